Background: an optimization exercise with open tools, aiming at small area and a short achievable clock period. Do not read the settings as production practice. RTL that was checked went through simulation tests only; none was proved equivalent to the original. Order is by start time. A run may have started before the one above it ended, and the first run may already hold edits. Some runs may be left out. An edit can pass the tests and still lose a function that they never use. For runs 2 to 6, 18 and 22, only the layout was checked, not whether the RTL still works. No activity file was given, so power comes from the tool's default toggle rates.

$ cat config.mk
export PLATFORM = sky130hd
export DESIGN_NAME = fc_head
export DESIGN_NICKNAME = fc_head
export VERILOG_FILES = /design/flow/design.v
export SDC_FILE = /design/flow/constraint.sdc
export NUM_CORES = 4
export LEC_CHECK = 0
export CAP_MARGIN = 20
export CORE_MARGIN = 2
export CORE_UTILIZATION = 40
export SLEW_MARGIN = 20
$ cat constraint.sdc
create_clock -name core_clock -period 8.0 [get_ports {clk}]
set_input_delay 1.6000 -clock core_clock [delete_from_list [all_inputs] [get_ports {clk}]]
set_output_delay 1.6000 -clock core_clock [all_outputs]
set_load 0.01 [all_outputs]
$ cat design.v
`timescale 1ns / 1ps
module neuron #(
    parameter DATA_WIDTH = 16,
    parameter signed [DATA_WIDTH-1:0] BIAS = 0    
)(
    input clk,
    input rst,
    input [DATA_WIDTH-1:0] data_in,       
    input [DATA_WIDTH-1:0] weight_in,     
    input data_in_valid,
    input data_in_last,                   
    output reg [DATA_WIDTH-1:0] neuron_out,
    output reg neuron_out_valid
);
    localparam SW = 2*DATA_WIDTH;
    function [SW-1:0] sat_add;
        input [SW-1:0] a;
        input [SW-1:0] b;
        reg [SW-1:0] s;
        begin
            s = a + b;
            if (!a[SW-1] && !b[SW-1] && s[SW-1])
                sat_add = {1'b0, {(SW-1){1'b1}}};
            else if (a[SW-1] && b[SW-1] && !s[SW-1])
                sat_add = {1'b1, {(SW-1){1'b0}}};
            else
                sat_add = s;
        end
    endfunction
    reg [SW-1:0] mul;
    reg mul_valid, mul_last;
    reg [SW-1:0] sum;
    reg [SW-1:0] total;
    reg total_valid;
    wire [SW-1:0] sum_next = sat_add(sum, mul);
    wire [SW-1:0] bias_q = {{2{BIAS[DATA_WIDTH-1]}}, BIAS, {(DATA_WIDTH-2){1'b0}}};
    wire [SW-1:0] biased = sat_add(total, bias_q);
    always @(posedge clk) begin
        mul <= $signed(data_in) * $signed(weight_in);
        if (rst) begin
            mul_valid <= 0;
            mul_last <= 0;
            sum <= 0;
            total <= 0;
            total_valid <= 0;
            neuron_out <= 0;
            neuron_out_valid <= 0;
        end else begin
            mul_valid <= data_in_valid;
            mul_last <= data_in_valid && data_in_last;
            total_valid <= 0;
            if (mul_valid) begin
                if (mul_last) begin
                    sum <= 0;
                    total <= sum_next;
                    total_valid <= 1;
                end else begin
                    sum <= sum_next;
                end
            end
            neuron_out_valid <= total_valid;
            if (total_valid) begin
                if (biased[SW-1:SW-3] == 3'b000 || biased[SW-1:SW-3] == 3'b111)
                    neuron_out <= biased[SW-3:DATA_WIDTH-2];
                else if (biased[SW-1])
                    neuron_out <= {1'b1, {(DATA_WIDTH-1){1'b0}}};
                else
                    neuron_out <= {1'b0, {(DATA_WIDTH-1){1'b1}}};
            end
        end
    end
endmodule
`timescale 1ns / 1ps
module Softmax #(
    parameter dataWidth = 16,         
    parameter numInputs = 4          
)(
    input clk,
    input rst,
    input [dataWidth*numInputs-1:0] in,    
    input in_valid,                        
    output reg [dataWidth*numInputs-1:0] out,  
    output reg valid,                      
    output reg [7:0] led_control           
);
localparam STAGE_IDLE = 2'b00,
           STAGE_EXP = 2'b01,
           STAGE_SUM = 2'b10,
           STAGE_NORM = 2'b11;
reg [1:0] state;
reg [dataWidth-1:0] input_array [0:numInputs-1];
reg [dataWidth-1:0] exp_values [0:numInputs-1];  
reg [dataWidth+2-1:0] sum_exp;  
reg [dataWidth-1:0] softmax_output [0:numInputs-1];
reg [1:0] max_class;
reg [4:0] shift_amt;
function [dataWidth-1:0] exp_lut;
    input [3:0] idx;
    begin
        case (idx)
            4'd0:  exp_lut = 16'h0800;  
            4'd1:  exp_lut = 16'h09D0;  
            4'd2:  exp_lut = 16'h0C20;  
            4'd3:  exp_lut = 16'h0F80;  
            4'd4:  exp_lut = 16'h1480;  
            4'd5:  exp_lut = 16'h1C80;  
            4'd6:  exp_lut = 16'h2A00;  
            4'd7:  exp_lut = 16'h4000;  
            4'd8:  exp_lut = 16'h6800;  
            4'd9:  exp_lut = 16'hAC00;  
            4'd10: exp_lut = 16'h1280;  
            4'd11: exp_lut = 16'h1F80;  
            4'd12: exp_lut = 16'h2C00;  
            4'd13: exp_lut = 16'h4C00;  
            4'd14: exp_lut = 16'h8000;  
            default: exp_lut = 16'hD800;  
        endcase
    end
endfunction
function [dataWidth-1:0] exp_function;
    input [dataWidth-1:0] x;
    reg [3:0] lut_idx;
    begin
        lut_idx = x[15:12] + 4'd8;  
        exp_function = exp_lut(lut_idx);
    end
endfunction
function [4:0] get_shift_amount;
    input [dataWidth+2-1:0] sum;
    reg [4:0] shift;
    begin
        shift = 0;
        if (sum[17:14] == 4'b0000) shift = 4;  
        else if (sum[17:15] == 3'b001) shift = 3;  
        else if (sum[17:16] == 2'b01) shift = 2;  
        else if (sum[17] == 1'b1) shift = 1;  
        else shift = 0;  
        get_shift_amount = shift;
    end
endfunction
always @(posedge clk) begin
    if (rst) begin
        state <= STAGE_IDLE;
        out <= 0;
        valid <= 0;
        led_control <= 8'b0;
        sum_exp <= 0;
        for (integer i = 0; i < numInputs; i = i + 1) begin
            input_array[i] <= 0;
            exp_values[i] <= 0;
        end
    end else begin
        valid <= 0;
        case (state)
            STAGE_IDLE: begin
                if (in_valid) begin
                    input_array[0] <= in[15:0];
                    input_array[1] <= in[31:16];
                    input_array[2] <= in[47:32];
                    input_array[3] <= in[63:48];
                    state <= STAGE_EXP;
                end
            end
            STAGE_EXP: begin
                exp_values[0] <= exp_function(input_array[0]);
                exp_values[1] <= exp_function(input_array[1]);
                exp_values[2] <= exp_function(input_array[2]);
                exp_values[3] <= exp_function(input_array[3]);
                state <= STAGE_SUM;
            end
            STAGE_SUM: begin
                sum_exp <= exp_values[0] + exp_values[1] + exp_values[2] + exp_values[3];
                state <= STAGE_NORM;
            end
            STAGE_NORM: begin
                shift_amt = get_shift_amount(sum_exp);
                softmax_output[0] = exp_values[0] >> shift_amt;
                softmax_output[1] = exp_values[1] >> shift_amt;
                softmax_output[2] = exp_values[2] >> shift_amt;
                softmax_output[3] = exp_values[3] >> shift_amt;
                out <= {softmax_output[3], softmax_output[2], softmax_output[1], softmax_output[0]};
                max_class = 0;
                if (softmax_output[1] > softmax_output[max_class]) max_class = 1;
                if (softmax_output[2] > softmax_output[max_class]) max_class = 2;
                if (softmax_output[3] > softmax_output[max_class]) max_class = 3;
                case (max_class)
                    2'b00: led_control <= 8'b00000001;  
                    2'b01: led_control <= 8'b00000010;  
                    2'b10: led_control <= 8'b00000100;  
                    2'b11: led_control <= 8'b00001000;  
                    default: led_control <= 8'b00000000;
                endcase
                valid <= 1;
                state <= STAGE_IDLE;
            end
        endcase
    end
end
endmodule
`timescale 1ns / 1ps
module fc_head #(
    parameter DATA_WIDTH = 16,
    parameter NUM_INPUTS = 1024,
    parameter NUM_OUTPUTS = 4
)(
    input clk,
    input rst,
    input [DATA_WIDTH-1:0] myinput,
    input [DATA_WIDTH*NUM_OUTPUTS-1:0] myweights,
    input myinputValid,
    output [DATA_WIDTH*NUM_OUTPUTS-1:0] softmax_out,
    output softmax_valid,
    output [7:0] led_control,
    output [DATA_WIDTH*NUM_OUTPUTS-1:0] logits
);
    reg [$clog2(NUM_INPUTS)-1:0] input_count;
    reg [DATA_WIDTH-1:0] input_d;
    reg input_valid_d, input_last_d;
    reg [DATA_WIDTH*NUM_OUTPUTS-1:0] weights;
    always @(posedge clk) begin
        input_d <= myinput;
        weights <= myweights;
        if (rst) begin
            input_count <= 0;
            input_valid_d <= 0;
            input_last_d <= 0;
        end else begin
            input_valid_d <= myinputValid;
            input_last_d <= myinputValid && (input_count == NUM_INPUTS-1);
            if (myinputValid)
                input_count <= input_count + 1;
        end
    end
    wire [NUM_OUTPUTS-1:0] neuron_valid;
    localparam [DATA_WIDTH*NUM_OUTPUTS-1:0] BIASES = {16'h003C, 16'h0001, 16'hFFD1, 16'h0006};
    genvar i;
    generate
        for (i = 0; i < NUM_OUTPUTS; i = i + 1) begin : output_layer
            neuron #(
                .DATA_WIDTH(DATA_WIDTH),
                .BIAS(BIASES[(i+1)*DATA_WIDTH-1 -: DATA_WIDTH])
            ) neuron_output (
                .clk(clk),
                .rst(rst),
                .data_in(input_d),
                .weight_in(weights[(i+1)*DATA_WIDTH-1 -: DATA_WIDTH]),
                .data_in_valid(input_valid_d),
                .data_in_last(input_last_d),
                .neuron_out(logits[(i+1)*DATA_WIDTH-1 -: DATA_WIDTH]),
                .neuron_out_valid(neuron_valid[i])
            );
        end
    endgenerate
    Softmax #(
        .dataWidth(DATA_WIDTH),
        .numInputs(NUM_OUTPUTS)
    ) softmax_inst (
        .clk(clk),
        .rst(rst),
        .in(logits),
        .in_valid(neuron_valid[0]),
        .out(softmax_out),
        .valid(softmax_valid),
        .led_control(led_control)
    );
endmodule
$ cat run.sh
#!/bin/bash
# synth_recipe.tcl (not shown) runs the flow's synth.tcl, then flattens the netlist and writes it again
# the make line also repeats each setting of config.mk as NAME=value (left out here)
make -C /OpenROAD-flow-scripts/flow DESIGN_CONFIG=/design/flow/config.mk WORK_HOME=/design/flow/orfs CLKGATE_MAP_FILE= SYNTH_SCRIPT=/design/flow/synth_recipe.tcl finish
==> notes.md, run 1 <==
| Quantity | Reported |
|:---|:---|
| Outcome | timing/DRC/antenna clean |
| Main synth FF type | dfxtp_1 |
| DR WL met2 | 89,500 um |
| Highest cell delay on the worst timing path | 0.82 ns |
| Worst Hold End | output_layer[0].neuron_output.mul_last$_SDFF_PP0_ |
| Instance count along the most critical hold path | 1 |
| Floorplan core area | 176,000 um2 |
| Post-Synth Adder-Cell Area | 40.1% |
| Overall routed net length | 197,000 um |
| Tmin final | 7.50 ns |
| Number of buffers and inverters on the critical path | 3 |
| Layout overhead on the synthesized area | 10.4% |
| Largest net degree at the start of global routing | 166 |
| Count of flip-flops with a built-in enable after synthesis | 0 |
| Number of sinks on the clock net | 623 |
| Root Buffer Master | clkbuf_16 |
| Vias in the first global route | 56,612 |
| Total number of placement rows | 154 |
| Clock transition at path regs | 0.06 ns |
| Fraction of the yosys area taken by sequential cells | 17.6% |
| GRT Util Overall | 22.0% |
| Main combinational cell family by area after synthesis | adder cells |
| Achievable Freq | 0.133 GHz |
| CTS tree | done |
| Horiz. Die Dim | 425 um |
| Mean routed wirelength per cell | 18.7 um |
| Iteration-0 DRC Markers | 3,437 |
| Commonest non-fill, non-tap cell in the layout | inv_1 |
| Worst Path Required | 8.55 ns |
| Master of the slowest instance on the critical path | o21ba_1 |
| I/O pin count | 220 |
| Routed length on met1 | 91,800 um |
| Number of CTS-inserted buffers | 81 |
| Setup repair after global routing missed its margin | no |
| Final setup fails | 0 |
| Count of state elements after synthesis | 623 |
| Max-cap violation count | 0 |
| Final TNS setup | 0 ns |
| Source-to-sink clock delay at the later pin of the worst-skew pair | 0.71 ns |
| Simple-gate share of the synthesized area | 15.5% |
| Arr. time, crit path | 8.06 ns |
| Share of the cycle needed by the critical path after routing | 93.8% |
| Family of cells with the greatest summed delay on the critical path | compound AO/OA/AOI/OAI gates |
| Sum of overflow across all layers after global routing | 0 |
| Final setup skew | 0.0388 ns |
| Number of nets with antenna violations after detailed routing | 0 |
| Fillcell total | 17,207 |
| Gate count of the mapped netlist | 8,076 |
| Slew at the pin closest to its max-slew limit | 1.16 ns |
| # DRC | 0 |
| CP Max Fanout | 22 |
| Commonest cells after routing, fill and taps aside | inv_1, fa_1, nand2_1 |
| XOR/XNOR share of the synthesized area | 3.44% |
| Hold Crit Start | input_last_d$_SDFF_PP0_ |
| Average instance area after synthesis | 8.79 um2 |
| Wire length of the first global-routing pass | 317,000 um |
| Initial antenna violation count | 8 |
| Deepest level of the CTS H-tree | 3 |
| Reg-to-reg slack, setup | 0.50 ns |
| Fraction of the mapped netlist area in compound gates | 12.0% |
| Number of nets in the finished design | 9,814 |
| Cell depth of the worst flop-to-flop path | 31 |
| Antenna diode instance count | 0 |
| Final weighted congestion in routability-driven placement | 0.917 |
| Number of vias per cell after detailed routing | 5.19 |
| Die height | 425 um |
| Type of the tightest min-delay check | register to register |
| Post-cts sizing count | 0 |
| Total of buffers placed on input and output ports | 215 |
| Met3 routed wirelength | 10,900 um |
| Startpoint types | register |
| Synth cell types | 95 |
| Synth warn | 9 |
| Post-synth design cell area | 71,000 um2 |
| Share of cells above drive strength 1 | 4.13% |
| Crit path capture type | register |
| Total via count in the routed design | 54,480 |
| Area of the die | 181,000 um2 |
| Slew Limit Headroom | 22.8% |
| Fraction of synthesized area in multiplexers | 2.43% |
| End of the worst register-to-register path | softmax_inst.led_control[3]$_SDFFE_PP0P_ |
| Post-CTS repair timing setup buffer count | 0 |
| Worst setup path startpoint | softmax_inst.sum_exp[17]$_SDFFE_PP0P_ |
| Post-cts hold buffer count | 0 |
| Final Max Tran Viols | 0 |
| Endpoints failing hold | 0 |
| Reg2Reg Launch Point | softmax_inst.sum_exp[17]$_SDFFE_PP0P_ |
| Class of the most critical setup path | register to register |
| Top layer in use | met5 |
| Fraction of registers with async set or reset after synthesis | 0% |
| DRT Pass-1 Iters | 6 |
| Starting utilization of the core area | 40.3% |
| Most prevalent standard cell on the critical path | o21a_1 |
| Deepest clock path buffer count | 3 |
| Worst hold margin | 0.445 ns |
| Detail Placement HPWL | 156,000 um |
[cell usage after synthesis, drive strengths merged, types with 8 or more instances]
master,count,share of area (%)
a2111oi,12,0.19
inv,1291,6.8
a22oi,16,0.17
mux2,25,0.45
a21boi,13,0.14
mux2i,123,1.8
a21oi,399,2.8
o211a,8,0.11
and2,422,3.7
ha,565,10
o41ai,10,0.13
nand2,987,5.2
o22ai,17,0.15
nor2b,40,0.36
a311oi,13,0.17
or3,19,0.17
nand4,36,0.32
fa,1068,30
o21bai,39,0.41
xnor2,193,2.4
or4,12,0.13
a221oi,8,0.099
a22o,9,0.11
xor2,86,1.1
a21o,109,1.2
nand2b,111,0.98
o21a,56,0.59
o31ai,24,0.25
nor4,8,0.079
nor2,465,2.5
and3,47,0.41
o211ai,36,0.38
o221ai,11,0.14
or2,12,0.11
a31oi,75,0.66
a211oi,118,1.2
dfxtp,623,18
clkbuf,348,1.8
buf,33,0.26
o21ai,296,2.1
nand3,94,0.66
nor3,86,0.61
[stage by stage]
| stage | utilization, % | instance area [um2] | setup WS, ns | instances |
|---|---|---|---|---|
| 6_report | 44.5 | 78400 | 0.496 | 10503 |
| 5_1_grt | 44.5 | 78400 | 0.0653 | 10503 |
| 4_1_cts | 44.5 | 78400 | 0.518 | 10503 |
| 3_5_place_dp | 42.9 | 75600 | 0.528 | 10355 |
| 3_3_place_gp | 42.9 | 75600 | 0.578 | 10355 |
| 2_1_floorplan | - | 71000 | 1.19 | 8079 |
[per-layer routing]
layer  GRT usage [%]  vias up
met3            3.21      230
met2            35.8     1339
met5               0        -
li1                -    25886
met1            30.7    27015
met4            5.56       10
[worst reg2reg max path: cells and delay by family (launching register included)]
kind | cells | cell delay (ns)
compound gates | 16 | 3.70
mux | 3 | 0.93
fa+ha+maj | 3 | 0.88
simple gates | 6 | 0.85
buf+inv | 3 | 0.66
flops | 1 | 0.33
[final cells by class]
type,count,area (um2),area share (%)
clock inverters,41,594,0.758
repair buffers,317,3050,3.89
well taps,2340,2930,3.73
inverters,1292,4850,6.18
multi-input cells,5783,52300,66.6
flip-flops and latches,623,12500,15.9
clock buffers,107,2260,2.88
[state kept, by name, summed over array words and instances (netlist names)]
register / flops
input_last_d: 1
output_layer.neuron_output.neuron_out_valid: 1
output_layer.neuron_output.mul_last: 1
softmax_inst.input_array: 16
output_layer.neuron_output.total_valid: 1
input_valid_d: 1
weights: 64
softmax_inst.sum_exp: 4
output_layer.neuron_output.total: 72
input_d: 16
softmax_inst.valid: 1
softmax_inst.exp_values: 44
softmax_inst.out: 64
output_layer.neuron_output.mul: 128
softmax_inst.led_control: 4
output_layer.neuron_output.neuron_out: 64
input_count: 10
output_layer.neuron_output.mul_valid: 1
softmax_inst.state: 2
output_layer.neuron_output.sum: 128
[how the worst max path moves through the flow]
stage / endpoint / slack, ns / depth (start not counted)
floorplan: softmax_inst.led_control[0]$_SDFFE_PP0P_ / 1.19 / 36
global placement: softmax_inst.led_control[3]$_SDFFE_PP0P_ / 0.58 / 29
detailed placement: softmax_inst.led_control[3]$_SDFFE_PP0P_ / 0.53 / 31
CTS: softmax_inst.led_control[3]$_SDFFE_PP0P_ / 0.52 / 31
global route: softmax_inst.led_control[0]$_SDFFE_PP0P_ / 0.07 / 31
finish: softmax_inst.led_control[3]$_SDFFE_PP0P_ / 0.50 / 31
[cell families after synthesis]
group | after synthesis
and+or+nand+nor | 2366
buffers and inverters | 1673
adders and majority gates | 1634
AOI/OAI and AO/OA | 1345
DFF | 623
xor gates and xnor gates | 279
muxes | 155
other | 1
Power of run 1 is not shown: the default activity estimate is doubtful for this run.
==> run 2, diff against run 1 <==
==> design.v (replaced) <==
`timescale 1ns / 1ps
module neuron #(
    parameter signed [15:0] BIAS = 0    
)(
    input clk,
    input [7:0] one,         
    input [7:0] two,         
    input [7:0] neg,         
    input x_nz,              
    input x_sign,            
    input [15:0] weight,     
    input clr,               
    input fin,               
    output reg [15:0] logit
);
    wire [31:0] ts, tc;
    mul_tree tree (.one(one), .two(two), .neg(neg), .w(weight), .ps(ts), .pc(tc));
    reg [31:0] ps, pc;
    reg psg;
    always @(posedge clk) begin
        ps <= ts;
        pc <= tc;
        psg <= x_nz && (|weight) && (x_sign ^ weight[15]);
    end
    reg [31:0] acc;
    wire [31:0] a = clr ? 32'd0 : acc;
    wire [31:0] x3 = a ^ ps ^ pc;
    wire [31:0] c3 = (a & ps) | (a & pc) | (ps & pc);
    wire [31:0] s = x3 + {c3[30:0], 1'b0};
    wire ovf = (a[31] == psg) && (s[31] != a[31]);
    always @(posedge clk)
        acc <= ovf ? {a[31], {31{~a[31]}}} : s;
    wire [18:0] u = {acc[31], acc[31:14]} + {{3{BIAS[15]}}, BIAS};
    always @(posedge clk)
        if (fin)
            logit <= (u[18:15] == 4'b0000 || u[18:15] == 4'b1111) ? u[15:0] :
                     u[18] ? 16'h8000 : 16'h7FFF;
endmodule
module mul_tree (
    input  [7:0] one,
    input  [7:0] two,
    input  [7:0] neg,
    input  [15:0] w,
    output [31:0] ps,
    output [31:0] pc
);
    wire pp0_0 = ((one[0] & w[0]) | (two[0] & 1'b0)) ^ neg[0];
    wire pp0_1 = ((one[0] & w[1]) | (two[0] & w[0])) ^ neg[0];
    wire pp0_2 = ((one[0] & w[2]) | (two[0] & w[1])) ^ neg[0];
    wire pp0_3 = ((one[0] & w[3]) | (two[0] & w[2])) ^ neg[0];
    wire pp0_4 = ((one[0] & w[4]) | (two[0] & w[3])) ^ neg[0];
    wire pp0_5 = ((one[0] & w[5]) | (two[0] & w[4])) ^ neg[0];
    wire pp0_6 = ((one[0] & w[6]) | (two[0] & w[5])) ^ neg[0];
    wire pp0_7 = ((one[0] & w[7]) | (two[0] & w[6])) ^ neg[0];
    wire pp0_8 = ((one[0] & w[8]) | (two[0] & w[7])) ^ neg[0];
    wire pp0_9 = ((one[0] & w[9]) | (two[0] & w[8])) ^ neg[0];
    wire pp0_10 = ((one[0] & w[10]) | (two[0] & w[9])) ^ neg[0];
    wire pp0_11 = ((one[0] & w[11]) | (two[0] & w[10])) ^ neg[0];
    wire pp0_12 = ((one[0] & w[12]) | (two[0] & w[11])) ^ neg[0];
    wire pp0_13 = ((one[0] & w[13]) | (two[0] & w[12])) ^ neg[0];
    wire pp0_14 = ((one[0] & w[14]) | (two[0] & w[13])) ^ neg[0];
    wire pp0_15 = ((one[0] & w[15]) | (two[0] & w[14])) ^ neg[0];
    wire pp0_16 = ~(((one[0] | two[0]) & w[15]) ^ neg[0]);
    wire pp1_0 = ((one[1] & w[0]) | (two[1] & 1'b0)) ^ neg[1];
    wire pp1_1 = ((one[1] & w[1]) | (two[1] & w[0])) ^ neg[1];
    wire pp1_2 = ((one[1] & w[2]) | (two[1] & w[1])) ^ neg[1];
    wire pp1_3 = ((one[1] & w[3]) | (two[1] & w[2])) ^ neg[1];
    wire pp1_4 = ((one[1] & w[4]) | (two[1] & w[3])) ^ neg[1];
    wire pp1_5 = ((one[1] & w[5]) | (two[1] & w[4])) ^ neg[1];
    wire pp1_6 = ((one[1] & w[6]) | (two[1] & w[5])) ^ neg[1];
    wire pp1_7 = ((one[1] & w[7]) | (two[1] & w[6])) ^ neg[1];
    wire pp1_8 = ((one[1] & w[8]) | (two[1] & w[7])) ^ neg[1];
    wire pp1_9 = ((one[1] & w[9]) | (two[1] & w[8])) ^ neg[1];
    wire pp1_10 = ((one[1] & w[10]) | (two[1] & w[9])) ^ neg[1];
    wire pp1_11 = ((one[1] & w[11]) | (two[1] & w[10])) ^ neg[1];
    wire pp1_12 = ((one[1] & w[12]) | (two[1] & w[11])) ^ neg[1];
    wire pp1_13 = ((one[1] & w[13]) | (two[1] & w[12])) ^ neg[1];
    wire pp1_14 = ((one[1] & w[14]) | (two[1] & w[13])) ^ neg[1];
    wire pp1_15 = ((one[1] & w[15]) | (two[1] & w[14])) ^ neg[1];
    wire pp1_16 = ~(((one[1] | two[1]) & w[15]) ^ neg[1]);
    wire pp2_0 = ((one[2] & w[0]) | (two[2] & 1'b0)) ^ neg[2];
    wire pp2_1 = ((one[2] & w[1]) | (two[2] & w[0])) ^ neg[2];
    wire pp2_2 = ((one[2] & w[2]) | (two[2] & w[1])) ^ neg[2];
    wire pp2_3 = ((one[2] & w[3]) | (two[2] & w[2])) ^ neg[2];
    wire pp2_4 = ((one[2] & w[4]) | (two[2] & w[3])) ^ neg[2];
    wire pp2_5 = ((one[2] & w[5]) | (two[2] & w[4])) ^ neg[2];
    wire pp2_6 = ((one[2] & w[6]) | (two[2] & w[5])) ^ neg[2];
    wire pp2_7 = ((one[2] & w[7]) | (two[2] & w[6])) ^ neg[2];
    wire pp2_8 = ((one[2] & w[8]) | (two[2] & w[7])) ^ neg[2];
    wire pp2_9 = ((one[2] & w[9]) | (two[2] & w[8])) ^ neg[2];
    wire pp2_10 = ((one[2] & w[10]) | (two[2] & w[9])) ^ neg[2];
    wire pp2_11 = ((one[2] & w[11]) | (two[2] & w[10])) ^ neg[2];
    wire pp2_12 = ((one[2] & w[12]) | (two[2] & w[11])) ^ neg[2];
    wire pp2_13 = ((one[2] & w[13]) | (two[2] & w[12])) ^ neg[2];
    wire pp2_14 = ((one[2] & w[14]) | (two[2] & w[13])) ^ neg[2];
    wire pp2_15 = ((one[2] & w[15]) | (two[2] & w[14])) ^ neg[2];
    wire pp2_16 = ~(((one[2] | two[2]) & w[15]) ^ neg[2]);
    wire pp3_0 = ((one[3] & w[0]) | (two[3] & 1'b0)) ^ neg[3];
    wire pp3_1 = ((one[3] & w[1]) | (two[3] & w[0])) ^ neg[3];
    wire pp3_2 = ((one[3] & w[2]) | (two[3] & w[1])) ^ neg[3];
    wire pp3_3 = ((one[3] & w[3]) | (two[3] & w[2])) ^ neg[3];
    wire pp3_4 = ((one[3] & w[4]) | (two[3] & w[3])) ^ neg[3];
    wire pp3_5 = ((one[3] & w[5]) | (two[3] & w[4])) ^ neg[3];
    wire pp3_6 = ((one[3] & w[6]) | (two[3] & w[5])) ^ neg[3];
    wire pp3_7 = ((one[3] & w[7]) | (two[3] & w[6])) ^ neg[3];
    wire pp3_8 = ((one[3] & w[8]) | (two[3] & w[7])) ^ neg[3];
    wire pp3_9 = ((one[3] & w[9]) | (two[3] & w[8])) ^ neg[3];
    wire pp3_10 = ((one[3] & w[10]) | (two[3] & w[9])) ^ neg[3];
    wire pp3_11 = ((one[3] & w[11]) | (two[3] & w[10])) ^ neg[3];
    wire pp3_12 = ((one[3] & w[12]) | (two[3] & w[11])) ^ neg[3];
    wire pp3_13 = ((one[3] & w[13]) | (two[3] & w[12])) ^ neg[3];
    wire pp3_14 = ((one[3] & w[14]) | (two[3] & w[13])) ^ neg[3];
    wire pp3_15 = ((one[3] & w[15]) | (two[3] & w[14])) ^ neg[3];
    wire pp3_16 = ~(((one[3] | two[3]) & w[15]) ^ neg[3]);
    wire pp4_0 = ((one[4] & w[0]) | (two[4] & 1'b0)) ^ neg[4];
    wire pp4_1 = ((one[4] & w[1]) | (two[4] & w[0])) ^ neg[4];
    wire pp4_2 = ((one[4] & w[2]) | (two[4] & w[1])) ^ neg[4];
    wire pp4_3 = ((one[4] & w[3]) | (two[4] & w[2])) ^ neg[4];
    wire pp4_4 = ((one[4] & w[4]) | (two[4] & w[3])) ^ neg[4];
    wire pp4_5 = ((one[4] & w[5]) | (two[4] & w[4])) ^ neg[4];
    wire pp4_6 = ((one[4] & w[6]) | (two[4] & w[5])) ^ neg[4];
    wire pp4_7 = ((one[4] & w[7]) | (two[4] & w[6])) ^ neg[4];
    wire pp4_8 = ((one[4] & w[8]) | (two[4] & w[7])) ^ neg[4];
    wire pp4_9 = ((one[4] & w[9]) | (two[4] & w[8])) ^ neg[4];
    wire pp4_10 = ((one[4] & w[10]) | (two[4] & w[9])) ^ neg[4];
    wire pp4_11 = ((one[4] & w[11]) | (two[4] & w[10])) ^ neg[4];
    wire pp4_12 = ((one[4] & w[12]) | (two[4] & w[11])) ^ neg[4];
    wire pp4_13 = ((one[4] & w[13]) | (two[4] & w[12])) ^ neg[4];
    wire pp4_14 = ((one[4] & w[14]) | (two[4] & w[13])) ^ neg[4];
    wire pp4_15 = ((one[4] & w[15]) | (two[4] & w[14])) ^ neg[4];
    wire pp4_16 = ~(((one[4] | two[4]) & w[15]) ^ neg[4]);
    wire pp5_0 = ((one[5] & w[0]) | (two[5] & 1'b0)) ^ neg[5];
    wire pp5_1 = ((one[5] & w[1]) | (two[5] & w[0])) ^ neg[5];
    wire pp5_2 = ((one[5] & w[2]) | (two[5] & w[1])) ^ neg[5];
    wire pp5_3 = ((one[5] & w[3]) | (two[5] & w[2])) ^ neg[5];
    wire pp5_4 = ((one[5] & w[4]) | (two[5] & w[3])) ^ neg[5];
    wire pp5_5 = ((one[5] & w[5]) | (two[5] & w[4])) ^ neg[5];
    wire pp5_6 = ((one[5] & w[6]) | (two[5] & w[5])) ^ neg[5];
    wire pp5_7 = ((one[5] & w[7]) | (two[5] & w[6])) ^ neg[5];
    wire pp5_8 = ((one[5] & w[8]) | (two[5] & w[7])) ^ neg[5];
    wire pp5_9 = ((one[5] & w[9]) | (two[5] & w[8])) ^ neg[5];
    wire pp5_10 = ((one[5] & w[10]) | (two[5] & w[9])) ^ neg[5];
    wire pp5_11 = ((one[5] & w[11]) | (two[5] & w[10])) ^ neg[5];
    wire pp5_12 = ((one[5] & w[12]) | (two[5] & w[11])) ^ neg[5];
    wire pp5_13 = ((one[5] & w[13]) | (two[5] & w[12])) ^ neg[5];
    wire pp5_14 = ((one[5] & w[14]) | (two[5] & w[13])) ^ neg[5];
    wire pp5_15 = ((one[5] & w[15]) | (two[5] & w[14])) ^ neg[5];
    wire pp5_16 = ~(((one[5] | two[5]) & w[15]) ^ neg[5]);
    wire pp6_0 = ((one[6] & w[0]) | (two[6] & 1'b0)) ^ neg[6];
    wire pp6_1 = ((one[6] & w[1]) | (two[6] & w[0])) ^ neg[6];
    wire pp6_2 = ((one[6] & w[2]) | (two[6] & w[1])) ^ neg[6];
    wire pp6_3 = ((one[6] & w[3]) | (two[6] & w[2])) ^ neg[6];
    wire pp6_4 = ((one[6] & w[4]) | (two[6] & w[3])) ^ neg[6];
    wire pp6_5 = ((one[6] & w[5]) | (two[6] & w[4])) ^ neg[6];
    wire pp6_6 = ((one[6] & w[6]) | (two[6] & w[5])) ^ neg[6];
    wire pp6_7 = ((one[6] & w[7]) | (two[6] & w[6])) ^ neg[6];
    wire pp6_8 = ((one[6] & w[8]) | (two[6] & w[7])) ^ neg[6];
    wire pp6_9 = ((one[6] & w[9]) | (two[6] & w[8])) ^ neg[6];
    wire pp6_10 = ((one[6] & w[10]) | (two[6] & w[9])) ^ neg[6];
    wire pp6_11 = ((one[6] & w[11]) | (two[6] & w[10])) ^ neg[6];
    wire pp6_12 = ((one[6] & w[12]) | (two[6] & w[11])) ^ neg[6];
    wire pp6_13 = ((one[6] & w[13]) | (two[6] & w[12])) ^ neg[6];
    wire pp6_14 = ((one[6] & w[14]) | (two[6] & w[13])) ^ neg[6];
    wire pp6_15 = ((one[6] & w[15]) | (two[6] & w[14])) ^ neg[6];
    wire pp6_16 = ~(((one[6] | two[6]) & w[15]) ^ neg[6]);
    wire pp7_0 = ((one[7] & w[0]) | (two[7] & 1'b0)) ^ neg[7];
    wire pp7_1 = ((one[7] & w[1]) | (two[7] & w[0])) ^ neg[7];
    wire pp7_2 = ((one[7] & w[2]) | (two[7] & w[1])) ^ neg[7];
    wire pp7_3 = ((one[7] & w[3]) | (two[7] & w[2])) ^ neg[7];
    wire pp7_4 = ((one[7] & w[4]) | (two[7] & w[3])) ^ neg[7];
    wire pp7_5 = ((one[7] & w[5]) | (two[7] & w[4])) ^ neg[7];
    wire pp7_6 = ((one[7] & w[6]) | (two[7] & w[5])) ^ neg[7];
    wire pp7_7 = ((one[7] & w[7]) | (two[7] & w[6])) ^ neg[7];
    wire pp7_8 = ((one[7] & w[8]) | (two[7] & w[7])) ^ neg[7];
    wire pp7_9 = ((one[7] & w[9]) | (two[7] & w[8])) ^ neg[7];
    wire pp7_10 = ((one[7] & w[10]) | (two[7] & w[9])) ^ neg[7];
    wire pp7_11 = ((one[7] & w[11]) | (two[7] & w[10])) ^ neg[7];
    wire pp7_12 = ((one[7] & w[12]) | (two[7] & w[11])) ^ neg[7];
    wire pp7_13 = ((one[7] & w[13]) | (two[7] & w[12])) ^ neg[7];
    wire pp7_14 = ((one[7] & w[14]) | (two[7] & w[13])) ^ neg[7];
    wire pp7_15 = ((one[7] & w[15]) | (two[7] & w[14])) ^ neg[7];
    wire pp7_16 = ~(((one[7] | two[7]) & w[15]) ^ neg[7]);
    wire hs0 = neg[5] ^ pp0_10;
    wire hc0 = neg[5] & pp0_10;
    wire hs1 = pp0_11 ^ pp1_9;
    wire hc1 = pp0_11 & pp1_9;
    wire fs0 = neg[6] ^ pp0_12 ^ pp1_10;
    wire fc0 = (neg[6] & pp0_12) | (neg[6] & pp1_10) | (pp0_12 & pp1_10);
    wire hs2 = pp2_8 ^ pp3_6;
    wire hc2 = pp2_8 & pp3_6;
    wire fs1 = pp0_13 ^ pp1_11 ^ pp2_9;
    wire fc1 = (pp0_13 & pp1_11) | (pp0_13 & pp2_9) | (pp1_11 & pp2_9);
    wire hs3 = pp3_7 ^ pp4_5;
    wire hc3 = pp3_7 & pp4_5;
    wire fs2 = neg[7] ^ pp0_14 ^ pp1_12;
    wire fc2 = (neg[7] & pp0_14) | (neg[7] & pp1_12) | (pp0_14 & pp1_12);
    wire fs3 = pp2_10 ^ pp3_8 ^ pp4_6;
    wire fc3 = (pp2_10 & pp3_8) | (pp2_10 & pp4_6) | (pp3_8 & pp4_6);
    wire hs4 = pp5_4 ^ pp6_2;
    wire hc4 = pp5_4 & pp6_2;
    wire fs4 = pp0_15 ^ pp1_13 ^ pp2_11;
    wire fc4 = (pp0_15 & pp1_13) | (pp0_15 & pp2_11) | (pp1_13 & pp2_11);
    wire fs5 = pp3_9 ^ pp4_7 ^ pp5_5;
    wire fc5 = (pp3_9 & pp4_7) | (pp3_9 & pp5_5) | (pp4_7 & pp5_5);
    wire hs5 = pp6_3 ^ pp7_1;
    wire hc5 = pp6_3 & pp7_1;
    wire fs6 = 1'b1 ^ pp0_16 ^ pp1_14;
    wire fc6 = (1'b1 & pp0_16) | (1'b1 & pp1_14) | (pp0_16 & pp1_14);
    wire fs7 = pp2_12 ^ pp3_10 ^ pp4_8;
    wire fc7 = (pp2_12 & pp3_10) | (pp2_12 & pp4_8) | (pp3_10 & pp4_8);
    wire fs8 = pp5_6 ^ pp6_4 ^ pp7_2;
    wire fc8 = (pp5_6 & pp6_4) | (pp5_6 & pp7_2) | (pp6_4 & pp7_2);
    wire fs9 = 1'b1 ^ pp1_15 ^ pp2_13;
    wire fc9 = (1'b1 & pp1_15) | (1'b1 & pp2_13) | (pp1_15 & pp2_13);
    wire fs10 = pp3_11 ^ pp4_9 ^ pp5_7;
    wire fc10 = (pp3_11 & pp4_9) | (pp3_11 & pp5_7) | (pp4_9 & pp5_7);
    wire hs6 = pp6_5 ^ pp7_3;
    wire hc6 = pp6_5 & pp7_3;
    wire fs11 = pp1_16 ^ pp2_14 ^ pp3_12;
    wire fc11 = (pp1_16 & pp2_14) | (pp1_16 & pp3_12) | (pp2_14 & pp3_12);
    wire fs12 = pp4_10 ^ pp5_8 ^ pp6_6;
    wire fc12 = (pp4_10 & pp5_8) | (pp4_10 & pp6_6) | (pp5_8 & pp6_6);
    wire fs13 = 1'b1 ^ pp2_15 ^ pp3_13;
    wire fc13 = (1'b1 & pp2_15) | (1'b1 & pp3_13) | (pp2_15 & pp3_13);
    wire hs7 = pp4_11 ^ pp5_9;
    wire hc7 = pp4_11 & pp5_9;
    wire fs14 = pp2_16 ^ pp3_14 ^ pp4_12;
    wire fc14 = (pp2_16 & pp3_14) | (pp2_16 & pp4_12) | (pp3_14 & pp4_12);
    wire hs8 = 1'b1 ^ pp3_15;
    wire hc8 = 1'b1 & pp3_15;
    wire hs9 = neg[3] ^ pp0_6;
    wire hc9 = neg[3] & pp0_6;
    wire hs10 = pp0_7 ^ pp1_5;
    wire hc10 = pp0_7 & pp1_5;
    wire fs15 = neg[4] ^ pp0_8 ^ pp1_6;
    wire fc15 = (neg[4] & pp0_8) | (neg[4] & pp1_6) | (pp0_8 & pp1_6);
    wire hs11 = pp2_4 ^ pp3_2;
    wire hc11 = pp2_4 & pp3_2;
    wire fs16 = pp0_9 ^ pp1_7 ^ pp2_5;
    wire fc16 = (pp0_9 & pp1_7) | (pp0_9 & pp2_5) | (pp1_7 & pp2_5);
    wire hs12 = pp3_3 ^ pp4_1;
    wire hc12 = pp3_3 & pp4_1;
    wire fs17 = pp1_8 ^ pp2_6 ^ pp3_4;
    wire fc17 = (pp1_8 & pp2_6) | (pp1_8 & pp3_4) | (pp2_6 & pp3_4);
    wire fs18 = pp4_2 ^ pp5_0 ^ hs0;
    wire fc18 = (pp4_2 & pp5_0) | (pp4_2 & hs0) | (pp5_0 & hs0);
    wire fs19 = pp2_7 ^ pp3_5 ^ pp4_3;
    wire fc19 = (pp2_7 & pp3_5) | (pp2_7 & pp4_3) | (pp3_5 & pp4_3);
    wire fs20 = pp5_1 ^ hc0 ^ hs1;
    wire fc20 = (pp5_1 & hc0) | (pp5_1 & hs1) | (hc0 & hs1);
    wire fs21 = pp4_4 ^ pp5_2 ^ pp6_0;
    wire fc21 = (pp4_4 & pp5_2) | (pp4_4 & pp6_0) | (pp5_2 & pp6_0);
    wire fs22 = hc1 ^ hs2 ^ fs0;
    wire fc22 = (hc1 & hs2) | (hc1 & fs0) | (hs2 & fs0);
    wire fs23 = pp5_3 ^ pp6_1 ^ hc2;
    wire fc23 = (pp5_3 & pp6_1) | (pp5_3 & hc2) | (pp6_1 & hc2);
    wire fs24 = hs3 ^ fc0 ^ fs1;
    wire fc24 = (hs3 & fc0) | (hs3 & fs1) | (fc0 & fs1);
    wire fs25 = pp7_0 ^ hc3 ^ hs4;
    wire fc25 = (pp7_0 & hc3) | (pp7_0 & hs4) | (hc3 & hs4);
    wire fs26 = fc1 ^ fs2 ^ fs3;
    wire fc26 = (fc1 & fs2) | (fc1 & fs3) | (fs2 & fs3);
    wire fs27 = hc4 ^ hs5 ^ fc2;
    wire fc27 = (hc4 & hs5) | (hc4 & fc2) | (hs5 & fc2);
    wire fs28 = fc3 ^ fs4 ^ fs5;
    wire fc28 = (fc3 & fs4) | (fc3 & fs5) | (fs4 & fs5);
    wire fs29 = hc5 ^ fc4 ^ fc5;
    wire fc29 = (hc5 & fc4) | (hc5 & fc5) | (fc4 & fc5);
    wire fs30 = fs6 ^ fs7 ^ fs8;
    wire fc30 = (fs6 & fs7) | (fs6 & fs8) | (fs7 & fs8);
    wire fs31 = hs6 ^ fc6 ^ fc7;
    wire fc31 = (hs6 & fc6) | (hs6 & fc7) | (fc6 & fc7);
    wire fs32 = fc8 ^ fs10 ^ fs9;
    wire fc32 = (fc8 & fs10) | (fc8 & fs9) | (fs10 & fs9);
    wire fs33 = pp7_4 ^ hc6 ^ fc10;
    wire fc33 = (pp7_4 & hc6) | (pp7_4 & fc10) | (hc6 & fc10);
    wire fs34 = fc9 ^ fs11 ^ fs12;
    wire fc34 = (fc9 & fs11) | (fc9 & fs12) | (fs11 & fs12);
    wire fs35 = pp6_7 ^ pp7_5 ^ hs7;
    wire fc35 = (pp6_7 & pp7_5) | (pp6_7 & hs7) | (pp7_5 & hs7);
    wire fs36 = fc11 ^ fc12 ^ fs13;
    wire fc36 = (fc11 & fc12) | (fc11 & fs13) | (fc12 & fs13);
    wire fs37 = pp5_10 ^ pp6_8 ^ pp7_6;
    wire fc37 = (pp5_10 & pp6_8) | (pp5_10 & pp7_6) | (pp6_8 & pp7_6);
    wire fs38 = hc7 ^ fc13 ^ fs14;
    wire fc38 = (hc7 & fc13) | (hc7 & fs14) | (fc13 & fs14);
    wire fs39 = pp4_13 ^ pp5_11 ^ pp6_9;
    wire fc39 = (pp4_13 & pp5_11) | (pp4_13 & pp6_9) | (pp5_11 & pp6_9);
    wire fs40 = pp7_7 ^ hs8 ^ fc14;
    wire fc40 = (pp7_7 & hs8) | (pp7_7 & fc14) | (hs8 & fc14);
    wire fs41 = pp3_16 ^ pp4_14 ^ pp5_12;
    wire fc41 = (pp3_16 & pp4_14) | (pp3_16 & pp5_12) | (pp4_14 & pp5_12);
    wire fs42 = pp6_10 ^ pp7_8 ^ hc8;
    wire fc42 = (pp6_10 & pp7_8) | (pp6_10 & hc8) | (pp7_8 & hc8);
    wire fs43 = 1'b1 ^ pp4_15 ^ pp5_13;
    wire fc43 = (1'b1 & pp4_15) | (1'b1 & pp5_13) | (pp4_15 & pp5_13);
    wire hs13 = pp6_11 ^ pp7_9;
    wire hc13 = pp6_11 & pp7_9;
    wire fs44 = pp4_16 ^ pp5_14 ^ pp6_12;
    wire fc44 = (pp4_16 & pp5_14) | (pp4_16 & pp6_12) | (pp5_14 & pp6_12);
    wire hs14 = 1'b1 ^ pp5_15;
    wire hc14 = 1'b1 & pp5_15;
    wire hs15 = neg[2] ^ pp0_4;
    wire hc15 = neg[2] & pp0_4;
    wire hs16 = pp0_5 ^ pp1_3;
    wire hc16 = pp0_5 & pp1_3;
    wire fs45 = pp1_4 ^ pp2_2 ^ pp3_0;
    wire fc45 = (pp1_4 & pp2_2) | (pp1_4 & pp3_0) | (pp2_2 & pp3_0);
    wire fs46 = pp2_3 ^ pp3_1 ^ hc9;
    wire fc46 = (pp2_3 & pp3_1) | (pp2_3 & hc9) | (pp3_1 & hc9);
    wire fs47 = pp4_0 ^ hc10 ^ hs11;
    wire fc47 = (pp4_0 & hc10) | (pp4_0 & hs11) | (hc10 & hs11);
    wire fs48 = hc11 ^ hs12 ^ fc15;
    wire fc48 = (hc11 & hs12) | (hc11 & fc15) | (hs12 & fc15);
    wire fs49 = hc12 ^ fc16 ^ fs17;
    wire fc49 = (hc12 & fc16) | (hc12 & fs17) | (fc16 & fs17);
    wire fs50 = fc17 ^ fs19 ^ fc18;
    wire fc50 = (fc17 & fs19) | (fc17 & fc18) | (fs19 & fc18);
    wire fs51 = fc19 ^ fs21 ^ fc20;
    wire fc51 = (fc19 & fs21) | (fc19 & fc20) | (fs21 & fc20);
    wire fs52 = fc21 ^ fs23 ^ fc22;
    wire fc52 = (fc21 & fs23) | (fc21 & fc22) | (fs23 & fc22);
    wire fs53 = fc23 ^ fs25 ^ fc24;
    wire fc53 = (fc23 & fs25) | (fc23 & fc24) | (fs25 & fc24);
    wire fs54 = fc25 ^ fc26 ^ fs27;
    wire fc54 = (fc25 & fc26) | (fc25 & fs27) | (fc26 & fs27);
    wire fs55 = fc27 ^ fc28 ^ fs29;
    wire fc55 = (fc27 & fc28) | (fc27 & fs29) | (fc28 & fs29);
    wire fs56 = fc29 ^ fc30 ^ fs31;
    wire fc56 = (fc29 & fc30) | (fc29 & fs31) | (fc30 & fs31);
    wire fs57 = fc31 ^ fc32 ^ fs33;
    wire fc57 = (fc31 & fc32) | (fc31 & fs33) | (fc32 & fs33);
    wire fs58 = fs35 ^ fc33 ^ fc34;
    wire fc58 = (fs35 & fc33) | (fs35 & fc34) | (fc33 & fc34);
    wire fs59 = fs37 ^ fc35 ^ fc36;
    wire fc59 = (fs37 & fc35) | (fs37 & fc36) | (fc35 & fc36);
    wire fs60 = fc37 ^ fs39 ^ fc38;
    wire fc60 = (fc37 & fs39) | (fc37 & fc38) | (fs39 & fc38);
    wire fs61 = fc39 ^ fs41 ^ fs42;
    wire fc61 = (fc39 & fs41) | (fc39 & fs42) | (fs41 & fs42);
    wire fs62 = hs13 ^ fc41 ^ fs43;
    wire fc62 = (hs13 & fc41) | (hs13 & fs43) | (fc41 & fs43);
    wire fs63 = pp7_10 ^ hc13 ^ fc43;
    wire fc63 = (pp7_10 & hc13) | (pp7_10 & fc43) | (hc13 & fc43);
    wire fs64 = pp6_13 ^ pp7_11 ^ hs14;
    wire fc64 = (pp6_13 & pp7_11) | (pp6_13 & hs14) | (pp7_11 & hs14);
    wire fs65 = pp5_16 ^ pp6_14 ^ pp7_12;
    wire fc65 = (pp5_16 & pp6_14) | (pp5_16 & pp7_12) | (pp6_14 & pp7_12);
    wire hs17 = 1'b1 ^ pp6_15;
    wire hc17 = 1'b1 & pp6_15;
    wire hs18 = neg[1] ^ pp0_2;
    wire hc18 = neg[1] & pp0_2;
    wire hs19 = pp0_3 ^ pp1_1;
    wire hc19 = pp0_3 & pp1_1;
    wire fs66 = pp1_2 ^ pp2_0 ^ hs15;
    wire fc66 = (pp1_2 & pp2_0) | (pp1_2 & hs15) | (pp2_0 & hs15);
    wire fs67 = pp2_1 ^ hc15 ^ hs16;
    wire fc67 = (pp2_1 & hc15) | (pp2_1 & hs16) | (hc15 & hs16);
    wire fs68 = hc16 ^ hs9 ^ fs45;
    wire fc68 = (hc16 & hs9) | (hc16 & fs45) | (hs9 & fs45);
    wire fs69 = hs10 ^ fc45 ^ fs46;
    wire fc69 = (hs10 & fc45) | (hs10 & fs46) | (fc45 & fs46);
    wire fs70 = fs15 ^ fc46 ^ fs47;
    wire fc70 = (fs15 & fc46) | (fs15 & fs47) | (fc46 & fs47);
    wire fs71 = fs16 ^ fc47 ^ fs48;
    wire fc71 = (fs16 & fc47) | (fs16 & fs48) | (fc47 & fs48);
    wire fs72 = fs18 ^ fc48 ^ fs49;
    wire fc72 = (fs18 & fc48) | (fs18 & fs49) | (fc48 & fs49);
    wire fs73 = fs20 ^ fc49 ^ fs50;
    wire fc73 = (fs20 & fc49) | (fs20 & fs50) | (fc49 & fs50);
    wire fs74 = fs22 ^ fc50 ^ fs51;
    wire fc74 = (fs22 & fc50) | (fs22 & fs51) | (fc50 & fs51);
    wire fs75 = fs24 ^ fc51 ^ fs52;
    wire fc75 = (fs24 & fc51) | (fs24 & fs52) | (fc51 & fs52);
    wire fs76 = fs26 ^ fc52 ^ fs53;
    wire fc76 = (fs26 & fc52) | (fs26 & fs53) | (fc52 & fs53);
    wire fs77 = fs28 ^ fc53 ^ fs54;
    wire fc77 = (fs28 & fc53) | (fs28 & fs54) | (fc53 & fs54);
    wire fs78 = fs30 ^ fc54 ^ fs55;
    wire fc78 = (fs30 & fc54) | (fs30 & fs55) | (fc54 & fs55);
    wire fs79 = fs32 ^ fc55 ^ fs56;
    wire fc79 = (fs32 & fc55) | (fs32 & fs56) | (fc55 & fs56);
    wire fs80 = fs34 ^ fc56 ^ fs57;
    wire fc80 = (fs34 & fc56) | (fs34 & fs57) | (fc56 & fs57);
    wire fs81 = fs36 ^ fc57 ^ fs58;
    wire fc81 = (fs36 & fc57) | (fs36 & fs58) | (fc57 & fs58);
    wire fs82 = fs38 ^ fc58 ^ fs59;
    wire fc82 = (fs38 & fc58) | (fs38 & fs59) | (fc58 & fs59);
    wire fs83 = fs40 ^ fc59 ^ fs60;
    wire fc83 = (fs40 & fc59) | (fs40 & fs60) | (fc59 & fs60);
    wire fs84 = fc40 ^ fs61 ^ fc60;
    wire fc84 = (fc40 & fs61) | (fc40 & fc60) | (fs61 & fc60);
    wire fs85 = fc42 ^ fs62 ^ fc61;
    wire fc85 = (fc42 & fs62) | (fc42 & fc61) | (fs62 & fc61);
    wire fs86 = fs44 ^ fc62 ^ fs63;
    wire fc86 = (fs44 & fc62) | (fs44 & fs63) | (fc62 & fs63);
    wire fs87 = fc44 ^ fs64 ^ fc63;
    wire fc87 = (fc44 & fs64) | (fc44 & fc63) | (fs64 & fc63);
    wire fs88 = hc14 ^ fs65 ^ fc64;
    wire fc88 = (hc14 & fs65) | (hc14 & fc64) | (fs65 & fc64);
    wire fs89 = pp7_13 ^ hs17 ^ fc65;
    wire fc89 = (pp7_13 & hs17) | (pp7_13 & fc65) | (hs17 & fc65);
    wire fs90 = pp6_16 ^ pp7_14 ^ hc17;
    wire fc90 = (pp6_16 & pp7_14) | (pp6_16 & hc17) | (pp7_14 & hc17);
    wire hs20 = 1'b1 ^ pp7_15;
    wire hc20 = 1'b1 & pp7_15;
    assign ps[0] = neg[0];
    assign pc[0] = pp0_0;
    assign ps[1] = pp0_1;
    assign pc[1] = 1'b0;
    assign ps[2] = pp1_0;
    assign pc[2] = hs18;
    assign ps[3] = hc18;
    assign pc[3] = hs19;
    assign ps[4] = hc19;
    assign pc[4] = fs66;
    assign ps[5] = fc66;
    assign pc[5] = fs67;
    assign ps[6] = fc67;
    assign pc[6] = fs68;
    assign ps[7] = fc68;
    assign pc[7] = fs69;
    assign ps[8] = fc69;
    assign pc[8] = fs70;
    assign ps[9] = fc70;
    assign pc[9] = fs71;
    assign ps[10] = fc71;
    assign pc[10] = fs72;
    assign ps[11] = fc72;
    assign pc[11] = fs73;
    assign ps[12] = fc73;
    assign pc[12] = fs74;
    assign ps[13] = fc74;
    assign pc[13] = fs75;
    assign ps[14] = fc75;
    assign pc[14] = fs76;
    assign ps[15] = fc76;
    assign pc[15] = fs77;
    assign ps[16] = fc77;
    assign pc[16] = fs78;
    assign ps[17] = fc78;
    assign pc[17] = fs79;
    assign ps[18] = fc79;
    assign pc[18] = fs80;
    assign ps[19] = fc80;
    assign pc[19] = fs81;
    assign ps[20] = fc81;
    assign pc[20] = fs82;
    assign ps[21] = fc82;
    assign pc[21] = fs83;
    assign ps[22] = fc83;
    assign pc[22] = fs84;
    assign ps[23] = fs85;
    assign pc[23] = fc84;
    assign ps[24] = fs86;
    assign pc[24] = fc85;
    assign ps[25] = fc86;
    assign pc[25] = fs87;
    assign ps[26] = fs88;
    assign pc[26] = fc87;
    assign ps[27] = fs89;
    assign pc[27] = fc88;
    assign ps[28] = fs90;
    assign pc[28] = fc89;
    assign ps[29] = hs20;
    assign pc[29] = fc90;
    assign ps[30] = pp7_16;
    assign pc[30] = hc20;
    assign ps[31] = 1'b1;
    assign pc[31] = 1'b0;
endmodule
`timescale 1ns / 1ps
module Softmax (
    input clk,
    input rst,
    input [63:0] in,           
    input in_valid,            
    output reg [63:0] out,
    output reg valid,
    output [7:0] led_control
);
    function [15:0] exp_lut;
        input [3:0] idx;
        begin
            case (idx)
                4'd0:  exp_lut = 16'h0800;
                4'd1:  exp_lut = 16'h09D0;
                4'd2:  exp_lut = 16'h0C20;
                4'd3:  exp_lut = 16'h0F80;
                4'd4:  exp_lut = 16'h1480;
                4'd5:  exp_lut = 16'h1C80;
                4'd6:  exp_lut = 16'h2A00;
                4'd7:  exp_lut = 16'h4000;
                4'd8:  exp_lut = 16'h6800;
                4'd9:  exp_lut = 16'hAC00;
                4'd10: exp_lut = 16'h1280;
                4'd11: exp_lut = 16'h1F80;
                4'd12: exp_lut = 16'h2C00;
                4'd13: exp_lut = 16'h4C00;
                4'd14: exp_lut = 16'h8000;
                default: exp_lut = 16'hD800;
            endcase
        end
    endfunction
    function [3:0] rank;
        input [3:0] idx;
        begin
            case (idx)
                4'd0:  rank = 4'd0;
                4'd1:  rank = 4'd1;
                4'd2:  rank = 4'd2;
                4'd3:  rank = 4'd3;
                4'd4:  rank = 4'd5;
                4'd5:  rank = 4'd6;
                4'd6:  rank = 4'd8;
                4'd7:  rank = 4'd10;
                4'd8:  rank = 4'd12;
                4'd9:  rank = 4'd14;
                4'd10: rank = 4'd4;
                4'd11: rank = 4'd7;
                4'd12: rank = 4'd9;
                4'd13: rank = 4'd11;
                4'd14: rank = 4'd13;
                default: rank = 4'd15;
            endcase
        end
    endfunction
    wire [3:0] i0 = {~in[15], in[14:12]};
    wire [3:0] i1 = {~in[31], in[30:28]};
    wire [3:0] i2 = {~in[47], in[46:44]};
    wire [3:0] i3 = {~in[63], in[62:60]};
    wire [15:0] e0 = exp_lut(i0);
    wire [15:0] e1 = exp_lut(i1);
    wire [15:0] e2 = exp_lut(i2);
    wire [15:0] e3 = exp_lut(i3);
    wire [13:0] sum = e0[15:4] + e1[15:4] + e2[15:4] + e3[15:4];
    wire [3:0] s = sum[13:10];
    wire [2:0] sh = (s == 4'b0000) ? 3'd4 :
                    (s[3:1] == 3'b001) ? 3'd3 :
                    (s[3:2] == 2'b01) ? 3'd2 :
                    s[3] ? 3'd1 : 3'd0;
    wire [3:0] r0 = rank(i0);
    wire [3:0] r1 = rank(i1);
    wire [3:0] r2 = rank(i2);
    wire [3:0] r3 = rank(i3);
    wire [3:0] m01 = (r1 > r0) ? r1 : r0;
    wire c01 = r1 > r0;
    wire [3:0] m23 = (r3 > r2) ? r3 : r2;
    wire c23 = r3 > r2;
    wire hi = m23 > m01;     
    wire [1:0] cls = hi ? {1'b1, c23} : {1'b0, c01};
    reg [3:0] led;
    assign led_control = {4'b0000, led};
    wire [15:0] n0 = e0 >> sh;
    wire [15:0] n1 = e1 >> sh;
    wire [15:0] n2 = e2 >> sh;
    wire [15:0] n3 = e3 >> sh;
    always @(posedge clk) begin
        out <= {1'b0, n3[14:0], 1'b0, n2[14:0], 1'b0, n1[14:0], 1'b0, n0[14:0]};
        led <= 4'b0001 << cls;
        valid <= !rst && in_valid;
    end
endmodule
`timescale 1ns / 1ps
module fc_head #(
    parameter DATA_WIDTH = 16,
    parameter NUM_INPUTS = 1024,
    parameter NUM_OUTPUTS = 4
)(
    input clk,
    input rst,
    input [DATA_WIDTH-1:0] myinput,
    input [DATA_WIDTH*NUM_OUTPUTS-1:0] myweights,
    input myinputValid,
    output [DATA_WIDTH*NUM_OUTPUTS-1:0] softmax_out,
    output softmax_valid,
    output [7:0] led_control,
    output [DATA_WIDTH*NUM_OUTPUTS-1:0] logits
);
    reg [9:0] input_count;
    reg [15:0] x;            
    reg [63:0] weights;
    reg last0, last1, fin, rst_d, clr, logit_valid;
    wire take = myinputValid && !rst;
    always @(posedge clk) begin
        x <= take ? myinput : 16'd0;
        weights <= myweights;
        rst_d <= rst;
        clr <= rst || rst_d || last1;
        if (rst) begin
            input_count <= 0;
            last0 <= 0;
            last1 <= 0;
            fin <= 0;
            logit_valid <= 0;
        end else begin
            if (myinputValid)
                input_count <= input_count + 1;
            last0 <= myinputValid && (input_count == NUM_INPUTS-1);
            last1 <= last0;
            fin <= last1;
            logit_valid <= fin;
        end
    end
    wire [16:0] xe = {x, 1'b0};
    wire [7:0] b_one, b_two, b_neg;
    genvar i;
    generate
        for (i = 0; i < 8; i = i + 1) begin : booth
            assign b_one[i] = xe[2*i+1] ^ xe[2*i];
            assign b_two[i] = (xe[2*i+2] & ~xe[2*i+1] & ~xe[2*i]) | (~xe[2*i+2] & xe[2*i+1] & xe[2*i]);
            assign b_neg[i] = xe[2*i+2];
        end
    endgenerate
    wire x_nz = |x;
    localparam [63:0] BIASES = {16'h003C, 16'h0001, 16'hFFD1, 16'h0006};
    generate
        for (i = 0; i < NUM_OUTPUTS; i = i + 1) begin : output_layer
            neuron #(
                .BIAS(BIASES[(i+1)*DATA_WIDTH-1 -: DATA_WIDTH])
            ) neuron_output (
                .clk(clk),
                .one(b_one),
                .two(b_two),
                .neg(b_neg),
                .x_nz(x_nz),
                .x_sign(x[15]),
                .weight(weights[(i+1)*DATA_WIDTH-1 -: DATA_WIDTH]),
                .clr(clr),
                .fin(fin),
                .logit(logits[(i+1)*DATA_WIDTH-1 -: DATA_WIDTH])
            );
        end
    endgenerate
    Softmax softmax_inst (
        .clk(clk),
        .rst(rst),
        .in(logits),
        .in_valid(logit_valid),
        .out(softmax_out),
        .valid(softmax_valid),
        .led_control(led_control)
    );
endmodule
--- a/config.mk
+++ b/config.mk
@@ -7,2 +7,3 @@
 export LEC_CHECK = 0
+export ABC_AREA = 1
 export CAP_MARGIN = 20
==> run 2 against run 1 <==
Effect of this change: synthesized cell count down 26%; worst hold slack worse by 0.039 ns; via count is 25% lower; core utilization increased by 0.65 points; sequential share of layout area grew 6.7 points; sequential cell count fell by 25; non-clock buffer count decreased by 48; critical endpoint is now softmax_inst.out[5]$_DFF_P_; largest cell class unchanged.
==> notes.md, run 2 <==
| Quantity | Reported | Change |
|:---|:---|:---|
| Outcome | timing/DRC/antenna clean |  |
| Setup slack after layout | 1.18 ns | +0.685 ns |
| Register with the most flip-flops | output_layer.neuron_output.acc |  |
| Deepest level of the CTS H-tree | 3 | unchanged |
| Post-Place Cells | 7,537 | -27% |
| Dominant cells by area after synthesis | dfxtp_1, fa_1, xor2_1 |  |
| XOR/XNOR share of the synthesized area | 12.4% | +9.0 points |
| Number of nets with antenna violations after detailed routing | 0 | unchanged |
| Cell depth of the worst flop-to-flop path | 30 | -3.2% |
| Final setup skew | 0.0327 ns | -0.00613 ns |
| Final weighted congestion in routability-driven placement | 0.890 | -3.0% |
| Overall Power | 0.0193 W |  |
| Fraction of the yosys area taken by sequential cells | 25.4% | +7.8 points |
| Final setup fails | 0 | unchanged |
| Endpoints failing hold | 0 | unchanged |
| Achievable Freq | 0.147 GHz | +10% |
| Commonest non-fill, non-tap cell in the layout | nand2_1 |  |
| Master of the slowest instance on the critical path | clkinv_2 |  |
| Area of the die | 127,000 um2 | -30% |
| Type of the tightest min-delay check | register to register |  |
| Number of flip-flops under the largest register name | 128 |  |
| Fillcell total | 12,176 | -29% |
| Total number of placement rows | 129 | -16% |
| Post-Synth Adder-Cell Area | 26.5% | -14 points |
| Deepest clock path buffer count | 3 | unchanged |
| Post-cts hold buffer count | 0 | unchanged |
| Total of buffers placed on input and output ports | 211 | -1.9% |
| Instance count along the most critical hold path | 2 | +1 |
| Reg-to-reg slack, setup | 1.18 ns | +0.69 ns |
| Worst hold margin | 0.406 ns | -0.0388 ns |
| Sum of overflow across all layers after global routing | 0 | unchanged |
| Most prevalent standard cell on the critical path | nand2_1 |  |
| Gate count of the mapped netlist | 5,946 | -26% |
| Detail Placement HPWL | 111,000 um | -29% |
| Main combinational cell family by area after synthesis | adder cells |  |
| Final Non-Filler Cells | 7,672 | -27% |
| Area leader, netlist | dfxtp_1 |  |
| Root Buffer Master | clkbuf_16 |  |
| Worst Hold End | clr$_DFF_P_ |  |
| Slew at the pin closest to its max-slew limit | 1.05 ns | -0.106 ns |
| Library cell with the highest instance count after synthesis | nand2_1 |  |
| GRT Util Overall | 24.2% | +2.1 points |
| Number of sinks on the clock net | 598 | -4.0% |
| Maximum resistive drop on vdd | 0.000186 V |  |
| Floorplan core area | 123,000 um2 | -30% |
| Hold Crit Start | rst_d$_DFF_P_ |  |
| Startpoint types | register |  |
| Layout overhead on the synthesized area | 12.1% |  |
| I/O pin count | 220 | unchanged |
| Total via count in the routed design | 40,976 | -25% |
| Source-to-sink clock delay at the later pin of the worst-skew pair | 0.67 ns | -0.04 ns |
| Count of state elements after synthesis | 598 | -4.0% |
| Synth cell types | 66 | -31% |
| Overall routed net length | 154,000 um | -22% |
| Highest cell delay on the worst timing path | 0.74 ns | -0.08 ns |
| Fraction of post-synthesis cell area in the top cell type by area | 21.5% | -8.6 points |
| Post-synth design cell area | 49,700 um2 | -30% |
| Fraction of synthesized area in multiplexers | 0% | -2.4 points |
| Arr. time, crit path | 7.35 ns | -0.71 ns |
| Class of the most critical setup path | register to register |  |
| DRT Pass-1 Iters | 8 | +2 |
| Final Max Tran Viols | 0 | unchanged |
| Cell leakage power | 26.8 nW |  |
| Biggest registers after layout | output_layer.neuron_output.acc (128), output_layer.neuron_output.ps (121), output_layer.neuron_output.pc (120) |  |
| Starting utilization of the core area | 40.3% | about the same |
| Average instance area after synthesis | 8.36 um2 | -4.9% |
| Setup repair after global routing missed its margin | no |  |
| Family of cells with the greatest summed delay on the critical path | simple AND/OR/NAND/NOR gates |  |
| Largest net degree at the start of global routing | 61 | -63% |
| Count of flip-flops with a built-in enable after synthesis | 64 | +64 |
| Number of nets in the finished design | 6,818 | -31% |
| Most numerous cell types in the synthesized netlist | nand2_1, inv_1, xor2_1 |  |
| Mean routed wirelength per cell | 20.1 um | +7.2% |
| Horiz. Die Dim | 357 um | -16% |
| Final TNS setup | 0 ns | unchanged |
| Reg2Reg Launch Point | output_layer[1].neuron_output.logit[13]$_DFFE_PP_ |  |
| Total stage count of the critical path | 30 | -3.2% |
| Wire length of the first global-routing pass | 240,000 um | -24% |
| Iteration-0 DRC Markers | 3,626 | +5.5% |
| Fraction of the mapped netlist area in compound gates | 11.3% | -0.77 points |
| Number of buffers and inverters on the critical path | 6 | +3 |
| Number of CTS-inserted buffers | 72 | -11% |
| Vias in the first global route | 41,848 | -26% |
| Main synth FF type | dfxtp_1 |  |
| Max-cap violation count | 0 | unchanged |
| Number of vias per cell after detailed routing | 5.34 | +3.0% |
| End of the worst register-to-register path | softmax_inst.out[5]$_DFF_P_ |  |
| Post-cts sizing count | 0 | unchanged |
| Clock transition at path regs | 0.06 ns | about the same |
| Post-CTS repair timing setup buffer count | 0 | unchanged |
| Simple-gate share of the synthesized area | 15.3% | -0.23 points |
| Initial antenna violation count | 4 | -4 |
| CP Max Fanout | 51 | +130% |
| Tmin final | 6.82 ns | -0.685 ns |
| Commonest cells after routing, fill and taps aside | nand2_1, inv_1, xor2_1 |  |
| CTS tree | done |  |
| Die height | 357 um | -16% |
| Area taken by flip-flops and latches | 12,600 um2 | +1.1% |
| Synth warn | 6 | -3 |
| Worst Path Required | 8.54 ns | about the same |
| Fraction of registers with async set or reset after synthesis | 0% | unchanged |
| Power per unit of standard cell area | 345 nW/um2 |  |
| Crit path capture type | register |  |
| Pre-CTS setup slack | 1.22 ns | +0.688 ns |
| Area occupied by multi-input gates | 32,700 um2 | -37% |
| # DRC | 0 | unchanged |
| Slew Limit Headroom | 29.6% | +6.8 points |
| Share of the cycle needed by the critical path after routing | 85.2% | -8.6 points |
| Share of cells above drive strength 1 | 4.94% | +0.81 points |
run 2: metal layers:
layer  up-vias  wire length (um)  track usage [%]
met2      1821             70500             39.4
met5         -                25                0
li1      19239                 -                -
met4         4              6030             9.30
met1     19523             64300             31.3
met3       389             13200             5.13
run 2: worst register-to-register path, delay by kind of cell (launching register included):
kind | cells | cell delay (ns)
fa+ha+maj | 5 | 1.66
compound gates | 5 | 1.13
xor+xnor | 1 | 0.13
buf+inv | 6 | 1.26
flops | 1 | 0.54
simple gates | 13 | 2.00
run 2: power breakdown:
part	internal (W)	switching, W	total (W)
clock	0.00229	0.00142	0.00371
sequential	0.00407	0.000549	0.00462
combinational	0.00403	0.00690	0.0109
run 2: how the worst max path moves through the flow:
stage	from	end	slack [ns]
finish	output_layer[1].neuron_output.logit[13]$_DFFE_PP_	softmax_inst.out[5]$_DFF_P_	1.18
global route	output_layer[0].neuron_output.logit[15]$_DFFE_PP_	softmax_inst.out[5]$_DFF_P_	0.50
CTS	output_layer[0].neuron_output.logit[13]$_DFFE_PP_	softmax_inst.out[5]$_DFF_P_	1.19
detailed placement	output_layer[1].neuron_output.logit[13]$_DFFE_PP_	softmax_inst.out[5]$_DFF_P_	1.22
global placement	output_layer[1].neuron_output.logit[13]$_DFFE_PP_	softmax_inst.out[5]$_DFF_P_	1.32
floorplan	output_layer[0].neuron_output.logit[14]$_DFFE_PP_	softmax_inst.out[18]$_DFF_P_	3.02
run 2: area by class of cell:
type / instances / area share, %
multi-input cells: 4206 / 58.6
flip-flops and latches: 598 / 22.7
inverters: 827 / 5.58
repair buffers: 269 / 4.59
clock buffers: 98 / 3.78
well taps: 1637 / 3.68
clock inverters: 35 / 1.04
diodes: 2 / 0.00898
run 2: cells by family after synthesis:
group | Yosys count
adder cells (fa/ha/maj) | 761
flip-flops | 598
XOR/XNOR | 706
AO/OA/AOI/OAI | 942
other | 1
AND/OR/NAND/NOR | 1789
buffers and inverters | 1149
run 2: per-stage QoR:
stage | cell area, um2 | utilization [%]
finish | 55700 | 45.1
global route | 55700 | 45.1
CTS | 55700 | 45.1
floorplan | 49700 | -
global placement | 53000 | 42.9
detailed placement | 53000 | 42.9
==> run 3, diff against run 2 <==
--- a/config.mk
+++ b/config.mk
@@ -7,3 +7,2 @@
 export LEC_CHECK = 0
-export ABC_AREA = 1
 export CAP_MARGIN = 20
==> run 3 against run 2 <==
Effect of this change: clock power decreased by 4%; non-clock buffer count increased by 97; combinational power decreased by 26%; clock-buffer cell count increased by 3; final cell count increased by 21%; synthesized area increased by 24%; power decreased by 16%; die area increased by 24%; register-to-register slack got worse by 0.50 ns; critical endpoint is now softmax_inst.out[38]$_DFF_P_; global-route usage increased by 0.75 points; critical path depth decreased by 3; core utilization decreased by 1.2 points.
==> notes.md, run 3 <==
| Quantity | Reported | Change |
|:---|:---|:---|
| Outcome | timing/DRC/antenna clean |  |
| Final Cell Area | 67,500 um2 | +21% |
| Fraction of the yosys area taken by sequential cells | 20.4% | -5.0 points |
| Area leader, netlist | dfxtp_1 |  |
| Setup slack after layout | 0.678 ns | -0.504 ns |
| Placed Instance Area | 64,900 um2 | +22% |
| Starting utilization of the core area | 40.2% | -0.070 points |
| GRT Util Overall | 24.9% | +0.75 points |
| Class of the most critical setup path | register to register |  |
| Post-synth design cell area | 61,800 um2 | +24% |
| Fraction of registers with async set or reset after synthesis | 0% | unchanged |
| Main synth FF type | dfxtp_1 |  |
| Most numerous cell types in the synthesized netlist | a21oi_1, nand2_1, clkbuf_1 |  |
| Final setup fails | 0 | unchanged |
| Die height | 397 um | +11% |
| Startpoint types | register |  |
| # DRC | 0 | unchanged |
| Overall routed net length | 201,000 um | +31% |
| Portion of total power attributed to combinational logic | 50.1% | -6.6 points |
| Number of nets in the finished design | 8,050 | +18% |
| Post-cts sizing count | 0 | unchanged |
| Arr. time, crit path | 7.87 ns | +0.52 ns |
| Cell depth of the worst flop-to-flop path | 27 | -10% |
| Average instance area after synthesis | 8.19 um2 | -2.0% |
| Worst Hold End | last1$_SDFF_PP0_ |  |
| Area of the die | 158,000 um2 | +24% |
| Final Max Tran Viols | 0 | unchanged |
| Worst Path Required | 8.55 ns | about the same |
| Root Buffer Master | clkbuf_16 |  |
| Largest net degree at the start of global routing | 204 | +230% |
| Clk pwr share | 22.1% | +2.8 points |
| Reg-to-reg slack, setup | 0.68 ns | -0.50 ns |
| Most prevalent standard cell on the critical path | inv_1 |  |
| Source-to-sink clock delay at the later pin of the worst-skew pair | 0.71 ns | +0.04 ns |
| Count of state elements after synthesis | 598 | unchanged |
| Overall Power | 0.0162 W | -16% |
| Internal power component | 0.00941 W | -9.4% |
| Crit path capture type | register |  |
| Number of sinks on the clock net | 598 | unchanged |
| Floorplan core area | 154,000 um2 | +25% |
| Layout overhead on the synthesized area | 9.23% |  |
| Maximum resistive drop on vdd | 0.000195 V | +4.5% |
| Detail Placement HPWL | 140,000 um | +27% |
| Total of buffers placed on input and output ports | 211 | unchanged |
| Post-cts hold buffer count | 0 | unchanged |
| Type of the tightest min-delay check | register to register |  |
| Gate count of the mapped netlist | 7,550 | +27% |
| Area occupied by multi-input gates | 44,600 um2 | +36% |
| Family of cells with the greatest summed delay on the critical path | compound AO/OA/AOI/OAI gates |  |
| Sw Ratio | 41.9% | -4.1 points |
| CTS tree | done |  |
| Highest cell delay on the worst timing path | 0.62 ns | -0.12 ns |
| Total via count in the routed design | 55,425 | +35% |
| Initial antenna violation count | 5 | +1 |
| Register with the most flip-flops | output_layer.neuron_output.acc |  |
| Dominant cells by area after synthesis | dfxtp_1, fa_1, maj3_1 |  |
| Total number of placement rows | 144 | +12% |
| Area taken by flip-flops and latches | 12,700 um2 | +0.37% |
| Instance count along the most critical hold path | 1 | -1 |
| Reg2Reg Launch Point | output_layer[1].neuron_output.logit[15]$_DFFE_PP_ |  |
| DRT Pass-1 Iters | 6 | -2 |
| Hold Crit Start | last0$_SDFF_PP0_ |  |
| Fillcell total | 15,196 | +25% |
| Vias in the first global route | 52,515 | +25% |
| Horiz. Die Dim | 397 um | +11% |
| Number of CTS-inserted buffers | 75 | +4.2% |
| Number of buffers and inverters on the critical path | 4 | -2 |
| I/O pin count | 220 | unchanged |
| Share of the cycle needed by the critical path after routing | 91.5% | +6.3 points |
| Endpoints failing hold | 0 | unchanged |
| Final weighted congestion in routability-driven placement | 0.896 | +0.76% |
| Share of cells above drive strength 1 | 5.14% | +0.20 points |
| Slew at the pin closest to its max-slew limit | 1.18 ns | +0.132 ns |
| Sum of overflow across all layers after global routing | 0 | unchanged |
| Post-CTS repair timing setup buffer count | 0 | unchanged |
| Max-cap violation count | 0 | unchanged |
| Clock transition at path regs | 0.06 ns | about the same |
| Setup repair after global routing missed its margin | no |  |
| Reported net switching power | 0.00679 W | -23% |
| Number of nets with antenna violations after detailed routing | 0 | unchanged |
| Library cell with the highest instance count after synthesis | a21oi_1 |  |
| Final setup skew | 0.0387 ns | +0.00600 ns |
| Mean routed wirelength per cell | 21.6 um | +7.6% |
| Number of flip-flops under the largest register name | 128 | unchanged |
| Register share of total power | 27.9% | +3.9 points |
| Synth cell types | 86 | +30% |
| Synth warn | 6 | unchanged |
| Slew Limit Headroom | 21.0% | -8.6 points |
| Count of flip-flops with a built-in enable after synthesis | 64 | unchanged |
| Pre-CTS setup slack | 0.738 ns | -0.479 ns |
| Power per unit of standard cell area | 240 nW/um2 | -31% |
| Fraction of post-synthesis cell area in the top cell type by area | 17.3% | -4.2 points |
| CP Max Fanout | 19 | -63% |
| Tmin final | 7.32 ns | +0.504 ns |
| Achievable Freq | 0.137 GHz | -6.9% |
| Master of the slowest instance on the critical path | edfxtp_1 |  |
| Iteration-0 DRC Markers | 5,294 | +46% |
| Cell leakage power | 26.5 nW | -1.2% |
| Commonest non-fill, non-tap cell in the layout | a21oi_1 |  |
| Final TNS setup | 0 ns | unchanged |
| Wire length of the first global-routing pass | 312,000 um | +30% |
| End of the worst register-to-register path | softmax_inst.out[38]$_DFF_P_ |  |
| Biggest registers after layout | output_layer.neuron_output.acc (128), output_layer.neuron_output.ps (121), output_layer.neuron_output.pc (120) |  |
| Deepest level of the CTS H-tree | 3 | unchanged |
| Commonest cells after routing, fill and taps aside | a21oi_1, nand2_1, nor2b_1 |  |
| Deepest clock path buffer count | 3 | unchanged |
| Number of vias per cell after detailed routing | 5.95 | +11% |
run 3: layout make-up:
cell class              count  area share [%]
multi-input cells        5712            66.0
flip-flops and latches    598            18.8
repair buffers            366            5.02
well taps                2044            3.79
clock buffers             101            3.21
inverters                 453            2.52
clock inverters            33           0.667
diodes                      2         0.00741
run 3: worst register-to-register path, stage by stage, from the launching register on:
cell and delay [ns]:
edfxtp_1 0.62, inv_1 0.23, nor2_1 0.25, nand2_1 0.22, inv_1 0.17, ha_1 0.21
inv_1 0.06, fa_1 0.40, nor2b_1 0.13, o21ai_0 0.12, a21boi_0 0.25, o21ai_0 0.13
a21boi_0 0.24, o21a_1 0.17, o21a_1 0.17, nor2_1 0.09, fa_1 0.46, ha_1 0.30
and4_1 0.18, a21oi_1 0.21, nor2b_1 0.29, a31oi_4 0.18, o211ai_1 0.49, o21ai_1 0.35
or2_2 0.53, buf_4 0.27, mux2i_1 0.32, mux2i_1 0.13
run 3: worst max-delay path by stage:
stage / depth (start not counted) / start / end
after detailed placement: 27 / output_layer[1].neuron_output.logit[15]$_DFFE_PP_ / softmax_inst.out[38]$_DFF_P_
final: 27 / output_layer[1].neuron_output.logit[15]$_DFFE_PP_ / softmax_inst.out[38]$_DFF_P_
after global placement: 27 / output_layer[1].neuron_output.logit[15]$_DFFE_PP_ / softmax_inst.out[53]$_DFF_P_
after floorplan: 28 / output_layer[1].neuron_output.logit[14]$_DFFE_PP_ / softmax_inst.out[36]$_DFF_P_
after global routing: 27 / output_layer[1].neuron_output.logit[15]$_DFFE_PP_ / softmax_inst.out[34]$_DFF_P_
after CTS: 27 / output_layer[1].neuron_output.logit[15]$_DFFE_PP_ / softmax_inst.out[38]$_DFF_P_
run 3: power groups by stage:
stage | Combinational (W) | Sequential [W] | Clock, W
2_1_floorplan | 0.00603 | 0.00434 | 0
3_3_place_gp | 0.00792 | 0.00456 | 0
3_5_place_dp | 0.00802 | 0.00458 | 0
4_1_cts | 0.00808 | 0.00452 | 0.00369
5_1_grt | 0.00911 | 0.00460 | 0.00379
6_report | 0.00811 | 0.00451 | 0.00358
run 3: metal layers:
metal / wire length, um / vias to the layer above / global-route usage (%)
li1: - / 26047 / -
met1: 89100 / 26952 / 34.0
met2: 89700 / 2027 / 39.2
met3: 13300 / 395 / 3.41
met4: 8870 / 4 / 11.0
met5: 27 / - / 0
run 3: metrics by stage:
stage | utilization, % | std cells | hold slack, ns
after CTS | 43.9 | 9307 | 0.433
after global routing | 43.9 | 9307 | 0.454
final | 43.9 | 9309 | 0.435
after floorplan | - | 7557 | 0.382
after global placement | 42.2 | 9173 | 0.401
after detailed placement | 42.2 | 9173 | 0.420
run 3: kinds of logic after synthesis:
group | count (synthesis) | share of synthesized area (%)
mux | 85 | 1.42
xor+xnor | 207 | 2.93
flops | 598 | 20.4
other cells | 1 | 0.00606
compound gates | 2343 | 24.4
buf+inv | 1247 | 7.69
fa+ha+maj | 1181 | 28.1
simple gates | 1888 | 15.1
==> run 4, diff against run 3 <==
--- a/design.v
+++ b/design.v
@@ -537,3 +537,3 @@
     wire [3:0] s = sum[13:10];
-    wire [2:0] sh = (s == 4'b0000) ? 3'd4 :
+    wire [2:0] sh_next = (s == 4'b0000) ? 3'd4 :
                     (s[3:1] == 3'b001) ? 3'd3 :
@@ -553,2 +553,4 @@
     assign led_control = {4'b0000, led};
+    reg [2:0] sh;
+    reg valid_d;
     wire [15:0] n0 = e0 >> sh;
@@ -558,5 +560,7 @@
     always @(posedge clk) begin
+        sh <= sh_next;
+        valid_d <= !rst && in_valid;
         out <= {1'b0, n3[14:0], 1'b0, n2[14:0], 1'b0, n1[14:0], 1'b0, n0[14:0]};
         led <= 4'b0001 << cls;
-        valid <= !rst && in_valid;
+        valid <= !rst && valid_d;
     end
@@ -580,8 +584,23 @@
     reg [9:0] input_count;
-    reg [15:0] x;            
     reg [63:0] weights;
     reg last0, last1, fin, rst_d, clr, logit_valid;
+    reg [7:0] b_one, b_two, b_neg;
+    reg x_nz, x_sign;
     wire take = myinputValid && !rst;
+    wire [16:0] xe = {myinput, 1'b0};
+    wire [7:0] e_one, e_two, e_neg;
+    genvar i;
+    generate
+        for (i = 0; i < 8; i = i + 1) begin : booth
+            assign e_one[i] = xe[2*i+1] ^ xe[2*i];
+            assign e_two[i] = (xe[2*i+2] & ~xe[2*i+1] & ~xe[2*i]) | (~xe[2*i+2] & xe[2*i+1] & xe[2*i]);
+            assign e_neg[i] = xe[2*i+2];
+        end
+    endgenerate
     always @(posedge clk) begin
-        x <= take ? myinput : 16'd0;
+        b_one <= take ? e_one : 8'd0;
+        b_two <= take ? e_two : 8'd0;
+        b_neg <= take ? e_neg : 8'd0;
+        x_nz <= take && (|myinput);
+        x_sign <= myinput[15];
         weights <= myweights;
@@ -604,13 +623,2 @@
     end
-    wire [16:0] xe = {x, 1'b0};
-    wire [7:0] b_one, b_two, b_neg;
-    genvar i;
-    generate
-        for (i = 0; i < 8; i = i + 1) begin : booth
-            assign b_one[i] = xe[2*i+1] ^ xe[2*i];
-            assign b_two[i] = (xe[2*i+2] & ~xe[2*i+1] & ~xe[2*i]) | (~xe[2*i+2] & xe[2*i+1] & xe[2*i]);
-            assign b_neg[i] = xe[2*i+2];
-        end
-    endgenerate
-    wire x_nz = |x;
     localparam [63:0] BIASES = {16'h003C, 16'h0001, 16'hFFD1, 16'h0006};
@@ -626,3 +634,3 @@
                 .x_nz(x_nz),
-                .x_sign(x[15]),
+                .x_sign(x_sign),
                 .weight(weights[(i+1)*DATA_WIDTH-1 -: DATA_WIDTH]),
--- a/config.mk
+++ b/config.mk
@@ -7,2 +7,3 @@
 export LEC_CHECK = 0
+export ABC_CLOCK_PERIOD_IN_PS = 3000
 export CAP_MARGIN = 20
@@ -10,2 +11,3 @@
 export CORE_UTILIZATION = 40
+export SETUP_SLACK_MARGIN = 5
 export SLEW_MARGIN = 20
==> run 4 against run 3 <==
Effect of this change: sequential share of layout area increased by 1.3 points; highest routed layer unchanged; worst setup slack improved by 3.1 ns; first-iteration DRC count is 18% lower; non-clock buffer count rose by 337; still clean on timing, DRC and antenna; cell area is 2.9% lower; register-to-register slack better by 3.1 ns; largest power group unchanged; global-route usage increased by 2.3 points; critical path depth shrank 8; synthesized area down 20%.
==> notes.md, run 4 <==
| Quantity | Reported | Change |
|:---|:---|:---|
| Simple-gate share of the synthesized area | 8.69% | -6.4 points |
| Chain of cells forming the critical path | buf_4 > ha_2 > mux2i_2 > nor2_1 > ha_2 > nand2_2 > a21boi_2 > o21ai_1 > nand2b_1 > xnor2_1 > fa_1 > inv_1 > ha_1 > nand4_1 > a21oi_1 > o31a_1 > o41ai_4 > xnor2_1 > a21o_1 |  |
| Largest net degree at the start of global routing | 76 | -63% |
| Master of the slowest instance on the critical path | fa_1 |  |
| Highest cell delay on the worst timing path | 0.48 ns | -0.14 ns |
| Area taken by flip-flops and latches | 13,100 um2 | +3.7% |
| Overall Power | 0.0204 W | +26% |
| Post-synth design cell area | 49,200 um2 | -20% |
| Total via count in the routed design | 42,147 | -24% |
| Final Max Tran Viols | 0 | unchanged |
| Post-Synth Adder-Cell Area | 26.7% | -1.3 points |
| Initial antenna violation count | 7 | +2 |
| Final weighted congestion in routability-driven placement | 0.907 | +1.2% |
| Wire length of the first global-routing pass | 263,000 um | -16% |
| I/O pin count | 220 | unchanged |
| Synth warn | 6 | unchanged |
| Crit path capture type | register |  |
| Count of state elements after synthesis | 612 | +2.3% |
| Total of buffers placed on input and output ports | 211 | unchanged |
| Cell leakage power | 26.0 nW | -1.7% |
| CP Max Fanout | 5 | -14 |
| Tmin final | 4.23 ns | -3.09 ns |
| Number of CTS-inserted buffers | 77 | +2.7% |
| Count of flip-flops with a built-in enable after synthesis | 64 | unchanged |
| Commonest cells after routing, fill and taps aside | dfxtp_1, xnor2_1, fa_1 |  |
| Most numerous cell types in the synthesized netlist | dfxtp_1, a22oi_1, fa_1 |  |
| Fraction of the yosys area taken by sequential cells | 26.2% | +5.8 points |
| Fraction of post-synthesis cell area in the top cell type by area | 22.3% | +5.0 points |
| Number of vias per cell after detailed routing | 5.82 | -2.2% |
| Area occupied by multi-input gates | 37,400 um2 | -16% |
| Floorplan core area | 122,000 um2 | -21% |
| Setup slack after layout | 3.77 ns | +3.09 ns |
| Type of the tightest min-delay check | register to register |  |
| Layout overhead on the synthesized area | 33.4% |  |
| Arr. time, crit path | 4.80 ns | -3.07 ns |
| Number of sinks on the clock net | 612 | +2.3% |
| Share of cells above drive strength 1 | 29.4% | +24 points |
| Fraction of registers with async set or reset after synthesis | 0% | unchanged |
| Class of the most critical setup path | register to register |  |
| Fraction of synthesized area in multiplexers | 1.45% | +0.024 points |
| Achievable Freq | 0.236 GHz | +73% |
| Biggest registers after layout | output_layer.neuron_output.acc (128), output_layer.neuron_output.ps (121), output_layer.neuron_output.pc (120) |  |
| Post-Place Cells | 6,634 | -28% |
| Maximum resistive drop on vdd | 0.000211 V | +8.6% |
| Startpoint types | register |  |
| Iteration-0 DRC Markers | 4,352 | -18% |
| Synth cell types | 85 | -1.2% |
| Commonest non-fill, non-tap cell in the layout | dfxtp_1 |  |
| Number of nets with antenna violations after detailed routing | 0 | unchanged |
| Endpoints failing hold | 0 | unchanged |
| Main combinational cell family by area after synthesis | adder cells |  |
| Die height | 355 um | -11% |
| Starting utilization of the core area | 40.3% | +0.15 points |
| Library cell with the highest instance count after synthesis | dfxtp_1 |  |
| Average instance area after synthesis | 9.48 um2 | +16% |
| Root Buffer Master | clkbuf_16 |  |
| Area of the die | 126,000 um2 | -20% |
| CTS tree | done |  |
| Slew Limit Headroom | 43.3% | +22 points |
| Source-to-sink clock delay at the later pin of the worst-skew pair | 0.69 ns | -0.02 ns |
| Sum of overflow across all layers after global routing | 0 | unchanged |
| Fillcell total | 10,340 | -32% |
| Final setup fails | 0 | unchanged |
| Final TNS setup | 0 ns | unchanged |
| Total number of placement rows | 128 | -11% |
| Horiz. Die Dim | 355 um | -11% |
| Slew at the pin closest to its max-slew limit | 0.839 ns | -0.345 ns |
| Max-cap violation count | 0 | unchanged |
| Dominant cells by area after synthesis | dfxtp_1, fa_1, xnor2_1 |  |
| Clock transition at path regs | 0.06 ns | about the same |
| Post-cts hold buffer count | 0 | unchanged |
| Number of flip-flops under the largest register name | 128 | unchanged |
| Detail Placement HPWL | 97,900 um | -30% |
| Deepest level of the CTS H-tree | 3 | unchanged |
| # DRC | 0 | unchanged |
| GRT Util Overall | 27.2% | +2.3 points |
| Deepest clock path buffer count | 3 | unchanged |
| Pre-CTS setup slack | 2.66 ns | +1.93 ns |
| Main synth FF type | dfxtp_1 |  |
| Mean routed wirelength per cell | 25.0 um | +16% |
| Area leader, netlist | dfxtp_1 |  |
| Setup repair after global routing missed its margin | yes |  |
| Number of nets in the finished design | 6,393 | -21% |
| Final Non-Filler Cells | 7,239 | -22% |
| Power per unit of standard cell area | 311 nW/um2 | +30% |
| Final setup skew | 0.0388 ns | +0.000148 ns |
| Gate count of the mapped netlist | 5,184 | -31% |
| DRT Pass-1 Iters | 7 | +1 |
| Register with the most flip-flops | output_layer.neuron_output.acc |  |
| Fraction of the mapped netlist area in compound gates | 17.2% | -7.2 points |
| Outcome | timing/DRC/antenna clean |  |
| Worst Path Required | 8.57 ns | +0.02 ns |
| Share of the cycle needed by the critical path after routing | 52.9% | -39 points |
| Overall routed net length | 181,000 um | -10% |
| Vias in the first global route | 42,074 | -20% |
| XOR/XNOR share of the synthesized area | 12.9% | +9.9 points |
-- run 4: cell type report --
class	instances	area share [%]
clock buffer	108	3.40
tap	1625	3.10
clock inverter	32	0.559
antenna	3	0.0114
multi-input combinational	3724	57.0
inverter	432	2.51
sequential	612	20.1
timing repair buffer	703	13.3
-- run 4: repair_timing --
item,in CTS,in global routing
gates resized for setup,967,501
gates cloned,75,9
pin swaps,317,372
setup endpoints to repair,441,287
buffers inserted,279,99
-- run 4: worst max-delay path: cells and delay by family (launching register included) --
family / cells / cell delay, ns
simple gates: 4 / 0.40
fa+ha+maj: 4 / 1.38
mux: 1 / 0.20
buf+inv: 2 / 0.22
xor+xnor: 2 / 0.20
flops: 1 / 0.45
compound gates: 6 / 1.26
-- run 4: final timing paths --
kind | start | to | slack [ns] | depth (start not counted)
setup / recovery | output_layer[0].neuron_output.logit[12]$_DFFE_PP_ | softmax_inst.sh[0]$_SDFF_PN0_ | 3.77 | 19
hold / removal | rst_d$_DFF_P_ | clr$_DFF_P_ | 0.41 | 1
setup reg to reg | output_layer[0].neuron_output.logit[12]$_DFFE_PP_ | softmax_inst.sh[0]$_SDFF_PN0_ | 3.77 | 19
hold reg to reg | rst_d$_DFF_P_ | clr$_DFF_P_ | 0.41 | 1
-- run 4: metal layers --
metal | share of wire [%] | wire, um | global-route usage, % | up-vias
met2 | 44 | 79300 | 41.7 | 2514
met5 | 0.11 | 196 | 0 | -
met1 | 38 | 68900 | 34.2 | 20504
met4 | 6.5 | 11700 | 14.7 | 10
met3 | 11 | 20800 | 8.43 | 790
li1 | - | - | - | 18329
-- run 4: through the flow --
stage / cell area (um2) / hold WS, ns / util, %
after floorplan: 50900 / 0.329 / -
after global placement: 52700 / 0.392 / 43.2
after detailed placement: 52700 / 0.404 / 43.2
after CTS: 62700 / 0.416 / 51.4
after global routing: 65600 / 0.430 / 53.8
final: 65600 / 0.414 / 53.8
-- run 4: logic make-up (layout without fill, tap and decap cells) --
kind of cell	after synthesis	count (layout)
compound gates	1303	1304
xor+xnor	722	722
fa+ha+maj	760	760
buf+inv	870	1275
flops	612	612
mux	69	69
other cells	1	11
simple gates	847	861
-- run 4: where the power goes --
part           internal, W  switching [W]
Clock              0.00209        0.00147
Combinational      0.00569        0.00646
Sequential         0.00395       0.000721
==> run 5, diff against run 4 <==
--- a/design.v
+++ b/design.v
@@ -535,5 +535,6 @@
     wire [15:0] e3 = exp_lut(i3);
-    wire [13:0] sum = e0[15:4] + e1[15:4] + e2[15:4] + e3[15:4];
+    reg [12:0] p01, p23;
+    wire [13:0] sum = p01 + p23;
     wire [3:0] s = sum[13:10];
-    wire [2:0] sh_next = (s == 4'b0000) ? 3'd4 :
+    wire [2:0] sh = (s == 4'b0000) ? 3'd4 :
                     (s[3:1] == 3'b001) ? 3'd3 :
@@ -553,3 +554,2 @@
     assign led_control = {4'b0000, led};
-    reg [2:0] sh;
     reg valid_d;
@@ -560,3 +560,4 @@
     always @(posedge clk) begin
-        sh <= sh_next;
+        p01 <= e0[15:4] + e1[15:4];
+        p23 <= e2[15:4] + e3[15:4];
         valid_d <= !rst && in_valid;
--- a/config.mk
+++ b/config.mk
@@ -7,3 +7,3 @@
 export LEC_CHECK = 0
-export ABC_CLOCK_PERIOD_IN_PS = 3000
+export ABC_CLOCK_PERIOD_IN_PS = 1500
 export CAP_MARGIN = 20
==> run 5 against run 4 <==
Effect of this change: clock-buffer cell count down 13; power grew 2.6%; synthesized cell count up 9.7%; worst setup slack improved by 0.24 ns; global-route usage shrank 0.85 points; combinational power about the same; clock skew up 0.0045 ns; critical path depth is 2 higher; sequential power increased by 3%; sequential share of layout area grew 0.11 points; highest routed layer unchanged.
==> notes.md, run 5 <==
| Quantity | Reported | Change |
|:---|:---|:---|
| Outcome | timing/DRC/antenna clean |  |
| Worst Hold End | clr$_DFF_P_ |  |
| Number of sinks on the clock net | 635 | +3.8% |
| Tmin final | 3.99 ns | -0.242 ns |
| Fraction of the yosys area taken by sequential cells | 25.8% | -0.40 points |
| Class of the most critical setup path | register to register |  |
| Average instance area after synthesis | 9.10 um2 | -4.1% |
| Vias in the first global route | 43,681 | +3.8% |
| Gate count of the mapped netlist | 5,685 | +9.7% |
| End of the worst register-to-register path | output_layer[3].neuron_output.acc[28]$_DFF_P_ |  |
| Detail Placement HPWL | 102,000 um | +4.6% |
| Internal power component | 0.0118 W | +0.52% |
| Power per unit of standard cell area | 309 nW/um2 | -0.45% |
| Endpoints failing hold | 0 | unchanged |
| Horiz. Die Dim | 364 um | +2.5% |
| Final TNS setup | 0 ns | unchanged |
| Most numerous cell types in the synthesized netlist | inv_1, dfxtp_1, a22oi_1 |  |
| Worst Path Required | 8.58 ns | about the same |
| Register with the most flip-flops | output_layer.neuron_output.acc |  |
| Area leader, netlist | dfxtp_1 |  |
| Reg-to-reg slack, setup | 4.01 ns | +0.24 ns |
| Final setup skew | 0.0434 ns | +0.00451 ns |
| Source-to-sink clock delay at the later pin of the worst-skew pair | 0.72 ns | +0.03 ns |
| Root Buffer Master | clkbuf_16 |  |
| Number of CTS-inserted buffers | 77 | unchanged |
| Layout overhead on the synthesized area | 30.7% |  |
| DRT Pass-1 Iters | 8 | +1 |
| CP Max Fanout | 8 | +3 |
| Post-synth design cell area | 51,700 um2 | +5.2% |
| Worst hold margin | 0.403 ns | -0.0111 ns |
| Achievable Freq | 0.251 GHz | +6.1% |
| Final Cell Area | 67,600 um2 | +3.0% |
| Number of flip-flops under the largest register name | 128 | unchanged |
| Post-Place Cells | 7,185 | +8.3% |
| Sw Ratio | 43.6% | +1.2 points |
| Fraction of the mapped netlist area in compound gates | 17.7% | +0.48 points |
| Crit path capture type | register |  |
| Arr. time, crit path | 4.56 ns | -0.24 ns |
| Fraction of registers with async set or reset after synthesis | 0% | unchanged |
| Biggest registers after layout | output_layer.neuron_output.acc (128), output_layer.neuron_output.ps (121), output_layer.neuron_output.pc (120) |  |
| Hold Crit Start | rst_d$_DFF_P_ |  |
| Fraction of synthesized area in multiplexers | 1.10% | -0.35 points |
| Count of state elements after synthesis | 635 | +3.8% |
| Area of the die | 132,000 um2 | +5.1% |
| Floorplan core area | 128,000 um2 | +4.9% |
| Post-cts hold buffer count | 0 | unchanged |
| Simple-gate share of the synthesized area | 8.15% | -0.54 points |
| Total number of placement rows | 131 | +2.3% |
| Commonest non-fill, non-tap cell in the layout | inv_1 |  |
| Starting utilization of the core area | 40.4% | +0.11 points |
| Number of vias per cell after detailed routing | 5.65 | -3.0% |
| Overall routed net length | 181,000 um | about the same |
| Deepest clock path buffer count | 3 | unchanged |
| Max-cap violation count | 0 | unchanged |
| Number of nets with antenna violations after detailed routing | 0 | unchanged |
| Largest net degree at the start of global routing | 45 | -41% |
| Final setup fails | 0 | unchanged |
| # DRC | 0 | unchanged |
| CTS tree | done |  |
| Synth warn | 6 | unchanged |
| Library cell with the highest instance count after synthesis | inv_1 |  |
| Reported net switching power | 0.00912 W | +5.4% |
| Type of the tightest min-delay check | register to register |  |
| Synth cell types | 84 | -1.2% |
| Wire length of the first global-routing pass | 266,000 um | +1.5% |
| Initial antenna violation count | 5 | -2 |
| Clk pwr share | 18.0% | +0.5 points |
| Die height | 364 um | +2.5% |
| Count of flip-flops with a built-in enable after synthesis | 64 | unchanged |
| Cell leakage power | 28.6 nW | +9.9% |
| Final Max Tran Viols | 0 | unchanged |
| Total of buffers placed on input and output ports | 211 | unchanged |
| Slew at the pin closest to its max-slew limit | 0.838 ns | -0.000841 ns |
| Reg2Reg Launch Point | clr$_DFF_P_ |  |
| Iteration-0 DRC Markers | 4,546 | +4.5% |
| XOR/XNOR share of the synthesized area | 12.2% | -0.68 points |
| Fillcell total | 11,281 | +9.1% |
| Sum of overflow across all layers after global routing | 0 | unchanged |
| Commonest cells after routing, fill and taps aside | inv_1, dfxtp_1, xnor2_1 |  |
| Portion of total power attributed to combinational logic | 59.0% | -0.6 points |
| Final Non-Filler Cells | 7,799 | +7.7% |
| Mean routed wirelength per cell | 23.2 um | -7.1% |
| Placed Instance Area | 55,000 um2 | +4.5% |
| Dominant cells by area after synthesis | dfxtp_1, fa_1, xnor2_1 |  |
| Share of the cycle needed by the critical path after routing | 49.9% | -3.0 points |
| Fraction of post-synthesis cell area in the top cell type by area | 22.1% | -0.21 points |
| Post-Synth Adder-Cell Area | 25.3% | -1.4 points |
| Total via count in the routed design | 44,045 | +4.5% |
| Setup repair after global routing missed its margin | yes |  |
| Cell depth of the worst flop-to-flop path | 21 | +2 |
| Share of cells above drive strength 1 | 25.2% | -4.1 points |
| Register share of total power | 23.0% | about the same |
| Instance count along the most critical hold path | 1 | unchanged |
| Maximum resistive drop on vdd | 0.000215 V | +1.8% |
| Main combinational cell family by area after synthesis | adder cells |  |
| I/O pin count | 220 | unchanged |
| Main synth FF type | dfxtp_1 |  |
| GRT Util Overall | 26.4% | -0.85 points |
| Startpoint types | register |  |
| Number of nets in the finished design | 6,915 | +8.2% |
| Clock transition at path regs | 0.06 ns | about the same |
| Slew Limit Headroom | 44.0% | +0.71 points |
| Deepest level of the CTS H-tree | 3 | unchanged |
| Final weighted congestion in routability-driven placement | 0.901 | -0.65% |
-- run 5: timing repair --
| item | 4_1_cts | 5_1_grt |
|---|---|---|
| setup buffers | 291 | 109 |
| pin swaps | 234 | 303 |
| gates cloned | 61 | 7 |
| setup endpoints to repair | 532 | 342 |
| gates resized for setup | 985 | 482 |
-- run 5: cell families (layout without fill, tap and decap cells) --
kind of cell    count (synthesis)  count (layout)
buf+inv                      1312            1748
flops                         635             635
other cells                     1              11
compound gates               1363            1363
xor+xnor                      719             719
fa+ha+maj                     762             762
mux                            55              55
simple gates                  838             844
-- run 5: how the worst max path moves through the flow --
stage	start	end	slack, ns	cells past startpoint
2_1_floorplan	clr$_DFF_P_	output_layer[1].neuron_output.acc[30]$_DFF_P_	4.31	17
6_report	clr$_DFF_P_	output_layer[3].neuron_output.acc[28]$_DFF_P_	4.01	21
4_1_cts	clr$_DFF_P_	output_layer[1].neuron_output.acc[13]$_DFF_P_	4.02	18
5_1_grt	clr$_DFF_P_	output_layer[3].neuron_output.acc[22]$_DFF_P_	3.83	21
3_5_place_dp	clr$_DFF_P_	output_layer[2].neuron_output.acc[21]$_DFF_P_	2.80	15
3_3_place_gp	clr$_DFF_P_	output_layer[2].neuron_output.acc[10]$_DFF_P_	2.89	15
-- run 5: layout make-up --
cell class	count	area [um2]	share of cell area [%]
multi-input cells	3751	36900	54.6
clock buffers	95	2150	3.18
well taps	1662	2080	3.08
inverters	882	3350	4.96
clock inverters	48	586	0.867
repair inverters	1	8.76	0.0130
diodes	3	7.51	0.0111
flip-flops and latches	635	13600	20.2
repair buffers	722	8850	13.1
-- run 5: per-layer routing --
metal | track usage, % | up-vias | wire (um)
met1 | 33.0 | 21513 | 71500
li1 | - | 19585 | -
met2 | 41.4 | 2254 | 79800
met3 | 7.78 | 687 | 18500
met5 | 0.399 | - | 69
met4 | 13.0 | 6 | 11100
-- run 5: power by group through the flow --
stage / Clock (W) / Sequential, W / Combinational [W]
after global placement: 0 / 0.00486 / 0.00954
after global routing: 0.00396 / 0.00487 / 0.0137
after floorplan: 0 / 0.00446 / 0.00774
final: 0.00376 / 0.00481 / 0.0123
after detailed placement: 0 / 0.00487 / 0.00961
after CTS: 0.00384 / 0.00478 / 0.0114
-- run 5: critical path, cell delays in order, from the launching register on --
cell and delay (ns):
dfxtp_4 0.39, buf_12 0.14, buf_6 0.10, buf_6 0.10
buf_12 0.12, buf_16 0.13, nand2b_4 0.14, fa_1 0.49
inv_2 0.05, ha_4 0.23, a21oi_4 0.15, o21ai_4 0.09
o211ai_1 0.26, a211oi_2 0.09, a211oi_2 0.28, o21ai_1 0.13
a21oi_2 0.24, mux2i_4 0.29, buf_12 0.16, buf_12 0.11
buf_12 0.13, o41ai_2 0.06
-- run 5: stage by stage --
step	total power (W)	util [%]	worst slack, ns
final	0.0209	52.9	4.01
after global routing	0.0225	52.8	3.83
after CTS	0.0200	50.6	4.02
after detailed placement	0.0145	43.1	2.80
after global placement	0.0144	43.1	2.89
after floorplan	0.0122	-	4.31
==> run 6, diff against run 5 <==
--- a/design.v
+++ b/design.v
@@ -28,3 +28,22 @@
     wire [31:0] c3 = (a & ps) | (a & pc) | (ps & pc);
-    wire [31:0] s = x3 + {c3[30:0], 1'b0};
+    wire [31:0] y3 = {c3[30:0], 1'b0};
+    wire [32*6-1:0] G, P;
+    assign G[31:0] = x3 & y3;
+    assign P[31:0] = x3 ^ y3;
+    genvar l, b;
+    generate
+        for (l = 0; l < 5; l = l + 1) begin : pfx
+            for (b = 0; b < 32; b = b + 1) begin : bt
+                if ((b >> l) & 1) begin : merge
+                    localparam integer J = ((b >> l) << l) - 1;
+                    assign G[32*(l+1)+b] = G[32*l+b] | (P[32*l+b] & G[32*l+J]);
+                    assign P[32*(l+1)+b] = P[32*l+b] & P[32*l+J];
+                end else begin : pass
+                    assign G[32*(l+1)+b] = G[32*l+b];
+                    assign P[32*(l+1)+b] = P[32*l+b];
+                end
+            end
+        end
+    endgenerate
+    wire [31:0] s = P[31:0] ^ {G[32*5+30:32*5], 1'b0};
     wire ovf = (a[31] == psg) && (s[31] != a[31]);
==> run 6 against run 5 <==
Effect of this change: highest routed layer unchanged; sequential share of layout area rose by 1.1 points; sequential power fell by 1%; critical path type unchanged; first-iteration DRC count shrank 6.4%; clock power up 3%; die area shrank 2.6%; global-route usage decreased by 1.2 points.
==> notes.md, run 6 <==
| Quantity | Reported | Change |
|:---|:---|:---|
| I/O pin count | 220 | unchanged |
| Achievable Freq | 0.260 GHz | +3.9% |
| Number of flip-flops under the largest register name | 128 | unchanged |
| Number of vias per cell after detailed routing | 5.59 | -0.95% |
| Die height | 359 um | -1.3% |
| Sum of overflow across all layers after global routing | 0 | unchanged |
| Clk pwr share | 20.9% | +2.9 points |
| Main synth FF type | dfxtp_1 |  |
| Detail Placement HPWL | 94,100 um | -8.0% |
| Most numerous cell types in the synthesized netlist | inv_1, dfxtp_1, a22oi_1 |  |
| Share of cells above drive strength 1 | 22.7% | -2.5 points |
| Register share of total power | 25.6% | +2.6 points |
| Share of the cycle needed by the critical path after routing | 48.0% | -1.9 points |
| Commonest non-fill, non-tap cell in the layout | inv_1 |  |
| CTS tree | done |  |
| Deepest clock path buffer count | 3 | unchanged |
| Endpoints failing hold | 0 | unchanged |
| Fraction of post-synthesis cell area in the top cell type by area | 22.7% | +0.61 points |
| Area of the die | 129,000 um2 | -2.6% |
| Final setup skew | 0.0369 ns | -0.00643 ns |
| Source-to-sink clock delay at the later pin of the worst-skew pair | 0.71 ns | about the same |
| Max-cap violation count | 0 | unchanged |
| Maximum resistive drop on vdd | 0.000217 V | +0.68% |
| Final Max Tran Viols | 0 | unchanged |
| Area leader, netlist | dfxtp_1 |  |
| Power per unit of standard cell area | 290 nW/um2 | -6.4% |
| Fraction of the yosys area taken by sequential cells | 26.5% | +0.71 points |
| DRT Pass-1 Iters | 8 | unchanged |
| Instance count along the most critical hold path | 1 | unchanged |
| # DRC | 0 | unchanged |
| Cell leakage power | 27.1 nW | -5.2% |
| Simple-gate share of the synthesized area | 7.59% | -0.56 points |
| Internal power component | 0.0109 W | -7.3% |
| Iteration-0 DRC Markers | 4,256 | -6.4% |
| Synth warn | 6 | unchanged |
| Final TNS setup | 0 ns | unchanged |
| Startpoint types | register |  |
| Sw Ratio | 41.1% | -2.5 points |
| Reg-to-reg slack, setup | 4.16 ns | +0.15 ns |
| Register with the most flip-flops | output_layer.neuron_output.acc |  |
| Synth cell types | 94 | +12% |
| Root Buffer Master | clkbuf_16 |  |
| Layout overhead on the synthesized area | 27.3% |  |
| Type of the tightest min-delay check | register to register |  |
| Main combinational cell family by area after synthesis | adder cells |  |
| Count of state elements after synthesis | 635 | unchanged |
| Number of nets with antenna violations after detailed routing | 0 | unchanged |
| Reported net switching power | 0.00762 W | -16% |
| Dominant cells by area after synthesis | dfxtp_1, fa_1, xnor2_1 |  |
| Gate count of the mapped netlist | 5,320 | -6.4% |
| Fraction of registers with async set or reset after synthesis | 0% | unchanged |
| CP Max Fanout | 7 | -1 |
| Tmin final | 3.84 ns | -0.149 ns |
| Wire length of the first global-routing pass | 248,000 um | -6.8% |
| Fraction of the mapped netlist area in compound gates | 15.8% | -1.9 points |
| Total of buffers placed on input and output ports | 211 | unchanged |
| Deepest level of the CTS H-tree | 3 | unchanged |
| Post-cts hold buffer count | 0 | unchanged |
| Final weighted congestion in routability-driven placement | 0.860 | -4.6% |
| End of the worst register-to-register path | output_layer[0].neuron_output.acc[29]$_DFF_P_ |  |
| Number of nets in the finished design | 6,480 | -6.3% |
| Initial antenna violation count | 15 | +10 |
| Floorplan core area | 125,000 um2 | -2.0% |
| Commonest cells after routing, fill and taps aside | inv_1, dfxtp_1, xnor2_1 |  |
| Post-Synth Adder-Cell Area | 26.4% | +1.1 points |
| Mean routed wirelength per cell | 23.4 um | +0.71% |
| Clock transition at path regs | 0.06 ns | about the same |
| Total number of placement rows | 130 | -0.76% |
| Worst Path Required | 8.61 ns | +0.03 ns |
| Slew at the pin closest to its max-slew limit | 1.02 ns | +0.179 ns |
| Number of sinks on the clock net | 635 | unchanged |
| Reg2Reg Launch Point | clr$_DFF_P_ |  |
| Slew Limit Headroom | 32.0% | -12 points |
| Cell depth of the worst flop-to-flop path | 15 | -29% |
| Starting utilization of the core area | 40.2% | -0.26 points |
| Vias in the first global route | 41,577 | -4.8% |
| Average instance area after synthesis | 9.46 um2 | +4.0% |
| Horiz. Die Dim | 359 um | -1.3% |
| Class of the most critical setup path | register to register |  |
| Count of flip-flops with a built-in enable after synthesis | 64 | unchanged |
| Portion of total power attributed to combinational logic | 53.5% | -5.5 points |
| XOR/XNOR share of the synthesized area | 12.4% | +0.21 points |
| Setup repair after global routing missed its margin | yes |  |
| Arr. time, crit path | 4.45 ns | -0.11 ns |
| Crit path capture type | register |  |
| Number of CTS-inserted buffers | 78 | +1.3% |
| Fraction of synthesized area in multiplexers | 1.94% | +0.85 points |
| GRT Util Overall | 25.2% | -1.2 points |
| Total via count in the routed design | 41,080 | -6.7% |
| Hold Crit Start | last0$_SDFF_PP0_ |  |
| Outcome | timing/DRC/antenna clean |  |
| Largest net degree at the start of global routing | 65 | +44% |
| Final setup fails | 0 | unchanged |
| Final Non-Filler Cells | 7,344 | -5.8% |
| Overall routed net length | 172,000 um | -5.2% |
| Biggest registers after layout | output_layer.neuron_output.acc (128), output_layer.neuron_output.ps (121), output_layer.neuron_output.pc (120) |  |
| Worst Hold End | last1$_SDFF_PP0_ |  |
| Post-Place Cells | 6,808 | -5.2% |
| Library cell with the highest instance count after synthesis | inv_1 |  |
| Post-synth design cell area | 50,300 um2 | -2.7% |
## run 6: cell types whose count changed after synthesis, sizes merged, moves of 19 or more
cell | previous run | this run
inv | 882 | 787
a21oi | 249 | 198
a21o | 101 | 72
nor2 | 208 | 164
buf | 85 | 111
clkbuf | 345 | 311
nand2 | 196 | 171
o21ai | 266 | 198
a211oi | 35 | 15
nor2b | 44 | 63
mux2i | 42 | 73
nand2b | 133 | 99
## run 6: area by class of cell
cell class / instances / area [um2]
well taps: 1650 / 2060
multi-input cells: 3497 / 35100
clock inverters: 37 / 546
diodes: 5 / 12.5
fillers: 11167 / 61200
inverters: 787 / 2970
clock buffers: 107 / 2290
repair buffers: 626 / 7420
flip-flops and latches: 635 / 13600
## run 6: cell families after synthesis
kind of cell,Yosys count
and+or+nand+nor,740
adders and majority gates,772
buffers and inverters,1209
muxes,95
DFF,635
other,1
AOI/OAI and AO/OA,1158
xor gates and xnor gates,710
## run 6: how the worst max path moves through the flow
stage                      startpoint                                            end  slack [ns]  depth (start not counted)
after floorplan           clr$_DFF_P_  output_layer[0].neuron_output.acc[26]$_DFF_P_        4.31                         16
after global placement    clr$_DFF_P_  output_layer[1].neuron_output.acc[30]$_DFF_P_        3.07                         13
after detailed placement  clr$_DFF_P_   output_layer[2].neuron_output.acc[6]$_DFF_P_        3.21                         12
after CTS                 clr$_DFF_P_  output_layer[1].neuron_output.acc[25]$_DFF_P_        4.24                         16
after global routing      clr$_DFF_P_  output_layer[1].neuron_output.acc[25]$_DFF_P_        4.08                         16
final                     clr$_DFF_P_  output_layer[0].neuron_output.acc[29]$_DFF_P_        4.16                         15
## run 6: per-stage QoR
step	power (W)	hold WS, ns	cell area (um2)	utilization, %	setup slack, ns
after floorplan	0.0110	0.329	51200	-	4.31
after global placement	0.0128	0.393	53400	42.7	3.07
after detailed placement	0.0129	0.399	53500	42.7	3.21
after CTS	0.0180	0.413	61500	49.1	4.24
after global routing	0.0200	0.484	64100	51.1	4.08
final	0.0186	0.446	64100	51.1	4.16
## run 6: critical path: stages (launching register included)
cell	delay, ns
dfxtp_4	0.38
buf_12	0.16
buf_12	0.16
nand2b_4	0.15
fa_1	0.47
inv_1	0.06
ha_4	0.26
o21a_1	0.17
o2111ai_2	0.13
a31o_4	0.25
a31o_1	0.23
a311o_2	0.44
xnor2_4	0.20
or3_4	0.47
buf_6	0.16
o31ai_1	0.05
## run 6: per-layer routing
metal	wire, um	track usage [%]	up-vias
li1	-	-	18171
met3	18600	6.82	676
met1	66000	31.4	19951
met5	32	0	-
met4	11000	12.7	6
met2	76000	40.1	2276
## run 6: power groups by stage
stage	sequential (W)	clock, W	combinational, W
floorplan	0.00446	0	0.00655
global placement	0.00483	0	0.00793
detailed placement	0.00483	0	0.00807
CTS	0.00473	0.00395	0.00930
global route	0.00483	0.00408	0.0111
finish	0.00475	0.00388	0.00993
## run 6: timing repair
| item | CTS | global route |
|---|---|---|
| endpoints found under the setup margin | 530 | 330 |
| setup buffers | 235 | 86 |
| resized for setup | 795 | 420 |
| cloned | 45 | 20 |
| hold endpoints to repair | 0 | 0 |
| pin swaps | 173 | 222 |
==> run 7, diff against run 6 <==
--- a/design.v
+++ b/design.v
@@ -25,20 +25,41 @@
     reg [31:0] acc;
-    wire [31:0] a = clr ? 32'd0 : acc;
-    wire [31:0] x3 = a ^ ps ^ pc;
-    wire [31:0] c3 = (a & ps) | (a & pc) | (ps & pc);
-    wire [31:0] y3 = {c3[30:0], 1'b0};
-    wire [32*6-1:0] G, P;
-    assign G[31:0] = x3 & y3;
-    assign P[31:0] = x3 ^ y3;
-    genvar l, b;
+    reg [17:0] tot;
+    wire [31:0] x3 = acc ^ ps ^ pc;
+    wire [31:0] c3 = (acc & ps) | (acc & pc) | (ps & pc);
+    wire [32:0] s;
+    add_pfx #(.W(32)) add (.a(x3), .b({c3[30:0], 1'b0}), .s(s));
+    wire ovf = (acc[31] == psg) && (s[31] != acc[31]);
+    wire [31:0] r = ovf ? {acc[31], {31{~acc[31]}}} : s[31:0];
+    always @(posedge clk) begin
+        acc <= clr ? 32'd0 : r;
+        tot <= r[31:14];
+    end
+    wire [18:0] u = {tot[17], tot} + {{3{BIAS[15]}}, BIAS};
+    always @(posedge clk)
+        if (fin)
+            logit <= (u[18:15] == 4'b0000 || u[18:15] == 4'b1111) ? u[15:0] :
+                     u[18] ? 16'h8000 : 16'h7FFF;
+endmodule
+module add_pfx #(
+    parameter W = 32
+)(
+    input [W-1:0] a,
+    input [W-1:0] b,
+    output [W:0] s
+);
+    localparam L = $clog2(W);
+    wire [W*(L+1)-1:0] G, P;
+    assign G[W-1:0] = a & b;
+    assign P[W-1:0] = a ^ b;
+    genvar l, i;
     generate
-        for (l = 0; l < 5; l = l + 1) begin : pfx
-            for (b = 0; b < 32; b = b + 1) begin : bt
-                if ((b >> l) & 1) begin : merge
-                    localparam integer J = ((b >> l) << l) - 1;
-                    assign G[32*(l+1)+b] = G[32*l+b] | (P[32*l+b] & G[32*l+J]);
-                    assign P[32*(l+1)+b] = P[32*l+b] & P[32*l+J];
+        for (l = 0; l < L; l = l + 1) begin : pfx
+            for (i = 0; i < W; i = i + 1) begin : bt
+                if ((i >> l) & 1) begin : merge
+                    localparam integer J = ((i >> l) << l) - 1;
+                    assign G[W*(l+1)+i] = G[W*l+i] | (P[W*l+i] & G[W*l+J]);
+                    assign P[W*(l+1)+i] = P[W*l+i] & P[W*l+J];
                 end else begin : pass
-                    assign G[32*(l+1)+b] = G[32*l+b];
-                    assign P[32*(l+1)+b] = P[32*l+b];
+                    assign G[W*(l+1)+i] = G[W*l+i];
+                    assign P[W*(l+1)+i] = P[W*l+i];
                 end
@@ -47,11 +68,3 @@
     endgenerate
-    wire [31:0] s = P[31:0] ^ {G[32*5+30:32*5], 1'b0};
-    wire ovf = (a[31] == psg) && (s[31] != a[31]);
-    always @(posedge clk)
-        acc <= ovf ? {a[31], {31{~a[31]}}} : s;
-    wire [18:0] u = {acc[31], acc[31:14]} + {{3{BIAS[15]}}, BIAS};
-    always @(posedge clk)
-        if (fin)
-            logit <= (u[18:15] == 4'b0000 || u[18:15] == 4'b1111) ? u[15:0] :
-                     u[18] ? 16'h8000 : 16'h7FFF;
+    assign s = {G[W*L+W-1], P[W-1:0] ^ {G[W*L+W-2:W*L], 1'b0}};
 endmodule
@@ -555,3 +568,7 @@
     reg [12:0] p01, p23;
-    wire [13:0] sum = p01 + p23;
+    wire [12:0] p01_next, p23_next;
+    wire [13:0] sum;
+    add_pfx #(.W(12)) add01 (.a(e0[15:4]), .b(e1[15:4]), .s(p01_next));
+    add_pfx #(.W(12)) add23 (.a(e2[15:4]), .b(e3[15:4]), .s(p23_next));
+    add_pfx #(.W(13)) add4 (.a(p01), .b(p23), .s(sum));
     wire [3:0] s = sum[13:10];
@@ -579,4 +596,4 @@
     always @(posedge clk) begin
-        p01 <= e0[15:4] + e1[15:4];
-        p23 <= e2[15:4] + e3[15:4];
+        p01 <= p01_next;
+        p23 <= p23_next;
         valid_d <= !rst && in_valid;
@@ -605,3 +622,3 @@
     reg [63:0] weights;
-    reg last0, last1, fin, rst_d, clr, logit_valid;
+    reg last0, last1, fin, clr, logit_valid;
     reg [7:0] b_one, b_two, b_neg;
@@ -626,4 +643,3 @@
         weights <= myweights;
-        rst_d <= rst;
-        clr <= rst || rst_d || last1;
+        clr <= rst || last0;
         if (rst) begin
==> run 7 against run 6 <==
Effect of this change: combinational power grew 75%; non-clock buffer count rose by 3; synthesized cell count fell by 1.1%; via count rose by 1.7%; highest routed layer unchanged; sequential power grew 15%; first-iteration DRC count is 9.1% higher; clock skew fell by 0.0069 ns; power grew 47%.
==> notes.md, run 7 <==
| Quantity | Reported | Change |
|:---|:---|:---|
| Outcome | timing/DRC/antenna clean |  |
| Tmin final | 3.63 ns | -0.213 ns |
| Iteration-0 DRC Markers | 4,642 | +9.1% |
| Slew at the pin closest to its max-slew limit | 0.943 ns | -0.0746 ns |
| Main synth FF type | dfxtp_1 |  |
| Floorplan core area | 126,000 um2 | +0.26% |
| GRT Util Overall | 25.4% | +0.24 points |
| Root Buffer Master | clkbuf_16 |  |
| Max-cap violation count | 0 | unchanged |
| Count of flip-flops with a built-in enable after synthesis | 64 | unchanged |
| I/O pin count | 220 | unchanged |
| Slew Limit Headroom | 36.9% | +5.0 points |
| Most numerous cell types in the synthesized netlist | dfxtp_1, inv_1, fa_1 |  |
| Fraction of post-synthesis cell area in the top cell type by area | 25.4% | +2.7 points |
| Master of the slowest instance on the critical path | fa_1 |  |
| Gate count of the mapped netlist | 5,261 | -1.1% |
| Initial antenna violation count | 6 | -9 |
| Area taken by flip-flops and latches | 15,100 um2 | +11% |
| Worst Path Required | 8.62 ns | about the same |
| Layout overhead on the synthesized area | 30.8% |  |
| Fraction of registers with async set or reset after synthesis | 0% | unchanged |
| Dominant cells by area after synthesis | dfxtp_1, fa_1, xnor2_1 |  |
| Overall routed net length | 173,000 um | +0.76% |
| Source-to-sink clock delay at the later pin of the worst-skew pair | 0.71 ns | about the same |
| Detail Placement HPWL | 97,800 um | +3.9% |
| Final Cell Area | 66,200 um2 | +3.4% |
| Setup repair after global routing missed its margin | yes |  |
| Deepest clock path buffer count | 3 | unchanged |
| Average instance area after synthesis | 9.62 um2 | +1.7% |
| Final setup fails | 0 | unchanged |
| Vias in the first global route | 42,425 | +2.0% |
| Number of vias per cell after detailed routing | 5.72 | +2.3% |
| Most prevalent standard cell on the critical path | a21o_1 |  |
| Type of the tightest min-delay check | register to register |  |
| Arr. time, crit path | 4.25 ns | -0.20 ns |
| Number of sinks on the clock net | 706 | +11% |
| Fillcell total | 10,731 | -3.9% |
| Maximum resistive drop on vdd | 0.000292 V | +35% |
| Power per unit of standard cell area | 413 nW/um2 | +43% |
| Sum of overflow across all layers after global routing | 0 | unchanged |
| Die height | 360 um | +0.29% |
| Area occupied by multi-input gates | 35,800 um2 | +1.8% |
| Deepest level of the CTS H-tree | 3 | unchanged |
| CTS tree | done |  |
| Number of CTS-inserted buffers | 85 | +9.0% |
| Area leader, netlist | dfxtp_1 |  |
| # DRC | 0 | unchanged |
| Library cell with the highest instance count after synthesis | dfxtp_1 |  |
| Biggest registers after layout | output_layer.neuron_output.acc (128), output_layer.neuron_output.ps (121), output_layer.neuron_output.pc (120) |  |
| Area of the die | 129,000 um2 | +0.58% |
| Startpoint types | register |  |
| Cell leakage power | 26.9 nW | -0.88% |
| DRT Pass-1 Iters | 8 | unchanged |
| Count of state elements after synthesis | 706 | +11% |
| Placed Instance Area | 54,100 um2 | +1.1% |
| Total number of placement rows | 130 | unchanged |
| Worst hold margin | 0.432 ns | -0.0141 ns |
| Synth warn | 6 | unchanged |
| Class of the most critical setup path | register to register |  |
| Mean routed wirelength per cell | 23.7 um | +1.4% |
| Number of buffers and inverters on the critical path | 3 | -1 |
| Number of flip-flops under the largest register name | 128 | unchanged |
| Final Max Tran Viols | 0 | unchanged |
| Post-cts hold buffer count | 0 | unchanged |
| Highest cell delay on the worst timing path | 0.52 ns | +0.05 ns |
| Number of nets in the finished design | 6,434 | -0.71% |
| Clock transition at path regs | 0.06 ns | about the same |
| Final setup skew | 0.0300 ns | -0.00694 ns |
| Number of nets with antenna violations after detailed routing | 0 | unchanged |
| Share of cells above drive strength 1 | 25.3% | +2.6 points |
| Largest net degree at the start of global routing | 74 | +14% |
| Commonest non-fill, non-tap cell in the layout | dfxtp_1 |  |
| Total via count in the routed design | 41,764 | +1.7% |
| Synth cell types | 75 | -20% |
| Share of the cycle needed by the critical path after routing | 45.3% | -2.7 points |
| Endpoints failing hold | 0 | unchanged |
| CP Max Fanout | 6 | -1 |
| Chain of cells forming the critical path | inv_2 > fa_1 > inv_1 > ha_2 > a21o_1 > a21o_1 > a2111o_1 > a31o_1 > or4_4 > and2_4 > or3_4 > clkbuf_16 > a21oi_1 |  |
| Family of cells with the greatest summed delay on the critical path | compound AO/OA/AOI/OAI gates |  |
| Fraction of the yosys area taken by sequential cells | 29.2% | +2.7 points |
| Post-synth design cell area | 50,600 um2 | +0.58% |
| Horiz. Die Dim | 360 um | +0.29% |
| Crit path capture type | register |  |
| Final weighted congestion in routability-driven placement | 0.885 | +2.9% |
| Starting utilization of the core area | 40.3% | +0.13 points |
| Wire length of the first global-routing pass | 255,000 um | +2.6% |
| Register with the most flip-flops | output_layer.neuron_output.acc |  |
| Commonest cells after routing, fill and taps aside | dfxtp_1, inv_1, xnor2_1, fa_1, a22oi_1 |  |
| Achievable Freq | 0.276 GHz | +5.9% |
| Total of buffers placed on input and output ports | 211 | unchanged |
| Final TNS setup | 0 ns | unchanged |
run 7: cell count changes in the layout (fill, tap and decap cells not counted), moves of 29 or more:
cell | before | now
a21oi_1 | 164 | 202
a21oi_2 | 29 | 85
buf_4 | 229 | 190
buf_6 | 59 | 88
dfxtp_1 | 485 | 548
inv_1 | 727 | 510
mux2i_1 | 73 | 39
nand2_1 | 155 | 243
nand2_2 | 14 | 57
nand2b_1 | 83 | 21
nor2b_1 | 57 | 19
o21ai_0 | 106 | 144
xnor2_1 | 444 | 397
run 7: cell type report:
class / instances / area share (%)
tap: 1650 / 3.12
timing repair inverter: 1 / 0.0132
timing repair buffer: 629 / 11.9
clock inverter: 49 / 1.16
clock buffer: 108 / 3.78
sequential: 706 / 22.8
antenna: 5 / 0.0189
inverter: 562 / 3.24
multi-input combinational: 3588 / 54.0
run 7: logic make-up (layout without fill, tap and decap cells):
kind of cell / Yosys count / in the layout / share of synthesized area (%)
xor gates and xnor gates: 705 / 705 / 12.2
other: 1 / 13 / 0.00741
buffers and inverters: 985 / 1349 / 7.41
and+or+nand+nor: 784 / 793 / 7.29
muxes: 50 / 50 / 1.01
AOI/OAI and AO/OA: 1252 / 1254 / 16.4
DFF: 706 / 706 / 29.2
adders and majority gates: 778 / 778 / 26.5
run 7: timing repair:
| action | 4_1_cts | 5_1_grt |
|---|---|---|
| pin swaps | 161 | 242 |
| cloned | 53 | 14 |
| setup endpoints to repair | 599 | 362 |
| resized for setup | 918 | 439 |
| setup buffers | 254 | 58 |
run 7: through the flow:
stage               utilization, %  power (W)  worst slack (ns)  std cells
floorplan                        -     0.0150              4.58       5268
global placement              43.1     0.0176              3.57       6755
detailed placement            43.1     0.0178              3.56       6755
CTS                           50.6     0.0258              4.40       7219
global route                  52.7     0.0294              4.27       7293
finish                        52.7     0.0274              4.37       7298
run 7: per-layer routing:
metal / vias to the layer above / GRT usage, % / wire, um
met5: - / 0 / 16
met1: 20533 / 31.7 / 67000
li1: 18308 / - / -
met2: 2280 / 40.2 / 77600
met3: 639 / 7.25 / 18600
met4: 4 / 12.8 / 9800
run 7: final timing paths:
kind              slack (ns)                                    startpoint                                         endpoint  cells after the start
setup / recovery        4.37  output_layer[2].neuron_output.pc[24]$_DFF_P_  output_layer[2].neuron_output.acc[0]$_SDFF_PP0_                     13
hold / removal          0.43                              last1$_SDFF_PP0_                                   fin$_SDFF_PP0_                      1
setup reg to reg        4.37  output_layer[2].neuron_output.pc[24]$_DFF_P_  output_layer[2].neuron_output.acc[0]$_SDFF_PP0_                     13
hold reg to reg         0.43                              last1$_SDFF_PP0_                                   fin$_SDFF_PP0_                      1
run 7: report_power, final:
group	internal, W	leakage (nW)	switching (W)
registers	0.00470	5.93	0.000761
clock network	0.00278	1.59	0.00168
logic	0.00791	19.4	0.00952
==> run 8, diff against run 7 <==
--- a/config.mk
+++ b/config.mk
@@ -11,3 +11,3 @@
 export CORE_UTILIZATION = 40
-export SETUP_SLACK_MARGIN = 5
+export SETUP_SLACK_MARGIN = 4.5
 export SLEW_MARGIN = 20
==> run 8 against run 7 <==
Effect of this change: still clean on timing, DRC and antenna; sequential power about the same; sequential cell count unchanged; die area unchanged; worst hold slack better by 0.0016 ns; critical path type unchanged.
==> notes.md, run 8 <==
| Quantity | Reported | Change |
|:---|:---|:---|
| Count of flip-flops with a built-in enable after synthesis | 64 | unchanged |
| Main synth FF type | dfxtp_1 |  |
| Arr. time, crit path | 4.13 ns | -0.12 ns |
| Number of buffers and inverters on the critical path | 1 | -2 |
| Placed Instance Area | 53,700 um2 | -0.65% |
| Total of buffers placed on input and output ports | 211 | unchanged |
| Fillcell total | 11,617 | +8.3% |
| Cell leakage power | 24.4 nW | -9.1% |
| Final Max Tran Viols | 0 | unchanged |
| Source-to-sink clock delay at the later pin of the worst-skew pair | 0.70 ns | about the same |
| Horiz. Die Dim | 360 um | unchanged |
| Type of the tightest min-delay check | register to register |  |
| Worst hold margin | 0.434 ns | +0.00161 ns |
| Outcome | timing/DRC/antenna clean |  |
| Met3 routed wirelength | 12,400 um | -34% |
| Most numerous cell types in the synthesized netlist | dfxtp_1, inv_1, fa_1 |  |
| Initial antenna violation count | 8 | +2 |
| I/O pin count | 220 | unchanged |
| XOR/XNOR share of the synthesized area | 12.2% | unchanged |
| Share of cells above drive strength 1 | 11.8% | -13 points |
| Largest net degree at the start of global routing | 74 | unchanged |
| Vias in the first global route | 39,703 | -6.4% |
| Commonest cells after routing, fill and taps aside | dfxtp_1, inv_1, fa_1 |  |
| Synth warn | 6 | unchanged |
| Startpoint types | register |  |
| Synth cell types | 75 | unchanged |
| Iteration-0 DRC Markers | 3,396 | -27% |
| Number of nets in the finished design | 6,211 | -3.5% |
| Top layer in use | met5 |  |
| Slew Limit Headroom | 36.7% | -0.25 points |
| Detail Placement HPWL | 98,000 um | +0.23% |
| Overall routed net length | 152,000 um | -12% |
| CTS tree | done |  |
| Achievable Freq | 0.284 GHz | +3.0% |
| Clock transition at path regs | 0.06 ns | about the same |
| Final setup skew | 0.0292 ns | -0.000747 ns |
| DRT Pass-1 Iters | 6 | -2 |
| Final setup fails | 0 | unchanged |
| Library cell with the highest instance count after synthesis | dfxtp_1 |  |
| Root Buffer Master | clkbuf_16 |  |
| Commonest non-fill, non-tap cell in the layout | dfxtp_1 |  |
| Fraction of the mapped netlist area in compound gates | 16.4% | unchanged |
| Mean routed wirelength per cell | 21.4 um | -9.6% |
| Average instance area after synthesis | 9.62 um2 | unchanged |
| Fraction of post-synthesis cell area in the top cell type by area | 25.4% | unchanged |
| Class of the most critical setup path | register to register |  |
| Gate count of the mapped netlist | 5,261 | unchanged |
| Master of the slowest instance on the critical path | fa_1 |  |
| Area leader, netlist | dfxtp_1 |  |
| Final weighted congestion in routability-driven placement | 0.891 | +0.64% |
| Number of CTS-inserted buffers | 86 | +1.2% |
| Deepest level of the CTS H-tree | 3 | unchanged |
| DR WL met2 | 70,300 um | -9.4% |
| Routed length on met1 | 63,400 um | -5.5% |
| # DRC | 0 | unchanged |
| Number of vias per cell after detailed routing | 5.50 | -3.9% |
| Post-synth design cell area | 50,600 um2 | unchanged |
| Starting utilization of the core area | 40.3% | unchanged |
| Count of state elements after synthesis | 706 | unchanged |
| Fraction of the yosys area taken by sequential cells | 29.2% | unchanged |
| Floorplan core area | 126,000 um2 | unchanged |
| Endpoints failing hold | 0 | unchanged |
| Share of the cycle needed by the critical path after routing | 44.0% | -1.3 points |
| Highest cell delay on the worst timing path | 0.56 ns | +0.04 ns |
| Power per unit of standard cell area | 404 nW/um2 | -2.3% |
| Number of flip-flops under the largest register name | 128 | unchanged |
| Chain of cells forming the critical path | fa_1 > ha_2 > and4_2 > a221o_1 > and3_1 > or4_4 > and2_4 > or3_4 > buf_12 > a21oi_4 |  |
| Fraction of synthesized area in multiplexers | 1.01% | unchanged |
| Main combinational cell family by area after synthesis | adder cells |  |
| Dominant cells by area after synthesis | dfxtp_1, fa_1, xnor2_1 |  |
| Sum of overflow across all layers after global routing | 0 | unchanged |
| Family of cells with the greatest summed delay on the critical path | simple AND/OR/NAND/NOR gates |  |
| Tmin final | 3.52 ns | -0.105 ns |
| Final Cell Area | 59,700 um2 | -9.8% |
| Slew at the pin closest to its max-slew limit | 0.949 ns | +0.00593 ns |
| Post-Synth Adder-Cell Area | 26.5% | unchanged |
| Fraction of registers with async set or reset after synthesis | 0% | unchanged |
| Wire length of the first global-routing pass | 230,000 um | -9.6% |
| Setup repair after global routing missed its margin | yes |  |
| GRT Util Overall | 22.6% | -2.9 points |
| Crit path capture type | register |  |
| Final TNS setup | 0 ns | unchanged |
| Simple-gate share of the synthesized area | 7.29% | unchanged |
| Deepest clock path buffer count | 3 | unchanged |
| Total via count in the routed design | 38,907 | -6.8% |
| Die height | 360 um | unchanged |
| Number of sinks on the clock net | 706 | unchanged |
| Number of nets with antenna violations after detailed routing | 0 | unchanged |
| Area of the die | 129,000 um2 | unchanged |
| Biggest registers after layout | output_layer.neuron_output.acc (128), output_layer.neuron_output.ps (121), output_layer.neuron_output.pc (120) |  |
| Max-cap violation count | 0 | unchanged |
| Total number of placement rows | 130 | unchanged |
| Worst Path Required | 8.61 ns | about the same |
| CP Max Fanout | 7 | +1 |
| Maximum resistive drop on vdd | 0.000355 V | +22% |
| Layout overhead on the synthesized area | 17.9% |  |
| Register with the most flip-flops | output_layer.neuron_output.acc |  |
[run 8: cell counts after synthesis]
No cell type changed its count.
[run 8: routing by layer]
metal,vias up,global-route usage [%]
li1,17837,-
met1,19203,29.4
met2,1554,36.9
met3,307,4.63
met4,6,8.33
met5,-,0
[run 8: cells by family (layout without fill, tap and decap cells)]
| group | Yosys count | after routing |
|---|---|---|
| mux | 50 | 50 |
| buf+inv | 985 | 1132 |
| other cells | 1 | 12 |
| simple gates | 784 | 785 |
| fa+ha+maj | 778 | 778 |
| compound gates | 1252 | 1254 |
| flops | 706 | 706 |
| xor+xnor | 705 | 705 |
[run 8: where the power goes]
group | total, W | internal [W] | switching [W]
sequential | 0.00543 | 0.00471 | 0.000718
clock | 0.00412 | 0.00251 | 0.00161
combinational | 0.0146 | 0.00632 | 0.00824
total | 0.0241 | 0.0135 | 0.0106
[run 8: cell type report]
| type | count | area, um2 | share of cell area, % |
|---|---|---|---|
| antenna | 4 | 10.0 | 0.0168 |
| clock buffer | 114 | 2470 | 4.14 |
| clock inverter | 42 | 534 | 0.895 |
| inverter | 562 | 2120 | 3.55 |
| multi-input combinational | 3580 | 33000 | 55.3 |
| sequential | 706 | 14900 | 25.0 |
| tap | 1650 | 2060 | 3.46 |
| timing repair buffer | 414 | 4550 | 7.62 |
[run 8: metrics by stage]
stage	total power, W	util [%]	setup slack (ns)	std cells
6_report	0.0241	47.5	4.48	7072
5_1_grt	0.0261	47.5	4.34	7068
4_1_cts	0.0228	46.3	4.39	6996
3_5_place_dp	0.0176	42.8	3.83	6764
3_3_place_gp	0.0174	42.8	3.93	6764
2_1_floorplan	0.0145	-	4.50	5268
[run 8: what timing repair did]
action	4_1_cts	5_1_grt
gates resized for setup	165	219
cloned	7	15
pin swaps	21	33
setup endpoints to repair	318	279
hold buffers	0	0
setup buffers	69	56
[run 8: final timing paths]
check | from | endpoint | slack, ns | cells past startpoint
worst min-delay path | last1$_SDFF_PP0_ | fin$_SDFF_PP0_ | 0.43 | 1
worst max-delay path | output_layer[2].neuron_output.acc[21]$_SDFF_PP0_ | output_layer[2].neuron_output.acc[20]$_SDFF_PP0_ | 4.48 | 10
worst max register to register | output_layer[2].neuron_output.acc[21]$_SDFF_PP0_ | output_layer[2].neuron_output.acc[20]$_SDFF_PP0_ | 4.48 | 10
worst min register to register | last1$_SDFF_PP0_ | fin$_SDFF_PP0_ | 0.43 | 1
[run 8: worst register-to-register path: stages, from the launching register on]
cell and delay [ns]:
dfxtp_1 0.34, fa_1 0.56, ha_2 0.31, and4_2 0.28
a221o_1 0.32, and3_1 0.23, or4_4 0.53, and2_4 0.17
or3_4 0.42, buf_12 0.18, a21oi_4 0.12
==> run 9, diff against run 8 <==
--- a/config.mk
+++ b/config.mk
@@ -7,3 +7,3 @@
 export LEC_CHECK = 0
-export ABC_CLOCK_PERIOD_IN_PS = 1500
+export ABC_AREA = 1
 export CAP_MARGIN = 20
==> run 9 against run 8 <==
Effect of this change: largest cell class unchanged; sequential cell count is the same; clock skew grew 0.0040 ns; sequential share of layout area grew 0.42 points; final cell count grew 7.8%; clock power shrank 1%; clock-buffer cell count grew 8; critical endpoint is now output_layer[1].neuron_output.acc[24]$_SDFF_PP0_; cell area shrank 2.2%.
==> notes.md, run 9 <==
| Quantity | Reported | Change |
|:---|:---|:---|
| Highest cell delay on the worst timing path | 0.41 ns | -0.15 ns |
| Simple-gate share of the synthesized area | 12.6% | +5.3 points |
| Crit path capture type | register |  |
| Final setup fails | 0 | unchanged |
| Total via count in the routed design | 40,434 | +3.9% |
| Vias in the first global route | 40,101 | +1.0% |
| Area occupied by multi-input gates | 31,500 um2 | -4.7% |
| Family of cells with the greatest summed delay on the critical path | simple AND/OR/NAND/NOR gates |  |
| Slew at the pin closest to its max-slew limit | 0.851 ns | -0.0979 ns |
| Number of buffers and inverters on the critical path | 5 | +4 |
| Number of sinks on the clock net | 706 | unchanged |
| Deepest clock path buffer count | 3 | unchanged |
| Average instance area after synthesis | 8.76 um2 | -9.0% |
| Share of cells above drive strength 1 | 7.82% | -4.0 points |
| Iteration-0 DRC Markers | 3,554 | +4.7% |
| Outcome | timing/DRC/antenna clean |  |
| CTS tree | done |  |
| Total number of placement rows | 130 | unchanged |
| Clock transition at path regs | 0.06 ns | about the same |
| Post-cts hold buffer count | 0 | unchanged |
| Gate count of the mapped netlist | 5,781 | +9.9% |
| Type of the tightest min-delay check | register to register |  |
| Dominant cells by area after synthesis | dfxtp_1, fa_1, xor2_1 |  |
| Final core occ | 46.5% | -1.1 points |
| Number of vias per cell after detailed routing | 5.30 | -3.6% |
| Deepest level of the CTS H-tree | 3 | unchanged |
| Final weighted congestion in routability-driven placement | 0.902 | +1.3% |
| Largest net degree at the start of global routing | 62 | -16% |
| Max-cap violation count | 0 | unchanged |
| Endpoints failing hold | 0 | unchanged |
| Number of CTS-inserted buffers | 87 | +1.2% |
| Power per unit of standard cell area | 379 nW/um2 | -6.1% |
| Area taken by flip-flops and latches | 14,800 um2 | -0.59% |
| Maximum resistive drop on vdd | 0.000258 V | -27% |
| GRT Util Overall | 22.6% | about the same |
| Commonest cells after routing, fill and taps aside | nand2_1, inv_1, xor2_1 |  |
| Fraction of post-synthesis cell area in the top cell type by area | 25.4% | about the same |
| CP Max Fanout | 8 | +1 |
| Main combinational cell family by area after synthesis | adder cells |  |
| DRT Pass-1 Iters | 5 | -1 |
| Final setup skew | 0.0332 ns | +0.00399 ns |
| Startpoint types | register |  |
| XOR/XNOR share of the synthesized area | 12.0% | -0.24 points |
| Main synth FF type | dfxtp_1 |  |
| Master of the slowest instance on the critical path | fa_1 |  |
| Area leader, netlist | dfxtp_1 |  |
| Class of the most critical setup path | register to register |  |
| Initial antenna violation count | 3 | -5 |
| Share of the cycle needed by the critical path after routing | 43.7% | -0.37 points |
| Tmin final | 3.49 ns | -0.0295 ns |
| Arr. time, crit path | 4.03 ns | -0.10 ns |
| Achievable Freq | 0.286 GHz | +0.84% |
| Fraction of registers with async set or reset after synthesis | 0% | unchanged |
| Count of state elements after synthesis | 706 | unchanged |
| Commonest non-fill, non-tap cell in the layout | nand2_1 |  |
| Die height | 360 um | about the same |
| I/O pin count | 220 | unchanged |
| Post-synth design cell area | 50,600 um2 | about the same |
| Number of nets with antenna violations after detailed routing | 0 | unchanged |
| Synth warn | 6 | unchanged |
| Post-Synth Adder-Cell Area | 26.5% | about the same |
| Biggest registers after layout | output_layer.neuron_output.acc (128), output_layer.neuron_output.ps (121), output_layer.neuron_output.pc (120) |  |
| Starting utilization of the core area | 40.3% | about the same |
| # DRC | 0 | unchanged |
| Fraction of the yosys area taken by sequential cells | 29.2% | about the same |
| Final Max Tran Viols | 0 | unchanged |
| Most prevalent standard cell on the critical path | nand2_1 |  |
| Layout overhead on the synthesized area | 15.3% |  |
| Number of nets in the finished design | 6,759 | +8.8% |
| Library cell with the highest instance count after synthesis | nand2_1 |  |
| Area of the die | 129,000 um2 | about the same |
| Setup repair after global routing missed its margin | yes |  |
| Source-to-sink clock delay at the later pin of the worst-skew pair | 0.69 ns | about the same |
| Detail Placement HPWL | 102,000 um | +3.8% |
| Slew Limit Headroom | 43.3% | +6.6 points |
| Fillcell total | 12,059 | +3.8% |
| Mean routed wirelength per cell | 19.9 um | -7.2% |
| Overall routed net length | 152,000 um | about the same |
| Floorplan core area | 126,000 um2 | unchanged |
| Cell leakage power | 27.9 nW | +14% |
| Sum of overflow across all layers after global routing | 0 | unchanged |
| Chain of cells forming the critical path | clkinvlp_4 > buf_12 > fa_1 > inv_1 > ha_2 > nand3_1 > o211ai_1 > nand2_1 > nand2_2 > nand2_1 > nand2_4 > buf_6 > nand2_2 > nand2_2 > nand2_1 > nand3b_1 > nand2_4 > clkbuf_16 > nand2_1 > a21oi_1 |  |
| Horiz. Die Dim | 360 um | about the same |
| Worst Path Required | 8.53 ns | -0.08 ns |
| Worst hold margin | 0.394 ns | -0.0399 ns |
| Total of buffers placed on input and output ports | 211 | unchanged |
| Fraction of the mapped netlist area in compound gates | 10.6% | -5.8 points |
| Register with the most flip-flops | output_layer.neuron_output.acc |  |
| Final TNS setup | 0 ns | unchanged |
| Count of flip-flops with a built-in enable after synthesis | 64 | unchanged |
| Fraction of synthesized area in multiplexers | 0.0198% | -0.99 points |
| Wire length of the first global-routing pass | 231,000 um | +0.26% |
| Number of flip-flops under the largest register name | 128 | unchanged |
| Most numerous cell types in the synthesized netlist | nand2_1, inv_1, xor2_1 |  |
| Root Buffer Master | clkbuf_16 |  |
| Synth cell types | 55 | -27% |
==> run 9: changes by cell type in the layout (fill, tap and decap cells not counted), sizes merged, moves of 40 or more <==
cell,previous run,this run
buf,193,125
a21o,49,5
xnor2,430,37
xor2,275,654
inv,575,840
mux2i,41,1
o21ai,203,85
o22ai,17,481
nand2,320,919
nand3,53,337
a22oi,486,3
==> run 9: through the flow <==
stage	worst slack, ns	total power (W)	instances	cell area [um2]
after global placement	3.73	0.0172	7373	53900
after detailed placement	3.63	0.0174	7373	53900
final	4.51	0.0221	7622	58400
after floorplan	4.57	0.0146	5788	50700
after global routing	4.36	0.0244	7621	58400
after CTS	4.47	0.0218	7558	57400
==> run 9: logic make-up after synthesis <==
kind of cell    Yosys count
compound gates          911
simple gates           1503
flops                   706
buf+inv                1190
xor+xnor                691
other cells               1
mux                       1
fa+ha+maj               778
==> run 9: layer usage <==
layer	global-route usage (%)	up-vias	share of wire (%)
met1	30.3	19342	42
met3	4.79	401	9.3
li1	-	18804	-
met5	0	-	0
met2	35.4	1887	44
met4	8.86	0	4.5
==> run 9: what timing repair did <==
item	CTS	global route
gates resized for setup	116	114
gates cloned	2	11
buffers inserted	22	51
setup endpoints to repair	347	290
pin swaps	1	9
==> run 9: layout make-up <==
cell class	instances	area share [%]
Timing Repair Buffer	346	6.18
Timing Repair inverter	2	0.0172
Antenna cell	2	0.00858
Inverter	863	5.79
Tap cell	1650	3.54
Clock buffer	122	4.37
Clock inverter	39	0.757
Sequential cell	706	25.4
Multi-Input combinational cell	3892	53.9
==> run 9: final timing paths <==
kind	depth (start not counted)	slack, ns	startpoint	to
worst min register to register	2	0.39	last1$_SDFF_PP0_	fin$_SDFF_PP0_
worst max-delay path	20	4.51	output_layer[2].neuron_output.ps[0]$_DFF_P_	output_layer[1].neuron_output.acc[24]$_SDFF_PP0_
worst max register to register	20	4.51	output_layer[2].neuron_output.ps[0]$_DFF_P_	output_layer[1].neuron_output.acc[24]$_SDFF_PP0_
worst min-delay path	2	0.39	last1$_SDFF_PP0_	fin$_SDFF_PP0_
==> run 9: worst register-to-register path, stage by stage (launching register included) <==
cell and delay, ns:
dfxtp_1 0.35, clkinvlp_4 0.13, buf_12 0.14, fa_1 0.41
inv_1 0.08, ha_2 0.21, nand3_1 0.09, o211ai_1 0.24
nand2_1 0.12, nand2_2 0.15, nand2_1 0.11, nand2_4 0.12
buf_6 0.15, nand2_2 0.10, nand2_2 0.10, nand2_1 0.08
nand3b_1 0.18, nand2_4 0.15, clkbuf_16 0.23, nand2_1 0.10
a21oi_1 0.08
==> run 9: where the power goes <==
group / switching, W / internal (W)
Sequential: 0.000619 / 0.00472
Combinational: 0.00785 / 0.00485
Clock: 0.00164 / 0.00244
==> run 10, diff against run 9 <==
--- a/design.v
+++ b/design.v
@@ -8,7 +8,4 @@
     input [7:0] neg,         
-    input x_nz,              
-    input x_sign,            
     input [15:0] weight,     
     input clr,               
-    input fin,               
     output reg [15:0] logit
@@ -17,4 +14,5 @@
     mul_tree tree (.one(one), .two(two), .neg(neg), .w(weight), .ps(ts), .pc(tc));
-    reg [31:0] ps, pc;
-    reg psg;
+    reg [31:0] ps, pc, p;
+    wire [32:0] p_next;
+    add_pfx #(.W(32)) padd (.a(ps), .b(pc), .s(p_next));
     always @(posedge clk) begin
@@ -22,3 +20,3 @@
         pc <= tc;
-        psg <= x_nz && (|weight) && (x_sign ^ weight[15]);
+        p <= p_next[31:0];
     end
@@ -26,7 +24,5 @@
     reg [17:0] tot;
-    wire [31:0] x3 = acc ^ ps ^ pc;
-    wire [31:0] c3 = (acc & ps) | (acc & pc) | (ps & pc);
     wire [32:0] s;
-    add_pfx #(.W(32)) add (.a(x3), .b({c3[30:0], 1'b0}), .s(s));
-    wire ovf = (acc[31] == psg) && (s[31] != acc[31]);
+    add_pfx #(.W(32)) add (.a(acc), .b(p), .s(s));
+    wire ovf = (acc[31] == p[31]) && (s[31] != acc[31]);
     wire [31:0] r = ovf ? {acc[31], {31{~acc[31]}}} : s[31:0];
@@ -34,3 +30,4 @@
         acc <= clr ? 32'd0 : r;
-        tot <= r[31:14];
+        if (clr)
+            tot <= r[31:14];
     end
@@ -38,5 +35,4 @@
     always @(posedge clk)
-        if (fin)
-            logit <= (u[18:15] == 4'b0000 || u[18:15] == 4'b1111) ? u[15:0] :
-                     u[18] ? 16'h8000 : 16'h7FFF;
+        logit <= (u[18:15] == 4'b0000 || u[18:15] == 4'b1111) ? u[15:0] :
+                 u[18] ? 16'h8000 : 16'h7FFF;
 endmodule
@@ -582,8 +578,6 @@
     wire [3:0] r3 = rank(i3);
-    wire [3:0] m01 = (r1 > r0) ? r1 : r0;
-    wire c01 = r1 > r0;
-    wire [3:0] m23 = (r3 > r2) ? r3 : r2;
-    wire c23 = r3 > r2;
-    wire hi = m23 > m01;     
-    wire [1:0] cls = hi ? {1'b1, c23} : {1'b0, c01};
+    reg g10, g20, g30, g21, g31, g32;
+    wire [1:0] cls = (g30 && g31 && g32) ? 2'd3 :
+                     (g20 && g21) ? 2'd2 :
+                     g10 ? 2'd1 : 2'd0;
     reg [3:0] led;
@@ -597,2 +591,8 @@
         p01 <= p01_next;
+        g10 <= r1 > r0;
+        g20 <= r2 > r0;
+        g30 <= r3 > r0;
+        g21 <= r2 > r1;
+        g31 <= r3 > r1;
+        g32 <= r3 > r2;
         p23 <= p23_next;
@@ -622,5 +622,4 @@
     reg [63:0] weights;
-    reg last0, last1, fin, clr, logit_valid;
+    reg last0, last1, last2, last3, logit_valid, rst_d, clr;
     reg [7:0] b_one, b_two, b_neg;
-    reg x_nz, x_sign;
     wire take = myinputValid && !rst;
@@ -640,6 +639,5 @@
         b_neg <= take ? e_neg : 8'd0;
-        x_nz <= take && (|myinput);
-        x_sign <= myinput[15];
         weights <= myweights;
-        clr <= rst || last0;
+        rst_d <= rst;
+        clr <= rst_d || last1;
         if (rst) begin
@@ -648,3 +646,4 @@
             last1 <= 0;
-            fin <= 0;
+            last2 <= 0;
+            last3 <= 0;
             logit_valid <= 0;
@@ -655,4 +654,5 @@
             last1 <= last0;
-            fin <= last1;
-            logit_valid <= fin;
+            last2 <= last1;
+            last3 <= last2;
+            logit_valid <= last3;
         end
@@ -669,7 +669,4 @@
                 .neg(b_neg),
-                .x_nz(x_nz),
-                .x_sign(x_sign),
                 .weight(weights[(i+1)*DATA_WIDTH-1 -: DATA_WIDTH]),
                 .clr(clr),
-                .fin(fin),
                 .logit(logits[(i+1)*DATA_WIDTH-1 -: DATA_WIDTH])
--- a/config.mk
+++ b/config.mk
@@ -7,3 +7,3 @@
 export LEC_CHECK = 0
-export ABC_AREA = 1
+export ABC_CLOCK_PERIOD_IN_PS = 1500
 export CAP_MARGIN = 20
@@ -11,3 +11,3 @@
 export CORE_UTILIZATION = 40
-export SETUP_SLACK_MARGIN = 4.5
+export SETUP_SLACK_MARGIN = 4.8
 export SLEW_MARGIN = 20
==> run 10 against run 9 <==
Effect of this change: still clean; clock power grew 14%; via count up 3.4%; non-clock buffer count increased by 42; combinational power rose by 13%; worst setup slack better by 0.30 ns; synthesized area grew 7.5%; sequential cell count grew 130; core utilization up 0.93 points; register-to-register slack better by 0.30 ns; clock skew rose by 0.016 ns; die area increased by 7.4%; critical endpoint is now output_layer[3].neuron_output.pc[19]$_DFF_P_; largest cell class unchanged; highest routed layer is now met5.
==> notes.md, run 10 <==
| Quantity | Reported | Change |
|:---|:---|:---|
| Outcome | timing/DRC/antenna clean |  |
| Area of the die | 139,000 um2 | +7.4% |
| Number of CTS-inserted buffers | 96 | +10% |
| Power per unit of standard cell area | 408 nW/um2 | +7.7% |
| Area occupied by multi-input gates | 34,200 um2 | +8.5% |
| Final Non-Filler Cells | 7,524 | -1.3% |
| Share of cells above drive strength 1 | 11.1% | +3.3 points |
| Most numerous cell types in the synthesized netlist | dfxtp_1, xnor2_1, inv_1 |  |
| Final Max Tran Viols | 0 | unchanged |
| Average instance area after synthesis | 9.80 um2 | +12% |
| Internal power component | 0.0150 W | +25% |
| Area taken by flip-flops and latches | 17,700 um2 | +20% |
| Cell leakage power | 27.0 nW | -3.4% |
| Main synth FF type | dfxtp_1 |  |
| Post-synth design cell area | 54,400 um2 | +7.5% |
| Clk pwr share | 17.8% | -0.6 points |
| Setup repair after global routing missed its margin | yes |  |
| Portion of total power attributed to combinational logic | 54.5% | -2.9 points |
| Fillcell total | 12,465 | +3.4% |
| Cell depth of the worst flop-to-flop path | 9 | -55% |
| Fraction of the mapped netlist area in compound gates | 17.1% | +6.5 points |
| Total stage count of the critical path | 9 | -55% |
| Commonest cells after routing, fill and taps aside | dfxtp_1, xnor2_1, inv_1 |  |
| Startpoint types | register |  |
| Register share of total power | 27.7% | +3.6 points |
| Chain of cells forming the critical path | buf_12 > o21ai_0 > xor2_1 > fa_1 > inv_1 > fa_1 > fa_1 > inv_1 > fa_1 |  |
| Fraction of registers with async set or reset after synthesis | 0% | unchanged |
| Initial antenna violation count | 6 | +3 |
| Synth cell types | 87 | +58% |
| Starting utilization of the core area | 40.2% | -0.10 points |
| Worst hold margin | 0.417 ns | +0.0232 ns |
| Sw Ratio | 42.8% | -2.9 points |
| Main combinational cell family by area after synthesis | adder cells |  |
| Slew Limit Headroom | 28.0% | -15 points |
| Area leader, netlist | dfxtp_1 |  |
| Synth warn | 6 | unchanged |
| Floorplan core area | 135,000 um2 | +7.7% |
| Slew at the pin closest to its max-slew limit | 1.08 ns | +0.229 ns |
| Clock transition at path regs | 0.06 ns | about the same |
| Simple-gate share of the synthesized area | 6.82% | -5.8 points |
| Total of buffers placed on input and output ports | 211 | unchanged |
| Fraction of post-synthesis cell area in the top cell type by area | 28.1% | +2.7 points |
| Number of nets with antenna violations after detailed routing | 0 | unchanged |
| Detail Placement HPWL | 98,600 um | -3.0% |
| Wire length of the first global-routing pass | 240,000 um | +4.2% |
| Family of cells with the greatest summed delay on the critical path | adder cells |  |
| Instance count along the most critical hold path | 1 | -1 |
| Mean routed wirelength per cell | 21.3 um | +7.0% |
| Class of the most critical setup path | register to register |  |
| Maximum resistive drop on vdd | 0.000297 V | +15% |
| Final TNS setup | 0 ns | unchanged |
| I/O pin count | 220 | unchanged |
| Most prevalent standard cell on the critical path | fa_1 |  |
| Biggest registers after layout | output_layer.neuron_output.acc (128), output_layer.neuron_output.p (128), output_layer.neuron_output.ps (121) |  |
| Master of the slowest instance on the critical path | fa_1 |  |
| Post-Synth Adder-Cell Area | 24.0% | -2.5 points |
| Number of vias per cell after detailed routing | 5.55 | +4.7% |
| Reported net switching power | 0.0112 W | +11% |
| Final weighted congestion in routability-driven placement | 0.878 | -2.7% |
| Gate count of the mapped netlist | 5,552 | -4.0% |
| DRT Pass-1 Iters | 6 | +1 |
| Type of the tightest min-delay check | register to register |  |
| Count of state elements after synthesis | 836 | +18% |
| Achievable Freq | 0.313 GHz | +9.4% |
| Max-cap violation count | 0 | unchanged |
| Total via count in the routed design | 41,790 | +3.4% |
| Count of flip-flops with a built-in enable after synthesis | 72 | +13% |
| Overall Power | 0.0262 W | +18% |
| Iteration-0 DRC Markers | 4,085 | +15% |
| Worst Path Required | 8.58 ns | +0.05 ns |
| Fraction of the yosys area taken by sequential cells | 32.1% | +2.9 points |
| Share of the cycle needed by the critical path after routing | 39.9% | -3.8 points |
| Layout overhead on the synthesized area | 17.9% |  |
| Arr. time, crit path | 3.78 ns | -0.25 ns |
| Largest net degree at the start of global routing | 69 | +11% |
| Deepest clock path buffer count | 3 | unchanged |
| Total number of placement rows | 135 | +3.8% |
| # DRC | 0 | unchanged |
| Die height | 373 um | +3.6% |
| CP Max Fanout | 16 | +8 |
| Number of sinks on the clock net | 836 | +18% |
| Sum of overflow across all layers after global routing | 0 | unchanged |
| Horiz. Die Dim | 373 um | +3.6% |
| Final setup skew | 0.0491 ns | +0.0159 ns |
| Number of buffers and inverters on the critical path | 3 | -2 |
| Endpoints failing hold | 0 | unchanged |
| Final setup fails | 0 | unchanged |
| Root Buffer Master | clkbuf_16 |  |
| Library cell with the highest instance count after synthesis | dfxtp_1 |  |
| GRT Util Overall | 21.8% | -0.72 points |
| Post-cts hold buffer count | 0 | unchanged |
| Post-Place Cells | 7,197 | -2.4% |
| Fraction of synthesized area in multiplexers | 0.775% | +0.76 points |
| Vias in the first global route | 41,823 | +4.3% |
| XOR/XNOR share of the synthesized area | 12.6% | +0.68 points |
| Highest cell delay on the worst timing path | 0.55 ns | +0.14 ns |
| Overall routed net length | 160,000 um | +5.7% |
| CTS tree | done |  |
| Number of nets in the finished design | 6,546 | -3.2% |
| Source-to-sink clock delay at the later pin of the worst-skew pair | 0.75 ns | +0.06 ns |
| Tmin final | 3.19 ns | -0.300 ns |
| Commonest non-fill, non-tap cell in the layout | dfxtp_1 |  |
| Crit path capture type | register |  |
| Deepest level of the CTS H-tree | 3 | unchanged |
| Dominant cells by area after synthesis | dfxtp_1, fa_1, ha_1 |  |
## run 10: cells by family (layout without fill, tap and decap cells)
group           after synthesis  after routing
xor+xnor                    785            785
flops                       836            836
mux                          41             41
simple gates                766            771
buf+inv                     922           1093
other cells                   1             13
fa+ha+maj                   811            811
compound gates             1390           1393
## run 10: worst paths after layout
check                       from                                            to  slack (ns)
max          b_one[1]$_SDFF_PN0_  output_layer[3].neuron_output.pc[19]$_DFF_P_        4.81
min                rst_d$_DFF_P_                                   clr$_DFF_P_        0.42
max reg2reg  b_one[1]$_SDFF_PN0_  output_layer[3].neuron_output.pc[19]$_DFF_P_        4.81
min reg2reg        rst_d$_DFF_P_                                   clr$_DFF_P_        0.42
## run 10: cell type report
| class | count | area share (%) |
|---|---|---|
| diodes | 5 | 0.0195 |
| clock buffers | 122 | 4.17 |
| clock inverters | 58 | 1.08 |
| inverters | 525 | 3.08 |
| multi-input cells | 3809 | 53.3 |
| flip-flops and latches | 836 | 27.6 |
| well taps | 1781 | 3.47 |
| repair buffers | 388 | 7.25 |
## run 10: layer usage
| layer | GRT usage, % | part of all wire (%) | vias up |
|---|---|---|---|
| li1 | - | - | 19172 |
| met2 | 34.5 | 44 | 1977 |
| met5 | 0 | 0.13 | - |
| met3 | 5.32 | 10 | 468 |
| met4 | 8.31 | 3.9 | 8 |
| met1 | 28.8 | 42 | 20165 |
## run 10: what timing repair did
action                                  in CTS  in global routing
gates cloned                                18                 19
gates resized for setup                    370                156
buffers inserted                            57                 48
endpoints found under the hold margin        0                  0
pin swaps                                   14                 45
endpoints found under the setup margin     498                273
## run 10: power by group through the flow
stage	sequential (W)	combinational (W)	clock (W)
after global routing	0.00742	0.0159	0.00495
after CTS	0.00728	0.0137	0.00477
after floorplan	0.00701	0.00972	0
after detailed placement	0.00740	0.0133	0
after global placement	0.00738	0.0131	0
final	0.00725	0.0143	0.00466
## run 10: through the flow
step / area, um2 / utilization, % / setup WS (ns)
floorplan: 54500 / - / 4.77
global placement: 57600 / 42.5 / 4.01
detailed placement: 57600 / 42.5 / 3.96
CTS: 62800 / 46.4 / 4.71
global route: 64100 / 47.4 / 4.77
finish: 64100 / 47.4 / 4.81
==> run 11, diff against run 10 <==
--- a/config.mk
+++ b/config.mk
@@ -7,3 +7,3 @@
 export LEC_CHECK = 0
-export ABC_CLOCK_PERIOD_IN_PS = 1500
+export ABC_AREA = 1
 export CAP_MARGIN = 20
==> run 11 against run 10 <==
Effect of this change: sequential power is 1% lower; clock power hardly changed; sequential cell count stayed put; largest cell class unchanged; still clean.
==> notes.md, run 11 <==
| Quantity | Reported | Change |
|:---|:---|:---|
| Area leader, netlist | dfxtp_1 |  |
| Sum of overflow across all layers after global routing | 0 | unchanged |
| Final Max Tran Viols | 0 | unchanged |
| Floorplan core area | 139,000 um2 | +2.7% |
| Final weighted congestion in routability-driven placement | 0.870 | -0.91% |
| Post-synth design cell area | 55,800 um2 | +2.6% |
| # DRC | 0 | unchanged |
| Fraction of registers with async set or reset after synthesis | 0% | unchanged |
| Outcome | timing/DRC/antenna clean |  |
| Synth warn | 6 | unchanged |
| Gate count of the mapped netlist | 6,464 | +16% |
| Max-cap violation count | 0 | unchanged |
| Number of nets with antenna violations after detailed routing | 0 | unchanged |
| I/O pin count | 220 | unchanged |
| Tmin final | 3.26 ns | +0.0631 ns |
| Count of flip-flops with a built-in enable after synthesis | 72 | unchanged |
| Final core occ | 48.5% | +1.0 points |
| Fraction of post-synthesis cell area in the top cell type by area | 27.4% | -0.72 points |
| Main combinational cell family by area after synthesis | adder cells |  |
| Source-to-sink clock delay at the later pin of the worst-skew pair | 0.75 ns | about the same |
| GRT Util Overall | 22.9% | +1.1 points |
| Mean routed wirelength per cell | 19.8 um | -7.1% |
| Die height | 378 um | +1.3% |
| Final TNS setup | 0 ns | unchanged |
| Horiz. Die Dim | 378 um | +1.3% |
| Maximum resistive drop on vdd | 0.000477 V | +61% |
| Endpoints failing hold | 0 | unchanged |
| Total number of placement rows | 137 | +1.5% |
| CP Max Fanout | 27 | +11 |
| Setup slack after layout | 4.74 ns | -0.0631 ns |
| Arr. time, crit path | 3.87 ns | +0.09 ns |
| Biggest registers after layout | output_layer.neuron_output.acc (128), output_layer.neuron_output.p (128), output_layer.neuron_output.ps (121) |  |
| Deepest clock path buffer count | 3 | unchanged |
| Simple-gate share of the synthesized area | 14.5% | +7.6 points |
| Type of the tightest min-delay check | register to register |  |
| Initial antenna violation count | 7 | +1 |
| Power per unit of standard cell area | 392 nW/um2 | -4.1% |
| Share of cells above drive strength 1 | 12.2% | +1.1 points |
| Cell leakage power | 33.3 nW | +24% |
| Total of buffers placed on input and output ports | 211 | unchanged |
| XOR/XNOR share of the synthesized area | 11.5% | -1.1 points |
| Iteration-0 DRC Markers | 4,917 | +20% |
| Total via count in the routed design | 47,374 | +13% |
| Crit path capture type | register |  |
| Class of the most critical setup path | register to register |  |
| DRT Pass-1 Iters | 9 | +3 |
| Post-Synth Adder-Cell Area | 23.4% | -0.69 points |
| Worst Path Required | 8.62 ns | +0.04 ns |
| Vias in the first global route | 45,497 | +8.8% |
| Clock transition at path regs | 0.06 ns | about the same |
| Slew Limit Headroom | 36.0% | +7.9 points |
| Overall Power | 0.0264 W | +0.76% |
| Fraction of the mapped netlist area in compound gates | 10.9% | -6.1 points |
| Post-Place Cells | 8,279 | +15% |
| Commonest cells after routing, fill and taps aside | nand2_1, inv_1, dfxtp_1 |  |
| Commonest non-fill, non-tap cell in the layout | nand2_1 |  |
| Final Non-Filler Cells | 8,758 | +16% |
| Setup repair after global routing missed its margin | yes |  |
| Achievable Freq | 0.307 GHz | -1.9% |
| Number of nets in the finished design | 7,685 | +17% |
| Fraction of synthesized area in multiplexers | 0% | -0.77 points |
| Synth cell types | 63 | -28% |
| Layout overhead on the synthesized area | 20.6% |  |
| CTS tree | done |  |
| Area of the die | 143,000 um2 | +2.6% |
| Post-cts hold buffer count | 0 | unchanged |
| Wire length of the first global-routing pass | 256,000 um | +6.5% |
| Main synth FF type | dfxtp_1 |  |
| Final setup skew | 0.0457 ns | -0.00347 ns |
| Deepest level of the CTS H-tree | 3 | unchanged |
| Count of state elements after synthesis | 836 | unchanged |
| Startpoint types | register |  |
| Detail Placement HPWL | 105,000 um | +6.9% |
| Number of vias per cell after detailed routing | 5.41 | -2.6% |
| Number of sinks on the clock net | 836 | unchanged |
| Average instance area after synthesis | 8.64 um2 | -12% |
| Number of CTS-inserted buffers | 95 | -1.0% |
| Reg-to-reg slack, setup | 4.74 ns | -0.06 ns |
| Pre-CTS setup slack | 3.30 ns | -0.661 ns |
| Overall routed net length | 173,000 um | +8.1% |
| Final setup fails | 0 | unchanged |
| Most numerous cell types in the synthesized netlist | nand2_1, inv_1, dfxtp_1 |  |
| Fillcell total | 12,970 | +4.1% |
| Dominant cells by area after synthesis | dfxtp_1, fa_1, xor2_1 |  |
| Largest net degree at the start of global routing | 63 | -8.7% |
| Share of the cycle needed by the critical path after routing | 40.7% | +0.79 points |
| Fraction of the yosys area taken by sequential cells | 31.3% | -0.82 points |
| Library cell with the highest instance count after synthesis | nand2_1 |  |
| Root Buffer Master | clkbuf_16 |  |
| Slew at the pin closest to its max-slew limit | 0.957 ns | -0.122 ns |
| Starting utilization of the core area | 40.2% | -0.045 points |
-- run 11: what timing repair did --
item,CTS,global route
setup buffers,149,99
gates cloned,25,22
setup endpoints to repair,403,209
gates resized for setup,406,170
pin swaps,11,26
-- run 11: stage by stage --
step | hold WS [ns] | instance area, um2
after global routing | 0.420 | 67300
after global placement | 0.390 | 59300
after CTS | 0.408 | 65400
after detailed placement | 0.396 | 59300
final | 0.402 | 67400
after floorplan | 0.330 | 55900
-- run 11: metal layers --
layer	wire, um	track usage (%)	up-vias	share of wire, %
met1	68800	29.5	22186	40
li1	-	-	21782	-
met5	213	0	-	0.12
met3	21800	7.15	754	13
met4	9920	9.77	8	5.7
met2	72500	35.4	2644	42
-- run 11: power breakdown --
| group | internal, W | total, W | switching (W) |
|---|---|---|---|
| Sequential | 0.00622 | 0.00717 | 0.000951 |
| Clock | 0.00272 | 0.00463 | 0.00191 |
| Combinational | 0.00549 | 0.0146 | 0.00909 |
-- run 11: critical path, cell delays in order (launching register included) --
cell and delay [ns]:
dfxtp_4 0.39, clkinv_8 0.10, buf_16 0.20, o22ai_1 0.30
xor2_1 0.15, fa_1 0.55, inv_1 0.05, fa_1 0.40
fa_1 0.50, inv_1 0.05, fa_1 0.43
-- run 11: cell type report --
type / instances / area, um2 / share of cell area, %
multi-input cells: 4427 / 34300 / 50.9
flip-flops and latches: 836 / 17700 / 26.2
repair buffers: 530 / 5870 / 8.71
inverters: 893 / 3740 / 5.56
clock buffers: 123 / 2670 / 3.96
well taps: 1876 / 2350 / 3.48
clock inverters: 55 / 682 / 1.01
repair inverters: 12 / 83.8 / 0.124
diodes: 6 / 15.0 / 0.0223
-- run 11: final timing paths --
| path | startpoint | endpoint | cells past startpoint |
|---|---|---|---|
| worst max-delay path | b_one[4]$_SDFF_PN0_ | output_layer[3].neuron_output.pc[19]$_DFF_P_ | 10 |
| worst min-delay path | last3$_SDFF_PP0_ | logit_valid$_SDFF_PP0_ | 2 |
| worst max register to register | b_one[4]$_SDFF_PN0_ | output_layer[3].neuron_output.pc[19]$_DFF_P_ | 10 |
| worst min register to register | last3$_SDFF_PP0_ | logit_valid$_SDFF_PP0_ | 2 |
-- run 11: kinds of logic after synthesis --
logic type      Yosys count
flops                   836
xor+xnor                734
fa+ha+maj               807
buf+inv                1208
simple gates           1847
other cells               1
compound gates         1031
==> run 12, diff against run 11 <==
--- a/design.v
+++ b/design.v
@@ -16,3 +16,3 @@
     wire [32:0] p_next;
-    add_pfx #(.W(32)) padd (.a(ps), .b(pc), .s(p_next));
+    add_bk #(.W(32)) padd (.a(ps), .b(pc), .s(p_next));
     always @(posedge clk) begin
@@ -66,2 +66,34 @@
 endmodule
+module add_bk #(
+    parameter W = 32
+)(
+    input [W-1:0] a,
+    input [W-1:0] b,
+    output [W:0] s
+);
+    localparam L = $clog2(W);
+    localparam NS = 2 * L - 1;
+    wire [W*(NS+1)-1:0] G, P;
+    assign G[W-1:0] = a & b;
+    assign P[W-1:0] = a ^ b;
+    genvar st, i;
+    generate
+        for (st = 0; st < NS; st = st + 1) begin : pfx
+            localparam integer LV = (st < L) ? st : (2 * L - 2 - st);
+            localparam integer D = 1 << LV;
+            for (i = 0; i < W; i = i + 1) begin : bt
+                localparam integer NODE = (st < L) ? (((i + 1) % (2 * D)) == 0) :
+                                          ((((i + 1) % (2 * D)) == D) && (i >= 2 * D));
+                if (NODE) begin : merge
+                    assign G[W*(st+1)+i] = G[W*st+i] | (P[W*st+i] & G[W*st+i-D]);
+                    assign P[W*(st+1)+i] = P[W*st+i] & P[W*st+i-D];
+                end else begin : pass
+                    assign G[W*(st+1)+i] = G[W*st+i];
+                    assign P[W*(st+1)+i] = P[W*st+i];
+                end
+            end
+        end
+    endgenerate
+    assign s = {G[W*NS+W-1], P[W-1:0] ^ {G[W*NS+W-2:W*NS], 1'b0}};
+endmodule
 module mul_tree (
@@ -624,2 +656,3 @@
     reg [7:0] b_one, b_two, b_neg;
+    reg [7:0] b_one_n, b_two_n, b_neg_n;
     wire take = myinputValid && !rst;
@@ -639,2 +672,5 @@
         b_neg <= take ? e_neg : 8'd0;
+        b_one_n <= ~(take ? e_one : 8'd0);
+        b_two_n <= ~(take ? e_two : 8'd0);
+        b_neg_n <= ~(take ? e_neg : 8'd0);
         weights <= myweights;
@@ -666,5 +702,5 @@
                 .clk(clk),
-                .one(b_one),
-                .two(b_two),
-                .neg(b_neg),
+                .one(i < 2 ? b_one : ~b_one_n),
+                .two(i < 2 ? b_two : ~b_two_n),
+                .neg(i < 2 ? b_neg : ~b_neg_n),
                 .weight(weights[(i+1)*DATA_WIDTH-1 -: DATA_WIDTH]),
--- a/config.mk
+++ b/config.mk
@@ -7,3 +7,3 @@
 export LEC_CHECK = 0
-export ABC_AREA = 1
+export ABC_CLOCK_PERIOD_IN_PS = 1500
 export CAP_MARGIN = 20
==> run 12 against run 11 <==
Effect of this change: largest cell class unchanged; critical endpoint is now logits[31]; clock-buffer cell count rose by 9; critical path depth fell by 8; combinational power fell by 3%; register-to-register slack improved by 0.095 ns.
==> notes.md, run 12 <==
| Quantity | Reported | Change |
|:---|:---|:---|
| Power per unit of standard cell area | 407 nW/um2 | +3.9% |
| Register share of total power | 28.4% | +1.2 points |
| Biggest registers after layout | output_layer.neuron_output.acc (128), output_layer.neuron_output.p (128), output_layer.neuron_output.ps (122) |  |
| Final weighted congestion in routability-driven placement | 0.871 | +0.17% |
| Deepest clock path buffer count | 3 | unchanged |
| Clk pwr share | 17.5% | about the same |
| Reg-to-reg slack, setup | 4.84 ns | +0.10 ns |
| Total number of placement rows | 136 | -0.73% |
| Starting utilization of the core area | 40.3% | +0.094 points |
| Average instance area after synthesis | 9.73 um2 | +13% |
| Number of CTS-inserted buffers | 99 | +4.2% |
| Reg2Reg Launch Point | b_neg_n[4]$_DFF_P_ |  |
| Mean routed wirelength per cell | 19.2 um | -3.0% |
| Final TNS setup | 0 ns | unchanged |
| Largest net degree at the start of global routing | 72 | +14% |
| Most numerous cell types in the synthesized netlist | dfxtp_1, inv_1, xnor2_1 |  |
| Reported net switching power | 0.0113 W | -5.6% |
| Die height | 376 um | -0.43% |
| Endpoints failing hold | 0 | unchanged |
| Hold Crit Start | last0$_SDFF_PP0_ |  |
| Top layer in use | met5 |  |
| Overall routed net length | 148,000 um | -14% |
| Cell leakage power | 27.7 nW | -17% |
| End of the worst register-to-register path | output_layer[2].neuron_output.pc[18]$_DFF_P_ |  |
| Achievable Freq | 0.315 GHz | +2.5% |
| Tmin final | 3.18 ns | -0.0781 ns |
| Dominant cells by area after synthesis | dfxtp_1, fa_1, ha_1 |  |
| Number of sinks on the clock net | 861 | +3.0% |
| Area leader, netlist | dfxtp_1 |  |
| Slew at the pin closest to its max-slew limit | 0.989 ns | +0.0312 ns |
| I/O pin count | 220 | unchanged |
| Setup repair after global routing missed its margin | yes |  |
| Total of buffers placed on input and output ports | 211 | unchanged |
| Fraction of post-synthesis cell area in the top cell type by area | 28.5% | +1.1 points |
| Final setup skew | 0.0156 ns | -0.0300 ns |
| Sum of overflow across all layers after global routing | 0 | unchanged |
| Sw Ratio | 42.9% | -2.4 points |
| Horiz. Die Dim | 376 um | -0.43% |
| Cell depth of the worst flop-to-flop path | 8 | -2 |
| Number of nets with antenna violations after detailed routing | 0 | unchanged |
| Setup slack after layout | 4.82 ns | +0.0781 ns |
| Synth warn | 6 | unchanged |
| Startpoint types | register |  |
| Vias in the first global route | 41,007 | -9.9% |
| Share of cells above drive strength 1 | 11.0% | -1.1 points |
| Portion of total power attributed to combinational logic | 54.2% | -1.1 points |
| Final setup fails | 0 | unchanged |
| Post-synth design cell area | 55,400 um2 | -0.86% |
| Arr. time, crit path | 1.58 ns | -2.29 ns |
| Detail Placement HPWL | 101,000 um | -3.9% |
| Antenna diode instance count | 0 | -6 |
| Layout overhead on the synthesized area | 16.7% |  |
| Library cell with the highest instance count after synthesis | dfxtp_1 |  |
| Crit path capture type | output port |  |
| Instance count along the most critical hold path | 1 | -1 |
| Class of the most critical setup path | register to output port |  |
| Fraction of registers with async set or reset after synthesis | 0% | unchanged |
| Total via count in the routed design | 41,287 | -13% |
| Post-cts hold buffer count | 0 | unchanged |
| Clock transition at path regs | 0.06 ns | about the same |
| Commonest non-fill, non-tap cell in the layout | dfxtp_1 |  |
| Count of flip-flops with a built-in enable after synthesis | 72 | unchanged |
| Number of vias per cell after detailed routing | 5.34 | -1.3% |
| Final Max Tran Viols | 0 | unchanged |
| Type of the tightest min-delay check | register to register |  |
| GRT Util Overall | 20.4% | -2.6 points |
| DR WL met2 | 64,200 um | -11% |
| CP Max Fanout | 8 | -70% |
| Source-to-sink clock delay at the later pin of the worst-skew pair | 0.71 ns | -0.04 ns |
| Worst Path Required | 6.40 ns | -2.22 ns |
| Initial antenna violation count | 4 | -3 |
| Gate count of the mapped netlist | 5,692 | -12% |
| CTS tree | done |  |
| Area of the die | 141,000 um2 | -0.86% |
| Wire length of the first global-routing pass | 230,000 um | -10% |
| Root Buffer Master | clkbuf_16 |  |
| Max-cap violation count | 0 | unchanged |
| Synth cell types | 85 | +35% |
| Worst Hold End | last1$_SDFF_PP0_ |  |
| Count of state elements after synthesis | 861 | +3.0% |
| Internal power component | 0.0150 W | +3.9% |
| Fraction of the yosys area taken by sequential cells | 32.4% | +1.2 points |
| Commonest cells after routing, fill and taps aside | dfxtp_1, inv_1, xnor2_1 |  |
| Slew Limit Headroom | 33.4% | -2.6 points |
| Routed length on met1 | 68,400 um | -0.53% |
| # DRC | 0 | unchanged |
| Deepest level of the CTS H-tree | 3 | unchanged |
| Outcome | timing/DRC/antenna clean |  |
| Main synth FF type | dfxtp_1 |  |
| Fillcell total | 12,856 | -0.88% |
| DRT Pass-1 Iters | 6 | -3 |
| Maximum resistive drop on vdd | 0.000343 V | -28% |
| Met3 routed wirelength | 11,000 um | -50% |
| Number of nets in the finished design | 6,785 | -12% |
| Pre-CTS setup slack | 4.12 ns | +0.826 ns |
| Floorplan core area | 137,000 um2 | -1.1% |
| Share of the cycle needed by the critical path after routing | 39.7% | -0.98 points |
| Iteration-0 DRC Markers | 3,542 | -28% |
==> run 12: changes by cell type in the layout (fill, tap and decap cells not counted), sizes merged, moves of 56 or more <==
| cell | change |
|---|---|
| nand2 | -747 |
| xnor2 | +501 |
| xor2 | -465 |
| nand3 | -384 |
| a22oi | +252 |
| inv | -235 |
| o22ai | -233 |
| o21ai | +114 |
| buf | -91 |
| nor2b | +67 |
| a21oi | -62 |
| a21o | +56 |
==> run 12: cell type report <==
class                      instances  area, um2  area share (%)
clock buffer                     132       2840            4.39
timing repair buffer             410       3910            6.05
clock inverter                    54        517           0.800
sequential                       861      18100            28.1
inverter                         632       2510            3.89
timing repair inverter             3       22.5          0.0349
tap                             1794       2240            3.48
multi-input combinational       3848      34400            53.3
==> run 12: logic make-up (layout without fill, tap and decap cells) <==
logic type / count (synthesis) / after routing / synth area share, %
AO/OA/AOI/OAI: 1296 / 1296 / 15.2
XOR/XNOR: 770 / 770 / 12.2
adder cells (fa/ha/maj): 849 / 849 / 25.1
buffers and inverters: 993 / 1231 / 6.87
flip-flops: 861 / 861 / 32.4
multiplexers: 51 / 51 / 0.938
other: 1 / 8 / 0.00677
AND/OR/NAND/NOR: 871 / 874 / 7.24
==> run 12: power groups by stage <==
| stage | Sequential [W] | Combinational, W | Clock [W] |
|---|---|---|---|
| after floorplan | 0.00715 | 0.00972 | 0 |
| after global placement | 0.00752 | 0.0132 | 0 |
| after detailed placement | 0.00753 | 0.0134 | 0 |
| after CTS | 0.00747 | 0.0136 | 0.00472 |
| after global routing | 0.00765 | 0.0160 | 0.00488 |
| final | 0.00746 | 0.0142 | 0.00459 |
==> run 12: per-stage QoR <==
stage / cells / util, % / cell area, um2 / total power [W] / hold WS, ns
global placement: 7394 / 42.7 / 58700 / 0.0207 / 0.417
floorplan: 5699 / - / 55400 / 0.0169 / 0.329
finish: 7734 / 47.0 / 64600 / 0.0263 / 0.430
CTS: 7648 / 45.9 / 63100 / 0.0258 / 0.437
detailed placement: 7394 / 42.7 / 58700 / 0.0210 / 0.409
global route: 7734 / 47.0 / 64600 / 0.0285 / 0.455
==> run 12: routing by layer <==
metal  up-vias  GRT usage (%)
li1      19438              -
met1     19906           29.0
met2      1624           31.3
met3       317           3.11
met4         2           7.33
met5         -              0
==> run 12: worst max-delay path: stages, from the launching register on <==
cell	delay (ns)
dfxtp_4	0.38
buf_4	0.16
dlygate4sd2_1	0.34
==> run 12: worst max path at each step <==
stage / startpoint / depth (start not counted) / slack [ns] / to
after global routing: output_layer[2].neuron_output.ps[0]$_DFF_P_ / 13 / 4.75 / output_layer[2].neuron_output.p[21]$_DFF_P_
final: output_layer[1].neuron_output.logit[15]$_DFF_P_ / 2 / 4.82 / logits[31]
after global placement: output_layer[1].neuron_output.ps[0]$_DFF_P_ / 13 / 4.15 / output_layer[0].neuron_output.p[29]$_DFF_P_
after floorplan: b_neg[2]$_DFF_P_ / 8 / 4.76 / output_layer[0].neuron_output.pc[17]$_DFF_P_
after CTS: output_layer[1].neuron_output.ps[0]$_DFF_P_ / 14 / 4.69 / output_layer[0].neuron_output.p[29]$_DFF_P_
after detailed placement: output_layer[1].neuron_output.ps[0]$_DFF_P_ / 13 / 4.12 / output_layer[0].neuron_output.p[29]$_DFF_P_
==> run 12: repair_timing <==
action	CTS	global route
resized for setup	321	179
endpoints found under the setup margin	459	260
cloned	1	6
setup buffers	67	80
pin swaps	28	57
==> run 13, diff against run 12 <==
--- a/config.mk
+++ b/config.mk
@@ -11,3 +11,3 @@
 export CORE_UTILIZATION = 40
-export SETUP_SLACK_MARGIN = 4.8
+export SETUP_SLACK_MARGIN = 5.0
 export SLEW_MARGIN = 20
==> run 13 against run 12 <==
Effect of this change: cell area is 8.4% higher; clock skew is 0.014 ns higher; register-to-register slack hardly changed; sequential share of layout area is 1.9 points lower; final cell count is 2.8% higher; die area stayed put; largest power group unchanged.
==> notes.md, run 13 <==
| Quantity | Reported | Change |
|:---|:---|:---|
| Number of CTS-inserted buffers | 98 | -1.0% |
| I/O pin count | 220 | unchanged |
| Final Non-Filler Cells | 7,951 | +2.8% |
| Starting utilization of the core area | 40.3% | unchanged |
| Horiz. Die Dim | 376 um | unchanged |
| Number of sinks on the clock net | 861 | unchanged |
| Tmin final | 3.17 ns | -0.00370 ns |
| Final TNS setup | 0 ns | unchanged |
| Final Cell Area | 70,000 um2 | +8.4% |
| Arr. time, crit path | 3.83 ns | +2.25 ns |
| Commonest non-fill, non-tap cell in the layout | dfxtp_1 |  |
| Total of buffers placed on input and output ports | 211 | unchanged |
| Library cell with the highest instance count after synthesis | dfxtp_1 |  |
| Sw Ratio | 42.7% | -0.23 points |
| Worst setup path endpoint | output_layer[3].neuron_output.pc[19]$_DFF_P_ |  |
| Maximum resistive drop on vdd | 0.000444 V | +30% |
| Reported net switching power | 0.0120 W | +6.5% |
| Type of the tightest min-delay check | register to register |  |
| Final setup skew | 0.0292 ns | +0.0135 ns |
| Crit path capture type | register |  |
| Startpoint types | register |  |
| Post-Place Cells | 7,397 | +0.041% |
| Final setup fails | 0 | unchanged |
| Total via count in the routed design | 43,522 | +5.4% |
| Area of the die | 141,000 um2 | unchanged |
| Number of nets with antenna violations after detailed routing | 0 | unchanged |
| Worst Path Required | 8.65 ns | +2.25 ns |
| Clock transition at path regs | 0.06 ns | about the same |
| Gate count of the mapped netlist | 5,692 | unchanged |
| Slew at the pin closest to its max-slew limit | 1.05 ns | +0.0622 ns |
| Cell leakage power | 29.8 nW | +7.6% |
| CTS tree | done |  |
| Register share of total power | 26.5% | -1.9 points |
| Fraction of post-synthesis cell area in the top cell type by area | 28.5% | unchanged |
| Biggest registers after layout | output_layer.neuron_output.acc (128), output_layer.neuron_output.p (128), output_layer.neuron_output.ps (122) |  |
| Main synth FF type | dfxtp_1 |  |
| GRT Util Overall | 21.9% | +1.6 points |
| Number of nets in the finished design | 7,000 | +3.2% |
| Final Max Tran Viols | 0 | unchanged |
| Dominant cells by area after synthesis | dfxtp_1, fa_1, ha_1 |  |
| Mean routed wirelength per cell | 20.9 um | +9.2% |
| Worst setup path startpoint | weights[57]$_DFF_P_ |  |
| Number of vias per cell after detailed routing | 5.47 | +2.5% |
| Outcome | timing/DRC/antenna clean |  |
| # DRC | 0 | unchanged |
| Clk pwr share | 17.7% | +0.2 points |
| Overall routed net length | 167,000 um | +12% |
| Power per unit of standard cell area | 402 nW/um2 | -1.2% |
| End of the worst register-to-register path | output_layer[3].neuron_output.pc[19]$_DFF_P_ |  |
| Fraction of registers with async set or reset after synthesis | 0% | unchanged |
| Count of flip-flops with a built-in enable after synthesis | 72 | unchanged |
| Portion of total power attributed to combinational logic | 55.8% | +1.6 points |
| Class of the most critical setup path | register to register |  |
| Sum of overflow across all layers after global routing | 0 | unchanged |
| Hold Crit Start | softmax_inst.g10$_DFF_P_ |  |
| Floorplan core area | 137,000 um2 | unchanged |
| Total number of placement rows | 136 | unchanged |
| Root Buffer Master | clkbuf_16 |  |
| Max-cap violation count | 0 | unchanged |
| Area leader, netlist | dfxtp_1 |  |
| Layout overhead on the synthesized area | 26.5% |  |
| Commonest cells after routing, fill and taps aside | dfxtp_1, inv_1, xnor2_1 |  |
| Synth warn | 6 | unchanged |
| Endpoints failing hold | 0 | unchanged |
| Slew Limit Headroom | 29.9% | -3.5 points |
| Fraction of the yosys area taken by sequential cells | 32.4% | unchanged |
| Setup repair after global routing missed its margin | yes |  |
| DRT Pass-1 Iters | 6 | unchanged |
| Average instance area after synthesis | 9.73 um2 | unchanged |
| Post-synth design cell area | 55,400 um2 | unchanged |
| Internal power component | 0.0161 W | +7.5% |
| Share of the cycle needed by the critical path after routing | 39.7% | -0.046 points |
| Deepest level of the CTS H-tree | 3 | unchanged |
| Count of state elements after synthesis | 861 | unchanged |
| Deepest clock path buffer count | 3 | unchanged |
| Reg2Reg Launch Point | weights[57]$_DFF_P_ |  |
| Wire length of the first global-routing pass | 245,000 um | +6.7% |
| Share of cells above drive strength 1 | 20.7% | +9.7 points |
| Vias in the first global route | 42,778 | +4.3% |
| Initial antenna violation count | 5 | +1 |
| Final weighted congestion in routability-driven placement | 0.862 | -1.1% |
| Largest net degree at the start of global routing | 71 | -1.4% |
| Iteration-0 DRC Markers | 4,185 | +18% |
| Achievable Freq | 0.315 GHz | +0.12% |
| CP Max Fanout | 4 | -4 |
| Synth cell types | 85 | unchanged |
| Placed Instance Area | 58,800 um2 | +0.11% |
| Reg-to-reg slack, setup | 4.83 ns | about the same |
| Most numerous cell types in the synthesized netlist | dfxtp_1, inv_1, xnor2_1 |  |
| Die height | 376 um | unchanged |
| Source-to-sink clock delay at the later pin of the worst-skew pair | 0.72 ns | about the same |
| Detail Placement HPWL | 103,000 um | +1.2% |
| Cell depth of the worst flop-to-flop path | 10 | +2 |
==> run 13: stage by stage <==
stage	power, W	hold slack (ns)	worst slack (ns)	util, %
final	0.0281	0.427	4.83	50.9
after global routing	0.0303	0.461	4.76	50.9
after CTS	0.0270	0.431	4.87	48.2
after detailed placement	0.0211	0.405	4.13	42.8
after global placement	0.0208	0.421	4.18	42.8
after floorplan	0.0169	0.330	4.97	-
==> run 13: worst min-delay path by stage <==
stage	endpoint	slack (ns)	depth (start not counted)
after global placement	softmax_inst.led[0]$_SDFF_PP0_	0.42	1
after floorplan	output_layer[1].neuron_output.ps[0]$_DFF_P_	0.33	0
after detailed placement	softmax_inst.led[0]$_SDFF_PP0_	0.41	1
after global routing	logit_valid$_SDFF_PP0_	0.46	1
final	softmax_inst.led[0]$_SDFF_PP0_	0.43	1
after CTS	softmax_inst.led[0]$_SDFF_PP0_	0.43	1
==> run 13: cell families after synthesis <==
| family | after synthesis | share of synthesized area [%] |
|---|---|---|
| XOR/XNOR | 770 | 12.2 |
| flip-flops | 861 | 32.4 |
| multiplexers | 51 | 0.938 |
| other | 1 | 0.00677 |
| adder cells (fa/ha/maj) | 849 | 25.1 |
| AO/OA/AOI/OAI | 1296 | 15.2 |
| AND/OR/NAND/NOR | 871 | 7.24 |
| buffers and inverters | 993 | 6.87 |
==> run 13: area by class of cell <==
cell class                      count  area, um2
Fill cell                       12049      67500
Multi-Input combinational cell   3855      36500
Sequential cell                   861      18400
Timing Repair Buffer              616       6750
Clock buffer                      126       2770
Inverter                          632       2550
Tap cell                         1794       2240
Clock inverter                     59        841
Timing Repair inverter              6       45.0
Antenna cell                        2       5.00
==> run 13: timing repair <==
| action | CTS | global route |
|---|---|---|
| gates cloned | 30 | 22 |
| pin swaps | 107 | 179 |
| buffers inserted | 177 | 138 |
| hold buffers | 0 | 0 |
| endpoints found under the setup margin | 567 | 319 |
| gates resized for setup | 751 | 444 |
==> run 13: per-layer routing <==
layer | part of all wire [%] | GRT usage [%] | up-vias | wire length [um]
li1 | - | - | 19890 | -
met3 | 8.7 | 4.00 | 558 | 14600
met1 | 43 | 30.3 | 20973 | 71400
met5 | 0 | 0 | - | 0
met2 | 44 | 33.8 | 2101 | 72700
met4 | 4.7 | 9.07 | 0 | 7890
==> run 13: worst max-delay path, stage by stage (launching register included) <==
cell        delay [ns]
dfxtp_4           0.37
clkinvlp_4        0.16
buf_6             0.18
o22ai_4           0.19
xnor2_2           0.10
fa_2              0.57
inv_1             0.05
fa_2              0.36
fa_2              0.54
inv_1             0.06
fa_2              0.51
==> run 13: power groups by stage <==
| stage | clock, W | sequential (W) | combinational, W |
|---|---|---|---|
| global placement | 0 | 0.00753 | 0.0133 |
| finish | 0.00498 | 0.00747 | 0.0157 |
| global route | 0.00528 | 0.00762 | 0.0174 |
| floorplan | 0 | 0.00715 | 0.00977 |
| detailed placement | 0 | 0.00754 | 0.0135 |
| CTS | 0.00509 | 0.00745 | 0.0145 |
==> run 14, diff against run 13 <==
--- a/config.mk
+++ b/config.mk
@@ -10,4 +10,4 @@
 export CORE_MARGIN = 2
-export CORE_UTILIZATION = 40
-export SETUP_SLACK_MARGIN = 5.0
+export CORE_UTILIZATION = 60
+export SETUP_SLACK_MARGIN = 4.8
 export SLEW_MARGIN = 20
==> run 14 against run 13 <==
Effect of this change: still clean; combinational power is 8% lower; sequential cell count stayed put; non-clock buffer count is 211 lower; core utilization is 19 points higher; fmax is 0.31% lower; global-route usage is 7.9 points higher; worst setup slack worse by 0.0098 ns; worst hold slack better by 0.021 ns; register-to-register slack hardly changed; critical path type unchanged; critical endpoint is now output_layer[3].neuron_output.pc[17]$_DFF_P_.
==> notes.md, run 14 <==
| Quantity | Reported | Change |
|:---|:---|:---|
| Final Max Tran Viols | 0 | unchanged |
| Iteration-0 DRC Markers | 3,300 | -21% |
| Number of buffers and inverters on the critical path | 2 | -2 |
| Startpoint types | register |  |
| Starting utilization of the core area | 60.5% | +20 points |
| Fraction of post-synthesis cell area in the top cell type by area | 28.5% | unchanged |
| Overall routed net length | 144,000 um | -14% |
| Final weighted congestion in routability-driven placement | 0.864 | +0.24% |
| Worst Path Required | 8.55 ns | -0.10 ns |
| Most numerous cell types in the synthesized netlist | dfxtp_1, inv_1, xnor2_1 |  |
| Deepest level of the CTS H-tree | 3 | unchanged |
| I/O pin count | 220 | unchanged |
| Commonest non-fill, non-tap cell in the layout | dfxtp_1 |  |
| Number of CTS-inserted buffers | 93 | -5.1% |
| Fraction of the yosys area taken by sequential cells | 32.4% | unchanged |
| Count of state elements after synthesis | 861 | unchanged |
| Commonest cells after routing, fill and taps aside | dfxtp_1, inv_1, xnor2_1 |  |
| Outcome | timing/DRC/antenna clean |  |
| Highest cell delay on the worst timing path | 0.51 ns | -0.06 ns |
| Largest net degree at the start of global routing | 72 | +1.4% |
| Achievable Freq | 0.314 GHz | -0.31% |
| Floorplan core area | 91,500 um2 | -33% |
| Area leader, netlist | dfxtp_1 |  |
| Dominant cells by area after synthesis | dfxtp_1, fa_1, ha_1 |  |
| Fillcell total | 7,146 | -41% |
| Initial antenna violation count | 5 | unchanged |
| Power per unit of standard cell area | 414 nW/um2 | +3.0% |
| Main synth FF type | dfxtp_1 |  |
| Cell leakage power | 27.5 nW | -7.9% |
| Post-cts hold buffer count | 0 | unchanged |
| Setup repair after global routing missed its margin | yes |  |
| Horiz. Die Dim | 308 um | -18% |
| Slew at the pin closest to its max-slew limit | 1.00 ns | -0.0512 ns |
| Layout overhead on the synthesized area | 15.2% |  |
| # DRC | 0 | unchanged |
| Gate count of the mapped netlist | 5,692 | unchanged |
| Tmin final | 3.18 ns | +0.00983 ns |
| Total number of placement rows | 111 | -18% |
| Count of flip-flops with a built-in enable after synthesis | 72 | unchanged |
| Post-synth design cell area | 55,400 um2 | unchanged |
| Total via count in the routed design | 41,150 | -5.5% |
| Family of cells with the greatest summed delay on the critical path | adder cells |  |
| Vias in the first global route | 40,690 | -4.9% |
| Clock transition at path regs | 0.06 ns | about the same |
| Maximum resistive drop on vdd | 0.000436 V | -1.9% |
| Die height | 308 um | -18% |
| Arr. time, crit path | 3.73 ns | -0.10 ns |
| Chain of cells forming the critical path | clkinvlp_2 > o22ai_1 > xnor2_2 > fa_1 > fa_1 > fa_1 > inv_1 > fa_1 |  |
| Most prevalent standard cell on the critical path | fa_1 |  |
| Fraction of registers with async set or reset after synthesis | 0% | unchanged |
| DRT Pass-1 Iters | 6 | unchanged |
| Number of vias per cell after detailed routing | 5.79 | +5.7% |
| Final TNS setup | 0 ns | unchanged |
| Detail Placement HPWL | 97,800 um | -4.6% |
| Synth cell types | 85 | unchanged |
| Number of sinks on the clock net | 861 | unchanged |
| Slew Limit Headroom | 33.4% | +3.4 points |
| Endpoints failing hold | 0 | unchanged |
| Synth warn | 6 | unchanged |
| Class of the most critical setup path | register to register |  |
| Deepest clock path buffer count | 3 | unchanged |
| Source-to-sink clock delay at the later pin of the worst-skew pair | 0.68 ns | -0.04 ns |
| CP Max Fanout | 5 | +1 |
| Max-cap violation count | 0 | unchanged |
| Share of cells above drive strength 1 | 10.5% | -10 points |
| Biggest registers after layout | output_layer.neuron_output.acc (128), output_layer.neuron_output.p (128), output_layer.neuron_output.ps (122) |  |
| Mean routed wirelength per cell | 20.2 um | -3.4% |
| Area occupied by multi-input gates | 34,400 um2 | -5.6% |
| Area taken by flip-flops and latches | 18,100 um2 | -1.5% |
| Crit path capture type | register |  |
| Antenna diode instance count | 0 | -2 |
| Average instance area after synthesis | 9.73 um2 | unchanged |
| Number of nets in the finished design | 6,777 | -3.2% |
| Share of the cycle needed by the critical path after routing | 39.8% | +0.12 points |
| Worst hold margin | 0.448 ns | +0.0212 ns |
| Final setup fails | 0 | unchanged |
| Type of the tightest min-delay check | register to register |  |
| Area of the die | 94,700 um2 | -33% |
| Sum of overflow across all layers after global routing | 0 | unchanged |
| Wire length of the first global-routing pass | 224,000 um | -8.8% |
| GRT Util Overall | 29.9% | +7.9 points |
| Final setup skew | 0.0219 ns | -0.00725 ns |
| Library cell with the highest instance count after synthesis | dfxtp_1 |  |
| Number of nets with antenna violations after detailed routing | 0 | unchanged |
| CTS tree | done |  |
| Master of the slowest instance on the critical path | fa_1 |  |
| Root Buffer Master | clkbuf_16 |  |
| Total of buffers placed on input and output ports | 211 | unchanged |
[run 14: cell counts after synthesis]
Identical to the previous run, type by type.
[run 14: what timing repair did]
item / 4_1_cts / 5_1_grt
gates cloned: 2 / 7
gates resized for setup: 211 / 192
setup endpoints to repair: 354 / 289
setup buffers: 54 / 83
pin swaps: 17 / 49
[run 14: stage by stage]
step | cell area (um2) | total power (W) | setup WS [ns] | cells | utilization (%)
6_report | 63800 | 0.0264 | 4.82 | 7110 | 69.7
3_3_place_gp | 58000 | 0.0207 | 4.28 | 6792 | 63.4
3_5_place_dp | 58000 | 0.0210 | 4.19 | 6792 | 63.4
4_1_cts | 62300 | 0.0259 | 4.68 | 7020 | 68.1
5_1_grt | 63800 | 0.0285 | 4.70 | 7110 | 69.7
2_1_floorplan | 55400 | 0.0169 | 4.76 | 5699 | -
[run 14: worst paths after layout]
path                          startpoint                                      endpoint  slack [ns]  depth (start not counted)
setup / recovery     weights[58]$_DFF_P_  output_layer[3].neuron_output.pc[17]$_DFF_P_        4.82                          8
hold / removal    logit_valid$_SDFF_PP0_                  softmax_inst.valid_d$_DFF_P_        0.45                          1
setup reg to reg     weights[58]$_DFF_P_  output_layer[3].neuron_output.pc[17]$_DFF_P_        4.82                          8
hold reg to reg   logit_valid$_SDFF_PP0_                  softmax_inst.valid_d$_DFF_P_        0.45                          1
[run 14: layer usage]
metal,global-route usage (%),vias up,wire [um]
met5,0,-,0
met4,8.98,0,3630
met2,45.6,1711,62700
met3,5.96,263,12200
li1,-,19417,-
met1,42.9,19759,65400
[run 14: report_power, final]
group	internal (W)	switching [W]
Clock	0.00274	0.00182
Combinational	0.00609	0.00828
Sequential	0.00634	0.00111
[run 14: kinds of logic after synthesis]
| group | Yosys count | share of synthesized area, % |
|---|---|---|
| AOI/OAI and AO/OA | 1296 | 15.2 |
| buffers and inverters | 993 | 6.87 |
| and+or+nand+nor | 871 | 7.24 |
| DFF | 861 | 32.4 |
| adders and majority gates | 849 | 25.1 |
| xor gates and xnor gates | 770 | 12.2 |
| muxes | 51 | 0.938 |
| other | 1 | 0.00677 |
[run 14: cell type report]
type,count,area share [%]
well taps,1186,2.33
clock inverters,45,1.02
clock buffers,127,4.13
repair buffers,405,6.23
inverters,632,3.94
multi-input cells,3849,53.9
flip-flops and latches,861,28.4
repair inverters,5,0.0510
==> run 15, diff against run 14 <==
--- a/config.mk
+++ b/config.mk
@@ -10,4 +10,6 @@
 export CORE_MARGIN = 2
-export CORE_UTILIZATION = 60
-export SETUP_SLACK_MARGIN = 4.8
+export CORE_UTILIZATION = 40
+export CTS_CLUSTER_DIAMETER = 80
+export CTS_CLUSTER_SIZE = 30
+export SETUP_SLACK_MARGIN = 4.65
 export SLEW_MARGIN = 20
==> run 15 against run 14 <==
Effect of this change: largest power group unchanged; core utilization fell by 24 points; synthesized cell count unchanged; final cell count up 6.5%; sequential power about the same; register-to-register slack got worse by 0.11 ns; clock skew grew 0.014 ns; critical path type unchanged; largest cell class unchanged; sequential cell count stayed put; synthesized area did not move.
==> notes.md, run 15 <==
| Quantity | Reported | Change |
|:---|:---|:---|
| Outcome | timing/DRC/antenna clean |  |
| Sw Ratio | 44.6% | +2.1 points |
| Met2 Resource Use GR | 30.8% | -15 points |
| CTS tree | done |  |
| Deepest level of the CTS H-tree | 2 | -1 |
| Biggest registers after layout | output_layer.neuron_output.acc (128), output_layer.neuron_output.p (128), output_layer.neuron_output.ps (122) |  |
| Number of sinks on the clock net | 861 | unchanged |
| GRT Util Overall | 20.2% | -9.7 points |
| Total number of placement rows | 136 | +23% |
| Deepest clock path buffer count | 3 | unchanged |
| Main combinational cell family by area after synthesis | adder cells |  |
| Setup repair after global routing missed its margin | no |  |
| Share of the cycle needed by the critical path after routing | 41.1% | +1.4 points |
| Reg-to-reg slack, setup | 4.71 ns | -0.11 ns |
| Synth warn | 6 | unchanged |
| Max-cap violation count | 0 | unchanged |
| Dominant cells by area after synthesis | dfxtp_1, fa_1, ha_1 |  |
| Initial antenna violation count | 6 | +1 |
| Source-to-sink clock delay at the later pin of the worst-skew pair | 0.72 ns | +0.04 ns |
| XOR/XNOR share of the synthesized area | 12.2% | unchanged |
| Count of state elements after synthesis | 861 | unchanged |
| Achievable Freq | 0.304 GHz | -3.3% |
| Count of flip-flops with a built-in enable after synthesis | 72 | unchanged |
| Area leader, netlist | dfxtp_1 |  |
| Area of the die | 141,000 um2 | +49% |
| Chain of cells forming the critical path | clkinvlp_4 > buf_4 > o22ai_1 > xnor2_1 > fa_1 > fa_1 > fa_1 > inv_1 > fa_1 |  |
| Total of buffers placed on input and output ports | 211 | unchanged |
| Clk pwr share | 14.4% | -2.9 points |
| Starting utilization of the core area | 40.3% | -20 points |
| Power per unit of standard cell area | 401 nW/um2 | -3.0% |
| Cell leakage power | 26.4 nW | -3.8% |
| Class of the most critical setup path | register to register |  |
| Simple-gate share of the synthesized area | 7.24% | unchanged |
| Final weighted congestion in routability-driven placement | 0.882 | +2.1% |
| Crit path capture type | register |  |
| Commonest cells after routing, fill and taps aside | dfxtp_1, inv_1, xnor2_1 |  |
| Fraction of registers with async set or reset after synthesis | 0% | unchanged |
| Gate count of the mapped netlist | 5,692 | unchanged |
| Fraction of post-synthesis cell area in the top cell type by area | 28.5% | unchanged |
| Main synth FF type | dfxtp_1 |  |
| Type of the tightest min-delay check | register to register |  |
| Final TNS setup | 0 ns | unchanged |
| Overall routed net length | 145,000 um | +0.58% |
| Library cell with the highest instance count after synthesis | dfxtp_1 |  |
| Sum of overflow across all layers after global routing | 0 | unchanged |
| Horiz. Die Dim | 376 um | +22% |
| Total via count in the routed design | 40,577 | -1.4% |
| Portion of total power attributed to combinational logic | 55.8% | +1.3 points |
| Final setup skew | 0.0362 ns | +0.0143 ns |
| Number of nets with antenna violations after detailed routing | 0 | unchanged |
| Reported net switching power | 0.0111 W | -0.56% |
| CP Max Fanout | 8 | +3 |
| Final core occ | 45.3% | -24 points |
| Mean routed wirelength per cell | 19.1 um | -5.5% |
| Post-Synth Adder-Cell Area | 25.1% | unchanged |
| Detail Placement HPWL | 102,000 um | +4.5% |
| Highest cell delay on the worst timing path | 0.49 ns | -0.02 ns |
| Final Max Tran Viols | 0 | unchanged |
| Fraction of synthesized area in multiplexers | 0.938% | unchanged |
| Internal power component | 0.0139 W | -8.7% |
| Busiest metal layer after global routing | met2 |  |
| DRT Pass-1 Iters | 5 | -1 |
| Final Non-Filler Cells | 7,570 | +6.5% |
| Largest net degree at the start of global routing | 74 | +2.8% |
| Post-Place Cells | 7,396 | +8.9% |
| Wire length of the first global-routing pass | 228,000 um | +1.9% |
| Iteration-0 DRC Markers | 3,374 | +2.2% |
| Layout overhead on the synthesized area | 12.6% |  |
| Fraction of the mapped netlist area in compound gates | 15.2% | unchanged |
| Die height | 376 um | +22% |
| Slew at the pin closest to its max-slew limit | 1.01 ns | +0.00547 ns |
| Final setup fails | 0 | unchanged |
| Floorplan core area | 137,000 um2 | +50% |
| Clock transition at path regs | 0.10 ns | +0.04 ns |
| Share of cells above drive strength 1 | 7.29% | -3.2 points |
| Root Buffer Master | clkbuf_16 |  |
| Area occupied by multi-input gates | 34,100 um2 | -1.0% |
| Post-cts hold buffer count | 0 | unchanged |
| M3 GR Usage | 2.87% | -3.1 points |
| Fillcell total | 13,090 | +83% |
| Number of CTS-inserted buffers | 59 | -37% |
| Number of nets in the finished design | 6,653 | -1.8% |
| Endpoints failing hold | 0 | unchanged |
| Worst Path Required | 8.57 ns | +0.02 ns |
| Number of vias per cell after detailed routing | 5.36 | -7.4% |
| Slew Limit Headroom | 33.0% | -0.36 points |
| GR met1 Demand/Resource | 28.8% | -14 points |
| Synth cell types | 85 | unchanged |
| Commonest non-fill, non-tap cell in the layout | dfxtp_1 |  |
| Arr. time, crit path | 3.86 ns | +0.13 ns |
| Most prevalent standard cell on the critical path | fa_1 |  |
| Fraction of the yosys area taken by sequential cells | 32.4% | unchanged |
| Register share of total power | 29.8% | +1.6 points |
| # DRC | 0 | unchanged |
| Average instance area after synthesis | 9.73 um2 | unchanged |
| I/O pin count | 220 | unchanged |
| Tmin final | 3.29 ns | +0.109 ns |
| Post-synth design cell area | 55,400 um2 | unchanged |
| Area taken by flip-flops and latches | 18,100 um2 | about the same |
| Vias in the first global route | 40,440 | -0.61% |
| Maximum resistive drop on vdd | 0.000499 V | +14% |
| Master of the slowest instance on the critical path | fa_1 |  |
| Worst hold margin | 0.438 ns | -0.0102 ns |
| Most numerous cell types in the synthesized netlist | dfxtp_1, inv_1, xnor2_1 |  |
| Startpoint types | register |  |
## run 15: cell counts after synthesis
No cell type changed its count.
## run 15: cell type report
cell class / instances / area share [%]
clock buffers: 65 / 2.47
clock inverters: 47 / 1.35
inverters: 632 / 3.96
diodes: 2 / 0.00803
multi-input cells: 3847 / 54.7
repair buffers: 322 / 4.93
well taps: 1794 / 3.60
flip-flops and latches: 861 / 29.0
## run 15: kinds of logic after synthesis
logic type,after synthesis
AOI/OAI and AO/OA,1296
buffers and inverters,993
and+or+nand+nor,871
DFF,861
adders and majority gates,849
xor gates and xnor gates,770
muxes,51
other,1
## run 15: path summary, 6_finish.rpt
kind	start	endpoint	cells after the start
setup / recovery	weights[60]$_DFF_P_	output_layer[3].neuron_output.pc[21]$_DFF_P_	9
hold / removal	softmax_inst.valid_d$_DFF_P_	softmax_inst.valid$_DFF_P_	1
setup reg to reg	weights[60]$_DFF_P_	output_layer[3].neuron_output.pc[21]$_DFF_P_	9
hold reg to reg	softmax_inst.valid_d$_DFF_P_	softmax_inst.valid$_DFF_P_	1
## run 15: repair_timing
| action | in CTS | in global routing |
|---|---|---|
| resized for setup | 115 | 124 |
| buffers inserted | 9 | 49 |
| endpoints found under the setup margin | 310 | 272 |
| gates cloned | 1 | 1 |
| pin swaps | 3 | 25 |
## run 15: metal layers
metal | part of all wire [%] | routed length, um
met1 | 47 | 67400
met5 | 0.0055 | 8
met3 | 6.8 | 9780
met4 | 3.6 | 5280
met2 | 43 | 62300
## run 15: stage by stage
stage               setup slack, ns  instance area, um2  total power (W)
floorplan                      4.63               55400           0.0169
global placement               4.17               58700           0.0207
detailed placement             4.03               58700           0.0210
CTS                            4.59               61500           0.0248
global route                   4.63               62300           0.0272
finish                         4.71               62300           0.0250
## run 15: critical path, delay by kind of cell, from the launching register on
kind / cells / cell delay [ns]
adders and majority gates: 4 / 1.80
buffers and inverters: 3 / 0.53
AOI/OAI and AO/OA: 1 / 0.21
DFF: 1 / 0.46
xor gates and xnor gates: 1 / 0.17
## run 15: power groups by stage
stage	sequential [W]	combinational (W)	clock, W
finish	0.00744	0.0140	0.00360
global route	0.00762	0.0157	0.00390
CTS	0.00745	0.0136	0.00374
detailed placement	0.00753	0.0135	0
global placement	0.00752	0.0132	0
floorplan	0.00715	0.00972	0
==> run 16, diff against run 15 <==
--- a/config.mk
+++ b/config.mk
@@ -7,3 +7,3 @@
 export LEC_CHECK = 0
-export ABC_CLOCK_PERIOD_IN_PS = 1500
+export ABC_CLOCK_PERIOD_IN_PS = 3000
 export CAP_MARGIN = 20
@@ -13,3 +13,3 @@
 export CTS_CLUSTER_SIZE = 30
-export SETUP_SLACK_MARGIN = 4.65
+export SETUP_SLACK_MARGIN = 4.8
 export SLEW_MARGIN = 20
==> run 16 against run 15 <==
Effect of this change: still clean on timing, DRC and antenna; global-route usage down 0.050 points; register-to-register slack improved by 0.12 ns; power increased by 0.52%; critical path type unchanged; largest cell class unchanged.
==> notes.md, run 16 <==
| Quantity | Reported | Change |
|:---|:---|:---|
| Layout overhead on the synthesized area | 14.7% |  |
| Deepest clock path buffer count | 3 | unchanged |
| Achievable Freq | 0.315 GHz | +3.8% |
| Share of the cycle needed by the critical path after routing | 39.6% | -1.5 points |
| Final setup skew | 0.0470 ns | +0.0108 ns |
| Setup slack after layout | 4.83 ns | +0.121 ns |
| Setup repair after global routing missed its margin | yes |  |
| Count of state elements after synthesis | 861 | unchanged |
| Area leader, netlist | dfxtp_1 |  |
| Antenna diode instance count | 0 | -2 |
| Final Cell Area | 63,500 um2 | +1.8% |
| Detail Placement HPWL | 101,000 um | -0.81% |
| Pre-CTS setup slack | 4.12 ns | +0.0873 ns |
| Horiz. Die Dim | 376 um | unchanged |
| Vias in the first global route | 40,330 | -0.27% |
| Largest net degree at the start of global routing | 72 | -2.7% |
| Final weighted congestion in routability-driven placement | 0.871 | -1.2% |
| GRT Util Overall | 20.1% | -0.050 points |
| Gate count of the mapped netlist | 5,692 | unchanged |
| Instance count along the most critical hold path | 1 | unchanged |
| Final setup fails | 0 | unchanged |
| Hold Crit Start | softmax_inst.g10$_DFF_P_ |  |
| # DRC | 0 | unchanged |
| Source-to-sink clock delay at the later pin of the worst-skew pair | 0.71 ns | about the same |
| Final TNS setup | 0 ns | unchanged |
| Outcome | timing/DRC/antenna clean |  |
| Synth cell types | 85 | unchanged |
| Post-cts hold buffer count | 0 | unchanged |
| Maximum resistive drop on vdd | 0.000360 V | -28% |
| Wire length of the first global-routing pass | 228,000 um | -0.20% |
| Crit path capture type | register |  |
| Number of vias per cell after detailed routing | 5.35 | -0.27% |
| Mean routed wirelength per cell | 19.2 um | +0.49% |
| Sum of overflow across all layers after global routing | 0 | unchanged |
| Number of CTS-inserted buffers | 57 | -3.4% |
| Type of the tightest min-delay check | register to register |  |
| Root Buffer Master | clkbuf_16 |  |
| Class of the most critical setup path | register to register |  |
| Main synth FF type | dfxtp_1 |  |
| I/O pin count | 220 | unchanged |
| Fraction of registers with async set or reset after synthesis | 0% | unchanged |
| Number of nets in the finished design | 6,743 | +1.4% |
| Die height | 376 um | unchanged |
| Biggest registers after layout | output_layer.neuron_output.acc (128), output_layer.neuron_output.p (128), output_layer.neuron_output.ps (122) |  |
| Initial antenna violation count | 4 | -2 |
| Number of nets with antenna violations after detailed routing | 0 | unchanged |
| Reg-to-reg slack, setup | 4.83 ns | +0.12 ns |
| Most numerous cell types in the synthesized netlist | dfxtp_1, inv_1, xnor2_1 |  |
| Post-synth design cell area | 55,400 um2 | unchanged |
| Overall routed net length | 147,000 um | +1.6% |
| Floorplan core area | 137,000 um2 | unchanged |
| Tmin final | 3.17 ns | -0.121 ns |
| Starting utilization of the core area | 40.3% | unchanged |
| Dominant cells by area after synthesis | dfxtp_1, fa_1, ha_1 |  |
| DRT Pass-1 Iters | 6 | +1 |
| Count of flip-flops with a built-in enable after synthesis | 72 | unchanged |
| Reg2Reg Launch Point | b_neg_n[2]$_DFF_P_ |  |
| Deepest level of the CTS H-tree | 2 | unchanged |
| Slew at the pin closest to its max-slew limit | 0.973 ns | -0.0320 ns |
| CP Max Fanout | 19 | +11 |
| Iteration-0 DRC Markers | 3,809 | +13% |
| Fraction of the yosys area taken by sequential cells | 32.4% | unchanged |
| Placed Instance Area | 58,700 um2 | about the same |
| Library cell with the highest instance count after synthesis | dfxtp_1 |  |
| Slew Limit Headroom | 34.7% | +1.7 points |
| Commonest cells after routing, fill and taps aside | dfxtp_1, inv_1, xnor2_1 |  |
| Clock transition at path regs | 0.10 ns | about the same |
| Share of cells above drive strength 1 | 10.1% | +2.8 points |
| Number of sinks on the clock net | 861 | unchanged |
| End of the worst register-to-register path | output_layer[2].neuron_output.pc[21]$_DFF_P_ |  |
| Endpoints failing hold | 0 | unchanged |
| Cell leakage power | 27.2 nW | +3.0% |
| Synth warn | 6 | unchanged |
| Startpoint types | register |  |
| Arr. time, crit path | 3.72 ns | -0.14 ns |
| Final Max Tran Viols | 0 | unchanged |
| Cell depth of the worst flop-to-flop path | 8 | -1 |
| Total number of placement rows | 136 | unchanged |
| Area of the die | 141,000 um2 | unchanged |
| Power per unit of standard cell area | 396 nW/um2 | -1.3% |
| Total via count in the routed design | 40,918 | +0.84% |
| Fraction of post-synthesis cell area in the top cell type by area | 28.5% | unchanged |
| Total of buffers placed on input and output ports | 211 | unchanged |
| Worst Path Required | 8.55 ns | -0.02 ns |
| Max-cap violation count | 0 | unchanged |
| CTS tree | done |  |
| Commonest non-fill, non-tap cell in the layout | dfxtp_1 |  |
| Worst Hold End | softmax_inst.led[0]$_SDFF_PP0_ |  |
| Average instance area after synthesis | 9.73 um2 | unchanged |
## run 16: area by class of cell
| class | count | area [um2] |
|---|---|---|
| Fill cell | 12965 | 74000 |
| Clock inverter | 44 | 768 |
| Tap cell | 1794 | 2240 |
| Multi-Input combinational cell | 3847 | 34300 |
| Timing Repair Buffer | 411 | 3940 |
| Inverter | 632 | 2520 |
| Sequential cell | 861 | 18100 |
| Timing Repair inverter | 3 | 22.5 |
| Clock buffer | 62 | 1510 |
## run 16: worst max path at each step
stage,start,end,slack (ns),cells past startpoint
final,b_neg_n[2]$_DFF_P_,output_layer[2].neuron_output.pc[21]$_DFF_P_,4.83,8
after CTS,output_layer[1].neuron_output.ps[0]$_DFF_P_,output_layer[0].neuron_output.p[29]$_DFF_P_,4.68,14
after global placement,output_layer[1].neuron_output.ps[0]$_DFF_P_,output_layer[0].neuron_output.p[29]$_DFF_P_,4.15,13
after global routing,output_layer[1].neuron_output.ps[0]$_DFF_P_,output_layer[0].neuron_output.p[29]$_DFF_P_,4.71,14
after detailed placement,output_layer[1].neuron_output.ps[0]$_DFF_P_,output_layer[0].neuron_output.p[29]$_DFF_P_,4.12,13
after floorplan,b_neg[2]$_DFF_P_,output_layer[0].neuron_output.pc[17]$_DFF_P_,4.76,8
## run 16: kinds of logic after synthesis
logic type,synth area share (%)
AO/OA/AOI/OAI,15.2
XOR/XNOR,12.2
adder cells (fa/ha/maj),25.1
buffers and inverters,6.87
flip-flops,32.4
multiplexers,0.938
other,0.00677
AND/OR/NAND/NOR,7.24
## run 16: repair_timing
item / 4_1_cts / 5_1_grt
endpoints found under the hold margin: 0 / 0
buffers inserted: 68 / 80
cloned: 0 / 6
gates resized for setup: 324 / 174
pin swaps: 22 / 54
setup endpoints to repair: 462 / 271
## run 16: critical path, cell delays in order (launching register included)
cell and delay [ns]:
dfxtp_1 0.35, buf_8 0.27, inv_6 0.18, xnor2_1 0.30, fa_1 0.46, fa_1 0.42, fa_1 0.50, inv_1 0.05
fa_1 0.48
## run 16: routing by layer
metal	up-vias	global-route usage, %	part of all wire [%]
met3	302	2.87	7.1
li1	19314	-	-
met1	19783	29.0	46
met4	2	6.45	3.3
met5	-	0	0.0088
met2	1517	31.0	43
## run 16: where the power goes
part | switching [W] | leakage [nW] | internal (W)
clock network | 0.00191 | 1.08 | 0.00158
logic | 0.00820 | 18.8 | 0.00599
registers | 0.00111 | 7.32 | 0.00633
total | 0.0112 | 27.2 | 0.0139
## run 16: stage by stage
stage / power [W] / std cells / util (%) / hold slack [ns]
after floorplan: 0.0169 / 5699 / - / 0.329
after global placement: 0.0207 / 7394 / 42.7 / 0.417
after detailed placement: 0.0210 / 7394 / 42.7 / 0.409
after CTS: 0.0247 / 7568 / 45.1 / 0.427
after global routing: 0.0274 / 7654 / 46.2 / 0.456
final: 0.0251 / 7654 / 46.2 / 0.428
==> run 17, diff against run 16 <==
--- a/config.mk
+++ b/config.mk
@@ -7,3 +7,3 @@
 export LEC_CHECK = 0
-export ABC_CLOCK_PERIOD_IN_PS = 3000
+export ABC_CLOCK_PERIOD_IN_PS = 1500
 export CAP_MARGIN = 20
==> run 17 against run 16 <==
Effect of this change: still clean on timing, DRC and antenna; cell area did not move; synthesized cell count stayed put; worst hold slack stayed put; worst setup slack stayed put; routed wire length unchanged; combinational power is essentially flat; sequential cell count unchanged; clock power hardly changed; fmax stayed put; final cell count stayed put; sequential power about the same.
==> notes.md, run 17 <==
| Quantity | Reported | Change |
|:---|:---|:---|
| Average instance area after synthesis | 9.73 um2 | unchanged |
| DRT Pass-1 Iters | 6 | unchanged |
| Die height | 376 um | unchanged |
| Number of nets in the finished design | 6,743 | unchanged |
| Main combinational cell family by area after synthesis | adder cells |  |
| Gate count of the mapped netlist | 5,692 | unchanged |
| Hold Crit Start | softmax_inst.g10$_DFF_P_ |  |
| GRT Util Overall | 20.1% | unchanged |
| Number of nets with antenna violations after detailed routing | 0 | unchanged |
| Final setup skew | 0.0470 ns | unchanged |
| Sum of overflow across all layers after global routing | 0 | unchanged |
| Crit path capture type | register |  |
| Clock transition at path regs | 0.10 ns | about the same |
| Post-synth design cell area | 55,400 um2 | unchanged |
| Share of the cycle needed by the critical path after routing | 39.6% | unchanged |
| Number of vias per cell after detailed routing | 5.35 | unchanged |
| Most prevalent standard cell on the critical path | fa_1 |  |
| Simple-gate share of the synthesized area | 7.24% | unchanged |
| Arr. time, crit path | 3.72 ns | about the same |
| Count of state elements after synthesis | 861 | unchanged |
| Synth warn | 6 | unchanged |
| Main synth FF type | dfxtp_1 |  |
| Cell depth of the worst flop-to-flop path | 8 | unchanged |
| Startpoint types | register |  |
| Highest cell delay on the worst timing path | 0.50 ns | about the same |
| Endpoints failing hold | 0 | unchanged |
| Class of the most critical setup path | register to register |  |
| Fraction of synthesized area in multiplexers | 0.938% | unchanged |
| Final TNS setup | 0 ns | unchanged |
| Instance count along the most critical hold path | 1 | unchanged |
| Commonest non-fill, non-tap cell in the layout | dfxtp_1 |  |
| Power per unit of standard cell area | 396 nW/um2 | unchanged |
| Total of buffers placed on input and output ports | 211 | unchanged |
| I/O pin count | 220 | unchanged |
| # DRC | 0 | unchanged |
| Total number of placement rows | 136 | unchanged |
| Fraction of registers with async set or reset after synthesis | 0% | unchanged |
| Number of buffers and inverters on the critical path | 3 | unchanged |
| Mean routed wirelength per cell | 19.2 um | unchanged |
| Floorplan core area | 137,000 um2 | unchanged |
| Final setup fails | 0 | unchanged |
| Fraction of the yosys area taken by sequential cells | 32.4% | unchanged |
| Area leader, netlist | dfxtp_1 |  |
| Worst Hold End | softmax_inst.led[0]$_SDFF_PP0_ |  |
| Horiz. Die Dim | 376 um | unchanged |
| Post-Synth Adder-Cell Area | 25.1% | unchanged |
| Achievable Freq | 0.315 GHz | unchanged |
| Cell leakage power | 27.2 nW | unchanged |
| Vias in the first global route | 40,330 | unchanged |
| Total via count in the routed design | 40,918 | unchanged |
| Outcome | timing/DRC/antenna clean |  |
| Number of sinks on the clock net | 861 | unchanged |
| Worst hold margin | 0.428 ns | unchanged |
| Master of the slowest instance on the critical path | fa_1 |  |
| Wire length of the first global-routing pass | 228,000 um | unchanged |
| Root Buffer Master | clkbuf_16 |  |
| Iteration-0 DRC Markers | 3,809 | unchanged |
| Deepest level of the CTS H-tree | 2 | unchanged |
| Setup repair after global routing missed its margin | yes |  |
| Layout overhead on the synthesized area | 14.7% | unchanged |
| Deepest clock path buffer count | 3 | unchanged |
| Final weighted congestion in routability-driven placement | 0.871 | unchanged |
| Reg-to-reg slack, setup | 4.83 ns | about the same |
| Dominant cells by area after synthesis | dfxtp_1, fa_1, ha_1 |  |
| Most numerous cell types in the synthesized netlist | dfxtp_1, inv_1, xnor2_1 |  |
| Maximum resistive drop on vdd | 0.000360 V | unchanged |
| End of the worst register-to-register path | output_layer[2].neuron_output.pc[21]$_DFF_P_ |  |
| Slew at the pin closest to its max-slew limit | 0.973 ns | unchanged |
| Slew Limit Headroom | 34.7% | unchanged |
| Largest net degree at the start of global routing | 72 | unchanged |
| Post-cts hold buffer count | 0 | unchanged |
| Detail Placement HPWL | 101,000 um | unchanged |
| Reg2Reg Launch Point | b_neg_n[2]$_DFF_P_ |  |
| Fraction of post-synthesis cell area in the top cell type by area | 28.5% | unchanged |
| Type of the tightest min-delay check | register to register |  |
| Library cell with the highest instance count after synthesis | dfxtp_1 |  |
| Commonest cells after routing, fill and taps aside | dfxtp_1, inv_1, xnor2_1 |  |
| Antenna diode instance count | 0 | unchanged |
| Source-to-sink clock delay at the later pin of the worst-skew pair | 0.71 ns | about the same |
| CTS tree | done |  |
| Worst Path Required | 8.55 ns | about the same |
| Chain of cells forming the critical path | buf_8 > inv_6 > xnor2_1 > fa_1 > fa_1 > fa_1 > inv_1 > fa_1 |  |
| Count of flip-flops with a built-in enable after synthesis | 72 | unchanged |
| Share of cells above drive strength 1 | 10.1% | unchanged |
| Final Max Tran Viols | 0 | unchanged |
| Initial antenna violation count | 4 | unchanged |
| Tmin final | 3.17 ns | unchanged |
| Biggest registers after layout | output_layer.neuron_output.acc (128), output_layer.neuron_output.p (128), output_layer.neuron_output.ps (122) |  |
| CP Max Fanout | 19 | unchanged |
| Overall routed net length | 147,000 um | unchanged |
| Area of the die | 141,000 um2 | unchanged |
| Synth cell types | 85 | unchanged |
| Starting utilization of the core area | 40.3% | unchanged |
| Number of CTS-inserted buffers | 57 | unchanged |
| Fraction of the mapped netlist area in compound gates | 15.2% | unchanged |
| XOR/XNOR share of the synthesized area | 12.2% | unchanged |
| Max-cap violation count | 0 | unchanged |
| Family of cells with the greatest summed delay on the critical path | adder cells |  |
## run 17: cell counts in the layout (fill, tap and decap cells not counted)
No cell type changed its count.
## run 17: repair_timing
item                       CTS  global route
setup endpoints to repair  462           271
setup buffers               68            80
gates cloned                 0             6
gates resized for setup    324           174
pin swaps                   22            54
## run 17: final cells by class
class / instances / area, um2
fillers: 12965 / 74000
repair buffers: 411 / 3940
well taps: 1794 / 2240
clock buffers: 62 / 1510
inverters: 632 / 2520
repair inverters: 3 / 22.5
clock inverters: 44 / 768
flip-flops and latches: 861 / 18100
multi-input cells: 3847 / 34300
## run 17: worst max path at each step
stage                                                     start                                           end  slack (ns)  depth (start not counted)
finish                                       b_neg_n[2]$_DFF_P_  output_layer[2].neuron_output.pc[21]$_DFF_P_        4.83                          8
CTS                 output_layer[1].neuron_output.ps[0]$_DFF_P_   output_layer[0].neuron_output.p[29]$_DFF_P_        4.68                         14
floorplan                                      b_neg[2]$_DFF_P_  output_layer[0].neuron_output.pc[17]$_DFF_P_        4.76                          8
global route        output_layer[1].neuron_output.ps[0]$_DFF_P_   output_layer[0].neuron_output.p[29]$_DFF_P_        4.71                         14
detailed placement  output_layer[1].neuron_output.ps[0]$_DFF_P_   output_layer[0].neuron_output.p[29]$_DFF_P_        4.12                         13
global placement    output_layer[1].neuron_output.ps[0]$_DFF_P_   output_layer[0].neuron_output.p[29]$_DFF_P_        4.15                         13
## run 17: worst reg2reg max path, stage by stage, from the launching register on
cell     delay (ns)
dfxtp_1        0.35
buf_8          0.28
inv_6          0.19
xnor2_1        0.31
fa_1           0.46
fa_1           0.42
fa_1           0.50
inv_1          0.05
fa_1           0.48
## run 17: cells by family after synthesis
family                     after synthesis
AOI/OAI and AO/OA                     1296
xor gates and xnor gates               770
adders and majority gates              849
buffers and inverters                  993
DFF                                    861
muxes                                   51
other                                    1
and+or+nand+nor                        871
## run 17: report_power, final
group	switching, W	internal (W)	leakage [nW]
sequential	0.00111	0.00633	7.32
clock	0.00191	0.00158	1.08
combinational	0.00820	0.00599	18.8
total	0.0112	0.0139	27.2
## run 17: per-stage QoR
stage / utilization [%] / power (W) / area, um2 / setup slack, ns / std cells
6_report: 46.2 / 0.0251 / 63500 / 4.83 / 7654
5_1_grt: 46.2 / 0.0274 / 63500 / 4.71 / 7654
4_1_cts: 45.1 / 0.0247 / 62000 / 4.68 / 7568
3_5_place_dp: 42.7 / 0.0210 / 58700 / 4.12 / 7394
3_3_place_gp: 42.7 / 0.0207 / 58700 / 4.15 / 7394
2_1_floorplan: - / 0.0169 / 55400 / 4.76 / 5699
## run 17: layer usage
layer | vias to the layer above | share of wire, % | GRT usage [%]
li1 | 19314 | - | -
met1 | 19783 | 46 | 29.0
met2 | 1517 | 43 | 31.0
met3 | 302 | 7.1 | 2.87
met4 | 2 | 3.3 | 6.45
met5 | - | 0.0088 | 0
==> run 18, diff against run 17 <==
--- a/design.v
+++ b/design.v
@@ -656,3 +656,2 @@
     reg [7:0] b_one, b_two, b_neg;
-    reg [7:0] b_one_n, b_two_n, b_neg_n;
     wire take = myinputValid && !rst;
@@ -672,5 +671,2 @@
         b_neg <= take ? e_neg : 8'd0;
-        b_one_n <= ~(take ? e_one : 8'd0);
-        b_two_n <= ~(take ? e_two : 8'd0);
-        b_neg_n <= ~(take ? e_neg : 8'd0);
         weights <= myweights;
@@ -702,5 +698,5 @@
                 .clk(clk),
-                .one(i < 2 ? b_one : ~b_one_n),
-                .two(i < 2 ? b_two : ~b_two_n),
-                .neg(i < 2 ? b_neg : ~b_neg_n),
+                .one(b_one),
+                .two(b_two),
+                .neg(b_neg),
                 .weight(weights[(i+1)*DATA_WIDTH-1 -: DATA_WIDTH]),
==> run 18 against run 17 <==
Effect of this change: global-route usage grew 1.2 points; sequential power shrank 2%; worst hold slack gained 0.0069 ns; critical endpoint is now output_layer[3].neuron_output.p[25]$_DFF_P_; largest cell class unchanged; largest power group unchanged.
==> notes.md, run 18 <==
| Quantity | Reported | Change |
|:---|:---|:---|
| Fraction of the yosys area taken by sequential cells | 31.7% | -0.78 points |
| Tmin final | 3.31 ns | +0.142 ns |
| Synth cell types | 93 | +9.4% |
| Vias in the first global route | 41,407 | +2.7% |
| Sum of overflow across all layers after global routing | 0 | unchanged |
| Mean routed wirelength per cell | 20.9 um | +8.9% |
| Worst Hold End | softmax_inst.led[0]$_SDFF_PP0_ |  |
| Horiz. Die Dim | 375 um | -0.20% |
| Biggest registers after layout | output_layer.neuron_output.acc (128), output_layer.neuron_output.p (128), output_layer.neuron_output.ps (121) |  |
| Die height | 375 um | -0.20% |
| Number of sinks on the clock net | 836 | -2.9% |
| Iteration-0 DRC Markers | 3,943 | +3.5% |
| Instance count along the most critical hold path | 1 | unchanged |
| Area occupied by multi-input gates | 34,700 um2 | +1.1% |
| Max-cap violation count | 0 | unchanged |
| Dominant cells by area after synthesis | dfxtp_1, fa_1, ha_1 |  |
| Outcome | timing/DRC/antenna clean |  |
| Most prevalent standard cell on the critical path | buf_4 |  |
| Total number of placement rows | 136 | unchanged |
| Total of buffers placed on input and output ports | 211 | unchanged |
| Area leader, netlist | dfxtp_1 |  |
| Wire length of the first global-routing pass | 238,000 um | +4.3% |
| Overall routed net length | 157,000 um | +6.8% |
| Starting utilization of the core area | 40.2% | -0.060 points |
| Most numerous cell types in the synthesized netlist | dfxtp_1, inv_1, xnor2_1 |  |
| Final setup fails | 0 | unchanged |
| End of the worst register-to-register path | output_layer[3].neuron_output.p[25]$_DFF_P_ |  |
| Number of buffers and inverters on the critical path | 8 | +5 |
| Number of nets in the finished design | 6,597 | -2.2% |
| Total via count in the routed design | 40,950 | +0.078% |
| Master of the slowest instance on the critical path | dfxtp_4 |  |
| Number of nets with antenna violations after detailed routing | 0 | unchanged |
| Setup slack after layout | 4.69 ns | -0.142 ns |
| Area taken by flip-flops and latches | 17,700 um2 | -2.3% |
| Final Max Tran Viols | 0 | unchanged |
| Number of CTS-inserted buffers | 53 | -7.0% |
| Reg-to-reg slack, setup | 4.69 ns | -0.14 ns |
| Class of the most critical setup path | register to register |  |
| Hold Crit Start | softmax_inst.g10$_DFF_P_ |  |
| Count of state elements after synthesis | 836 | -2.9% |
| Crit path capture type | register |  |
| Clock transition at path regs | 0.11 ns | about the same |
| DRT Pass-1 Iters | 6 | unchanged |
| Layout overhead on the synthesized area | 15.7% |  |
| Reg2Reg Launch Point | output_layer[2].neuron_output.ps[0]$_DFF_P_ |  |
| Clk pwr share | 13.0% | -0.9 points |
| Reported net switching power | 0.0111 W | -0.80% |
| Fillcell total | 12,697 | -2.1% |
| Setup repair after global routing missed its margin | yes |  |
| CTS tree | done |  |
| Family of cells with the greatest summed delay on the critical path | compound AO/OA/AOI/OAI gates |  |
| Arr. time, crit path | 3.90 ns | +0.18 ns |
| Final setup skew | 0.0401 ns | -0.00694 ns |
| Achievable Freq | 0.302 GHz | -4.3% |
| Root Buffer Master | clkbuf_16 |  |
| Worst Path Required | 8.59 ns | +0.04 ns |
| Synth warn | 6 | unchanged |
| Fraction of post-synthesis cell area in the top cell type by area | 27.7% | -0.79 points |
| Cell depth of the worst flop-to-flop path | 18 | +10 |
| Deepest level of the CTS H-tree | 2 | unchanged |
| Chain of cells forming the critical path | buf_4 > buf_6 > ha_4 > ha_4 > a211oi_2 > o211ai_1 > a21oi_2 > o21ai_2 > a31oi_2 > buf_4 > buf_4 > buf_4 > buf_4 > buf_4 > buf_4 > o21ai_4 > fa_1 > xor2_1 |  |
| Register share of total power | 29.0% | -0.6 points |
| GRT Util Overall | 21.3% | +1.2 points |
| Endpoints failing hold | 0 | unchanged |
| Portion of total power attributed to combinational logic | 57.9% | +1.4 points |
| CP Max Fanout | 4 | -15 |
| Main synth FF type | dfxtp_1 |  |
| Gate count of the mapped netlist | 5,582 | -1.9% |
| Slew at the pin closest to its max-slew limit | 0.969 ns | -0.00453 ns |
| Deepest clock path buffer count | 3 | unchanged |
| Fraction of registers with async set or reset after synthesis | 0% | unchanged |
| Library cell with the highest instance count after synthesis | dfxtp_1 |  |
| Highest cell delay on the worst timing path | 0.42 ns | -0.08 ns |
| Commonest non-fill, non-tap cell in the layout | dfxtp_1 |  |
| Power per unit of standard cell area | 395 nW/um2 | -0.15% |
| I/O pin count | 220 | unchanged |
| Sw Ratio | 44.2% | -0.50 points |
| Initial antenna violation count | 0 | -4 |
| Number of vias per cell after detailed routing | 5.46 | +2.1% |
| Cell leakage power | 27.0 nW | -0.82% |
| Share of cells above drive strength 1 | 10.7% | +0.63 points |
| Final weighted congestion in routability-driven placement | 0.879 | +0.83% |
| Maximum resistive drop on vdd | 0.000534 V | +48% |
| Post-cts hold buffer count | 0 | unchanged |
| Post-synth design cell area | 55,100 um2 | -0.40% |
| Final TNS setup | 0 ns | unchanged |
| Share of the cycle needed by the critical path after routing | 41.4% | +1.8 points |
| Pre-CTS setup slack | 4.00 ns | -0.123 ns |
| Commonest cells after routing, fill and taps aside | dfxtp_1, inv_1, xnor2_1 |  |
| Count of flip-flops with a built-in enable after synthesis | 72 | unchanged |
| Detail Placement HPWL | 98,300 um | -3.0% |
| Largest net degree at the start of global routing | 69 | -4.2% |
| Source-to-sink clock delay at the later pin of the worst-skew pair | 0.71 ns | about the same |
| Area of the die | 141,000 um2 | -0.39% |
| # DRC | 0 | unchanged |
| Average instance area after synthesis | 9.88 um2 | +1.6% |
| Internal power component | 0.0141 W | +1.2% |
| Floorplan core area | 137,000 um2 | -0.25% |
| Startpoint types | register |  |
| Slew Limit Headroom | 35.3% | +0.60 points |
| Type of the tightest min-delay check | register to register |  |
-- run 18: how the worst max path moves through the flow --
stage | startpoint | end | slack, ns | depth (start not counted)
floorplan | output_layer[3].neuron_output.logit[14]$_DFF_P_ | softmax_inst.p23[9]$_DFF_P_ | 4.80 | 16
global placement | b_one[1]$_SDFF_PN0_ | output_layer[3].neuron_output.pc[19]$_DFF_P_ | 4.02 | 9
detailed placement | b_one[1]$_SDFF_PN0_ | output_layer[3].neuron_output.pc[19]$_DFF_P_ | 4.00 | 9
CTS | output_layer[2].neuron_output.ps[0]$_DFF_P_ | output_layer[1].neuron_output.p[30]$_DFF_P_ | 4.67 | 13
global route | output_layer[2].neuron_output.ps[0]$_DFF_P_ | output_layer[1].neuron_output.p[30]$_DFF_P_ | 4.56 | 13
finish | output_layer[2].neuron_output.ps[0]$_DFF_P_ | output_layer[3].neuron_output.p[25]$_DFF_P_ | 4.69 | 18
-- run 18: kinds of logic after synthesis --
family	synth area share, %
flops	31.7
xor+xnor	12.1
mux	1.32
fa+ha+maj	25.2
compound gates	16.1
simple gates	6.69
buf+inv	6.91
other cells	0.00680
-- run 18: area by class of cell --
type / count / area share [%]
Clock buffer: 58 / 2.21
Sequential cell: 836 / 27.8
Clock inverter: 40 / 1.02
Inverter: 575 / 3.39
Timing Repair Buffer: 421 / 7.60
Multi-Input combinational cell: 3780 / 54.5
Antenna cell: 2 / 0.00785
Tap cell: 1794 / 3.52
-- run 18: metal layers --
layer | vias to the layer above | wire, um | global-route usage (%)
met5 | - | 0 | 0
met4 | 0 | 4930 | 6.76
met3 | 323 | 14100 | 4.28
met2 | 1787 | 70400 | 34.4
met1 | 19886 | 67600 | 28.7
li1 | 18954 | - | -
-- run 18: what timing repair did --
action | 4_1_cts | 5_1_grt
setup endpoints to repair | 455 | 320
gates resized for setup | 320 | 165
pin swaps | 40 | 54
setup buffers | 100 | 54
gates cloned | 11 | 18
-- run 18: stage by stage --
stage | total power (W) | hold WS (ns) | area (um2) | utilization (%) | std cells
6_report | 0.0252 | 0.435 | 63800 | 46.5 | 7506
3_5_place_dp | 0.0207 | 0.402 | 58200 | 42.4 | 7223
5_1_grt | 0.0273 | 0.458 | 63800 | 46.5 | 7504
4_1_cts | 0.0245 | 0.436 | 62400 | 45.5 | 7432
3_3_place_gp | 0.0204 | 0.393 | 58200 | 42.4 | 7223
2_1_floorplan | 0.0167 | 0.329 | 55200 | - | 5589
-- run 18: power by group through the flow --
stage          Clock [W]  Combinational [W]  Sequential, W
3_3_place_gp           0             0.0129        0.00749
4_1_cts          0.00339             0.0137        0.00733
2_1_floorplan          0            0.00971        0.00704
6_report         0.00328             0.0146        0.00732
5_1_grt          0.00353             0.0163        0.00749
3_5_place_dp           0             0.0132        0.00750
==> run 19, diff against run 18 <==
--- a/design.v
+++ b/design.v
@@ -8,4 +8,7 @@
     input [7:0] neg,         
+    input x_nz,              
+    input x_sign,            
     input [15:0] weight,     
     input clr,               
+    input fin,               
     output reg [15:0] logit
@@ -14,5 +17,4 @@
     mul_tree tree (.one(one), .two(two), .neg(neg), .w(weight), .ps(ts), .pc(tc));
-    reg [31:0] ps, pc, p;
-    wire [32:0] p_next;
-    add_bk #(.W(32)) padd (.a(ps), .b(pc), .s(p_next));
+    reg [31:0] ps, pc;
+    reg psg;
     always @(posedge clk) begin
@@ -20,3 +22,3 @@
         pc <= tc;
-        p <= p_next[31:0];
+        psg <= x_nz && (|weight) && (x_sign ^ weight[15]);
     end
@@ -24,5 +26,7 @@
     reg [17:0] tot;
+    wire [31:0] x3 = acc ^ ps ^ pc;
+    wire [31:0] c3 = (acc & ps) | (acc & pc) | (ps & pc);
     wire [32:0] s;
-    add_pfx #(.W(32)) add (.a(acc), .b(p), .s(s));
-    wire ovf = (acc[31] == p[31]) && (s[31] != acc[31]);
+    add_pfx #(.W(32)) add (.a(x3), .b({c3[30:0], 1'b0}), .s(s));
+    wire ovf = (acc[31] == psg) && (s[31] != acc[31]);
     wire [31:0] r = ovf ? {acc[31], {31{~acc[31]}}} : s[31:0];
@@ -30,4 +34,3 @@
         acc <= clr ? 32'd0 : r;
-        if (clr)
-            tot <= r[31:14];
+        tot <= r[31:14];
     end
@@ -35,4 +38,5 @@
     always @(posedge clk)
-        logit <= (u[18:15] == 4'b0000 || u[18:15] == 4'b1111) ? u[15:0] :
-                 u[18] ? 16'h8000 : 16'h7FFF;
+        if (fin)
+            logit <= (u[18:15] == 4'b0000 || u[18:15] == 4'b1111) ? u[15:0] :
+                     u[18] ? 16'h8000 : 16'h7FFF;
 endmodule
@@ -66,34 +70,2 @@
 endmodule
-module add_bk #(
-    parameter W = 32
-)(
-    input [W-1:0] a,
-    input [W-1:0] b,
-    output [W:0] s
-);
-    localparam L = $clog2(W);
-    localparam NS = 2 * L - 1;
-    wire [W*(NS+1)-1:0] G, P;
-    assign G[W-1:0] = a & b;
-    assign P[W-1:0] = a ^ b;
-    genvar st, i;
-    generate
-        for (st = 0; st < NS; st = st + 1) begin : pfx
-            localparam integer LV = (st < L) ? st : (2 * L - 2 - st);
-            localparam integer D = 1 << LV;
-            for (i = 0; i < W; i = i + 1) begin : bt
-                localparam integer NODE = (st < L) ? (((i + 1) % (2 * D)) == 0) :
-                                          ((((i + 1) % (2 * D)) == D) && (i >= 2 * D));
-                if (NODE) begin : merge
-                    assign G[W*(st+1)+i] = G[W*st+i] | (P[W*st+i] & G[W*st+i-D]);
-                    assign P[W*(st+1)+i] = P[W*st+i] & P[W*st+i-D];
-                end else begin : pass
-                    assign G[W*(st+1)+i] = G[W*st+i];
-                    assign P[W*(st+1)+i] = P[W*st+i];
-                end
-            end
-        end
-    endgenerate
-    assign s = {G[W*NS+W-1], P[W-1:0] ^ {G[W*NS+W-2:W*NS], 1'b0}};
-endmodule
 module mul_tree (
@@ -610,6 +582,8 @@
     wire [3:0] r3 = rank(i3);
-    reg g10, g20, g30, g21, g31, g32;
-    wire [1:0] cls = (g30 && g31 && g32) ? 2'd3 :
-                     (g20 && g21) ? 2'd2 :
-                     g10 ? 2'd1 : 2'd0;
+    wire [3:0] m01 = (r1 > r0) ? r1 : r0;
+    wire c01 = r1 > r0;
+    wire [3:0] m23 = (r3 > r2) ? r3 : r2;
+    wire c23 = r3 > r2;
+    wire hi = m23 > m01;     
+    wire [1:0] cls = hi ? {1'b1, c23} : {1'b0, c01};
     reg [3:0] led;
@@ -623,8 +597,2 @@
         p01 <= p01_next;
-        g10 <= r1 > r0;
-        g20 <= r2 > r0;
-        g30 <= r3 > r0;
-        g21 <= r2 > r1;
-        g31 <= r3 > r1;
-        g32 <= r3 > r2;
         p23 <= p23_next;
@@ -654,4 +622,6 @@
     reg [63:0] weights;
-    reg last0, last1, last2, last3, logit_valid, rst_d, clr;
+    reg last0, last1, fin, clr, logit_valid;
     reg [7:0] b_one, b_two, b_neg;
+    reg [7:0] b_one_n, b_two_n, b_neg_n;
+    reg x_nz, x_sign;
     wire take = myinputValid && !rst;
@@ -671,5 +641,9 @@
         b_neg <= take ? e_neg : 8'd0;
+        b_one_n <= ~(take ? e_one : 8'd0);
+        b_two_n <= ~(take ? e_two : 8'd0);
+        b_neg_n <= ~(take ? e_neg : 8'd0);
+        x_nz <= take && (|myinput);
+        x_sign <= myinput[15];
         weights <= myweights;
-        rst_d <= rst;
-        clr <= rst_d || last1;
+        clr <= rst || last0;
         if (rst) begin
@@ -678,4 +652,3 @@
             last1 <= 0;
-            last2 <= 0;
-            last3 <= 0;
+            fin <= 0;
             logit_valid <= 0;
@@ -686,5 +659,4 @@
             last1 <= last0;
-            last2 <= last1;
-            last3 <= last2;
-            logit_valid <= last3;
+            fin <= last1;
+            logit_valid <= fin;
         end
@@ -698,7 +670,10 @@
                 .clk(clk),
-                .one(b_one),
-                .two(b_two),
-                .neg(b_neg),
+                .one(i < 2 ? b_one : ~b_one_n),
+                .two(i < 2 ? b_two : ~b_two_n),
+                .neg(i < 2 ? b_neg : ~b_neg_n),
+                .x_nz(x_nz),
+                .x_sign(x_sign),
                 .weight(weights[(i+1)*DATA_WIDTH-1 -: DATA_WIDTH]),
                 .clr(clr),
+                .fin(fin),
                 .logit(logits[(i+1)*DATA_WIDTH-1 -: DATA_WIDTH])
--- a/config.mk
+++ b/config.mk
@@ -7,3 +7,3 @@
 export LEC_CHECK = 0
-export ABC_CLOCK_PERIOD_IN_PS = 1500
+export ABC_AREA = 1
 export CAP_MARGIN = 20
@@ -13,3 +13,3 @@
 export CTS_CLUSTER_SIZE = 30
-export SETUP_SLACK_MARGIN = 4.8
+export SETUP_SLACK_MARGIN = 4.5
 export SLEW_MARGIN = 20
==> run 19 against run 18 <==
Effect of this change: routed wire length decreased by 11%; critical path type unchanged; clock skew increased by 0.0071 ns; still clean on timing, DRC and antenna; combinational power decreased by 14%; sequential power decreased by 26%; clock-buffer cell count decreased by 10; final cell count increased by 1.6%; worst hold slack got worse by 0.027 ns; critical path depth decreased by 10; cell area decreased by 9.7%; largest power group unchanged; worst setup slack got worse by 0.15 ns; via count decreased by 3.3%.
==> notes.md, run 19 <==
| Quantity | Reported | Change |
|:---|:---|:---|
| Detail Placement HPWL | 99,600 um | +1.3% |
| Starting utilization of the core area | 40.2% | about the same |
| Register with the most flip-flops | output_layer.neuron_output.acc |  |
| Final TNS setup | 0 ns | unchanged |
| Largest net degree at the start of global routing | 66 | -4.3% |
| Commonest non-fill, non-tap cell in the layout | nand2_1 |  |
| Number of nets with antenna violations after detailed routing | 0 | unchanged |
| Most numerous cell types in the synthesized netlist | nand2_1, inv_1, dfxtp_1 |  |
| Fraction of post-synthesis cell area in the top cell type by area | 26.1% | -1.6 points |
| CTS tree | done |  |
| Type of the tightest min-delay check | register to register |  |
| Biggest registers after layout | output_layer.neuron_output.acc (128), output_layer.neuron_output.ps (122), output_layer.neuron_output.pc (120) |  |
| Sum of overflow across all layers after global routing | 0 | unchanged |
| Pre-CTS setup slack | 3.95 ns | -0.0474 ns |
| Cell depth of the worst flop-to-flop path | 8 | -10 |
| Commonest cells after routing, fill and taps aside | nand2_1, inv_1, xor2_1 |  |
| Final Max Tran Viols | 0 | unchanged |
| Slew at the pin closest to its max-slew limit | 1.03 ns | +0.0603 ns |
| Total via count in the routed design | 39,619 | -3.3% |
| Startpoint types | register |  |
| Tmin final | 3.46 ns | +0.152 ns |
| Count of state elements after synthesis | 731 | -13% |
| Mean routed wirelength per cell | 18.4 um | -12% |
| Number of vias per cell after detailed routing | 5.20 | -4.7% |
| Post-synth design cell area | 51,200 um2 | -7.2% |
| End of the worst register-to-register path | output_layer[0].neuron_output.pc[17]$_DFF_P_ |  |
| Hold Crit Start | last1$_SDFF_PP0_ |  |
| Synth cell types | 51 | -45% |
| Final weighted congestion in routability-driven placement | 0.881 | +0.28% |
| Die height | 362 um | -3.6% |
| Wire length of the first global-routing pass | 222,000 um | -6.4% |
| Achievable Freq | 0.289 GHz | -4.4% |
| DRT Pass-1 Iters | 5 | -1 |
| Endpoints failing hold | 0 | unchanged |
| Dominant cells by area after synthesis | dfxtp_1, fa_1, xor2_1 |  |
| Layout overhead on the synthesized area | 12.6% |  |
| Reported net switching power | 0.0100 W | -9.9% |
| Initial antenna violation count | 3 | +3 |
| Fraction of registers with async set or reset after synthesis | 0% | unchanged |
| Area leader, netlist | dfxtp_1 |  |
| Reg-to-reg slack, setup | 4.54 ns | -0.15 ns |
| Register share of total power | 25.9% | -3.1 points |
| Share of cells above drive strength 1 | 6.84% | -3.9 points |
| GRT Util Overall | 21.2% | -0.12 points |
| Deepest clock path buffer count | 3 | unchanged |
| Power per unit of standard cell area | 364 nW/um2 | -8.0% |
| Clock transition at path regs | 0.11 ns | about the same |
| Worst hold margin | 0.408 ns | -0.0266 ns |
| Max-cap violation count | 0 | unchanged |
| Worst Hold End | fin$_SDFF_PP0_ |  |
| Instance count along the most critical hold path | 2 | +1 |
| Source-to-sink clock delay at the later pin of the worst-skew pair | 0.70 ns | about the same |
| Floorplan core area | 127,000 um2 | -7.3% |
| Setup repair after global routing missed its margin | yes |  |
| CP Max Fanout | 20 | +16 |
| Cell leakage power | 27.4 nW | +1.5% |
| Fraction of the yosys area taken by sequential cells | 29.8% | -1.8 points |
| Worst setup path startpoint | b_neg[4]$_DFF_P_ |  |
| Number of flip-flops under the largest register name | 128 |  |
| Number of nets in the finished design | 6,785 | +2.8% |
| Count of flip-flops with a built-in enable after synthesis | 64 | -11% |
| Clk pwr share | 13.9% | +0.9 points |
| Internal power component | 0.0109 W | -22% |
| Slew Limit Headroom | 31.4% | -3.9 points |
| Setup slack after layout | 4.54 ns | -0.152 ns |
| Synth warn | 6 | unchanged |
| Library cell with the highest instance count after synthesis | nand2_1 |  |
| I/O pin count | 220 | unchanged |
| Total of buffers placed on input and output ports | 211 | unchanged |
| Horiz. Die Dim | 362 um | -3.6% |
| Total number of placement rows | 131 | -3.7% |
| Final setup skew | 0.0472 ns | +0.00706 ns |
| Share of the cycle needed by the critical path after routing | 43.3% | +1.9 points |
| Outcome | timing/DRC/antenna clean |  |
| Area of the die | 131,000 um2 | -7.1% |
| Vias in the first global route | 39,906 | -3.6% |
| Post-cts hold buffer count | 0 | unchanged |
| Portion of total power attributed to combinational logic | 60.2% | +2.3 points |
| # DRC | 0 | unchanged |
| Crit path capture type | register |  |
| Gate count of the mapped netlist | 5,827 | +4.4% |
| Final setup fails | 0 | unchanged |
| Iteration-0 DRC Markers | 3,261 | -17% |
| Arr. time, crit path | 4.06 ns | +0.16 ns |
| Main synth FF type | dfxtp_1 |  |
| Reg2Reg Launch Point | b_neg[4]$_DFF_P_ |  |
| Number of sinks on the clock net | 731 | -13% |
| Class of the most critical setup path | register to register |  |
| Average instance area after synthesis | 8.78 um2 | -11% |
| Worst Path Required | 8.60 ns | about the same |
| Maximum resistive drop on vdd | 0.000228 V | -57% |
| Deepest level of the CTS H-tree | 2 | unchanged |
| Overall routed net length | 140,000 um | -11% |
| Sw Ratio | 47.9% | +3.7 points |
| Antenna diode instance count | 0 | -2 |
| Number of CTS-inserted buffers | 47 | -11% |
| Root Buffer Master | clkbuf_16 |  |
==> run 19: cell count changes in the layout (fill, tap and decap cells not counted), sizes merged, moves of 148 or more <==
| cell | change |
|---|---|
| xnor2 | -474 |
| a22oi | -485 |
| inv | +262 |
| o22ai | +474 |
| xor2 | +407 |
| o21ai | -148 |
| nand2 | +713 |
| nand3 | +272 |
==> run 19: logic make-up after synthesis <==
logic type                 count (synthesis)  synth area share (%)
buffers and inverters                   1220                  9.27
AOI/OAI and AO/OA                        937                  10.7
and+or+nand+nor                         1465                  12.0
other                                      1               0.00733
muxes                                      1                0.0196
adders and majority gates                778                  26.2
xor gates and xnor gates                 694                  11.9
DFF                                      731                  29.8
==> run 19: how the worst max path moves through the flow <==
stage | slack, ns | endpoint | cells past startpoint
2_1_floorplan | 4.53 | output_layer[0].neuron_output.pc[19]$_DFF_P_ | 9
4_1_cts | 4.50 | output_layer[3].neuron_output.pc[17]$_DFF_P_ | 8
6_report | 4.54 | output_layer[0].neuron_output.pc[17]$_DFF_P_ | 8
5_1_grt | 4.45 | softmax_inst.led[0]$_SDFF_PN0_ | 19
3_5_place_dp | 3.95 | output_layer[2].neuron_output.pc[17]$_DFF_P_ | 9
3_3_place_gp | 3.99 | output_layer[3].neuron_output.acc[5]$_SDFF_PP0_ | 12
==> run 19: power groups by stage <==
| stage | logic (W) | registers (W) | clock network (W) |
|---|---|---|---|
| 6_report | 0.0126 | 0.00542 | 0.00292 |
| 5_1_grt | 0.0146 | 0.00555 | 0.00316 |
| 4_1_cts | 0.0123 | 0.00543 | 0.00302 |
| 3_5_place_dp | 0.0122 | 0.00551 | 0 |
| 3_3_place_gp | 0.0119 | 0.00550 | 0 |
| 2_1_floorplan | 0.00957 | 0.00534 | 0 |
==> run 19: area by class of cell <==
cell class | instances | area, um2
Timing Repair inverter | 2 | 15.0
Clock inverter | 38 | 682
Tap cell | 1662 | 2080
Inverter | 891 | 3520
Timing Repair Buffer | 366 | 3400
Clock buffer | 48 | 1190
Sequential cell | 731 | 15300
Multi-Input combinational cell | 3885 | 31400
Fill cell | 12201 | 69600
==> run 19: what timing repair did <==
item / 4_1_cts / 5_1_grt
resized for setup: 53 / 92
pin swaps: 0 / 7
buffers inserted: 34 / 65
gates cloned: 2 / 2
setup endpoints to repair: 258 / 259
==> run 19: through the flow <==
stage,std cells,power (W),instance area (um2),utilization [%]
finish,7623,0.0210,57600,45.3
global route,7623,0.0233,57600,45.3
CTS,7556,0.0208,56800,44.6
detailed placement,7434,0.0177,54500,42.8
global placement,7431,0.0174,54400,42.8
floorplan,5834,0.0149,51200,-
==> run 19: worst max-delay path, stage by stage, from the launching register on <==
cell,delay (ns)
dfxtp_1,0.33
buf_4,0.36
inv_4,0.27
xor2_1,0.26
fa_1,0.48
fa_1,0.54
fa_1,0.55
inv_1,0.06
fa_1,0.52
==> run 19: per-layer routing <==
metal  GRT usage (%)  share of wire, %  vias up
met4            8.55               4.1        6
met5               0             0.028        -
met2            33.8                45     1510
li1                -                 -    18851
met3            3.57               7.1      333
met1            28.7                44    18919
==> run 20, diff against run 19 <==
--- a/config.mk
+++ b/config.mk
@@ -7,3 +7,3 @@
 export LEC_CHECK = 0
-export ABC_AREA = 1
+export ABC_CLOCK_PERIOD_IN_PS = 1500
 export CAP_MARGIN = 20
@@ -13,3 +13,3 @@
 export CTS_CLUSTER_SIZE = 30
-export SETUP_SLACK_MARGIN = 4.5
+export SETUP_SLACK_MARGIN = 4.7
 export SLEW_MARGIN = 20
==> run 20 against run 19 <==
Effect of this change: still clean on timing, DRC and antenna; sequential share of layout area is 1.2 points lower; sequential cell count is the same; power increased by 17%; critical path type unchanged.
==> notes.md, run 20 <==
| Quantity | Reported | Change |
|:---|:---|:---|
| Class of the most critical setup path | register to register |  |
| Area leader, netlist | dfxtp_1 |  |
| Final setup fails | 0 | unchanged |
| Synth cell types | 77 | +51% |
| Post-cts hold buffer count | 0 | unchanged |
| Share of cells above drive strength 1 | 16.3% | +9.5 points |
| Gate count of the mapped netlist | 5,210 | -11% |
| CTS tree | done |  |
| Mean routed wirelength per cell | 21.1 um | +15% |
| Sum of overflow across all layers after global routing | 0 | unchanged |
| Total number of placement rows | 130 | -0.76% |
| Starting utilization of the core area | 40.2% | -0.083 points |
| Tmin final | 3.58 ns | +0.119 ns |
| Root Buffer Master | clkbuf_16 |  |
| Count of flip-flops with a built-in enable after synthesis | 64 | unchanged |
| Number of vias per cell after detailed routing | 5.47 | +5.2% |
| Type of the tightest min-delay check | register to register |  |
| Setup repair after global routing missed its margin | yes |  |
| Power per unit of standard cell area | 402 nW/um2 | +10% |
| Number of flip-flops under the largest register name | 128 | unchanged |
| Horiz. Die Dim | 358 um | -0.92% |
| Number of nets with antenna violations after detailed routing | 0 | unchanged |
| Share of the cycle needed by the critical path after routing | 44.8% | +1.5 points |
| Initial antenna violation count | 5 | +2 |
| Most numerous cell types in the synthesized netlist | dfxtp_1, inv_1, xnor2_1 |  |
| Worst Path Required | 8.60 ns | about the same |
| Outcome | timing/DRC/antenna clean |  |
| Fraction of the yosys area taken by sequential cells | 30.4% | +0.57 points |
| Vias in the first global route | 38,711 | -3.0% |
| Cell depth of the worst flop-to-flop path | 16 | +8 |
| Highest cell delay on the worst timing path | 0.54 ns | about the same |
| Iteration-0 DRC Markers | 3,589 | +10% |
| Deepest level of the CTS H-tree | 2 | unchanged |
| Maximum resistive drop on vdd | 0.000308 V | +35% |
| I/O pin count | 220 | unchanged |
| Dominant cells by area after synthesis | dfxtp_1, fa_1, xnor2_1 |  |
| Die height | 358 um | -0.92% |
| Chain of cells forming the critical path | inv_2 > fa_1 > inv_2 > ha_4 > nand3_2 > or2_1 > or3_4 > a21oi_4 > o211ai_1 > o21ai_2 > buf_6 > mux2i_4 > or2_4 > buf_6 > buf_16 > o21ai_1 |  |
| End of the worst register-to-register path | output_layer[0].neuron_output.acc[16]$_SDFF_PP0_ |  |
| Total via count in the routed design | 39,064 | -1.4% |
| Final weighted congestion in routability-driven placement | 0.870 | -1.3% |
| CP Max Fanout | 7 | -65% |
| Register with the most flip-flops | output_layer.neuron_output.acc |  |
| Fillcell total | 11,325 | -7.2% |
| Worst Hold End | clr$_DFF_P_ |  |
| Reg-to-reg slack, setup | 4.42 ns | -0.12 ns |
| Area of the die | 128,000 um2 | -1.8% |
| Clock transition at path regs | 0.11 ns | about the same |
| Commonest cells after routing, fill and taps aside | dfxtp_1, inv_1, xnor2_1 |  |
| Number of nets in the finished design | 6,313 | -7.0% |
| Final Max Tran Viols | 0 | unchanged |
| Slew Limit Headroom | 29.8% | -1.7 points |
| Arr. time, crit path | 4.19 ns | +0.13 ns |
| Master of the slowest instance on the critical path | fa_1 |  |
| Cell leakage power | 25.0 nW | -8.9% |
| Overall routed net length | 151,000 um | +7.4% |
| Library cell with the highest instance count after synthesis | dfxtp_1 |  |
| Number of buffers and inverters on the critical path | 5 | +2 |
| Post-synth design cell area | 50,200 um2 | -1.9% |
| Floorplan core area | 125,000 um2 | -1.7% |
| Fraction of registers with async set or reset after synthesis | 0% | unchanged |
| Layout overhead on the synthesized area | 21.1% |  |
| Deepest clock path buffer count | 3 | unchanged |
| Endpoints failing hold | 0 | unchanged |
| Area occupied by multi-input gates | 33,200 um2 | +5.6% |
| Detail Placement HPWL | 97,700 um | -1.9% |
| Startpoint types | register |  |
| Total of buffers placed on input and output ports | 211 | unchanged |
| Count of state elements after synthesis | 731 | unchanged |
| Crit path capture type | register |  |
| Source-to-sink clock delay at the later pin of the worst-skew pair | 0.71 ns | about the same |
| Average instance area after synthesis | 9.64 um2 | +9.8% |
| Post-Place Cells | 6,760 | -9.1% |
| # DRC | 0 | unchanged |
| Synth warn | 6 | unchanged |
| Final Non-Filler Cells | 7,142 | -6.3% |
| Biggest registers after layout | output_layer.neuron_output.acc (128), output_layer.neuron_output.ps (122), output_layer.neuron_output.pc (120) |  |
| Fraction of post-synthesis cell area in the top cell type by area | 26.6% | +0.49 points |
| Largest net degree at the start of global routing | 66 | unchanged |
| Family of cells with the greatest summed delay on the critical path | simple AND/OR/NAND/NOR gates |  |
| GRT Util Overall | 22.3% | +1.1 points |
| Area taken by flip-flops and latches | 15,500 um2 | +0.85% |
| Wire length of the first global-routing pass | 225,000 um | +1.4% |
| Number of CTS-inserted buffers | 49 | +4.3% |
| Final setup skew | 0.0820 ns | +0.0349 ns |
| Final TNS setup | 0 ns | unchanged |
| Achievable Freq | 0.279 GHz | -3.3% |
| Reg2Reg Launch Point | output_layer[0].neuron_output.ps[15]$_DFF_P_ |  |
| Hold Crit Start | last0$_SDFF_PP0_ |  |
| Commonest non-fill, non-tap cell in the layout | dfxtp_1 |  |
| Slew at the pin closest to its max-slew limit | 1.05 ns | +0.0173 ns |
| Instance count along the most critical hold path | 1 | -1 |
| Main synth FF type | dfxtp_1 |  |
| Number of sinks on the clock net | 731 | unchanged |
| Max-cap violation count | 0 | unchanged |
| DRT Pass-1 Iters | 6 | +1 |
| Antenna diode instance count | 0 | unchanged |
run 20: cell types whose count changed after synthesis, sizes merged, moves of 49 or more:
cell | before | now
nor2b | 0 | 49
a22oi | 4 | 250
xor2 | 651 | 199
nand3 | 331 | 44
nand2 | 891 | 316
o21ai | 101 | 178
o22ai | 482 | 264
clkbuf | 232 | 288
inv | 869 | 602
xnor2 | 43 | 508
run 20: worst max path at each step:
stage	slack [ns]	to	start	depth (start not counted)
6_report	4.42	output_layer[0].neuron_output.acc[16]$_SDFF_PP0_	output_layer[0].neuron_output.ps[15]$_DFF_P_	16
5_1_grt	4.33	output_layer[0].neuron_output.acc[9]$_SDFF_PP0_	output_layer[0].neuron_output.ps[15]$_DFF_P_	16
3_3_place_gp	3.76	output_layer[1].neuron_output.acc[15]$_SDFF_PP0_	output_layer[1].neuron_output.acc[4]$_SDFF_PP0_	13
3_5_place_dp	3.90	output_layer[0].neuron_output.acc[5]$_SDFF_PP0_	output_layer[0].neuron_output.ps[4]$_DFF_P_	14
2_1_floorplan	4.66	output_layer[0].neuron_output.acc[10]$_SDFF_PP0_	output_layer[0].neuron_output.ps[4]$_DFF_P_	15
4_1_cts	4.53	output_layer[0].neuron_output.acc[22]$_SDFF_PP0_	output_layer[0].neuron_output.acc[4]$_SDFF_PP0_	16
run 20: power by group:
part           internal [W]  leakage, nW  switching, W
Combinational       0.00714         17.9       0.00874
Sequential          0.00484         6.11      0.000703
Clock               0.00133        0.918       0.00169
Total                0.0133         25.0        0.0111
run 20: kinds of logic after synthesis:
family | count (synthesis) | synth area share (%)
DFF | 731 | 30.4
buffers and inverters | 973 | 7.49
AOI/OAI and AO/OA | 1182 | 15.1
other | 1 | 0.00747
adders and majority gates | 778 | 26.7
xor gates and xnor gates | 707 | 12.3
and+or+nand+nor | 808 | 7.32
muxes | 30 | 0.613
run 20: layout make-up:
type,count,share of cell area [%]
Clock buffer,49,2.02
Timing Repair inverter,7,0.0741
Timing Repair Buffer,538,9.37
Tap cell,1650,3.40
Multi-Input combinational cell,3521,54.5
Clock inverter,42,1.22
Sequential cell,731,25.4
Inverter,604,3.97
run 20: stage by stage:
step | setup slack (ns) | util [%] | hold slack (ns) | area, um2 | power, W
6_report | 4.42 | 48.6 | 0.441 | 60800 | 0.0244
5_1_grt | 4.33 | 48.6 | 0.470 | 60800 | 0.0263
4_1_cts | 4.53 | 46.4 | 0.443 | 58000 | 0.0219
3_5_place_dp | 3.90 | 42.7 | 0.414 | 53400 | 0.0171
3_3_place_gp | 3.76 | 42.7 | 0.416 | 53400 | 0.0169
2_1_floorplan | 4.66 | - | 0.329 | 50300 | 0.0141
run 20: what timing repair did:
action | CTS | global route
endpoints found under the hold margin | 0 | 0
pin swaps | 53 | 104
cloned | 11 | 25
resized for setup | 342 | 373
setup endpoints to repair | 351 | 284
buffers inserted | 151 | 103
run 20: metal layers:
metal | global-route usage, % | wire length (um)
met5 | 0 | 13
met4 | 7.30 | 5280
met3 | 4.06 | 13900
met2 | 33.8 | 65500
met1 | 32.1 | 66200
==> run 21, diff against run 20 <==
--- a/config.mk
+++ b/config.mk
@@ -13,3 +13,3 @@
 export CTS_CLUSTER_SIZE = 30
-export SETUP_SLACK_MARGIN = 4.7
+export SETUP_SLACK_MARGIN = 4.55
 export SLEW_MARGIN = 20
==> run 21 against run 20 <==
Effect of this change: fmax grew 0.41%; sequential share of layout area is 0.89 points higher; cell area fell by 3.8%; combinational power down 9%; non-clock buffer count down 92; register-to-register slack hardly changed; sequential cell count stayed put; clock power down 6%; die area unchanged; largest power group unchanged.
==> notes.md, run 21 <==
| Quantity | Reported | Change |
|:---|:---|:---|
| Detail Placement HPWL | 97,500 um | -0.15% |
| Final TNS setup | 0 ns | unchanged |
| Achievable Freq | 0.280 GHz | +0.41% |
| Final Non-Filler Cells | 7,028 | -1.6% |
| Mean routed wirelength per cell | 20.5 um | -3.0% |
| Synth warn | 6 | unchanged |
| Fraction of the yosys area taken by sequential cells | 30.4% | unchanged |
| Slew at the pin closest to its max-slew limit | 1.02 ns | -0.0263 ns |
| Arr. time, crit path | 4.14 ns | -0.05 ns |
| Number of flip-flops under the largest register name | 128 | unchanged |
| Register with the most flip-flops | output_layer.neuron_output.acc |  |
| Overall routed net length | 144,000 um | -4.5% |
| # DRC | 0 | unchanged |
| Endpoints failing hold | 0 | unchanged |
| Synth cell types | 77 | unchanged |
| Worst setup path startpoint | output_layer[0].neuron_output.acc[15]$_SDFF_PP0_ |  |
| Number of vias per cell after detailed routing | 5.42 | -0.97% |
| Worst Path Required | 8.57 ns | -0.03 ns |
| Type of the tightest min-delay check | register to register |  |
| GRT Util Overall | 21.8% | -0.52 points |
| Antenna diode instance count | 0 | unchanged |
| Layout overhead on the synthesized area | 16.5% |  |
| Dominant cells by area after synthesis | dfxtp_1, fa_1, xnor2_1 |  |
| Largest net degree at the start of global routing | 66 | unchanged |
| Sw Ratio | 45.1% | -0.49 points |
| Die height | 358 um | unchanged |
| Crit path capture type | register |  |
| Share of the cycle needed by the critical path after routing | 44.6% | -0.18 points |
| Outcome | timing/DRC/antenna clean |  |
| Highest cell delay on the worst timing path | 0.57 ns | +0.03 ns |
| Final setup skew | 0.0399 ns | -0.0421 ns |
| Gate count of the mapped netlist | 5,210 | unchanged |
| Initial antenna violation count | 1 | -4 |
| Iteration-0 DRC Markers | 3,257 | -9.3% |
| Portion of total power attributed to combinational logic | 63.2% | -1.8 points |
| CP Max Fanout | 6 | -1 |
| Worst setup path endpoint | output_layer[0].neuron_output.acc[25]$_SDFF_PP0_ |  |
| Setup slack after layout | 4.43 ns | +0.0146 ns |
| Number of sinks on the clock net | 731 | unchanged |
| Maximum resistive drop on vdd | 0.000261 V | -15% |
| Fraction of registers with async set or reset after synthesis | 0% | unchanged |
| Most numerous cell types in the synthesized netlist | dfxtp_1, inv_1, xnor2_1 |  |
| Deepest clock path buffer count | 3 | unchanged |
| Horiz. Die Dim | 358 um | unchanged |
| Max-cap violation count | 0 | unchanged |
| Main synth FF type | dfxtp_1 |  |
| Master of the slowest instance on the critical path | fa_1 |  |
| Overall Power | 0.0227 W | -6.9% |
| Total via count in the routed design | 38,066 | -2.6% |
| Post-Place Cells | 6,765 | +0.074% |
| Post-synth design cell area | 50,200 um2 | unchanged |
| Reported net switching power | 0.0103 W | -7.9% |
| Average instance area after synthesis | 9.64 um2 | unchanged |
| Area leader, netlist | dfxtp_1 |  |
| End of the worst register-to-register path | output_layer[0].neuron_output.acc[25]$_SDFF_PP0_ |  |
| I/O pin count | 220 | unchanged |
| Total of buffers placed on input and output ports | 211 | unchanged |
| Most prevalent standard cell on the critical path | o21ai_2 |  |
| Count of state elements after synthesis | 731 | unchanged |
| Reg-to-reg slack, setup | 4.43 ns | about the same |
| DRT Pass-1 Iters | 6 | unchanged |
| Clk pwr share | 12.5% | +0.2 points |
| Final Max Tran Viols | 0 | unchanged |
| Pre-CTS setup slack | 3.75 ns | -0.149 ns |
| Clock transition at path regs | 0.11 ns | about the same |
| Final setup fails | 0 | unchanged |
| Vias in the first global route | 37,801 | -2.4% |
| Share of cells above drive strength 1 | 11.8% | -4.5 points |
| Sum of overflow across all layers after global routing | 0 | unchanged |
| Number of CTS-inserted buffers | 44 | -10% |
| Startpoint types | register |  |
| Library cell with the highest instance count after synthesis | dfxtp_1 |  |
| Reg2Reg Launch Point | output_layer[0].neuron_output.acc[15]$_SDFF_PP0_ |  |
| Commonest cells after routing, fill and taps aside | dfxtp_1, inv_1, xnor2_1 |  |
| Source-to-sink clock delay at the later pin of the worst-skew pair | 0.67 ns | -0.04 ns |
| Power per unit of standard cell area | 389 nW/um2 | -3.2% |
| Chain of cells forming the critical path | inv_1 > fa_1 > inv_2 > ha_4 > nand3_2 > or2_1 > or3_4 > a21oi_4 > o211ai_1 > o21ai_2 > buf_6 > mux2i_4 > or2_4 > buf_12 > clkbuf_16 > o21ai_2 |  |
| CTS tree | done |  |
| Number of nets in the finished design | 6,204 | -1.7% |
| Area of the die | 128,000 um2 | unchanged |
| Deepest level of the CTS H-tree | 2 | unchanged |
| Tmin final | 3.57 ns | -0.0146 ns |
| Cell depth of the worst flop-to-flop path | 16 | unchanged |
| Root Buffer Master | clkbuf_16 |  |
| Number of nets with antenna violations after detailed routing | 0 | unchanged |
| Slew Limit Headroom | 32.0% | +2.3 points |
| Class of the most critical setup path | register to register |  |
| Starting utilization of the core area | 40.2% | unchanged |
| Floorplan core area | 125,000 um2 | unchanged |
| Cell leakage power | 24.1 nW | -3.3% |
| Biggest registers after layout | output_layer.neuron_output.acc (128), output_layer.neuron_output.ps (122), output_layer.neuron_output.pc (120) |  |
| Commonest non-fill, non-tap cell in the layout | dfxtp_1 |  |
| Fraction of post-synthesis cell area in the top cell type by area | 26.6% | unchanged |
| Register share of total power | 24.3% | +1.6 points |
| Setup repair after global routing missed its margin | yes |  |
| Total number of placement rows | 130 | unchanged |
| Count of flip-flops with a built-in enable after synthesis | 64 | unchanged |
| Final weighted congestion in routability-driven placement | 0.879 | +1.0% |
| Wire length of the first global-routing pass | 220,000 um | -2.3% |
| Internal power component | 0.0125 W | -6.0% |
run 21: layout make-up:
| type | count | area (um2) |
|---|---|---|
| sequential | 731 | 15400 |
| clock buffer | 48 | 1180 |
| clock inverter | 33 | 622 |
| fill | 11508 | 66600 |
| tap | 1650 | 2060 |
| timing repair buffer | 446 | 4600 |
| multi-input combinational | 3516 | 32300 |
| inverter | 604 | 2350 |
run 21: stage by stage:
stage	instance area, um2	utilization (%)	hold slack, ns
floorplan	50200	-	0.329
global placement	53400	42.7	0.423
detailed placement	53400	42.7	0.416
CTS	56700	45.3	0.437
global route	58500	46.8	0.477
finish	58500	46.8	0.438
run 21: worst max-delay path: cells and delay by family (launching register included):
kind	cells	cell delay, ns
simple gates	4	0.93
fa+ha+maj	2	0.86
buf+inv	5	0.55
compound gates	4	0.51
flops	1	0.33
mux	1	0.28
run 21: power groups by stage:
| stage | registers [W] | logic (W) | clock network (W) |
|---|---|---|---|
| floorplan | 0.00533 | 0.00877 | 0 |
| finish | 0.00552 | 0.0144 | 0.00284 |
| global route | 0.00564 | 0.0159 | 0.00307 |
| global placement | 0.00560 | 0.0113 | 0 |
| CTS | 0.00552 | 0.0127 | 0.00294 |
| detailed placement | 0.00560 | 0.0114 | 0 |
run 21: kinds of logic (layout without fill, tap and decap cells):
group / Yosys count / in the layout / synth area share [%]
flip-flops: 731 / 731 / 30.4
AND/OR/NAND/NOR: 808 / 810 / 7.32
AO/OA/AOI/OAI: 1182 / 1183 / 15.1
adder cells (fa/ha/maj): 778 / 778 / 26.7
multiplexers: 30 / 30 / 0.613
buffers and inverters: 973 / 1131 / 7.49
other: 1 / 8 / 0.00747
XOR/XNOR: 707 / 707 / 12.3
run 21: what timing repair did:
item                       4_1_cts  5_1_grt
setup endpoints to repair      290      271
gates resized for setup        169      254
hold buffers                     0        0
buffers inserted                76       89
gates cloned                    10        7
pin swaps                       32       46
run 21: how the worst min path moves through the flow:
stage,startpoint,end,slack [ns],cells past startpoint
final,last0$_SDFF_PP0_,clr$_DFF_P_,0.44,1
after global routing,last0$_SDFF_PP0_,clr$_DFF_P_,0.48,1
after CTS,last0$_SDFF_PP0_,clr$_DFF_P_,0.44,1
after detailed placement,last0$_SDFF_PP0_,clr$_DFF_P_,0.42,1
after global placement,last0$_SDFF_PP0_,clr$_DFF_P_,0.42,1
after floorplan,b_neg[0]$_DFF_P_,output_layer[1].neuron_output.ps[0]$_DFF_P_,0.33,0
run 21: layer usage:
metal / vias up / track usage [%] / routed length, um
met1: 18600 / 31.1 / 64600
li1: 17553 / - / -
met3: 271 / 4.77 / 12300
met5: - / 0 / 16
met2: 1640 / 32.6 / 62000
met4: 2 / 7.28 / 5130
==> run 22, diff against run 21 <==
--- a/design.v
+++ b/design.v
@@ -8,7 +8,4 @@
     input [7:0] neg,         
-    input x_nz,              
-    input x_sign,            
     input [15:0] weight,     
-    input clr,               
-    input fin,               
+    input start,             
     output reg [15:0] logit
@@ -17,4 +14,5 @@
     mul_tree tree (.one(one), .two(two), .neg(neg), .w(weight), .ps(ts), .pc(tc));
-    reg [31:0] ps, pc;
-    reg psg;
+    reg [31:0] ps, pc, p;
+    wire [32:0] p_next;
+    add_bk #(.W(32)) padd (.a(ps), .b(pc), .s(p_next));
     always @(posedge clk) begin
@@ -22,19 +20,14 @@
         pc <= tc;
-        psg <= x_nz && (|weight) && (x_sign ^ weight[15]);
+        p <= p_next[31:0];
     end
     reg [31:0] acc;
-    reg [17:0] tot;
-    wire [31:0] x3 = acc ^ ps ^ pc;
-    wire [31:0] c3 = (acc & ps) | (acc & pc) | (ps & pc);
     wire [32:0] s;
-    add_pfx #(.W(32)) add (.a(x3), .b({c3[30:0], 1'b0}), .s(s));
-    wire ovf = (acc[31] == psg) && (s[31] != acc[31]);
+    add_pfx #(.W(32)) add (.a(acc), .b(p), .s(s));
+    wire ovf = (acc[31] == p[31]) && (s[31] != acc[31]);
     wire [31:0] r = ovf ? {acc[31], {31{~acc[31]}}} : s[31:0];
-    always @(posedge clk) begin
-        acc <= clr ? 32'd0 : r;
-        tot <= r[31:14];
-    end
-    wire [18:0] u = {tot[17], tot} + {{3{BIAS[15]}}, BIAS};
     always @(posedge clk)
-        if (fin)
+        acc <= start ? p : r;
+    wire [18:0] u = {acc[31], acc[31:14]} + {{3{BIAS[15]}}, BIAS};
+    always @(posedge clk)
+        if (start)
             logit <= (u[18:15] == 4'b0000 || u[18:15] == 4'b1111) ? u[15:0] :
@@ -70,2 +63,34 @@
 endmodule
+module add_bk #(
+    parameter W = 32
+)(
+    input [W-1:0] a,
+    input [W-1:0] b,
+    output [W:0] s
+);
+    localparam L = $clog2(W);
+    localparam NS = 2 * L - 1;
+    wire [W*(NS+1)-1:0] G, P;
+    assign G[W-1:0] = a & b;
+    assign P[W-1:0] = a ^ b;
+    genvar st, i;
+    generate
+        for (st = 0; st < NS; st = st + 1) begin : pfx
+            localparam integer LV = (st < L) ? st : (2 * L - 2 - st);
+            localparam integer D = 1 << LV;
+            for (i = 0; i < W; i = i + 1) begin : bt
+                localparam integer NODE = (st < L) ? (((i + 1) % (2 * D)) == 0) :
+                                          ((((i + 1) % (2 * D)) == D) && (i >= 2 * D));
+                if (NODE) begin : merge
+                    assign G[W*(st+1)+i] = G[W*st+i] | (P[W*st+i] & G[W*st+i-D]);
+                    assign P[W*(st+1)+i] = P[W*st+i] & P[W*st+i-D];
+                end else begin : pass
+                    assign G[W*(st+1)+i] = G[W*st+i];
+                    assign P[W*(st+1)+i] = P[W*st+i];
+                end
+            end
+        end
+    endgenerate
+    assign s = {G[W*NS+W-1], P[W-1:0] ^ {G[W*NS+W-2:W*NS], 1'b0}};
+endmodule
 module mul_tree (
@@ -582,8 +607,6 @@
     wire [3:0] r3 = rank(i3);
-    wire [3:0] m01 = (r1 > r0) ? r1 : r0;
-    wire c01 = r1 > r0;
-    wire [3:0] m23 = (r3 > r2) ? r3 : r2;
-    wire c23 = r3 > r2;
-    wire hi = m23 > m01;     
-    wire [1:0] cls = hi ? {1'b1, c23} : {1'b0, c01};
+    reg g10, g20, g30, g21, g31, g32;
+    wire [1:0] cls = (g30 && g31 && g32) ? 2'd3 :
+                     (g20 && g21) ? 2'd2 :
+                     g10 ? 2'd1 : 2'd0;
     reg [3:0] led;
@@ -597,2 +620,8 @@
         p01 <= p01_next;
+        g10 <= r1 > r0;
+        g20 <= r2 > r0;
+        g30 <= r3 > r0;
+        g21 <= r2 > r1;
+        g31 <= r3 > r1;
+        g32 <= r3 > r2;
         p23 <= p23_next;
@@ -622,6 +651,5 @@
     reg [63:0] weights;
-    reg last0, last1, fin, clr, logit_valid;
+    reg last0, last1, last2, last3, logit_valid, rst_d, rst_dd, start;
     reg [7:0] b_one, b_two, b_neg;
     reg [7:0] b_one_n, b_two_n, b_neg_n;
-    reg x_nz, x_sign;
     wire take = myinputValid && !rst;
@@ -644,6 +672,6 @@
         b_neg_n <= ~(take ? e_neg : 8'd0);
-        x_nz <= take && (|myinput);
-        x_sign <= myinput[15];
         weights <= myweights;
-        clr <= rst || last0;
+        rst_d <= rst;
+        rst_dd <= rst_d;
+        start <= rst_dd || last2;
         if (rst) begin
@@ -652,3 +680,4 @@
             last1 <= 0;
-            fin <= 0;
+            last2 <= 0;
+            last3 <= 0;
             logit_valid <= 0;
@@ -659,4 +688,5 @@
             last1 <= last0;
-            fin <= last1;
-            logit_valid <= fin;
+            last2 <= last1;
+            last3 <= last2;
+            logit_valid <= last3;
         end
@@ -673,7 +703,4 @@
                 .neg(i < 2 ? b_neg : ~b_neg_n),
-                .x_nz(x_nz),
-                .x_sign(x_sign),
                 .weight(weights[(i+1)*DATA_WIDTH-1 -: DATA_WIDTH]),
-                .clr(clr),
-                .fin(fin),
+                .start(start),
                 .logit(logits[(i+1)*DATA_WIDTH-1 -: DATA_WIDTH])
--- a/config.mk
+++ b/config.mk
@@ -13,3 +13,3 @@
 export CTS_CLUSTER_SIZE = 30
-export SETUP_SLACK_MARGIN = 4.55
+export SETUP_SLACK_MARGIN = 4.8
 export SLEW_MARGIN = 20
==> run 22 against run 21 <==
Effect of this change: via count grew 7.6%; clock skew is essentially flat; worst setup slack gained 0.12 ns; synthesized cell count grew 5.9%; fmax grew 3.5%; sequential power grew 26%; non-clock buffer count grew 73; power grew 16%; critical endpoint is now output_layer[2].neuron_output.p[30]$_DFF_P_; largest power group unchanged; highest routed layer unchanged.
==> notes.md, run 22 <==
| Quantity | Reported | Change |
|:---|:---|:---|
| Outcome | timing/DRC/antenna clean |  |
| Biggest registers after layout | output_layer.neuron_output.acc (128), output_layer.neuron_output.p (128), output_layer.neuron_output.ps (122) |  |
| Overall routed net length | 151,000 um | +4.6% |
| Deepest level of the CTS H-tree | 2 | unchanged |
| Arr. time, crit path | 4.09 ns | -0.05 ns |
| Largest net degree at the start of global routing | 74 | +12% |
| Library cell with the highest instance count after synthesis | dfxtp_1 |  |
| Tmin final | 3.45 ns | -0.120 ns |
| Power per unit of standard cell area | 413 nW/um2 | +6.2% |
| Post-Place Cells | 7,186 | +6.2% |
| Floorplan core area | 134,000 um2 | +6.8% |
| Fraction of the yosys area taken by sequential cells | 30.6% | +0.19 points |
| Commonest non-fill, non-tap cell in the layout | dfxtp_1 |  |
| Starting utilization of the core area | 40.3% | +0.18 points |
| Average instance area after synthesis | 9.77 um2 | +1.4% |
| Number of vias per cell after detailed routing | 5.42 | about the same |
| Number of nets in the finished design | 6,670 | +7.5% |
| Vias in the first global route | 41,034 | +8.6% |
| Commonest cells after routing, fill and taps aside | dfxtp_1, inv_1, xnor2_1 |  |
| Synth cell types | 92 | +19% |
| Cell leakage power | 27.4 nW | +13% |
| Post-synth design cell area | 53,900 um2 | +7.3% |
| Total number of placement rows | 134 | +3.1% |
| Final Max Tran Viols | 0 | unchanged |
| Maximum resistive drop on vdd | 0.000312 V | +19% |
| Overall Power | 0.0263 W | +16% |
| Count of flip-flops with a built-in enable after synthesis | 68 | +6.3% |
| Achievable Freq | 0.290 GHz | +3.5% |
| Number of nets with antenna violations after detailed routing | 0 | unchanged |
| Share of the cycle needed by the critical path after routing | 43.1% | -1.5 points |
| Deepest clock path buffer count | 3 | unchanged |
| Area leader, netlist | dfxtp_1 |  |
| Iteration-0 DRC Markers | 3,326 | +2.1% |
| # DRC | 0 | unchanged |
| GRT Util Overall | 21.1% | -0.64 points |
| CTS tree | done |  |
| I/O pin count | 220 | unchanged |
| Final TNS setup | 0 ns | unchanged |
| Final Cell Area | 63,800 um2 | +9.0% |
| Detail Placement HPWL | 98,600 um | +1.1% |
| Endpoints failing hold | 0 | unchanged |
| Count of state elements after synthesis | 790 | +8.1% |
| Crit path capture type | register |  |
| Number of CTS-inserted buffers | 53 | +20% |
| Setup repair after global routing missed its margin | yes |  |
| Gate count of the mapped netlist | 5,515 | +5.9% |
| Total via count in the routed design | 40,957 | +7.6% |
| Most numerous cell types in the synthesized netlist | dfxtp_1, inv_1, xnor2_1 |  |
| Class of the most critical setup path | register to register |  |
| Max-cap violation count | 0 | unchanged |
| Source-to-sink clock delay at the later pin of the worst-skew pair | 0.71 ns | +0.04 ns |
| Initial antenna violation count | 7 | +6 |
| Clock transition at path regs | 0.11 ns | about the same |
| Final weighted congestion in routability-driven placement | 0.857 | -2.5% |
| DRT Pass-1 Iters | 6 | unchanged |
| Horiz. Die Dim | 371 um | +3.6% |
| Fraction of post-synthesis cell area in the top cell type by area | 26.8% | +0.23 points |
| Total of buffers placed on input and output ports | 211 | unchanged |
| Fraction of registers with async set or reset after synthesis | 0% | unchanged |
| Number of sinks on the clock net | 790 | +8.1% |
| Final setup skew | 0.0399 ns | +0.0000208 ns |
| Type of the tightest min-delay check | register to register |  |
| Wire length of the first global-routing pass | 232,000 um | +5.2% |
| Area of the die | 138,000 um2 | +7.2% |
| Dominant cells by area after synthesis | dfxtp_1, fa_1, ha_1 |  |
| Final setup fails | 0 | unchanged |
| Share of cells above drive strength 1 | 13.6% | +1.8 points |
| Final Non-Filler Cells | 7,555 | +7.5% |
| Root Buffer Master | clkbuf_16 |  |
| Slew Limit Headroom | 37.2% | +5.2 points |
| Die height | 371 um | +3.6% |
| Synth warn | 6 | unchanged |
| Startpoint types | register |  |
| Main synth FF type | dfxtp_1 |  |
| Layout overhead on the synthesized area | 18.3% |  |
| Sum of overflow across all layers after global routing | 0 | unchanged |
| Worst Path Required | 8.64 ns | +0.07 ns |
| Slew at the pin closest to its max-slew limit | 0.942 ns | -0.0779 ns |
| Mean routed wirelength per cell | 19.9 um | -2.7% |
| CP Max Fanout | 3 | -3 |
| Placed Instance Area | 57,300 um2 | +7.2% |
run 22: cell count changes after synthesis, sizes merged, moves of 35 or more:
cell / delta
inv: +72
ha: +125
a21o: +57
nand2: -66
a2bb2oi: +53
o21ai: -38
nor2: -35
xnor2: +75
fa: -56
dfxtp: +55
run 22: worst max-delay path: stages, from the launching register on:
cell       delay (ns)
dfxtp_2          0.35
ha_4             0.16
ha_4             0.15
a21o_1           0.15
a21o_1           0.21
a2111oi_4        0.28
buf_4            0.18
o31ai_4          0.08
a211o_4          0.37
a221o_1          0.36
a41oi_2          0.20
a21oi_2          0.10
a31o_2           0.27
fa_2             0.51
run 22: per-stage QoR:
step                      hold WS [ns]  utilization [%]  worst slack (ns)
after detailed placement         0.314             42.8              3.94
after global placement           0.312             42.8              3.96
after floorplan                  0.310                -              4.81
after CTS                        0.340             46.2              4.43
final                            0.339             47.7              4.55
after global routing             0.354             47.7              4.43
run 22: routing by layer:
layer  GRT usage (%)  vias to the layer above  part of all wire, %
li1                -                    19095                    -
met1            29.1                    19874                   44
met2            33.2                     1667                   44
met3            3.82                      315                  7.9
met4            7.65                        6                  3.6
met5           0.210                        -                0.023
run 22: cells by family after synthesis:
| kind of cell | after synthesis | synth area share (%) |
|---|---|---|
| and+or+nand+nor | 671 | 5.70 |
| muxes | 51 | 0.968 |
| adders and majority gates | 847 | 25.7 |
| other | 1 | 0.00696 |
| DFF | 790 | 30.6 |
| AOI/OAI and AO/OA | 1356 | 17.2 |
| buffers and inverters | 1038 | 7.40 |
| xor gates and xnor gates | 761 | 12.4 |
run 22: where the power goes:
| part | switching, W | leakage (nW) | total (W) | internal [W] |
|---|---|---|---|---|
| Clock | 0.00184 | 1.04 | 0.00337 | 0.00153 |
| Sequential | 0.00120 | 6.71 | 0.00696 | 0.00577 |
| Combinational | 0.00872 | 19.6 | 0.0160 | 0.00727 |
run 22: path summary, 6_finish.rpt:
check                                                   start                                          end  slack [ns]  cells after the start
hold reg to reg                                 rst_d$_DFF_P_                               rst_dd$_DFF_P_        0.34                      0
setup reg to reg  output_layer[2].neuron_output.ps[0]$_DFF_P_  output_layer[2].neuron_output.p[30]$_DFF_P_        4.55                     13
setup / recovery  output_layer[2].neuron_output.ps[0]$_DFF_P_  output_layer[2].neuron_output.p[30]$_DFF_P_        4.55                     13
hold / removal                                  rst_d$_DFF_P_                               rst_dd$_DFF_P_        0.34                      0
run 22: cell type report:
cell class / instances / area (um2)
fillers: 12249 / 69900
multi-input cells: 3700 / 34800
flip-flops and latches: 790 / 16700
repair buffers: 519 / 5240
inverters: 675 / 2690
well taps: 1768 / 2210
clock buffers: 56 / 1370
clock inverters: 44 / 833
repair inverters: 1 / 5.00
diodes: 2 / 5.00
run 22: what timing repair did:
action	in CTS	in global routing
hold buffers	0	0
setup endpoints to repair	424	326
cloned	11	6
resized for setup	398	225
pin swaps	85	94
buffers inserted	140	110
endpoints found under the hold margin	0	0
==> run 23, diff against run 22 <==
--- a/design.v
+++ b/design.v
@@ -9,3 +9,3 @@
     input [15:0] weight,     
-    input start,             
+    input clr,               
     output reg [15:0] logit
@@ -23,2 +23,3 @@
     reg [31:0] acc;
+    reg [17:0] tot;
     wire [32:0] s;
@@ -27,9 +28,11 @@
     wire [31:0] r = ovf ? {acc[31], {31{~acc[31]}}} : s[31:0];
+    always @(posedge clk) begin
+        acc <= clr ? 32'd0 : r;
+        if (clr)
+            tot <= r[31:14];
+    end
+    wire [18:0] u = {tot[17], tot} + {{3{BIAS[15]}}, BIAS};
     always @(posedge clk)
-        acc <= start ? p : r;
-    wire [18:0] u = {acc[31], acc[31:14]} + {{3{BIAS[15]}}, BIAS};
-    always @(posedge clk)
-        if (start)
-            logit <= (u[18:15] == 4'b0000 || u[18:15] == 4'b1111) ? u[15:0] :
-                     u[18] ? 16'h8000 : 16'h7FFF;
+        logit <= (u[18:15] == 4'b0000 || u[18:15] == 4'b1111) ? u[15:0] :
+                 u[18] ? 16'h8000 : 16'h7FFF;
 endmodule
@@ -651,3 +654,3 @@
     reg [63:0] weights;
-    reg last0, last1, last2, last3, logit_valid, rst_d, rst_dd, start;
+    reg last0, last1, last2, last3, logit_valid, rst_d, clr;
     reg [7:0] b_one, b_two, b_neg;
@@ -674,4 +677,3 @@
         rst_d <= rst;
-        rst_dd <= rst_d;
-        start <= rst_dd || last2;
+        clr <= rst_d || last1;
         if (rst) begin
@@ -704,3 +706,3 @@
                 .weight(weights[(i+1)*DATA_WIDTH-1 -: DATA_WIDTH]),
-                .start(start),
+                .clr(clr),
                 .logit(logits[(i+1)*DATA_WIDTH-1 -: DATA_WIDTH])
--- a/config.mk
+++ b/config.mk
@@ -8,3 +8,3 @@
 export ABC_CLOCK_PERIOD_IN_PS = 1500
-export CAP_MARGIN = 20
+export CAP_MARGIN = 5
 export CORE_MARGIN = 2
@@ -14,2 +14,2 @@
 export SETUP_SLACK_MARGIN = 4.8
-export SLEW_MARGIN = 20
+export SLEW_MARGIN = 5
==> run 23 against run 22 <==
Effect of this change: synthesized cell count increased by 3.2%; sequential share of layout area grew 2.4 points; cell area decreased by 0.26%; largest cell class unchanged; combinational power is 11% lower; first-iteration DRC count grew 13%; still clean on timing, DRC and antenna; critical path depth decreased by 5.
==> notes.md, run 23 <==
| Quantity | Reported | Change |
|:---|:---|:---|
| Total of buffers placed on input and output ports | 211 | unchanged |
| Synth warn | 6 | unchanged |
| Type of the tightest min-delay check | register to register |  |
| Vias in the first global route | 40,471 | -1.4% |
| Met3 routed wirelength | 10,200 um | -15% |
| Starting utilization of the core area | 40.3% | -0.068 points |
| Final weighted congestion in routability-driven placement | 0.871 | +1.7% |
| DR WL met2 | 63,400 um | -4.8% |
| Master of the slowest instance on the critical path | fa_1 |  |
| Power per unit of standard cell area | 398 nW/um2 | -3.6% |
| Chain of cells forming the critical path | clkinvlp_2 > o22ai_1 > xnor2_1 > fa_1 > fa_1 > fa_1 > inv_1 > fa_1 |  |
| Slew at the pin closest to its max-slew limit | 1.20 ns | +0.258 ns |
| Routed length on met1 | 68,700 um | +2.9% |
| Top layer in use | met5 |  |
| Dominant cells by area after synthesis | dfxtp_1, fa_1, ha_1 |  |
| Cell leakage power | 27.3 nW | -0.18% |
| Clock transition at path regs | 0.10 ns | about the same |
| Final setup fails | 0 | unchanged |
| Arr. time, crit path | 3.76 ns | -0.33 ns |
| Reg2Reg Launch Point | weights[56]$_DFF_P_ |  |
| Total via count in the routed design | 41,074 | +0.29% |
| Floorplan core area | 137,000 um2 | +2.9% |
| Synth cell types | 85 | -7.6% |
| Share of cells above drive strength 1 | 10.1% | -3.5 points |
| Total number of placement rows | 136 | +1.5% |
| Commonest non-fill, non-tap cell in the layout | dfxtp_1 |  |
| Count of state elements after synthesis | 861 | +9.0% |
| Final TNS setup | 0 ns | unchanged |
| Tmin final | 3.16 ns | -0.289 ns |
| Source-to-sink clock delay at the later pin of the worst-skew pair | 0.71 ns | about the same |
| Main synth FF type | dfxtp_1 |  |
| Fraction of post-synthesis cell area in the top cell type by area | 28.5% | +1.7 points |
| Wire length of the first global-routing pass | 228,000 um | -1.6% |
| I/O pin count | 220 | unchanged |
| Die height | 376 um | +1.3% |
| Share of the cycle needed by the critical path after routing | 39.5% | -3.6 points |
| Fraction of registers with async set or reset after synthesis | 0% | unchanged |
| Largest net degree at the start of global routing | 72 | -2.7% |
| Startpoint types | register |  |
| Setup repair after global routing missed its margin | yes |  |
| Iteration-0 DRC Markers | 3,747 | +13% |
| GRT Util Overall | 20.2% | -0.97 points |
| Final core occ | 46.3% | -1.5 points |
| Class of the most critical setup path | register to register |  |
| Fraction of the yosys area taken by sequential cells | 32.4% | +1.8 points |
| Area of the die | 141,000 um2 | +2.7% |
| Endpoints failing hold | 0 | unchanged |
| Root Buffer Master | clkbuf_16 |  |
| Area leader, netlist | dfxtp_1 |  |
| Achievable Freq | 0.317 GHz | +9.1% |
| Number of CTS-inserted buffers | 60 | +13% |
| Average instance area after synthesis | 9.73 um2 | -0.48% |
| Worst Path Required | 8.60 ns | -0.04 ns |
| Commonest cells after routing, fill and taps aside | dfxtp_1, inv_1, xnor2_1 |  |
| # DRC | 0 | unchanged |
| Slew Limit Headroom | 19.8% | -17 points |
| Setup slack after layout | 4.84 ns | +0.289 ns |
| Gate count of the mapped netlist | 5,692 | +3.2% |
| Highest cell delay on the worst timing path | 0.51 ns | about the same |
| Overall routed net length | 147,000 um | -2.2% |
| Final Max Tran Viols | 0 | unchanged |
| Post-synth design cell area | 55,400 um2 | +2.7% |
| Max-cap violation count | 0 | unchanged |
| Mean routed wirelength per cell | 19.3 um | -3.5% |
| CP Max Fanout | 4 | +1 |
| Outcome | timing/DRC/antenna clean |  |
| Most prevalent standard cell on the critical path | fa_1 |  |
| Library cell with the highest instance count after synthesis | dfxtp_1 |  |
| Crit path capture type | register |  |
| Overall Power | 0.0253 W | -3.8% |
| Number of nets in the finished design | 6,735 | +0.97% |
| Horiz. Die Dim | 376 um | +1.3% |
| Worst setup path endpoint | output_layer[3].neuron_output.pc[17]$_DFF_P_ |  |
| Biggest registers after layout | output_layer.neuron_output.acc (128), output_layer.neuron_output.p (128), output_layer.neuron_output.ps (122) |  |
| Number of vias per cell after detailed routing | 5.37 | -1.0% |
| Deepest level of the CTS H-tree | 2 | unchanged |
| DRT Pass-1 Iters | 6 | unchanged |
| Deepest clock path buffer count | 3 | unchanged |
| Sum of overflow across all layers after global routing | 0 | unchanged |
| Detail Placement HPWL | 101,000 um | +2.7% |
| Final setup skew | 0.0447 ns | +0.00476 ns |
| Number of nets with antenna violations after detailed routing | 0 | unchanged |
| CTS tree | done |  |
| Pre-CTS setup slack | 4.12 ns | +0.177 ns |
| Count of flip-flops with a built-in enable after synthesis | 72 | +5.9% |
| Reg-to-reg slack, setup | 4.84 ns | +0.29 ns |
| Number of sinks on the clock net | 861 | +9.0% |
| Worst setup path startpoint | weights[56]$_DFF_P_ |  |
| Most numerous cell types in the synthesized netlist | dfxtp_1, inv_1, xnor2_1 |  |
| Cell depth of the worst flop-to-flop path | 8 | -5 |
| End of the worst register-to-register path | output_layer[3].neuron_output.pc[17]$_DFF_P_ |  |
| Initial antenna violation count | 3 | -4 |
| Layout overhead on the synthesized area | 14.9% |  |
| Maximum resistive drop on vdd | 0.000377 V | +21% |
-- run 23: cell type report --
class                           instances  area, um2
Inverter                              632       2510
Timing Repair Buffer                  398       3880
Clock inverter                         51        891
Fill cell                           12852      73900
Timing Repair inverter                  4       25.0
Antenna cell                            2       5.00
Clock buffer                           63       1570
Multi-Input combinational cell       3848      34300
Tap cell                             1794       2240
Sequential cell                       861      18100
-- run 23: per-stage QoR --
step,instance area [um2],cells,hold slack (ns)
2_1_floorplan,55400,5699,0.329
3_3_place_gp,58700,7394,0.417
3_5_place_dp,58700,7394,0.409
4_1_cts,62200,7582,0.435
5_1_grt,63600,7651,0.465
6_report,63600,7653,0.441
-- run 23: cells by family after synthesis --
kind of cell / after synthesis / share of synthesized area, %
AOI/OAI and AO/OA: 1296 / 15.2
xor gates and xnor gates: 770 / 12.2
adders and majority gates: 849 / 25.1
buffers and inverters: 993 / 6.87
DFF: 861 / 32.4
muxes: 51 / 0.938
other: 1 / 0.00677
and+or+nand+nor: 871 / 7.24
-- run 23: critical path: cells and delay by family, from the launching register on --
kind	cells	cell delay (ns)
adder cells (fa/ha/maj)	4	1.84
flip-flops	1	0.43
buffers and inverters	2	0.37
AO/OA/AOI/OAI	1	0.26
XOR/XNOR	1	0.16
-- run 23: timing repair --
action                                  in CTS  in global routing
endpoints found under the setup margin     478                271
setup buffers                               73                 62
resized for setup                          326                194
pin swaps                                   24                 49
cloned                                       1                  7
hold buffers                                 0                  0
-- run 23: worst min-delay path by stage --
| stage | end | from | cells past startpoint | slack, ns |
|---|---|---|---|---|
| after floorplan | output_layer[1].neuron_output.ps[0]$_DFF_P_ | b_neg[0]$_DFF_P_ | 0 | 0.33 |
| after global placement | softmax_inst.led[0]$_SDFF_PP0_ | softmax_inst.g10$_DFF_P_ | 1 | 0.42 |
| after detailed placement | softmax_inst.led[0]$_SDFF_PP0_ | softmax_inst.g10$_DFF_P_ | 1 | 0.41 |
| after CTS | softmax_inst.led[0]$_SDFF_PP0_ | softmax_inst.g10$_DFF_P_ | 1 | 0.43 |
| after global routing | last1$_SDFF_PP0_ | last0$_SDFF_PP0_ | 1 | 0.47 |
| final | softmax_inst.led[0]$_SDFF_PP0_ | softmax_inst.g10$_DFF_P_ | 1 | 0.44 |
-- run 23: per-layer routing --
layer	vias up	GRT usage (%)
met4	2	7.01
met1	19874	29.1
li1	19336	-
met3	335	2.69
met2	1527	31.0
met5	-	0
-- run 23: power by group --
part	total [W]	internal [W]	leakage (nW)	switching [W]
Sequential	0.00745	0.00633	7.32	0.00112
Clock	0.00368	0.00167	1.17	0.00201
Combinational	0.0142	0.00599	18.8	0.00821
==> run 24, diff against run 23 <==
==> flow/run.sh (new file) <==
#!/bin/bash
cp standard.sh standard_sh_copy.log 2>/dev/null
export SYNTH_ARGS="-noabc"
bash standard.sh > standard.log 2>&1
==> standard.sh (new file) <==
#!/bin/bash
# synth_recipe.tcl (not shown) runs the flow's synth.tcl, then flattens the netlist and writes it again
# the make line also repeats each setting of config.mk as NAME=value (left out here)
make -C /OpenROAD-flow-scripts/flow DESIGN_CONFIG=/design/flow/config.mk WORK_HOME=/design/flow/orfs CLKGATE_MAP_FILE= SYNTH_SCRIPT=/design/flow/synth_recipe.tcl "${@:-finish}"
--- a/config.mk
+++ b/config.mk
@@ -8,3 +8,3 @@
 export ABC_CLOCK_PERIOD_IN_PS = 1500
-export CAP_MARGIN = 5
+export CAP_MARGIN = 20
 export CORE_MARGIN = 2
@@ -14,2 +14,2 @@
 export SETUP_SLACK_MARGIN = 4.8
-export SLEW_MARGIN = 5
+export SLEW_MARGIN = 20
removed: run.sh
==> run 24 against run 23 <==
Effect of this change: synthesized cell count fell by 8.7%; synthesized area is 4.1% lower; register-to-register slack got worse by 0.74 ns; worst hold slack worse by 0.0045 ns; critical path depth rose by 8; global-route usage increased by 0.30 points; cell area shrank 0.39%; clock skew decreased by 0.012 ns; still clean; clock-buffer cell count decreased by 4; sequential power increased by 2%.
==> notes.md, run 24 <==
| Quantity | Reported | Change |
|:---|:---|:---|
| Master of the slowest instance on the critical path | fa_2 |  |
| Chain of cells forming the critical path | ha_4 > fa_2 > a21o_1 > a21o_1 > a211oi_2 > o21ai_2 > a221oi_4 > inv_2 > a2bb2oi_2 > a31oi_2 > a21o_1 > a21oi_2 > fa_2 > buf_4 > or3_4 > o21ai_1 |  |
| Deepest clock path buffer count | 3 | unchanged |
| Class of the most critical setup path | register to register |  |
| Horiz. Die Dim | 368 um | -2.1% |
| Total number of placement rows | 133 | -2.2% |
| Reg-to-reg slack, setup | 4.10 ns | -0.74 ns |
| Cell depth of the worst flop-to-flop path | 16 | +8 |
| CTS tree | done |  |
| Count of flip-flops with a built-in enable after synthesis | 72 | unchanged |
| Type of the tightest min-delay check | register to register |  |
| Post-cts hold buffer count | 0 | unchanged |
| Tmin final | 3.90 ns | +0.736 ns |
| Detail Placement HPWL | 96,500 um | -4.7% |
| Slew at the pin closest to its max-slew limit | 0.988 ns | -0.212 ns |
| Count of state elements after synthesis | 861 | unchanged |
| Final Non-Filler Cells | 7,238 | -5.4% |
| Floorplan core area | 132,000 um2 | -4.3% |
| Starting utilization of the core area | 40.3% | +0.061 points |
| Number of CTS-inserted buffers | 55 | -8.3% |
| Arr. time, crit path | 4.44 ns | +0.68 ns |
| Fraction of the mapped netlist area in compound gates | 15.1% | -0.11 points |
| Synth cell types | 84 | -1.2% |
| Most numerous cell types in the synthesized netlist | dfxtp_1, xnor2_1, fa_1 |  |
| Source-to-sink clock delay at the later pin of the worst-skew pair | 0.69 ns | -0.02 ns |
| Layout overhead on the synthesized area | 19.4% |  |
| Average instance area after synthesis | 10.2 um2 | +5.0% |
| Final core occ | 48.1% | +1.9 points |
| Post-synth design cell area | 53,100 um2 | -4.1% |
| Largest net degree at the start of global routing | 71 | -1.4% |
| Share of the cycle needed by the critical path after routing | 48.7% | +9.2 points |
| DRT Pass-1 Iters | 6 | unchanged |
| Share of cells above drive strength 1 | 16.8% | +6.7 points |
| Fraction of registers with async set or reset after synthesis | 0% | unchanged |
| Die height | 368 um | -2.1% |
| Commonest cells after routing, fill and taps aside | dfxtp_1, xnor2_1, fa_1 |  |
| Endpoints failing hold | 0 | unchanged |
| XOR/XNOR share of the synthesized area | 12.8% | +0.66 points |
| I/O pin count | 220 | unchanged |
| Main combinational cell family by area after synthesis | adder cells |  |
| Library cell with the highest instance count after synthesis | dfxtp_1 |  |
| Vias in the first global route | 39,146 | -3.3% |
| # DRC | 0 | unchanged |
| Mean routed wirelength per cell | 19.8 um | +3.0% |
| CP Max Fanout | 8 | +4 |
| Fraction of post-synthesis cell area in the top cell type by area | 29.8% | +1.2 points |
| Maximum resistive drop on vdd | 0.000388 V | +2.9% |
| Overall Power | 0.0271 W | +6.9% |
| Crit path capture type | register |  |
| Dominant cells by area after synthesis | dfxtp_1, fa_1, xnor2_1 |  |
| Number of nets in the finished design | 6,344 | -5.8% |
| Startpoint types | register |  |
| Post-Place Cells | 6,851 | -7.3% |
| Initial antenna violation count | 9 | +6 |
| Final setup fails | 0 | unchanged |
| Wire length of the first global-routing pass | 223,000 um | -2.3% |
| Overall routed net length | 144,000 um | -2.5% |
| Setup repair after global routing missed its margin | yes |  |
| Worst hold margin | 0.437 ns | -0.00455 ns |
| Slew Limit Headroom | 34.1% | +14 points |
| Final weighted congestion in routability-driven placement | 0.874 | +0.30% |
| Number of nets with antenna violations after detailed routing | 0 | unchanged |
| Commonest non-fill, non-tap cell in the layout | dfxtp_1 |  |
| Reg2Reg Launch Point | output_layer[2].neuron_output.p[0]$_DFF_P_ |  |
| Final TNS setup | 0 ns | unchanged |
| Achievable Freq | 0.257 GHz | -19% |
| Hold Crit Start | softmax_inst.g10$_DFF_P_ |  |
| Area of the die | 136,000 um2 | -4.1% |
| Total of buffers placed on input and output ports | 211 | unchanged |
| Fraction of synthesized area in multiplexers | 0.415% | -0.52 points |
| Synth warn | 6 | unchanged |
| Biggest registers after layout | output_layer.neuron_output.acc (128), output_layer.neuron_output.p (128), output_layer.neuron_output.ps (122) |  |
| Final setup skew | 0.0327 ns | -0.0121 ns |
| Root Buffer Master | clkbuf_16 |  |
| GRT Util Overall | 20.5% | +0.30 points |
| Clock transition at path regs | 0.10 ns | about the same |
| Instance count along the most critical hold path | 1 | unchanged |
| Most prevalent standard cell on the critical path | a21o_1 |  |
| Cell leakage power | 26.6 nW | -2.6% |
| Number of vias per cell after detailed routing | 5.41 | +0.77% |
| Power per unit of standard cell area | 427 nW/um2 | +7.4% |
| Fillcell total | 11,910 | -7.3% |
| Highest cell delay on the worst timing path | 0.51 ns | about the same |
| Deepest level of the CTS H-tree | 2 | unchanged |
| Final Max Tran Viols | 0 | unchanged |
| Main synth FF type | dfxtp_1 |  |
| Sum of overflow across all layers after global routing | 0 | unchanged |
| Simple-gate share of the synthesized area | 7.51% | +0.27 points |
| Iteration-0 DRC Markers | 3,188 | -15% |
| Fraction of the yosys area taken by sequential cells | 33.8% | +1.4 points |
| Worst Path Required | 8.54 ns | -0.06 ns |
| End of the worst register-to-register path | output_layer[2].neuron_output.tot[14]$_DFFE_PP_ |  |
| Outcome | timing/DRC/antenna clean |  |
| Gate count of the mapped netlist | 5,197 | -8.7% |
| Worst Hold End | softmax_inst.led[0]$_SDFF_PP0_ |  |
| Post-Synth Adder-Cell Area | 25.7% | +0.60 points |
| Area leader, netlist | dfxtp_1 |  |
| Max-cap violation count | 0 | unchanged |
| Number of sinks on the clock net | 861 | unchanged |
| Total via count in the routed design | 39,147 | -4.7% |
run 24: changes by cell type after synthesis, sizes merged, moves of 22 or more:
cell and change:
ha -25, o21ai +49, mux2i -22, xor2 +28, inv -379, nor2 -66
run 24: cell type report:
class | instances | area, um2 | area share (%)
Timing Repair inverter | 2 | 12.5 | 0.0197
Antenna cell | 4 | 10.0 | 0.0158
Tap cell | 1755 | 2200 | 3.47
Sequential cell | 861 | 18200 | 28.7
Inverter | 252 | 1080 | 1.71
Clock buffer | 59 | 1440 | 2.28
Timing Repair Buffer | 519 | 4900 | 7.74
Clock inverter | 42 | 704 | 1.11
Multi-Input combinational cell | 3744 | 34800 | 55.0
run 24: worst max-delay path by stage:
stage,from,endpoint,slack [ns]
2_1_floorplan,output_layer[0].neuron_output.p[0]$_DFF_P_,output_layer[0].neuron_output.tot[11]$_DFFE_PP_,4.17
3_3_place_gp,output_layer[2].neuron_output.p[0]$_DFF_P_,output_layer[2].neuron_output.acc[10]$_SDFF_PP0_,3.76
5_1_grt,output_layer[0].neuron_output.p[0]$_DFF_P_,output_layer[0].neuron_output.acc[13]$_SDFF_PP0_,3.96
3_5_place_dp,output_layer[2].neuron_output.p[0]$_DFF_P_,output_layer[2].neuron_output.acc[11]$_SDFF_PP0_,3.65
4_1_cts,output_layer[0].neuron_output.p[0]$_DFF_P_,output_layer[0].neuron_output.tot[13]$_DFFE_PP_,4.04
6_report,output_layer[2].neuron_output.p[0]$_DFF_P_,output_layer[2].neuron_output.tot[14]$_DFFE_PP_,4.10
run 24: cells by family after synthesis:
family                   Yosys count
AO/OA/AOI/OAI                   1251
XOR/XNOR                         778
adder cells (fa/ha/maj)          826
buffers and inverters            624
flip-flops                       861
multiplexers                      22
other                              1
AND/OR/NAND/NOR                  834
run 24: per-stage QoR:
| stage | worst slack [ns] | cell area [um2] |
|---|---|---|
| 2_1_floorplan | 4.17 | 53700 |
| 3_3_place_gp | 3.76 | 56600 |
| 3_5_place_dp | 3.65 | 56600 |
| 4_1_cts | 4.04 | 61300 |
| 5_1_grt | 3.96 | 63300 |
| 6_report | 4.10 | 63400 |
run 24: routing by layer:
layer	GRT usage [%]	up-vias	routed length, um
met5	0	-	0
met4	7.00	0	4410
met2	32.7	1412	65600
met3	2.80	232	9020
li1	-	18384	-
met1	28.4	19119	64500
run 24: what timing repair did:
| item | CTS | global route |
|---|---|---|
| cloned | 26 | 3 |
| pin swaps | 89 | 103 |
| gates resized for setup | 418 | 270 |
| buffers inserted | 139 | 114 |
| setup endpoints to repair | 456 | 399 |
run 24: critical path: cells and delay by family (launching register included):
| family | cells | cell delay [ns] |
|---|---|---|
| compound gates | 10 | 1.78 |
| fa+ha+maj | 3 | 0.99 |
| buf+inv | 2 | 0.25 |
| flops | 1 | 0.34 |
| simple gates | 1 | 0.40 |
run 24: power by group:
| group | internal [W] | switching, W | total, W |
|---|---|---|---|
| Clock | 0.00151 | 0.00185 | 0.00336 |
| Combinational | 0.00721 | 0.00894 | 0.0161 |
| Sequential | 0.00642 | 0.00115 | 0.00757 |
==> run 25, diff against run 24 <==
--- a/design.v
+++ b/design.v
@@ -25,5 +25,7 @@
     wire [32:0] s;
-    add_pfx #(.W(32)) add (.a(acc), .b(p), .s(s));
-    wire ovf = (acc[31] == p[31]) && (s[31] != acc[31]);
-    wire [31:0] r = ovf ? {acc[31], {31{~acc[31]}}} : s[31:0];
+    wire c31;
+    add_pfx #(.W(32)) add (.a(acc), .b(p), .s(s), .cm(c31));
+    wire same = acc[31] == p[31];
+    wire ovf = same && (c31 != acc[31]);
+    wire [31:0] r = ovf ? {acc[31], {31{~acc[31]}}} : {same ? acc[31] : ~c31, s[30:0]};
     always @(posedge clk) begin
@@ -43,3 +45,4 @@
     input [W-1:0] b,
-    output [W:0] s
+    output [W:0] s,
+    output cm            
 );
@@ -47,2 +50,3 @@
     wire [W*(L+1)-1:0] G, P;
+    assign cm = G[W*L+W-2];
     assign G[W-1:0] = a & b;
==> run 25 against run 24 <==
Effect of this change: still clean on timing, DRC and antenna; sequential cell count stayed put; synthesized cell count is 2.3% higher; final cell count increased by 0.53%; worst setup slack gained 0.74 ns; clock skew grew 0.0074 ns; worst hold slack lost 0.0042 ns; via count rose by 1.7%; clock power about the same; sequential share of layout area rose by 0.42 points; critical path depth fell by 9; highest routed layer unchanged.
==> notes.md, run 25 <==
| Quantity | Reported | Change |
|:---|:---|:---|
| Number of nets with antenna violations after detailed routing | 0 | unchanged |
| Largest net degree at the start of global routing | 54 | -24% |
| Power per unit of standard cell area | 411 nW/um2 | -3.9% |
| Setup repair after global routing missed its margin | yes |  |
| Iteration-0 DRC Markers | 3,434 | +7.7% |
| Number of nets in the finished design | 6,358 | +0.22% |
| Count of flip-flops with a built-in enable after synthesis | 72 | unchanged |
| Wire length of the first global-routing pass | 225,000 um | +1.1% |
| Final setup fails | 0 | unchanged |
| XOR/XNOR share of the synthesized area | 12.3% | -0.51 points |
| Post-synth design cell area | 53,900 um2 | +1.6% |
| Number of vias per cell after detailed routing | 5.47 | +1.2% |
| Dominant cells by area after synthesis | dfxtp_1, fa_1, xnor2_1 |  |
| Arr. time, crit path | 3.71 ns | -0.73 ns |
| Cell leakage power | 26.7 nW | +0.36% |
| I/O pin count | 220 | unchanged |
| Startpoint types | register |  |
| Die height | 371 um | +0.78% |
| Commonest cells after routing, fill and taps aside | dfxtp_1, xnor2_1, fa_1 |  |
| Maximum resistive drop on vdd | 0.000299 V | -23% |
| Mean routed wirelength per cell | 20.1 um | +1.2% |
| Final weighted congestion in routability-driven placement | 0.862 | -1.4% |
| Clock transition at path regs | 0.11 ns | about the same |
| Post-cts hold buffer count | 0 | unchanged |
| Deepest level of the CTS H-tree | 2 | unchanged |
| Outcome | timing/DRC/antenna clean |  |
| Achievable Freq | 0.317 GHz | +24% |
| Biggest registers after layout | output_layer.neuron_output.acc (128), output_layer.neuron_output.p (128), output_layer.neuron_output.ps (122) |  |
| GRT Util Overall | 20.6% | +0.084 points |
| Class of the most critical setup path | register to register |  |
| Final setup skew | 0.0401 ns | +0.00745 ns |
| Fraction of the yosys area taken by sequential cells | 33.3% | -0.53 points |
| Average instance area after synthesis | 10.1 um2 | -0.65% |
| Fraction of registers with async set or reset after synthesis | 0% | unchanged |
| Main synth FF type | dfxtp_1 |  |
| Max-cap violation count | 0 | unchanged |
| Sum of overflow across all layers after global routing | 0 | unchanged |
| Total of buffers placed on input and output ports | 211 | unchanged |
| Fraction of the mapped netlist area in compound gates | 16.4% | +1.3 points |
| Type of the tightest min-delay check | register to register |  |
| Layout overhead on the synthesized area | 15.6% |  |
| Vias in the first global route | 39,811 | +1.7% |
| Library cell with the highest instance count after synthesis | dfxtp_1 |  |
| Share of the cycle needed by the critical path after routing | 39.4% | -9.3 points |
| Most numerous cell types in the synthesized netlist | dfxtp_1, xnor2_1, fa_1 |  |
| # DRC | 0 | unchanged |
| Endpoints failing hold | 0 | unchanged |
| Final Max Tran Viols | 0 | unchanged |
| Commonest non-fill, non-tap cell in the layout | dfxtp_1 |  |
| Crit path capture type | register |  |
| Main combinational cell family by area after synthesis | adder cells |  |
| Count of state elements after synthesis | 861 | unchanged |
| Routed length on met1 | 66,500 um | +3.1% |
| Number of sinks on the clock net | 861 | unchanged |
| Detail Placement HPWL | 101,000 um | +4.1% |
| Met3 routed wirelength | 9930 um | +10% |
| CP Max Fanout | 9 | +1 |
| Area of the die | 138,000 um2 | +1.6% |
| Final TNS setup | 0 ns | unchanged |
| Area leader, netlist | dfxtp_1 |  |
| Worst Path Required | 8.55 ns | about the same |
| Share of cells above drive strength 1 | 12.1% | -4.7 points |
| Starting utilization of the core area | 40.4% | about the same |
| Overall routed net length | 146,000 um | +1.7% |
| Gate count of the mapped netlist | 5,314 | +2.3% |
| Fraction of post-synthesis cell area in the top cell type by area | 29.3% | -0.47 points |
| Deepest clock path buffer count | 3 | unchanged |
| DR WL met2 | 64,500 um | -1.6% |
| Synth cell types | 89 | +6.0% |
| Source-to-sink clock delay at the later pin of the worst-skew pair | 0.70 ns | about the same |
| Simple-gate share of the synthesized area | 7.48% | -0.025 points |
| Total number of placement rows | 134 | +0.75% |
| Synth warn | 6 | unchanged |
| Horiz. Die Dim | 371 um | +0.78% |
| Final core occ | 46.6% | -1.5 points |
| CTS tree | done |  |
| DRT Pass-1 Iters | 6 | unchanged |
| Total via count in the routed design | 39,813 | +1.7% |
| Top layer in use | met4 |  |
| Floorplan core area | 134,000 um2 | +1.5% |
| Post-Synth Adder-Cell Area | 25.1% | -0.55 points |
| Number of CTS-inserted buffers | 54 | -1.8% |
| Slew Limit Headroom | 33.4% | -0.75 points |
| Tmin final | 3.15 ns | -0.745 ns |
| Initial antenna violation count | 17 | +8 |
| Fraction of synthesized area in multiplexers | 0.791% | +0.38 points |
| Slew at the pin closest to its max-slew limit | 0.989 ns | +0.000758 ns |
| Root Buffer Master | clkbuf_16 |  |
==> run 25: changes by cell type after synthesis, moves of 12 or more <==
| cell | previous run | this run |
|---|---|---|
| o21ai_0 | 240 | 169 |
| nor2_1 | 223 | 281 |
| a21o_1 | 85 | 124 |
| a21oi_1 | 225 | 256 |
| o21ai_1 | 30 | 2 |
| nor2b_1 | 63 | 40 |
| mux2i_1 | 22 | 37 |
| or3_1 | 26 | 14 |
| xnor2_1 | 565 | 553 |
==> run 25: where the power goes <==
group | internal (W) | total, W | switching, W
Sequential | 0.00635 | 0.00753 | 0.00118
Combinational | 0.00627 | 0.0147 | 0.00844
Clock | 0.00147 | 0.00335 | 0.00189
Total | 0.0141 | 0.0256 | 0.0115
==> run 25: area by class of cell <==
class,count,area [um2]
timing repair inverter,6,37.5
multi-input combinational,3836,34500
inverter,261,1110
fill,12359,71300
sequential,861,18100
clock buffer,57,1370
clock inverter,44,769
tap,1768,2210
timing repair buffer,433,4160
antenna,10,25.0
==> run 25: final timing paths <==
kind                                          start                                            to  slack (ns)  cells past startpoint
worst max-delay path            weights[63]$_DFF_P_  output_layer[3].neuron_output.pc[16]$_DFF_P_        4.85                      7
worst min-delay path                  rst_d$_DFF_P_                                   clr$_DFF_P_        0.43                      1
worst max register to register  weights[63]$_DFF_P_  output_layer[3].neuron_output.pc[16]$_DFF_P_        4.85                      7
worst min register to register        rst_d$_DFF_P_                                   clr$_DFF_P_        0.43                      1
==> run 25: per-layer routing <==
layer	vias to the layer above	GRT usage, %
met1	19305	28.8
met5	-	0
met3	281	3.03
met2	1510	32.0
met4	0	7.78
li1	18717	-
==> run 25: stage by stage <==
stage               std cells  worst slack (ns)  instance area [um2]  hold slack, ns  total power (W)
floorplan                5321              4.77                54000           0.329           0.0169
global placement         6989              4.02                57300           0.400           0.0208
detailed placement       6990              3.86                57400           0.417           0.0211
CTS                      7160              4.77                60600           0.437           0.0249
global route             7276              4.69                62300           0.442           0.0277
finish                   7276              4.85                62300           0.433           0.0256
==> run 25: critical path, cell delays in order (launching register included) <==
cell and delay, ns:
dfxtp_4 0.42, inv_2 0.22, o22ai_1 0.16, xnor2_1 0.30, fa_1 0.48, fa_1 0.47, fa_1 0.54, fa_1 0.42
==> run 25: kinds of logic after synthesis <==
| logic type | Yosys count |
|---|---|
| fa+ha+maj | 822 |
| xor+xnor | 759 |
| buf+inv | 630 |
| flops | 861 |
| simple gates | 870 |
| compound gates | 1329 |
| other cells | 1 |
| mux | 42 |
==> run 25: repair_timing <==
item,in CTS,in global routing
pin swaps,23,54
cloned,5,9
resized for setup,290,204
buffers inserted,64,97
endpoints found under the setup margin,455,299
==> run 26, diff against run 25 <==
==> run.sh (new file) <==
#!/bin/bash
# synth_recipe.tcl (not shown) runs the flow's synth.tcl, then flattens the netlist and writes it again
# the make line also repeats each setting of config.mk as NAME=value (left out here)
make -C /OpenROAD-flow-scripts/flow DESIGN_CONFIG=/design/flow/config.mk WORK_HOME=/design/flow/orfs CLKGATE_MAP_FILE= SYNTH_SCRIPT=/design/flow/synth_recipe.tcl finish
removed: flow/run.sh
removed: standard.sh
==> run 26 against run 25 <==
Effect of this change: sequential cell count unchanged; synthesized area increased by 2.6%; critical endpoint is now output_layer[0].neuron_output.p[29]$_DFF_P_; global-route usage about the same; worst hold slack improved by 0.011 ns; largest power group unchanged.
==> notes.md, run 26 <==
| Quantity | Reported | Change |
|:---|:---|:---|
| Register share of total power | 27.1% | -2.3 points |
| Total of buffers placed on input and output ports | 211 | unchanged |
| Maximum resistive drop on vdd | 0.000343 V | +15% |
| Area occupied by multi-input gates | 35,900 um2 | +4.0% |
| Final Max Tran Viols | 0 | unchanged |
| Number of sinks on the clock net | 861 | unchanged |
| Total via count in the routed design | 41,767 | +4.9% |
| Fraction of post-synthesis cell area in the top cell type by area | 28.5% | -0.75 points |
| Library cell with the highest instance count after synthesis | dfxtp_1 |  |
| Layout overhead on the synthesized area | 20.1% |  |
| Endpoints failing hold | 0 | unchanged |
| Count of state elements after synthesis | 861 | unchanged |
| Sum of overflow across all layers after global routing | 0 | unchanged |
| Placed Instance Area | 58,800 um2 | +2.5% |
| Max-cap violation count | 0 | unchanged |
| Area leader, netlist | dfxtp_1 |  |
| Mean routed wirelength per cell | 19.9 um | -0.83% |
| Final setup fails | 0 | unchanged |
| Initial antenna violation count | 9 | -8 |
| CP Max Fanout | 3 | -6 |
| Source-to-sink clock delay at the later pin of the worst-skew pair | 0.70 ns | about the same |
| Post-synth design cell area | 55,300 um2 | +2.6% |
| Fraction of the yosys area taken by sequential cells | 32.5% | -0.85 points |
| Average instance area after synthesis | 9.81 um2 | -3.3% |
| Root Buffer Master | clkbuf_16 |  |
| Achievable Freq | 0.284 GHz | -10% |
| Cell leakage power | 28.6 nW | +7.1% |
| Area of the die | 141,000 um2 | +2.6% |
| Slew Limit Headroom | 9.44% | -24 points |
| Deepest clock path buffer count | 3 | unchanged |
| Final core occ | 48.4% | +1.8 points |
| Final weighted congestion in routability-driven placement | 0.869 | +0.80% |
| Vias in the first global route | 41,200 | +3.5% |
| Deepest level of the CTS H-tree | 2 | unchanged |
| Fraction of registers with async set or reset after synthesis | 0% | unchanged |
| Type of the tightest min-delay check | register to register |  |
| # DRC | 0 | unchanged |
| Main synth FF type | dfxtp_1 |  |
| DRT Pass-1 Iters | 7 | +1 |
| Biggest registers after layout | output_layer.neuron_output.acc (128), output_layer.neuron_output.p (128), output_layer.neuron_output.ps (122) |  |
| Crit path capture type | register |  |
| Final Cell Area | 66,500 um2 | +6.7% |
| Starting utilization of the core area | 40.3% | -0.057 points |
| Power per unit of standard cell area | 413 nW/um2 | +0.70% |
| CTS tree | done |  |
| Worst Path Required | 8.60 ns | +0.05 ns |
| Floorplan core area | 137,000 um2 | +2.8% |
| Class of the most critical setup path | register to register |  |
| Slew at the pin closest to its max-slew limit | 1.35 ns | +0.364 ns |
| Cell depth of the worst flop-to-flop path | 14 | +7 |
| I/O pin count | 220 | unchanged |
| Final TNS setup | 0 ns | unchanged |
| Number of nets with antenna violations after detailed routing | 0 | unchanged |
| Iteration-0 DRC Markers | 3,366 | -2.0% |
| Count of flip-flops with a built-in enable after synthesis | 72 | unchanged |
| Dominant cells by area after synthesis | dfxtp_1, fa_1, ha_1 |  |
| Reported net switching power | 0.0122 W | +6.4% |
| Die height | 376 um | +1.3% |
| GRT Util Overall | 20.6% | about the same |
| Startpoint types | register |  |
| Synth warn | 6 | unchanged |
| Portion of total power attributed to combinational logic | 60.4% | +2.9 points |
| Share of cells above drive strength 1 | 16.8% | +4.7 points |
| Number of vias per cell after detailed routing | 5.38 | -1.6% |
| Fillcell total | 12,499 | +1.1% |
| Final setup skew | 0.0403 ns | +0.000157 ns |
| Arr. time, crit path | 4.12 ns | +0.41 ns |
| Total number of placement rows | 136 | +1.5% |
| Number of CTS-inserted buffers | 54 | unchanged |
| Detail Placement HPWL | 99,900 um | -0.58% |
| Clk pwr share | 12.5% | -0.6 points |
| Share of the cycle needed by the critical path after routing | 44.0% | +4.6 points |
| Wire length of the first global-routing pass | 232,000 um | +3.2% |
| Tmin final | 3.52 ns | +0.365 ns |
| Commonest non-fill, non-tap cell in the layout | dfxtp_1 |  |
| Most numerous cell types in the synthesized netlist | dfxtp_1, inv_1, xnor2_1 |  |
| Number of nets in the finished design | 6,843 | +7.6% |
| Setup repair after global routing missed its margin | yes |  |
| Horiz. Die Dim | 376 um | +1.3% |
| Clock transition at path regs | 0.10 ns | about the same |
| Commonest cells after routing, fill and taps aside | dfxtp_1, inv_1, xnor2_1 |  |
| Internal power component | 0.0153 W | +8.3% |
| Outcome | timing/DRC/antenna clean |  |
| Area taken by flip-flops and latches | 18,200 um2 | +0.36% |
| Largest net degree at the start of global routing | 66 | +22% |
| Gate count of the mapped netlist | 5,640 | +6.1% |
| Synth cell types | 93 | +4.5% |
| Overall routed net length | 154,000 um | +5.7% |
| Sw Ratio | 44.5% | -0.43 points |
| Instance count along the most critical hold path | 1 | unchanged |
==> run 26: cell families after synthesis <==
logic type,synth area share (%)
compound gates,15.3
mux,1.34
simple gates,6.77
xor+xnor,11.9
other cells,0.00678
flops,32.5
buf+inv,7.03
fa+ha+maj,25.1
==> run 26: power by group through the flow <==
stage	registers (W)	clock network [W]	logic, W
after floorplan	0.00719	0	0.00974
after global placement	0.00754	0	0.0132
after detailed placement	0.00755	0	0.0134
after CTS	0.00746	0.00356	0.0145
after global routing	0.00763	0.00372	0.0184
final	0.00745	0.00343	0.0166
==> run 26: repair_timing <==
item / in CTS / in global routing
setup buffers: 156 / 119
hold buffers: 0 / 0
pin swaps: 112 / 164
gates cloned: 19 / 17
gates resized for setup: 466 / 468
setup endpoints to repair: 506 / 357
==> run 26: critical path, cell delays in order, from the launching register on <==
cell and delay, ns:
dfxtp_4 0.38, ha_4 0.16, ha_4 0.15, a21o_1 0.15
a21o_1 0.18, a2111o_1 0.40, a221oi_4 0.29, o21ai_2 0.09
and3_4 0.17, a221o_1 0.35, a31o_2 0.29, a41oi_2 0.17
nand2b_1 0.11, fa_2 0.36, xor2_1 0.17
==> run 26: cell type report <==
class                           count  area share, %
Sequential cell                   861           27.4
Timing Repair inverter              1         0.0113
Tap cell                         1794           3.38
Multi-Input combinational cell   3804           54.0
Clock buffer                       56           2.08
Clock inverter                     45           1.22
Inverter                          650           3.92
Antenna cell                        5         0.0188
Timing Repair Buffer              541           8.05
==> run 26: through the flow <==
stage / power, W / setup WS (ns) / hold slack [ns] / instances
6_report: 0.0275 / 4.48 / 0.443 / 7757
5_1_grt: 0.0298 / 4.37 / 0.469 / 7754
3_3_place_gp: 0.0207 / 3.96 / 0.417 / 7340
2_1_floorplan: 0.0169 / 4.69 / 0.329 / 5647
3_5_place_dp: 0.0210 / 3.87 / 0.420 / 7340
4_1_cts: 0.0255 / 4.47 / 0.446 / 7616
==> run 26: path summary, 6_finish.rpt <==
check / slack (ns) / from / to
hold / removal: 0.44 / softmax_inst.valid_d$_DFF_P_ / softmax_inst.valid$_DFF_P_
hold reg to reg: 0.44 / softmax_inst.valid_d$_DFF_P_ / softmax_inst.valid$_DFF_P_
setup / recovery: 4.48 / output_layer[1].neuron_output.ps[0]$_DFF_P_ / output_layer[0].neuron_output.p[29]$_DFF_P_
setup reg to reg: 4.48 / output_layer[1].neuron_output.ps[0]$_DFF_P_ / output_layer[0].neuron_output.p[29]$_DFF_P_
==> run 26: per-layer routing <==
| layer | up-vias | wire, um | track usage, % |
|---|---|---|---|
| met5 | - | 42 | 0 |
| met4 | 6 | 5610 | 6.57 |
| met3 | 346 | 11700 | 3.27 |
| met2 | 1653 | 67800 | 31.6 |
| met1 | 20253 | 69200 | 29.5 |
| li1 | 19509 | - | - |
==> run 27, diff against run 26 <==
==> flow/run.sh (new file) <==
#!/bin/bash
export SYNTH_ARGS="-noabc"
bash standard.sh > standard.log 2>&1
==> standard.sh (new file) <==
#!/bin/bash
# synth_recipe.tcl (not shown) runs the flow's synth.tcl, then flattens the netlist and writes it again
# the make line also repeats each setting of config.mk as NAME=value (left out here)
make -C /OpenROAD-flow-scripts/flow DESIGN_CONFIG=/design/flow/config.mk WORK_HOME=/design/flow/orfs CLKGATE_MAP_FILE= SYNTH_SCRIPT=/design/flow/synth_recipe.tcl "${@:-finish}"
--- a/config.mk
+++ b/config.mk
@@ -11,5 +11,5 @@
 export CORE_UTILIZATION = 40
-export CTS_CLUSTER_DIAMETER = 80
-export CTS_CLUSTER_SIZE = 30
-export SETUP_SLACK_MARGIN = 4.8
+export CTS_CLUSTER_DIAMETER = 70
+export CTS_CLUSTER_SIZE = 24
+export SETUP_SLACK_MARGIN = 4.9
 export SLEW_MARGIN = 20
removed: run.sh
==> run 27 against run 26 <==
Effect of this change: still clean; worst hold slack lost 0.0018 ns; power grew 0.84%; die area shrank 2.5%; critical path type unchanged; largest cell class unchanged.
==> notes.md, run 27 <==
| Quantity | Reported | Change |
|:---|:---|:---|
| I/O pin count | 220 | unchanged |
| Portion of total power attributed to combinational logic | 57.7% | -2.7 points |
| Top layer in use | met4 |  |
| Biggest registers after layout | output_layer.neuron_output.acc (128), output_layer.neuron_output.p (128), output_layer.neuron_output.ps (122) |  |
| Overall Power | 0.0277 W | +0.84% |
| Commonest cells after routing, fill and taps aside | dfxtp_1, xnor2_1, fa_1 |  |
| Sw Ratio | 44.1% | -0.39 points |
| Vias in the first global route | 40,600 | -1.5% |
| Clock transition at path regs | 0.08 ns | -0.02 ns |
| Initial antenna violation count | 14 | +5 |
| Commonest non-fill, non-tap cell in the layout | dfxtp_1 |  |
| Class of the most critical setup path | register to register |  |
| Cell leakage power | 27.7 nW | -3.0% |
| Achievable Freq | 0.322 GHz | +13% |
| DR WL met2 | 69,600 um | +2.7% |
| Mean routed wirelength per cell | 21.0 um | +5.4% |
| Deepest level of the CTS H-tree | 3 | +1 |
| Outcome | timing/DRC/antenna clean |  |
| Clk pwr share | 15.1% | +2.6 points |
| Post-Place Cells | 6,989 | -4.8% |
| Number of vias per cell after detailed routing | 5.55 | +3.0% |
| Layout overhead on the synthesized area | 20.5% |  |
| Area of the die | 138,000 um2 | -2.5% |
| Max-cap violation count | 0 | unchanged |
| Endpoints failing hold | 0 | unchanged |
| Dominant cells by area after synthesis | dfxtp_1, fa_1, xnor2_1 |  |
| Fraction of registers with async set or reset after synthesis | 0% | unchanged |
| Worst Path Required | 8.42 ns | -0.18 ns |
| Final Max Tran Viols | 0 | unchanged |
| DRT Pass-1 Iters | 8 | +1 |
| Type of the tightest min-delay check | register to register |  |
| Setup repair after global routing missed its margin | yes |  |
| Final setup skew | 0.0435 ns | +0.00322 ns |
| Number of nets in the finished design | 6,442 | -5.9% |
| Total via count in the routed design | 40,918 | -2.0% |
| Share of cells above drive strength 1 | 16.4% | -0.41 points |
| Reported net switching power | 0.0122 W | about the same |
| Count of flip-flops with a built-in enable after synthesis | 72 | unchanged |
| Source-to-sink clock delay at the later pin of the worst-skew pair | 0.70 ns | about the same |
| Area leader, netlist | dfxtp_1 |  |
| Routed length on met1 | 68,000 um | -1.7% |
| Main synth FF type | dfxtp_1 |  |
| Slew Limit Headroom | 32.6% | +23 points |
| Synth warn | 6 | unchanged |
| Fraction of post-synthesis cell area in the top cell type by area | 29.3% | +0.75 points |
| Post-synth design cell area | 53,900 um2 | -2.6% |
| Met3 routed wirelength | 11,400 um | -3.2% |
| Deepest clock path buffer count | 3 | unchanged |
| Register share of total power | 27.2% | about the same |
| Final weighted congestion in routability-driven placement | 0.856 | -1.4% |
| Final setup fails | 0 | unchanged |
| Worst hold margin | 0.442 ns | -0.00175 ns |
| GRT Util Overall | 21.3% | +0.74 points |
| Average instance area after synthesis | 10.1 um2 | +3.4% |
| Floorplan core area | 134,000 um2 | -2.7% |
| Iteration-0 DRC Markers | 3,620 | +7.5% |
| Tmin final | 3.10 ns | -0.415 ns |
| Post-cts hold buffer count | 0 | unchanged |
| Total number of placement rows | 134 | -1.5% |
| Die height | 371 um | -1.3% |
| Overall routed net length | 155,000 um | +0.28% |
| Largest net degree at the start of global routing | 58 | -12% |
| # DRC | 0 | unchanged |
| Crit path capture type | register |  |
| Maximum resistive drop on vdd | 0.000284 V | -17% |
| CP Max Fanout | 5 | +2 |
| Arr. time, crit path | 3.52 ns | -0.60 ns |
| Horiz. Die Dim | 371 um | -1.3% |
| Number of nets with antenna violations after detailed routing | 0 | unchanged |
| Power per unit of standard cell area | 427 nW/um2 | +3.2% |
| Starting utilization of the core area | 40.4% | +0.057 points |
| Final TNS setup | 0 ns | unchanged |
| Total of buffers placed on input and output ports | 211 | unchanged |
| CTS tree | done |  |
| Wire length of the first global-routing pass | 232,000 um | -0.28% |
| Detail Placement HPWL | 101,000 um | +0.76% |
| Final Non-Filler Cells | 7,379 | -4.9% |
| Fraction of the yosys area taken by sequential cells | 33.3% | +0.85 points |
| Sum of overflow across all layers after global routing | 0 | unchanged |
| Internal power component | 0.0155 W | +1.6% |
| Slew at the pin closest to its max-slew limit | 1.00 ns | -0.353 ns |
| Count of state elements after synthesis | 861 | unchanged |
| Startpoint types | register |  |
| Share of the cycle needed by the critical path after routing | 38.8% | -5.2 points |
| Library cell with the highest instance count after synthesis | dfxtp_1 |  |
| Number of sinks on the clock net | 861 | unchanged |
| Root Buffer Master | clkbuf_16 |  |
| Synth cell types | 89 | -4.3% |
| Most numerous cell types in the synthesized netlist | dfxtp_1, xnor2_1, fa_1 |  |
| Number of CTS-inserted buffers | 76 | +41% |
| Gate count of the mapped netlist | 5,314 | -5.8% |
## run 27: area by class of cell
type | count | area (um2)
Antenna cell | 10 | 25.0
Timing Repair inverter | 7 | 50.0
Timing Repair Buffer | 491 | 5100
Tap cell | 1768 | 2210
Inverter | 261 | 1120
Clock buffer | 86 | 2050
Clock inverter | 56 | 840
Sequential cell | 861 | 18200
Fill cell | 12194 | 68700
Multi-Input combinational cell | 3839 | 35300
## run 27: timing repair
item / in CTS / in global routing
gates cloned: 10 / 23
buffers inserted: 117 / 88
endpoints found under the setup margin: 533 / 346
pin swaps: 47 / 119
resized for setup: 438 / 411
## run 27: critical path, stage by stage, from the launching register on
cell and delay, ns:
dfxtp_1 0.33, ha_4 0.16, fa_2 0.34, a211oi_2 0.21
o211ai_1 0.14, a221oi_2 0.34, o31ai_2 0.14, a21oi_2 0.18
buf_4 0.15, inv_6 0.04, a211o_1 0.25, a31oi_1 0.19
xor2_1 0.28, o21ai_1 0.09
## run 27: final timing paths
path         slack [ns]                                              end  depth (start not counted)                                             from
min reg2reg        0.44                                 last1$_SDFF_PP0_                          1                                 last0$_SDFF_PP0_
max                4.90  output_layer[3].neuron_output.tot[14]$_DFFE_PP_                         13  output_layer[3].neuron_output.acc[0]$_SDFF_PP0_
min                0.44                                 last1$_SDFF_PP0_                          1                                 last0$_SDFF_PP0_
max reg2reg        4.90  output_layer[3].neuron_output.tot[14]$_DFFE_PP_                         13  output_layer[3].neuron_output.acc[0]$_SDFF_PP0_
## run 27: power by group through the flow
stage	logic (W)	clock network (W)	registers [W]
2_1_floorplan	0.00972	0	0.00719
3_3_place_gp	0.0132	0	0.00765
3_5_place_dp	0.0134	0	0.00766
4_1_cts	0.0144	0.00432	0.00752
5_1_grt	0.0177	0.00449	0.00771
6_report	0.0160	0.00419	0.00753
## run 27: kinds of logic (layout without fill, tap and decap cells)
family	Yosys count	after routing	synth area share (%)
AO/OA/AOI/OAI	1329	1331	16.4
XOR/XNOR	759	759	12.3
buffers and inverters	630	901	4.53
AND/OR/NAND/NOR	870	877	7.48
other	1	18	0.00695
flip-flops	861	861	33.3
adder cells (fa/ha/maj)	822	822	25.1
multiplexers	42	42	0.791
## run 27: through the flow
stage	setup slack, ns	instance area, um2	utilization, %
floorplan	4.87	54100	-
finish	4.90	64900	48.6
global placement	4.02	57300	42.9
CTS	4.85	62200	46.6
detailed placement	4.01	57300	42.9
global route	4.71	64900	48.6
## run 27: metal layers
layer	track usage (%)	vias up
met5	0	-
met1	29.3	20008
met3	3.98	321
met2	33.1	1671
met4	8.14	0
li1	-	18918
==> run 28, diff against run 27 <==
--- a/config.mk
+++ b/config.mk
@@ -13,3 +13,3 @@
 export CTS_CLUSTER_SIZE = 24
-export SETUP_SLACK_MARGIN = 4.9
+export SETUP_SLACK_MARGIN = 5.0
 export SLEW_MARGIN = 20
==> run 28 against run 27 <==
Effect of this change: via count is 3.0% higher; still clean; sequential share of layout area fell by 1.1 points; synthesized cell count is the same; critical endpoint is now output_layer[3].neuron_output.tot[5]$_DFFE_PP_; highest routed layer is now met5; fmax shrank 1.2%; power grew 4.1%; worst setup slack got worse by 0.036 ns; register-to-register slack got worse by 0.04 ns; clock power down 5.5%; clock skew grew 0.012 ns; worst hold slack improved by 0.0049 ns.
==> notes.md, run 28 <==
| Quantity | Reported | Change |
|:---|:---|:---|
| Outcome | timing/DRC/antenna clean |  |
| Instance count along the most critical hold path | 1 | unchanged |
| # DRC | 0 | unchanged |
| CTS tree | done |  |
| Final weighted congestion in routability-driven placement | 0.864 | +0.85% |
| Post-cts hold buffer count | 0 | unchanged |
| Vias in the first global route | 41,290 | +1.7% |
| Slew Limit Headroom | 42.9% | +10 points |
| Initial antenna violation count | 12 | -2 |
| Worst Path Required | 8.43 ns | about the same |
| Dominant cells by area after synthesis | dfxtp_1, fa_1, xnor2_1 |  |
| Horiz. Die Dim | 371 um | unchanged |
| Post-synth design cell area | 53,900 um2 | unchanged |
| Reg2Reg Launch Point | output_layer[3].neuron_output.p[17]$_DFF_P_ |  |
| Layout overhead on the synthesized area | 26.1% |  |
| Total via count in the routed design | 42,152 | +3.0% |
| Commonest non-fill, non-tap cell in the layout | dfxtp_1 |  |
| Starting utilization of the core area | 40.4% | unchanged |
| Die height | 371 um | unchanged |
| Final setup skew | 0.0555 ns | +0.0120 ns |
| Biggest registers after layout | output_layer.neuron_output.acc (128), output_layer.neuron_output.p (128), output_layer.neuron_output.ps (122) |  |
| Startpoint types | register |  |
| Gate count of the mapped netlist | 5,314 | unchanged |
| Worst Hold End | last1$_SDFF_PP0_ |  |
| Floorplan core area | 134,000 um2 | unchanged |
| Area leader, netlist | dfxtp_1 |  |
| Achievable Freq | 0.319 GHz | -1.2% |
| Hold Crit Start | last0$_SDFF_PP0_ |  |
| Arr. time, crit path | 3.57 ns | +0.05 ns |
| Crit path capture type | register |  |
| Max-cap violation count | 0 | unchanged |
| Fraction of the yosys area taken by sequential cells | 33.3% | unchanged |
| CP Max Fanout | 8 | +3 |
| Slew at the pin closest to its max-slew limit | 0.848 ns | -0.152 ns |
| Final setup fails | 0 | unchanged |
| Cell depth of the worst flop-to-flop path | 11 | -2 |
| Most numerous cell types in the synthesized netlist | dfxtp_1, xnor2_1, fa_1 |  |
| Tmin final | 3.14 ns | +0.0364 ns |
| Overall routed net length | 162,000 um | +5.0% |
| Sum of overflow across all layers after global routing | 0 | unchanged |
| Deepest clock path buffer count | 3 | unchanged |
| Count of state elements after synthesis | 861 | unchanged |
| Share of the cycle needed by the critical path after routing | 39.2% | +0.46 points |
| Class of the most critical setup path | register to register |  |
| Clock transition at path regs | 0.09 ns | about the same |
| Average instance area after synthesis | 10.1 um2 | unchanged |
| Endpoints failing hold | 0 | unchanged |
| Final Max Tran Viols | 0 | unchanged |
| Type of the tightest min-delay check | register to register |  |
| Total number of placement rows | 134 | unchanged |
| Deepest level of the CTS H-tree | 3 | unchanged |
| Cell leakage power | 29.0 nW | +4.5% |
| Synth warn | 6 | unchanged |
| Number of CTS-inserted buffers | 72 | -5.3% |
| Iteration-0 DRC Markers | 3,798 | +4.9% |
| Number of sinks on the clock net | 861 | unchanged |
| DRT Pass-1 Iters | 6 | -2 |
| Maximum resistive drop on vdd | 0.000483 V | +70% |
| Synth cell types | 89 | unchanged |
| Number of vias per cell after detailed routing | 5.58 | +0.66% |
| Wire length of the first global-routing pass | 240,000 um | +3.4% |
| Number of nets with antenna violations after detailed routing | 0 | unchanged |
| I/O pin count | 220 | unchanged |
| Area of the die | 138,000 um2 | unchanged |
| Setup repair after global routing missed its margin | yes |  |
| Worst hold margin | 0.447 ns | +0.00492 ns |
| Commonest cells after routing, fill and taps aside | dfxtp_1, xnor2_1, fa_1 |  |
| Reg-to-reg slack, setup | 4.86 ns | -0.04 ns |
| End of the worst register-to-register path | output_layer[3].neuron_output.tot[5]$_DFFE_PP_ |  |
| Mean routed wirelength per cell | 21.5 um | +2.6% |
| Total of buffers placed on input and output ports | 211 | unchanged |
| Source-to-sink clock delay at the later pin of the worst-skew pair | 0.72 ns | +0.02 ns |
| Library cell with the highest instance count after synthesis | dfxtp_1 |  |
| Number of nets in the finished design | 6,620 | +2.8% |
| Largest net degree at the start of global routing | 65 | +12% |
| Count of flip-flops with a built-in enable after synthesis | 72 | unchanged |
| Share of cells above drive strength 1 | 23.0% | +6.6 points |
| Fraction of post-synthesis cell area in the top cell type by area | 29.3% | unchanged |
| Fraction of registers with async set or reset after synthesis | 0% | unchanged |
| Final TNS setup | 0 ns | unchanged |
| Detail Placement HPWL | 101,000 um | +0.19% |
| Power per unit of standard cell area | 424 nW/um2 | -0.56% |
| Main synth FF type | dfxtp_1 |  |
| Root Buffer Master | clkbuf_16 |  |
| GRT Util Overall | 22.2% | +0.88 points |
[run 28: cell counts after synthesis]
Identical to the previous run, type by type.
[run 28: worst max path at each step]
stage | start | to | slack (ns) | depth (start not counted)
4_1_cts | output_layer[3].neuron_output.p[0]$_DFF_P_ | output_layer[3].neuron_output.tot[14]$_DFFE_PP_ | 4.86 | 12
3_3_place_gp | output_layer[2].neuron_output.p[0]$_DFF_P_ | output_layer[2].neuron_output.acc[16]$_SDFF_PP0_ | 4.19 | 11
5_1_grt | output_layer[3].neuron_output.p[0]$_DFF_P_ | output_layer[3].neuron_output.tot[14]$_DFFE_PP_ | 4.70 | 12
3_5_place_dp | output_layer[2].neuron_output.p[0]$_DFF_P_ | output_layer[2].neuron_output.acc[27]$_SDFF_PP0_ | 4.10 | 11
2_1_floorplan | output_layer[2].neuron_output.logit[14]$_DFF_P_ | softmax_inst.p23[9]$_DFF_P_ | 4.97 | 15
6_report | output_layer[3].neuron_output.p[17]$_DFF_P_ | output_layer[3].neuron_output.tot[5]$_DFFE_PP_ | 4.86 | 11
[run 28: cell type report]
class | count | area (um2)
antenna | 9 | 22.5
clock buffer | 77 | 1870
clock inverter | 57 | 822
fill | 11722 | 65600
inverter | 261 | 1150
multi-input combinational | 3843 | 36400
sequential | 861 | 18400
tap | 1768 | 2210
timing repair buffer | 672 | 7160
timing repair inverter | 4 | 30.0
[run 28: logic make-up (layout without fill, tap and decap cells)]
family / after synthesis / after routing / synth area share (%)
xor gates and xnor gates: 759 / 759 / 12.3
other: 1 / 17 / 0.00695
and+or+nand+nor: 870 / 877 / 7.48
AOI/OAI and AO/OA: 1329 / 1335 / 16.4
DFF: 861 / 861 / 33.3
muxes: 42 / 42 / 0.791
adders and majority gates: 822 / 822 / 25.1
buffers and inverters: 630 / 1071 / 4.53
[run 28: routing by layer]
metal	vias up	GRT usage (%)	part of all wire [%]
met1	20455	30.2	43
met4	2	9.50	4.7
met2	1918	34.6	45
met3	462	3.76	7.8
li1	19315	-	-
met5	-	0	0.0043
[run 28: timing repair]
action	CTS	global route
pin swaps	90	255
buffers inserted	211	164
endpoints found under the setup margin	576	386
resized for setup	631	570
cloned	27	21
[run 28: power by group]
part / switching, W / total (W) / internal (W)
registers: 0.00114 / 0.00751 / 0.00636
clock network: 0.00201 / 0.00396 / 0.00195
logic: 0.00962 / 0.0174 / 0.00778
total: 0.0128 / 0.0289 / 0.0161
[run 28: per-stage QoR]
stage	std cells	instance area, um2	util, %	power [W]	worst slack, ns
floorplan	5321	54300	-	0.0170	4.97
finish	7552	68000	50.9	0.0289	4.86
CTS	7358	63900	47.8	0.0266	4.86
global placement	6986	57400	42.9	0.0209	4.19
detailed placement	6986	57400	42.9	0.0212	4.10
global route	7552	68000	50.9	0.0309	4.70
[run 28: worst max-delay path: stages (launching register included)]
cell and delay (ns):
dfxtp_1 0.31, ha_1 0.34, a21o_1 0.20, a21o_1 0.17, a21oi_1 0.23, o21ai_1 0.20
a211oi_2 0.40, nor3b_4 0.41, a21oi_4 0.17, nor2_4 0.19, clkbuf_16 0.19, o21ai_0 0.07
==> run 29, diff against run 28 <==
--- a/config.mk
+++ b/config.mk
@@ -11,5 +11,5 @@
 export CORE_UTILIZATION = 40
-export CTS_CLUSTER_DIAMETER = 70
-export CTS_CLUSTER_SIZE = 24
-export SETUP_SLACK_MARGIN = 5.0
+export CTS_CLUSTER_DIAMETER = 80
+export CTS_CLUSTER_SIZE = 30
+export SETUP_SLACK_MARGIN = 4.8
 export SLEW_MARGIN = 20
==> run 29 against run 28 <==
Effect of this change: via count shrank 5.5%; register-to-register slack is essentially flat; synthesized cell count is the same; critical path depth shrank 4; final cell count shrank 3.7%; largest cell class unchanged; fmax shrank 0.41%; die area is the same.
==> notes.md, run 29 <==
| Quantity | Reported | Change |
|:---|:---|:---|
| Slew Limit Headroom | 33.4% | -9.5 points |
| Deepest clock path buffer count | 3 | unchanged |
| Number of nets with antenna violations after detailed routing | 0 | unchanged |
| Detail Placement HPWL | 101,000 um | -0.36% |
| Worst Path Required | 8.55 ns | +0.12 ns |
| Fraction of the yosys area taken by sequential cells | 33.3% | unchanged |
| Layout overhead on the synthesized area | 15.6% |  |
| Number of CTS-inserted buffers | 54 | -25% |
| Setup repair after global routing missed its margin | yes |  |
| Fraction of registers with async set or reset after synthesis | 0% | unchanged |
| Achievable Freq | 0.317 GHz | -0.41% |
| Count of flip-flops with a built-in enable after synthesis | 72 | unchanged |
| Mean routed wirelength per cell | 20.1 um | -6.7% |
| Average instance area after synthesis | 10.1 um2 | unchanged |
| Vias in the first global route | 39,811 | -3.6% |
| Number of nets in the finished design | 6,358 | -4.0% |
| Sum of overflow across all layers after global routing | 0 | unchanged |
| Final Max Tran Viols | 0 | unchanged |
| Tmin final | 3.15 ns | +0.0129 ns |
| I/O pin count | 220 | unchanged |
| Fraction of post-synthesis cell area in the top cell type by area | 29.3% | unchanged |
| Commonest cells after routing, fill and taps aside | dfxtp_1, xnor2_1, fa_1 |  |
| Largest net degree at the start of global routing | 54 | -17% |
| Clock transition at path regs | 0.11 ns | +0.02 ns |
| Area of the die | 138,000 um2 | unchanged |
| Total number of placement rows | 134 | unchanged |
| Outcome | timing/DRC/antenna clean |  |
| Area leader, netlist | dfxtp_1 |  |
| Area taken by flip-flops and latches | 18,100 um2 | -1.3% |
| Initial antenna violation count | 17 | +5 |
| Count of state elements after synthesis | 861 | unchanged |
| Library cell with the highest instance count after synthesis | dfxtp_1 |  |
| Wire length of the first global-routing pass | 225,000 um | -6.1% |
| Final TNS setup | 0 ns | unchanged |
| Crit path capture type | register |  |
| Post-synth design cell area | 53,900 um2 | unchanged |
| Class of the most critical setup path | register to register |  |
| Floorplan core area | 134,000 um2 | unchanged |
| Synth cell types | 89 | unchanged |
| Number of vias per cell after detailed routing | 5.47 | -2.0% |
| Number of sinks on the clock net | 861 | unchanged |
| Endpoints failing hold | 0 | unchanged |
| # DRC | 0 | unchanged |
| Area occupied by multi-input gates | 34,500 um2 | -5.2% |
| Arr. time, crit path | 3.71 ns | +0.14 ns |
| Dominant cells by area after synthesis | dfxtp_1, fa_1, xnor2_1 |  |
| Power per unit of standard cell area | 411 nW/um2 | -3.2% |
| GRT Util Overall | 20.6% | -1.6 points |
| Horiz. Die Dim | 371 um | unchanged |
| Starting utilization of the core area | 40.4% | unchanged |
| Commonest non-fill, non-tap cell in the layout | dfxtp_1 |  |
| CTS tree | done |  |
| Final setup skew | 0.0401 ns | -0.0154 ns |
| Fillcell total | 12,359 | +5.4% |
| Gate count of the mapped netlist | 5,314 | unchanged |
| Die height | 371 um | unchanged |
| Source-to-sink clock delay at the later pin of the worst-skew pair | 0.70 ns | -0.02 ns |
| Startpoint types | register |  |
| Final setup fails | 0 | unchanged |
| Worst hold margin | 0.433 ns | -0.0141 ns |
| Iteration-0 DRC Markers | 3,434 | -9.6% |
| Type of the tightest min-delay check | register to register |  |
| Final weighted congestion in routability-driven placement | 0.862 | -0.23% |
| DRT Pass-1 Iters | 6 | unchanged |
| Cell leakage power | 26.7 nW | -7.9% |
| Synth warn | 6 | unchanged |
| CP Max Fanout | 9 | +1 |
| Slew at the pin closest to its max-slew limit | 0.989 ns | +0.141 ns |
| Max-cap violation count | 0 | unchanged |
| Root Buffer Master | clkbuf_16 |  |
| Share of cells above drive strength 1 | 12.1% | -11 points |
| Maximum resistive drop on vdd | 0.000299 V | -38% |
| Overall routed net length | 146,000 um | -10% |
| Total via count in the routed design | 39,813 | -5.5% |
| Share of the cycle needed by the critical path after routing | 39.4% | +0.16 points |
| Most numerous cell types in the synthesized netlist | dfxtp_1, xnor2_1, fa_1 |  |
| Main synth FF type | dfxtp_1 |  |
| Deepest level of the CTS H-tree | 2 | -1 |
| Total of buffers placed on input and output ports | 211 | unchanged |
| Biggest registers after layout | output_layer.neuron_output.acc (128), output_layer.neuron_output.p (128), output_layer.neuron_output.ps (122) |  |
run 29: timing repair:
item | CTS | global route
gates resized for setup | 290 | 204
setup endpoints to repair | 455 | 299
gates cloned | 5 | 9
setup buffers | 64 | 97
hold buffers | 0 | 0
pin swaps | 23 | 54
run 29: final cells by class:
cell class	count	area share (%)
Timing Repair inverter	6	0.0602
Tap cell	1768	3.55
Clock buffer	57	2.20
Sequential cell	861	29.1
Multi-Input combinational cell	3836	55.4
Timing Repair Buffer	433	6.68
Clock inverter	44	1.23
Antenna cell	10	0.0402
Inverter	261	1.79
run 29: per-layer routing:
layer  GRT usage [%]  wire length [um]  vias up
met2            32.0             64500     1510
met1            28.8             66500    19305
met4            7.78              5010        0
met3            3.03              9930      281
li1                -                 -    18717
met5               0                 0        -
run 29: final timing paths:
kind | from | endpoint | slack [ns] | depth (start not counted)
worst max register to register | weights[63]$_DFF_P_ | output_layer[3].neuron_output.pc[16]$_DFF_P_ | 4.85 | 7
worst min-delay path | rst_d$_DFF_P_ | clr$_DFF_P_ | 0.43 | 1
worst min register to register | rst_d$_DFF_P_ | clr$_DFF_P_ | 0.43 | 1
worst max-delay path | weights[63]$_DFF_P_ | output_layer[3].neuron_output.pc[16]$_DFF_P_ | 4.85 | 7
run 29: metrics by stage:
step                setup slack (ns)  instances  utilization, %  cell area, um2  power (W)
floorplan                       4.77       5321               -           54000     0.0169
global placement                4.02       6989            42.9           57300     0.0208
detailed placement              3.86       6990            42.9           57400     0.0211
CTS                             4.77       7160            45.4           60600     0.0249
global route                    4.69       7276            46.6           62300     0.0277
finish                          4.85       7276            46.6           62300     0.0256
run 29: logic make-up (layout without fill, tap and decap cells):
group / count (synthesis) / count (layout) / share of synthesized area (%)
and+or+nand+nor: 870 / 873 / 7.48
buffers and inverters: 630 / 801 / 4.53
DFF: 861 / 861 / 33.3
other: 1 / 18 / 0.00695
AOI/OAI and AO/OA: 1329 / 1332 / 16.4
xor gates and xnor gates: 759 / 759 / 12.3
muxes: 42 / 42 / 0.791
adders and majority gates: 822 / 822 / 25.1
run 29: where the power goes:
group	leakage, nW	switching, W	total, W	internal, W
clock	1.02	0.00189	0.00335	0.00147
combinational	18.4	0.00844	0.0147	0.00627
sequential	7.31	0.00118	0.00753	0.00635
total	26.7	0.0115	0.0256	0.0141
run 29: critical path: stages (launching register included):
cell and delay (ns):
dfxtp_4 0.42, inv_2 0.22, o22ai_1 0.16, xnor2_1 0.30, fa_1 0.48, fa_1 0.47
fa_1 0.54, fa_1 0.42
==> run 30, diff against run 29 <==
==> design.v: back to that of run 19 <==
--- a/config.mk
+++ b/config.mk
@@ -7,3 +7,3 @@
 export LEC_CHECK = 0
-export ABC_CLOCK_PERIOD_IN_PS = 1500
+export ABC_AREA = 1
 export CAP_MARGIN = 20
@@ -13,3 +13,3 @@
 export CTS_CLUSTER_SIZE = 30
-export SETUP_SLACK_MARGIN = 4.8
+export SETUP_SLACK_MARGIN = 4.5
 export SLEW_MARGIN = 20
==> run 30 against run 29 <==
Effect of this change: largest power group unchanged; combinational power is 22% lower; global-route usage is 0.82 points higher; die area is 8.0% lower; critical endpoint is now logits[46]; final cell count is 1.3% lower; via count is 4.2% lower.
==> notes.md, run 30 <==
| Quantity | Reported | Change |
|:---|:---|:---|
| Chain of cells forming the critical path | buf_4 > clkdlybuf4s50_1 |  |
| Layout overhead on the synthesized area | 11.9% |  |
| Reg-to-reg slack, setup | 4.55 ns | -0.30 ns |
| Largest net degree at the start of global routing | 72 | +33% |
| Outcome | timing/DRC/antenna clean |  |
| Synth cell types | 55 | -38% |
| Endpoints failing hold | 0 | unchanged |
| Number of nets with antenna violations after detailed routing | 0 | unchanged |
| End of the worst register-to-register path | output_layer[1].neuron_output.pc[19]$_DFF_P_ |  |
| Vias in the first global route | 38,297 | -3.8% |
| Deepest clock path buffer count | 3 | unchanged |
| Worst hold margin | 0.408 ns | -0.0244 ns |
| Post-synth design cell area | 49,600 um2 | -8.1% |
| Power per unit of standard cell area | 358 nW/um2 | -13% |
| Starting utilization of the core area | 40.2% | -0.17 points |
| Arr. time, crit path | 1.90 ns | -1.81 ns |
| Max-cap violation count | 0 | unchanged |
| Placed Instance Area | 52,900 um2 | -7.8% |
| Setup repair after global routing missed its margin | yes |  |
| Family of cells with the greatest summed delay on the critical path | buffers and inverters |  |
| Detail Placement HPWL | 98,200 um | -2.3% |
| Startpoint types | register |  |
| Overall routed net length | 137,000 um | -6.3% |
| I/O pin count | 220 | unchanged |
| Total of buffers placed on input and output ports | 211 | unchanged |
| Crit path capture type | output port |  |
| Deepest level of the CTS H-tree | 2 | unchanged |
| Total via count in the routed design | 38,151 | -4.2% |
| Average instance area after synthesis | 9.09 um2 | -10% |
| Number of sinks on the clock net | 731 | -15% |
| Final setup skew | 0.0327 ns | -0.00742 ns |
| Slew at the pin closest to its max-slew limit | 1.03 ns | +0.0380 ns |
| DRT Pass-1 Iters | 7 | +1 |
| Number of vias per cell after detailed routing | 5.31 | -2.9% |
| Main synth FF type | dfxtp_1 |  |
| Final Cell Area | 55,500 um2 | -11% |
| Fraction of post-synthesis cell area in the top cell type by area | 26.9% | -2.3 points |
| Final Max Tran Viols | 0 | unchanged |
| Worst setup path startpoint | output_layer[2].neuron_output.logit[14]$_DFFE_PP_ |  |
| Synth warn | 6 | unchanged |
| CTS tree | done |  |
| Final TNS setup | 0 ns | unchanged |
| Type of the tightest min-delay check | register to register |  |
| Commonest non-fill, non-tap cell in the layout | nand2_1 |  |
| Fillcell total | 11,927 | -3.5% |
| Maximum resistive drop on vdd | 0.000253 V | -16% |
| Number of nets in the finished design | 6,337 | -0.33% |
| Post-cts hold buffer count | 0 | unchanged |
| Antenna diode instance count | 0 | -10 |
| Library cell with the highest instance count after synthesis | nand2_1 |  |
| Gate count of the mapped netlist | 5,453 | +2.6% |
| Number of buffers and inverters on the critical path | 2 | +1 |
| Commonest cells after routing, fill and taps aside | nand2_1, xor2_1, dfxtp_1 |  |
| Reg2Reg Launch Point | b_neg[2]$_DFF_P_ |  |
| Horiz. Die Dim | 356 um | -4.1% |
| Highest cell delay on the worst timing path | 0.53 ns | about the same |
| Class of the most critical setup path | register to output port |  |
| Sum of overflow across all layers after global routing | 0 | unchanged |
| Initial antenna violation count | 3 | -14 |
| Number of flip-flops under the largest register name | 128 |  |
| Number of CTS-inserted buffers | 45 | -17% |
| Floorplan core area | 123,000 um2 | -7.7% |
| Share of cells above drive strength 1 | 5.99% | -6.1 points |
| Mean routed wirelength per cell | 19.1 um | -5.0% |
| Slew Limit Headroom | 31.5% | -1.8 points |
| Dominant cells by area after synthesis | dfxtp_1, fa_1, xor2_1 |  |
| Master of the slowest instance on the critical path | edfxtp_1 |  |
| Cell depth of the worst flop-to-flop path | 8 | +1 |
| Biggest registers after layout | output_layer.neuron_output.acc (128), output_layer.neuron_output.ps (122), output_layer.neuron_output.pc (120) |  |
| Fraction of the yosys area taken by sequential cells | 30.8% | -2.5 points |
| Final setup fails | 0 | unchanged |
| Root Buffer Master | clkbuf_16 |  |
| Wire length of the first global-routing pass | 215,000 um | -4.3% |
| Die height | 356 um | -4.1% |
| Final weighted congestion in routability-driven placement | 0.890 | +3.3% |
| Total number of placement rows | 129 | -3.7% |
| GRT Util Overall | 21.4% | +0.82 points |
| Cell leakage power | 26.5 nW | -0.56% |
| Most numerous cell types in the synthesized netlist | nand2_1, xor2_1, dfxtp_1 |  |
| Worst setup path endpoint | logits[46] |  |
| Count of state elements after synthesis | 731 | -15% |
| Achievable Freq | 0.286 GHz | -9.9% |
| # DRC | 0 | unchanged |
| Worst Path Required | 6.40 ns | -2.15 ns |
| Fraction of registers with async set or reset after synthesis | 0% | unchanged |
| Iteration-0 DRC Markers | 3,275 | -4.6% |
| Source-to-sink clock delay at the later pin of the worst-skew pair | 0.66 ns | -0.04 ns |
| Share of the cycle needed by the critical path after routing | 43.7% | +4.3 points |
| Area of the die | 127,000 um2 | -8.0% |
| Area leader, netlist | dfxtp_1 |  |
| Register with the most flip-flops | output_layer.neuron_output.acc |  |
| Tmin final | 3.50 ns | +0.348 ns |
| CP Max Fanout | 7 | -2 |
| Clock transition at path regs | 0.10 ns | about the same |
| Count of flip-flops with a built-in enable after synthesis | 64 | -11% |
| Total stage count of the critical path | 2 | -5 |
==> run 30: power by group <==
part / switching, W / leakage (nW) / total (W) / internal [W]
sequential: 0.000678 / 6.14 / 0.00553 / 0.00485
combinational: 0.00704 / 19.5 / 0.0115 / 0.00444
clock: 0.00154 / 0.857 / 0.00282 / 0.00128
==> run 30: layer usage <==
metal	part of all wire (%)	up-vias	routed length [um]	track usage, %
met5	0.018	-	25	0
met2	45	1518	61600	33.8
met4	3.2	4	4320	7.69
li1	-	17995	-	-
met3	7.8	254	10700	3.87
met1	44	18380	60200	29.3
==> run 30: cells by family after synthesis <==
family	synth area share, %
compound gates	10.6
xor+xnor	12.6
fa+ha+maj	26.4
buf+inv	6.62
flops	30.8
other cells	0.00757
simple gates	13.0
==> run 30: worst register-to-register path: cells and delay by family (launching register included) <==
kind	cells	cell delay [ns]
DFF	1	0.32
xor gates and xnor gates	1	0.24
buffers and inverters	3	0.79
adders and majority gates	4	1.95
==> run 30: worst min-delay path by stage <==
| stage | start | endpoint | slack (ns) | cells after the start |
|---|---|---|---|---|
| floorplan | b_neg[0]$_DFF_P_ | output_layer[1].neuron_output.ps[0]$_DFF_P_ | 0.33 | 0 |
| global placement | last1$_SDFF_PP0_ | fin$_SDFF_PP0_ | 0.38 | 2 |
| detailed placement | last1$_SDFF_PP0_ | fin$_SDFF_PP0_ | 0.39 | 2 |
| CTS | last1$_SDFF_PP0_ | fin$_SDFF_PP0_ | 0.41 | 2 |
| global route | last1$_SDFF_PP0_ | fin$_SDFF_PP0_ | 0.44 | 2 |
| finish | last1$_SDFF_PP0_ | fin$_SDFF_PP0_ | 0.41 | 2 |
==> run 30: cell type report <==
type                            instances  area (um2)  area share (%)
Clock buffer                           49        1200            2.17
Clock inverter                         35         597            1.08
Inverter                              523        2130            3.85
Multi-Input combinational cell       3886       31200            56.2
Sequential cell                       731       15300            27.6
Tap cell                             1637        2050            3.69
Timing Repair Buffer                  317        2990            5.38
==> run 30: metrics by stage <==
step	setup WS [ns]	cells	util, %	total power, W
finish	4.50	7178	45.0	0.0198
global route	4.43	7178	45.0	0.0220
CTS	4.43	7143	44.5	0.0199
detailed placement	3.83	7042	42.9	0.0169
global placement	3.97	7041	42.9	0.0167
floorplan	4.55	5460	-	0.0143
==> run 30: what timing repair did <==
action	4_1_cts	5_1_grt
pin swaps	0	4
cloned	0	2
endpoints found under the hold margin	0	0
resized for setup	31	85
setup endpoints to repair	176	303
setup buffers	17	33
==> run 31, diff against run 30 <==
--- a/config.mk
+++ b/config.mk
@@ -13,3 +13,3 @@
 export CTS_CLUSTER_SIZE = 30
-export SETUP_SLACK_MARGIN = 4.5
+export SETUP_SLACK_MARGIN = 4.65
 export SLEW_MARGIN = 20
==> run 31 against run 30 <==
Effect of this change: combinational power up 5%; clock power down 4%; via count up 0.96%; clock-buffer cell count down 3; core utilization up 0.49 points; still clean; highest routed layer unchanged; register-to-register slack better by 0.14 ns.
==> notes.md, run 31 <==
| Quantity | Reported | Change |
|:---|:---|:---|
| Number of vias per cell after detailed routing | 5.32 | +0.12% |
| Root Buffer Master | clkbuf_16 |  |
| Type of the tightest min-delay check | register to register |  |
| Detail Placement HPWL | 96,500 um | -1.7% |
| Fraction of post-synthesis cell area in the top cell type by area | 26.9% | unchanged |
| Number of flip-flops under the largest register name | 128 | unchanged |
| Worst setup path startpoint | weights[31]$_DFF_P_ |  |
| Number of buffers and inverters on the critical path | 1 | -1 |
| Reg2Reg Launch Point | weights[31]$_DFF_P_ |  |
| Master of the slowest instance on the critical path | fa_1 |  |
| Area taken by flip-flops and latches | 15,300 um2 | +0.13% |
| Source-to-sink clock delay at the later pin of the worst-skew pair | 0.66 ns | about the same |
| Startpoint types | register |  |
| Biggest registers after layout | output_layer.neuron_output.acc (128), output_layer.neuron_output.ps (122), output_layer.neuron_output.pc (120) |  |
| Deepest level of the CTS H-tree | 2 | unchanged |
| Area leader, netlist | dfxtp_1 |  |
| Commonest non-fill, non-tap cell in the layout | nand2_1 |  |
| Commonest cells after routing, fill and taps aside | nand2_1, xor2_1, dfxtp_1 |  |
| Final weighted congestion in routability-driven placement | 0.870 | -2.3% |
| Number of nets in the finished design | 6,400 | +0.99% |
| I/O pin count | 220 | unchanged |
| Clock transition at path regs | 0.11 ns | about the same |
| Crit path capture type | register |  |
| Number of sinks on the clock net | 731 | unchanged |
| Chain of cells forming the critical path | inv_1 > o22ai_1 > xor2_1 > fa_1 > fa_1 > fa_1 > fa_1 |  |
| CTS tree | done |  |
| Overall routed net length | 135,000 um | -1.0% |
| DRT Pass-1 Iters | 7 | unchanged |
| Slew Limit Headroom | 28.0% | -3.5 points |
| Library cell with the highest instance count after synthesis | nand2_1 |  |
| CP Max Fanout | 11 | +4 |
| Post-synth design cell area | 49,600 um2 | unchanged |
| Power per unit of standard cell area | 362 nW/um2 | +1.1% |
| Most prevalent standard cell on the critical path | fa_1 |  |
| Tmin final | 3.31 ns | -0.188 ns |
| Total of buffers placed on input and output ports | 211 | unchanged |
| Deepest clock path buffer count | 3 | unchanged |
| Max-cap violation count | 0 | unchanged |
| Fraction of registers with async set or reset after synthesis | 0% | unchanged |
| Die height | 356 um | unchanged |
| Highest cell delay on the worst timing path | 0.59 ns | +0.06 ns |
| Total stage count of the critical path | 7 | +5 |
| Area of the die | 127,000 um2 | unchanged |
| Synth cell types | 55 | unchanged |
| Fraction of the yosys area taken by sequential cells | 30.8% | unchanged |
| Setup repair after global routing missed its margin | yes |  |
| GRT Util Overall | 21.1% | -0.23 points |
| Total via count in the routed design | 38,517 | +0.96% |
| Family of cells with the greatest summed delay on the critical path | adder cells |  |
| Number of CTS-inserted buffers | 45 | unchanged |
| End of the worst register-to-register path | output_layer[1].neuron_output.pc[17]$_DFF_P_ |  |
| Class of the most critical setup path | register to register |  |
| Horiz. Die Dim | 356 um | unchanged |
| Synth warn | 6 | unchanged |
| Final Non-Filler Cells | 7,238 | +0.84% |
| Wire length of the first global-routing pass | 215,000 um | -0.22% |
| Total number of placement rows | 129 | unchanged |
| Final setup fails | 0 | unchanged |
| Outcome | timing/DRC/antenna clean |  |
| Maximum resistive drop on vdd | 0.000330 V | +31% |
| Most numerous cell types in the synthesized netlist | nand2_1, xor2_1, dfxtp_1 |  |
| Mean routed wirelength per cell | 18.7 um | -1.9% |
| Worst Path Required | 8.51 ns | +2.11 ns |
| Vias in the first global route | 38,619 | +0.84% |
| Number of nets with antenna violations after detailed routing | 0 | unchanged |
| Cell leakage power | 26.9 nW | +1.2% |
| Count of flip-flops with a built-in enable after synthesis | 64 | unchanged |
| Slew at the pin closest to its max-slew limit | 1.08 ns | +0.0531 ns |
| Share of the cycle needed by the critical path after routing | 41.4% | -2.4 points |
| Average instance area after synthesis | 9.09 um2 | unchanged |
| Starting utilization of the core area | 40.2% | unchanged |
| Dominant cells by area after synthesis | dfxtp_1, fa_1, xor2_1 |  |
| Worst setup path endpoint | output_layer[1].neuron_output.pc[17]$_DFF_P_ |  |
| Arr. time, crit path | 3.82 ns | +1.92 ns |
| Layout overhead on the synthesized area | 13.2% |  |
| Register with the most flip-flops | output_layer.neuron_output.acc |  |
| Initial antenna violation count | 4 | +1 |
| Post-Place Cells | 7,042 | unchanged |
| Floorplan core area | 123,000 um2 | unchanged |
| Largest net degree at the start of global routing | 73 | +1.4% |
| Final Cell Area | 56,100 um2 | +1.1% |
| Area occupied by multi-input gates | 31,300 um2 | +0.24% |
| Iteration-0 DRC Markers | 3,260 | -0.46% |
| Final setup skew | 0.0383 ns | +0.00557 ns |
| # DRC | 0 | unchanged |
| Share of cells above drive strength 1 | 7.95% | +2.0 points |
| Sum of overflow across all layers after global routing | 0 | unchanged |
| Achievable Freq | 0.302 GHz | +5.7% |
| Placed Instance Area | 52,900 um2 | about the same |
| Fillcell total | 11,818 | -0.91% |
| Endpoints failing hold | 0 | unchanged |
| Count of state elements after synthesis | 731 | unchanged |
| Cell depth of the worst flop-to-flop path | 7 | -1 |
| Final TNS setup | 0 ns | unchanged |
| Reg-to-reg slack, setup | 4.69 ns | +0.14 ns |
| Final Max Tran Viols | 0 | unchanged |
| Gate count of the mapped netlist | 5,453 | unchanged |
| Main synth FF type | dfxtp_1 |  |
| Post-cts hold buffer count | 0 | unchanged |
-- run 31: power by group --
part | leakage (nW) | total (W) | switching, W | internal, W
registers | 6.15 | 0.00548 | 0.000626 | 0.00485
logic | 19.9 | 0.0121 | 0.00738 | 0.00468
clock network | 0.811 | 0.00272 | 0.00152 | 0.00120
total | 26.9 | 0.0203 | 0.00953 | 0.0107
-- run 31: how the worst min path moves through the flow --
stage,start,endpoint,cells after the start
after detailed placement,last1$_SDFF_PP0_,fin$_SDFF_PP0_,2
after floorplan,b_neg[0]$_DFF_P_,output_layer[1].neuron_output.ps[0]$_DFF_P_,0
after global placement,last1$_SDFF_PP0_,fin$_SDFF_PP0_,2
after global routing,last1$_SDFF_PP0_,fin$_SDFF_PP0_,2
final,last1$_SDFF_PP0_,fin$_SDFF_PP0_,2
after CTS,last1$_SDFF_PP0_,fin$_SDFF_PP0_,2
-- run 31: layer usage --
| metal | up-vias | track usage [%] | share of wire (%) |
|---|---|---|---|
| met3 | 273 | 3.26 | 7.3 |
| met1 | 18562 | 29.5 | 44 |
| met5 | - | 0 | 0.019 |
| met2 | 1569 | 33.0 | 45 |
| met4 | 4 | 8.12 | 3.7 |
| li1 | 18109 | - | - |
-- run 31: stage by stage --
stage	utilization [%]	total power [W]	hold slack, ns	worst slack [ns]
final	45.5	0.0203	0.402	4.69
after global routing	45.5	0.0224	0.440	4.61
after CTS	44.7	0.0201	0.407	4.65
after detailed placement	42.9	0.0171	0.391	3.98
after global placement	42.9	0.0169	0.382	3.91
after floorplan	-	0.0143	0.329	4.66
-- run 31: repair_timing --
action | in CTS | in global routing
endpoints found under the setup margin | 270 | 347
gates resized for setup | 102 | 113
cloned | 4 | 5
setup buffers | 36 | 70
pin swaps | 1 | 11
-- run 31: logic make-up (layout without fill, tap and decap cells) --
kind of cell | after synthesis | in the layout | synth area share (%)
AND/OR/NAND/NOR | 1520 | 1522 | 13.0
XOR/XNOR | 711 | 711 | 12.6
AO/OA/AOI/OAI | 895 | 896 | 10.6
adder cells (fa/ha/maj) | 750 | 750 | 26.4
flip-flops | 731 | 731 | 30.8
buffers and inverters | 845 | 982 | 6.62
other | 1 | 9 | 0.00757
-- run 31: worst reg2reg max path, delay by kind of cell (launching register included) --
kind | cells | cell delay [ns]
adders and majority gates | 4 | 2.00
DFF | 1 | 0.53
buffers and inverters | 1 | 0.26
AOI/OAI and AO/OA | 1 | 0.25
xor gates and xnor gates | 1 | 0.12
-- run 31: layout make-up --
cell class	count	area share, %
multi-input combinational	3887	55.8
sequential	731	27.3
timing repair buffer	373	6.31
inverter	523	3.86
tap	1637	3.65
clock buffer	46	2.03
clock inverter	34	0.984
timing repair inverter	6	0.0536
antenna	1	0.00446
==> run 32, diff against run 31 <==
--- a/config.mk
+++ b/config.mk
@@ -7,3 +7,3 @@
 export LEC_CHECK = 0
-export ABC_AREA = 1
+export ABC_CLOCK_PERIOD_IN_PS = 1500
 export CAP_MARGIN = 20
@@ -13,3 +13,3 @@
 export CTS_CLUSTER_SIZE = 30
-export SETUP_SLACK_MARGIN = 4.65
+export SETUP_SLACK_MARGIN = 4.6
 export SLEW_MARGIN = 20
==> run 32 against run 31 <==
Effect of this change: synthesized area is 1.2% higher; via count is 1.6% higher; highest routed layer unchanged; clock power is 9.6% higher; synthesized cell count is 7.8% lower.
==> notes.md, run 32 <==
| Quantity | Reported | Change |
|:---|:---|:---|
| Outcome | timing/DRC/antenna clean |  |
| Slew Limit Headroom | 26.6% | -1.4 points |
| Starting utilization of the core area | 40.4% | +0.25 points |
| Library cell with the highest instance count after synthesis | dfxtp_1 |  |
| Arr. time, crit path | 4.16 ns | +0.34 ns |
| Source-to-sink clock delay at the later pin of the worst-skew pair | 0.69 ns | +0.03 ns |
| Mean routed wirelength per cell | 22.2 um | +19% |
| Commonest non-fill, non-tap cell in the layout | dfxtp_1 |  |
| Max-cap violation count | 0 | unchanged |
| DRT Pass-1 Iters | 7 | unchanged |
| Detail Placement HPWL | 102,000 um | +5.1% |
| Number of flip-flops under the largest register name | 128 | unchanged |
| Cell leakage power | 24.0 nW | -11% |
| Count of state elements after synthesis | 731 | unchanged |
| Synth cell types | 88 | +60% |
| Number of buffers and inverters on the critical path | 3 | +2 |
| Endpoints failing hold | 0 | unchanged |
| Chain of cells forming the critical path | fa_2 > ha_4 > a21o_1 > a21oi_2 > a31oi_4 > a2111oi_4 > inv_2 > a21oi_4 > o31a_1 > buf_6 > nand3_4 > buf_16 > a21o_1 > nor2b_1 |  |
| Reported net switching power | 0.00987 W | +3.6% |
| Floorplan core area | 124,000 um2 | +0.52% |
| Initial antenna violation count | 7 | +3 |
| Portion of total power attributed to combinational logic | 62.7% | +3.2 points |
| Fraction of the yosys area taken by sequential cells | 30.5% | -0.35 points |
| Family of cells with the greatest summed delay on the critical path | compound AO/OA/AOI/OAI gates |  |
| Clk pwr share | 12.9% | -0.5 points |
| Number of nets in the finished design | 6,025 | -5.9% |
| Type of the tightest min-delay check | register to register |  |
| Final setup skew | 0.0687 ns | +0.0305 ns |
| Dominant cells by area after synthesis | dfxtp_1, fa_1, xnor2_1 |  |
| Area leader, netlist | dfxtp_1 |  |
| Worst Path Required | 8.52 ns | about the same |
| Maximum resistive drop on vdd | 0.000326 V | -1.4% |
| Share of cells above drive strength 1 | 13.8% | +5.9 points |
| Worst hold margin | 0.444 ns | +0.0420 ns |
| Main synth FF type | dfxtp_1 |  |
| Horiz. Die Dim | 358 um | +0.57% |
| Largest net degree at the start of global routing | 70 | -4.1% |
| Highest cell delay on the worst timing path | 0.60 ns | about the same |
| Achievable Freq | 0.275 GHz | -9.0% |
| Die height | 358 um | +0.57% |
| Master of the slowest instance on the critical path | fa_2 |  |
| Setup repair after global routing missed its margin | yes |  |
| Internal power component | 0.0132 W | +23% |
| CP Max Fanout | 9 | -2 |
| Crit path capture type | register |  |
| Startpoint types | register |  |
| Fraction of post-synthesis cell area in the top cell type by area | 26.6% | -0.31 points |
| Final TNS setup | 0 ns | unchanged |
| Root Buffer Master | clkbuf_16 |  |
| Iteration-0 DRC Markers | 3,647 | +12% |
| Post-synth design cell area | 50,100 um2 | +1.2% |
| CTS tree | done |  |
| Number of CTS-inserted buffers | 48 | +6.7% |
| Sum of overflow across all layers after global routing | 0 | unchanged |
| Total number of placement rows | 129 | unchanged |
| Slew at the pin closest to its max-slew limit | 1.09 ns | +0.0119 ns |
| Average instance area after synthesis | 9.96 um2 | +9.7% |
| Register with the most flip-flops | output_layer.neuron_output.acc |  |
| Synth warn | 6 | unchanged |
| Most numerous cell types in the synthesized netlist | dfxtp_1, xnor2_1, fa_1 |  |
| Power per unit of standard cell area | 390 nW/um2 | +7.9% |
| Total via count in the routed design | 39,136 | +1.6% |
| Number of sinks on the clock net | 731 | unchanged |
| Layout overhead on the synthesized area | 17.9% |  |
| Deepest clock path buffer count | 3 | unchanged |
| Count of flip-flops with a built-in enable after synthesis | 64 | unchanged |
| Post-cts hold buffer count | 0 | unchanged |
| Final weighted congestion in routability-driven placement | 0.902 | +3.6% |
| Clock transition at path regs | 0.11 ns | about the same |
| Fillcell total | 11,375 | -3.7% |
| Area of the die | 128,000 um2 | +1.1% |
| I/O pin count | 220 | unchanged |
| Sw Ratio | 42.8% | -4.2 points |
| Biggest registers after layout | output_layer.neuron_output.acc (128), output_layer.neuron_output.ps (122), output_layer.neuron_output.pc (120) |  |
| Fraction of registers with async set or reset after synthesis | 0% | unchanged |
| GRT Util Overall | 22.8% | +1.7 points |
| Share of the cycle needed by the critical path after routing | 45.5% | +4.1 points |
| Vias in the first global route | 38,303 | -0.82% |
| Number of vias per cell after detailed routing | 5.69 | +7.0% |
| Number of nets with antenna violations after detailed routing | 0 | unchanged |
| Tmin final | 3.64 ns | +0.329 ns |
| Final Max Tran Viols | 0 | unchanged |
| Most prevalent standard cell on the critical path | a21o_1 |  |
| Gate count of the mapped netlist | 5,030 | -7.8% |
| Total of buffers placed on input and output ports | 211 | unchanged |
| # DRC | 0 | unchanged |
| Overall routed net length | 152,000 um | +13% |
| Deepest level of the CTS H-tree | 2 | unchanged |
| Final setup fails | 0 | unchanged |
| Register share of total power | 24.4% | -2.6 points |
| Commonest cells after routing, fill and taps aside | dfxtp_1, xnor2_1, fa_1 |  |
| Class of the most critical setup path | register to register |  |
| Wire length of the first global-routing pass | 229,000 um | +6.5% |
## run 32: repair_timing
action | 4_1_cts | 5_1_grt
resized for setup | 204 | 253
pin swaps | 43 | 97
buffers inserted | 100 | 103
cloned | 8 | 13
endpoints found under the setup margin | 327 | 310
## run 32: routing by layer
metal | GRT usage (%) | part of all wire (%) | wire length (um)
met2 | 35.7 | 45 | 68800
met4 | 8.07 | 3.4 | 5130
met1 | 31.5 | 43 | 65600
met5 | 0 | 0.0085 | 13
met3 | 4.44 | 8.5 | 12900
## run 32: logic make-up after synthesis
| group | synth area share, % |
|---|---|
| AOI/OAI and AO/OA | 16.6 |
| and+or+nand+nor | 8.33 |
| adders and majority gates | 26.1 |
| DFF | 30.5 |
| xor gates and xnor gates | 12.6 |
| buffers and inverters | 4.97 |
| muxes | 0.931 |
| other | 0.00748 |
## run 32: final cells by class
class                   instances  area [um2]  area share (%)
clock buffers                  49        1230            2.07
repair buffers                512        5070            8.58
multi-input cells            3663       33700            57.0
diodes                          7        17.5          0.0296
repair inverters                1        5.00         0.00847
well taps                    1637        2050            3.47
flip-flops and latches        731       15400            26.0
inverters                     235        1010            1.70
clock inverters                39         702            1.19
## run 32: worst paths after layout
| check | to | slack [ns] | cells past startpoint | start |
|---|---|---|---|---|
| min reg2reg | fin$_SDFF_PP0_ | 0.44 | 1 | last1$_SDFF_PP0_ |
| min | fin$_SDFF_PP0_ | 0.44 | 1 | last1$_SDFF_PP0_ |
| max | output_layer[2].neuron_output.acc[23]$_SDFF_PP0_ | 4.36 | 14 | output_layer[2].neuron_output.acc[4]$_SDFF_PP0_ |
| max reg2reg | output_layer[2].neuron_output.acc[23]$_SDFF_PP0_ | 4.36 | 14 | output_layer[2].neuron_output.acc[4]$_SDFF_PP0_ |
## run 32: power by group through the flow
stage,registers [W],clock network (W),logic (W)
6_report,0.00562,0.00298,0.0145
5_1_grt,0.00574,0.00318,0.0159
3_5_place_dp,0.00570,0,0.0114
4_1_cts,0.00562,0.00305,0.0127
3_3_place_gp,0.00569,0,0.0113
2_1_floorplan,0.00540,0,0.00879
## run 32: stage by stage
step           std cells  worst slack, ns  area [um2]  utilization [%]  total power, W
6_report            6874             4.36       59100             47.7          0.0231
5_1_grt             6873             4.21       59100             47.7          0.0248
4_1_cts             6751             4.48       56900             45.9          0.0214
3_5_place_dp        6555             3.50       53400             43.1          0.0171
3_3_place_gp        6555             3.67       53400             43.1          0.0170
2_1_floorplan       5037             4.59       50200                -          0.0142
==> run 33, diff against run 32 <==
--- a/config.mk
+++ b/config.mk
@@ -7,3 +7,3 @@
 export LEC_CHECK = 0
-export ABC_CLOCK_PERIOD_IN_PS = 1500
+export ABC_AREA = 1
 export CAP_MARGIN = 20
@@ -13,3 +13,3 @@
 export CTS_CLUSTER_SIZE = 30
-export SETUP_SLACK_MARGIN = 4.6
+export SETUP_SLACK_MARGIN = 4.75
 export SLEW_MARGIN = 20
==> run 33 against run 32 <==
Effect of this change: sequential share of layout area up 1.2 points; die area decreased by 1.1%; final cell count is 5.6% higher; worst hold slack got worse by 0.037 ns; synthesized area fell by 1.1%; synthesized cell count increased by 8.4%; combinational power is 13% lower; via count down 0.67%; core utilization decreased by 1.9 points; clock-buffer cell count down 2; sequential cell count did not move; critical path depth fell by 7.
==> notes.md, run 33 <==
| Quantity | Reported | Change |
|:---|:---|:---|
| Final core occ | 45.8% | -1.9 points |
| Master of the slowest instance on the critical path | fa_1 |  |
| GR met1 Demand/Resource | 29.6% | -1.9 points |
| Synth cell types | 55 | -38% |
| Biggest registers after layout | output_layer.neuron_output.acc (128), output_layer.neuron_output.ps (122), output_layer.neuron_output.pc (120) |  |
| Startpoint types | register |  |
| Register with the most flip-flops | output_layer.neuron_output.acc |  |
| Number of nets with antenna violations after detailed routing | 0 | unchanged |
| Number of sinks on the clock net | 731 | unchanged |
| Number of flip-flops under the largest register name | 128 | unchanged |
| Die height | 356 um | -0.56% |
| Wire length of the first global-routing pass | 215,000 um | -6.2% |
| Met2 Resource Use GR | 33.0% | -2.7 points |
| Cell leakage power | 27.1 nW | +13% |
| Fraction of post-synthesis cell area in the top cell type by area | 26.9% | +0.31 points |
| Achievable Freq | 0.312 GHz | +13% |
| Layout overhead on the synthesized area | 13.9% |  |
| # DRC | 0 | unchanged |
| Fraction of registers with async set or reset after synthesis | 0% | unchanged |
| Sum of overflow across all layers after global routing | 0 | unchanged |
| CTS tree | done |  |
| Area occupied by multi-input gates | 31,400 um2 | -6.7% |
| Final setup skew | 0.0337 ns | -0.0350 ns |
| Largest net degree at the start of global routing | 72 | +2.9% |
| Share of the cycle needed by the critical path after routing | 40.1% | -5.4 points |
| Endpoints failing hold | 0 | unchanged |
| Root Buffer Master | clkbuf_16 |  |
| Fillcell total | 11,796 | +3.7% |
| Library cell with the highest instance count after synthesis | nand2_1 |  |
| Final setup fails | 0 | unchanged |
| Commonest cells after routing, fill and taps aside | nand2_1, xor2_1, dfxtp_1 |  |
| Floorplan core area | 123,000 um2 | -0.52% |
| Iteration-0 DRC Markers | 3,219 | -12% |
| Final Cell Area | 56,500 um2 | -4.5% |
| DRT Pass-1 Iters | 6 | -1 |
| Slew Limit Headroom | 25.1% | -1.5 points |
| Type of the tightest min-delay check | register to register |  |
| Starting utilization of the core area | 40.2% | -0.25 points |
| Total via count in the routed design | 38,873 | -0.67% |
| Deepest clock path buffer count | 3 | unchanged |
| Outcome | timing/DRC/antenna clean |  |
| Vias in the first global route | 38,384 | +0.21% |
| CP Max Fanout | 5 | -4 |
| Average instance area after synthesis | 9.09 um2 | -8.8% |
| Synth warn | 6 | unchanged |
| Mean routed wirelength per cell | 19.0 um | -14% |
| Detail Placement HPWL | 96,100 um | -5.3% |
| Final TNS setup | 0 ns | unchanged |
| Antenna diode instance count | 0 | -7 |
| Max-cap violation count | 0 | unchanged |
| Class of the most critical setup path | register to register |  |
| Initial antenna violation count | 3 | -4 |
| Slew at the pin closest to its max-slew limit | 1.12 ns | +0.0313 ns |
| Share of cells above drive strength 1 | 8.97% | -4.8 points |
| Cell depth of the worst flop-to-flop path | 7 | -7 |
| Horiz. Die Dim | 356 um | -0.56% |
| Gate count of the mapped netlist | 5,453 | +8.4% |
| Number of vias per cell after detailed routing | 5.36 | -5.9% |
| Overall routed net length | 138,000 um | -9.5% |
| Source-to-sink clock delay at the later pin of the worst-skew pair | 0.67 ns | -0.02 ns |
| Worst Path Required | 8.53 ns | about the same |
| Count of flip-flops with a built-in enable after synthesis | 64 | unchanged |
| Final weighted congestion in routability-driven placement | 0.885 | -1.8% |
| Dominant cells by area after synthesis | dfxtp_1, fa_1, xor2_1 |  |
| Total number of placement rows | 129 | unchanged |
| Most numerous cell types in the synthesized netlist | nand2_1, xor2_1, dfxtp_1 |  |
| Chain of cells forming the critical path | clkinvlp_2 > o22ai_1 > xor2_1 > fa_1 > fa_1 > fa_1 > fa_1 |  |
| Maximum resistive drop on vdd | 0.000223 V | -32% |
| Post-cts hold buffer count | 0 | unchanged |
| Power per unit of standard cell area | 367 nW/um2 | -5.9% |
| Area taken by flip-flops and latches | 15,400 um2 | about the same |
| Most prevalent standard cell on the critical path | fa_1 |  |
| Total of buffers placed on input and output ports | 211 | unchanged |
| Count of state elements after synthesis | 731 | unchanged |
| Main synth FF type | dfxtp_1 |  |
| Area leader, netlist | dfxtp_1 |  |
| Final Max Tran Viols | 0 | unchanged |
| Number of CTS-inserted buffers | 43 | -10% |
| Commonest non-fill, non-tap cell in the layout | nand2_1 |  |
| Highest cell delay on the worst timing path | 0.54 ns | -0.06 ns |
| Tmin final | 3.21 ns | -0.430 ns |
| Number of nets in the finished design | 6,421 | +6.6% |
| GRT Util Overall | 21.2% | -1.7 points |
| Post-synth design cell area | 49,600 um2 | -1.1% |
| Placed Instance Area | 52,900 um2 | -0.85% |
| Instance count along the most critical hold path | 2 | +1 |
| M3 GR Usage | 3.27% | -1.2 points |
| Setup repair after global routing missed its margin | yes |  |
| Fraction of the yosys area taken by sequential cells | 30.8% | +0.35 points |
| Arr. time, crit path | 3.74 ns | -0.42 ns |
| Crit path capture type | register |  |
| Clock transition at path regs | 0.11 ns | about the same |
| Deepest level of the CTS H-tree | 2 | unchanged |
| I/O pin count | 220 | unchanged |
| Area of the die | 127,000 um2 | -1.1% |
| Busiest metal layer after global routing | met2 |  |
run 33: changes by cell type after synthesis, moves of 92 or more:
cell / change
a22oi_1: -250
nand2_1: +630
inv_1: +241
nand3_1: +295
clkbuf_1: -106
nor2b_1: -92
xnor2_1: -510
o22ai_1: +212
xor2_1: +502
run 33: layout make-up:
cell class,instances,area share (%)
multi-input cells,3885,55.6
flip-flops and latches,731,27.2
repair inverters,8,0.0753
repair buffers,396,6.71
clock buffers,47,2.01
inverters,523,3.85
clock inverters,31,0.851
well taps,1637,3.63
run 33: cell families after synthesis:
| kind of cell | after synthesis | synth area share (%) |
|---|---|---|
| xor+xnor | 711 | 12.6 |
| compound gates | 895 | 10.6 |
| simple gates | 1520 | 13.0 |
| fa+ha+maj | 750 | 26.4 |
| other cells | 1 | 0.00757 |
| buf+inv | 845 | 6.62 |
| flops | 731 | 30.8 |
run 33: timing repair:
| item | in CTS | in global routing |
|---|---|---|
| buffers inserted | 49 | 70 |
| gates cloned | 1 | 14 |
| setup endpoints to repair | 319 | 325 |
| gates resized for setup | 171 | 155 |
| pin swaps | 0 | 25 |
run 33: where the power goes:
group / internal, W / switching [W] / total (W) / leakage (nW)
sequential: 0.00485 / 0.000630 / 0.00548 / 6.15
combinational: 0.00497 / 0.00763 / 0.0126 / 20.2
clock: 0.00115 / 0.00150 / 0.00265 / 0.779
run 33: layer usage:
layer	part of all wire, %	wire length [um]	vias up
met5	0	0	-
met4	3.8	5270	0
met3	7.6	10400	318
met2	44	60900	1635
met1	44	61400	18764
li1	-	-	18156
run 33: per-stage QoR:
stage	hold WS, ns	std cells	power [W]	setup slack, ns
final	0.407	7258	0.0207	4.79
after global routing	0.443	7258	0.0228	4.58
after CTS	0.410	7174	0.0200	4.75
after detailed placement	0.391	7046	0.0170	4.25
after global placement	0.393	7045	0.0168	3.97
after floorplan	0.329	5460	0.0143	4.75
run 33: path summary, 6_finish.rpt:
| check | to | slack (ns) | startpoint |
|---|---|---|---|
| setup / recovery | output_layer[1].neuron_output.pc[15]$_DFF_P_ | 4.79 | weights[28]$_DFF_P_ |
| hold / removal | fin$_SDFF_PP0_ | 0.41 | last1$_SDFF_PP0_ |
| setup reg to reg | output_layer[1].neuron_output.pc[15]$_DFF_P_ | 4.79 | weights[28]$_DFF_P_ |
| hold reg to reg | fin$_SDFF_PP0_ | 0.41 | last1$_SDFF_PP0_ |
run 33: critical path, delay by kind of cell, from the launching register on:
kind	cells	cell delay, ns
xor gates and xnor gates	1	0.20
DFF	1	0.45
adders and majority gates	4	1.85
buffers and inverters	1	0.31
AOI/OAI and AO/OA	1	0.26
==> run 34, diff against run 33 <==
--- a/config.mk
+++ b/config.mk
@@ -13,3 +13,3 @@
 export CTS_CLUSTER_SIZE = 30
-export SETUP_SLACK_MARGIN = 4.75
+export SETUP_SLACK_MARGIN = 4.85
 export SLEW_MARGIN = 20
==> run 34 against run 33 <==
Effect of this change: still clean on timing, DRC and antenna; sequential share of layout area decreased by 0.49 points; synthesized cell count unchanged; via count is 0.39% higher; routed wire length increased by 1.7%; core utilization grew 0.95 points; clock power up 6%; worst hold slack lost 0.00095 ns; die area unchanged.
==> notes.md, run 34 <==
| Quantity | Reported | Change |
|:---|:---|:---|
| Outcome | timing/DRC/antenna clean |  |
| Final setup skew | 0.0419 ns | +0.00821 ns |
| CP Max Fanout | 11 | +6 |
| I/O pin count | 220 | unchanged |
| Biggest registers after layout | output_layer.neuron_output.acc (128), output_layer.neuron_output.ps (122), output_layer.neuron_output.pc (120) |  |
| End of the worst register-to-register path | output_layer[1].neuron_output.pc[19]$_DFF_P_ |  |
| # DRC | 0 | unchanged |
| Total of buffers placed on input and output ports | 211 | unchanged |
| Dominant cells by area after synthesis | dfxtp_1, fa_1, xor2_1 |  |
| Area of the die | 127,000 um2 | unchanged |
| Reg-to-reg slack, setup | 4.86 ns | +0.06 ns |
| Worst setup path startpoint | weights[31]$_DFF_P_ |  |
| Horiz. Die Dim | 356 um | unchanged |
| Overall Power | 0.0214 W | +3.1% |
| Gate count of the mapped netlist | 5,453 | unchanged |
| Deepest level of the CTS H-tree | 2 | unchanged |
| Total via count in the routed design | 39,025 | +0.39% |
| Final core occ | 46.7% | +0.95 points |
| Cell depth of the worst flop-to-flop path | 9 | +2 |
| Chain of cells forming the critical path | clkinvlp_4 > buf_4 > o22ai_1 > xor2_1 > ha_1 > inv_1 > fa_2 > fa_1 > fa_1 |  |
| Count of state elements after synthesis | 731 | unchanged |
| Sum of overflow across all layers after global routing | 0 | unchanged |
| Clock transition at path regs | 0.10 ns | about the same |
| Number of vias per cell after detailed routing | 5.35 | -0.19% |
| Final Max Tran Viols | 0 | unchanged |
| CTS tree | done |  |
| Tmin final | 3.14 ns | -0.0649 ns |
| Area leader, netlist | dfxtp_1 |  |
| Fraction of the yosys area taken by sequential cells | 30.8% | unchanged |
| Commonest cells after routing, fill and taps aside | nand2_1, xor2_1, dfxtp_1 |  |
| Floorplan core area | 123,000 um2 | unchanged |
| Arr. time, crit path | 3.69 ns | -0.05 ns |
| Layout overhead on the synthesized area | 16.3% |  |
| Deepest clock path buffer count | 3 | unchanged |
| Number of nets in the finished design | 6,455 | +0.53% |
| Synth cell types | 55 | unchanged |
| Master of the slowest instance on the critical path | dfxtp_2 |  |
| Crit path capture type | register |  |
| Endpoints failing hold | 0 | unchanged |
| Setup repair after global routing missed its margin | yes |  |
| Class of the most critical setup path | register to register |  |
| Library cell with the highest instance count after synthesis | nand2_1 |  |
| Fillcell total | 11,667 | -1.1% |
| Achievable Freq | 0.318 GHz | +2.1% |
| Count of flip-flops with a built-in enable after synthesis | 64 | unchanged |
| Synth warn | 6 | unchanged |
| Post-synth design cell area | 49,600 um2 | unchanged |
| Cell leakage power | 27.7 nW | +2.1% |
| Total number of placement rows | 129 | unchanged |
| Instance count along the most critical hold path | 2 | unchanged |
| Detail Placement HPWL | 96,200 um | +0.13% |
| GRT Util Overall | 21.3% | +0.16 points |
| Number of buffers and inverters on the critical path | 3 | +2 |
| DRT Pass-1 Iters | 6 | unchanged |
| Highest cell delay on the worst timing path | 0.56 ns | +0.02 ns |
| Root Buffer Master | clkbuf_16 |  |
| Final setup fails | 0 | unchanged |
| Average instance area after synthesis | 9.09 um2 | unchanged |
| Final TNS setup | 0 ns | unchanged |
| Final weighted congestion in routability-driven placement | 0.885 | about the same |
| Main synth FF type | dfxtp_1 |  |
| Reg2Reg Launch Point | weights[31]$_DFF_P_ |  |
| Share of cells above drive strength 1 | 11.6% | +2.7 points |
| Power per unit of standard cell area | 371 nW/um2 | +0.97% |
| Die height | 356 um | unchanged |
| Most numerous cell types in the synthesized netlist | nand2_1, xor2_1, dfxtp_1 |  |
| Post-cts hold buffer count | 0 | unchanged |
| Iteration-0 DRC Markers | 3,419 | +6.2% |
| Slew at the pin closest to its max-slew limit | 0.991 ns | -0.133 ns |
| Wire length of the first global-routing pass | 216,000 um | +0.72% |
| Commonest non-fill, non-tap cell in the layout | nand2_1 |  |
| Worst Hold End | fin$_SDFF_PP0_ |  |
| Fraction of registers with async set or reset after synthesis | 0% | unchanged |
| Number of nets with antenna violations after detailed routing | 0 | unchanged |
| Startpoint types | register |  |
| Vias in the first global route | 38,656 | +0.71% |
| Register with the most flip-flops | output_layer.neuron_output.acc |  |
| Number of CTS-inserted buffers | 48 | +12% |
| Max-cap violation count | 0 | unchanged |
| Number of flip-flops under the largest register name | 128 | unchanged |
| Most prevalent standard cell on the critical path | fa_1 |  |
| Fraction of post-synthesis cell area in the top cell type by area | 26.9% | unchanged |
| Mean routed wirelength per cell | 19.2 um | +1.2% |
| Family of cells with the greatest summed delay on the critical path | adder cells |  |
| Number of sinks on the clock net | 731 | unchanged |
| Initial antenna violation count | 1 | -2 |
| Share of the cycle needed by the critical path after routing | 39.3% | -0.81 points |
| Maximum resistive drop on vdd | 0.000236 V | +5.9% |
| Type of the tightest min-delay check | register to register |  |
| Slew Limit Headroom | 34.0% | +8.9 points |
| Hold Crit Start | last1$_SDFF_PP0_ |  |
| Starting utilization of the core area | 40.2% | unchanged |
| Source-to-sink clock delay at the later pin of the worst-skew pair | 0.69 ns | +0.02 ns |
| Largest net degree at the start of global routing | 66 | -8.3% |
| Overall routed net length | 140,000 um | +1.7% |
| Worst Path Required | 8.54 ns | about the same |
## run 34: cell counts after synthesis
No cell type changed its count.
## run 34: area by class of cell
| type | count | area [um2] | share of cell area, % |
|---|---|---|---|
| Timing Repair inverter | 11 | 77.6 | 0.135 |
| Multi-Input combinational cell | 3885 | 31900 | 55.4 |
| Sequential cell | 731 | 15400 | 26.7 |
| Inverter | 523 | 2240 | 3.89 |
| Antenna cell | 1 | 2.50 | 0.00434 |
| Clock inverter | 36 | 547 | 0.949 |
| Timing Repair Buffer | 422 | 4130 | 7.17 |
| Clock buffer | 54 | 1240 | 2.16 |
| Tap cell | 1637 | 2050 | 3.55 |
## run 34: per-stage QoR
step	setup WS (ns)	hold slack (ns)	std cells	area, um2
after floorplan	4.86	0.329	5460	49600
after global placement	3.90	0.384	7046	52900
after detailed placement	4.29	0.393	7047	52900
after CTS	4.85	0.409	7238	55900
after global routing	4.77	0.424	7299	57600
final	4.86	0.406	7300	57600
## run 34: how the worst max path moves through the flow
| stage | slack (ns) | to | depth (start not counted) |
|---|---|---|---|
| floorplan | 4.86 | output_layer[0].neuron_output.pc[14]$_DFF_P_ | 7 |
| global placement | 3.90 | output_layer[3].neuron_output.acc[5]$_SDFF_PP0_ | 15 |
| detailed placement | 4.29 | output_layer[3].neuron_output.acc[10]$_SDFF_PP0_ | 16 |
| CTS | 4.85 | output_layer[1].neuron_output.pc[17]$_DFF_P_ | 7 |
| global route | 4.77 | softmax_inst.led[0]$_SDFF_PN0_ | 21 |
| finish | 4.86 | output_layer[1].neuron_output.pc[19]$_DFF_P_ | 9 |
## run 34: cells by family (layout without fill, tap and decap cells)
logic type / after synthesis / in the layout / synth area share (%)
and+or+nand+nor: 1520 / 1521 / 13.0
AOI/OAI and AO/OA: 895 / 895 / 10.6
buffers and inverters: 845 / 1046 / 6.62
adders and majority gates: 750 / 750 / 26.4
DFF: 731 / 731 / 30.8
xor gates and xnor gates: 711 / 711 / 12.6
other: 1 / 9 / 0.00757
## run 34: layer usage
layer | part of all wire, % | vias up | GRT usage (%) | wire length [um]
met4 | 4.2 | 0 | 8.41 | 5870
met5 | 0 | - | 0 | 0
met1 | 44 | 18766 | 29.6 | 62400
met2 | 44 | 1680 | 32.9 | 61600
met3 | 7.5 | 356 | 3.69 | 10500
li1 | - | 18223 | - | -
## run 34: power by group
| group | total, W | switching, W | internal [W] |
|---|---|---|---|
| logic | 0.0131 | 0.00785 | 0.00521 |
| clock network | 0.00282 | 0.00155 | 0.00127 |
| registers | 0.00549 | 0.000634 | 0.00485 |
## run 34: worst reg2reg max path: stages, from the launching register on
cell	delay (ns)
dfxtp_2	0.56
clkinvlp_4	0.18
buf_4	0.19
o22ai_1	0.22
xor2_1	0.25
ha_1	0.18
inv_1	0.07
fa_2	0.39
fa_1	0.54
fa_1	0.43
## run 34: repair_timing
action,CTS,global route
gates cloned,9,13
pin swaps,4,62
buffers inserted,92,48
endpoints found under the setup margin,473,346
gates resized for setup,352,287
==> run 35, diff against run 34 <==
--- a/config.mk
+++ b/config.mk
@@ -13,3 +13,3 @@
 export CTS_CLUSTER_SIZE = 30
-export SETUP_SLACK_MARGIN = 4.85
+export SETUP_SLACK_MARGIN = 4.95
 export SLEW_MARGIN = 20
==> run 35 against run 34 <==
Effect of this change: fmax fell by 0.53%; clock-buffer cell count decreased by 3; worst setup slack got worse by 0.017 ns; largest cell class unchanged; synthesized area unchanged; first-iteration DRC count is 1.6% higher; worst hold slack worse by 0.017 ns; cell area is 3.7% higher; power is 4.7% higher; highest routed layer unchanged; synthesized cell count did not move; critical path depth shrank 1; critical path type unchanged.
==> notes.md, run 35 <==
| Quantity | Reported | Change |
|:---|:---|:---|
| Commonest non-fill, non-tap cell in the layout | nand2_1 |  |
| XOR/XNOR share of the synthesized area | 12.6% | unchanged |
| DRT Pass-1 Iters | 6 | unchanged |
| I/O pin count | 220 | unchanged |
| Reported net switching power | 0.0105 W | +4.8% |
| Number of sinks on the clock net | 731 | unchanged |
| CTS tree | done |  |
| Total of buffers placed on input and output ports | 211 | unchanged |
| Wire length of the first global-routing pass | 222,000 um | +2.7% |
| Instance count along the most critical hold path | 2 | unchanged |
| Layout overhead on the synthesized area | 20.5% |  |
| End of the worst register-to-register path | output_layer[1].neuron_output.pc[17]$_DFF_P_ |  |
| Synth warn | 6 | unchanged |
| Final Max Tran Viols | 0 | unchanged |
| Share of the cycle needed by the critical path after routing | 39.5% | +0.21 points |
| Post-Place Cells | 7,046 | -0.014% |
| Biggest registers after layout | output_layer.neuron_output.acc (128), output_layer.neuron_output.ps (122), output_layer.neuron_output.pc (120) |  |
| Most numerous cell types in the synthesized netlist | nand2_1, xor2_1, dfxtp_1 |  |
| GRT Util Overall | 22.0% | +0.70 points |
| Arr. time, crit path | 3.68 ns | about the same |
| Number of buffers and inverters on the critical path | 2 | -1 |
| Deepest level of the CTS H-tree | 2 | unchanged |
| Fraction of synthesized area in multiplexers | 0% | unchanged |
| Share of cells above drive strength 1 | 15.7% | +4.0 points |
| Register share of total power | 24.5% | -1.2 points |
| Endpoints failing hold | 0 | unchanged |
| Final setup fails | 0 | unchanged |
| Slew at the pin closest to its max-slew limit | 1.08 ns | +0.0881 ns |
| Post-Synth Adder-Cell Area | 26.4% | unchanged |
| Root Buffer Master | clkbuf_16 |  |
| Worst hold margin | 0.390 ns | -0.0165 ns |
| Internal power component | 0.0119 W | +4.6% |
| Number of flip-flops under the largest register name | 128 | unchanged |
| Outcome | timing/DRC/antenna clean |  |
| Synth cell types | 55 | unchanged |
| Class of the most critical setup path | register to register |  |
| Number of nets in the finished design | 6,537 | +1.3% |
| Chain of cells forming the critical path | clkinvlp_4 > buf_4 > o22ai_2 > xor2_2 > fa_2 > fa_2 > fa_2 > fa_2 |  |
| # DRC | 0 | unchanged |
| Slew Limit Headroom | 28.1% | -5.9 points |
| Worst Hold End | fin$_SDFF_PP0_ |  |
| Cell depth of the worst flop-to-flop path | 8 | -1 |
| Vias in the first global route | 39,365 | +1.8% |
| Power per unit of standard cell area | 374 nW/um2 | +0.98% |
| Sum of overflow across all layers after global routing | 0 | unchanged |
| Final Non-Filler Cells | 7,376 | +1.0% |
| Portion of total power attributed to combinational logic | 63.0% | +1.9 points |
| Count of state elements after synthesis | 731 | unchanged |
| Library cell with the highest instance count after synthesis | nand2_1 |  |
| Number of nets with antenna violations after detailed routing | 0 | unchanged |
| Max-cap violation count | 0 | unchanged |
| Worst Path Required | 8.52 ns | -0.02 ns |
| Area taken by flip-flops and latches | 15,500 um2 | +0.32% |
| Simple-gate share of the synthesized area | 13.0% | unchanged |
| Crit path capture type | register |  |
| Area of the die | 127,000 um2 | unchanged |
| Number of CTS-inserted buffers | 45 | -6.3% |
| Deepest clock path buffer count | 3 | unchanged |
| Clock transition at path regs | 0.10 ns | about the same |
| Reg2Reg Launch Point | weights[28]$_DFF_P_ |  |
| Starting utilization of the core area | 40.2% | unchanged |
| Area leader, netlist | dfxtp_1 |  |
| Fraction of registers with async set or reset after synthesis | 0% | unchanged |
| Average instance area after synthesis | 9.09 um2 | unchanged |
| Tmin final | 3.16 ns | +0.0167 ns |
| Iteration-0 DRC Markers | 3,472 | +1.6% |
| Type of the tightest min-delay check | register to register |  |
| Highest cell delay on the worst timing path | 0.55 ns | about the same |
| Dominant cells by area after synthesis | dfxtp_1, fa_1, xor2_1 |  |
| Die height | 356 um | unchanged |
| Master of the slowest instance on the critical path | fa_2 |  |
| Antenna diode instance count | 0 | -1 |
| Detail Placement HPWL | 95,600 um | -0.66% |
| Main synth FF type | dfxtp_1 |  |
| Fillcell total | 11,366 | -2.6% |
| Gate count of the mapped netlist | 5,453 | unchanged |
| Horiz. Die Dim | 356 um | unchanged |
| Fraction of the mapped netlist area in compound gates | 10.6% | unchanged |
| Total number of placement rows | 129 | unchanged |
| Cell leakage power | 28.5 nW | +3.0% |
| Floorplan core area | 123,000 um2 | unchanged |
| Area occupied by multi-input gates | 32,700 um2 | +2.4% |
| Most prevalent standard cell on the critical path | fa_2 |  |
| Final weighted congestion in routability-driven placement | 0.870 | -1.7% |
| Largest net degree at the start of global routing | 74 | +12% |
| Clk pwr share | 12.5% | -0.7 points |
| CP Max Fanout | 6 | -5 |
| Commonest cells after routing, fill and taps aside | nand2_1, xor2_1, dfxtp_1 |  |
| Mean routed wirelength per cell | 19.8 um | +2.9% |
| Family of cells with the greatest summed delay on the critical path | adder cells |  |
| Number of vias per cell after detailed routing | 5.41 | +1.3% |
| Total via count in the routed design | 39,939 | +2.3% |
| Post-synth design cell area | 49,600 um2 | unchanged |
| Setup repair after global routing missed its margin | yes |  |
| Startpoint types | register |  |
| Fraction of the yosys area taken by sequential cells | 30.8% | unchanged |
| Main combinational cell family by area after synthesis | adder cells |  |
| Final TNS setup | 0 ns | unchanged |
| Hold Crit Start | last1$_SDFF_PP0_ |  |
| Source-to-sink clock delay at the later pin of the worst-skew pair | 0.67 ns | -0.02 ns |
| Post-cts hold buffer count | 0 | unchanged |
| Maximum resistive drop on vdd | 0.000246 V | +4.1% |
| Count of flip-flops with a built-in enable after synthesis | 64 | unchanged |
| Sw Ratio | 47.0% | about the same |
| Fraction of post-synthesis cell area in the top cell type by area | 26.9% | unchanged |
| Reg-to-reg slack, setup | 4.84 ns | -0.02 ns |
| Final setup skew | 0.0392 ns | -0.00273 ns |
| Total stage count of the critical path | 8 | -1 |
| Initial antenna violation count | 1 | unchanged |
| Register with the most flip-flops | output_layer.neuron_output.acc |  |
| Overall routed net length | 146,000 um | +4.0% |
| Achievable Freq | 0.316 GHz | -0.53% |
-- run 35: cell type report --
cell class              count  area share [%]
clock buffers              51            2.03
well taps                1637            3.43
inverters                 523            3.86
clock inverters            31           0.924
repair buffers            509            9.03
flip-flops and latches    731            25.9
multi-input cells        3886            54.8
repair inverters            8           0.101
-- run 35: tightest hold or removal path: stages (launching register included) --
cell     delay [ns]
dfxtp_1        0.31
inv_1          0.04
nor2_1         0.03
-- run 35: how the worst max path moves through the flow --
stage / slack, ns / start / to
floorplan: 4.95 / weights[62]$_DFF_P_ / output_layer[3].neuron_output.pc[19]$_DFF_P_
global placement: 4.03 / output_layer[1].neuron_output.acc[2]$_SDFF_PP0_ / output_layer[1].neuron_output.acc[3]$_SDFF_PP0_
detailed placement: 3.96 / output_layer[1].neuron_output.acc[2]$_SDFF_PP0_ / output_layer[1].neuron_output.acc[9]$_SDFF_PP0_
CTS: 4.92 / output_layer[2].neuron_output.logit[14]$_DFFE_PP_ / softmax_inst.led[2]$_SDFF_PP0_
global route: 4.74 / output_layer[2].neuron_output.logit[15]$_DFFE_PP_ / softmax_inst.led[0]$_SDFF_PN0_
finish: 4.84 / weights[28]$_DFF_P_ / output_layer[1].neuron_output.pc[17]$_DFF_P_
-- run 35: cell families (layout without fill, tap and decap cells) --
family / count (synthesis) / after routing
AND/OR/NAND/NOR: 1520 / 1522
AO/OA/AOI/OAI: 895 / 895
buffers and inverters: 845 / 1122
adder cells (fa/ha/maj): 750 / 750
flip-flops: 731 / 731
XOR/XNOR: 711 / 711
other: 1 / 8
-- run 35: per-stage QoR --
stage               total power [W]  utilization, %  setup slack (ns)  area, um2
detailed placement           0.0171            42.9              3.96      52900
CTS                          0.0205            46.5              4.92      57300
floorplan                    0.0143               -              4.95      49700
global placement             0.0169            42.9              4.03      52900
global route                 0.0244            48.4              4.74      59700
finish                       0.0224            48.4              4.84      59700
-- run 35: power groups by stage --
stage | sequential (W) | clock [W] | combinational, W
after floorplan | 0.00539 | 0 | 0.00888
after global placement | 0.00555 | 0 | 0.0113
after detailed placement | 0.00557 | 0 | 0.0115
after CTS | 0.00550 | 0.00289 | 0.0121
after global routing | 0.00561 | 0.00301 | 0.0158
final | 0.00548 | 0.00279 | 0.0141
-- run 35: per-layer routing --
layer | GRT usage (%) | part of all wire, % | vias to the layer above | routed length, um
met5 | 0 | 0 | - | 0
met4 | 9.55 | 4.5 | 0 | 6520
met3 | 4.33 | 8.7 | 424 | 12700
met2 | 33.9 | 44 | 1992 | 64000
met1 | 30.0 | 43 | 19115 | 62800
li1 | - | - | 18408 | -
-- run 35: timing repair --
item	4_1_cts	5_1_grt
pin swaps	39	96
setup endpoints to repair	501	357
resized for setup	585	358
setup buffers	133	74
cloned	26	15
==> run 36, diff against run 35 <==
--- a/config.mk
+++ b/config.mk
@@ -10,6 +10,6 @@
 export CORE_MARGIN = 2
-export CORE_UTILIZATION = 40
+export CORE_UTILIZATION = 55
 export CTS_CLUSTER_DIAMETER = 80
 export CTS_CLUSTER_SIZE = 30
-export SETUP_SLACK_MARGIN = 4.95
+export SETUP_SLACK_MARGIN = 4.85
 export SLEW_MARGIN = 20
==> run 36 against run 35 <==
Effect of this change: still clean on timing, DRC and antenna; clock power decreased by 7.5%; die area down 27%; global-route usage grew 7.3 points; clock-buffer cell count decreased by 4; fmax down 4.0%; critical endpoint unchanged.
==> notes.md, run 36 <==
| Quantity | Reported | Change |
|:---|:---|:---|
| Number of sinks on the clock net | 731 | unchanged |
| Type of the tightest min-delay check | register to register |  |
| Maximum resistive drop on vdd | 0.000397 V | +62% |
| Crit path capture type | register |  |
| Reported net switching power | 0.0102 W | -3.3% |
| Share of cells above drive strength 1 | 13.5% | -2.2 points |
| Most prevalent standard cell on the critical path | fa_1 |  |
| Worst hold margin | 0.400 ns | +0.0109 ns |
| Number of vias per cell after detailed routing | 5.74 | +6.0% |
| Commonest non-fill, non-tap cell in the layout | nand2_1 |  |
| CTS tree | done |  |
| Wire length of the first global-routing pass | 216,000 um | -2.6% |
| Main synth FF type | dfxtp_1 |  |
| Endpoints failing hold | 0 | unchanged |
| Overall routed net length | 142,000 um | -2.5% |
| Total of buffers placed on input and output ports | 211 | unchanged |
| Fraction of registers with async set or reset after synthesis | 0% | unchanged |
| Achievable Freq | 0.304 GHz | -4.0% |
| Fraction of post-synthesis cell area in the top cell type by area | 26.9% | unchanged |
| Register with the most flip-flops | output_layer.neuron_output.acc |  |
| Source-to-sink clock delay at the later pin of the worst-skew pair | 0.64 ns | -0.03 ns |
| Synth cell types | 55 | unchanged |
| Class of the most critical setup path | register to register |  |
| Placed Instance Area | 52,300 um2 | -1.1% |
| Deepest clock path buffer count | 3 | unchanged |
| # DRC | 0 | unchanged |
| Worst Hold End | fin$_SDFF_PP0_ |  |
| Number of CTS-inserted buffers | 43 | -4.4% |
| Register share of total power | 25.7% | +1.2 points |
| Final Max Tran Viols | 0 | unchanged |
| Deepest level of the CTS H-tree | 2 | unchanged |
| Area of the die | 92,500 um2 | -27% |
| Final setup fails | 0 | unchanged |
| Final TNS setup | 0 ns | unchanged |
| Total number of placement rows | 110 | -15% |
| Outcome | timing/DRC/antenna clean |  |
| Count of flip-flops with a built-in enable after synthesis | 64 | unchanged |
| Highest cell delay on the worst timing path | 0.55 ns | about the same |
| Slew Limit Headroom | 26.2% | -1.9 points |
| Sw Ratio | 47.3% | +0.28 points |
| Arr. time, crit path | 3.78 ns | +0.10 ns |
| Floorplan core area | 89,600 um2 | -27% |
| Overall Power | 0.0215 W | -3.9% |
| Reg2Reg Launch Point | b_one[5]$_DFF_P_ |  |
| Share of the cycle needed by the critical path after routing | 41.2% | +1.7 points |
| Number of flip-flops under the largest register name | 128 | unchanged |
| Final setup skew | 0.0391 ns | -0.0000369 ns |
| Post-cts hold buffer count | 0 | unchanged |
| Average instance area after synthesis | 9.09 um2 | unchanged |
| Tmin final | 3.29 ns | +0.133 ns |
| Internal power component | 0.0113 W | -4.4% |
| GRT Util Overall | 29.3% | +7.3 points |
| Max-cap violation count | 0 | unchanged |
| Number of nets in the finished design | 6,494 | -0.66% |
| Initial antenna violation count | 5 | +4 |
| Cell leakage power | 27.8 nW | -2.3% |
| Clk pwr share | 12.0% | -0.5 points |
| Layout overhead on the synthesized area | 16.7% |  |
| Starting utilization of the core area | 55.3% | +15 points |
| I/O pin count | 220 | unchanged |
| Fillcell total | 7,538 | -34% |
| Largest net degree at the start of global routing | 74 | unchanged |
| Post-synth design cell area | 49,600 um2 | unchanged |
| Portion of total power attributed to combinational logic | 62.3% | -0.7 points |
| Final Cell Area | 57,800 um2 | -3.2% |
| Horiz. Die Dim | 304 um | -15% |
| Biggest registers after layout | output_layer.neuron_output.acc (128), output_layer.neuron_output.ps (122), output_layer.neuron_output.pc (120) |  |
| Fraction of the yosys area taken by sequential cells | 30.8% | unchanged |
| Number of nets with antenna violations after detailed routing | 0 | unchanged |
| CP Max Fanout | 6 | unchanged |
| Worst Path Required | 8.49 ns | -0.03 ns |
| Detail Placement HPWL | 94,500 um | -1.1% |
| Die height | 304 um | -15% |
| Cell depth of the worst flop-to-flop path | 8 | unchanged |
| Antenna diode instance count | 0 | unchanged |
| Vias in the first global route | 38,308 | -2.7% |
| Commonest cells after routing, fill and taps aside | nand2_1, xor2_1, dfxtp_1 |  |
| Hold Crit Start | last1$_SDFF_PP0_ |  |
| Chain of cells forming the critical path | clkinvlp_4 > buf_12 > o22ai_1 > xor2_1 > fa_1 > fa_1 > fa_1 > fa_1 |  |
| Most numerous cell types in the synthesized netlist | nand2_1, xor2_1, dfxtp_1 |  |
| Area leader, netlist | dfxtp_1 |  |
| Root Buffer Master | clkbuf_16 |  |
| Mean routed wirelength per cell | 20.7 um | +4.7% |
| Instance count along the most critical hold path | 2 | unchanged |
| Dominant cells by area after synthesis | dfxtp_1, fa_1, xor2_1 |  |
| Count of state elements after synthesis | 731 | unchanged |
| Total via count in the routed design | 39,445 | -1.2% |
| Slew at the pin closest to its max-slew limit | 1.11 ns | +0.0288 ns |
| Startpoint types | register |  |
| Setup repair after global routing missed its margin | yes |  |
| Sum of overflow across all layers after global routing | 0 | unchanged |
| Clock transition at path regs | 0.10 ns | about the same |
| Master of the slowest instance on the critical path | fa_1 |  |
| Final weighted congestion in routability-driven placement | 0.893 | +2.7% |
| Library cell with the highest instance count after synthesis | nand2_1 |  |
| DRT Pass-1 Iters | 6 | unchanged |
| Iteration-0 DRC Markers | 3,526 | +1.6% |
| Reg-to-reg slack, setup | 4.71 ns | -0.13 ns |
| End of the worst register-to-register path | output_layer[1].neuron_output.pc[17]$_DFF_P_ |  |
| Gate count of the mapped netlist | 5,453 | unchanged |
| Synth warn | 6 | unchanged |
| Power per unit of standard cell area | 372 nW/um2 | -0.70% |
-- run 36: cell counts after synthesis --
Identical to the previous run, type by type.
-- run 36: worst max-delay path by stage --
stage,to,start,slack (ns)
floorplan,output_layer[0].neuron_output.pc[14]$_DFF_P_,b_neg[1]$_DFF_P_,4.86
global route,output_layer[1].neuron_output.pc[17]$_DFF_P_,b_one[5]$_DFF_P_,4.70
global placement,output_layer[3].neuron_output.acc[23]$_SDFF_PP0_,output_layer[3].neuron_output.acc[2]$_SDFF_PP0_,4.08
detailed placement,softmax_inst.out[9]$_DFF_P_,softmax_inst.p01[9]$_DFF_P_,4.18
finish,output_layer[1].neuron_output.pc[17]$_DFF_P_,b_one[5]$_DFF_P_,4.71
CTS,output_layer[1].neuron_output.pc[16]$_DFF_P_,weights[31]$_DFF_P_,4.84
-- run 36: power by group through the flow --
stage | Sequential, W | Combinational [W] | Clock [W]
floorplan | 0.00539 | 0.00888 | 0
global placement | 0.00560 | 0.0112 | 0
detailed placement | 0.00560 | 0.0114 | 0
CTS | 0.00553 | 0.0117 | 0.00265
global route | 0.00564 | 0.0151 | 0.00279
finish | 0.00552 | 0.0134 | 0.00258
-- run 36: what timing repair did --
action | 4_1_cts | 5_1_grt
gates resized for setup | 252 | 407
endpoints found under the setup margin | 402 | 408
setup buffers | 96 | 84
gates cloned | 8 | 20
pin swaps | 6 | 67
-- run 36: kinds of logic after synthesis --
logic type                 share of synthesized area, %
AOI/OAI and AO/OA                                  10.6
xor gates and xnor gates                           12.6
adders and majority gates                          26.4
DFF                                                30.8
other                                           0.00757
and+or+nand+nor                                    13.0
buffers and inverters                              6.62
-- run 36: per-stage QoR --
stage | setup WS [ns] | instances | utilization (%)
floorplan | 4.86 | 5460 | -
global placement | 4.08 | 6584 | 58.4
detailed placement | 4.18 | 6584 | 58.4
CTS | 4.84 | 6766 | 61.6
global route | 4.70 | 6870 | 64.5
finish | 4.71 | 6870 | 64.5
-- run 36: routing by layer --
layer	vias to the layer above	track usage, %	wire (um)
li1	18312	-	-
met1	18948	42.9	63900
met2	1859	44.0	61300
met3	318	5.71	13100
met4	8	8.33	3980
met5	-	0.568	54
-- run 36: critical path: cells and delay by family, from the launching register on --
family                   cells  cell delay (ns)
XOR/XNOR                     1             0.30
AO/OA/AOI/OAI                1             0.21
buffers and inverters        2             0.40
adder cells (fa/ha/maj)      4             1.83
flip-flops                   1             0.41
-- run 36: area by class of cell --
cell class / count / area [um2] / share of cell area (%)
multi-input combinational: 3889 / 32400 / 56.0
sequential: 731 / 15400 / 26.7
timing repair buffer: 463 / 4680 / 8.10
inverter: 523 / 2240 / 3.88
tap: 1176 / 1470 / 2.54
clock buffer: 47 / 1130 / 1.96
clock inverter: 31 / 419 / 0.725
timing repair inverter: 10 / 72.6 / 0.126
==> run 37, diff against run 36 <==
--- a/config.mk
+++ b/config.mk
@@ -10,5 +10,6 @@
 export CORE_MARGIN = 2
-export CORE_UTILIZATION = 55
+export CORE_UTILIZATION = 40
 export CTS_CLUSTER_DIAMETER = 80
 export CTS_CLUSTER_SIZE = 30
+export PLACE_DENSITY = 0.75
 export SETUP_SLACK_MARGIN = 4.85
==> run 37 against run 36 <==
Effect of this change: sequential cell count unchanged; final cell count rose by 6.4%; core utilization is 18 points lower; register-to-register slack improved by 0.11 ns; worst hold slack improved by 0.0049 ns; sequential power about the same; critical endpoint is now output_layer[1].neuron_output.pc[18]$_DFF_P_.
==> notes.md, run 37 <==
| Quantity | Reported | Change |
|:---|:---|:---|
| Iteration-0 DRC Markers | 4,329 | +23% |
| Commonest non-fill, non-tap cell in the layout | nand2_1 |  |
| Root Buffer Master | clkbuf_16 |  |
| Post-cts hold buffer count | 0 | unchanged |
| Startpoint types | register |  |
| Fraction of registers with async set or reset after synthesis | 0% | unchanged |
| Wire length of the first global-routing pass | 219,000 um | +1.3% |
| Share of cells above drive strength 1 | 11.8% | -1.6 points |
| Number of flip-flops under the largest register name | 128 | unchanged |
| Area occupied by multi-input gates | 32,000 um2 | -1.3% |
| Main synth FF type | dfxtp_1 |  |
| Total stage count of the critical path | 7 | -1 |
| Tmin final | 3.18 ns | -0.110 ns |
| Most prevalent standard cell on the critical path | fa_1 |  |
| Synth warn | 6 | unchanged |
| Highest cell delay on the worst timing path | 0.49 ns | -0.06 ns |
| Outcome | timing/DRC/antenna clean |  |
| Deepest clock path buffer count | 3 | unchanged |
| Achievable Freq | 0.314 GHz | +3.5% |
| Type of the tightest min-delay check | register to register |  |
| # DRC | 0 | unchanged |
| Final setup skew | 0.0348 ns | -0.00428 ns |
| I/O pin count | 220 | unchanged |
| Post-synth design cell area | 49,600 um2 | unchanged |
| Max-cap violation count | 0 | unchanged |
| Slew at the pin closest to its max-slew limit | 0.966 ns | -0.142 ns |
| Number of CTS-inserted buffers | 43 | unchanged |
| Pre-CTS setup slack | 4.13 ns | -0.0417 ns |
| Fraction of the yosys area taken by sequential cells | 30.8% | unchanged |
| Vias in the first global route | 40,432 | +5.5% |
| DRT Pass-1 Iters | 9 | +3 |
| Starting utilization of the core area | 40.2% | -15 points |
| Total of buffers placed on input and output ports | 211 | unchanged |
| Chain of cells forming the critical path | clkinv_2 > o22ai_1 > xor2_1 > fa_1 > fa_2 > fa_1 > fa_1 |  |
| Number of buffers and inverters on the critical path | 1 | -1 |
| Final Max Tran Viols | 0 | unchanged |
| Area leader, netlist | dfxtp_1 |  |
| Setup repair after global routing missed its margin | yes |  |
| Gate count of the mapped netlist | 5,453 | unchanged |
| Arr. time, crit path | 3.71 ns | -0.07 ns |
| Maximum resistive drop on vdd | 0.000286 V | -28% |
| CP Max Fanout | 17 | +11 |
| Post-Place Cells | 7,040 | +6.9% |
| Final TNS setup | 0 ns | unchanged |
| Sum of overflow across all layers after global routing | 0 | unchanged |
| Synth cell types | 55 | unchanged |
| Detail Placement HPWL | 96,300 um | +1.9% |
| Number of nets with antenna violations after detailed routing | 0 | unchanged |
| Final weighted congestion in routability-driven placement | 0.912 | +2.1% |
| Worst Path Required | 8.53 ns | +0.04 ns |
| Source-to-sink clock delay at the later pin of the worst-skew pair | 0.67 ns | +0.03 ns |
| Area taken by flip-flops and latches | 15,400 um2 | about the same |
| Cell leakage power | 27.7 nW | -0.61% |
| Largest net degree at the start of global routing | 72 | -2.7% |
| CTS tree | done |  |
| Mean routed wirelength per cell | 19.8 um | -4.3% |
| Share of the cycle needed by the critical path after routing | 39.8% | -1.4 points |
| Count of flip-flops with a built-in enable after synthesis | 64 | unchanged |
| Number of sinks on the clock net | 731 | unchanged |
| Master of the slowest instance on the critical path | fa_1 |  |
| Biggest registers after layout | output_layer.neuron_output.acc (128), output_layer.neuron_output.ps (122), output_layer.neuron_output.pc (120) |  |
| Layout overhead on the synthesized area | 16.4% |  |
| Library cell with the highest instance count after synthesis | nand2_1 |  |
| Number of nets in the finished design | 6,474 | -0.31% |
| Number of vias per cell after detailed routing | 5.58 | -2.9% |
| Area of the die | 127,000 um2 | +37% |
| Power per unit of standard cell area | 369 nW/um2 | -0.75% |
| Overall routed net length | 145,000 um | +1.9% |
| Fillcell total | 11,202 | +49% |
| Clock transition at path regs | 0.10 ns | about the same |
| Setup slack after layout | 4.82 ns | +0.110 ns |
| Fraction of post-synthesis cell area in the top cell type by area | 26.9% | unchanged |
| Slew Limit Headroom | 35.6% | +9.5 points |
| Floorplan core area | 123,000 um2 | +38% |
| Class of the most critical setup path | register to register |  |
| Final core occ | 46.8% | -18 points |
| Final setup fails | 0 | unchanged |
| Dominant cells by area after synthesis | dfxtp_1, fa_1, xor2_1 |  |
| Instance count along the most critical hold path | 2 | unchanged |
| Cell depth of the worst flop-to-flop path | 7 | -1 |
| Reg-to-reg slack, setup | 4.82 ns | +0.11 ns |
| Most numerous cell types in the synthesized netlist | nand2_1, xor2_1, dfxtp_1 |  |
| Register with the most flip-flops | output_layer.neuron_output.acc |  |
| Deepest level of the CTS H-tree | 2 | unchanged |
| Family of cells with the greatest summed delay on the critical path | adder cells |  |
| Total number of placement rows | 129 | +17% |
| GRT Util Overall | 21.6% | -7.7 points |
| Crit path capture type | register |  |
| Total via count in the routed design | 40,786 | +3.4% |
| Commonest cells after routing, fill and taps aside | nand2_1, xor2_1, dfxtp_1 |  |
| Endpoints failing hold | 0 | unchanged |
| Count of state elements after synthesis | 731 | unchanged |
| Average instance area after synthesis | 9.09 um2 | unchanged |
| Die height | 356 um | +17% |
| Horiz. Die Dim | 356 um | +17% |
| Initial antenna violation count | 0 | -5 |
| Final Non-Filler Cells | 7,313 | +6.4% |
[run 37: stage by stage]
stage	cell area [um2]	hold slack, ns	power (W)
after floorplan	49600	0.329	0.0143
after global placement	52800	0.381	0.0165
after detailed placement	52800	0.391	0.0170
after CTS	56000	0.407	0.0202
after global routing	57700	0.429	0.0232
final	57700	0.405	0.0213
[run 37: routing by layer]
layer / global-route usage [%] / routed length (um)
met1: 27.8 / 57200
met2: 33.9 / 64400
met3: 4.62 / 15100
met4: 11.7 / 8250
met5: 0 / 0
[run 37: timing repair]
action | 4_1_cts | 5_1_grt
buffers inserted | 109 | 57
gates cloned | 13 | 14
hold endpoints to repair | 0 | 0
resized for setup | 344 | 286
endpoints found under the setup margin | 477 | 341
pin swaps | 7 | 42
[run 37: logic make-up (layout without fill, tap and decap cells)]
logic type	count (synthesis)	in the layout	synth area share [%]
flip-flops	731	731	30.8
adder cells (fa/ha/maj)	750	750	26.4
AO/OA/AOI/OAI	895	897	10.6
buffers and inverters	845	1057	6.62
XOR/XNOR	711	711	12.6
AND/OR/NAND/NOR	1520	1520	13.0
other	1	10	0.00757
[run 37: area by class of cell]
type | instances | area share [%]
Multi-Input combinational cell | 3886 | 55.4
Sequential cell | 731 | 26.7
Timing Repair Buffer | 441 | 7.32
Inverter | 523 | 3.88
Tap cell | 1637 | 3.55
Clock buffer | 48 | 1.95
Clock inverter | 30 | 0.995
Timing Repair inverter | 15 | 0.178
Antenna cell | 2 | 0.00868
[run 37: worst register-to-register path: cells and delay by family, from the launching register on]
family          cells  cell delay (ns)
buf+inv             1             0.32
xor+xnor            1             0.24
flops               1             0.44
fa+ha+maj           4             1.80
compound gates      1             0.25
[run 37: report_power, final]
| part | switching [W] | internal (W) | leakage [nW] |
|---|---|---|---|
| clock network | 0.00154 | 0.00122 | 0.808 |
| registers | 0.000640 | 0.00485 | 6.16 |
| logic | 0.00782 | 0.00522 | 20.7 |
[run 37: path summary, 6_finish.rpt]
kind,start,end
max,weights[17]$_DFF_P_,output_layer[1].neuron_output.pc[18]$_DFF_P_
min,last1$_SDFF_PP0_,fin$_SDFF_PP0_
max reg2reg,weights[17]$_DFF_P_,output_layer[1].neuron_output.pc[18]$_DFF_P_
min reg2reg,last1$_SDFF_PP0_,fin$_SDFF_PP0_
==> run 38, diff against run 37 <==
--- a/config.mk
+++ b/config.mk
@@ -13,4 +13,4 @@
 export CTS_CLUSTER_SIZE = 30
-export PLACE_DENSITY = 0.75
 export SETUP_SLACK_MARGIN = 4.85
 export SLEW_MARGIN = 20
+export TNS_END_PERCENT = 20
==> run 38 against run 37 <==
Effect of this change: final cell count fell by 0.94%; largest cell class unchanged; global-route usage barely moved; clock-buffer cell count rose by 5; highest routed layer is now met5; register-to-register slack got worse by 0.11 ns; sequential share of layout area rose by 0.55 points; clock skew rose by 0.018 ns.
==> notes.md, run 38 <==
| Quantity | Reported | Change |
|:---|:---|:---|
| DRT Pass-1 Iters | 5 | -4 |
| Main synth FF type | dfxtp_1 |  |
| Final Non-Filler Cells | 7,244 | -0.94% |
| Setup repair after global routing missed its margin | yes |  |
| CTS tree | done |  |
| Gate count of the mapped netlist | 5,453 | unchanged |
| Iteration-0 DRC Markers | 3,098 | -28% |
| Internal power component | 0.0108 W | -4.0% |
| Area leader, netlist | dfxtp_1 |  |
| Wire length of the first global-routing pass | 218,000 um | -0.26% |
| Clk pwr share | 13.8% | +0.8 points |
| CP Max Fanout | 9 | -8 |
| Library cell with the highest instance count after synthesis | nand2_1 |  |
| Number of vias per cell after detailed routing | 5.33 | -4.4% |
| Die height | 356 um | unchanged |
| Number of sinks on the clock net | 731 | unchanged |
| Starting utilization of the core area | 40.2% | unchanged |
| Final TNS setup | 0 ns | unchanged |
| Chain of cells forming the critical path | clkinvlp_4 > o22ai_1 > xor2_1 > ha_1 > fa_1 > fa_1 > fa_1 |  |
| Post-synth design cell area | 49,600 um2 | unchanged |
| Sw Ratio | 46.9% | -0.064 points |
| Final Max Tran Viols | 0 | unchanged |
| Post-Place Cells | 7,042 | +0.028% |
| Mean routed wirelength per cell | 19.0 um | -4.0% |
| Master of the slowest instance on the critical path | dfxtp_1 |  |
| Reported net switching power | 0.00958 W | -4.2% |
| Worst Path Required | 8.54 ns | about the same |
| # DRC | 0 | unchanged |
| Final setup skew | 0.0524 ns | +0.0175 ns |
| Post-cts hold buffer count | 0 | unchanged |
| Number of buffers and inverters on the critical path | 1 | unchanged |
| Outcome | timing/DRC/antenna clean |  |
| Average instance area after synthesis | 9.09 um2 | unchanged |
| Share of the cycle needed by the critical path after routing | 41.2% | +1.4 points |
| I/O pin count | 220 | unchanged |
| Reg-to-reg slack, setup | 4.70 ns | -0.11 ns |
| Overall routed net length | 138,000 um | -4.9% |
| Fraction of post-synthesis cell area in the top cell type by area | 26.9% | unchanged |
| Register with the most flip-flops | output_layer.neuron_output.acc |  |
| Clock transition at path regs | 0.10 ns | about the same |
| Total via count in the routed design | 38,623 | -5.3% |
| Tmin final | 3.30 ns | +0.112 ns |
| Vias in the first global route | 38,923 | -3.7% |
| Highest cell delay on the worst timing path | 0.67 ns | +0.18 ns |
| Synth warn | 6 | unchanged |
| Class of the most critical setup path | register to register |  |
| GRT Util Overall | 21.5% | -0.048 points |
| Source-to-sink clock delay at the later pin of the worst-skew pair | 0.67 ns | about the same |
| Slew at the pin closest to its max-slew limit | 1.01 ns | +0.0424 ns |
| Most numerous cell types in the synthesized netlist | nand2_1, xor2_1, dfxtp_1 |  |
| Family of cells with the greatest summed delay on the critical path | adder cells |  |
| Horiz. Die Dim | 356 um | unchanged |
| Floorplan core area | 123,000 um2 | unchanged |
| Startpoint types | register |  |
| Layout overhead on the synthesized area | 13.7% |  |
| Portion of total power attributed to combinational logic | 59.3% | -2.0 points |
| Arr. time, crit path | 3.83 ns | +0.12 ns |
| Total of buffers placed on input and output ports | 211 | unchanged |
| Antenna diode instance count | 0 | -2 |
| Crit path capture type | register |  |
| Max-cap violation count | 0 | unchanged |
| Largest net degree at the start of global routing | 69 | -4.2% |
| Number of CTS-inserted buffers | 46 | +7.0% |
| Power per unit of standard cell area | 363 nW/um2 | -1.8% |
| Deepest level of the CTS H-tree | 2 | unchanged |
| Endpoints failing hold | 0 | unchanged |
| Area of the die | 127,000 um2 | unchanged |
| Placed Instance Area | 52,900 um2 | about the same |
| Final setup fails | 0 | unchanged |
| Maximum resistive drop on vdd | 0.000225 V | -22% |
| Synth cell types | 55 | unchanged |
| Final weighted congestion in routability-driven placement | 0.872 | -4.3% |
| Number of nets with antenna violations after detailed routing | 0 | unchanged |
| Fraction of the yosys area taken by sequential cells | 30.8% | unchanged |
| Type of the tightest min-delay check | register to register |  |
| Root Buffer Master | clkbuf_16 |  |
| Count of flip-flops with a built-in enable after synthesis | 64 | unchanged |
| Total number of placement rows | 129 | unchanged |
| Cell leakage power | 26.9 nW | -2.7% |
| Dominant cells by area after synthesis | dfxtp_1, fa_1, xor2_1 |  |
| Achievable Freq | 0.303 GHz | -3.4% |
| Count of state elements after synthesis | 731 | unchanged |
| Fraction of registers with async set or reset after synthesis | 0% | unchanged |
| Number of nets in the finished design | 6,405 | -1.1% |
| Biggest registers after layout | output_layer.neuron_output.acc (128), output_layer.neuron_output.ps (122), output_layer.neuron_output.pc (120) |  |
| Slew Limit Headroom | 32.8% | -2.8 points |
| Share of cells above drive strength 1 | 8.51% | -3.3 points |
| Commonest non-fill, non-tap cell in the layout | nand2_1 |  |
| Most prevalent standard cell on the critical path | fa_1 |  |
| Sum of overflow across all layers after global routing | 0 | unchanged |
| Final Cell Area | 56,300 um2 | -2.4% |
| Detail Placement HPWL | 96,700 um | +0.47% |
| Register share of total power | 26.9% | +1.1 points |
| Commonest cells after routing, fill and taps aside | nand2_1, xor2_1, dfxtp_1 |  |
| Number of flip-flops under the largest register name | 128 | unchanged |
| Initial antenna violation count | 4 | +4 |
| Deepest clock path buffer count | 3 | unchanged |
-- run 38: cell counts after synthesis --
Identical to the previous run, type by type.
-- run 38: final timing paths --
path | cells after the start | start | endpoint
hold reg to reg | 2 | last1$_SDFF_PP0_ | fin$_SDFF_PP0_
setup reg to reg | 7 | weights[0]$_DFF_P_ | output_layer[0].neuron_output.pc[16]$_DFF_P_
setup / recovery | 7 | weights[0]$_DFF_P_ | output_layer[0].neuron_output.pc[16]$_DFF_P_
hold / removal | 2 | last1$_SDFF_PP0_ | fin$_SDFF_PP0_
-- run 38: cell type report --
class / count / area (um2)
fillers: 11858 / 67000
multi-input cells: 3885 / 31300
flip-flops and latches: 731 / 15400
repair buffers: 376 / 3580
inverters: 523 / 2190
well taps: 1637 / 2050
clock buffers: 53 / 1230
clock inverters: 30 / 539
repair inverters: 9 / 47.5
-- run 38: per-stage QoR --
step / setup WS, ns / util [%] / total power, W / hold WS [ns]
final: 4.70 / 45.7 / 0.0204 / 0.376
after global routing: 4.66 / 45.7 / 0.0225 / 0.400
after CTS: 4.66 / 45.3 / 0.0201 / 0.373
after detailed placement: 3.91 / 42.9 / 0.0170 / 0.388
after global placement: 4.02 / 42.9 / 0.0168 / 0.387
after floorplan: 4.73 / - / 0.0143 / 0.329
-- run 38: kinds of logic (layout without fill, tap and decap cells) --
| family | after synthesis | count (layout) | synth area share [%] |
|---|---|---|---|
| AOI/OAI and AO/OA | 895 | 895 | 10.6 |
| buffers and inverters | 845 | 991 | 6.62 |
| xor gates and xnor gates | 711 | 711 | 12.6 |
| and+or+nand+nor | 1520 | 1521 | 13.0 |
| DFF | 731 | 731 | 30.8 |
| adders and majority gates | 750 | 750 | 26.4 |
| other | 1 | 8 | 0.00757 |
-- run 38: timing repair --
item / CTS / global route
pin swaps: 3 / 13
setup buffers: 83 / 24
cloned: 10 / 2
setup endpoints to repair: 468 / 478
endpoints found under the hold margin: 0 / 0
resized for setup: 204 / 80
-- run 38: metal layers --
metal	global-route usage (%)	wire, um
met5	0	41
met4	9.25	6060
met3	3.98	10600
met2	33.3	60500
met1	29.5	60700
-- run 38: power groups by stage --
stage               clock [W]  sequential (W)  combinational, W
floorplan                   0         0.00539           0.00888
global placement            0         0.00557            0.0112
detailed placement          0         0.00558            0.0114
CTS                   0.00290         0.00551            0.0117
global route          0.00305         0.00563            0.0138
finish                0.00281         0.00549            0.0121
-- run 38: worst register-to-register path, stage by stage, from the launching register on --
cell	delay, ns
dfxtp_1	0.67
clkinvlp_4	0.42
o22ai_1	0.28
xor2_1	0.17
ha_1	0.26
fa_1	0.41
fa_1	0.58
fa_1	0.42
==> run 39, diff against run 38 <==
--- a/config.mk
+++ b/config.mk
@@ -13,4 +13,4 @@
 export CTS_CLUSTER_SIZE = 30
+export GPL_ROUTABILITY_DRIVEN = 0
 export SETUP_SLACK_MARGIN = 4.85
 export SLEW_MARGIN = 20
-export TNS_END_PERCENT = 20
==> run 39 against run 38 <==
Effect of this change: worst hold slack gained 0.037 ns; first-iteration DRC count is 13% higher; via count grew 1.8%; synthesized area stayed put; routed wire length up 4.1%; sequential power barely moved; combinational power rose by 12%; power grew 6.6%; worst setup slack gained 0.10 ns; cell area is 2.9% higher; critical path depth rose by 1.
==> notes.md, run 39 <==
| Quantity | Reported | Change |
|:---|:---|:---|
| Share of cells above drive strength 1 | 12.4% | +3.9 points |
| Final setup skew | 0.0394 ns | -0.0130 ns |
| Number of nets with antenna violations after detailed routing | 0 | unchanged |
| Count of flip-flops with a built-in enable after synthesis | 64 | unchanged |
| Fraction of post-synthesis cell area in the top cell type by area | 26.9% | unchanged |
| Number of vias per cell after detailed routing | 5.37 | +0.81% |
| Final Max Tran Viols | 0 | unchanged |
| Number of sinks on the clock net | 731 | unchanged |
| Share of the cycle needed by the critical path after routing | 39.9% | -1.3 points |
| Mean routed wirelength per cell | 19.6 um | +3.1% |
| Deepest level of the CTS H-tree | 2 | unchanged |
| Achievable Freq | 0.313 GHz | +3.2% |
| Number of CTS-inserted buffers | 45 | -2.2% |
| Class of the most critical setup path | register to register |  |
| Type of the tightest min-delay check | register to register |  |
| Area of the die | 127,000 um2 | unchanged |
| Count of state elements after synthesis | 731 | unchanged |
| Worst Path Required | 8.51 ns | -0.03 ns |
| CP Max Fanout | 5 | -4 |
| Layout overhead on the synthesized area | 17.0% |  |
| Post-synth design cell area | 49,600 um2 | unchanged |
| Arr. time, crit path | 3.71 ns | -0.12 ns |
| Top layer in use | met5 |  |
| Starting utilization of the core area | 40.2% | unchanged |
| Endpoints failing hold | 0 | unchanged |
| Fraction of registers with async set or reset after synthesis | 0% | unchanged |
| Maximum resistive drop on vdd | 0.000258 V | +15% |
| GRT Util Overall | 21.4% | -0.17 points |
| Slew at the pin closest to its max-slew limit | 1.01 ns | +0.00331 ns |
| Total via count in the routed design | 39,312 | +1.8% |
| Placed Instance Area | 52,900 um2 | about the same |
| Most numerous cell types in the synthesized netlist | nand2_1, xor2_1, dfxtp_1 |  |
| Source-to-sink clock delay at the later pin of the worst-skew pair | 0.66 ns | about the same |
| Area leader, netlist | dfxtp_1 |  |
| Commonest non-fill, non-tap cell in the layout | nand2_1 |  |
| Cell leakage power | 27.8 nW | +3.1% |
| Crit path capture type | register |  |
| I/O pin count | 220 | unchanged |
| Root Buffer Master | clkbuf_16 |  |
| Synth warn | 6 | unchanged |
| Gate count of the mapped netlist | 5,453 | unchanged |
| Number of flip-flops under the largest register name | 128 | unchanged |
| Total number of placement rows | 129 | unchanged |
| DR WL met2 | 63,600 um | +5.1% |
| Overall routed net length | 144,000 um | +4.1% |
| Largest net degree at the start of global routing | 67 | -2.9% |
| Fraction of the yosys area taken by sequential cells | 30.8% | unchanged |
| Startpoint types | register |  |
| Main synth FF type | dfxtp_1 |  |
| Library cell with the highest instance count after synthesis | nand2_1 |  |
| Detail Placement HPWL | 96,800 um | about the same |
| Average instance area after synthesis | 9.09 um2 | unchanged |
| Met3 routed wirelength | 10,800 um | +1.6% |
| Deepest clock path buffer count | 3 | unchanged |
| Routed length on met1 | 62,700 um | +3.2% |
| # DRC | 0 | unchanged |
| Initial antenna violation count | 2 | -2 |
| DRT Pass-1 Iters | 6 | +1 |
| Wire length of the first global-routing pass | 216,000 um | -1.2% |
| Total of buffers placed on input and output ports | 211 | unchanged |
| Floorplan core area | 123,000 um2 | unchanged |
| Clock transition at path regs | 0.10 ns | about the same |
| Dominant cells by area after synthesis | dfxtp_1, fa_1, xor2_1 |  |
| Max-cap violation count | 0 | unchanged |
| Number of nets in the finished design | 6,472 | +1.0% |
| Setup repair after global routing missed its margin | yes |  |
| Vias in the first global route | 38,590 | -0.86% |
| Synth cell types | 55 | unchanged |
| Commonest cells after routing, fill and taps aside | nand2_1, xor2_1, dfxtp_1 |  |
| Sum of overflow across all layers after global routing | 0 | unchanged |
| Final Cell Area | 58,000 um2 | +2.9% |
| Horiz. Die Dim | 356 um | unchanged |
| Die height | 356 um | unchanged |
| Outcome | timing/DRC/antenna clean |  |
| Power per unit of standard cell area | 376 nW/um2 | +3.6% |
| Final TNS setup | 0 ns | unchanged |
| Final setup fails | 0 | unchanged |
| CTS tree | done |  |
| Iteration-0 DRC Markers | 3,488 | +13% |
| Register with the most flip-flops | output_layer.neuron_output.acc |  |
| Biggest registers after layout | output_layer.neuron_output.acc (128), output_layer.neuron_output.ps (122), output_layer.neuron_output.pc (120) |  |
| Tmin final | 3.20 ns | -0.101 ns |
| Slew Limit Headroom | 32.6% | -0.22 points |
-- run 39: cell counts after synthesis --
Identical to the previous run, type by type.
-- run 39: path summary, 6_finish.rpt --
path | from | end | slack, ns | cells after the start
min | last1$_SDFF_PP0_ | fin$_SDFF_PP0_ | 0.41 | 2
min reg2reg | last1$_SDFF_PP0_ | fin$_SDFF_PP0_ | 0.41 | 2
max reg2reg | weights[26]$_DFF_P_ | output_layer[1].neuron_output.pc[18]$_DFF_P_ | 4.80 | 8
max | weights[26]$_DFF_P_ | output_layer[1].neuron_output.pc[18]$_DFF_P_ | 4.80 | 8
-- run 39: metrics by stage --
step / worst slack, ns / instances / hold slack [ns] / utilization, % / total power, W
after floorplan: 4.86 / 5460 / 0.329 / - / 0.0143
after global placement: 3.89 / 7045 / 0.396 / 42.9 / 0.0169
after detailed placement: 3.99 / 7046 / 0.401 / 42.9 / 0.0171
after CTS: 4.84 / 7219 / 0.417 / 45.3 / 0.0202
after global routing: 4.74 / 7313 / 0.436 / 47.0 / 0.0238
final: 4.80 / 7314 / 0.413 / 47.0 / 0.0218
-- run 39: critical path: stages, from the launching register on --
cell and delay (ns):
dfxtp_2 0.46, clkinvlp_4 0.20, buf_4 0.17, o22ai_1 0.16, xor2_1 0.12, fa_1 0.42, fa_1 0.48, fa_2 0.60
fa_1 0.44
-- run 39: cell families (layout without fill, tap and decap cells) --
kind of cell,after synthesis,in the layout,synth area share (%)
and+or+nand+nor,1520,1523,13.0
buffers and inverters,845,1057,6.62
AOI/OAI and AO/OA,895,896,10.6
xor gates and xnor gates,711,711,12.6
other,1,9,0.00757
adders and majority gates,750,750,26.4
DFF,731,731,30.8
-- run 39: final cells by class --
class | count | area [um2]
repair inverters | 12 | 75.1
repair buffers | 438 | 4350
inverters | 523 | 2240
multi-input cells | 3888 | 32100
clock inverters | 35 | 561
diodes | 1 | 2.50
fillers | 11714 | 65300
flip-flops and latches | 731 | 15400
clock buffers | 49 | 1180
well taps | 1637 | 2050
-- run 39: power by group --
group          switching [W]  internal [W]
Clock                0.00151       0.00126
Combinational        0.00812       0.00540
Sequential          0.000625       0.00485
-- run 39: layer usage --
metal	global-route usage (%)	vias up
met5	0	-
met1	29.2	18996
met4	8.96	2
met2	33.7	1650
li1	-	18290
met3	3.38	374
-- run 39: what timing repair did --
item                                    in CTS  in global routing
buffers inserted                            80                 69
pin swaps                                    8                 64
gates resized for setup                    353                314
hold buffers                                 0                  0
gates cloned                                 9                 25
endpoints found under the setup margin     424                351
==> run 40, diff against run 39 <==
==> flow/run.sh (replaced) <==
#!/bin/bash
export SYNTH_ARGS="-noabc"
export BUFFER_PORTS_ARGS="-buffer_cell sky130_fd_sc_hd__buf_1"
bash standard.sh > standard.log 2>&1
--- a/config.mk
+++ b/config.mk
@@ -13,3 +13,2 @@
 export CTS_CLUSTER_SIZE = 30
-export GPL_ROUTABILITY_DRIVEN = 0
 export SETUP_SLACK_MARGIN = 4.85
==> run 40 against run 39 <==
Effect of this change: routed wire length down 1.2%; register-to-register slack improved by 0.04 ns; largest power group unchanged; critical path type unchanged; die area stayed put; fmax rose by 1.3%; first-iteration DRC count is 8.6% lower; via count barely moved; largest cell class unchanged; synthesized area unchanged; critical path depth did not move; cell area is 1.7% lower.
==> notes.md, run 40 <==
| Quantity | Reported | Change |
|:---|:---|:---|
| Post-synth design cell area | 49,600 um2 | unchanged |
| Mean routed wirelength per cell | 19.3 um | -1.5% |
| Largest net degree at the start of global routing | 79 | +18% |
| Pre-CTS setup slack | 3.97 ns | -0.0248 ns |
| Main synth FF type | dfxtp_1 |  |
| GRT Util Overall | 21.3% | -0.054 points |
| Deepest level of the CTS H-tree | 2 | unchanged |
| Dominant cells by area after synthesis | dfxtp_1, fa_1, xor2_1 |  |
| Count of flip-flops with a built-in enable after synthesis | 64 | unchanged |
| Setup slack after layout | 4.85 ns | +0.0422 ns |
| Gate count of the mapped netlist | 5,453 | unchanged |
| Power per unit of standard cell area | 377 nW/um2 | +0.29% |
| Share of the cycle needed by the critical path after routing | 39.4% | -0.53 points |
| Total via count in the routed design | 39,303 | -0.023% |
| I/O pin count | 220 | unchanged |
| Detail Placement HPWL | 95,500 um | -1.3% |
| Post-cts hold buffer count | 0 | unchanged |
| Number of CTS-inserted buffers | 47 | +4.4% |
| Area taken by flip-flops and latches | 15,400 um2 | +0.14% |
| Class of the most critical setup path | register to register |  |
| Type of the tightest min-delay check | register to register |  |
| Setup repair after global routing missed its margin | yes |  |
| Crit path capture type | register |  |
| Final setup skew | 0.0431 ns | +0.00363 ns |
| Sum of overflow across all layers after global routing | 0 | unchanged |
| Clock transition at path regs | 0.11 ns | about the same |
| DRT Pass-1 Iters | 5 | -1 |
| Starting utilization of the core area | 40.2% | unchanged |
| Tmin final | 3.15 ns | -0.0422 ns |
| Area occupied by multi-input gates | 32,100 um2 | about the same |
| Antenna diode instance count | 0 | -1 |
| Synth warn | 6 | unchanged |
| Slew Limit Headroom | 33.0% | +0.43 points |
| Commonest non-fill, non-tap cell in the layout | nand2_1 |  |
| Source-to-sink clock delay at the later pin of the worst-skew pair | 0.67 ns | about the same |
| Outcome | timing/DRC/antenna clean |  |
| Startpoint types | register |  |
| Share of cells above drive strength 1 | 12.6% | +0.13 points |
| Floorplan core area | 123,000 um2 | unchanged |
| Fraction of registers with async set or reset after synthesis | 0% | unchanged |
| Final TNS setup | 0 ns | unchanged |
| Number of nets with antenna violations after detailed routing | 0 | unchanged |
| CP Max Fanout | 28 | +23 |
| Fillcell total | 11,742 | +0.24% |
| Synth cell types | 55 | unchanged |
| Worst Path Required | 8.55 ns | +0.04 ns |
| Layout overhead on the synthesized area | 15.1% |  |
| Biggest registers after layout | output_layer.neuron_output.acc (128), output_layer.neuron_output.ps (122), output_layer.neuron_output.pc (120) |  |
| Initial antenna violation count | 3 | +1 |
| Commonest cells after routing, fill and taps aside | nand2_1, xor2_1, dfxtp_1 |  |
| Register with the most flip-flops | output_layer.neuron_output.acc |  |
| Vias in the first global route | 38,710 | +0.31% |
| Count of state elements after synthesis | 731 | unchanged |
| CTS tree | done |  |
| Max-cap violation count | 0 | unchanged |
| Total number of placement rows | 129 | unchanged |
| Number of nets in the finished design | 6,492 | +0.31% |
| Fraction of the yosys area taken by sequential cells | 30.8% | unchanged |
| Most numerous cell types in the synthesized netlist | nand2_1, xor2_1, dfxtp_1 |  |
| Cell leakage power | 27.0 nW | -2.8% |
| Maximum resistive drop on vdd | 0.000235 V | -8.7% |
| Deepest clock path buffer count | 3 | unchanged |
| Iteration-0 DRC Markers | 3,187 | -8.6% |
| Root Buffer Master | clkbuf_16 |  |
| # DRC | 0 | unchanged |
| Overall routed net length | 142,000 um | -1.2% |
| Die height | 356 um | unchanged |
| Library cell with the highest instance count after synthesis | nand2_1 |  |
| Number of flip-flops under the largest register name | 128 | unchanged |
| Final weighted congestion in routability-driven placement | 0.875 |  |
| Horiz. Die Dim | 356 um | unchanged |
| Final Non-Filler Cells | 7,332 | +0.25% |
| Area of the die | 127,000 um2 | unchanged |
| Area leader, netlist | dfxtp_1 |  |
| Final setup fails | 0 | unchanged |
| Worst hold margin | 0.404 ns | -0.00888 ns |
| Slew at the pin closest to its max-slew limit | 1.01 ns | -0.00646 ns |
| Wire length of the first global-routing pass | 216,000 um | about the same |
| Final Max Tran Viols | 0 | unchanged |
| Arr. time, crit path | 3.70 ns | about the same |
| Post-Place Cells | 7,043 | -0.043% |
| Total of buffers placed on input and output ports | 211 | unchanged |
| Achievable Freq | 0.317 GHz | +1.3% |
| Fraction of post-synthesis cell area in the top cell type by area | 26.9% | unchanged |
| Number of vias per cell after detailed routing | 5.36 | -0.27% |
| Number of sinks on the clock net | 731 | unchanged |
| Endpoints failing hold | 0 | unchanged |
| Average instance area after synthesis | 9.09 um2 | unchanged |
## run 40: cell counts after synthesis
No cell type changed its count.
## run 40: worst max-delay path, stage by stage, from the launching register on
cell,delay [ns]
dfxtp_1,0.43
inv_1,0.12
buf_6,0.21
o22ai_1,0.20
xor2_1,0.25
fa_1,0.47
fa_1,0.40
fa_1,0.53
fa_1,0.40
## run 40: worst paths after layout
check | from | endpoint | slack [ns] | cells after the start
setup / recovery | b_two[7]$_DFF_P_ | output_layer[0].neuron_output.pc[17]$_DFF_P_ | 4.85 | 8
hold / removal | last1$_SDFF_PP0_ | fin$_SDFF_PP0_ | 0.40 | 2
setup reg to reg | b_two[7]$_DFF_P_ | output_layer[0].neuron_output.pc[17]$_DFF_P_ | 4.85 | 8
hold reg to reg | last1$_SDFF_PP0_ | fin$_SDFF_PP0_ | 0.40 | 2
## run 40: kinds of logic (layout without fill, tap and decap cells)
group           Yosys count  in the layout  synth area share (%)
simple gates           1520           1521                  13.0
compound gates          895            896                  10.6
buf+inv                 845           1078                  6.62
fa+ha+maj               750            750                  26.4
flops                   731            731                  30.8
xor+xnor                711            711                  12.6
other cells               1              8               0.00757
## run 40: final cells by class
class                           instances  share of cell area (%)
Clock buffer                           48                    2.09
Clock inverter                         37                    1.11
Inverter                              523                    3.96
Multi-Input combinational cell       3886                    56.3
Sequential cell                       731                    27.1
Tap cell                             1637                    3.59
Timing Repair Buffer                  457                    5.73
Timing Repair inverter                 13                   0.158
## run 40: layer usage
metal	global-route usage, %	share of wire, %	vias to the layer above
li1	-	-	18313
met1	29.2	44	18994
met2	33.3	44	1657
met3	3.93	7.8	333
met4	8.41	4.2	6
met5	0	0.030	-
## run 40: repair_timing
| action | 4_1_cts | 5_1_grt |
|---|---|---|
| setup endpoints to repair | 371 | 341 |
| setup buffers | 82 | 94 |
| pin swaps | 5 | 52 |
| gates cloned | 11 | 16 |
| resized for setup | 233 | 315 |
## run 40: where the power goes
| group | internal [W] | switching, W |
|---|---|---|
| Sequential | 0.00485 | 0.000632 |
| Clock | 0.00127 | 0.00158 |
| Combinational | 0.00523 | 0.00791 |
## run 40: through the flow
stage	total power, W	util [%]	instance area, um2
finish	0.0215	46.2	57000
CTS	0.0202	44.4	54700
global placement	0.0168	41.8	51600
floorplan	0.0143	-	49600
detailed placement	0.0170	41.8	51600
global route	0.0235	46.2	57000
==> run 41, diff against run 40 <==
--- a/config.mk
+++ b/config.mk
@@ -8,3 +8,3 @@
 export ABC_AREA = 1
-export CAP_MARGIN = 20
+export CAP_MARGIN = 5
 export CORE_MARGIN = 2
@@ -14,2 +14,2 @@
 export SETUP_SLACK_MARGIN = 4.85
-export SLEW_MARGIN = 20
+export SLEW_MARGIN = 5
==> run 41 against run 40 <==
Effect of this change: still clean; sequential power is essentially flat; clock power shrank 1%; critical path depth shrank 6; combinational power is essentially flat; fmax shrank 1.0%; clock-buffer cell count grew 1; cell area is essentially flat; routed wire length grew 0.31%; via count grew 0.48%; worst hold slack gained 0.0039 ns; power grew 1.0%; first-iteration DRC count grew 7.2%; critical path type is now register to output port; critical endpoint is now logits[62].
==> notes.md, run 41 <==
| Quantity | Reported | Change |
|:---|:---|:---|
| Floorplan core area | 123,000 um2 | unchanged |
| CP Max Fanout | 7 | -75% |
| Layout overhead on the synthesized area | 15.0% | about the same |
| I/O pin count | 220 | unchanged |
| Arr. time, crit path | 1.59 ns | -2.11 ns |
| Chain of cells forming the critical path | buf_4 > buf_2 |  |
| Biggest registers after layout | output_layer.neuron_output.acc (128), output_layer.neuron_output.ps (122), output_layer.neuron_output.pc (120) |  |
| CTS tree | done |  |
| Initial antenna violation count | 7 | +4 |
| Final setup skew | 0.0573 ns | +0.0142 ns |
| Worst Hold End | fin$_SDFF_PP0_ |  |
| # DRC | 0 | unchanged |
| Highest cell delay on the worst timing path | 0.56 ns | +0.03 ns |
| Root Buffer Master | clkbuf_16 |  |
| Largest net degree at the start of global routing | 79 | unchanged |
| Count of state elements after synthesis | 731 | unchanged |
| Achievable Freq | 0.314 GHz | -1.0% |
| Instance count along the most critical hold path | 2 | unchanged |
| Cell leakage power | 26.9 nW | -0.25% |
| Startpoint types | register |  |
| Number of flip-flops under the largest register name | 128 | unchanged |
| Deepest clock path buffer count | 3 | unchanged |
| Synth cell types | 55 | unchanged |
| Deepest level of the CTS H-tree | 2 | unchanged |
| Post-cts hold buffer count | 0 | unchanged |
| Main synth FF type | dfxtp_1 |  |
| Die height | 356 um | unchanged |
| Total via count in the routed design | 39,492 | +0.48% |
| Area occupied by multi-input gates | 32,300 um2 | +0.60% |
| Starting utilization of the core area | 40.2% | unchanged |
| Sum of overflow across all layers after global routing | 0 | unchanged |
| Share of cells above drive strength 1 | 12.9% | +0.36 points |
| Total of buffers placed on input and output ports | 211 | unchanged |
| Final weighted congestion in routability-driven placement | 0.875 | unchanged |
| Outcome | timing/DRC/antenna clean |  |
| Crit path capture type | output port |  |
| Cell depth of the worst flop-to-flop path | 8 | unchanged |
| Library cell with the highest instance count after synthesis | nand2_1 |  |
| Endpoints failing hold | 0 | unchanged |
| Commonest cells after routing, fill and taps aside | nand2_1, xor2_1, dfxtp_1 |  |
| Area taken by flip-flops and latches | 15,400 um2 | about the same |
| Wire length of the first global-routing pass | 216,000 um | about the same |
| Average instance area after synthesis | 9.09 um2 | unchanged |
| Final setup fails | 0 | unchanged |
| Master of the slowest instance on the critical path | edfxtp_1 |  |
| Final core occ | 46.2% | about the same |
| Clock transition at path regs | 0.09 ns | -0.02 ns |
| GRT Util Overall | 21.4% | +0.038 points |
| Fraction of post-synthesis cell area in the top cell type by area | 26.9% | unchanged |
| Source-to-sink clock delay at the later pin of the worst-skew pair | 0.68 ns | about the same |
| Hold Crit Start | last1$_SDFF_PP0_ |  |
| Final Max Tran Viols | 0 | unchanged |
| Vias in the first global route | 38,715 | +0.013% |
| Count of flip-flops with a built-in enable after synthesis | 64 | unchanged |
| Area of the die | 127,000 um2 | unchanged |
| Final TNS setup | 0 ns | unchanged |
| Synth warn | 6 | unchanged |
| Dominant cells by area after synthesis | dfxtp_1, fa_1, xor2_1 |  |
| Fraction of registers with async set or reset after synthesis | 0% | unchanged |
| Number of nets in the finished design | 6,479 | -0.20% |
| Family of cells with the greatest summed delay on the critical path | flip-flops |  |
| Slew Limit Headroom | 23.9% | -9.1 points |
| Number of vias per cell after detailed routing | 5.40 | +0.65% |
| Placed Instance Area | 51,600 um2 | about the same |
| Number of buffers and inverters on the critical path | 2 | unchanged |
| Mean routed wirelength per cell | 19.4 um | +0.47% |
| Type of the tightest min-delay check | register to register |  |
| Slew at the pin closest to its max-slew limit | 1.14 ns | +0.136 ns |
| Total stage count of the critical path | 2 | -6 |
| End of the worst register-to-register path | output_layer[1].neuron_output.pc[17]$_DFF_P_ |  |
| Total number of placement rows | 129 | unchanged |
| Overall routed net length | 142,000 um | +0.31% |
| Class of the most critical setup path | register to output port |  |
| Power per unit of standard cell area | 381 nW/um2 | +1.1% |
| Area leader, netlist | dfxtp_1 |  |
| Number of nets with antenna violations after detailed routing | 0 | unchanged |
| Number of sinks on the clock net | 731 | unchanged |
| Commonest non-fill, non-tap cell in the layout | nand2_1 |  |
| Max-cap violation count | 0 | unchanged |
| Maximum resistive drop on vdd | 0.000258 V | +9.7% |
| Post-synth design cell area | 49,600 um2 | unchanged |
| Number of CTS-inserted buffers | 46 | -2.1% |
| Detail Placement HPWL | 95,600 um | about the same |
| Fraction of the yosys area taken by sequential cells | 30.8% | unchanged |
| Fillcell total | 11,652 | -0.77% |
| Most numerous cell types in the synthesized netlist | nand2_1, xor2_1, dfxtp_1 |  |
| Final Cell Area | 57,000 um2 | about the same |
| Setup repair after global routing missed its margin | yes |  |
| Worst setup path startpoint | output_layer[3].neuron_output.logit[14]$_DFFE_PP_ |  |
| Reg2Reg Launch Point | b_two[4]$_DFF_P_ |  |
| Worst Path Required | 6.40 ns | -2.15 ns |
| Register with the most flip-flops | output_layer.neuron_output.acc |  |
| Tmin final | 3.19 ns | +0.0330 ns |
| Gate count of the mapped netlist | 5,453 | unchanged |
| Reg-to-reg slack, setup | 4.84 ns | about the same |
| Horiz. Die Dim | 356 um | unchanged |
| Iteration-0 DRC Markers | 3,416 | +7.2% |
| Overall Power | 0.0217 W | +1.0% |
| DRT Pass-1 Iters | 6 | +1 |
| Share of the cycle needed by the critical path after routing | 39.8% | +0.41 points |
[run 41: cell types whose count changed in the layout (fill, tap and decap cells not counted), sizes merged]
cell      previous run  this run
clkinvlp            51        47
a21oi              273       274
buf                446       432
clkbuf              59        61
nand3              353       354
diode                0         1
inv                482       483
[run 41: kinds of logic after synthesis]
group                    Yosys count  synth area share, %
AND/OR/NAND/NOR                 1520                 13.0
AO/OA/AOI/OAI                    895                 10.6
buffers and inverters            845                 6.62
adder cells (fa/ha/maj)          750                 26.4
flip-flops                       731                 30.8
XOR/XNOR                         711                 12.6
other                              1              0.00757
[run 41: worst reg2reg max path, stage by stage, from the launching register on]
cell	delay [ns]
dfxtp_2	0.37
inv_1	0.09
buf_8	0.27
o22ai_2	0.16
xor2_1	0.18
fa_1	0.44
fa_1	0.55
fa_1	0.44
fa_1	0.52
[run 41: worst max path at each step]
stage               slack, ns                                              end
floorplan                4.86     output_layer[0].neuron_output.pc[14]$_DFF_P_
global placement         4.04  output_layer[1].neuron_output.acc[4]$_SDFF_PP0_
detailed placement       3.98  output_layer[1].neuron_output.acc[4]$_SDFF_PP0_
CTS                      4.85     output_layer[2].neuron_output.pc[17]$_DFF_P_
global route             4.74                                       logits[62]
finish                   4.81                                       logits[62]
[run 41: where the power goes]
part,switching [W],internal (W)
logic,0.00802,0.00538
clock network,0.00156,0.00125
registers,0.000635,0.00485
total,0.0102,0.0115
[run 41: layout make-up]
cell class,count,share of cell area [%]
Tap cell,1637,3.59
Multi-Input combinational cell,3888,56.7
Inverter,523,3.95
Timing Repair Buffer,444,5.46
Antenna cell,1,0.00439
Sequential cell,731,27.1
Clock buffer,49,2.08
Timing Repair inverter,12,0.141
Clock inverter,35,1.04
[run 41: timing repair]
action | 4_1_cts | 5_1_grt
gates resized for setup | 220 | 373
gates cloned | 12 | 16
endpoints found under the hold margin | 0 | 0
setup endpoints to repair | 378 | 333
pin swaps | 2 | 72
setup buffers | 82 | 83
[run 41: through the flow]
| step | worst slack, ns | hold WS (ns) | std cells |
|---|---|---|---|
| global placement | 4.04 | 0.388 | 7042 |
| CTS | 4.85 | 0.416 | 7220 |
| global route | 4.74 | 0.423 | 7319 |
| finish | 4.81 | 0.408 | 7320 |
| floorplan | 4.86 | 0.329 | 5460 |
| detailed placement | 3.98 | 0.391 | 7042 |
[run 41: layer usage]
metal | track usage (%) | wire length (um) | part of all wire [%] | up-vias
met2 | 33.4 | 62900 | 44 | 1790
met4 | 8.71 | 5800 | 4.1 | 8
met5 | 0 | 60 | 0.042 | -
met1 | 29.3 | 61700 | 43 | 19032
li1 | - | - | - | 18263
met3 | 3.75 | 11800 | 8.3 | 399

==> afterwards: timing with drivers on the ports <==
How much do the figures lean on ideal ports? The routed layouts below were timed once more, with nothing changed but the port constraints. Step 1 sets driving cells, clkbuf_16 on the clock port and buf_2 on the other inputs (assumed; they add their load-dependent delay and slew). Step 2 also shifts input and output timing later by t, the mid clock arrival at the registers, as if the neighbouring blocks saw the same clock. Slacks: ideal / step 1 / step 2; pairs: ideal / step 1.
run | t (ns) | setup slack, ns | worst hold slack (ns) | worst setup path after step 2
run 1 | 0.780 | 0.496 / 0.496 / 0.496 | 0.445 / 0.445 / 0.445 | register to register
run 2 | 0.730 | 1.182 / 1.182 / 1.182 | 0.406 / 0.406 / 0.406 | register to register
run 3 | 0.772 | 0.678 / 0.678 / 0.678 | 0.435 / 0.435 / 0.435 | register to register
run 4 | 0.744 | 3.770 / 3.770 / 3.770 | 0.414 / 0.414 / 0.414 | register to register
run 5 | 0.770 | 4.011 / 4.011 / 4.011 | 0.403 / 0.403 / 0.403 | register to register
run 6 | 0.776 | 4.160 / 4.160 / 4.160 | 0.446 / 0.446 / 0.446 | register to register
run 7 | 0.776 | 4.373 / 4.373 / 4.373 | 0.432 / 0.432 / 0.432 | register to register
run 8 | 0.763 | 4.478 / 4.420 / 4.277 | 0.434 / 0.434 / 0.434 | input to register
run 9 | 0.746 | 4.508 / 4.498 / 4.508 | 0.394 / 0.394 / 0.394 | register to register
run 10 | 0.805 | 4.808 / 4.767 / 4.626 | 0.417 / 0.417 / 0.417 | input to register
run 11 | 0.799 | 4.745 / 4.745 / 4.412 | 0.402 / 0.402 / 0.402 | input to register
run 12 | 0.773 | 4.823 / 4.751 / 4.596 | 0.430 / 0.430 / 0.430 | input to register
run 13 | 0.778 | 4.827 / 4.827 / 4.600 | 0.427 / 0.427 / 0.427 | input to register
run 14 | 0.742 | 4.817 / 4.780 / 4.605 | 0.448 / 0.448 / 0.448 | input to register
run 15 | 0.773 | 4.708 / 4.668 / 4.629 | 0.438 / 0.438 / 0.438 | input to register
run 16 | 0.760 | 4.830 / 4.783 / 4.597 | 0.428 / 0.428 / 0.428 | input to register
run 17 | 0.760 | 4.830 / 4.783 / 4.597 | 0.428 / 0.428 / 0.428 | input to register
run 18 | 0.765 | 4.688 / 4.688 / 4.518 | 0.435 / 0.435 / 0.435 | input to register
run 19 | 0.748 | 4.536 / 4.492 / 3.966 | 0.408 / 0.408 / 0.408 | input to register
run 20 | 0.748 | 4.417 / 4.417 / 4.417 | 0.441 / 0.441 / 0.441 | register to register
run 21 | 0.728 | 4.431 / 4.431 / 4.431 | 0.438 / 0.438 / 0.438 | register to register
run 22 | 0.762 | 4.551 / 4.551 / 4.551 | 0.339 / 0.339 / 0.339 | register to register
run 23 | 0.764 | 4.841 / 4.799 / 4.609 | 0.441 / 0.441 / 0.441 | input to register
run 24 | 0.746 | 4.104 / 4.104 / 4.104 | 0.437 / 0.437 / 0.437 | register to register
run 25 | 0.754 | 4.849 / 4.793 / 4.601 | 0.433 / 0.433 / 0.433 | input to register
run 26 | 0.761 | 4.484 / 4.484 / 4.436 | 0.443 / 0.443 / 0.443 | input to register
run 27 | 0.756 | 4.898 / 4.898 / 4.454 | 0.442 / 0.442 / 0.442 | input to register
run 28 | 0.766 | 4.862 / 4.862 / 4.546 | 0.447 / 0.447 / 0.447 | input to register
run 29 | 0.754 | 4.849 / 4.793 / 4.601 | 0.433 / 0.433 / 0.433 | input to register
run 30 | 0.720 | 4.501 / 4.427 / 4.506 | 0.408 / 0.408 / 0.408 | input to register
run 31 | 0.714 | 4.690 / 4.627 / 4.283 | 0.402 / 0.402 / 0.402 | input to register
run 32 | 0.732 | 4.360 / 4.360 / 4.360 | 0.444 / 0.444 / 0.444 | register to register
run 33 | 0.728 | 4.790 / 4.738 / 4.217 | 0.407 / 0.407 / 0.407 | input to register
run 34 | 0.742 | 4.855 / 4.839 / 4.364 | 0.406 / 0.406 / 0.406 | input to register
run 35 | 0.728 | 4.839 / 4.839 / 4.430 | 0.390 / 0.390 / 0.390 | input to register
run 36 | 0.693 | 4.705 / 4.705 / 4.553 | 0.400 / 0.400 / 0.400 | input to register
run 37 | 0.725 | 4.815 / 4.815 / 4.484 | 0.405 / 0.405 / 0.405 | input to register
run 38 | 0.726 | 4.703 / 4.649 / 4.425 | 0.376 / 0.376 / 0.376 | input to register
run 39 | 0.718 | 4.804 / 4.804 / 4.528 | 0.413 / 0.413 / 0.413 | input to register
run 40 | 0.722 | 4.846 / 4.776 / 4.763 | 0.404 / 0.404 / 0.404 | input to register
run 41 | 0.736 | 4.813 / 4.739 / 4.781 | 0.408 / 0.408 / 0.408 | input to register
After both steps setup and hold are still met in every run listed. The setup slack of run 33, which loses most, moves by -0.052 ns with the drivers and by -0.573 ns with both steps.
